Context: an optimization exercise on an open-source flow, tuned for small area. The choices shown serve that exercise and are no tape-out recipe.
At most, simulation tests tie the RTL to the original design; equivalence was not proved.
The runs stand in the order in which they began. Some may have run side by side, so a run need not build on the results above it, and the first need not be the original design.
The series may have gaps, and a smaller design here may also do less where the tests do not look.
Function not checked in runs 11 and 13: the RTL went through the layout flow alone.
Power figures rest on the tool's default switching activity, not on a simulated workload.

$ cat flow/design.v
module RAM (
  input clka,
  input wea,
  input [5:0] addra,
  input [63:0] dina,
  output reg [63:0] douta
);
  reg [63:0] mem [0:63];
  always @(posedge clka) begin
    if (wea) begin
      mem[addra] <= dina;
      douta <= dina;
    end else begin
      douta <= mem[addra];
    end
  end
endmodule
module RAM_ctrl (
  input [99:0] game_table,  
  input clk,
  input rst_n,
  input change,
  input [3:0]addr_in,
  input en,
  output reg [7:0] data_out,
  output reg data_valid
);
  parameter IDLE  = 2'd0;
  parameter WRITE = 2'd1;
  parameter GETDATA = 2'd2;
  parameter TRANSDATA = 2'd3;
  reg [5:0] addr, addr_next;
  reg [5:0] counter_word, counter_word_next;
  wire [63:0] data_out_64;
  reg [63:0] data_in;
  reg [5:0] in_temp0, in_temp1, in_temp2, in_temp3,in_temp4,in_temp5,in_temp6,in_temp7,in_temp8,in_temp9;
  reg [3:0] cnt, cnt_next;   
  reg [511:0] mem, mem_next;
  reg [1:0] state, state_next;
  reg flag, flag_next;
  reg [7:0] data_out_next;
  reg data_valid_next;
  reg wen, wen_next;
  reg temp_change, temp_change_next;
	reg [9:0] data;
	always @*
	begin
		case(cnt)
			4'd0: data = game_table[9:0];
			4'd1: data = game_table[19:10];
			4'd2: data = game_table[29:20];
			4'd3: data = game_table[39:30];
			4'd4: data = game_table[49:40];
			4'd5: data = game_table[59:50];
			4'd6: data = game_table[69:60];
			4'd7: data = game_table[79:70];
			4'd8: data = game_table[89:80];
			4'd9: data = game_table[99:90];
			default: data = 10'd0;
		endcase
	end
  always @*
   begin
    if(data[9]==0)
        in_temp9 = 6'b0000_00;
    else 
        in_temp9 = 6'b1111_11;
    if(data[8]==0)
        in_temp8 = 6'b0000_00;
    else 
        in_temp8 = 6'b1111_11;
    if(data[7]==0)
        in_temp7 = 6'b0000_00;
    else 
        in_temp7 = 6'b1111_11;
    if(data[6]==0)
        in_temp6 = 6'b0000_00;
    else 
        in_temp6 = 6'b1111_11;
    if(data[5]==0)
        in_temp5 = 6'b0000_00;
    else 
        in_temp5 = 6'b1111_11;
    if(data[4]==0)
        in_temp4 = 6'b0000_00;
    else 
        in_temp4 = 6'b1111_11;
    if(data[3]==0)
        in_temp3 = 6'b0000_00;
    else 
        in_temp3 = 6'b1111_11;
    if(data[2]==0)
        in_temp2 = 6'b0000_00;
    else 
        in_temp2 = 6'b1111_11;
    if(data[1]==0)
        in_temp1 = 6'b0000_00;
    else 
        in_temp1 = 6'b1111_11;
    if(data[0]==0)
        in_temp0 = 6'b0000_00;
    else 
        in_temp0 = 6'b1111_11;
  end
  RAM R1(
    .clka(clk),
    .wea(wen),
    .addra(addr),
    .dina(data_in),
    .douta(data_out_64)
  );
  always @(posedge clk or negedge rst_n) begin
    if (!rst_n) begin
      addr <= 6'd0;
      cnt <= 2'd0;
      mem <= 512'd0;
      state <= IDLE;
      flag <= 1'b0;
      counter_word <= 6'd0;
      data_out <= 8'd0;
      data_valid <= 1'd0;
      wen <= 1'b1;
      temp_change <= 1'b0;
    end else begin
      addr <= addr_next;
      cnt <= cnt_next;
      mem <= mem_next;
      state <= state_next;
      flag <= flag_next;
      counter_word <= counter_word_next;
      data_out <= data_out_next;
      data_valid <= data_valid_next;
      wen <= wen_next;
      temp_change <= temp_change_next;
    end
  end
  always @(*) begin
    state_next = state;
    case(state)
      IDLE: begin
        if (wen) begin
          state_next = WRITE;
        end else begin
          state_next = GETDATA;
        end
      end
      WRITE: begin
        if (addr == 6'd63) begin
          state_next = GETDATA;
        end
      end
      GETDATA: begin
        if (flag == 1'b1) begin
          state_next = TRANSDATA;
        end
      end
      TRANSDATA: begin
        if (addr == 6'd0 && counter_word == 6'd63 && en) begin
          state_next = IDLE;
        end else if (counter_word == 6'd63 && en) begin
          state_next = GETDATA;
        end
      end
    endcase
  end
  always @(*) begin
    addr_next = addr;
    data_in = 64'd0;
    cnt_next = cnt;
    mem_next = mem;
    flag_next = 1'b0;
    counter_word_next = counter_word;
    data_valid_next = 1'd0;
    data_out_next = 8'd0;
    case(state)
      WRITE: begin
        addr_next = addr + 1'b1;
        if(addr == 6'd0 || addr == 6'd1 || addr == 6'd62 || addr == 6'd63)
          data_in = 64'b11111111_11111111_11111111_11111111_11111111_11111111_11111111_11111111;
        else
          data_in = {2'b11,in_temp0, in_temp1, in_temp2, in_temp3,in_temp4,in_temp5,in_temp6,in_temp7,in_temp8,in_temp9,2'b11};
        if (addr == 6'd7 || addr == 6'd13 || addr == 6'd19 || addr == 6'd25 || addr == 6'd31 || addr == 6'd37 || addr == 6'd43 || addr == 6'd49 || addr == 6'd55 || addr == 6'd61)
        begin
          if(cnt == 4'd9)
            cnt_next =4'd0;
          else
            cnt_next = cnt + 1'd1;
        end
      end
      GETDATA: begin
        if (!flag) begin
          addr_next = addr + 1'b1;
        end
        if ((addr%8) == 6'd7) begin
          flag_next = 1'b1;
        end
        if ((addr%8) >= 6'd1 || flag) begin
          mem_next[(((addr-1)%8)*64)+:64] = data_out_64;
        end
      end
      TRANSDATA: begin
        if (en) begin
          counter_word_next = counter_word + 1'b1;
          data_valid_next = 1'b1;
          data_out_next = {mem[511 - counter_word],
            mem[447 - counter_word],
            mem[383 - counter_word],
            mem[319 - counter_word],
            mem[255 - counter_word],
            mem[191 - counter_word],
            mem[127 - counter_word],
            mem[63 - counter_word]};
        end
      end
    endcase
  end
  always @(*) begin
    wen_next = wen;
    temp_change_next = temp_change;
    if (change) begin
      temp_change_next = 1'b1;
    end
    if (state == WRITE && addr == 6'd63) begin
      wen_next = 1'b0;
    end
    if (state == TRANSDATA && addr == 6'd0 && counter_word == 6'd63 && temp_change == 1'b1) begin
      temp_change_next = 1'b0;
      wen_next = 1'b1;
    end
  end
endmodule
module LCD_control (
  input wire clk,
  input wire rst_n,
  input wire [7:0] data,     
  input wire data_valid,     
  output reg LCD_di,
  output wire LCD_rw,
  output reg LCD_en,
  output wire LCD_rst,
  output wire [1:0] LCD_cs,
  output reg [7:0] LCD_data,
  output reg en_tran
);
  parameter SETDSL = 3'd0;
  parameter SetY = 3'd1;
  parameter SetX = 3'd2;
  parameter Display = 3'd3;
  parameter IDLE = 3'd4;
  parameter EARSE = 3'd5;
  assign LCD_rst = rst_n;
  assign LCD_cs = 2'b10;
  assign LCD_rw = 1'b0;
  reg LCD_di_next;
  reg [7:0] LCD_data_next;
  reg LCD_en_next;
  reg [2:0] state,state_next;
  reg en_tran_next;
  reg [5:0] y_cnt,y_cnt_next;
  reg [1:0] flag,flag_next;
  reg [2:0] x_cnt,x_cnt_next;
  always @(posedge clk or negedge rst_n) begin
    if (~rst_n) begin
      LCD_di <= 1'd0;
      LCD_data <= 8'b0000_0000;
      LCD_en <= 1'b1;
      state <= SETDSL;
      en_tran <= 1'b0;
      y_cnt <= 6'd0;
      x_cnt <= 3'd0;
      flag <= 2'd0;
    end else begin
      LCD_di <= LCD_di_next;
      LCD_data <= LCD_data_next;
      LCD_en <= LCD_en_next;
      state <= state_next;
      en_tran <= en_tran_next;
      y_cnt <= y_cnt_next;
      x_cnt <= x_cnt_next;
      flag <= flag_next;
    end
  end
  always @* begin
    state_next = state;
    if (LCD_en == 1'b0) begin
      case (state)
        SETDSL: begin
          state_next = EARSE;
        end
        EARSE: begin
          if ({x_cnt,y_cnt} == {3'd7,6'd63}) state_next = SetX;
        end
        SetX: begin
          state_next = SetY;
        end
        SetY: begin
          state_next = IDLE;
        end
        Display: begin
          if(flag == 1'b1 && x_cnt == 3'd0 && y_cnt == 6'd0) state_next = IDLE;
        end
        IDLE:begin
          state_next = Display;
        end
      endcase
    end
  end
  always @(*) begin
    LCD_en_next = ~LCD_en;
    LCD_data_next = LCD_data;
    LCD_di_next = LCD_di;
    en_tran_next = 1'd0;
    y_cnt_next = y_cnt;
    x_cnt_next = x_cnt;
    flag_next = flag;
    if (LCD_en ==1'd0) begin
      case (state)
        SETDSL: begin
          LCD_data_next = 8'b1100_0000;
          LCD_di_next   = 1'd0;
        end
        EARSE: begin
          if (flag == 2'b0) begin
            LCD_di_next   = 1'd0;
            LCD_data_next = {5'b10111,x_cnt};
            flag_next = flag + 1'b1;
          end else if (flag == 2'b1) begin
            LCD_di_next   = 1'd0;
            LCD_data_next = 8'b0100_0000;
            flag_next = flag + 1'b1;
          end else begin
            LCD_di_next   = 1'd1;
            LCD_data_next  = 8'b0000_0000;
            if (y_cnt == 6'd63) begin
              y_cnt_next = 6'd0;
              flag_next = 2'd0;
              x_cnt_next = x_cnt + 1'b1;
            end else begin
              y_cnt_next = y_cnt + 1'b1;
            end
          end
        end
        SetX: begin
          LCD_data_next = 8'b10111000;
          LCD_di_next   = 1'd0;
        end
        SetY: begin
          LCD_data_next = 8'b0100_0000;
          LCD_di_next   = 1'd0;
        end
        Display: begin
          if (flag == 2'b0) begin
            en_tran_next = 1'd1;
          end else if (flag == 2'd1) begin
            LCD_data_next = {5'b10111, x_cnt};
            LCD_di_next = 1'd0;
            flag_next = 2'd0;
          end
          if (data_valid) begin
            y_cnt_next = y_cnt + 1'b1;
            LCD_di_next = 1'd1;
            LCD_data_next = data;
            if (y_cnt == 6'd63) begin
              flag_next = flag + 1'b1;
              x_cnt_next = x_cnt + 1'b1;
            end
          end
        end
        IDLE: begin
          LCD_di_next = 1'd0;
          LCD_data_next = 8'b0011_1111;
        end
      endcase
    end
  end
endmodule
module lcd_renderer (
  input clk,
  input rst_n,
  input [99:0] game_table,
  output LCD_rst,
  output [1:0] LCD_cs,
  output LCD_rw,
  output LCD_di,
  output [7:0] LCD_data,
  output LCD_en
);
  wire en;
  wire [7:0] ram_data_out;
  wire out_valid;
  RAM_ctrl ram_c (
    .game_table(game_table),
    .clk(clk),
    .rst_n(rst_n),
    .change(1'b1),
    .addr_in(4'd0),
    .en(en),
    .data_out(ram_data_out),
    .data_valid(out_valid)
  );
  LCD_control LCD_ctrl (
    .clk(clk),
    .rst_n(rst_n),
    .data(ram_data_out),
    .data_valid(out_valid),
    .LCD_di(LCD_di),
    .LCD_rw(LCD_rw),
    .LCD_en(LCD_en),
    .LCD_rst(LCD_rst),
    .LCD_cs(LCD_cs),
    .LCD_data(LCD_data),
    .en_tran(en)
  );
endmodule
$ cat flow/run.sh
#!/bin/bash
# synth_recipe.tcl (not shown) runs the flow's synth.tcl, then flattens the netlist and writes it again
# the make line also repeats each setting of config.mk as NAME=value (left out here)
make -C /OpenROAD-flow-scripts/flow DESIGN_CONFIG=/design/flow/config.mk WORK_HOME=/design/flow/orfs CLKGATE_MAP_FILE= SYNTH_SCRIPT=/design/flow/synth_recipe.tcl finish
$ cat flow/config.mk
export PLATFORM = sky130hd
export DESIGN_NAME = lcd_renderer
export DESIGN_NICKNAME = lcd_renderer
export VERILOG_FILES = /design/flow/design.v
export SDC_FILE = /design/flow/constraint.sdc
export NUM_CORES = 4
export LEC_CHECK = 0
export CAP_MARGIN = 20
export CORE_MARGIN = 2
export CORE_UTILIZATION = 40
export SLEW_MARGIN = 20
$ cat flow/constraint.sdc
create_clock -name core_clock -period 10.0 [get_ports {clk}]
set_input_delay 2.0000 -clock core_clock [delete_from_list [all_inputs] [get_ports {clk}]]
set_output_delay 2.0000 -clock core_clock [all_outputs]
set_load 0.01 [all_outputs]
==> results.txt, run 1 <==
- Syn avg cell area: 14.48 um2
- Simple-gate share of the synthesized area: 8.583%
- TritonRoute pass-1 iters: 6
- Avg Vias per Cell: 5.756
- Filler cell count: 11,580
- Crit path time final: 5.135 ns
- Full die area: 136,500 um2
- Share of layout cells above drive strength 1: 15.68%
- Main combinational cell family by area after synthesis: multiplexers
- Reg2reg end: ram_c.mem[200]
- WL/cell: 24.35 um
- Setup_tns: 0 ns
- Hold wc startpoint: ram_c.mem[183]
- DRT met1 WL: 60.69 mm
- CTS Buffer Depth: 3
- Max_cap viols: 0
- Pre-CTS setup slack: 4.777 ns
- Most frequent cells in the layout: 704 x edfxtp_1, 560 x dfrtp_1, 437 x nand2_1, 364 x nand3_1, 250 x mux2i_1
- Delay-heaviest family, CP: buffers and inverters
- Slowest CP cell: clkdlybuf4s50_1
- DRT Wirelength: 139.0 mm
- Final worst slack: 4.865 ns
- H-tree Lvls: 4
- Post-route DRC: 0
- Routed Antenna Nets: 0
- Adder-cell share of the synthesized area: 0.4449%
- Yosys warnings: 3
- Number of cells produced by synthesis: 3,691
- Die width: 369.5 um
- Num rows: 134
- Post-Synth XOR/XNOR Area: 0.3278%
- Total setup buffers inserted after CTS: 0
- IO buf count: 112
- Final setup violation count: 0
- Max frequency: 0.1947 GHz
- Hold WC Path Type: flip-flop to flip-flop
- Worst hold path cell count: 1
- First-pass GRT wire length: 208.2 mm
- Clock transition at path regs: 0.06 ns
- CP Buf/Inv Count: 2
- Status: complete, no violations
- Top layer in use: met4
- CP cell instances: buf_8 > clkdlybuf4s50_1
- Worst-path fanout max: 90
- Routability cong.: 0.8191
- TritonCTS clock tree: done
- Reg-to-reg slack, setup: 5.40 ns
- Met3 WL: 8.979 mm
- Initial Util: 40.19%
- R2R depth: 9
- Crit end category: primary output
- Clk_skew: 0.02715 ns
- Vias: 32,870
- Unrepaired setup endpoints after global routing: false
- Commonest non-fill, non-tap cell in the layout: edfxtp_1
- Number of CTS-inserted buffers: 132
- Die Ht: 369.5 um
- Tcrit/Tclk final: 51.35%
- Seq/Total Area, Yosys: 66.34%
- Worst Max-Slew Pin Slew: 1.169 ns
- Core ar.: 133,000 um2
- Synth cell types: 66
- Number of synthesized flops with an enable pin: 704
- Yosys reg bits: 1,277
- Vias in the first global route: 32,260
- Area Overhead vs Synth: 14.71%
- Final net count: 3,959
- Dpl hpwl: 81.42 mm
- Worst path required time: 8.00 ns
- Cell area after synthesis: 53,440 um2
- Crit Path Category: primary input to primary output
- Post-cts resize count: 0
- Met2 routed WL: 65.63 mm
- Ys flop type: edfxtp_1
- Largest net degree at the start of global routing: 174
- Compound-gate portion of the synthesized area: 8.291%
- Mux cell area share after synthesis: 14.22%
- Slew Viols, Final: 0
- Hold buffers post-CTS: 0
- Initial drt markers: 3,612
- Total GRT Usage: 20.20%
- Synth async-reset ratio: 44.40%
- Initial antenna violation count: 0
- Clock latency (worst-skew pair): 0.76 ns
- Number of I/O pins: 116
- Crit-path max cell delay: 0.66 ns
- Final hold vios: 0
- Hold Crit Endpoint: ram_c.mem[183]
- Critical path arrival: 3.13 ns
- Worst setup SP type: primary input
- Total clock sinks: 1,277
- Root Driver: clkbuf_16
- Max transition margin: 20.54%
- Grt ovf: 0
-- final cells by class --
class	count	area [um2]	share of cell area, %
Sequential cell	1277	35470	57.87
Multi-Input combinational cell	2183	17370	28.34
Clock buffer	176	3661	5.973
Tap cell	1768	2212	3.609
Timing Repair Buffer	221	1973	3.219
Clock inverter	61	520.5	0.8491
Inverter	23	86.33	0.1408
Antenna cell	1	2.502	0.004082
-- cell usage after synthesis (all sizes together), types with 3 or more instances --
cell | count | area (um2)
o21ai | 133 | 665.6
nand3b | 3 | 22.52
a31oi | 11 | 68.82
o21bai | 8 | 60.06
dfxtp | 6 | 120.1
nand4 | 11 | 68.82
nor3 | 28 | 140.1
xnor2 | 15 | 131.4
nand4b | 3 | 26.28
clkbuf | 126 | 473.0
nand2b | 7 | 43.79
edfxtp | 704 | 21140
o211ai | 3 | 22.52
a21oi | 19 | 95.09
dfrtp | 565 | 14140
xor2 | 5 | 43.79
nor2 | 105 | 394.1
and3 | 13 | 81.33
nor2b | 17 | 106.4
mux2 | 6 | 67.56
a22oi | 144 | 1081
and4b | 3 | 30.03
mux2i | 258 | 2665
a22o | 21 | 183.9
o31a | 5 | 43.79
nand3 | 365 | 1827
buf | 83 | 392.9
or3 | 5 | 31.28
a2111oi | 4 | 35.03
o31ai | 8 | 60.06
a21o | 179 | 1344
and4 | 3 | 26.28
ha | 19 | 237.7
nand2 | 443 | 1663
inv | 23 | 86.33
a221oi | 8 | 70.07
and2 | 9 | 56.30
a221o | 6 | 60.06
a211oi | 8 | 60.06
o22ai | 69 | 481.7
mux4 | 216 | 4865
-- kinds of logic (layout without fill, tap and decap cells) --
kind of cell	after synthesis	after routing
flip-flops	1277	1277
AO/OA/AOI/OAI	637	637
XOR/XNOR	20	20
AND/OR/NAND/NOR	1024	1024
other	2	4
multiplexers	480	480
buffers and inverters	232	481
adder cells (fa/ha/maj)	19	19
-- through the flow --
stage	utilization, %	instance area [um2]	cells	hold WS [ns]
after floorplan	-	53440	3692	0.3590
after global placement	42.87	57000	5470	0.4534
after detailed placement	42.90	57040	5471	0.4598
after CTS	46.04	61220	5708	0.4727
after global routing	46.10	61300	5709	0.4824
final	46.10	61300	5710	0.4703
-- how the worst max path moves through the flow --
stage              startpoint             endpoint  slack (ns)  cells past startpoint
6_report                rst_n              LCD_rst        4.87                      2
5_1_grt                 rst_n              LCD_rst        4.70                      2
4_1_cts                 rst_n              LCD_rst        4.78                      2
3_5_place_dp            rst_n              LCD_rst        4.78                      2
3_3_place_gp            rst_n              LCD_rst        4.78                      2
2_1_floorplan  game_table[33]  ram_c.R1.mem[0][43]        5.20                      3
-- flip-flops by register name, indices dropped and copies added, names as in the netlist, 2 cells and up, named ones only --
register and cells:
LCD_ctrl.LCD_data 8, LCD_ctrl.flag 2, LCD_ctrl.state 3, LCD_ctrl.x_cnt 3, LCD_ctrl.y_cnt 6, ram_c.R1.mem 704
ram_c.addr 6, ram_c.cnt 4, ram_c.counter_word 6, ram_c.data_out 8, ram_c.mem 512, ram_c.state 2
-- metal layers --
| metal | vias to the layer above | GRT usage [%] |
|---|---|---|
| met3 | 236 | 3.343 |
| met1 | 17000 | 28.81 |
| met2 | 1188 | 31.60 |
| met4 | 0 | 6.531 |
| met5 | - | 0 |
| li1 | 14440 | - |
Power of run 1 is not shown: the default activity estimate is doubtful for this run.
==> run 2, diff against run 1 <==
==> flow/design.v (replaced) <==
module RAM (
  input clk,
  input we_s,           
  input we_f,           
  input [9:0] din,      
  input [2:0] sel,      
  output reg [7:0] dout
);
  reg [127:0] r0, r1, r2, r3, r4;
  wire [127:0] n0, n1, n2, n3, n4;
  function [127:0] step;
    input [127:0] r;
    input [6:0] es_a, es_b, ef_a, ef_b;
    input a, b, ws, wf;
    begin
      step = {r[126:0], r[127]};
      if (ws) begin step[es_a] = a; step[es_b] = b; end
      if (wf) begin step[ef_a] = a; step[ef_b] = b; end
    end
  endfunction
  assign n0 = step(r0, 7'd57, 7'd125, 7'd90, 7'd30, din[0], din[5], we_s, we_f);
  assign n1 = step(r1, 7'd45, 7'd113, 7'd78, 7'd18, din[1], din[6], we_s, we_f);
  assign n2 = step(r2, 7'd33, 7'd101, 7'd66, 7'd6,  din[2], din[7], we_s, we_f);
  assign n3 = step(r3, 7'd21, 7'd89,  7'd54, 7'd122, din[3], din[8], we_s, we_f);
  assign n4 = step(r4, 7'd9,  7'd77,  7'd42, 7'd110, din[4], din[9], we_s, we_f);
  always @(posedge clk) begin
    r0 <= n0; r1 <= n1; r2 <= n2; r3 <= n3; r4 <= n4;
  end
  integer i;
  always @* begin
    for (i = 0; i < 8; i = i + 1)
      case (sel)
        3'd0: dout[i] = r0[7-i];
        3'd1: dout[i] = r1[7-i];
        3'd2: dout[i] = r2[7-i];
        3'd3: dout[i] = r3[7-i];
        default: dout[i] = r4[7-i];
      endcase
  end
endmodule
module RAM_ctrl (
  input [99:0] game_table,
  input clk,
  input rst_n,
  input en,
  input y_last,           
  input x_last,           
  output reg data_valid,
  output we_s,
  output we_f,
  output reg [9:0] din
);
  localparam IDLE = 2'd0, WRITE = 2'd1, GETDATA = 2'd2, TRANSDATA = 2'd3;
  reg [1:0] state;
  reg [5:0] addr;
  reg [3:0] cnt;
  reg first;
  always @* begin
    case (cnt)
      4'd0: din = game_table[9:0];
      4'd1: din = game_table[19:10];
      4'd2: din = game_table[29:20];
      4'd3: din = game_table[39:30];
      4'd4: din = game_table[49:40];
      4'd5: din = game_table[59:50];
      4'd6: din = game_table[69:60];
      4'd7: din = game_table[79:70];
      4'd8: din = game_table[89:80];
      default: din = game_table[99:90];
    endcase
  end
  wire wr = (state == WRITE) && (addr[5:1] != 5'b11111);
  assign we_s = wr && !first;
  assign we_f = wr && first;
  always @(posedge clk or negedge rst_n) begin
    if (!rst_n) begin
      state <= IDLE;
      addr <= 6'd0;
      cnt <= 4'd0;
      first <= 1'b1;
      data_valid <= 1'b0;
    end else begin
      data_valid <= (state == TRANSDATA) && en;
      case (state)
        IDLE: state <= WRITE;
        WRITE: begin
          addr <= addr + 1'b1;
          if (addr == 6'd7 || addr == 6'd13 || addr == 6'd19 || addr == 6'd25 || addr == 6'd31 ||
              addr == 6'd37 || addr == 6'd43 || addr == 6'd49 || addr == 6'd55)
            cnt <= cnt + 1'b1;
          if (addr == 6'd61) cnt <= 4'd0;
          if (addr == 6'd63) begin
            state <= GETDATA;
            first <= 1'b0;
          end
        end
        GETDATA: begin
          addr <= addr + 1'b1;
          if (addr == 6'd8) begin
            state <= TRANSDATA;
            addr <= 6'd0;
          end
        end
        TRANSDATA: begin
          if (en && y_last) state <= x_last ? IDLE : GETDATA;
        end
      endcase
    end
  end
endmodule
module LCD_control (
  input wire clk,
  input wire rst_n,
  input wire [7:0] tap,      
  input wire data_valid,     
  output reg [2:0] sel,      
  output wire y_last,
  output wire x_last,
  output reg LCD_di,
  output wire LCD_rw,
  output reg LCD_en,
  output wire LCD_rst,
  output wire [1:0] LCD_cs,
  output reg [7:0] LCD_data,
  output reg en_tran
);
  parameter SETDSL = 3'd0;
  parameter SetY = 3'd1;
  parameter SetX = 3'd2;
  parameter Display = 3'd3;
  parameter IDLE = 3'd4;
  parameter EARSE = 3'd5;
  assign LCD_rst = rst_n;
  assign LCD_cs = 2'b10;
  assign LCD_rw = 1'b0;
  reg LCD_di_next;
  reg [7:0] LCD_data_next;
  reg LCD_en_next;
  reg [2:0] state,state_next;
  reg en_tran_next;
  reg [5:0] y_cnt,y_cnt_next;
  reg [1:0] flag,flag_next;
  reg [2:0] x_cnt,x_cnt_next;
  assign y_last = (y_cnt == 6'd63);
  assign x_last = (x_cnt == 3'd7);
  wire border_col = (y_cnt < 6'd2) || (y_cnt > 6'd61);
  reg first_byte;
  always @* begin
    first_byte = 1'b0;
    sel = 3'd0;
    case (y_cnt)
      6'd2:  begin first_byte = 1'b1; sel = 3'd0; end
      6'd8:  begin first_byte = 1'b1; sel = 3'd1; end
      6'd14: begin first_byte = 1'b1; sel = 3'd2; end
      6'd20: begin first_byte = 1'b1; sel = 3'd3; end
      6'd26: begin first_byte = 1'b1; sel = 3'd4; end
      6'd32: begin first_byte = 1'b1; sel = 3'd0; end
      6'd38: begin first_byte = 1'b1; sel = 3'd1; end
      6'd44: begin first_byte = 1'b1; sel = 3'd2; end
      6'd50: begin first_byte = 1'b1; sel = 3'd3; end
      6'd56: begin first_byte = 1'b1; sel = 3'd4; end
      default: ;
    endcase
  end
  wire [7:0] rowmask = (x_cnt == 3'd0) ? 8'b0000_0011 : (x_cnt == 3'd7) ? 8'b1100_0000 : 8'b0;
  always @(posedge clk or negedge rst_n) begin
    if (~rst_n) begin
      LCD_di <= 1'd0;
      LCD_data <= 8'b0000_0000;
      LCD_en <= 1'b1;
      state <= SETDSL;
      en_tran <= 1'b0;
      y_cnt <= 6'd0;
      x_cnt <= 3'd0;
      flag <= 2'd0;
    end else begin
      LCD_di <= LCD_di_next;
      LCD_data <= LCD_data_next;
      LCD_en <= LCD_en_next;
      state <= state_next;
      en_tran <= en_tran_next;
      y_cnt <= y_cnt_next;
      x_cnt <= x_cnt_next;
      flag <= flag_next;
    end
  end
  always @* begin
    state_next = state;
    if (LCD_en == 1'b0) begin
      case (state)
        SETDSL: begin
          state_next = EARSE;
        end
        EARSE: begin
          if ({x_cnt,y_cnt} == {3'd7,6'd63}) state_next = SetX;
        end
        SetX: begin
          state_next = SetY;
        end
        SetY: begin
          state_next = IDLE;
        end
        Display: begin
          if(flag == 1'b1 && x_cnt == 3'd0 && y_cnt == 6'd0) state_next = IDLE;
        end
        IDLE:begin
          state_next = Display;
        end
      endcase
    end
  end
  always @(*) begin
    LCD_en_next = ~LCD_en;
    LCD_data_next = LCD_data;
    LCD_di_next = LCD_di;
    en_tran_next = 1'd0;
    y_cnt_next = y_cnt;
    x_cnt_next = x_cnt;
    flag_next = flag;
    if (LCD_en ==1'd0) begin
      case (state)
        SETDSL: begin
          LCD_data_next = 8'b1100_0000;
          LCD_di_next   = 1'd0;
        end
        EARSE: begin
          if (flag == 2'b0) begin
            LCD_di_next   = 1'd0;
            LCD_data_next = {5'b10111,x_cnt};
            flag_next = flag + 1'b1;
          end else if (flag == 2'b1) begin
            LCD_di_next   = 1'd0;
            LCD_data_next = 8'b0100_0000;
            flag_next = flag + 1'b1;
          end else begin
            LCD_di_next   = 1'd1;
            LCD_data_next  = 8'b0000_0000;
            if (y_cnt == 6'd63) begin
              y_cnt_next = 6'd0;
              flag_next = 2'd0;
              x_cnt_next = x_cnt + 1'b1;
            end else begin
              y_cnt_next = y_cnt + 1'b1;
            end
          end
        end
        SetX: begin
          LCD_data_next = 8'b10111000;
          LCD_di_next   = 1'd0;
        end
        SetY: begin
          LCD_data_next = 8'b0100_0000;
          LCD_di_next   = 1'd0;
        end
        Display: begin
          if (flag == 2'b0) begin
            en_tran_next = 1'd1;
          end else if (flag == 2'd1) begin
            LCD_data_next = {5'b10111, x_cnt};
            LCD_di_next = 1'd0;
            flag_next = 2'd0;
          end
          if (data_valid) begin
            y_cnt_next = y_cnt + 1'b1;
            LCD_di_next = 1'd1;
            if (border_col) LCD_data_next = 8'hff;
            else if (first_byte) LCD_data_next = tap | rowmask;
            if (y_cnt == 6'd63) begin
              flag_next = flag + 1'b1;
              x_cnt_next = x_cnt + 1'b1;
            end
          end
        end
        IDLE: begin
          LCD_di_next = 1'd0;
          LCD_data_next = 8'b0011_1111;
        end
      endcase
    end
  end
endmodule
module lcd_renderer (
  input clk,
  input rst_n,
  input [99:0] game_table,
  output LCD_rst,
  output [1:0] LCD_cs,
  output LCD_rw,
  output LCD_di,
  output [7:0] LCD_data,
  output LCD_en
);
  wire en, out_valid, we_s, we_f, y_last, x_last;
  wire [9:0] din;
  wire [2:0] sel;
  wire [7:0] tap;
  RAM_ctrl ram_c (
    .game_table(game_table), .clk(clk), .rst_n(rst_n), .en(en),
    .y_last(y_last), .x_last(x_last), .data_valid(out_valid),
    .we_s(we_s), .we_f(we_f), .din(din)
  );
  RAM R1 (.clk(clk), .we_s(we_s), .we_f(we_f), .din(din), .sel(sel), .dout(tap));
  LCD_control LCD_ctrl (
    .clk(clk), .rst_n(rst_n), .tap(tap), .data_valid(out_valid),
    .sel(sel), .y_last(y_last), .x_last(x_last),
    .LCD_di(LCD_di), .LCD_rw(LCD_rw), .LCD_en(LCD_en), .LCD_rst(LCD_rst),
    .LCD_cs(LCD_cs), .LCD_data(LCD_data), .en_tran(en)
  );
endmodule
==> run 2 against run 1 <==
Against the previous run: still clean on timing, DRC and antenna; clock skew increased by 0.0076 ns; non-clock buffer count decreased by 103; cell area decreased by 66%; synthesized cell count decreased by 68%; final cell count decreased by 67%; utilization increased by 3.0 points; clock-buffer cell count decreased by 91; fmax decreased by 0.71%; register-to-register slack improved by 1.4 ns; via count decreased by 74%; global-route usage decreased by 6.2 points; critical path depth increased by 1; critical path type unchanged; highest routed layer unchanged.
==> results.txt, run 2 <==
- Fin cells: 1,895 (was 5,710)
- Dpl hpwl: 19.03 mm (was 81.42 mm)
- Crit Path Category: primary input to primary output (unchanged)
- Tcrit/Tclk final: 51.72% (was 51.35%)
- Worst Max-Slew Pin Slew: 1.125 ns (was 1.169 ns)
- Final hold vios: 0 (unchanged)
- Die Ht: 209.8 um (was 369.5 um)
- DRT Wirelength: 29.99 mm (was 139.0 mm)
- Placed Cells: 1,786 (was 5,471)
- Routability cong.: 0.8621 (was 0.8191)
- TritonCTS clock tree: done (unchanged)
- Number of synthesized flops with an enable pin: 0 (was 704)
- Crit end category: primary output (unchanged)
- H-tree Lvls: 2 (was 4)
- Seq/Total Area, Yosys: 81.37% (was 66.34%)
- Share of layout cells above drive strength 1: 10.32% (was 15.68%)
- Finished Core Util: 49.14% (was 46.10%)
- Syn avg cell area: 14.53 um2 (was 14.48 um2)
- Core ar.: 41,850 um2 (was 133,000 um2)
- Total clock sinks: 679 (was 1,277)
- Commonest non-fill, non-tap cell in the layout: dfxtp_1 (was edfxtp_1)
- Initial Util: 40.49% (was 40.19%)
- Final setup violation count: 0 (unchanged)
- Clock latency (worst-skew pair): 0.60 ns (was 0.76 ns)
- Initial antenna violation count: 0 (unchanged)
- Initial drt markers: 563 (was 3,612)
- Worst path required time: 8.00 ns (about the same)
- Synth cell types: 64 (was 66)
- Vias in the first global route: 8,741 (was 32,260)
- Avg Vias per Cell: 4.523 (was 5.756)
- Die width: 209.8 um (was 369.5 um)
- Ys flop type: dfxtp_1 (was edfxtp_1)
- Yosys reg bits: 679 (was 1,277)
- Hold WC Path Type: flip-flop to flip-flop (unchanged)
- Status: complete, no violations (unchanged)
- Post-route DRC: 0 (unchanged)
- Area Overhead vs Synth: 21.36% (was 14.71%)
- Total GRT Usage: 13.99% (was 20.20%)
- Vias: 8,572 (was 32,870)
- CTS Buffer Depth: 3 (unchanged)
- WL/cell: 15.82 um (was 24.35 um)
- Pwr Density: 249.4 nW/um2
- IO buf count: 112 (unchanged)
- Ant. Diodes: 0 (was 1)
- Number of I/O pins: 116 (unchanged)
- Cell area after synthesis: 16,950 um2 (was 53,440 um2)
- Most frequent cells in the layout: 640 x dfxtp_1, 111 x clkdlybuf4s50_1, 69 x nand2_1, 59 x clkbuf_16 (was 704 x edfxtp_1, 560 x dfrtp_1, 437 x nand2_1, 364 x nand3_1, 250 x mux2i_1)
- Crit path time final: 5.172 ns (was 5.135 ns)
- Max frequency: 0.1934 GHz (was 0.1947 GHz)
- Number of CTS-inserted buffers: 59 (was 132)
- Worst-path fanout max: 40 (was 90)
- P_leak: 8.389 nW
- Worst ir drop on vdd: 0.0001446 V
- Yosys top cell by area: dfxtp_1 (was edfxtp_1)
- Unrepaired setup endpoints after global routing: false (unchanged)
- Synth async-reset ratio: 5.744% (was 44.40%)
- Grt ovf: 0 (unchanged)
- Routed Antenna Nets: 0 (unchanged)
- Total setup buffers inserted after CTS: 0 (unchanged)
- Post-cts resize count: 0 (unchanged)
- Largest net degree at the start of global routing: 41 (was 174)
- Yosys warnings: 3 (unchanged)
- Final net count: 1,434 (was 3,959)
- Area contributors post-synth: dfxtp_1 76%, dfrtp_1 5.5%, ha_1 1.8% (was edfxtp_1 40%, dfrtp_1 26%, mux4_2 9.1%)
- Max_cap viols: 0 (unchanged)
- Number of cells produced by synthesis: 1,166 (was 3,691)
- Root Driver: clkbuf_16 (unchanged)
- Critical path arrival: 3.17 ns (was 3.13 ns)
- Most common cell in the netlist: dfxtp_1 (was edfxtp_1)
- Hold buffers post-CTS: 0 (unchanged)
- Max transition margin: 25.01% (was 20.54%)
- Clock transition at path regs: 0.06 ns (about the same)
- First-pass GRT wire length: 47.67 mm (was 208.2 mm)
- Slew Viols, Final: 0 (unchanged)
- Setup_tns: 0 ns (unchanged)
- Synth top area share: 75.60% (was 39.56%)
- Num rows: 75 (was 134)
- TritonRoute pass-1 iters: 5 (was 6)
- Clk_skew: 0.03475 ns (was 0.02715 ns)
- Worst setup SP type: primary input (unchanged)
- Full die area: 44,030 um2 (was 136,500 um2)
- Top post-synthesis cells by count: 640 x dfxtp_1, 69 x nand2_1, 42 x a21oi_1, 42 x o21ai_0, 37 x dfrtp_1 (was 704 x edfxtp_1, 565 x dfrtp_1, 443 x nand2_1)
## run 2: area by class of cell
| class | instances | area (um2) |
|---|---|---|
| Sequential cell | 679 | 13790 |
| Fill cell | 3585 | 21290 |
| Clock inverter | 24 | 259.0 |
| Timing Repair Buffer | 118 | 1161 |
| Clock buffer | 85 | 1704 |
| Tap cell | 539 | 674.4 |
| Multi-Input combinational cell | 425 | 2884 |
| Inverter | 25 | 93.84 |
## run 2: path summary, 6_finish.rpt
path | startpoint | endpoint | slack [ns] | cells after the start
setup / recovery | rst_n | LCD_rst | 4.83 | 3
hold / removal | R1.r3[127] | R1.r3[0] | 0.30 | 0
setup reg to reg | ram_c.cnt[0] | R1.r4[110] | 6.85 | 9
hold reg to reg | R1.r3[127] | R1.r3[0] | 0.30 | 0
max in group asynchronous | rst_n | ram_c.first | 8.14 | 2
min in group asynchronous | rst_n | LCD_ctrl.LCD_di | 1.49 | 2
## run 2: power breakdown
group,switching [mW],internal [mW],total (mW)
Sequential,0.0267,2.81,2.84
Clock,0.960,1.27,2.23
Combinational,0.0177,0.0428,0.0605
Total,1.00,4.12,5.13
## run 2: worst max-delay path, cell delays in order
cell	delay, ns
buf_2	0.07
buf_4	0.44
clkdlybuf4s50_1	0.64
## run 2: logic make-up (layout without fill, tap and decap cells)
kind of cell	count (synthesis)	after routing	synth area share, %
DFF	679	679	81.37
AOI/OAI and AO/OA	186	186	7.560
and+or+nand+nor	169	169	4.873
buffers and inverters	63	252	1.632
muxes	34	34	2.281
adders and majority gates	24	24	1.772
xor gates and xnor gates	9	9	0.4651
other	2	3	0.04431
## run 2: routing by layer
layer  track usage (%)  vias to the layer above  routed length [um]
met3             3.920                       62                1971
met2             20.66                      225               12450
met1             19.63                     4056               14730
met4             5.111                        0                 833
met5                 0                        -                   0
li1                  -                     4229                   -
## run 2: through the flow
| stage | setup WS, ns | hold slack, ns | instance area (um2) | power (mW) |
|---|---|---|---|---|
| floorplan | 5.881 | 0.3096 | 16950 | 2.897 |
| global placement | 4.808 | 0.3101 | 18600 | 2.956 |
| detailed placement | 4.779 | 0.3121 | 18600 | 2.957 |
| CTS | 4.783 | 0.2934 | 20570 | 5.190 |
| global route | 4.720 | 0.2978 | 20570 | 5.314 |
| finish | 4.828 | 0.2965 | 20570 | 5.129 |
==> run 3, diff against run 2 <==
==> flow/design.v (replaced) <==
module RAM (
  input clk,
  input we_s,           
  input we_f,           
  input [9:0] din,      
  input [3:0] col,      
  output reg [7:0] dout
);
  reg [127:0] r0, r1, r2, r3, r4;
  wire [127:0] n0, n1, n2, n3, n4;
  function [127:0] step;
    input [127:0] r;
    input [6:0] es_a, es_b, ef_a, ef_b;
    input a, b, ws, wf;
    begin
      step = {r[126:0], r[127]};
      if (ws) begin step[es_a] = a; step[es_b] = b; end
      if (wf) begin step[ef_a] = a; step[ef_b] = b; end
    end
  endfunction
  assign n0 = step(r0, 7'd57, 7'd125, 7'd90, 7'd30,  din[0], din[5], we_s, we_f);
  assign n1 = step(r1, 7'd45, 7'd113, 7'd78, 7'd18,  din[1], din[6], we_s, we_f);
  assign n2 = step(r2, 7'd33, 7'd101, 7'd66, 7'd6,   din[2], din[7], we_s, we_f);
  assign n3 = step(r3, 7'd21, 7'd89,  7'd54, 7'd122, din[3], din[8], we_s, we_f);
  assign n4 = step(r4, 7'd9,  7'd77,  7'd42, 7'd110, din[4], din[9], we_s, we_f);
  always @(posedge clk) begin
    r0 <= n0; r1 <= n1; r2 <= n2; r3 <= n3; r4 <= n4;
  end
  integer i;
  always @* begin
    for (i = 0; i < 8; i = i + 1)
      case (col)
        4'd1, 4'd6:  dout[i] = r0[7-i];
        4'd2, 4'd7:  dout[i] = r1[7-i];
        4'd3, 4'd8:  dout[i] = r2[7-i];
        4'd4, 4'd9:  dout[i] = r3[7-i];
        default:     dout[i] = r4[7-i];
      endcase
  end
endmodule
module RAM_ctrl (
  input [99:0] game_table,
  input clk,
  input rst_n,
  input en,
  input y_last,           
  input x_last,           
  input init,             
  output reg data_valid,
  output we_s,
  output we_f,
  output reg [9:0] din
);
  reg [3:0] b;
  reg [2:0] m;            
  localparam [2:0] M0 = 3'b000, M2 = 3'b011, M3 = 3'b111, M5 = 3'b100;
  always @* begin
    case (b)
      4'd1: din = game_table[9:0];
      4'd2: din = game_table[19:10];
      4'd3: din = game_table[29:20];
      4'd4: din = game_table[39:30];
      4'd5: din = game_table[49:40];
      4'd6: din = game_table[59:50];
      4'd7: din = game_table[69:60];
      4'd8: din = game_table[79:70];
      4'd9: din = game_table[89:80];
      default: din = game_table[99:90];
    endcase
  end
  wire wr = (b != 4'd0) && (b < 4'd11);
  assign we_s = wr && !init;
  assign we_f = wr && init;
  wire ready = (b == 4'd12) && m[2] && !m[1];    
  wire served = ready && en;
  always @(posedge clk or negedge rst_n) begin
    if (!rst_n) begin
      b <= 4'd0;
      m <= M3;
      data_valid <= 1'b0;
    end else begin
      data_valid <= served;
      if (served && y_last) begin
        if (x_last) begin b <= 4'd0; m <= M3; end
        else begin b <= 4'd11; m <= M2; end
      end else if (!ready) begin
        m <= {m[1:0], ~m[2]};
        if (m[2] && !m[1]) b <= b + 1'b1;
      end
    end
  end
endmodule
module LCD_control (
  input wire clk,
  input wire rst_n,
  input wire [7:0] tap,      
  input wire data_valid,     
  output wire [3:0] col,     
  output wire y_last,
  output wire x_last,
  output wire init,
  output reg LCD_di,
  output wire LCD_rw,
  output reg LCD_en,
  output wire LCD_rst,
  output wire [1:0] LCD_cs,
  output reg [7:0] LCD_data,
  output reg en_tran
);
  localparam [3:0] SETDSL = 4'd0, E_X = 4'd1, E_Y = 4'd2, E_D = 4'd3,
                   SETX = 4'd4, SETY = 4'd5, IDLE = 4'd6, D_D = 4'd7, D_X = 4'd8;
  assign LCD_rst = rst_n;
  assign LCD_cs = 2'b10;
  assign LCD_rw = 1'b0;
  reg [3:0] state;
  reg [2:0] x_cnt;
  reg [3:0] yb;
  reg [2:0] ym;
  assign y_last = (yb == 4'd11) && ym[0] && !ym[1];        
  assign x_last = (x_cnt == 3'd7);
  assign init = (state == SETDSL) || (state == E_X) || (state == E_Y) || (state == E_D);
  assign col = yb;
  wire border = (yb == 4'd0) || (yb == 4'd11);
  wire first_byte = !ym[2] && !ym[0];                       
  wire [7:0] rowmask = (x_cnt == 3'd0) ? 8'b0000_0011 : (x_cnt == 3'd7) ? 8'b1100_0000 : 8'b0;
  always @(posedge clk or negedge rst_n) begin
    if (!rst_n) begin
      LCD_di <= 1'b0;
      LCD_data <= 8'h00;
      LCD_en <= 1'b1;
      state <= SETDSL;
      en_tran <= 1'b0;
      x_cnt <= 3'd0;
      yb <= 4'd0;
      ym <= 3'b110;
    end else begin
      LCD_en <= ~LCD_en;
      en_tran <= 1'b0;
      if (!LCD_en) begin
        case (state)
          SETDSL: begin LCD_di <= 1'b0; LCD_data <= 8'hc0; state <= E_X; end
          E_X:    begin LCD_di <= 1'b0; LCD_data <= {5'b10111, x_cnt}; state <= E_Y; end
          E_Y:    begin LCD_di <= 1'b0; LCD_data <= 8'h40; state <= E_D; end
          E_D: begin
            LCD_di <= 1'b1; LCD_data <= 8'h00;
            if (y_last) begin
              x_cnt <= x_cnt + 1'b1;
              state <= x_last ? SETX : E_X;
            end
          end
          SETX:   begin LCD_di <= 1'b0; LCD_data <= 8'hb8; state <= SETY; end
          SETY:   begin LCD_di <= 1'b0; LCD_data <= 8'h40; state <= IDLE; end
          IDLE:   begin LCD_di <= 1'b0; LCD_data <= 8'h3f; state <= D_D; end
          D_D: begin
            en_tran <= 1'b1;
            if (data_valid) begin
              LCD_di <= 1'b1;
              if (border) LCD_data <= 8'hff;
              else if (first_byte) LCD_data <= tap | rowmask;
              if (y_last) begin
                x_cnt <= x_cnt + 1'b1;
                state <= D_X;
              end
            end
          end
          default: begin    
            LCD_di <= 1'b0; LCD_data <= {5'b10111, x_cnt};
            state <= (x_cnt == 3'd0) ? IDLE : D_D;
          end
        endcase
        if ((state == E_D) || (state == D_D && data_valid)) begin
          if (y_last) begin
            yb <= 4'd0; ym <= 3'b110;
          end else begin
            ym <= {ym[1:0], ~ym[2]};
            if (ym[2] && !ym[1]) yb <= yb + 1'b1;
          end
        end
      end
    end
  end
endmodule
module lcd_renderer (
  input clk,
  input rst_n,
  input [99:0] game_table,
  output LCD_rst,
  output [1:0] LCD_cs,
  output LCD_rw,
  output LCD_di,
  output [7:0] LCD_data,
  output LCD_en
);
  wire en, out_valid, we_s, we_f, y_last, x_last, init;
  wire [9:0] din;
  wire [3:0] col;
  wire [7:0] tap;
  RAM_ctrl ram_c (
    .game_table(game_table), .clk(clk), .rst_n(rst_n), .en(en),
    .y_last(y_last), .x_last(x_last), .init(init), .data_valid(out_valid),
    .we_s(we_s), .we_f(we_f), .din(din)
  );
  RAM R1 (.clk(clk), .we_s(we_s), .we_f(we_f), .din(din), .col(col), .dout(tap));
  LCD_control LCD_ctrl (
    .clk(clk), .rst_n(rst_n), .tap(tap), .data_valid(out_valid),
    .col(col), .y_last(y_last), .x_last(x_last), .init(init),
    .LCD_di(LCD_di), .LCD_rw(LCD_rw), .LCD_en(LCD_en), .LCD_rst(LCD_rst),
    .LCD_cs(LCD_cs), .LCD_data(LCD_data), .en_tran(en)
  );
endmodule
--- a/flow/config.mk
+++ b/flow/config.mk
@@ -6,6 +6,7 @@
 export NUM_CORES = 4
 export LEC_CHECK = 0
+export ABC_AREA = 1
 export CAP_MARGIN = 20
 export CORE_MARGIN = 2
-export CORE_UTILIZATION = 40
+export CORE_UTILIZATION = 70
 export SLEW_MARGIN = 20
==> run 3 against run 2 <==
Against the previous run: routed wire length is 18% higher; largest power group unchanged; clock power is 4% higher; critical path type unchanged; total power rose by 1.2%; die area fell by 45%; non-clock buffer count grew 1; flip-flop and latch count shrank 6; first-iteration DRC count rose by 34%; largest cell class unchanged; clock skew decreased by 0.025 ns; global-route usage is 16 points higher.
==> results.txt, run 3 <==
- Number of synthesized flops with an enable pin: 0 (unchanged)
- Slew Viols, Final: 0 (unchanged)
- Full die area: 24,260 um2 (was 44,030 um2)
- Initial Util: 71.21% (was 40.49%)
- Core ar.: 22,640 um2 (was 41,850 um2)
- Area Overhead vs Synth: 21.44% (was 21.36%)
- Initial drt markers: 752 (was 563)
- DRT Wirelength: 35.50 mm (was 29.99 mm)
- Top post-synthesis cells by count: 640 x dfxtp_1, 232 x nand2_1, 67 x nand3_1 (was 640 x dfxtp_1, 69 x nand2_1, 42 x a21oi_1, 42 x o21ai_0, 37 x dfrtp_1)
- CP Buf/Inv Count: 3 (unchanged)
- Total clock sinks: 673 (was 679)
- Final net count: 1,472 (was 1,434)
- Grt ovf: 0 (unchanged)
- Hold WC Path Type: flip-flop to flip-flop (unchanged)
- Crit path time final: 5.496 ns (was 5.172 ns)
- Slowest CP cell: clkdlybuf4s50_1 (unchanged)
- Area contributors post-synth: dfxtp_1 79%, nand2_1 5.4%, dfrtp_1 4.2% (was dfxtp_1 76%, dfrtp_1 5.5%, ha_1 1.8%)
- Critical path arrival: 3.50 ns (was 3.17 ns)
- Vias: 8,970 (was 8,572)
- TritonCTS clock tree: done (unchanged)
- Max frequency: 0.1820 GHz (was 0.1934 GHz)
- Filler cell count: 927 (was 3,585)
- Reg-to-reg slack, setup: 7.15 ns (was 6.85 ns)
- Yosys top cell by area: dfxtp_1 (unchanged)
- Post-cts resize count: 0 (unchanged)
- Clock transition at path regs: 0.07 ns (was 0.06 ns)
- Setup_tns: 0 ns (unchanged)
- Max transition margin: 42.34% (was 25.01%)
- Clock latency (worst-skew pair): 0.56 ns (was 0.60 ns)
- Final setup violation count: 0 (unchanged)
- Max_cap viols: 0 (unchanged)
- Number of CTS-inserted buffers: 57 (was 59)
- First-pass GRT wire length: 53.74 mm (was 47.67 mm)
- Commonest non-fill, non-tap cell in the layout: dfxtp_1 (unchanged)
- Post-route DRC: 0 (unchanged)
- Sequential cell area: 13,650 um2 (was 13,790 um2)
- Routed Antenna Nets: 0 (unchanged)
- Most frequent cells in the layout: 640 x dfxtp_1, 232 x nand2_1, 112 x clkdlybuf4s50_1, 67 x nand3_1, 58 x clkbuf_16 (was 640 x dfxtp_1, 111 x clkdlybuf4s50_1, 69 x nand2_1, 59 x clkbuf_16)
- Crit Path Category: primary input to primary output (unchanged)
- Most frequent CP cell: clkdlybuf4s50_1
- Die Ht: 155.8 um (was 209.8 um)
- Hold buffers post-CTS: 0 (unchanged)
- Largest net degree at the start of global routing: 35 (was 41)
- TritonRoute pass-1 iters: 5 (unchanged)
- Crit end category: primary output (unchanged)
- Root Driver: clkbuf_16 (unchanged)
- Vias in the first global route: 9,510 (was 8,741)
- Share of layout cells above drive strength 1: 10.81% (was 10.32%)
- Number of cells produced by synthesis: 1,196 (was 1,166)
- Status: complete, no violations (unchanged)
- H-tree Lvls: 2 (unchanged)
- CP cell instances: clkdlybuf4s50_1 > buf_4 > clkdlybuf4s50_1 (was buf_2 > buf_4 > clkdlybuf4s50_1)
- Unrepaired setup endpoints after global routing: false (unchanged)
- Total setup buffers inserted after CTS: 0 (unchanged)
- Number of I/O pins: 116 (unchanged)
- IO buf count: 112 (unchanged)
- Ant. Diodes: 0 (unchanged)
- Synth cell types: 37 (was 64)
- Total GRT Usage: 29.68% (was 13.99%)
- Delay-heaviest family, CP: buffers and inverters (unchanged)
- Worst path required time: 8.00 ns (about the same)
- Multi-input logic area: 2198 um2 (was 2884 um2)
- Clk_skew: 0.009534 ns (was 0.03475 ns)
- Syn avg cell area: 13.48 um2 (was 14.53 um2)
- Worst Max-Slew Pin Slew: 0.8640 ns (was 1.125 ns)
- Ys flop type: dfxtp_1 (unchanged)
- Die width: 155.8 um (was 209.8 um)
- Crit-path max cell delay: 0.64 ns (about the same)
- Yosys reg bits: 673 (was 679)
- Dpl hpwl: 18.12 mm (was 19.03 mm)
- Worst Hold Slack: 0.3209 ns (was 0.2965 ns)
- Worst-path fanout max: 34 (was 40)
- CTS Buffer Depth: 3 (unchanged)
- Yosys warnings: 3 (unchanged)
- WL/cell: 20.99 um (was 15.82 um)
- Num rows: 55 (was 75)
- Final hold vios: 0 (unchanged)
- P_leak: 8.513 nW (was 8.389 nW)
- Routability cong.: 0.8204 (was 0.8621)
- Cell area after synthesis: 16,120 um2 (was 16,950 um2)
- Worst ir drop on vdd: 0.0001961 V (was 0.0001446 V)
- Seq/Total Area, Yosys: 84.64% (was 81.37%)
- Pwr Density: 265.2 nW/um2 (was 249.4 nW/um2)
- Most common cell in the netlist: dfxtp_1 (unchanged)
- Initial antenna violation count: 0 (unchanged)
- Synth top area share: 79.47% (was 75.60%)
- Worst setup SP type: primary input (unchanged)
- Synth async-reset ratio: 4.903% (was 5.744%)
- Tcrit/Tclk final: 54.96% (was 51.72%)
- Avg Vias per Cell: 5.305 (was 4.523)
## run 3: kinds of logic after synthesis
| logic type | after synthesis | share of synthesized area [%] |
|---|---|---|
| compound gates | 41 | 1.529 |
| other cells | 2 | 0.04658 |
| fa+ha+maj | 11 | 0.8537 |
| buf+inv | 65 | 1.746 |
| simple gates | 400 | 10.97 |
| xor+xnor | 4 | 0.2173 |
| flops | 673 | 84.64 |
## run 3: cell type report
type                       count  area share, %
clock buffer                  82          8.743
clock inverter                24          1.547
inverter                      49         0.9650
multi-input combinational    459          11.23
sequential                   673          69.70
tap                          285          1.821
timing repair buffer         119          5.995
## run 3: final timing paths
path,start,endpoint,cells past startpoint
worst max-delay path,rst_n,LCD_rst,3
worst min-delay path,R1.r4[75],R1.r4[76],0
worst max register to register,ram_c.b[1],R1.r1[18],10
worst min register to register,R1.r4[75],R1.r4[76],0
max in group asynchronous,rst_n,LCD_ctrl.LCD_en,2
min in group asynchronous,rst_n,ram_c.b[1],2
## run 3: layer usage
layer / vias up / share of wire [%] / track usage (%)
li1: 4112 / - / -
met2: 433 / 50 / 51.03
met3: 129 / 6.7 / 5.917
met5: - / 0 / 0
met4: 0 / 4.1 / 11.88
met1: 4296 / 40 / 37.17
## run 3: report_power, final
part           leakage (nW)  switching [mW]  internal (mW)
sequential             5.75          0.0316           2.77
combinational          1.77          0.0205         0.0391
clock                 0.998           0.975           1.35
total                  8.51            1.03           4.16
## run 3: through the flow
stage	area [um2]	utilization [%]	std cells	total power, mW	setup slack, ns
2_1_floorplan	16130	-	1197	2.856	5.881
3_3_place_gp	17560	77.57	1585	2.911	4.506
3_5_place_dp	17560	77.57	1585	2.915	4.497
4_1_cts	19580	86.47	1691	5.211	4.471
5_1_grt	19580	86.47	1691	5.319	4.382
6_report	19580	86.47	1691	5.192	4.504
==> run 4, diff against run 3 <==
--- a/flow/config.mk
+++ b/flow/config.mk
@@ -10,3 +10,4 @@
 export CORE_MARGIN = 2
 export CORE_UTILIZATION = 70
+export CTS_BUF_LIST = sky130_fd_sc_hd__clkbuf_2 sky130_fd_sc_hd__clkbuf_4
 export SLEW_MARGIN = 20
==> run 4 against run 3 <==
Against the previous run: still clean; synthesized cell count stayed put; clock power decreased by 11%; global-route usage decreased by 2.5 points; final cell count increased by 8.9%; register-to-register slack improved by 0.16 ns; sequential share of layout area grew 0.46 points; die area unchanged; clock skew rose by 0.079 ns; fmax up 0.53%; non-clock buffer count did not move; largest cell class unchanged.
==> results.txt, run 4 <==
- Status: complete, no violations (unchanged)
- Post-cts resize count: 0 (unchanged)
- Avg Vias per Cell: 4.932 (was 5.305)
- Number of synthesized flops with an enable pin: 0 (unchanged)
- Full die area: 24,260 um2 (unchanged)
- Worst-path fanout max: 34 (unchanged)
- Sw Ratio: 21.48% (was 19.79%)
- Max frequency: 0.1829 GHz (was 0.1820 GHz)
- TritonCTS clock tree: done (unchanged)
- Critical path arrival: 3.47 ns (was 3.50 ns)
- Reg-to-reg startpoint: ram_c.b[1] (unchanged)
- Initial drt markers: 473 (was 752)
- Area Overhead vs Synth: 20.64% (was 21.44%)
- Met3 Use GR: 8.333% (was 5.917%)
- Clock latency (worst-skew pair): 0.82 ns (was 0.56 ns)
- Number of cells produced by synthesis: 1,196 (unchanged)
- Cell area after synthesis: 16,120 um2 (unchanged)
- Root Driver: clkbuf_4 (was clkbuf_16)
- Die width: 155.8 um (unchanged)
- Crit path launch: rst_n (unchanged)
- CTS Buffer Depth: 3 (unchanged)
- Initial antenna violation count: 1 (was 0)
- Final hold vios: 0 (unchanged)
- Tcrit/Tclk final: 54.66% (was 54.96%)
- Grt met1 use: 32.26% (was 37.17%)
- Total clock sinks: 673 (unchanged)
- Number of CTS-inserted buffers: 149 (was 57)
- Area contributors post-synth: dfxtp_1 79%, nand2_1 5.4%, dfrtp_1 4.2% (unchanged)
- First-pass GRT wire length: 49.64 mm (was 53.74 mm)
- Setup_tns: 0 ns (unchanged)
- Fin cells: 1,841 (was 1,691)
- R2R depth: 10 (unchanged)
- Dpl cell area: 17,560 um2 (unchanged)
- Post-Synth XOR/XNOR Area: 0.2173% (unchanged)
- Hold buffers post-CTS: 0 (unchanged)
- Mux cell area share after synthesis: 0% (unchanged)
- CP cell instances: clkdlybuf4s50_1 > buf_4 > clkdlybuf4s50_1 (unchanged)
- Yosys warnings: 3 (unchanged)
- Yosys reg bits: 673 (unchanged)
- Crit path time final: 5.466 ns (was 5.496 ns)
- Number of I/O pins: 116 (unchanged)
- Most frequent CP cell: clkdlybuf4s50_1 (unchanged)
- Vias: 9,079 (was 8,970)
- Most frequent cells in the layout: 640 x dfxtp_1, 232 x nand2_1, 218 x clkbuf_4, 112 x clkdlybuf4s50_1, 67 x nand3_1 (was 640 x dfxtp_1, 232 x nand2_1, 112 x clkdlybuf4s50_1, 67 x nand3_1, 58 x clkbuf_16)
- Hold wc startpoint: R1.r3[8] (was R1.r4[75])
- NetSw: 1.059 mW (was 1.027 mW)
- Max transition margin: 45.10% (was 42.34%)
- Dpl hpwl: 18.12 mm (unchanged)
- Clk_skew: 0.08864 ns (was 0.009534 ns)
- Hold Crit Endpoint: R1.r3[9] (was R1.r4[76])
- Reg-to-reg slack, setup: 7.31 ns (was 7.15 ns)
- DRT Wirelength: 31.61 mm (was 35.50 mm)
- Crit end category: primary output (unchanged)
- Adder-cell share of the synthesized area: 0.8537% (unchanged)
- Final instance area: 19,450 um2 (was 19,580 um2)
- Clk pwr share: 42.0% (was 44.8%)
- Hold WC Path Type: flip-flop to flip-flop (unchanged)
- Filler cell count: 1,082 (was 927)
- Worst Max-Slew Pin Slew: 0.8226 ns (was 0.8640 ns)
- WL/cell: 17.17 um (was 20.99 um)
- Top post-synthesis cells by count: 640 x dfxtp_1, 232 x nand2_1, 67 x nand3_1 (unchanged)
- Worst ir drop on vdd: 0.0002010 V (was 0.0001961 V)
- Pwr Density: 253.5 nW/um2 (was 265.2 nW/um2)
- Num rows: 55 (unchanged)
- Main combinational cell family by area after synthesis: simple AND/OR/NAND/NOR gates (unchanged)
- Vias in the first global route: 9,778 (was 9,510)
- Met2 Use GR: 45.51% (was 51.03%)
- Routability cong.: 0.8204 (unchanged)
- Routed Antenna Nets: 0 (unchanged)
- Slew Viols, Final: 0 (unchanged)
- Total setup buffers inserted after CTS: 0 (unchanged)
- Die Ht: 155.8 um (unchanged)
- Reg2reg end: R1.r2[101] (was R1.r1[18])
- Unrepaired setup endpoints after global routing: false (unchanged)
- Simple-gate share of the synthesized area: 10.97% (unchanged)
- Slowest CP cell: clkdlybuf4s50_1 (unchanged)
- Compound-gate portion of the synthesized area: 1.529% (unchanged)
- Largest net degree at the start of global routing: 35 (unchanged)
- Worst setup SP type: primary input (unchanged)
- Clock transition at path regs: 0.08 ns (was 0.07 ns)
- Crit-path max cell delay: 0.62 ns (was 0.64 ns)
- Share of layout cells above drive strength 1: 18.52% (was 10.81%)
- Most common cell in the netlist: dfxtp_1 (unchanged)
- Post-route DRC: 0 (unchanged)
- Synth cell types: 37 (unchanged)
- Worst hold path cell count: 0 (unchanged)
- Crit Path Category: primary input to primary output (unchanged)
- Synth async-reset ratio: 4.903% (unchanged)
- P_leak: 8.623 nW (was 8.513 nW)
- Seq/Total Area, Yosys: 84.64% (unchanged)
- Initial Util: 71.21% (unchanged)
- Sequential power share: 56.8% (was 54.0%)
- Final setup violation count: 0 (unchanged)
- Combinational share of power: 1.1% (about the same)
- Core ar.: 22,640 um2 (unchanged)
- Max_cap viols: 0 (unchanged)
- Worst path required time: 8.00 ns (about the same)
- Yosys top cell by area: dfxtp_1 (unchanged)
- Placed Cells: 1,585 (unchanged)
- Ys flop type: dfxtp_1 (unchanged)
- TritonRoute pass-1 iters: 5 (unchanged)
- Busiest grt layer: met2 (unchanged)
- Syn avg cell area: 13.48 um2 (unchanged)
- IO buf count: 112 (unchanged)
- H-tree Lvls: 4 (was 2)
- Grt ovf: 0 (unchanged)
- Total GRT Usage: 27.20% (was 29.68%)
- Synth top area share: 79.47% (unchanged)
- Final net count: 1,564 (was 1,472)
- Commonest non-fill, non-tap cell in the layout: dfxtp_1 (unchanged)
- Int Pwr: 3.871 mW (was 4.165 mW)
-- run 4: area by class of cell --
class,count,area (um2),share of cell area [%]
Clock buffer,218,1637,8.415
Timing Repair Buffer,119,1174,6.034
Tap cell,285,356.6,1.834
Sequential cell,673,13650,70.16
Antenna cell,1,2.502,0.01287
Clock inverter,37,246.5,1.267
Inverter,49,188.9,0.9714
Multi-Input combinational cell,459,2198,11.30
-- run 4: power by group through the flow --
stage	Sequential (mW)	Combinational [mW]	Clock [mW]
finish	2.80	0.0560	2.07
global route	2.81	0.0599	2.25
CTS	2.80	0.0562	2.12
detailed placement	2.86	0.0550	0
global placement	2.86	0.0539	0
floorplan	2.85	0.00947	0
-- run 4: layer usage --
layer | part of all wire, % | vias up
li1 | - | 4384
met1 | 41 | 4322
met2 | 49 | 295
met3 | 6.2 | 78
met4 | 3.1 | 0
met5 | 0 | -
-- run 4: stage by stage --
step	worst slack, ns	power, mW	hold slack [ns]	utilization [%]
after floorplan	5.881	2.856	0.3096	-
after global placement	4.506	2.911	0.3100	77.57
after detailed placement	4.497	2.915	0.3121	77.57
after CTS	4.499	4.978	0.2847	85.89
after global routing	4.402	5.120	0.2874	85.90
final	4.534	4.931	0.2882	85.90
-- run 4: worst max path at each step --
stage and endpoint:
5_1_grt LCD_rst, 6_report LCD_rst, 3_5_place_dp LCD_rst, 2_1_floorplan LCD_rst
4_1_cts LCD_rst, 3_3_place_gp LCD_rst
-- run 4: critical path: cells and delay by family --
family	cells	cell delay, ns
buffers and inverters	3	1.46
-- run 4: cells by family after synthesis --
group,Yosys count
buffers and inverters,65
XOR/XNOR,4
AND/OR/NAND/NOR,400
other,2
flip-flops,673
adder cells (fa/ha/maj),11
AO/OA/AOI/OAI,41
==> run 5, diff against run 4 <==
--- a/flow/config.mk
+++ b/flow/config.mk
@@ -10,4 +10,5 @@
 export CORE_MARGIN = 2
 export CORE_UTILIZATION = 70
-export CTS_BUF_LIST = sky130_fd_sc_hd__clkbuf_2 sky130_fd_sc_hd__clkbuf_4
+export CTS_BUF_LIST = sky130_fd_sc_hd__clkbuf_4
+export CTS_CLUSTER_SIZE = 30
 export SLEW_MARGIN = 20
==> run 5 against run 4 <==
Against the previous run: largest power group unchanged; still clean on timing, DRC and antenna; synthesized cell count did not move; clock-buffer cell count did not move; clock power about the same; first-iteration DRC count stayed put; die area did not move; area after synthesis unchanged; cell area unchanged.
==> results.txt, run 5 <==
- Status: complete, no violations (unchanged)
- Clock latency (worst-skew pair): 0.82 ns (about the same)
- Hold buffers post-CTS: 0 (unchanged)
- Syn avg cell area: 13.48 um2 (unchanged)
- Crit-path max cell delay: 0.62 ns (about the same)
- IO buf count: 112 (unchanged)
- Slew Viols, Final: 0 (unchanged)
- Cell area after synthesis: 16,120 um2 (unchanged)
- Most frequent CP cell: clkdlybuf4s50_1 (unchanged)
- Reg-to-reg startpoint: ram_c.b[1] (unchanged)
- Top post-synthesis cells by count: 640 x dfxtp_1, 232 x nand2_1, 67 x nand3_1 (unchanged)
- Worst hold path cell count: 0 (unchanged)
- Worst setup SP type: primary input (unchanged)
- Slowest CP cell: clkdlybuf4s50_1 (unchanged)
- TritonCTS clock tree: done (unchanged)
- Post-cts resize count: 0 (unchanged)
- Reg2reg end: R1.r2[101] (unchanged)
- Hold Crit Endpoint: R1.r3[9] (unchanged)
- Largest net degree at the start of global routing: 35 (unchanged)
- Reg-to-reg slack, setup: 7.31 ns (about the same)
- Yosys top cell by area: dfxtp_1 (unchanged)
- Seq/Total Area, Yosys: 84.64% (unchanged)
- Number of cells produced by synthesis: 1,196 (unchanged)
- Tcrit/Tclk final: 54.66% (unchanged)
- Yosys reg bits: 673 (unchanged)
- Share of layout cells above drive strength 1: 18.52% (unchanged)
- Number of CTS-inserted buffers: 149 (unchanged)
- Dpl hpwl: 18.12 mm (unchanged)
- Number of I/O pins: 116 (unchanged)
- Root Driver: clkbuf_4 (unchanged)
- Initial antenna violation count: 1 (unchanged)
- Most frequent cells in the layout: 640 x dfxtp_1, 232 x nand2_1, 218 x clkbuf_4, 112 x clkdlybuf4s50_1, 67 x nand3_1 (unchanged)
- Avg Vias per Cell: 4.932 (unchanged)
- Synth top area share: 79.47% (unchanged)
- Max transition margin: 45.10% (unchanged)
- Vias: 9,079 (unchanged)
- Worst ir drop on vdd: 0.0002010 V (unchanged)
- P_leak: 8.623 nW (unchanged)
- Most common cell in the netlist: dfxtp_1 (unchanged)
- Pre-CTS setup slack: 4.497 ns (unchanged)
- Grt ovf: 0 (unchanged)
- Total GRT Usage: 27.20% (unchanged)
- Crit Path Category: primary input to primary output (unchanged)
- Pwr Density: 253.5 nW/um2 (unchanged)
- Hold wc startpoint: R1.r3[8] (unchanged)
- CTS Buffer Depth: 3 (unchanged)
- Num rows: 55 (unchanged)
- Core ar.: 22,640 um2 (unchanged)
- Full die area: 24,260 um2 (unchanged)
- H-tree Lvls: 4 (unchanged)
- Setup_tns: 0 ns (unchanged)
- Final net count: 1,564 (unchanged)
- Final setup violation count: 0 (unchanged)
- Area Overhead vs Synth: 20.64% (unchanged)
- Commonest non-fill, non-tap cell in the layout: dfxtp_1 (unchanged)
- TritonRoute pass-1 iters: 5 (unchanged)
- Synth async-reset ratio: 4.903% (unchanged)
- Synth cell types: 37 (unchanged)
- Final hold vios: 0 (unchanged)
- Initial Util: 71.21% (unchanged)
- Die width: 155.8 um (unchanged)
- Crit end category: primary output (unchanged)
- CP cell instances: clkdlybuf4s50_1 > buf_4 > clkdlybuf4s50_1 (unchanged)
- Delay-heaviest family, CP: buffers and inverters (unchanged)
- Routability cong.: 0.8204 (unchanged)
- Final worst slack: 4.534 ns (unchanged)
- Worst-path fanout max: 34 (unchanged)
- Hold WC Path Type: flip-flop to flip-flop (unchanged)
- First-pass GRT wire length: 49.64 mm (unchanged)
- Total setup buffers inserted after CTS: 0 (unchanged)
- WL/cell: 17.17 um (unchanged)
- Total clock sinks: 673 (unchanged)
- Yosys warnings: 3 (unchanged)
- Die Ht: 155.8 um (unchanged)
- Number of synthesized flops with an enable pin: 0 (unchanged)
- Critical path arrival: 3.47 ns (about the same)
- Worst Max-Slew Pin Slew: 0.8226 ns (unchanged)
- Area contributors post-synth: dfxtp_1 79%, nand2_1 5.4%, dfrtp_1 4.2% (unchanged)
- Routed Antenna Nets: 0 (unchanged)
- R2R depth: 10 (unchanged)
- Clk_skew: 0.08864 ns (unchanged)
- Worst path required time: 8.00 ns (about the same)
- Ys flop type: dfxtp_1 (unchanged)
- Post-route DRC: 0 (unchanged)
- Max_cap viols: 0 (unchanged)
- Max frequency: 0.1829 GHz (unchanged)
- Unrepaired setup endpoints after global routing: false (unchanged)
- Clock transition at path regs: 0.08 ns (about the same)
- Vias in the first global route: 9,778 (unchanged)
- Crit path time final: 5.466 ns (unchanged)
- CP Buf/Inv Count: 3 (unchanged)
- Initial drt markers: 473 (unchanged)
- DRT Wirelength: 31.61 mm (unchanged)
run 5: kinds of logic after synthesis:
group	after synthesis	synth area share, %
flip-flops	673	84.64
AND/OR/NAND/NOR	400	10.97
buffers and inverters	65	1.746
AO/OA/AOI/OAI	41	1.529
adder cells (fa/ha/maj)	11	0.8537
XOR/XNOR	4	0.2173
other	2	0.04658
run 5: through the flow:
stage	hold WS (ns)	utilization, %	area [um2]	std cells	total power [mW]
final	0.2882	85.90	19450	1841	4.931
after global routing	0.2874	85.90	19450	1841	5.120
after CTS	0.2847	85.89	19450	1840	4.978
after detailed placement	0.3121	77.57	17560	1585	2.915
after global placement	0.3100	77.57	17560	1585	2.911
after floorplan	0.3096	-	16130	1197	2.856
run 5: how the worst max path moves through the flow:
stage               start  endpoint  slack, ns  cells after the start
finish              rst_n   LCD_rst       4.53                      3
CTS                 rst_n   LCD_rst       4.50                      3
global route        rst_n   LCD_rst       4.40                      3
floorplan           rst_n   LCD_rst       5.88                      1
global placement    rst_n   LCD_rst       4.51                      3
detailed placement  rst_n   LCD_rst       4.50                      3
run 5: routing by layer:
metal  up-vias  global-route usage (%)  wire [um]
met5         -                       0          0
met2       295                   45.51      15560
met1      4322                   32.26      13110
met4         0                   13.06        994
met3        78                   8.333       1945
li1       4384                       -          -
run 5: area by class of cell:
type                            count  area (um2)
Antenna cell                        1       2.502
Clock buffer                      218        1637
Clock inverter                     37       246.5
Fill cell                        1082        3192
Inverter                           49       188.9
Multi-Input combinational cell    459        2198
Sequential cell                   673       13650
Tap cell                          285       356.6
Timing Repair Buffer              119        1174
run 5: worst register-to-register path, stage by stage, from the launching register on:
cell and delay [ns]:
dfrtp_1 0.42, inv_1 0.12, ha_1 0.60, inv_1 0.12, nor2_2 0.67, nand2_1 0.13
nand4_1 0.23, nor2_1 0.07, nand3_1 0.11, nand2_1 0.07, nand2_1 0.07
run 5: report_power, final:
part           switching, mW  total, mW  internal, mW
sequential            0.0280       2.80          2.77
combinational         0.0172     0.0560        0.0388
clock                   1.01       2.07          1.06
==> run 6, diff against run 5 <==
--- a/flow/config.mk
+++ b/flow/config.mk
@@ -6,9 +6,9 @@
 export NUM_CORES = 4
 export LEC_CHECK = 0
-export ABC_AREA = 1
 export CAP_MARGIN = 20
 export CORE_MARGIN = 2
 export CORE_UTILIZATION = 70
-export CTS_BUF_LIST = sky130_fd_sc_hd__clkbuf_4
-export CTS_CLUSTER_SIZE = 30
+export CTS_BUF_LIST = sky130_fd_sc_hd__clkbuf_8
+export CTS_CLUSTER_DIAMETER = 60
+export CTS_CLUSTER_SIZE = 20
 export SLEW_MARGIN = 20
==> run 6 against run 5 <==
Against the previous run: via count down 17%; critical path type unchanged; clock skew down 0.068 ns; clock-buffer cell count is 176 lower; sequential power about the same.
==> results.txt, run 6 <==
- Top post-synthesis cells by count: 640 x dfxtp_1, 52 x nand2_1, 37 x o21ai_0 (was 640 x dfxtp_1, 232 x nand2_1, 67 x nand3_1)
- Dpl hpwl: 16.47 mm (was 18.12 mm)
- Max frequency: 0.1835 GHz (was 0.1829 GHz)
- Avg Vias per Cell: 5.199 (was 4.932)
- Num rows: 55 (unchanged)
- Yosys top cell by area: dfxtp_1 (unchanged)
- Mux cell area share after synthesis: 1.350% (was 0%)
- Worst Max-Slew Pin Slew: 1.073 ns (was 0.8226 ns)
- P_leak: 7.349 nW (was 8.623 nW)
- Clock transition at path regs: 0.12 ns (was 0.08 ns)
- Final setup violation count: 0 (unchanged)
- Hold wc startpoint: R1.r1[78] (was R1.r3[8])
- Slew Viols, Final: 0 (unchanged)
- Core ar.: 22,570 um2 (was 22,640 um2)
- Simple-gate share of the synthesized area: 3.746% (was 10.97%)
- Multi-input logic area: 2155 um2 (was 2198 um2)
- Commonest non-fill, non-tap cell in the layout: dfxtp_1 (unchanged)
- Reg2reg end: R1.r4[9] (was R1.r2[101])
- Largest net degree at the start of global routing: 35 (unchanged)
- Status: complete, no violations (unchanged)
- Crit-path max cell delay: 0.62 ns (about the same)
- TritonRoute pass-1 iters: 8 (was 5)
- Int Pwr: 3.205 mW (was 3.871 mW)
- Clk pwr share: 28.3% (was 42.0%)
- Most common cell in the netlist: dfxtp_1 (unchanged)
- Pwr Total: 3.985 mW (was 4.931 mW)
- Area contributors post-synth: dfxtp_1 80%, dfrtp_1 4.2%, nand2_1 1.2% (was dfxtp_1 79%, nand2_1 5.4%, dfrtp_1 4.2%)
- TritonCTS clock tree: done (unchanged)
- Number of synthesized flops with an enable pin: 0 (unchanged)
- Pwr Density: 221.5 nW/um2 (was 253.5 nW/um2)
- CP Buf/Inv Count: 3 (unchanged)
- Unrepaired setup endpoints after global routing: false (unchanged)
- Clock latency (worst-skew pair): 0.57 ns (was 0.82 ns)
- Cell area after synthesis: 16,030 um2 (was 16,120 um2)
- Crit end category: primary output (unchanged)
- CTS Buffer Depth: 3 (unchanged)
- Max transition margin: 28.44% (was 45.10%)
- Worst setup SP type: primary input (unchanged)
- Slowest CP cell: clkdlybuf4s50_1 (unchanged)
- CP cell instances: clkdlybuf4s50_1 > buf_4 > clkdlybuf4s50_1 (unchanged)
- Final net count: 1,280 (was 1,564)
- Die Ht: 155.3 um (was 155.8 um)
- Hold Crit Endpoint: R1.r1[79] (was R1.r3[9])
- DRT Wirelength: 26.23 mm (was 31.61 mm)
- Filler cell count: 1,280 (was 1,082)
- Number of I/O pins: 116 (unchanged)
- Yosys reg bits: 673 (unchanged)
- Fin cells: 1,457 (was 1,841)
- Hold WC Path Type: flip-flop to flip-flop (unchanged)
- Routed Antenna Nets: 0 (unchanged)
- Total clock sinks: 673 (unchanged)
- Crit Path Category: primary input to primary output (unchanged)
- Initial Util: 71.02% (was 71.21%)
- Clk_skew: 0.02078 ns (was 0.08864 ns)
- Vias: 7,575 (was 9,079)
- Initial antenna violation count: 1 (unchanged)
- Placed Cells: 1,410 (was 1,585)
- First-pass GRT wire length: 40.67 mm (was 49.64 mm)
- Combinational share of power: 1.4% (was 1.1%)
- Worst ir drop on vdd: 0.0001764 V (was 0.0002010 V)
- Final hold vios: 0 (unchanged)
- Worst hold path cell count: 0 (unchanged)
- Critical path arrival: 3.45 ns (was 3.47 ns)
- R2R depth: 6 (was 10)
- Grt ovf: 0 (unchanged)
- Post-route DRC: 0 (unchanged)
- Syn avg cell area: 15.41 um2 (was 13.48 um2)
- Pre-CTS setup slack: 4.525 ns (was 4.497 ns)
- Compound-gate portion of the synthesized area: 7.220% (was 1.529%)
- Vias in the first global route: 7,555 (was 9,778)
- Most frequent cells in the layout: 640 x dfxtp_1, 112 x clkdlybuf4s50_1, 52 x nand2_1, 42 x clkbuf_8, 37 x o21ai_0 (was 640 x dfxtp_1, 232 x nand2_1, 218 x clkbuf_4, 112 x clkdlybuf4s50_1, 67 x nand3_1)
- Area Overhead vs Synth: 12.24% (was 20.64%)
- Synth top area share: 79.93% (was 79.47%)
- Final worst slack: 4.550 ns (was 4.534 ns)
- Most frequent CP cell: clkdlybuf4s50_1 (unchanged)
- Number of CTS-inserted buffers: 40 (was 149)
- Crit path time final: 5.450 ns (was 5.466 ns)
- Total setup buffers inserted after CTS: 0 (unchanged)
- Seq/Total Area, Yosys: 85.12% (was 84.64%)
- Yosys warnings: 3 (unchanged)
- Delay-heaviest family, CP: buffers and inverters (unchanged)
- Hold buffers post-CTS: 0 (unchanged)
- Post-Synth XOR/XNOR Area: 0.1561% (was 0.2173%)
- Ys flop type: dfxtp_1 (unchanged)
- WL/cell: 18.00 um (was 17.17 um)
- Die width: 155.3 um (was 155.8 um)
- NetSw: 0.7801 mW (was 1.059 mW)
- Number of cells produced by synthesis: 1,040 (was 1,196)
- Ant. Diodes: 0 (was 1)
- Sequential power share: 70.3% (was 56.8%)
- IO buf count: 112 (unchanged)
- Sw Ratio: 19.58% (was 21.48%)
- H-tree Lvls: 2 (was 4)
- Reg-to-reg slack, setup: 7.08 ns (was 7.31 ns)
- Root Driver: clkbuf_8 (was clkbuf_4)
- Worst path required time: 8.00 ns (about the same)
- Max_cap viols: 0 (unchanged)
- Reg-to-reg startpoint: ram_c.b[0] (was ram_c.b[1])
- Synth async-reset ratio: 4.903% (unchanged)
- Synth cell types: 63 (was 37)
- Routability cong.: 0.8583 (was 0.8204)
- Sequential cell area: 13,650 um2 (unchanged)
- Adder-cell share of the synthesized area: 0.8586% (was 0.8537%)
- Full die area: 24,130 um2 (was 24,260 um2)
- Worst-path fanout max: 34 (unchanged)
- Post-cts resize count: 0 (unchanged)
- Setup_tns: 0 ns (unchanged)
- Tcrit/Tclk final: 54.50% (was 54.66%)
- Initial drt markers: 540 (was 473)
- Share of layout cells above drive strength 1: 7.082% (was 18.52%)
- Finished Core Util: 79.71% (was 85.90%)
- Main combinational cell family by area after synthesis: compound AO/OA/AOI/OAI gates (was simple AND/OR/NAND/NOR gates)
- Total GRT Usage: 21.99% (was 27.20%)
## run 6: cell count changes after synthesis, sizes merged, moves of 17 or more
cell    change
nand2     -189
nand3      -61
inv        -32
nand4      -29
nor2       -26
o21ai      +20
a22oi      +18
a221oi     +17
## run 6: worst max-delay path by stage
stage,slack (ns),startpoint,end,cells past startpoint
after CTS,4.52,rst_n,LCD_rst,3
after floorplan,5.88,rst_n,LCD_rst,1
final,4.55,rst_n,LCD_rst,3
after global routing,4.43,rst_n,LCD_rst,3
after detailed placement,4.52,rst_n,LCD_rst,3
after global placement,4.49,rst_n,LCD_rst,3
## run 6: routing by layer
metal | vias up | global-route usage, % | part of all wire, %
met5 | - | 0 | 0.046
met4 | 2 | 6.684 | 2.1
met3 | 48 | 4.680 | 5.4
met2 | 198 | 32.83 | 44
met1 | 3621 | 32.79 | 48
li1 | 3706 | - | -
## run 6: logic make-up (layout without fill, tap and decap cells)
family          after synthesis  after routing
flops                       673            673
compound gates              161            161
simple gates                125            125
buf+inv                      46            177
mux                          20             20
fa+ha+maj                    11             11
other cells                   2              3
xor+xnor                      2              2
## run 6: power by group through the flow
| stage | Clock, mW | Combinational [mW] | Sequential (mW) |
|---|---|---|---|
| after global routing | 1.25 | 0.0613 | 2.81 |
| after global placement | 0 | 0.0555 | 2.86 |
| final | 1.13 | 0.0568 | 2.80 |
| after detailed placement | 0 | 0.0566 | 2.86 |
| after floorplan | 0 | 0.0103 | 2.85 |
| after CTS | 1.15 | 0.0570 | 2.80 |
## run 6: area by class of cell
class	instances	share of cell area, %
flip-flops and latches	673	75.84
multi-input cells	322	11.97
repair buffers	118	6.481
clock buffers	42	3.213
well taps	285	1.982
clock inverters	5	0.2573
inverters	12	0.2503
## run 6: metrics by stage
stage	hold slack [ns]	instance area, um2
global route	0.3257	17990
global placement	0.3106	17370
CTS	0.3199	17990
finish	0.3187	17990
floorplan	0.3096	16030
detailed placement	0.3121	17370
==> run 7, diff against run 6 <==
--- a/flow/config.mk
+++ b/flow/config.mk
@@ -9,6 +9,6 @@
 export CORE_MARGIN = 2
 export CORE_UTILIZATION = 70
-export CTS_BUF_LIST = sky130_fd_sc_hd__clkbuf_8
+export CTS_BUF_LIST = sky130_fd_sc_hd__clkbuf_16
 export CTS_CLUSTER_DIAMETER = 60
-export CTS_CLUSTER_SIZE = 20
+export CTS_CLUSTER_SIZE = 30
 export SLEW_MARGIN = 20
==> run 7 against run 6 <==
Against the previous run: flip-flop and latch count is the same; still clean on timing, DRC and antenna; area after synthesis is the same; clock-buffer cell count shrank 14; register-to-register slack lost 0.10 ns; largest power group unchanged; final cell count shrank 0.62%; critical endpoint unchanged; clock power grew 17%; critical path depth is the same; critical path type unchanged; first-iteration DRC count grew 12%.
==> results.txt, run 7 <==
- Commonest non-fill, non-tap cell in the layout: dfxtp_1 (unchanged)
- Slew Viols, Final: 0 (unchanged)
- Clock latency (worst-skew pair): 0.58 ns (was 0.57 ns)
- H-tree Lvls: 1 (was 2)
- Most frequent cells in the layout: 640 x dfxtp_1, 112 x clkdlybuf4s50_1, 52 x nand2_1, 37 x o21ai_0, 28 x clkbuf_16 (was 640 x dfxtp_1, 112 x clkdlybuf4s50_1, 52 x nand2_1, 42 x clkbuf_8, 37 x o21ai_0)
- Share of layout cells above drive strength 1: 6.363% (was 7.082%)
- Grt ovf: 0 (unchanged)
- Clock transition at path regs: 0.11 ns (was 0.12 ns)
- Number of cells produced by synthesis: 1,040 (unchanged)
- TritonRoute pass-1 iters: 5 (was 8)
- Max_cap viols: 0 (unchanged)
- Final net count: 1,268 (was 1,280)
- Yosys top cell by area: dfxtp_1 (unchanged)
- Dpl hpwl: 16.47 mm (unchanged)
- CTS Buffer Depth: 3 (unchanged)
- Area contributors post-synth: dfxtp_1 80%, dfrtp_1 4.2%, nand2_1 1.2% (unchanged)
- Cell area after synthesis: 16,030 um2 (unchanged)
- Pwr Density: 229.9 nW/um2 (was 221.5 nW/um2)
- Number of I/O pins: 116 (unchanged)
- Initial drt markers: 603 (was 540)
- Worst ir drop on vdd: 0.0001764 V (about the same)
- First-pass GRT wire length: 43.19 mm (was 40.67 mm)
- P_leak: 7.419 nW (was 7.349 nW)
- Total GRT Usage: 23.56% (was 21.99%)
- Ys flop type: dfxtp_1 (unchanged)
- Worst-path fanout max: 34 (unchanged)
- Critical path arrival: 3.45 ns (about the same)
- Number of CTS-inserted buffers: 28 (was 40)
- Routability cong.: 0.8583 (unchanged)
- Hold buffers post-CTS: 0 (unchanged)
- Yosys warnings: 3 (unchanged)
- Initial Util: 71.02% (unchanged)
- Top post-synthesis cells by count: 640 x dfxtp_1, 52 x nand2_1, 37 x o21ai_0 (unchanged)
- Worst path required time: 8.00 ns (about the same)
- Crit path time final: 5.450 ns (about the same)
- Clk_skew: 0.02485 ns (was 0.02078 ns)
- Total setup buffers inserted after CTS: 0 (unchanged)
- Synth cell types: 63 (unchanged)
- Syn avg cell area: 15.41 um2 (unchanged)
- Most common cell in the netlist: dfxtp_1 (unchanged)
- Pre-CTS setup slack: 4.525 ns (unchanged)
- Fin cells: 1,448 (was 1,457)
- WL/cell: 19.42 um (was 18.00 um)
- Crit Path Category: primary input to primary output (unchanged)
- Seq/Total Area, Yosys: 85.12% (unchanged)
- Initial antenna violation count: 1 (unchanged)
- Full die area: 24,130 um2 (unchanged)
- Filler cell count: 1,214 (was 1,280)
- Yosys reg bits: 673 (unchanged)
- Number of synthesized flops with an enable pin: 0 (unchanged)
- Hold WC Path Type: flip-flop to flip-flop (unchanged)
- Reg-to-reg slack, setup: 6.98 ns (was 7.08 ns)
- Die width: 155.3 um (unchanged)
- Max transition margin: 28.43% (was 28.44%)
- Largest net degree at the start of global routing: 35 (unchanged)
- Avg Vias per Cell: 5.276 (was 5.199)
- Tcrit/Tclk final: 54.50% (about the same)
- Post-cts resize count: 0 (unchanged)
- Core ar.: 22,570 um2 (unchanged)
- Routed Antenna Nets: 0 (unchanged)
- Vias: 7,640 (was 7,575)
- Root Driver: clkbuf_16 (was clkbuf_8)
- Post-route DRC: 0 (unchanged)
- Final setup violation count: 0 (unchanged)
- Synth async-reset ratio: 4.903% (unchanged)
- Die Ht: 155.3 um (unchanged)
- Worst Max-Slew Pin Slew: 1.074 ns (was 1.073 ns)
- DRT Wirelength: 28.11 mm (was 26.23 mm)
- Final worst slack: 4.550 ns (about the same)
- Unrepaired setup endpoints after global routing: false (unchanged)
- Synth top area share: 79.93% (unchanged)
- Status: complete, no violations (unchanged)
- Num rows: 55 (unchanged)
- Vias in the first global route: 7,716 (was 7,555)
- Area Overhead vs Synth: 13.39% (was 12.24%)
- Final hold vios: 0 (unchanged)
- TritonCTS clock tree: done (unchanged)
- Crit end category: primary output (unchanged)
- Placed Cells: 1,410 (unchanged)
- Worst setup SP type: primary input (unchanged)
- Ant. Diodes: 0 (unchanged)
- Setup_tns: 0 ns (unchanged)
- Max frequency: 0.1835 GHz (about the same)
- Total clock sinks: 673 (unchanged)
- IO buf count: 112 (unchanged)
-- run 7: cell counts after synthesis --
No cell type changed its count.
-- run 7: final cells by class --
class,count,area [um2],share of cell area (%)
sequential,673,13650,75.07
clock buffer,28,700.7,3.855
tap,285,356.6,1.962
inverter,12,45.04,0.2478
timing repair buffer,118,1166,6.415
multi-input combinational,322,2155,11.85
clock inverter,10,108.9,0.5988
-- run 7: worst paths after layout --
kind / cells past startpoint / to / start
worst min register to register: 0 / R1.r2[126] / R1.r2[125]
worst min-delay path: 0 / R1.r2[126] / R1.r2[125]
worst max-delay path: 3 / LCD_rst / rst_n
max in group asynchronous: 2 / ram_c.m[1] / rst_n
worst max register to register: 6 / R1.r4[77] / ram_c.b[0]
min in group asynchronous: 2 / LCD_ctrl.state[2] / rst_n
-- run 7: through the flow --
step | hold slack [ns] | instance area (um2) | util (%) | total power, mW
2_1_floorplan | 0.3096 | 16030 | - | 2.857
3_3_place_gp | 0.3106 | 17370 | 76.93 | 2.912
3_5_place_dp | 0.3121 | 17370 | 76.93 | 2.917
4_1_cts | 0.3243 | 18170 | 80.52 | 4.201
5_1_grt | 0.3229 | 18180 | 80.53 | 4.305
6_report | 0.3208 | 18180 | 80.53 | 4.179
-- run 7: report_power, final --
| part | internal, mW | switching, mW | leakage, nW |
|---|---|---|---|
| clock | 0.529 | 0.790 | 0.398 |
| sequential | 2.77 | 0.0282 | 5.75 |
| combinational | 0.0404 | 0.0176 | 1.28 |
-- run 7: routing by layer --
layer	vias up	track usage, %	routed length [um]
li1	3696	-	-
met1	3696	33.56	12680
met2	198	37.82	13210
met3	48	4.290	1495
met4	2	6.378	715
met5	-	0	12
-- run 7: worst max-delay path, stage by stage --
cell             delay, ns
clkdlybuf4s50_1       0.45
buf_4                 0.37
clkdlybuf4s50_1       0.62
-- run 7: cell families (layout without fill, tap and decap cells) --
logic type	count (synthesis)	count (layout)	share of synthesized area (%)
xor+xnor	2	2	0.1561
simple gates	125	125	3.747
flops	673	673	85.12
other cells	2	3	0.04685
mux	20	20	1.350
compound gates	161	161	7.220
buf+inv	46	168	1.499
fa+ha+maj	11	11	0.8586
==> run 8, diff against run 7 <==
==> flow/flow/run.sh (new file) <==
#!/bin/bash
set -euo pipefail
cat >> config.mk <<'C'
export BUFFER_PORTS_ARGS = -buffer_cell sky130_fd_sc_hd__buf_1
export CTS_ARGS = -sink_clustering_enable -repair_clock_nets -dont_use_dummy_load -buf_list sky130_fd_sc_hd__clkbuf_8 -sink_clustering_size 16 -sink_clustering_max_diameter 40
C
bash standard.sh finish > make.log 2>&1
==> flow/standard.sh (new file) <==
#!/bin/bash
# synth_recipe.tcl (not shown) runs the flow's synth.tcl, then flattens the netlist and writes it again
# the make line also repeats each setting of config.mk as NAME=value (left out here)
make -C /OpenROAD-flow-scripts/flow DESIGN_CONFIG=/design/flow/config.mk WORK_HOME=/design/flow/orfs CLKGATE_MAP_FILE= SYNTH_SCRIPT=/design/flow/synth_recipe.tcl "${@:-finish}"
--- a/flow/config.mk
+++ b/flow/config.mk
@@ -9,6 +9,5 @@
 export CORE_MARGIN = 2
 export CORE_UTILIZATION = 70
-export CTS_BUF_LIST = sky130_fd_sc_hd__clkbuf_16
-export CTS_CLUSTER_DIAMETER = 60
-export CTS_CLUSTER_SIZE = 30
 export SLEW_MARGIN = 20
+export BUFFER_PORTS_ARGS = -buffer_cell sky130_fd_sc_hd__buf_1
+export CTS_ARGS = -sink_clustering_enable -repair_clock_nets -dont_use_dummy_load -buf_list sky130_fd_sc_hd__clkbuf_8 -sink_clustering_size 16 -sink_clustering_max_diameter 40
removed: flow/run.sh
==> run 8 against run 7 <==
Against the previous run: cell area fell by 4.4%; register-to-register slack improved by 0.26 ns; routed wire length shrank 11%; critical endpoint unchanged; area after synthesis stayed put; critical path type unchanged; global-route usage down 2.7 points; setup slack better by 0.57 ns; synthesized cell count stayed put; critical path depth down 1; total power fell by 3.8%.
==> results.txt, run 8 <==
- Ant. Diodes: 0 (unchanged)
- Clock transition at path regs: 0.08 ns (was 0.11 ns)
- Worst setup SP type: primary input (unchanged)
- H-tree Lvls: 2 (was 1)
- Crit Path Category: primary input to primary output (unchanged)
- Root Driver: clkbuf_8 (was clkbuf_16)
- Area Overhead vs Synth: 8.430% (was 13.39%)
- Delay-heaviest family, CP: buffers and inverters (unchanged)
- Largest net degree at the start of global routing: 35 (unchanged)
- Number of I/O pins: 116 (unchanged)
- Seq/Total Area, Yosys: 85.12% (unchanged)
- Number of CTS-inserted buffers: 52 (was 28)
- Clock latency (worst-skew pair): 0.59 ns (was 0.58 ns)
- Total clock sinks: 673 (unchanged)
- Tcrit/Tclk final: 48.80% (was 54.50%)
- Final net count: 1,292 (was 1,268)
- Final setup violation count: 0 (unchanged)
- Initial Util: 71.02% (unchanged)
- Crit path time final: 4.880 ns (was 5.450 ns)
- Worst path required time: 8.00 ns (about the same)
- Hold WC Path Type: flip-flop to flip-flop (unchanged)
- TritonCTS clock tree: done (unchanged)
- Synth async-reset ratio: 4.903% (unchanged)
- Most common cell in the netlist: dfxtp_1 (unchanged)
- Area contributors post-synth: dfxtp_1 80%, dfrtp_1 4.2%, nand2_1 1.2% (unchanged)
- Die width: 155.3 um (unchanged)
- Setup_tns: 0 ns (unchanged)
- Synth top area share: 79.93% (unchanged)
- WL/cell: 17.04 um (was 19.42 um)
- CP cell instances: clkbuf_2 > buf_1 (was clkdlybuf4s50_1 > buf_4 > clkdlybuf4s50_1)
- Unrepaired setup endpoints after global routing: false (unchanged)
- Commonest non-fill, non-tap cell in the layout: dfxtp_1 (unchanged)
- Sequential cell area: 13,650 um2 (unchanged)
- Initial antenna violation count: 0 (was 1)
- Num rows: 55 (unchanged)
- Yosys warnings: 3 (unchanged)
- P_leak: 7.099 nW (was 7.419 nW)
- Total setup buffers inserted after CTS: 0 (unchanged)
- Routed Antenna Nets: 0 (unchanged)
- Final hold vios: 0 (unchanged)
- Initial drt markers: 574 (was 603)
- Crit-path max cell delay: 0.66 ns (was 0.62 ns)
- CTS Buffer Depth: 3 (unchanged)
- Finished Core Util: 77.01% (was 80.53%)
- Status: complete, no violations (unchanged)
- Pwr Density: 231.3 nW/um2 (was 229.9 nW/um2)
- Syn avg cell area: 15.41 um2 (unchanged)
- Worst-path fanout max: 34 (unchanged)
- Slew Viols, Final: 0 (unchanged)
- Dpl cell area: 16,670 um2 (was 17,370 um2)
- Fin cells: 1,462 (was 1,448)
- Cell area after synthesis: 16,030 um2 (unchanged)
- Crit end category: primary output (unchanged)
- Worst ir drop on vdd: 0.0001629 V (was 0.0001764 V)
- Filler cell count: 1,351 (was 1,214)
- Max transition margin: 40.37% (was 28.43%)
- CP Buf/Inv Count: 2 (was 3)
- Grt ovf: 0 (unchanged)
- DRT Wirelength: 24.91 mm (was 28.11 mm)
- Most frequent cells in the layout: 640 x dfxtp_1, 111 x buf_1, 52 x nand2_1, 52 x clkbuf_8, 37 x o21ai_0 (was 640 x dfxtp_1, 112 x clkdlybuf4s50_1, 52 x nand2_1, 37 x o21ai_0, 28 x clkbuf_16)
- Critical path arrival: 2.88 ns (was 3.45 ns)
- Dpl hpwl: 15.67 mm (was 16.47 mm)
- Core ar.: 22,570 um2 (unchanged)
- Worst Max-Slew Pin Slew: 0.8943 ns (was 1.074 ns)
- Vias in the first global route: 7,351 (was 7,716)
- Synth cell types: 63 (unchanged)
- Yosys top cell by area: dfxtp_1 (unchanged)
- Max frequency: 0.2049 GHz (was 0.1835 GHz)
- Vias: 7,626 (was 7,640)
- First-pass GRT wire length: 38.58 mm (was 43.19 mm)
- Multi-input logic area: 2152 um2 (was 2155 um2)
- Yosys reg bits: 673 (unchanged)
- Number of synthesized flops with an enable pin: 0 (unchanged)
- Share of layout cells above drive strength 1: 7.562% (was 6.363%)
- Top post-synthesis cells by count: 640 x dfxtp_1, 52 x nand2_1, 37 x o21ai_0 (unchanged)
- Placed Cells: 1,410 (unchanged)
- Die Ht: 155.3 um (unchanged)
- Full die area: 24,130 um2 (unchanged)
- Final instance area: 17,380 um2 (was 18,180 um2)
- Hold buffers post-CTS: 0 (unchanged)
- Avg Vias per Cell: 5.216 (was 5.276)
- Number of cells produced by synthesis: 1,040 (unchanged)
- TritonRoute pass-1 iters: 8 (was 5)
- Ys flop type: dfxtp_1 (unchanged)
- Routability cong.: 0.8287 (was 0.8583)
- IO buf count: 112 (unchanged)
- Max_cap viols: 0 (unchanged)
- Post-cts resize count: 0 (unchanged)
- Total GRT Usage: 20.88% (was 23.56%)
- Post-route DRC: 0 (unchanged)
- Slowest CP cell: clkbuf_2 (was clkdlybuf4s50_1)
- Clk_skew: 0.04637 ns (was 0.02485 ns)
-- run 8: kinds of logic after synthesis --
| kind of cell | synth area share (%) |
|---|---|
| xor+xnor | 0.1561 |
| compound gates | 7.220 |
| simple gates | 3.747 |
| other cells | 0.04685 |
| mux | 1.350 |
| flops | 85.12 |
| buf+inv | 1.499 |
| fa+ha+maj | 0.8586 |
-- run 8: layout make-up --
cell class,instances,area share [%]
sequential,673,78.51
multi-input combinational,322,12.38
inverter,12,0.2591
tap,285,2.052
timing repair buffer,118,2.685
clock buffer,52,4.117
-- run 8: power breakdown --
group / internal, mW / total [mW] / switching, mW
registers: 2.77 / 2.80 / 0.0244
clock network: 0.465 / 1.19 / 0.727
logic: 0.0144 / 0.0312 / 0.0168
-- run 8: final timing paths --
| kind | slack [ns] | cells after the start | start | endpoint |
|---|---|---|---|---|
| min in group asynchronous | 1.52 | 1 | rst_n | ram_c.b[1] |
| worst max register to register | 7.24 | 7 | ram_c.b[0] | R1.r1[18] |
| max in group asynchronous | 7.88 | 1 | rst_n | LCD_ctrl.yb[3] |
| worst max-delay path | 5.12 | 2 | rst_n | LCD_rst |
| worst min register to register | 0.29 | 0 | R1.r3[9] | R1.r3[10] |
| worst min-delay path | 0.29 | 0 | R1.r3[9] | R1.r3[10] |
-- run 8: per-stage QoR --
step	setup WS (ns)	total power [mW]	hold slack (ns)
2_1_floorplan	5.881	2.857	0.3096
3_3_place_gp	5.085	2.887	0.3107
3_5_place_dp	5.069	2.890	0.3121
4_1_cts	5.067	4.060	0.2739
5_1_grt	4.971	4.168	0.2921
6_report	5.120	4.020	0.2922
-- run 8: layer usage --
metal / routed length [um] / global-route usage [%] / vias to the layer above
met4: 686 / 7.383 / 0
li1: - / - / 3719
met2: 10600 / 30.21 / 240
met5: 0 / 0 / -
met1: 11940 / 30.56 / 3608
met3: 1681 / 5.822 / 59
==> run 9, diff against run 8 <==
==> flow/flow/run.sh (replaced) <==
#!/bin/bash
set -euo pipefail
cat >> config.mk <<'C'
export BUFFER_PORTS_ARGS = -buffer_cell sky130_fd_sc_hd__buf_1
export CTS_ARGS = -sink_clustering_enable -repair_clock_nets -dont_use_dummy_load -buf_list sky130_fd_sc_hd__clkbuf_4 -sink_clustering_size 10 -sink_clustering_max_diameter 30
C
bash standard.sh finish > make.log 2>&1
--- a/flow/config.mk
+++ b/flow/config.mk
@@ -11,3 +11,3 @@
 export SLEW_MARGIN = 20
 export BUFFER_PORTS_ARGS = -buffer_cell sky130_fd_sc_hd__buf_1
-export CTS_ARGS = -sink_clustering_enable -repair_clock_nets -dont_use_dummy_load -buf_list sky130_fd_sc_hd__clkbuf_8 -sink_clustering_size 16 -sink_clustering_max_diameter 40
+export CTS_ARGS = -sink_clustering_enable -repair_clock_nets -dont_use_dummy_load -buf_list sky130_fd_sc_hd__clkbuf_4 -sink_clustering_size 10 -sink_clustering_max_diameter 30
==> run 9 against run 8 <==
Against the previous run: still clean; flip-flop and latch count unchanged; total power fell by 1.6%; synthesized cell count is the same; critical path depth did not move; global-route usage increased by 0.33 points; area after synthesis is the same; fmax about the same; register-to-register slack is essentially flat; sequential power about the same; sequential share of layout area is 0.31 points higher; critical endpoint unchanged.
==> results.txt, run 9 <==
- Status: complete, no violations (unchanged)
- Die Ht: 155.3 um (unchanged)
- R2R depth: 7 (unchanged)
- Number of I/O pins: 116 (unchanged)
- Reg-to-reg startpoint: ram_c.b[0] (unchanged)
- Post-cts resize count: 0 (unchanged)
- Initial drt markers: 635 (was 574)
- Most common cell in the netlist: dfxtp_1 (unchanged)
- Final net count: 1,326 (was 1,292)
- Reg-to-reg slack, setup: 7.23 ns (was 7.24 ns)
- Num rows: 55 (unchanged)
- Initial Util: 71.02% (unchanged)
- Root Driver: clkbuf_4 (was clkbuf_8)
- Core ar.: 22,570 um2 (unchanged)
- Clk_skew: 0.07181 ns (was 0.04637 ns)
- Syn avg cell area: 15.41 um2 (unchanged)
- Synth cell types: 63 (unchanged)
- Yosys reg bits: 673 (unchanged)
- Avg Vias per Cell: 5.242 (was 5.216)
- Crit-path max cell delay: 0.66 ns (about the same)
- Delay-heaviest family, CP: buffers and inverters (unchanged)
- Pre-CTS setup slack: 5.069 ns (unchanged)
- Crit path launch: rst_n (unchanged)
- Most frequent cells in the layout: 640 x dfxtp_1, 111 x buf_1, 86 x clkbuf_4, 52 x nand2_1, 37 x o21ai_0 (was 640 x dfxtp_1, 111 x buf_1, 52 x nand2_1, 52 x clkbuf_8, 37 x o21ai_0)
- Routability cong.: 0.8287 (unchanged)
- First-pass GRT wire length: 39.19 mm (was 38.58 mm)
- Share of layout cells above drive strength 1: 10.16% (was 7.562%)
- Yosys top cell by area: dfxtp_1 (unchanged)
- Hold wc startpoint: R1.r4[46] (was R1.r3[9])
- Total GRT Usage: 21.21% (was 20.88%)
- Total setup buffers inserted after CTS: 0 (unchanged)
- Vias in the first global route: 7,618 (was 7,351)
- Ys flop type: dfxtp_1 (unchanged)
- H-tree Lvls: 3 (was 2)
- Cell area after synthesis: 16,030 um2 (unchanged)
- Worst setup SP type: primary input (unchanged)
- P_leak: 7.121 nW (was 7.099 nW)
- Max transition margin: 38.14% (was 40.37%)
- Slowest CP cell: clkbuf_2 (unchanged)
- Unrepaired setup endpoints after global routing: false (unchanged)
- Pwr Density: 228.6 nW/um2 (was 231.3 nW/um2)
- Synth top area share: 79.93% (unchanged)
- Worst path required time: 8.00 ns (about the same)
- Slew Viols, Final: 0 (unchanged)
- CP cell instances: clkbuf_2 > buf_1 (unchanged)
- WP depth: 2 (unchanged)
- Initial antenna violation count: 1 (was 0)
- Final setup violation count: 0 (unchanged)
- Top post-synthesis cells by count: 640 x dfxtp_1, 52 x nand2_1, 37 x o21ai_0 (unchanged)
- Worst hold path cell count: 0 (unchanged)
- Max_cap viols: 0 (unchanged)
- WL/cell: 16.75 um (was 17.04 um)
- TritonRoute pass-1 iters: 6 (was 8)
- Clock transition at path regs: 0.09 ns (was 0.08 ns)
- Post-route DRC: 0 (unchanged)
- Crit path time final: 4.883 ns (was 4.880 ns)
- Vias: 7,848 (was 7,626)
- CP Buf/Inv Count: 2 (unchanged)
- Synth async-reset ratio: 4.903% (unchanged)
- Clock latency (worst-skew pair): 0.71 ns (was 0.59 ns)
- Area Overhead vs Synth: 8.008% (was 8.430%)
- Number of cells produced by synthesis: 1,040 (unchanged)
- Worst-path fanout max: 34 (unchanged)
- CTS Buffer Depth: 3 (unchanged)
- Crit Path Category: primary input to primary output (unchanged)
- Total clock sinks: 673 (unchanged)
- Hold buffers post-CTS: 0 (unchanged)
- Crit end category: primary output (unchanged)
- Tcrit/Tclk final: 48.83% (was 48.80%)
- Critical path arrival: 2.88 ns (about the same)
- Commonest non-fill, non-tap cell in the layout: dfxtp_1 (unchanged)
- Largest net degree at the start of global routing: 35 (unchanged)
- Worst ir drop on vdd: 0.0001541 V (was 0.0001629 V)
- Number of CTS-inserted buffers: 86 (was 52)
- Setup_tns: 0 ns (unchanged)
- Seq/Total Area, Yosys: 85.12% (unchanged)
- Dpl hpwl: 15.67 mm (unchanged)
- DRT Wirelength: 25.07 mm (was 24.91 mm)
- Hold WC Path Type: flip-flop to flip-flop (unchanged)
- TritonCTS clock tree: done (unchanged)
- Grt ovf: 0 (unchanged)
- IO buf count: 112 (unchanged)
- Routed Antenna Nets: 0 (unchanged)
- Full die area: 24,130 um2 (unchanged)
- Filler cell count: 1,398 (was 1,351)
- Area contributors post-synth: dfxtp_1 80%, dfrtp_1 4.2%, nand2_1 1.2% (unchanged)
- Die width: 155.3 um (unchanged)
- Yosys warnings: 3 (unchanged)
- Worst Max-Slew Pin Slew: 0.9279 ns (was 0.8943 ns)
- Final hold vios: 0 (unchanged)
- Number of synthesized flops with an enable pin: 0 (unchanged)
- Max frequency: 0.2048 GHz (was 0.2049 GHz)
- Final worst slack: 5.117 ns (was 5.120 ns)
==> run 9: cell counts after synthesis <==
No cell type changed its count.
==> run 9: cells by family after synthesis <==
logic type,synth area share [%]
other,0.04685
buffers and inverters,1.499
AND/OR/NAND/NOR,3.747
adder cells (fa/ha/maj),0.8586
AO/OA/AOI/OAI,7.220
multiplexers,1.350
flip-flops,85.12
XOR/XNOR,0.1561
==> run 9: layer usage <==
| layer | global-route usage [%] | vias up | part of all wire [%] |
|---|---|---|---|
| met1 | 30.44 | 3693 | 47 |
| met4 | 8.825 | 0 | 2.6 |
| met3 | 6.490 | 62 | 7.2 |
| li1 | - | 3822 | - |
| met2 | 30.28 | 271 | 43 |
| met5 | 0 | - | 0 |
==> run 9: layout make-up <==
type	count	area (um2)	share of cell area [%]
Sequential cell	673	13650	78.81
Multi-Input combinational cell	322	2152	12.43
Clock buffer	86	645.6	3.729
Timing Repair Buffer	118	466.7	2.695
Tap cell	285	356.6	2.060
Inverter	12	45.04	0.2602
Antenna cell	1	2.502	0.01445
==> run 9: worst register-to-register path: cells and delay by family, from the launching register on <==
family / cells / cell delay, ns
AO/OA/AOI/OAI: 1 / 0.12
adder cells (fa/ha/maj): 1 / 0.37
buffers and inverters: 2 / 0.50
flip-flops: 1 / 0.45
multiplexers: 1 / 0.42
AND/OR/NAND/NOR: 2 / 0.79
==> run 9: per-stage QoR <==
| step | std cells | instance area, um2 | utilization [%] | power [mW] | hold WS, ns |
|---|---|---|---|---|---|
| detailed placement | 1410 | 16670 | 73.84 | 2.890 | 0.3121 |
| floorplan | 1041 | 16030 | - | 2.857 | 0.3096 |
| global placement | 1410 | 16670 | 73.84 | 2.887 | 0.3107 |
| CTS | 1496 | 17310 | 76.70 | 4.009 | 0.2511 |
| finish | 1497 | 17310 | 76.71 | 3.957 | 0.2741 |
| global route | 1497 | 17310 | 76.71 | 4.127 | 0.2761 |
==> run 9: where the power goes <==
| group | leakage, nW | internal, mW | switching, mW | total [mW] |
|---|---|---|---|---|
| Sequential | 5.75 | 2.77 | 0.0243 | 2.80 |
| Combinational | 0.980 | 0.0144 | 0.0169 | 0.0313 |
| Clock | 0.396 | 0.397 | 0.732 | 1.13 |
| Total | 7.12 | 3.18 | 0.773 | 3.96 |
==> run 9: final timing paths <==
kind | to
setup / recovery | LCD_rst
hold / removal | R1.r4[47]
setup reg to reg | R1.r1[18]
hold reg to reg | R1.r4[47]
max in group asynchronous | LCD_ctrl.state[0]
min in group asynchronous | ram_c.b[1]
==> run 10, diff against run 9 <==
==> flow/flow/run.sh (replaced) <==
#!/bin/bash
set -euo pipefail
cat >> config.mk <<'C'
export BUFFER_PORTS_ARGS = -buffer_cell sky130_fd_sc_hd__buf_1
export CTS_ARGS = -sink_clustering_enable -repair_clock_nets -dont_use_dummy_load -buf_list sky130_fd_sc_hd__clkbuf_4 -sink_clustering_size 12 -sink_clustering_max_diameter 25
C
bash standard.sh finish > make.log 2>&1
--- a/flow/config.mk
+++ b/flow/config.mk
@@ -11,3 +11,3 @@
 export SLEW_MARGIN = 20
 export BUFFER_PORTS_ARGS = -buffer_cell sky130_fd_sc_hd__buf_1
-export CTS_ARGS = -sink_clustering_enable -repair_clock_nets -dont_use_dummy_load -buf_list sky130_fd_sc_hd__clkbuf_4 -sink_clustering_size 10 -sink_clustering_max_diameter 30
+export CTS_ARGS = -sink_clustering_enable -repair_clock_nets -dont_use_dummy_load -buf_list sky130_fd_sc_hd__clkbuf_4 -sink_clustering_size 12 -sink_clustering_max_diameter 25
==> run 10 against run 9 <==
Against the previous run: hold slack got worse by 0.014 ns; final cell count increased by 1.7%; utilization increased by 0.80 points; cell area increased by 1.0%; fmax about the same; register-to-register slack got worse by 0.04 ns; sequential power about the same; die area unchanged; first-iteration DRC count decreased by 15%; clock power increased by 12%.
==> results.txt, run 10 <==
- Status: complete, no violations (unchanged)
- NetSw: 0.8005 mW (was 0.7730 mW)
- TritonRoute pass-1 iters: 7 (was 6)
- Critical path arrival: 2.89 ns (was 2.88 ns)
- Combinational share of power: 0.8% (about the same)
- Crit-path max cell delay: 0.66 ns (about the same)
- Share of layout cells above drive strength 1: 11.83% (was 10.16%)
- Slowest CP cell: clkbuf_2 (unchanged)
- Clk_skew: 0.08096 ns (was 0.07181 ns)
- Yosys top cell by area: dfxtp_1 (unchanged)
- Number of I/O pins: 116 (unchanged)
- H-tree Lvls: 3 (unchanged)
- Clk pwr share: 30.8% (was 28.5%)
- Yosys warnings: 3 (unchanged)
- Crit Path Category: primary input to primary output (unchanged)
- Die Ht: 155.3 um (unchanged)
- Full die area: 24,130 um2 (unchanged)
- Tcrit/Tclk final: 48.86% (was 48.83%)
- P_leak: 7.227 nW (was 7.121 nW)
- Dpl cell area: 16,670 um2 (unchanged)
- CTS Buffer Depth: 3 (unchanged)
- Worst path required time: 8.00 ns (about the same)
- Routability cong.: 0.8287 (unchanged)
- Crit path time final: 4.886 ns (was 4.883 ns)
- Sequential power share: 68.5% (was 70.7%)
- Total clock sinks: 673 (unchanged)
- Final setup violation count: 0 (unchanged)
- Final hold vios: 0 (unchanged)
- Hold buffers post-CTS: 0 (unchanged)
- Pre-CTS setup slack: 5.069 ns (unchanged)
- Number of synthesized flops with an enable pin: 0 (unchanged)
- Pwr Density: 233.6 nW/um2 (was 228.6 nW/um2)
- Commonest non-fill, non-tap cell in the layout: dfxtp_1 (unchanged)
- Number of CTS-inserted buffers: 109 (was 86)
- Cell area after synthesis: 16,030 um2 (unchanged)
- Most frequent cells in the layout: 640 x dfxtp_1, 111 x buf_1, 109 x clkbuf_4, 52 x nand2_1, 37 x o21ai_0 (was 640 x dfxtp_1, 111 x buf_1, 86 x clkbuf_4, 52 x nand2_1, 37 x o21ai_0)
- Core ar.: 22,570 um2 (unchanged)
- Yosys reg bits: 673 (unchanged)
- CP Buf/Inv Count: 2 (unchanged)
- Avg Vias per Cell: 5.164 (was 5.242)
- Vias: 7,865 (was 7,848)
- Clock transition at path regs: 0.08 ns (was 0.09 ns)
- Final instance area: 17,490 um2 (was 17,310 um2)
- Grt ovf: 0 (unchanged)
- Delay-heaviest family, CP: buffers and inverters (unchanged)
- Worst Max-Slew Pin Slew: 0.8938 ns (was 0.9279 ns)
- Routed Antenna Nets: 0 (unchanged)
- Final worst slack: 5.114 ns (was 5.117 ns)
- Worst ir drop on vdd: 0.0001388 V (was 0.0001541 V)
- Hold WC Path Type: flip-flop to flip-flop (unchanged)
- Root Driver: clkbuf_4 (unchanged)
- Setup_tns: 0 ns (unchanged)
- Syn avg cell area: 15.41 um2 (unchanged)
- Unrepaired setup endpoints after global routing: false (unchanged)
- Final net count: 1,349 (was 1,326)
- Initial antenna violation count: 2 (was 1)
- Max_cap viols: 0 (unchanged)
- WP depth: 2 (unchanged)
- Dpl hpwl: 15.67 mm (unchanged)
- Max transition margin: 40.41% (was 38.14%)
- TritonCTS clock tree: done (unchanged)
- Die width: 155.3 um (unchanged)
- Largest net degree at the start of global routing: 35 (unchanged)
- Crit end category: primary output (unchanged)
- Total GRT Usage: 21.40% (was 21.21%)
- CP cell instances: clkbuf_2 > buf_1 (unchanged)
- Worst setup SP type: primary input (unchanged)
- Fin cells: 1,523 (was 1,497)
- Area contributors post-synth: dfxtp_1 80%, dfrtp_1 4.2%, nand2_1 1.2% (unchanged)
- Most common cell in the netlist: dfxtp_1 (unchanged)
- Clock latency (worst-skew pair): 0.72 ns (was 0.71 ns)
- IO buf count: 112 (unchanged)
- Slew Viols, Final: 0 (unchanged)
- Vias in the first global route: 7,876 (was 7,618)
- Initial drt markers: 538 (was 635)
- Number of cells produced by synthesis: 1,040 (unchanged)
- First-pass GRT wire length: 39.62 mm (was 39.19 mm)
- Total setup buffers inserted after CTS: 0 (unchanged)
- Top post-synthesis cells by count: 640 x dfxtp_1, 52 x nand2_1, 37 x o21ai_0 (unchanged)
- Sw Ratio: 19.59% (was 19.53%)
- Num rows: 55 (unchanged)
- Post-cts resize count: 0 (unchanged)
- Worst-path fanout max: 34 (unchanged)
- Area Overhead vs Synth: 9.132% (was 8.008%)
- Int Pwr: 3.286 mW (was 3.184 mW)
- Worst hold path cell count: 0 (unchanged)
- Synth async-reset ratio: 4.903% (unchanged)
- Synth top area share: 79.93% (unchanged)
- Placed Cells: 1,410 (unchanged)
- WL/cell: 16.57 um (was 16.75 um)
- Synth cell types: 63 (unchanged)
- R2R depth: 7 (unchanged)
- Initial Util: 71.02% (unchanged)
- Max frequency: 0.2047 GHz (was 0.2048 GHz)
- Seq/Total Area, Yosys: 85.12% (unchanged)
- DRT Wirelength: 25.24 mm (was 25.07 mm)
- Post-route DRC: 0 (unchanged)
- Ys flop type: dfxtp_1 (unchanged)
run 10: final cells by class:
class,count,area [um2]
timing repair buffer,118,466.7
multi-input combinational,322,2152
tap,285,356.6
inverter,12,45.04
sequential,673,13650
clock buffer,109,818.3
antenna,4,10.01
fill,1371,5077
run 10: logic make-up after synthesis:
family                   count (synthesis)  share of synthesized area, %
flip-flops                             673                         85.12
AO/OA/AOI/OAI                          161                         7.220
AND/OR/NAND/NOR                        125                         3.747
buffers and inverters                   46                         1.499
multiplexers                            20                         1.350
adder cells (fa/ha/maj)                 11                        0.8586
other                                    2                       0.04685
XOR/XNOR                                 2                        0.1561
run 10: stage by stage:
stage	hold slack, ns	power [mW]	util [%]
5_1_grt	0.2421	4.271	77.48
4_1_cts	0.2439	4.135	77.46
3_3_place_gp	0.3107	2.887	73.84
3_5_place_dp	0.3121	2.890	73.84
2_1_floorplan	0.3096	2.857	-
6_report	0.2605	4.087	77.51
run 10: power groups by stage:
stage / sequential [mW] / clock [mW] / combinational [mW]
finish: 2.80 / 1.26 / 0.0311
global route: 2.81 / 1.43 / 0.0347
CTS: 2.80 / 1.30 / 0.0309
detailed placement: 2.86 / 0 / 0.0308
global placement: 2.86 / 0 / 0.0299
floorplan: 2.85 / 0 / 0.0103
run 10: routing by layer:
metal  share of wire [%]  global-route usage [%]
met1                  47                   30.23
met2                  43                   30.43
met3                 7.2                   7.214
met4                 2.3                   9.262
met5                   0                       0
run 10: final timing paths:
| check | start | endpoint | slack, ns |
|---|---|---|---|
| setup / recovery | rst_n | LCD_rst | 5.11 |
| hold / removal | R1.r0[51] | R1.r0[52] | 0.26 |
| setup reg to reg | ram_c.b[0] | R1.r2[6] | 7.19 |
| max in group asynchronous | rst_n | LCD_ctrl.LCD_data[6] | 7.96 |
| hold reg to reg | R1.r0[51] | R1.r0[52] | 0.26 |
| min in group asynchronous | rst_n | ram_c.b[1] | 1.42 |
==> run 11, diff against run 10 <==
--- a/flow/design.v
+++ b/flow/design.v
@@ -43,9 +43,9 @@
   input clk,
   input rst_n,
-  input en,
+  input data_valid,       
   input y_last,           
   input x_last,           
   input init,             
-  output reg data_valid,
+  output ready,
   output we_s,
   output we_f,
@@ -54,5 +54,4 @@
   reg [3:0] b;
   reg [2:0] m;            
-  localparam [2:0] M0 = 3'b000, M2 = 3'b011, M3 = 3'b111, M5 = 3'b100;
   always @* begin
     case (b)
@@ -72,19 +71,16 @@
   assign we_s = wr && !init;
   assign we_f = wr && init;
-  wire ready = (b == 4'd12) && m[2] && !m[1];    
-  wire served = ready && en;
+  assign ready = (b == 4'd13) && m[2] && m[0];     
   always @(posedge clk or negedge rst_n) begin
     if (!rst_n) begin
       b <= 4'd0;
-      m <= M3;
-      data_valid <= 1'b0;
+      m <= 3'b000;                                    
     end else begin
-      data_valid <= served;
-      if (served && y_last) begin
-        if (x_last) begin b <= 4'd0; m <= M3; end
-        else begin b <= 4'd11; m <= M2; end
+      if (data_valid && y_last) begin
+        if (x_last) begin b <= 4'd0; m <= 3'b001; end    
+        else begin b <= 4'd11; m <= 3'b001; end           
       end else if (!ready) begin
         m <= {m[1:0], ~m[2]};
-        if (m[2] && !m[1]) b <= b + 1'b1;
+        if (m[1] && !m[2]) b <= b + 1'b1;              
       end
     end
@@ -95,5 +91,6 @@
   input wire rst_n,
   input wire [7:0] tap,      
-  input wire data_valid,     
+  input wire ready,          
+  output wire data_valid,    
   output wire [3:0] col,     
   output wire y_last,
@@ -105,9 +102,8 @@
   output wire LCD_rst,
   output wire [1:0] LCD_cs,
-  output reg [7:0] LCD_data,
-  output reg en_tran
+  output reg [7:0] LCD_data
 );
   localparam [3:0] SETDSL = 4'd0, E_X = 4'd1, E_Y = 4'd2, E_D = 4'd3,
-                   SETX = 4'd4, SETY = 4'd5, IDLE = 4'd6, D_D = 4'd7, D_X = 4'd8;
+                   SETX = 4'd4, SETY = 4'd5, IDLE = 4'd6, D_D = 4'd7, D_X = 4'd8, D_D0 = 4'd9;
   assign LCD_rst = rst_n;
   assign LCD_cs = 2'b10;
@@ -117,11 +113,26 @@
   reg [3:0] yb;
   reg [2:0] ym;
-  assign y_last = (yb == 4'd11) && ym[0] && !ym[1];        
+  assign data_valid = ready && (state == D_D) && !LCD_en;
+  assign y_last = (yb == 4'd11) && ym[2] && ym[0];         
   assign x_last = (x_cnt == 3'd7);
   assign init = (state == SETDSL) || (state == E_X) || (state == E_Y) || (state == E_D);
   assign col = yb;
   wire border = (yb == 4'd0) || (yb == 4'd11);
-  wire first_byte = !ym[2] && !ym[0];                       
+  wire first_byte = ym[1] && !ym[2];                        
   wire [7:0] rowmask = (x_cnt == 3'd0) ? 8'b0000_0011 : (x_cnt == 3'd7) ? 8'b1100_0000 : 8'b0;
+  reg [7:0] cmd;
+  always @* begin
+    case (state)
+      SETDSL:     cmd = 8'hc0;
+      E_X, D_X:   cmd = {5'b10111, x_cnt};
+      E_Y, SETY:  cmd = 8'h40;
+      SETX:       cmd = 8'hb8;
+      IDLE:       cmd = 8'h3f;
+      default:    cmd = 8'h00;    
+    endcase
+  end
+  wire data_st = (state == D_D) || (state == D_D0);
+  wire load = !LCD_en && (data_st ? (data_valid && (border || first_byte)) : 1'b1);
+  wire [7:0] data_next = data_st ? (tap | rowmask | {8{border}}) : cmd;
   always @(posedge clk or negedge rst_n) begin
     if (!rst_n) begin
@@ -130,18 +141,17 @@
       LCD_en <= 1'b1;
       state <= SETDSL;
-      en_tran <= 1'b0;
       x_cnt <= 3'd0;
       yb <= 4'd0;
-      ym <= 3'b110;
+      ym <= 3'b000;
     end else begin
       LCD_en <= ~LCD_en;
-      en_tran <= 1'b0;
+      if (load) LCD_data <= data_next;
       if (!LCD_en) begin
         case (state)
-          SETDSL: begin LCD_di <= 1'b0; LCD_data <= 8'hc0; state <= E_X; end
-          E_X:    begin LCD_di <= 1'b0; LCD_data <= {5'b10111, x_cnt}; state <= E_Y; end
-          E_Y:    begin LCD_di <= 1'b0; LCD_data <= 8'h40; state <= E_D; end
+          SETDSL: begin LCD_di <= 1'b0; state <= E_X; end
+          E_X:    begin LCD_di <= 1'b0; state <= E_Y; end
+          E_Y:    begin LCD_di <= 1'b0; state <= E_D; end
           E_D: begin
-            LCD_di <= 1'b1; LCD_data <= 8'h00;
+            LCD_di <= 1'b1;
             if (y_last) begin
               x_cnt <= x_cnt + 1'b1;
@@ -149,13 +159,11 @@
             end
           end
-          SETX:   begin LCD_di <= 1'b0; LCD_data <= 8'hb8; state <= SETY; end
-          SETY:   begin LCD_di <= 1'b0; LCD_data <= 8'h40; state <= IDLE; end
-          IDLE:   begin LCD_di <= 1'b0; LCD_data <= 8'h3f; state <= D_D; end
+          SETX:   begin LCD_di <= 1'b0; state <= SETY; end
+          SETY:   begin LCD_di <= 1'b0; state <= IDLE; end
+          IDLE:   begin LCD_di <= 1'b0; state <= D_D0; end
+          D_D0:   state <= D_D;    
           D_D: begin
-            en_tran <= 1'b1;
             if (data_valid) begin
               LCD_di <= 1'b1;
-              if (border) LCD_data <= 8'hff;
-              else if (first_byte) LCD_data <= tap | rowmask;
               if (y_last) begin
                 x_cnt <= x_cnt + 1'b1;
@@ -164,15 +172,16 @@
             end
           end
-          default: begin    
-            LCD_di <= 1'b0; LCD_data <= {5'b10111, x_cnt};
+          D_X: begin
+            LCD_di <= 1'b0;
             state <= (x_cnt == 3'd0) ? IDLE : D_D;
           end
+          default: ;
         endcase
         if ((state == E_D) || (state == D_D && data_valid)) begin
           if (y_last) begin
-            yb <= 4'd0; ym <= 3'b110;
+            yb <= 4'd0; ym <= 3'b000;
           end else begin
             ym <= {ym[1:0], ~ym[2]};
-            if (ym[2] && !ym[1]) yb <= yb + 1'b1;
+            if (ym[0] && !ym[1]) yb <= yb + 1'b1;    
           end
         end
@@ -192,19 +201,19 @@
   output LCD_en
 );
-  wire en, out_valid, we_s, we_f, y_last, x_last, init;
+  wire ready, out_valid, we_s, we_f, y_last, x_last, init;
   wire [9:0] din;
   wire [3:0] col;
   wire [7:0] tap;
   RAM_ctrl ram_c (
-    .game_table(game_table), .clk(clk), .rst_n(rst_n), .en(en),
-    .y_last(y_last), .x_last(x_last), .init(init), .data_valid(out_valid),
+    .game_table(game_table), .clk(clk), .rst_n(rst_n), .data_valid(out_valid),
+    .y_last(y_last), .x_last(x_last), .init(init), .ready(ready),
     .we_s(we_s), .we_f(we_f), .din(din)
   );
   RAM R1 (.clk(clk), .we_s(we_s), .we_f(we_f), .din(din), .col(col), .dout(tap));
   LCD_control LCD_ctrl (
-    .clk(clk), .rst_n(rst_n), .tap(tap), .data_valid(out_valid),
+    .clk(clk), .rst_n(rst_n), .tap(tap), .ready(ready), .data_valid(out_valid),
     .col(col), .y_last(y_last), .x_last(x_last), .init(init),
     .LCD_di(LCD_di), .LCD_rw(LCD_rw), .LCD_en(LCD_en), .LCD_rst(LCD_rst),
-    .LCD_cs(LCD_cs), .LCD_data(LCD_data), .en_tran(en)
+    .LCD_cs(LCD_cs), .LCD_data(LCD_data)
   );
 endmodule
==> flow/flow/run.sh (replaced) <==
#!/bin/bash
set -euo pipefail
cat >> config.mk <<'C'
export BUFFER_PORTS_ARGS = -buffer_cell sky130_fd_sc_hd__buf_1
export CTS_ARGS = -sink_clustering_enable -repair_clock_nets -dont_use_dummy_load -buf_list sky130_fd_sc_hd__clkbuf_4 -sink_clustering_size 10 -sink_clustering_max_diameter 30
C
bash standard.sh finish > make.log 2>&1
--- a/flow/config.mk
+++ b/flow/config.mk
@@ -11,3 +11,3 @@
 export SLEW_MARGIN = 20
 export BUFFER_PORTS_ARGS = -buffer_cell sky130_fd_sc_hd__buf_1
-export CTS_ARGS = -sink_clustering_enable -repair_clock_nets -dont_use_dummy_load -buf_list sky130_fd_sc_hd__clkbuf_4 -sink_clustering_size 12 -sink_clustering_max_diameter 25
+export CTS_ARGS = -sink_clustering_enable -repair_clock_nets -dont_use_dummy_load -buf_list sky130_fd_sc_hd__clkbuf_4 -sink_clustering_size 10 -sink_clustering_max_diameter 30
==> run 11 against run 10 <==
Against the previous run: synthesized cell count shrank 0.58%; sequential share of layout area up 0.57 points; hold slack improved by 0.022 ns; routed wire length is 2.2% higher; utilization fell by 0.65 points; global-route usage rose by 0.65 points; via count down 0.13%; cell area decreased by 1.1%; critical path depth is the same; non-clock buffer count did not move; critical endpoint unchanged.
==> results.txt, run 11 <==
- Hold wc startpoint: R1.r3[86] (was R1.r0[51])
- Max frequency: 0.2076 GHz (was 0.2047 GHz)
- Max_cap viols: 0 (unchanged)
- Hold buffers post-CTS: 0 (unchanged)
- Full die area: 24,050 um2 (was 24,130 um2)
- Commonest non-fill, non-tap cell in the layout: dfxtp_1 (unchanged)
- Initial drt markers: 491 (was 538)
- Area contributors post-synth: dfxtp_1 80%, dfrtp_1 4.7%, a22oi_1 1.1% (was dfxtp_1 80%, dfrtp_1 4.2%, nand2_1 1.2%)
- Worst path required time: 8.00 ns (about the same)
- Most frequent cells in the layout: 640 x dfxtp_1, 111 x buf_1, 86 x clkbuf_4, 40 x nand2_1, 30 x dfrtp_1 (was 640 x dfxtp_1, 111 x buf_1, 109 x clkbuf_4, 52 x nand2_1, 37 x o21ai_0)
- Cell area after synthesis: 15,980 um2 (was 16,030 um2)
- TritonCTS clock tree: done (unchanged)
- DRT met1 WL: 12.38 mm (was 11.92 mm)
- Met3 WL: 1.437 mm (was 1.823 mm)
- Dpl cell area: 16,650 um2 (was 16,670 um2)
- Clk_skew: 0.07078 ns (was 0.08096 ns)
- Unrepaired setup endpoints after global routing: false (unchanged)
- Crit-path max cell delay: 0.61 ns (was 0.66 ns)
- Initial antenna violation count: 1 (was 2)
- Worst-path fanout max: 32 (was 34)
- Crit path time final: 4.817 ns (was 4.886 ns)
- Adder-cell share of the synthesized area: 0.8614% (was 0.8586%)
- Final net count: 1,320 (was 1,349)
- Synth async-reset ratio: 4.620% (was 4.903%)
- Post-route DRC: 0 (unchanged)
- Worst setup SP type: primary input (unchanged)
- Clock transition at path regs: 0.09 ns (was 0.08 ns)
- Delay-heaviest family, CP: buffers and inverters (unchanged)
- CP Buf/Inv Count: 2 (unchanged)
- CP cell instances: clkbuf_2 > buf_1 (unchanged)
- Slowest CP cell: clkbuf_2 (unchanged)
- Yosys top cell by area: dfxtp_1 (unchanged)
- H-tree Lvls: 3 (unchanged)
- Number of CTS-inserted buffers: 86 (was 109)
- Area Overhead vs Synth: 8.246% (was 9.132%)
- Final hold vios: 0 (unchanged)
- Reg-to-reg startpoint: ram_c.b[0] (unchanged)
- Critical path arrival: 2.82 ns (was 2.89 ns)
- Routed Antenna Nets: 0 (unchanged)
- Simple-gate share of the synthesized area: 3.375% (was 3.746%)
- First-pass GRT wire length: 40.30 mm (was 39.62 mm)
- Final setup violation count: 0 (unchanged)
- TritonRoute pass-1 iters: 8 (was 7)
- Yosys reg bits: 671 (was 673)
- Total clock sinks: 671 (was 673)
- WL/cell: 17.30 um (was 16.57 um)
- Share of layout cells above drive strength 1: 8.880% (was 11.83%)
- Hold WC Path Type: flip-flop to flip-flop (unchanged)
- Worst Max-Slew Pin Slew: 1.184 ns (was 0.8938 ns)
- DRT Wirelength: 25.80 mm (was 25.24 mm)
- Met2 routed WL: 11.35 mm (was 10.92 mm)
- Seq/Total Area, Yosys: 85.05% (was 85.12%)
- Top post-synthesis cells by count: 640 x dfxtp_1, 40 x nand2_1, 30 x dfrtp_1 (was 640 x dfxtp_1, 52 x nand2_1, 37 x o21ai_0)
- Synth top area share: 80.19% (was 79.93%)
- Final instance area: 17,300 um2 (was 17,490 um2)
- IO buf count: 112 (unchanged)
- Status: complete, no violations (unchanged)
- Die Ht: 155.1 um (was 155.3 um)
- Grt ovf: 0 (unchanged)
- Setup_tns: 0 ns (unchanged)
- Tcrit/Tclk final: 48.17% (was 48.86%)
- Number of cells produced by synthesis: 1,034 (was 1,040)
- Die width: 155.1 um (was 155.3 um)
- Largest net degree at the start of global routing: 33 (was 35)
- Total GRT Usage: 22.05% (was 21.40%)
- Main combinational cell family by area after synthesis: compound AO/OA/AOI/OAI gates (unchanged)
- Crit end category: primary output (unchanged)
- Root Driver: clkbuf_4 (unchanged)
- Worst Hold Slack: 0.2824 ns (was 0.2605 ns)
- Total setup buffers inserted after CTS: 0 (unchanged)
- Post-cts resize count: 0 (unchanged)
- Number of I/O pins: 116 (unchanged)
- Clock latency (worst-skew pair): 0.68 ns (was 0.72 ns)
- Compound-gate portion of the synthesized area: 7.173% (was 7.220%)
- Vias in the first global route: 7,603 (was 7,876)
- Dpl hpwl: 16.05 mm (was 15.67 mm)
- Most common cell in the netlist: dfxtp_1 (unchanged)
- Mux cell area share after synthesis: 1.825% (was 1.350%)
- Ys flop type: dfxtp_1 (unchanged)
- Routability cong.: 0.8204 (was 0.8287)
- Max transition margin: 20.91% (was 40.41%)
- Crit Path Category: primary input to primary output (unchanged)
- Worst ir drop on vdd: 0.0001452 V (was 0.0001388 V)
- Synth cell types: 60 (was 63)
- Crit path launch: rst_n (unchanged)
- Core ar.: 22,500 um2 (was 22,570 um2)
- Initial Util: 71.00% (was 71.02%)
- Number of synthesized flops with an enable pin: 0 (unchanged)
- Syn avg cell area: 15.45 um2 (was 15.41 um2)
- Post-Synth XOR/XNOR Area: 0.3289% (was 0.1561%)
- Num rows: 55 (unchanged)
- Slew Viols, Final: 0 (unchanged)
- Vias: 7,855 (was 7,865)
- P_leak: 7.065 nW (was 7.227 nW)
- CTS Buffer Depth: 3 (unchanged)
- Pwr Density: 229.4 nW/um2 (was 233.6 nW/um2)
- Avg Vias per Cell: 5.268 (was 5.164)
- Top layer in use: met4 (unchanged)
- Yosys warnings: 3 (unchanged)
run 11: cell types whose count changed in the layout (fill, tap and decap cells not counted), moves of 8 or more:
cell / delta
clkbuf_4: -23
mux2_1: +9
nand2_1: -12
o21ai_0: -27
o21ai_1: +12
o22a_1: +8
run 11: stage by stage:
stage,worst slack [ns],util (%),cells,total power [mW]
detailed placement,5.115,73.98,1404,2.890
finish,5.183,76.86,1491,3.968
floorplan,5.881,-,1035,2.858
global placement,5.135,73.98,1404,2.887
global route,4.997,76.86,1491,4.130
CTS,5.115,76.85,1490,4.008
run 11: final cells by class:
| class | count | area (um2) |
|---|---|---|
| inverter | 14 | 52.55 |
| timing repair buffer | 118 | 466.7 |
| tap | 285 | 356.6 |
| clock buffer | 86 | 645.6 |
| multi-input combinational | 316 | 2182 |
| sequential | 671 | 13590 |
| fill | 1359 | 5207 |
| antenna | 1 | 2.502 |
run 11: worst paths after layout:
check | to | cells past startpoint | slack (ns)
min in group asynchronous | ram_c.b[1] | 1 | 1.41
worst max register to register | R1.r2[6] | 6 | 6.70
max in group asynchronous | LCD_ctrl.state[2] | 1 | 8.02
worst min-delay path | R1.r3[87] | 0 | 0.28
worst max-delay path | LCD_rst | 2 | 5.18
worst min register to register | R1.r3[87] | 0 | 0.28
run 11: where the power goes:
group | internal [mW] | total, mW | switching (mW)
logic | 0.0155 | 0.0310 | 0.0154
clock network | 0.397 | 1.14 | 0.742
registers | 2.77 | 2.80 | 0.0268
total | 3.18 | 3.97 | 0.784
run 11: layer usage:
layer / vias up / global-route usage, %
li1: 3812 / -
met1: 3697 / 32.07
met2: 276 / 33.27
met3: 70 / 4.708
met4: 0 / 7.848
met5: - / 0
run 11: cells by family after synthesis:
group / after synthesis
AO/OA/AOI/OAI: 158
XOR/XNOR: 6
flip-flops: 671
multiplexers: 27
adder cells (fa/ha/maj): 11
other: 2
AND/OR/NAND/NOR: 111
buffers and inverters: 48
==> run 12, diff against run 11 <==
==> flow/design.v: back to that of run 3 <==
==> flow/flow/run.sh (replaced) <==
#!/bin/bash
set -euo pipefail
cat >> config.mk <<'C'
export BUFFER_PORTS_ARGS = -buffer_cell sky130_fd_sc_hd__buf_1
export CTS_ARGS = -sink_clustering_enable -repair_clock_nets -dont_use_dummy_load -buf_list sky130_fd_sc_hd__clkbuf_4 -sink_clustering_size 11 -sink_clustering_max_diameter 30
C
bash standard.sh finish > make.log 2>&1
--- a/flow/config.mk
+++ b/flow/config.mk
@@ -11,3 +11,3 @@
 export SLEW_MARGIN = 20
 export BUFFER_PORTS_ARGS = -buffer_cell sky130_fd_sc_hd__buf_1
-export CTS_ARGS = -sink_clustering_enable -repair_clock_nets -dont_use_dummy_load -buf_list sky130_fd_sc_hd__clkbuf_4 -sink_clustering_size 10 -sink_clustering_max_diameter 30
+export CTS_ARGS = -sink_clustering_enable -repair_clock_nets -dont_use_dummy_load -buf_list sky130_fd_sc_hd__clkbuf_4 -sink_clustering_size 11 -sink_clustering_max_diameter 30
==> run 12 against run 11 <==
Against the previous run: clock-buffer cell count fell by 1; total power shrank 0.35%; critical path type unchanged; non-clock buffer count unchanged; still clean on timing, DRC and antenna; die area is 0.32% higher.
==> results.txt, run 12 <==
- Clk pwr share: 28.5% (was 28.7%)
- Number of synthesized flops with an enable pin: 0 (unchanged)
- Total GRT Usage: 21.15% (was 22.05%)
- H-tree Lvls: 3 (unchanged)
- Most common cell in the netlist: dfxtp_1 (unchanged)
- Core ar.: 22,570 um2 (was 22,500 um2)
- Critical path arrival: 2.88 ns (was 2.82 ns)
- Avg Vias per Cell: 5.231 (was 5.268)
- Crit Path Category: primary input to primary output (unchanged)
- Die Ht: 155.3 um (was 155.1 um)
- Int Pwr: 3.180 mW (was 3.184 mW)
- Fin cells: 1,496 (was 1,491)
- P_leak: 7.117 nW (was 7.065 nW)
- Full die area: 24,130 um2 (was 24,050 um2)
- Worst-path fanout max: 34 (was 32)
- Die width: 155.3 um (was 155.1 um)
- Status: complete, no violations (unchanged)
- Hold buffers post-CTS: 0 (unchanged)
- Worst Max-Slew Pin Slew: 0.8862 ns (was 1.184 ns)
- Sw Ratio: 19.58% (was 19.77%)
- Finished Core Util: 76.67% (was 76.86%)
- Yosys warnings: 3 (unchanged)
- Delay-heaviest family, CP: buffers and inverters (unchanged)
- Cell area after synthesis: 16,030 um2 (was 15,980 um2)
- DRT Wirelength: 25.09 mm (was 25.80 mm)
- Clock latency (worst-skew pair): 0.70 ns (was 0.68 ns)
- First-pass GRT wire length: 39.07 mm (was 40.30 mm)
- Final hold vios: 0 (unchanged)
- Synth cell types: 63 (was 60)
- Post-cts resize count: 0 (unchanged)
- Ys flop type: dfxtp_1 (unchanged)
- Root Driver: clkbuf_4 (unchanged)
- Slew Viols, Final: 0 (unchanged)
- Crit-path max cell delay: 0.66 ns (was 0.61 ns)
- TritonRoute pass-1 iters: 8 (unchanged)
- Area contributors post-synth: dfxtp_1 80%, dfrtp_1 4.2%, nand2_1 1.2% (was dfxtp_1 80%, dfrtp_1 4.7%, a22oi_1 1.1%)
- Max transition margin: 40.91% (was 20.91%)
- Combinational share of power: 0.8% (about the same)
- Final net count: 1,325 (was 1,320)
- Max frequency: 0.2050 GHz (was 0.2076 GHz)
- Number of CTS-inserted buffers: 85 (was 86)
- Largest net degree at the start of global routing: 35 (was 33)
- Clock transition at path regs: 0.10 ns (was 0.09 ns)
- NetSw: 0.7740 mW (was 0.7843 mW)
- WL/cell: 16.77 um (was 17.30 um)
- TritonCTS clock tree: done (unchanged)
- WP depth: 2 (unchanged)
- Synth top area share: 79.93% (was 80.19%)
- Crit end category: primary output (unchanged)
- Hold WC Path Type: flip-flop to flip-flop (unchanged)
- Sequential power share: 70.8% (was 70.5%)
- Share of layout cells above drive strength 1: 10.08% (was 8.880%)
- Routed Antenna Nets: 0 (unchanged)
- Number of I/O pins: 116 (unchanged)
- Post-route DRC: 0 (unchanged)
- Worst setup SP type: primary input (unchanged)
- CTS Buffer Depth: 3 (unchanged)
- IO buf count: 112 (unchanged)
- Total clock sinks: 673 (was 671)
- Pwr Density: 228.5 nW/um2 (was 229.4 nW/um2)
- Dpl hpwl: 15.67 mm (was 16.05 mm)
- Yosys reg bits: 673 (was 671)
- Routability cong.: 0.8287 (was 0.8204)
- R2R depth: 7 (was 6)
- Reg-to-reg slack, setup: 7.22 ns (was 6.70 ns)
- Final setup violation count: 0 (unchanged)
- Worst path required time: 8.00 ns (about the same)
- Crit path time final: 4.878 ns (was 4.817 ns)
- Synth async-reset ratio: 4.903% (was 4.620%)
- Most frequent cells in the layout: 640 x dfxtp_1, 111 x buf_1, 85 x clkbuf_4, 52 x nand2_1, 37 x o21ai_0 (was 640 x dfxtp_1, 111 x buf_1, 86 x clkbuf_4, 40 x nand2_1, 30 x dfrtp_1)
- Area Overhead vs Synth: 7.961% (was 8.246%)
- Initial Util: 71.02% (was 71.00%)
- Placed Cells: 1,410 (was 1,404)
- Yosys top cell by area: dfxtp_1 (unchanged)
- Vias in the first global route: 7,583 (was 7,603)
- Vias: 7,825 (was 7,855)
- Worst ir drop on vdd: 0.0001548 V (was 0.0001452 V)
- Max_cap viols: 0 (unchanged)
- Initial drt markers: 664 (was 491)
- Setup_tns: 0 ns (unchanged)
- Number of cells produced by synthesis: 1,040 (was 1,034)
- CP cell instances: clkbuf_2 > buf_1 (unchanged)
- Clk_skew: 0.06618 ns (was 0.07078 ns)
- Syn avg cell area: 15.41 um2 (was 15.45 um2)
- Seq/Total Area, Yosys: 85.12% (was 85.05%)
- Grt ovf: 0 (unchanged)
- Slowest CP cell: clkbuf_2 (unchanged)
- Initial antenna violation count: 1 (unchanged)
- Total setup buffers inserted after CTS: 0 (unchanged)
- Unrepaired setup endpoints after global routing: false (unchanged)
- Num rows: 55 (unchanged)
- CP Buf/Inv Count: 2 (unchanged)
- Top post-synthesis cells by count: 640 x dfxtp_1, 52 x nand2_1, 37 x o21ai_0 (was 640 x dfxtp_1, 40 x nand2_1, 30 x dfrtp_1)
- Tcrit/Tclk final: 48.78% (was 48.17%)
- Commonest non-fill, non-tap cell in the layout: dfxtp_1 (unchanged)
- Worst hold path cell count: 0 (unchanged)
-- run 12: cell count changes after synthesis, sizes merged, moves of 8 or more --
cell   delta
o22ai     +8
o22a      -8
o21ai    +16
nand2    +13
-- run 12: kinds of logic (layout without fill, tap and decap cells) --
logic type	count (synthesis)	count (layout)	share of synthesized area [%]
DFF	673	673	85.12
adders and majority gates	11	11	0.8586
muxes	20	20	1.350
other	2	4	0.04685
buffers and inverters	46	215	1.499
AOI/OAI and AO/OA	161	161	7.220
xor gates and xnor gates	2	2	0.1561
and+or+nand+nor	125	125	3.747
-- run 12: routing by layer --
layer / vias up / routed length, um / global-route usage (%)
met5: - / 0 / 0
li1: 3828 / - / -
met2: 266 / 10770 / 30.09
met4: 0 / 690 / 8.563
met1: 3670 / 11730 / 30.46
met3: 61 / 1902 / 6.630
-- run 12: power by group through the flow --
stage / combinational (mW) / clock, mW / sequential [mW]
after detailed placement: 0.0308 / 0 / 2.86
final: 0.0312 / 1.13 / 2.80
after CTS: 0.0310 / 1.17 / 2.80
after global routing: 0.0347 / 1.28 / 2.81
after global placement: 0.0299 / 0 / 2.86
after floorplan: 0.0103 / 0 / 2.85
-- run 12: area by class of cell --
type,count,area (um2)
inverter,12,45.04
antenna,1,2.502
tap,285,356.6
multi-input combinational,322,2152
timing repair buffer,118,466.7
sequential,673,13650
fill,1398,5265
clock buffer,85,638.1
-- run 12: path summary, 6_finish.rpt --
path	to	start
worst max-delay path	LCD_rst	rst_n
worst max register to register	R1.r1[18]	ram_c.b[0]
worst min register to register	R1.r1[88]	R1.r1[87]
min in group asynchronous	ram_c.b[1]	rst_n
worst min-delay path	R1.r1[88]	R1.r1[87]
max in group asynchronous	LCD_ctrl.yb[1]	rst_n
-- run 12: stage by stage --
stage	power (mW)	hold slack [ns]	setup WS, ns	cell area [um2]
6_report	3.954	0.2790	5.122	17310
5_1_grt	4.119	0.2741	4.971	17310
4_1_cts	4.000	0.2660	5.067	17300
3_5_place_dp	2.890	0.3121	5.069	16670
3_3_place_gp	2.887	0.3107	5.085	16670
2_1_floorplan	2.857	0.3096	5.881	16030
==> run 13, diff against run 12 <==
==> flow/design.v: back to that of run 11 <==
==> flow/flow/run.sh (replaced) <==
#!/bin/bash
set -euo pipefail
cat >> config.mk <<'C'
export BUFFER_PORTS_ARGS = -buffer_cell sky130_fd_sc_hd__buf_1
export CTS_ARGS = -sink_clustering_enable -repair_clock_nets -dont_use_dummy_load -buf_list sky130_fd_sc_hd__clkbuf_4 -sink_clustering_size 10 -sink_clustering_max_diameter 30
C
bash standard.sh finish > make.log 2>&1
==> flow/config.mk (replaced) <==
export PLATFORM = sky130hd
export DESIGN_NAME = lcd_renderer
export DESIGN_NICKNAME = lcd_renderer
export VERILOG_FILES = /design/flow/design.v
export SDC_FILE = /design/flow/constraint.sdc
export NUM_CORES = 4
export LEC_CHECK = 0
export CAP_MARGIN = 20
export CORE_MARGIN = 2
export CORE_UTILIZATION = 55
export SLEW_MARGIN = 20
export BUFFER_PORTS_ARGS = -buffer_cell sky130_fd_sc_hd__buf_1
export CTS_ARGS = -sink_clustering_enable -repair_clock_nets -dont_use_dummy_load -buf_list sky130_fd_sc_hd__clkbuf_4 -sink_clustering_size 10 -sink_clustering_max_diameter 30
==> run 13 against run 12 <==
Against the previous run: still clean; register-to-register slack got worse by 0.56 ns; area after synthesis is 0.33% lower; cell area is 0.89% higher; fmax is 0.27% higher; via count is 0.77% lower; critical endpoint unchanged; highest routed layer unchanged.
==> results.txt, run 13 <==
- Hold WC Path Type: flip-flop to flip-flop (unchanged)
- Yosys top cell by area: dfxtp_1 (unchanged)
- Worst path required time: 8.00 ns (about the same)
- Int Pwr: 3.210 mW (was 3.180 mW)
- Max_cap viols: 0 (unchanged)
- Slew Viols, Final: 0 (unchanged)
- Clock latency (worst-skew pair): 0.70 ns (about the same)
- Core ar.: 28,630 um2 (was 22,570 um2)
- Status: complete, no violations (unchanged)
- Slowest CP cell: clkbuf_2 (unchanged)
- CTS Buffer Depth: 3 (unchanged)
- Fin cells: 1,596 (was 1,496)
- Crit path time final: 4.865 ns (was 4.878 ns)
- Setup_tns: 0 ns (unchanged)
- Number of cells produced by synthesis: 1,034 (was 1,040)
- Routability cong.: 0.8106 (was 0.8287)
- Vias in the first global route: 7,607 (was 7,583)
- Clk pwr share: 29.2% (was 28.5%)
- Full die area: 30,430 um2 (was 24,130 um2)
- CP Buf/Inv Count: 2 (unchanged)
- Sw Ratio: 19.66% (was 19.58%)
- Worst setup SP type: primary input (unchanged)
- H-tree Lvls: 3 (unchanged)
- Clock transition at path regs: 0.07 ns (was 0.10 ns)
- Combinational share of power: 0.8% (about the same)
- Hold buffers post-CTS: 0 (unchanged)
- Area Overhead vs Synth: 9.280% (was 7.961%)
- Die width: 174.4 um (was 155.3 um)
- Total setup buffers inserted after CTS: 0 (unchanged)
- Synth async-reset ratio: 4.620% (was 4.903%)
- Top post-synthesis cells by count: 640 x dfxtp_1, 40 x nand2_1, 30 x dfrtp_1 (was 640 x dfxtp_1, 52 x nand2_1, 37 x o21ai_0)
- Yosys warnings: 3 (unchanged)
- CP cell instances: clkbuf_2 > buf_1 (unchanged)
- Final net count: 1,326 (was 1,325)
- Crit Path Category: primary input to primary output (unchanged)
- Seq/Total Area, Yosys: 85.05% (was 85.12%)
- Crit-path max cell delay: 0.64 ns (was 0.66 ns)
- Pwr Density: 228.8 nW/um2 (was 228.5 nW/um2)
- Initial drt markers: 435 (was 664)
- Root Driver: clkbuf_4 (unchanged)
- Largest net degree at the start of global routing: 35 (unchanged)
- Total GRT Usage: 17.01% (was 21.15%)
- Die Ht: 174.4 um (was 155.3 um)
- IO buf count: 112 (unchanged)
- Tcrit/Tclk final: 48.65% (was 48.78%)
- P_leak: 7.093 nW (was 7.117 nW)
- Syn avg cell area: 15.45 um2 (was 15.41 um2)
- Dpl hpwl: 15.73 mm (was 15.67 mm)
- Placed Cells: 1,503 (was 1,410)
- Vias: 7,765 (was 7,825)
- Sequential power share: 70.0% (was 70.8%)
- First-pass GRT wire length: 39.97 mm (was 39.07 mm)
- Grt ovf: 0 (unchanged)
- Dpl cell area: 16,770 um2 (was 16,670 um2)
- TritonRoute pass-1 iters: 5 (was 8)
- Final hold vios: 0 (unchanged)
- Total clock sinks: 671 (was 673)
- Worst-path fanout max: 32 (was 34)
- Delay-heaviest family, CP: buffers and inverters (unchanged)
- Commonest non-fill, non-tap cell in the layout: dfxtp_1 (unchanged)
- Post-cts resize count: 0 (unchanged)
- Area contributors post-synth: dfxtp_1 80%, dfrtp_1 4.7%, a22oi_1 1.1% (was dfxtp_1 80%, dfrtp_1 4.2%, nand2_1 1.2%)
- Share of layout cells above drive strength 1: 9.249% (was 10.08%)
- Final setup violation count: 0 (unchanged)
- Ys flop type: dfxtp_1 (unchanged)
- Max frequency: 0.2056 GHz (was 0.2050 GHz)
- Post-route DRC: 0 (unchanged)
- Crit end category: primary output (unchanged)
- Initial Util: 55.82% (was 71.02%)
- WL/cell: 15.87 um (was 16.77 um)
- Number of I/O pins: 116 (unchanged)
- Initial antenna violation count: 1 (unchanged)
- Final instance area: 17,460 um2 (was 17,310 um2)
- Avg Vias per Cell: 4.865 (was 5.231)
- Worst ir drop on vdd: 0.0001284 V (was 0.0001548 V)
- Synth cell types: 60 (was 63)
- Most common cell in the netlist: dfxtp_1 (unchanged)
- Critical path arrival: 2.86 ns (was 2.88 ns)
- Max transition margin: 32.53% (was 40.91%)
- Finished Core Util: 61.00% (was 76.67%)
- Number of synthesized flops with an enable pin: 0 (unchanged)
- Yosys reg bits: 671 (was 673)
- Num rows: 62 (was 55)
- Most frequent cells in the layout: 640 x dfxtp_1, 111 x buf_1, 92 x clkbuf_4, 40 x nand2_1, 30 x dfrtp_1 (was 640 x dfxtp_1, 111 x buf_1, 85 x clkbuf_4, 52 x nand2_1, 37 x o21ai_0)
- Routed Antenna Nets: 0 (unchanged)
- DRT Wirelength: 25.34 mm (was 25.09 mm)
- Cell area after synthesis: 15,980 um2 (was 16,030 um2)
- Number of CTS-inserted buffers: 92 (was 85)
- Clk_skew: 0.08515 ns (was 0.06618 ns)
- TritonCTS clock tree: done (unchanged)
- Synth top area share: 80.19% (was 79.93%)
- Unrepaired setup endpoints after global routing: false (unchanged)
- NetSw: 0.7853 mW (was 0.7740 mW)
- Worst Max-Slew Pin Slew: 1.010 ns (was 0.8862 ns)
## run 13: cell count changes in the layout (fill, tap and decap cells not counted), sizes merged, moves of 5 or more
cell | before | now
o21ai | 40 | 24
mux2 | 10 | 17
a22o | 4 | 11
o22a | 1 | 9
o22ai | 10 | 2
dfstp | 6 | 1
a31oi | 1 | 8
a211oi | 7 | 2
nor3 | 2 | 8
a222oi | 14 | 7
clkbuf | 86 | 93
nand2 | 53 | 40
## run 13: power by group through the flow
stage,Clock (mW),Sequential [mW],Combinational (mW)
2_1_floorplan,0,2.85,0.0113
3_3_place_gp,0,2.86,0.0303
3_5_place_dp,0,2.86,0.0308
4_1_cts,1.22,2.80,0.0310
5_1_grt,1.34,2.81,0.0343
6_report,1.17,2.80,0.0304
## run 13: kinds of logic (layout without fill, tap and decap cells)
| kind of cell | after synthesis | count (layout) | share of synthesized area [%] |
|---|---|---|---|
| AOI/OAI and AO/OA | 158 | 158 | 7.173 |
| DFF | 671 | 671 | 85.05 |
| xor gates and xnor gates | 6 | 6 | 0.3289 |
| adders and majority gates | 11 | 11 | 0.8614 |
| and+or+nand+nor | 111 | 111 | 3.375 |
| other | 2 | 4 | 0.04700 |
| buffers and inverters | 48 | 224 | 1.339 |
| muxes | 27 | 27 | 1.825 |
## run 13: path summary, 6_finish.rpt
| path | start | end | slack, ns | depth (start not counted) |
|---|---|---|---|---|
| worst min register to register | R1.r4[22] | R1.r4[23] | 0.25 | 0 |
| worst max register to register | ram_c.b[0] | R1.r2[6] | 6.66 | 6 |
| max in group asynchronous | rst_n | LCD_ctrl.LCD_data[1] | 7.97 | 1 |
| min in group asynchronous | rst_n | LCD_ctrl.LCD_data[7] | 1.44 | 1 |
| worst max-delay path | rst_n | LCD_rst | 5.14 | 2 |
| worst min-delay path | R1.r4[22] | R1.r4[23] | 0.25 | 0 |
## run 13: routing by layer
| metal | share of wire (%) | track usage, % | vias up | routed length (um) |
|---|---|---|---|---|
| li1 | - | - | 3839 | - |
| met1 | 50 | 24.86 | 3681 | 12680 |
| met2 | 42 | 24.11 | 187 | 10640 |
| met3 | 5.1 | 4.003 | 58 | 1301 |
| met4 | 2.8 | 7.703 | 0 | 715 |
| met5 | 0 | 0 | - | 0 |
## run 13: stage by stage
stage / power, mW / hold slack [ns] / setup slack (ns)
detailed placement: 2.889 / 0.3121 / 5.074
global route: 4.180 / 0.2432 / 5.009
finish: 3.996 / 0.2522 / 5.135
CTS: 4.054 / 0.2404 / 5.076
floorplan: 2.858 / 0.3096 / 5.881
global placement: 2.888 / 0.3101 / 5.081
## run 13: area by class of cell
cell class	instances	area, um2
multi-input combinational	316	2178
clock buffer	92	690.7
tap	384	480.5
inverter	14	52.55
timing repair buffer	118	466.7
antenna	1	2.502
fill	2239	11160
sequential	671	13590
==> run 14, diff against run 13 <==
--- a/flow/design.v
+++ b/flow/design.v
@@ -97,5 +97,5 @@
   output wire x_last,
   output wire init,
-  output reg LCD_di,
+  output wire LCD_di,
   output wire LCD_rw,
   output reg LCD_en,
@@ -104,17 +104,21 @@
   output reg [7:0] LCD_data
 );
-  localparam [3:0] SETDSL = 4'd0, E_X = 4'd1, E_Y = 4'd2, E_D = 4'd3,
-                   SETX = 4'd4, SETY = 4'd5, IDLE = 4'd6, D_D = 4'd7, D_X = 4'd8, D_D0 = 4'd9;
+  localparam [3:0] SETDSL = 4'b0000, E_X0 = 4'b0001, E_Y = 4'b0010, E_D0 = 4'b0011,
+                   SETY = 4'b0100, IDLE = 4'b0101, D_D0 = 4'b0110, D_D1 = 4'b0111,
+                   SETX = 4'b1000, E_X1 = 4'b1001, E_D = 4'b1011,
+                   D_X = 4'b1101, D_D = 4'b1111;
   assign LCD_rst = rst_n;
   assign LCD_cs = 2'b10;
   assign LCD_rw = 1'b0;
   reg [3:0] state;
+  assign LCD_di = state[3];
   reg [2:0] x_cnt;
   reg [3:0] yb;
   reg [2:0] ym;
-  assign data_valid = ready && (state == D_D) && !LCD_en;
+  wire data_st = (state[2:0] == 3'b111);         
+  assign data_valid = ready && data_st && !LCD_en;
   assign y_last = (yb == 4'd11) && ym[2] && ym[0];         
   assign x_last = (x_cnt == 3'd7);
-  assign init = (state == SETDSL) || (state == E_X) || (state == E_Y) || (state == E_D);
+  assign init = !state[2];
   assign col = yb;
   wire border = (yb == 4'd0) || (yb == 4'd11);
@@ -125,17 +129,14 @@
     case (state)
       SETDSL:     cmd = 8'hc0;
-      E_X, D_X:   cmd = {5'b10111, x_cnt};
+      E_X0, E_X1, D_X, SETX: cmd = {5'b10111, x_cnt};    
       E_Y, SETY:  cmd = 8'h40;
-      SETX:       cmd = 8'hb8;
       IDLE:       cmd = 8'h3f;
       default:    cmd = 8'h00;    
     endcase
   end
-  wire data_st = (state == D_D) || (state == D_D0);
-  wire load = !LCD_en && (data_st ? (data_valid && (border || first_byte)) : 1'b1);
+  wire load = !LCD_en && (state[2:1] == 2'b11 ? (data_valid && (border || first_byte)) : 1'b1);
   wire [7:0] data_next = data_st ? (tap | rowmask | {8{border}}) : cmd;
   always @(posedge clk or negedge rst_n) begin
     if (!rst_n) begin
-      LCD_di <= 1'b0;
       LCD_data <= 8'h00;
       LCD_en <= 1'b1;
@@ -149,21 +150,21 @@
       if (!LCD_en) begin
         case (state)
-          SETDSL: begin LCD_di <= 1'b0; state <= E_X; end
-          E_X:    begin LCD_di <= 1'b0; state <= E_Y; end
-          E_Y:    begin LCD_di <= 1'b0; state <= E_D; end
-          E_D: begin
-            LCD_di <= 1'b1;
+          SETDSL: state <= E_X0;
+          E_X0, E_X1: state <= E_Y;
+          E_Y:    state <= E_D0;
+          E_D0, E_D: begin
+            state <= E_D;
             if (y_last) begin
               x_cnt <= x_cnt + 1'b1;
-              state <= x_last ? SETX : E_X;
+              state <= x_last ? SETX : E_X1;
             end
           end
-          SETX:   begin LCD_di <= 1'b0; state <= SETY; end
-          SETY:   begin LCD_di <= 1'b0; state <= IDLE; end
-          IDLE:   begin LCD_di <= 1'b0; state <= D_D0; end
-          D_D0:   state <= D_D;    
-          D_D: begin
+          SETX:   state <= SETY;
+          SETY:   state <= IDLE;
+          IDLE:   state <= D_D0;
+          D_D0:   state <= D_D1;    
+          D_D1, D_D: begin
             if (data_valid) begin
-              LCD_di <= 1'b1;
+              state <= D_D;
               if (y_last) begin
                 x_cnt <= x_cnt + 1'b1;
@@ -172,11 +173,8 @@
             end
           end
-          D_X: begin
-            LCD_di <= 1'b0;
-            state <= (x_cnt == 3'd0) ? IDLE : D_D;
-          end
+          D_X:    state <= (x_cnt == 3'd0) ? IDLE : D_D1;
           default: ;
         endcase
-        if ((state == E_D) || (state == D_D && data_valid)) begin
+        if ((state[2:0] == 3'b011) || data_valid) begin    
           if (y_last) begin
             yb <= 4'd0; ym <= 3'b000;
--- a/flow/config.mk
+++ b/flow/config.mk
@@ -8,5 +8,5 @@
 export CAP_MARGIN = 20
 export CORE_MARGIN = 2
-export CORE_UTILIZATION = 55
+export CORE_UTILIZATION = 70
 export SLEW_MARGIN = 20
 export BUFFER_PORTS_ARGS = -buffer_cell sky130_fd_sc_hd__buf_1
==> run 14 against run 13 <==
Against the previous run: highest routed layer unchanged; synthesized cell count decreased by 1.9%; still clean on timing, DRC and antenna; first-iteration DRC count increased by 10%; largest cell class unchanged; cell area decreased by 1.4%; hold slack improved by 0.014 ns; critical path type unchanged; register-to-register slack improved by 0.34 ns; flip-flop and latch count decreased by 1; global-route usage increased by 3.2 points.
==> results.txt, run 14 <==
- Avg Vias per Cell: 5.143 (was 4.865)
- IO buf count: 112 (unchanged)
- Post-cts resize count: 0 (unchanged)
- Hold wc startpoint: R1.r3[93] (was R1.r4[22])
- Routability cong.: 0.8675 (was 0.8106)
- Syn avg cell area: 15.71 um2 (was 15.45 um2)
- Clock transition at path regs: 0.09 ns (was 0.07 ns)
- Die width: 154.9 um (was 174.4 um)
- CTS Buffer Depth: 3 (unchanged)
- Reg-to-reg startpoint: ram_c.b[1] (was ram_c.b[0])
- Sequential cell area: 13,560 um2 (was 13,590 um2)
- H-tree Lvls: 3 (unchanged)
- Seq/Total Area, Yosys: 85.15% (was 85.05%)
- Core ar.: 22,500 um2 (was 28,630 um2)
- Crit path time final: 4.795 ns (was 4.865 ns)
- Most common cell in the netlist: dfxtp_1 (unchanged)
- Number of I/O pins: 116 (unchanged)
- Worst setup SP type: primary input (unchanged)
- Int Pwr: 3.189 mW (was 3.210 mW)
- Synth cell types: 63 (was 60)
- Hold Crit Endpoint: R1.r3[94] (was R1.r4[23])
- CP cell instances: clkbuf_2 > buf_1 (unchanged)
- TritonCTS clock tree: done (unchanged)
- Sw Ratio: 19.40% (was 19.66%)
- Cell area after synthesis: 15,930 um2 (was 15,980 um2)
- Unrepaired setup endpoints after global routing: false (unchanged)
- Status: complete, no violations (unchanged)
- Commonest non-fill, non-tap cell in the layout: dfxtp_1 (unchanged)
- Final setup violation count: 0 (unchanged)
- Synth async-reset ratio: 4.478% (was 4.620%)
- Die Ht: 154.9 um (was 174.4 um)
- Ys flop type: dfxtp_1 (unchanged)
- Post-route DRC: 0 (unchanged)
- Slew Viols, Final: 0 (unchanged)
- Worst-path fanout max: 31 (was 32)
- Slowest CP cell: clkbuf_2 (unchanged)
- Crit end category: primary output (unchanged)
- Worst Max-Slew Pin Slew: 1.077 ns (was 1.010 ns)
- TritonRoute pass-1 iters: 7 (was 5)
- Routed Antenna Nets: 0 (unchanged)
- Vias: 7,576 (was 7,765)
- Hold WC Path Type: flip-flop to flip-flop (unchanged)
- Max transition margin: 28.19% (was 32.53%)
- Delay-heaviest family, CP: buffers and inverters (unchanged)
- Max_cap viols: 0 (unchanged)
- Crit Path Category: primary input to primary output (unchanged)
- NetSw: 0.7678 mW (was 0.7853 mW)
- Filler cell count: 1,358 (was 2,239)
- Multi-input logic area: 2126 um2 (was 2178 um2)
- Initial drt markers: 479 (was 435)
- Pwr Density: 229.9 nW/um2 (was 228.8 nW/um2)
- Final net count: 1,302 (was 1,326)
- Area contributors post-synth: dfxtp_1 80%, dfrtp_1 4.6%, mux2_2 1.2% (was dfxtp_1 80%, dfrtp_1 4.7%, a22oi_1 1.1%)
- WL/cell: 15.92 um (was 15.87 um)
- Final hold vios: 0 (unchanged)
- Pwr Total: 3.957 mW (was 3.996 mW)
- Max frequency: 0.2086 GHz (was 0.2056 GHz)
- Hold buffers post-CTS: 0 (unchanged)
- Largest net degree at the start of global routing: 32 (was 35)
- Worst ir drop on vdd: 0.0001388 V (was 0.0001284 V)
- Full die area: 23,980 um2 (was 30,430 um2)
- Number of CTS-inserted buffers: 88 (was 92)
- Clk_skew: 0.07091 ns (was 0.08515 ns)
- Tcrit/Tclk final: 47.95% (was 48.65%)
- Dpl hpwl: 14.38 mm (was 15.73 mm)
- Area Overhead vs Synth: 8.067% (was 9.280%)
- Yosys warnings: 3 (unchanged)
- Total GRT Usage: 20.21% (was 17.01%)
- Reg2reg end: R1.r4[9] (was R1.r2[6])
- Sequential power share: 70.6% (was 70.0%)
- Top post-synthesis cells by count: 640 x dfxtp_1, 35 x a21oi_1, 29 x dfrtp_1 (was 640 x dfxtp_1, 40 x nand2_1, 30 x dfrtp_1)
- Number of synthesized flops with an enable pin: 0 (unchanged)
- Yosys reg bits: 670 (was 671)
- Combinational share of power: 0.8% (about the same)
- Worst path required time: 8.00 ns (about the same)
- Finished Core Util: 76.50% (was 61.00%)
- First-pass GRT wire length: 37.34 mm (was 39.97 mm)
- DRT Wirelength: 23.46 mm (was 25.34 mm)
- R2R depth: 7 (was 6)
- Number of cells produced by synthesis: 1,014 (was 1,034)
- Total clock sinks: 670 (was 671)
- Total setup buffers inserted after CTS: 0 (unchanged)
- Reg-to-reg slack, setup: 7.00 ns (was 6.66 ns)
- Num rows: 55 (was 62)
- Initial antenna violation count: 1 (unchanged)
- Setup_tns: 0 ns (unchanged)
- Crit-path max cell delay: 0.58 ns (was 0.64 ns)
- Synth top area share: 80.43% (was 80.19%)
- CP Buf/Inv Count: 2 (unchanged)
- Most frequent cells in the layout: 640 x dfxtp_1, 111 x buf_1, 88 x clkbuf_4, 35 x a21oi_1, 29 x dfrtp_1 (was 640 x dfxtp_1, 111 x buf_1, 92 x clkbuf_4, 40 x nand2_1, 30 x dfrtp_1)
- Share of layout cells above drive strength 1: 10.36% (was 9.249%)
- Grt ovf: 0 (unchanged)
- Yosys top cell by area: dfxtp_1 (unchanged)
- Critical path arrival: 2.79 ns (was 2.86 ns)
- Clk pwr share: 28.6% (was 29.2%)
- Worst hold path cell count: 0 (unchanged)
- Clock latency (worst-skew pair): 0.71 ns (was 0.70 ns)
- P_leak: 7.075 nW (was 7.093 nW)
- Initial Util: 70.79% (was 55.82%)
- Root Driver: clkbuf_4 (unchanged)
- Vias in the first global route: 7,299 (was 7,607)
==> run 14: changes by cell type in the layout (fill, tap and decap cells not counted), moves of 5 or more <==
cell | previous run | this run
mux2_1 | 9 | 1
o22a_1 | 9 | 1
mux2_2 | 8 | 17
o21ai_1 | 13 | 8
a21oi_1 | 27 | 35
nand2_1 | 40 | 25
nor3_1 | 8 | 2
==> run 14: worst max path at each step <==
| stage | slack, ns | startpoint | endpoint | cells after the start |
|---|---|---|---|---|
| floorplan | 5.88 | rst_n | LCD_rst | 1 |
| global placement | 5.18 | rst_n | LCD_rst | 2 |
| detailed placement | 5.16 | rst_n | LCD_rst | 2 |
| CTS | 5.16 | rst_n | LCD_rst | 2 |
| global route | 5.06 | rst_n | LCD_rst | 2 |
| finish | 5.21 | rst_n | LCD_rst | 2 |
==> run 14: metal layers <==
layer  vias up  wire (um)  track usage [%]
met5         -          0                0
met4         0        384            7.363
met3        35       1239            4.847
met2       216      10170            28.87
met1      3557      11660            30.50
li1       3768          -                -
==> run 14: power groups by stage <==
stage	Combinational (mW)	Clock [mW]	Sequential, mW
2_1_floorplan	0.0130	0	2.84
3_3_place_gp	0.0318	0	2.85
3_5_place_dp	0.0324	0	2.85
4_1_cts	0.0328	1.19	2.80
5_1_grt	0.0361	1.29	2.80
6_report	0.0326	1.13	2.79
==> run 14: final cells by class <==
type,count,area share [%]
clock buffer,88,3.838
antenna,1,0.01454
sequential,670,78.80
multi-input combinational,300,12.35
inverter,12,0.2617
timing repair buffer,117,2.668
tap,285,2.072
==> run 14: kinds of logic after synthesis <==
kind of cell	count (synthesis)	share of synthesized area, %
other cells	2	0.04715
compound gates	158	7.266
xor+xnor	4	0.2200
fa+ha+maj	11	0.8640
buf+inv	45	1.524
simple gates	100	3.276
flops	670	85.15
mux	24	1.650
==> run 14: through the flow <==
stage          hold WS [ns]  cell area (um2)  setup slack, ns  instances
5_1_grt              0.2607            17210            5.064       1473
3_5_place_dp         0.3121            16550            5.162       1384
4_1_cts              0.2523            17210            5.161       1472
2_1_floorplan        0.3096            15930            5.881       1015
6_report             0.2663            17210            5.205       1473
3_3_place_gp         0.3097            16550            5.181       1384
==> run 15, diff against run 14 <==
--- a/flow/design.v
+++ b/flow/design.v
@@ -3,4 +3,5 @@
   input we_s,           
   input we_f,           
+  input first,          
   input [9:0] din,      
   input [3:0] col,      
@@ -12,16 +13,18 @@
     input [127:0] r;
     input [6:0] es_a, es_b, ef_a, ef_b;
-    input a, b, ws, wf;
+    input a, b, ws, wf, f;
     begin
       step = {r[126:0], r[127]};
-      if (ws) begin step[es_a] = a; step[es_b] = b; end
-      if (wf) begin step[ef_a] = a; step[ef_b] = b; end
+      step[es_a] = (a & !f) | (r[es_a - 1] & !ws);
+      step[es_b] = (b & !f) | (r[es_b - 1] & !ws);
+      step[ef_a] = (a & f) | (r[ef_a - 1] & !wf);
+      step[ef_b] = (b & f) | (r[ef_b - 1] & !wf);
     end
   endfunction
-  assign n0 = step(r0, 7'd57, 7'd125, 7'd90, 7'd30,  din[0], din[5], we_s, we_f);
-  assign n1 = step(r1, 7'd45, 7'd113, 7'd78, 7'd18,  din[1], din[6], we_s, we_f);
-  assign n2 = step(r2, 7'd33, 7'd101, 7'd66, 7'd6,   din[2], din[7], we_s, we_f);
-  assign n3 = step(r3, 7'd21, 7'd89,  7'd54, 7'd122, din[3], din[8], we_s, we_f);
-  assign n4 = step(r4, 7'd9,  7'd77,  7'd42, 7'd110, din[4], din[9], we_s, we_f);
+  assign n0 = step(r0, 7'd57, 7'd125, 7'd90, 7'd30,  din[0], din[5], we_s, we_f, first);
+  assign n1 = step(r1, 7'd45, 7'd113, 7'd78, 7'd18,  din[1], din[6], we_s, we_f, first);
+  assign n2 = step(r2, 7'd33, 7'd101, 7'd66, 7'd6,   din[2], din[7], we_s, we_f, first);
+  assign n3 = step(r3, 7'd21, 7'd89,  7'd54, 7'd122, din[3], din[8], we_s, we_f, first);
+  assign n4 = step(r4, 7'd9,  7'd77,  7'd42, 7'd110, din[4], din[9], we_s, we_f, first);
   always @(posedge clk) begin
     r0 <= n0; r1 <= n1; r2 <= n2; r3 <= n3; r4 <= n4;
@@ -54,17 +57,11 @@
   reg [3:0] b;
   reg [2:0] m;            
+  integer jj, kk;
   always @* begin
-    case (b)
-      4'd1: din = game_table[9:0];
-      4'd2: din = game_table[19:10];
-      4'd3: din = game_table[29:20];
-      4'd4: din = game_table[39:30];
-      4'd5: din = game_table[49:40];
-      4'd6: din = game_table[59:50];
-      4'd7: din = game_table[69:60];
-      4'd8: din = game_table[79:70];
-      4'd9: din = game_table[89:80];
-      default: din = game_table[99:90];
-    endcase
+    for (jj = 0; jj < 10; jj = jj + 1) begin
+      din[jj] = 1'b0;
+      for (kk = 0; kk < 10; kk = kk + 1)
+        din[jj] = din[jj] | ((b == kk + 1) & game_table[10*kk + jj]);
+    end
   end
   wire wr = (b != 4'd0) && (b < 4'd11);
@@ -208,5 +205,5 @@
     .we_s(we_s), .we_f(we_f), .din(din)
   );
-  RAM R1 (.clk(clk), .we_s(we_s), .we_f(we_f), .din(din), .col(col), .dout(tap));
+  RAM R1 (.clk(clk), .we_s(we_s), .we_f(we_f), .first(init), .din(din), .col(col), .dout(tap));
   LCD_control LCD_ctrl (
     .clk(clk), .rst_n(rst_n), .tap(tap), .ready(ready), .data_valid(out_valid),
==> flow/flow/run.sh (replaced) <==
#!/bin/bash
set -euo pipefail
cat >> config.mk <<'C'
export BUFFER_PORTS_ARGS = -buffer_cell sky130_fd_sc_hd__buf_1
export CTS_ARGS = -sink_clustering_enable -repair_clock_nets -dont_use_dummy_load -buf_list sky130_fd_sc_hd__clkbuf_4 -sink_clustering_size 10 -sink_clustering_max_diameter 30
export RECOVER_POWER = 100
C
bash standard.sh finish > make.log 2>&1
--- a/flow/config.mk
+++ b/flow/config.mk
@@ -12,2 +12,3 @@
 export BUFFER_PORTS_ARGS = -buffer_cell sky130_fd_sc_hd__buf_1
 export CTS_ARGS = -sink_clustering_enable -repair_clock_nets -dont_use_dummy_load -buf_list sky130_fd_sc_hd__clkbuf_4 -sink_clustering_size 10 -sink_clustering_max_diameter 30
+export RECOVER_POWER = 100
==> run 15 against run 14 <==
Against the previous run: sequential power barely moved; sequential share of layout area rose by 0.23 points; critical endpoint unchanged; total power rose by 0.52%; critical path depth did not move; now fails the layout checks on max-capacitance violations, max-slew violations; die area fell by 0.25%; synthesized cell count rose by 0.59%.
==> results.txt, run 15 <==
- Reg2reg end: LCD_ctrl.x_cnt[2] (was R1.r4[9])
- Reg-to-reg startpoint: ram_c.b[1] (unchanged)
- R2R depth: 6 (was 7)
- Routed Antenna Nets: 0 (unchanged)
- Critical path destination: LCD_rst (unchanged)
- Final net count: 1,309 (was 1,302)
- Root Driver: clkbuf_4 (unchanged)
- Hold buffers post-CTS: 0 (unchanged)
- Status: failed layout checks (was complete, no violations)
- Clk_skew: 0.06977 ns (was 0.07091 ns)
- Number of CTS-inserted buffers: 89 (was 88)
- Initial Util: 70.83% (was 70.79%)
- Worst-path fanout max: 31 (unchanged)
- Max_cap viols: 2 (was 0)
- Hold WC Path Type: flip-flop to flip-flop (unchanged)
- CTS Buffer Depth: 3 (unchanged)
- Post-route DRC: 0 (unchanged)
- Most common cell in the netlist: dfxtp_1 (unchanged)
- Routability cong.: 0.9003 (was 0.8675)
- Crit path launch: rst_n (unchanged)
- Slowest CP cell: clkbuf_1 (was clkbuf_2)
- Filler cell count: 1,398 (was 1,358)
- Crit-path max cell delay: 1.24 ns (was 0.58 ns)
- WL/cell: 17.38 um (was 15.92 um)
- Synth async-reset ratio: 4.478% (unchanged)
- Delay-heaviest family, CP: buffers and inverters (unchanged)
- Yosys top cell by area: dfxtp_1 (unchanged)
- Adder-cell share of the synthesized area: 0.8662% (was 0.8640%)
- CP Buf/Inv Count: 2 (unchanged)
- IO buf count: 112 (unchanged)
- Total clock sinks: 670 (unchanged)
- Crit Path Category: primary input to primary output (unchanged)
- Max transition margin: -17.38% (was 28.19%)
- Syn avg cell area: 15.58 um2 (was 15.71 um2)
- Largest net degree at the start of global routing: 32 (unchanged)
- Number of I/O pins: 116 (unchanged)
- Grt ovf: 0 (unchanged)
- Pwr Total: 3.978 mW (was 3.957 mW)
- Dpl cell area: 16,530 um2 (was 16,550 um2)
- Sequential cell area: 13,560 um2 (unchanged)
- Ys flop type: dfxtp_1 (unchanged)
- TritonCTS clock tree: done (unchanged)
- Num rows: 55 (unchanged)
- Critical path arrival: 3.47 ns (was 2.79 ns)
- Final setup violation count: 0 (unchanged)
- Die Ht: 154.7 um (was 154.9 um)
- Simple-gate share of the synthesized area: 3.244% (was 3.275%)
- Final hold vios: 0 (unchanged)
- Number of cells produced by synthesis: 1,020 (was 1,014)
- Cell area after synthesis: 15,890 um2 (was 15,930 um2)
- Post-Synth XOR/XNOR Area: 0.2205% (was 0.2199%)
- Finished Core Util: 76.51% (was 76.50%)
- CP cell instances: clkbuf_1 > buf_1 (was clkbuf_2 > buf_1)
- Final instance area: 17,160 um2 (was 17,210 um2)
- Share of layout cells above drive strength 1: 8.626% (was 10.36%)
- Top post-synthesis cells by count: 640 x dfxtp_1, 34 x nand2_1, 32 x a21oi_1 (was 640 x dfxtp_1, 35 x a21oi_1, 29 x dfrtp_1)
- Slew Viols, Final: 38 (was 0)
- Pwr Density: 231.8 nW/um2 (was 229.9 nW/um2)
- Max frequency: 0.1827 GHz (was 0.2086 GHz)
- Area contributors post-synth: dfxtp_1 81%, dfrtp_1 4.6%, a22o_1 1.3% (was dfxtp_1 80%, dfrtp_1 4.6%, mux2_2 1.2%)
- TritonRoute pass-1 iters: 7 (unchanged)
- First-pass GRT wire length: 39.41 mm (was 37.34 mm)
- Worst setup SP type: primary input (unchanged)
- Total GRT Usage: 21.89% (was 20.21%)
- Initial antenna violation count: 1 (unchanged)
- Avg Vias per Cell: 5.229 (was 5.143)
- Main combinational cell family by area after synthesis: compound AO/OA/AOI/OAI gates (unchanged)
- Yosys reg bits: 670 (unchanged)
- Compound-gate portion of the synthesized area: 8.142% (was 7.266%)
- Crit end category: primary output (unchanged)
- Post-cts resize count: 0 (unchanged)
- H-tree Lvls: 3 (unchanged)
- Vias in the first global route: 7,533 (was 7,299)
- Dpl hpwl: 16.26 mm (was 14.38 mm)
- Total setup buffers inserted after CTS: 0 (unchanged)
- Area Overhead vs Synth: 8.024% (was 8.067%)
- Setup_tns: 0 ns (unchanged)
- SO Faults: max-capacitance violations, max-slew violations
- Reg-to-reg slack, setup: 6.68 ns (was 7.00 ns)
- Seq/Total Area, Yosys: 85.37% (was 85.15%)
- Worst Max-Slew Pin Slew: 1.761 ns (was 1.077 ns)
- Tcrit/Tclk final: 54.74% (was 47.95%)
- Clock latency (worst-skew pair): 0.68 ns (was 0.71 ns)
- Core ar.: 22,430 um2 (was 22,500 um2)
- Synth top area share: 80.64% (was 80.43%)
- P_leak: 7.030 nW (was 7.075 nW)
- Full die area: 23,920 um2 (was 23,980 um2)
- Multi-input logic area: 2042 um2 (was 2126 um2)
- Worst ir drop on vdd: 0.0001346 V (was 0.0001388 V)
- Worst path required time: 8.00 ns (about the same)
- Yosys warnings: 3 (unchanged)
- Vias: 7,750 (was 7,576)
- Most frequent cells in the layout: 640 x dfxtp_1, 111 x buf_1, 89 x clkbuf_4, 35 x nand2_1, 32 x a21oi_1 (was 640 x dfxtp_1, 111 x buf_1, 88 x clkbuf_4, 35 x a21oi_1, 29 x dfrtp_1)
- Synth cell types: 65 (was 63)
- Number of synthesized flops with an enable pin: 0 (unchanged)
- DRT Wirelength: 25.75 mm (was 23.46 mm)
- Initial drt markers: 422 (was 479)
- WP depth: 2 (unchanged)
- Clock transition at path regs: 0.09 ns (about the same)
- Die width: 154.7 um (was 154.9 um)
- Crit path time final: 5.474 ns (was 4.795 ns)
- Unrepaired setup endpoints after global routing: false (unchanged)
- Mux cell area share after synthesis: 0.5827% (was 1.650%)
- Commonest non-fill, non-tap cell in the layout: dfxtp_1 (unchanged)
[run 15: changes by cell type after synthesis, sizes merged, moves of 7 or more]
| cell | before | now |
|---|---|---|
| mux2 | 18 | 2 |
| nor2 | 29 | 17 |
| a22o | 12 | 23 |
| nand2 | 26 | 36 |
| clkbuf | 6 | 15 |
| o21ai | 20 | 29 |
| o31ai | 8 | 0 |
| a22oi | 22 | 15 |
| buf | 27 | 20 |
| nand3 | 4 | 11 |
[run 15: metal layers]
layer | wire (um) | vias to the layer above | track usage, %
met2 | 10910 | 231 | 30.97
met3 | 1638 | 54 | 5.996
met5 | 0 | - | 0
li1 | - | 3796 | -
met4 | 756 | 0 | 9.788
met1 | 12450 | 3669 | 31.92
[run 15: logic make-up (layout without fill, tap and decap cells)]
kind of cell / Yosys count / in the layout
compound gates: 175 / 175
buf+inv: 49 / 222
simple gates: 100 / 100
flops: 670 / 670
other cells: 2 / 6
mux: 9 / 9
xor+xnor: 4 / 4
fa+ha+maj: 11 / 11
[run 15: worst min-delay path by stage]
stage               startpoint        end  cells past startpoint
floorplan           R1.r0[127]   R1.r0[0]                      0
global placement     R1.r1[22]  R1.r1[23]                      0
detailed placement   R1.r1[11]  R1.r1[12]                      0
CTS                  R1.r2[66]  R1.r2[67]                      0
global route          R1.r3[8]   R1.r3[9]                      0
finish                R1.r3[8]   R1.r3[9]                      0
[run 15: per-stage QoR]
step	hold WS, ns	setup WS (ns)	instances
after floorplan	0.3096	5.881	1021
after global placement	0.3103	5.126	1390
after detailed placement	0.3121	5.126	1390
final	0.2772	4.526	1482
after CTS	0.2746	5.122	1479
after global routing	0.2745	4.218	1481
[run 15: area by class of cell]
type | instances | area share [%]
Sequential cell | 670 | 79.03
Antenna cell | 3 | 0.04374
Tap cell | 285 | 2.078
Multi-Input combinational cell | 302 | 11.90
Clock buffer | 89 | 3.893
Inverter | 14 | 0.3062
Timing Repair Buffer | 119 | 2.755
[run 15: power breakdown]
group	total, mW	switching [mW]	internal, mW
sequential	2.79	0.0262	2.77
combinational	0.0343	0.0171	0.0171
clock	1.15	0.740	0.410
==> run 16, diff against run 15 <==
==> flow/flow/run.sh (replaced) <==
#!/bin/bash
set -euo pipefail
cat >> config.mk <<'C'
export BUFFER_PORTS_ARGS = -buffer_cell sky130_fd_sc_hd__buf_1
export CTS_ARGS = -sink_clustering_enable -repair_clock_nets -dont_use_dummy_load -buf_list sky130_fd_sc_hd__clkbuf_4 -sink_clustering_size 10 -sink_clustering_max_diameter 25
export RECOVER_POWER = 100
C
bash standard.sh finish > make.log 2>&1
==> flow/config.mk (replaced) <==
export PLATFORM = sky130hd
export DESIGN_NAME = lcd_renderer
export DESIGN_NICKNAME = lcd_renderer
export VERILOG_FILES = /design/flow/design.v
export SDC_FILE = /design/flow/constraint.sdc
export NUM_CORES = 4
export LEC_CHECK = 0
export CAP_MARGIN = 20
export CORE_MARGIN = 2
export CORE_UTILIZATION = 80
export SLEW_MARGIN = 20
export BUFFER_PORTS_ARGS = -buffer_cell sky130_fd_sc_hd__buf_1
export CTS_ARGS = -sink_clustering_enable -repair_clock_nets -dont_use_dummy_load -buf_list sky130_fd_sc_hd__clkbuf_4 -sink_clustering_size 10 -sink_clustering_max_diameter 25
export RECOVER_POWER = 100
==> run 16 against run 15 <==
Against the previous run: the layout still fails its checks (max-capacitance violations, max-slew violations); sequential share of layout area is 0.33 points lower; hold slack worse by 0.029 ns; global-route usage is 13 points higher; total power is 4.1% higher; clock power is 13% higher; sequential power hardly changed; via count is 12% higher; highest routed layer unchanged.
==> results.txt, run 16 <==
- Status: failed layout checks (unchanged)
- SO Faults: max-capacitance violations, max-slew violations (unchanged)
- Total setup buffers inserted after CTS: 0 (unchanged)
- Worst path required time: 8.00 ns (about the same)
- Post-cts resize count: 0 (unchanged)
- TritonRoute pass-1 iters: 8 (was 7)
- Synth cell types: 65 (unchanged)
- Pwr Density: 240.2 nW/um2 (was 231.8 nW/um2)
- Synth top area share: 80.64% (unchanged)
- H-tree Lvls: 3 (unchanged)
- Max transition margin: -20.62% (was -17.38%)
- Cell area after synthesis: 15,890 um2 (unchanged)
- Hold buffers post-CTS: 0 (unchanged)
- Num rows: 51 (was 55)
- Max_cap viols: 4 (was 2)
- Tcrit/Tclk final: 54.70% (was 54.74%)
- Routability cong.: 0.9173 (was 0.9003)
- Clk_skew: 0.08619 ns (was 0.06977 ns)
- Number of CTS-inserted buffers: 102 (was 89)
- Die Ht: 144.9 um (was 154.7 um)
- Die width: 144.9 um (was 154.7 um)
- Grt ovf: 0 (unchanged)
- WL/cell: 24.62 um (was 17.38 um)
- Met2 routed WL: 18.01 mm (was 10.91 mm)
- Clock latency (worst-skew pair): 0.74 ns (was 0.68 ns)
- Unrepaired setup endpoints after global routing: false (unchanged)
- Crit end category: primary output (unchanged)
- Number of cells produced by synthesis: 1,020 (unchanged)
- Vias in the first global route: 9,544 (was 7,533)
- Total GRT Usage: 34.86% (was 21.89%)
- Vias: 8,699 (was 7,750)
- Worst hold path cell count: 0 (unchanged)
- Worst-path fanout max: 31 (unchanged)
- Share of layout cells above drive strength 1: 9.512% (was 8.626%)
- Initial Util: 81.64% (was 70.83%)
- Full die area: 21,000 um2 (was 23,920 um2)
- WP depth: 2 (unchanged)
- Met3 WL: 2.513 mm (was 1.638 mm)
- Top post-synthesis cells by count: 640 x dfxtp_1, 34 x nand2_1, 32 x a21oi_1 (unchanged)
- Total clock sinks: 670 (unchanged)
- Worst setup SP type: primary input (unchanged)
- Most frequent cells in the layout: 640 x dfxtp_1, 111 x buf_1, 102 x clkbuf_4, 35 x nand2_1, 32 x a21oi_1 (was 640 x dfxtp_1, 111 x buf_1, 89 x clkbuf_4, 35 x nand2_1, 32 x a21oi_1)
- Syn avg cell area: 15.58 um2 (unchanged)
- Delay-heaviest family, CP: buffers and inverters (unchanged)
- Area Overhead vs Synth: 8.473% (was 8.024%)
- Commonest non-fill, non-tap cell in the layout: dfxtp_1 (unchanged)
- Slew Viols, Final: 63 (was 38)
- Root Driver: clkbuf_4 (unchanged)
- Sw Ratio: 21.42% (was 19.70%)
- CTS Buffer Depth: 3 (unchanged)
- Int Pwr: 3.253 mW (was 3.194 mW)
- Worst Hold Slack: 0.2485 ns (was 0.2772 ns)
- Largest net degree at the start of global routing: 32 (unchanged)
- Yosys reg bits: 670 (unchanged)
- Worst ir drop on vdd: 0.0001755 V (was 0.0001346 V)
- DRT Wirelength: 36.31 mm (was 25.75 mm)
- Initial drt markers: 813 (was 422)
- TritonCTS clock tree: done (unchanged)
- Final net count: 1,324 (was 1,309)
- Area contributors post-synth: dfxtp_1 81%, dfrtp_1 4.6%, a22o_1 1.3% (unchanged)
- Crit-path max cell delay: 1.23 ns (was 1.24 ns)
- Crit Path Category: primary input to primary output (unchanged)
- Seq/Total Area, Yosys: 85.37% (unchanged)
- Final hold vios: 0 (unchanged)
- First-pass GRT wire length: 54.41 mm (was 39.41 mm)
- Post-route DRC: 0 (unchanged)
- IO buf count: 112 (unchanged)
- Number of synthesized flops with an enable pin: 0 (unchanged)
- Top layer in use: met4 (unchanged)
- NetSw: 0.8868 mW (was 0.7836 mW)
- Worst Max-Slew Pin Slew: 1.809 ns (was 1.761 ns)
- Hold WC Path Type: flip-flop to flip-flop (unchanged)
- Avg Vias per Cell: 5.898 (was 5.229)
- Final setup violation count: 0 (unchanged)
- P_leak: 7.087 nW (was 7.030 nW)
- Initial antenna violation count: 1 (unchanged)
- Yosys top cell by area: dfxtp_1 (unchanged)
- Clk pwr share: 31.3% (was 28.9%)
- Crit path time final: 5.470 ns (was 5.474 ns)
- Routed Antenna Nets: 0 (unchanged)
- Clock transition at path regs: 0.10 ns (was 0.09 ns)
- R2R depth: 7 (was 6)
- Number of I/O pins: 116 (unchanged)
- Synth async-reset ratio: 4.478% (unchanged)
- DRT met1 WL: 13.72 mm (was 12.45 mm)
- Most common cell in the netlist: dfxtp_1 (unchanged)
- CP cell instances: clkbuf_1 > buf_1 (unchanged)
- CP Buf/Inv Count: 2 (unchanged)
- Final instance area: 17,240 um2 (was 17,160 um2)
- Critical path arrival: 3.47 ns (about the same)
- Yosys warnings: 3 (unchanged)
- Setup_tns: 0 ns (unchanged)
- Sequential power share: 67.8% (was 70.2%)
- Dpl hpwl: 21.36 mm (was 16.26 mm)
- Combinational share of power: 0.9% (about the same)
- Ys flop type: dfxtp_1 (unchanged)
- Max frequency: 0.1828 GHz (was 0.1827 GHz)
- Dpl cell area: 16,520 um2 (was 16,530 um2)
- Slowest CP cell: clkbuf_1 (unchanged)
- Core ar.: 19,460 um2 (was 22,430 um2)
[run 16: cell counts after synthesis]
Identical to the previous run, type by type.
[run 16: worst paths after layout]
path,from,end,slack (ns)
hold / removal,R1.r0[17],R1.r0[18],0.25
setup reg to reg,ram_c.b[1],LCD_ctrl.x_cnt[2],5.30
max in group asynchronous,rst_n,ram_c.b[2],7.20
min in group asynchronous,rst_n,ram_c.m[1],1.73
hold reg to reg,R1.r0[17],R1.r0[18],0.25
setup / recovery,rst_n,LCD_rst,4.53
[run 16: metrics by stage]
stage          setup slack [ns]  std cells  total power [mW]  utilization (%)
2_1_floorplan             5.881       1021             2.855                -
3_3_place_gp              5.167       1372             2.884            84.90
3_5_place_dp              5.147       1372             2.896            84.90
4_1_cts                   5.149       1474             4.144            88.83
5_1_grt                   4.313       1475             4.261            88.56
6_report                  4.530       1475             4.140            88.56
[run 16: cell families (layout without fill, tap and decap cells)]
group                    Yosys count  in the layout  synth area share (%)
flip-flops                       670            670                 85.37
AND/OR/NAND/NOR                  100            100                 3.244
XOR/XNOR                           4              4                0.2205
adder cells (fa/ha/maj)           11             11                0.8662
multiplexers                       9              9                0.5827
other                              2              4               0.04727
AO/OA/AOI/OAI                    175            175                 8.142
buffers and inverters             49            237                 1.528
[run 16: layout make-up]
class	count	area (um2)
Inverter	14	52.55
Antenna cell	1	2.502
Fill cell	743	2227
Clock buffer	102	765.7
Multi-Input combinational cell	302	2042
Tap cell	265	331.6
Timing Repair Buffer	121	476.7
Sequential cell	670	13560
[run 16: power groups by stage]
| stage | Combinational [mW] | Clock (mW) | Sequential [mW] |
|---|---|---|---|
| after global routing | 0.0411 | 1.41 | 2.81 |
| final | 0.0392 | 1.30 | 2.81 |
| after floorplan | 0.0134 | 0 | 2.84 |
| after CTS | 0.0383 | 1.30 | 2.81 |
| after detailed placement | 0.0360 | 0 | 2.86 |
| after global placement | 0.0315 | 0 | 2.85 |
[run 16: metal layers]
layer  global-route usage, %  up-vias
li1                        -     3808
met5                       0        -
met1                   41.29     4194
met3                   9.057      155
met4                   21.04        0
met2                   57.62      542
==> run 17, diff against run 16 <==
==> flow/flow/run.sh (replaced) <==
#!/bin/bash
set -euo pipefail
cat >> config.mk <<'C'
export BUFFER_PORTS_ARGS = -buffer_cell sky130_fd_sc_hd__buf_1
export CTS_ARGS = -sink_clustering_enable -repair_clock_nets -dont_use_dummy_load -buf_list sky130_fd_sc_hd__clkbuf_4 -sink_clustering_size 10 -sink_clustering_max_diameter 30
C
bash standard.sh finish > make.log 2>&1
==> flow/config.mk (replaced) <==
export PLATFORM = sky130hd
export DESIGN_NAME = lcd_renderer
export DESIGN_NICKNAME = lcd_renderer
export VERILOG_FILES = /design/flow/design.v
export SDC_FILE = /design/flow/constraint.sdc
export NUM_CORES = 4
export LEC_CHECK = 0
export CAP_MARGIN = 20
export CORE_MARGIN = 2
export CORE_UTILIZATION = 70
export SLEW_MARGIN = 20
export BUFFER_PORTS_ARGS = -buffer_cell sky130_fd_sc_hd__buf_1
export CTS_ARGS = -sink_clustering_enable -repair_clock_nets -dont_use_dummy_load -buf_list sky130_fd_sc_hd__clkbuf_4 -sink_clustering_size 10 -sink_clustering_max_diameter 30
==> run 17 against run 16 <==
Against the previous run: now clean on timing, DRC and antenna; cell area is 0.15% lower; sequential share of layout area is 0.12 points higher; area after synthesis stayed put; largest power group unchanged.
==> results.txt, run 17 <==
- Slowest CP cell: clkbuf_2 (was clkbuf_1)
- Sw Ratio: 19.67% (was 21.42%)
- Clock transition at path regs: 0.09 ns (was 0.10 ns)
- Final net count: 1,309 (was 1,324)
- Routed Antenna Nets: 0 (unchanged)
- IO buf count: 112 (unchanged)
- Number of cells produced by synthesis: 1,020 (unchanged)
- NetSw: 0.7821 mW (was 0.8868 mW)
- Syn avg cell area: 15.58 um2 (unchanged)
- P_leak: 7.054 nW (was 7.087 nW)
- Setup_tns: 0 ns (unchanged)
- Yosys warnings: 3 (unchanged)
- Area Overhead vs Synth: 8.308% (was 8.473%)
- CP cell instances: clkbuf_2 > buf_1 (was clkbuf_1 > buf_1)
- Number of synthesized flops with an enable pin: 0 (unchanged)
- Max_cap viols: 0 (was 4)
- Crit-path max cell delay: 0.62 ns (was 1.23 ns)
- Simple-gate share of the synthesized area: 3.244% (unchanged)
- Top post-synthesis cells by count: 640 x dfxtp_1, 34 x nand2_1, 32 x a21oi_1 (unchanged)
- Grt ovf: 0 (unchanged)
- Pwr Density: 231.1 nW/um2 (was 240.2 nW/um2)
- Die width: 154.7 um (was 144.9 um)
- Fin cells: 1,482 (was 1,475)
- Root Driver: clkbuf_4 (unchanged)
- Synth cell types: 65 (unchanged)
- CTS Buffer Depth: 3 (unchanged)
- Initial Util: 70.83% (was 81.64%)
- Max frequency: 0.2069 GHz (was 0.1828 GHz)
- Worst-path fanout max: 31 (unchanged)
- H-tree Lvls: 3 (unchanged)
- First-pass GRT wire length: 39.41 mm (was 54.41 mm)
- Compound-gate portion of the synthesized area: 8.142% (unchanged)
- Final hold vios: 0 (unchanged)
- Initial drt markers: 464 (was 813)
- DRT Wirelength: 25.65 mm (was 36.31 mm)
- Yosys reg bits: 670 (unchanged)
- Vias: 7,761 (was 8,699)
- Hold buffers post-CTS: 0 (unchanged)
- Share of layout cells above drive strength 1: 9.129% (was 9.512%)
- WL/cell: 17.31 um (was 24.62 um)
- Post-route DRC: 0 (unchanged)
- Worst setup SP type: primary input (unchanged)
- Adder-cell share of the synthesized area: 0.8662% (unchanged)
- Number of I/O pins: 116 (unchanged)
- Commonest non-fill, non-tap cell in the layout: dfxtp_1 (unchanged)
- Status: complete, no violations (was failed layout checks)
- Worst Max-Slew Pin Slew: 1.036 ns (was 1.809 ns)
- Slew Viols, Final: 0 (was 63)
- Clock latency (worst-skew pair): 0.68 ns (was 0.74 ns)
- Main combinational cell family by area after synthesis: compound AO/OA/AOI/OAI gates (unchanged)
- Largest net degree at the start of global routing: 32 (unchanged)
- Vias in the first global route: 7,533 (was 9,544)
- Total GRT Usage: 21.89% (was 34.86%)
- Total clock sinks: 670 (unchanged)
- Crit path time final: 4.834 ns (was 5.470 ns)
- Most common cell in the netlist: dfxtp_1 (unchanged)
- Finished Core Util: 76.71% (was 88.56%)
- Synth top area share: 80.64% (unchanged)
- Unrepaired setup endpoints after global routing: false (unchanged)
- Avg Vias per Cell: 5.237 (was 5.898)
- Post-cts resize count: 0 (unchanged)
- Yosys top cell by area: dfxtp_1 (unchanged)
- Number of CTS-inserted buffers: 89 (was 102)
- Int Pwr: 3.194 mW (was 3.253 mW)
- Placed Cells: 1,390 (was 1,372)
- Critical path arrival: 2.83 ns (was 3.47 ns)
- Worst ir drop on vdd: 0.0001346 V (was 0.0001755 V)
- Dpl hpwl: 16.26 mm (was 21.36 mm)
- Most frequent cells in the layout: 640 x dfxtp_1, 111 x buf_1, 89 x clkbuf_4, 34 x nand2_1, 32 x a21oi_1 (was 640 x dfxtp_1, 111 x buf_1, 102 x clkbuf_4, 35 x nand2_1, 32 x a21oi_1)
- Mux cell area share after synthesis: 0.5827% (unchanged)
- Ys flop type: dfxtp_1 (unchanged)
- Filler cell count: 1,388 (was 743)
- Post-Synth XOR/XNOR Area: 0.2205% (unchanged)
- Crit Path Category: primary input to primary output (unchanged)
- Synth async-reset ratio: 4.478% (unchanged)
- Total setup buffers inserted after CTS: 0 (unchanged)
- Hold WC Path Type: flip-flop to flip-flop (unchanged)
- TritonRoute pass-1 iters: 5 (was 8)
- Core ar.: 22,430 um2 (was 19,460 um2)
- Full die area: 23,920 um2 (was 21,000 um2)
- TritonCTS clock tree: done (unchanged)
- Combinational share of power: 0.9% (about the same)
- Area contributors post-synth: dfxtp_1 81%, dfrtp_1 4.6%, a22o_1 1.3% (unchanged)
- Die Ht: 154.7 um (was 144.9 um)
- Routability cong.: 0.9003 (was 0.9173)
- Sequential power share: 70.2% (was 67.8%)
- Max transition margin: 30.91% (was -20.62%)
- Seq/Total Area, Yosys: 85.37% (unchanged)
- Clk pwr share: 28.9% (was 31.3%)
- Final setup violation count: 0 (unchanged)
- Cell area after synthesis: 15,890 um2 (unchanged)
- Num rows: 55 (was 51)
- Clk_skew: 0.06885 ns (was 0.08619 ns)
- CP Buf/Inv Count: 2 (unchanged)
- Tcrit/Tclk final: 48.34% (was 54.70%)
- Delay-heaviest family, CP: buffers and inverters (unchanged)
- Initial antenna violation count: 1 (unchanged)
- Worst path required time: 8.00 ns (about the same)
- Crit end category: primary output (unchanged)
run 17: logic make-up (layout without fill, tap and decap cells):
family          Yosys count  in the layout
compound gates          175            175
xor+xnor                  4              4
fa+ha+maj                11             11
buf+inv                  49            222
flops                   670            670
mux                       9              9
other cells               2              6
simple gates            100            100
run 17: power groups by stage:
stage	Combinational (mW)	Sequential, mW	Clock [mW]
finish	0.0343	2.79	1.15
global route	0.0376	2.80	1.30
CTS	0.0343	2.80	1.19
detailed placement	0.0340	2.85	0
global placement	0.0334	2.85	0
floorplan	0.0134	2.84	0
run 17: per-layer routing:
| layer | up-vias | wire (um) | global-route usage (%) |
|---|---|---|---|
| li1 | 3797 | - | - |
| met1 | 3661 | 12370 | 31.92 |
| met2 | 241 | 10810 | 30.97 |
| met3 | 62 | 1656 | 5.996 |
| met4 | 0 | 816 | 9.788 |
| met5 | - | 0 | 0 |
run 17: final cells by class:
cell class | count | area (um2) | share of cell area [%]
inverters | 14 | 52.55 | 0.3054
diodes | 3 | 7.507 | 0.04362
multi-input cells | 302 | 2086 | 12.12
clock buffers | 89 | 668.1 | 3.883
well taps | 285 | 356.6 | 2.072
repair buffers | 119 | 474.2 | 2.756
flip-flops and latches | 670 | 13560 | 78.82
run 17: metrics by stage:
stage | hold slack, ns | setup slack [ns] | power (mW) | area, um2
final | 0.2766 | 5.166 | 3.976 | 17210
after floorplan | 0.3096 | 5.881 | 2.855 | 15890
after CTS | 0.2746 | 5.122 | 4.020 | 17200
after global routing | 0.2745 | 5.019 | 4.141 | 17210
after detailed placement | 0.3121 | 5.126 | 2.889 | 16530
after global placement | 0.3103 | 5.126 | 2.886 | 16530
run 17: path summary, 6_finish.rpt:
check                                 from                   end  slack, ns  depth (start not counted)
worst max register to register  ram_c.b[0]             R1.r2[66]       7.45                          6
worst min register to register    R1.r3[8]              R1.r3[9]       0.28                          0
worst min-delay path              R1.r3[8]              R1.r3[9]       0.28                          0
min in group asynchronous            rst_n            ram_c.b[0]       1.41                          1
worst max-delay path                 rst_n               LCD_rst       5.17                          2
max in group asynchronous            rst_n  LCD_ctrl.LCD_data[6]       8.00                          1
==> run 18, diff against run 17 <==
--- a/flow/design.v
+++ b/flow/design.v
@@ -5,40 +5,159 @@
   input first,          
   input [9:0] din,      
+  input [3:0] b,        
+  input [2:0] m,        
   input [3:0] col,      
-  output reg [7:0] dout
+  input [2:0] page,     
+  output [7:0] dout
 );
-  reg [127:0] r0, r1, r2, r3, r4;
-  wire [127:0] n0, n1, n2, n3, n4;
-  function [127:0] step;
-    input [127:0] r;
-    input [6:0] es_a, es_b, ef_a, ef_b;
-    input a, b, ws, wf, f;
-    begin
-      step = {r[126:0], r[127]};
-      step[es_a] = (a & !f) | (r[es_a - 1] & !ws);
-      step[es_b] = (b & !f) | (r[es_b - 1] & !ws);
-      step[ef_a] = (a & f) | (r[ef_a - 1] & !wf);
-      step[ef_b] = (b & f) | (r[ef_b - 1] & !wf);
-    end
-  endfunction
-  assign n0 = step(r0, 7'd57, 7'd125, 7'd90, 7'd30,  din[0], din[5], we_s, we_f, first);
-  assign n1 = step(r1, 7'd45, 7'd113, 7'd78, 7'd18,  din[1], din[6], we_s, we_f, first);
-  assign n2 = step(r2, 7'd33, 7'd101, 7'd66, 7'd6,   din[2], din[7], we_s, we_f, first);
-  assign n3 = step(r3, 7'd21, 7'd89,  7'd54, 7'd122, din[3], din[8], we_s, we_f, first);
-  assign n4 = step(r4, 7'd9,  7'd77,  7'd42, 7'd110, din[4], din[9], we_s, we_f, first);
+  wire n0 = !m[2] && !m[0];
+  wire n1 = m[0] && !m[1];
+  wire n2 = m[1] && !m[2];
+  wire n3 = m[2] && m[0];
+  wire n4 = m[1] && !m[0];
+  wire n5 = m[2] && !m[1];
+  wire w_r0 = (b == 4'd3) || ((b == 4'd4) && (n3 || n4));    
+  wire ws_r0 = we_s && w_r0;
+  wire wf_r0 = we_f && w_r0;
+  wire w_r1 = (b == 4'd5) || ((b == 4'd6) && (n3 || n4));    
+  wire ws_r1 = we_s && w_r1;
+  wire wf_r1 = we_f && w_r1;
+  wire w_r2 = (b == 4'd7) || ((b == 4'd8) && (n3 || n4));    
+  wire ws_r2 = we_s && w_r2;
+  wire wf_r2 = we_f && w_r2;
+  wire w_r3 = (b == 4'd9) || ((b == 4'd10) && (n3 || n4));    
+  wire ws_r3 = we_s && w_r3;
+  wire wf_r3 = we_f && w_r3;
+  wire w_ra = ((b == 4'd1) && (n0 || n3 || n4 || n5));    
+  wire ws_ra = we_s && w_ra;
+  wire wf_ra = we_f && w_ra;
+  wire w_rb = ((b == 4'd1) && (n1 || n2)) || (b == 4'd2) || ((b == 4'd6) && (n0 || n1 || n2 || n5)) || ((b == 4'd8) && (n0 || n1 || n2 || n5));    
+  wire ws_rb = we_s && w_rb;
+  wire wf_rb = we_f && w_rb;
+  wire w_rc = ((b == 4'd4) && (n0 || n1 || n2 || n5)) || ((b == 4'd10) && (n0 || n1 || n2 || n5));    
+  wire ws_rc = we_s && w_rc;
+  wire wf_rc = we_f && w_rc;
+  reg [127:0] r0;
+  reg [127:0] r1;
+  reg [127:0] r2;
+  reg [127:0] r3;
+  reg [63:0] ra;
+  reg [15:0] rb;
+  reg [7:0] rc;
   always @(posedge clk) begin
-    r0 <= n0; r1 <= n1; r2 <= n2; r3 <= n3; r4 <= n4;
-  end
-  integer i;
-  always @* begin
-    for (i = 0; i < 8; i = i + 1)
-      case (col)
-        4'd1, 4'd6:  dout[i] = r0[7-i];
-        4'd2, 4'd7:  dout[i] = r1[7-i];
-        4'd3, 4'd8:  dout[i] = r2[7-i];
-        4'd4, 4'd9:  dout[i] = r3[7-i];
-        default:     dout[i] = r4[7-i];
-      endcase
-  end
+    r0[30] <= (din[5] & first) | (r0[29] & !we_f);
+    r0[57] <= (din[0] & !first) | (r0[56] & !we_s);
+    r0[77] <= ws_r0 ? din[9] : r0[76];
+    r0[90] <= (din[0] & first) | (r0[89] & !we_f);
+    r0[110] <= wf_r0 ? din[9] : r0[109];
+    r0[125] <= (din[5] & !first) | (r0[124] & !we_s);
+    r0[0] <= r0[127];
+    r0[29:1] <= r0[28:0];
+    r0[56:31] <= r0[55:30];
+    r0[76:58] <= r0[75:57];
+    r0[89:78] <= r0[88:77];
+    r0[109:91] <= r0[108:90];
+    r0[124:111] <= r0[123:110];
+    r0[127:126] <= r0[126:125];
+    r1[18] <= (din[6] & first) | (r1[17] & !we_f);
+    r1[45] <= (din[1] & !first) | (r1[44] & !we_s);
+    r1[77] <= ws_r1 ? din[9] : r1[76];
+    r1[78] <= (din[1] & first) | (r1[77] & !we_f);
+    r1[110] <= wf_r1 ? din[9] : r1[109];
+    r1[113] <= (din[6] & !first) | (r1[112] & !we_s);
+    r1[0] <= r1[127];
+    r1[17:1] <= r1[16:0];
+    r1[44:19] <= r1[43:18];
+    r1[76:46] <= r1[75:45];
+    r1[109:79] <= r1[108:78];
+    r1[112:111] <= r1[111:110];
+    r1[127:114] <= r1[126:113];
+    r2[6] <= (din[7] & first) | (r2[5] & !we_f);
+    r2[33] <= (din[2] & !first) | (r2[32] & !we_s);
+    r2[66] <= (din[2] & first) | (r2[65] & !we_f);
+    r2[77] <= ws_r2 ? din[9] : r2[76];
+    r2[101] <= (din[7] & !first) | (r2[100] & !we_s);
+    r2[110] <= wf_r2 ? din[9] : r2[109];
+    r2[0] <= r2[127];
+    r2[5:1] <= r2[4:0];
+    r2[32:7] <= r2[31:6];
+    r2[65:34] <= r2[64:33];
+    r2[76:67] <= r2[75:66];
+    r2[100:78] <= r2[99:77];
+    r2[109:102] <= r2[108:101];
+    r2[127:111] <= r2[126:110];
+    r3[21] <= (din[3] & !first) | (r3[20] & !we_s);
+    r3[54] <= (din[3] & first) | (r3[53] & !we_f);
+    r3[77] <= ws_r3 ? din[9] : r3[76];
+    r3[89] <= (din[8] & !first) | (r3[88] & !we_s);
+    r3[110] <= wf_r3 ? din[9] : r3[109];
+    r3[122] <= (din[8] & first) | (r3[121] & !we_f);
+    r3[0] <= r3[127];
+    r3[20:1] <= r3[19:0];
+    r3[53:22] <= r3[52:21];
+    r3[76:55] <= r3[75:54];
+    r3[88:78] <= r3[87:77];
+    r3[109:90] <= r3[108:89];
+    r3[121:111] <= r3[120:110];
+    r3[127:123] <= r3[126:122];
+    ra[9] <= (din[4] & !first) | (ra[8] & !we_s);
+    ra[13] <= ws_ra ? din[9] : ra[12];
+    ra[42] <= (din[4] & first) | (ra[41] & !we_f);
+    ra[46] <= wf_ra ? din[9] : ra[45];
+    ra[0] <= ra[63];
+    ra[8:1] <= ra[7:0];
+    ra[12:10] <= ra[11:9];
+    ra[41:14] <= ra[40:13];
+    ra[45:43] <= ra[44:42];
+    ra[63:47] <= ra[62:46];
+    rb[13] <= ws_rb ? din[9] : rb[12];
+    rb[14] <= wf_rb ? din[9] : rb[13];
+    rb[0] <= rb[15];
+    rb[12:1] <= rb[11:0];
+    rb[15] <= rb[14];
+    rc[5] <= ws_rc ? din[9] : rc[4];
+    rc[6] <= wf_rc ? din[9] : rc[5];
+    rc[0] <= rc[7];
+    rc[4:1] <= rc[3:0];
+    rc[7] <= rc[6];
+  end
+  wire c9 = (col == 4'd10);
+  wire p0 = (page == 3'd0);
+  wire p1 = (page == 3'd1);
+  wire p2 = (page == 3'd2);
+  wire p3 = (page == 3'd3);
+  wire p4 = (page == 3'd4);
+  wire p5 = (page == 3'd5);
+  wire p6 = (page == 3'd6);
+  wire p7 = (page == 3'd7);
+  wire s0_r0 = (col == 4'd1) || (col == 4'd6) || (c9 && (p2));
+  wire s0_r1 = (col == 4'd2) || (col == 4'd7) || (c9 && (p4));
+  wire s0_r2 = (col == 4'd3) || (col == 4'd8) || (c9 && (p5));
+  wire s0_r3 = (col == 4'd4) || (col == 4'd9) || (c9 && (p7));
+  wire s0_ra = (col == 4'd5);
+  wire s0_rb = (c9 && (p1 || p6));
+  wire s0_rc = (c9 && (p3));
+  wire s1_r0 = (col == 4'd1) || (col == 4'd6) || (c9 && (p2));
+  wire s1_r1 = (col == 4'd2) || (col == 4'd7) || (c9 && (p3));
+  wire s1_r2 = (col == 4'd3) || (col == 4'd8) || (c9 && (p5));
+  wire s1_r3 = (col == 4'd4) || (col == 4'd9) || (c9 && (p6));
+  wire s1_ra = (col == 4'd5) || (c9 && (p0));
+  wire s1_rb = (c9 && (p1 || p4));
+  wire s1_rc = (c9 && (p7));
+  wire s2_r0 = (col == 4'd1) || (col == 4'd6) || (c9 && (p1));
+  wire s2_r1 = (col == 4'd2) || (col == 4'd7) || (c9 && (p3));
+  wire s2_r2 = (col == 4'd3) || (col == 4'd8) || (c9 && (p4));
+  wire s2_r3 = (col == 4'd4) || (col == 4'd9) || (c9 && (p6));
+  wire s2_ra = (col == 4'd5);
+  wire s2_rb = (c9 && (p0 || p5));
+  wire s2_rc = (c9 && (p2));
+  assign dout[0] = (s0_r0 & r0[7]) | (s0_r1 & r1[7]) | (s0_r2 & r2[7]) | (s0_r3 & r3[7]) | (s0_ra & ra[7]) | (s0_rb & rb[7]) | (s0_rc & rc[7]);
+  assign dout[1] = (s0_r0 & r0[6]) | (s0_r1 & r1[6]) | (s0_r2 & r2[6]) | (s0_r3 & r3[6]) | (s0_ra & ra[6]) | (s0_rb & rb[6]) | (s0_rc & rc[6]);
+  assign dout[2] = (s1_r0 & r0[5]) | (s1_r1 & r1[5]) | (s1_r2 & r2[5]) | (s1_r3 & r3[5]) | (s1_ra & ra[5]) | (s1_rb & rb[5]) | (s1_rc & rc[5]);
+  assign dout[3] = (s1_r0 & r0[4]) | (s1_r1 & r1[4]) | (s1_r2 & r2[4]) | (s1_r3 & r3[4]) | (s1_ra & ra[4]) | (s1_rb & rb[4]) | (s1_rc & rc[4]);
+  assign dout[4] = (s1_r0 & r0[3]) | (s1_r1 & r1[3]) | (s1_r2 & r2[3]) | (s1_r3 & r3[3]) | (s1_ra & ra[3]) | (s1_rb & rb[3]) | (s1_rc & rc[3]);
+  assign dout[5] = (s1_r0 & r0[2]) | (s1_r1 & r1[2]) | (s1_r2 & r2[2]) | (s1_r3 & r3[2]) | (s1_ra & ra[2]) | (s1_rb & rb[2]) | (s1_rc & rc[2]);
+  assign dout[6] = (s2_r0 & r0[1]) | (s2_r1 & r1[1]) | (s2_r2 & r2[1]) | (s2_r3 & r3[1]) | (s2_ra & ra[1]) | (s2_rb & rb[1]) | (s2_rc & rc[1]);
+  assign dout[7] = (s2_r0 & r0[0]) | (s2_r1 & r1[0]) | (s2_r2 & r2[0]) | (s2_r3 & r3[0]) | (s2_ra & ra[0]) | (s2_rb & rb[0]) | (s2_rc & rc[0]);
 endmodule
 module RAM_ctrl (
@@ -53,8 +172,8 @@
   output we_s,
   output we_f,
-  output reg [9:0] din
+  output reg [9:0] din,
+  output reg [3:0] b,
+  output reg [2:0] m      
 );
-  reg [3:0] b;
-  reg [2:0] m;            
   integer jj, kk;
   always @* begin
@@ -94,4 +213,5 @@
   output wire x_last,
   output wire init,
+  output wire [2:0] page,
   output wire LCD_di,
   output wire LCD_rw,
@@ -119,4 +239,5 @@
   assign init = !state[2];
   assign col = yb;
+  assign page = x_cnt;
   wire border = (yb == 4'd0) || (yb == 4'd11);
   wire first_byte = ym[1] && !ym[2];                        
@@ -200,13 +321,16 @@
   wire [3:0] col;
   wire [7:0] tap;
+  wire [3:0] wb;
+  wire [2:0] wm, page;
   RAM_ctrl ram_c (
     .game_table(game_table), .clk(clk), .rst_n(rst_n), .data_valid(out_valid),
     .y_last(y_last), .x_last(x_last), .init(init), .ready(ready),
-    .we_s(we_s), .we_f(we_f), .din(din)
+    .we_s(we_s), .we_f(we_f), .din(din), .b(wb), .m(wm)
   );
-  RAM R1 (.clk(clk), .we_s(we_s), .we_f(we_f), .first(init), .din(din), .col(col), .dout(tap));
+  RAM R1 (.clk(clk), .we_s(we_s), .we_f(we_f), .first(init), .din(din), .b(wb), .m(wm),
+          .col(col), .page(page), .dout(tap));
   LCD_control LCD_ctrl (
     .clk(clk), .rst_n(rst_n), .tap(tap), .ready(ready), .data_valid(out_valid),
-    .col(col), .y_last(y_last), .x_last(x_last), .init(init),
+    .col(col), .y_last(y_last), .x_last(x_last), .init(init), .page(page),
     .LCD_di(LCD_di), .LCD_rw(LCD_rw), .LCD_en(LCD_en), .LCD_rst(LCD_rst),
     .LCD_cs(LCD_cs), .LCD_data(LCD_data)
==> flow/flow/run.sh (replaced) <==
#!/bin/bash
# Layout flow: the standard ORFS flow (standard.sh) with these changes:
#  - synthesis: the standard synthesis, but yosys abc maps the logic with
#    the area-oriented script flow/abc_area.script (flow/synth_area.tcl);
#    the registers are the standard synthesis's;
#  - port buffers use the smallest buffer (buf_1) instead of ORFS's default
#    pick; every input and output port still gets its own buffer;
#  - clock tree synthesis builds leaf clusters of at most 10 sinks driven by
#    clkbuf_4 and inserts no dummy loads.
# Each tool's full output goes to a log file in this folder (make.log) and to
# ORFS's own per-step logs under orfs/logs/.
set -euo pipefail
export FLOW_SYNTH_TCL="$PWD/synth_recipe.tcl"
export FLOW_ABC_AREA_SCRIPT="$PWD/flow/abc_area.script"
cat >> config.mk <<'C'
export BUFFER_PORTS_ARGS = -buffer_cell sky130_fd_sc_hd__buf_1
export CTS_ARGS = -sink_clustering_enable -repair_clock_nets -dont_use_dummy_load -buf_list sky130_fd_sc_hd__clkbuf_4 -sink_clustering_size 10 -sink_clustering_max_diameter 30
C
bash standard.sh "SYNTH_SCRIPT=$PWD/flow/synth_area.tcl" finish > make.log 2>&1
==> flow/flow/abc_area.script (new file) <==
strash
&get -n
&fraig -x
&put
scorr
dc2
dretime
strash
&get -n
&dc2
&dch -f
&nf -R 1000
&put
==> flow/flow/synth_area.tcl (new file) <==
# The standard synthesis (synth_recipe.tcl, sourced unchanged: ORFS's
# synth.tcl with yosys synth -nofsm -noshare, then flatten and rename) with
# one change: the combinational mapping (yosys abc) runs the area-oriented
# script flow/abc_area.script instead of ORFS's delay-oriented one. Flip-flops
# are mapped before abc and abc does not touch them, so the registers (count,
# names, cell types) are those of the standard synthesis.
proc abc {args} {
  set i [lsearch -exact $args -script]
  if {$i >= 0} { lset args [expr {$i + 1}] $::env(FLOW_ABC_AREA_SCRIPT) }
  yosys abc {*}$args
}
source $::env(FLOW_SYNTH_TCL)
==> run 18 against run 17 <==
Against the previous run: register-to-register slack lost 0.79 ns; sequential power shrank 5%; global-route usage grew 0.56 points; die area shrank 5.3%; total power shrank 6.5%; via count shrank 1.1%; critical path depth is the same.
==> results.txt, run 18 <==
- Status: complete, no violations (unchanged)
- Synth async-reset ratio: 4.762% (was 4.478%)
- Hold buffers post-CTS: 0 (unchanged)
- Number of cells produced by synthesis: 978 (was 1,020)
- Worst Hold Slack: 0.2861 ns (was 0.2766 ns)
- CP cell instances: clkbuf_2 > buf_1 (unchanged)
- Reg2reg end: LCD_ctrl.LCD_data[3] (was R1.r2[66])
- Total clock sinks: 630 (was 670)
- Final net count: 1,292 (was 1,309)
- Filler cell count: 1,254 (was 1,388)
- Clk_skew: 0.05875 ns (was 0.06885 ns)
- Routed Antenna Nets: 0 (unchanged)
- WL/cell: 17.08 um (was 17.31 um)
- Pwr Density: 226.4 nW/um2 (was 231.1 nW/um2)
- Vias in the first global route: 7,390 (was 7,533)
- Die width: 150.5 um (was 154.7 um)
- Vias: 7,677 (was 7,761)
- Hold WC Path Type: flip-flop to flip-flop (unchanged)
- Yosys top cell by area: dfxtp_1 (unchanged)
- Unrepaired setup endpoints after global routing: false (unchanged)
- Most frequent cells in the layout: 600 x dfxtp_1, 111 x buf_1, 79 x clkbuf_4, 49 x nand2_1, 37 x nor2_1 (was 640 x dfxtp_1, 111 x buf_1, 89 x clkbuf_4, 34 x nand2_1, 32 x a21oi_1)
- Ys flop type: dfxtp_1 (unchanged)
- Crit path time final: 4.794 ns (was 4.834 ns)
- TritonCTS clock tree: done (unchanged)
- Final hold vios: 0 (unchanged)
- Pre-CTS setup slack: 5.137 ns (was 5.126 ns)
- Pwr Total: 3.718 mW (was 3.976 mW)
- Grt ovf: 0 (unchanged)
- Final instance area: 16,420 um2 (was 17,210 um2)
- Synth top area share: 79.95% (was 80.64%)
- Max transition margin: 40.47% (was 30.91%)
- Number of I/O pins: 116 (unchanged)
- Max_cap viols: 0 (unchanged)
- R2R depth: 7 (was 6)
- CTS Buffer Depth: 3 (unchanged)
- Delay-heaviest family, CP: buffers and inverters (unchanged)
- Hold wc startpoint: R1.r3[111] (was R1.r3[8])
- Reg-to-reg startpoint: LCD_ctrl.state[2] (was ram_c.b[0])
- Clock latency (worst-skew pair): 0.68 ns (about the same)
- Syn avg cell area: 15.36 um2 (was 15.58 um2)
- P_leak: 6.818 nW (was 7.054 nW)
- Post-cts resize count: 0 (unchanged)
- DRT Wirelength: 24.77 mm (was 25.65 mm)
- Initial antenna violation count: 1 (unchanged)
- Worst Max-Slew Pin Slew: 0.8930 ns (was 1.036 ns)
- Synth cell types: 41 (was 65)
- Tcrit/Tclk final: 47.94% (was 48.34%)
- First-pass GRT wire length: 38.07 mm (was 39.41 mm)
- Yosys warnings: 3 (unchanged)
- Cell area after synthesis: 15,020 um2 (was 15,890 um2)
- Worst hold path cell count: 0 (unchanged)
- Die Ht: 150.5 um (was 154.7 um)
- Yosys reg bits: 630 (was 670)
- Crit-path max cell delay: 0.57 ns (was 0.62 ns)
- Largest net degree at the start of global routing: 32 (unchanged)
- Post-route DRC: 0 (unchanged)
- Number of CTS-inserted buffers: 79 (was 89)
- Clock transition at path regs: 0.09 ns (about the same)
- Reg-to-reg slack, setup: 6.66 ns (was 7.45 ns)
- CP Buf/Inv Count: 2 (unchanged)
- H-tree Lvls: 3 (unchanged)
- Final worst slack: 5.206 ns (was 5.166 ns)
- Crit end category: primary output (unchanged)
- Avg Vias per Cell: 5.294 (was 5.237)
- Number of synthesized flops with an enable pin: 0 (unchanged)
- Worst-path fanout max: 31 (unchanged)
- Root Driver: clkbuf_4 (unchanged)
- Max frequency: 0.2086 GHz (was 0.2069 GHz)
- Critical path arrival: 2.79 ns (was 2.83 ns)
- Initial drt markers: 490 (was 464)
- Total setup buffers inserted after CTS: 0 (unchanged)
- Worst path required time: 8.00 ns (about the same)
- Slowest CP cell: clkbuf_2 (unchanged)
- Total GRT Usage: 22.45% (was 21.89%)
- Area Overhead vs Synth: 9.285% (was 8.308%)
- Most common cell in the netlist: dfxtp_1 (unchanged)
- Core ar.: 21,020 um2 (was 22,430 um2)
- Crit Path Category: primary input to primary output (unchanged)
- Worst ir drop on vdd: 0.0001538 V (was 0.0001346 V)
- Num rows: 53 (was 55)
- Slew Viols, Final: 0 (unchanged)
- Commonest non-fill, non-tap cell in the layout: dfxtp_1 (unchanged)
- Routability cong.: 0.8831 (was 0.9003)
- Initial Util: 71.47% (was 70.83%)
- Full die area: 22,650 um2 (was 23,920 um2)
- Worst setup SP type: primary input (unchanged)
- Area contributors post-synth: dfxtp_1 80%, dfrtp_1 4.8%, a222oi_1 1.9% (was dfxtp_1 81%, dfrtp_1 4.6%, a22o_1 1.3%)
- Dpl cell area: 15,820 um2 (was 16,530 um2)
- IO buf count: 112 (unchanged)
- Dpl hpwl: 15.98 mm (was 16.26 mm)
- TritonRoute pass-1 iters: 5 (unchanged)
- Seq/Total Area, Yosys: 84.95% (was 85.37%)
- Share of layout cells above drive strength 1: 7.581% (was 9.129%)
- Final setup violation count: 0 (unchanged)
- Setup_tns: 0 ns (unchanged)
- Top post-synthesis cells by count: 600 x dfxtp_1, 49 x nand2_1, 37 x nor2_1 (was 640 x dfxtp_1, 34 x nand2_1, 32 x a21oi_1)
- Hold Crit Endpoint: R1.r3[112] (was R1.r3[9])
## run 18: cell count changes in the layout (fill, tap and decap cells not counted), sizes merged, moves of 7 or more
cell | previous run | this run
nand3 | 11 | 18
clkbuf | 90 | 80
clkinv | 0 | 15
mux2 | 2 | 15
dfxtp | 640 | 600
a21boi | 0 | 9
a222oi | 13 | 28
and2 | 2 | 14
inv | 14 | 0
nand2 | 36 | 49
o22ai | 10 | 1
nor2 | 17 | 37
a21oi | 32 | 17
## run 18: worst max path at each step
stage	cells after the start	start	slack, ns	endpoint
2_1_floorplan	1	rst_n	5.88	LCD_rst
3_3_place_gp	2	rst_n	5.14	LCD_rst
3_5_place_dp	2	rst_n	5.14	LCD_rst
4_1_cts	2	rst_n	5.14	LCD_rst
5_1_grt	2	rst_n	5.04	LCD_rst
6_report	2	rst_n	5.21	LCD_rst
## run 18: where the power goes
group / switching, mW / internal (mW) / leakage (nW)
logic: 0.0162 / 0.0156 / 1.06
registers: 0.0284 / 2.61 / 5.39
clock network: 0.684 / 0.365 / 0.363
## run 18: metrics by stage
stage	cells	utilization, %
floorplan	979	-
global placement	1370	75.28
detailed placement	1370	75.28
CTS	1449	78.10
global route	1450	78.11
finish	1450	78.11
## run 18: area by class of cell
type / count / area, um2 / area share [%]
antenna: 1 / 2.502 / 0.01524
tap: 275 / 344.1 / 2.096
sequential: 630 / 12760 / 77.73
clock buffer: 79 / 593.1 / 3.612
multi-input combinational: 330 / 2178 / 13.27
inverter: 15 / 56.30 / 0.3429
timing repair buffer: 120 / 481.7 / 2.934
## run 18: kinds of logic (layout without fill, tap and decap cells)
family,Yosys count,in the layout,share of synthesized area [%]
flops,630,630,84.95
compound gates,147,147,7.354
simple gates,145,145,4.422
buf+inv,19,214,0.5746
mux,16,16,1.191
fa+ha+maj,14,14,1.166
xor+xnor,5,5,0.2915
other cells,2,4,0.04999
## run 18: per-layer routing
metal  track usage [%]  wire length (um)  part of all wire (%)
met5                 0                 0                     0
met4             7.877               545                   2.2
met3             5.818              1722                   7.0
met2             33.98             10860                    44
met1             31.83             11650                    47
==> run 19, diff against run 18 <==
==> flow/flow/abc_area.script (replaced) <==
strash
&get -n
&fraig -x
&put
dc2
strash
&get -n
&dc2
&dch -f
&nf -R 2000 -C 20
&put
==> run 19 against run 18 <==
Against the previous run: still clean on timing, DRC and antenna; fmax decreased by 0.18%; first-iteration DRC count increased by 7.3%; register-to-register slack improved by 0.16 ns; clock-buffer cell count rose by 1; hold slack got worse by 0.027 ns; critical path depth unchanged; clock power about the same; setup slack worse by 0.0086 ns; clock skew up 0.0060 ns; die area down 0.19%; critical endpoint unchanged; largest power group unchanged.
==> results.txt, run 19 <==
- Status: complete, no violations (unchanged)
- Final net count: 1,285 (was 1,292)
- Total clock sinks: 630 (unchanged)
- Setup_tns: 0 ns (unchanged)
- Final hold vios: 0 (unchanged)
- CP Buf/Inv Count: 2 (unchanged)
- NetSw: 0.7405 mW (was 0.7290 mW)
- Initial Util: 71.34% (was 71.47%)
- Avg Vias per Cell: 5.410 (was 5.294)
- Unrepaired setup endpoints after global routing: false (unchanged)
- Sequential power share: 70.6% (was 70.9%)
- Critical path arrival: 2.80 ns (was 2.79 ns)
- Worst Max-Slew Pin Slew: 1.005 ns (was 0.8930 ns)
- Slowest CP cell: clkbuf_2 (unchanged)
- Worst-path fanout max: 31 (unchanged)
- Crit-path max cell delay: 0.58 ns (was 0.57 ns)
- CP cell instances: clkbuf_2 > buf_1 (unchanged)
- Max transition margin: 32.96% (was 40.47%)
- Die Ht: 150.4 um (was 150.5 um)
- H-tree Lvls: 3 (unchanged)
- Crit path time final: 4.803 ns (was 4.794 ns)
- Root Driver: clkbuf_4 (unchanged)
- Fin cells: 1,443 (was 1,450)
- Tcrit/Tclk final: 48.03% (was 47.94%)
- Number of CTS-inserted buffers: 80 (was 79)
- Top post-synthesis cells by count: 600 x dfxtp_1, 61 x nand2_1, 34 x nor2_1 (was 600 x dfxtp_1, 49 x nand2_1, 37 x nor2_1)
- Pwr Density: 228.1 nW/um2 (was 226.4 nW/um2)
- Hold buffers post-CTS: 0 (unchanged)
- Most common cell in the netlist: dfxtp_1 (unchanged)
- Delay-heaviest family, CP: buffers and inverters (unchanged)
- Reg-to-reg slack, setup: 6.82 ns (was 6.66 ns)
- Clk pwr share: 28.5% (was 28.2%)
- Synth async-reset ratio: 4.762% (unchanged)
- Core ar.: 21,020 um2 (unchanged)
- Seq/Total Area, Yosys: 85.11% (was 84.95%)
- Number of synthesized flops with an enable pin: 0 (unchanged)
- Total GRT Usage: 23.78% (was 22.45%)
- Worst ir drop on vdd: 0.0001529 V (was 0.0001538 V)
- IO buf count: 112 (unchanged)
- Synth cell types: 44 (was 41)
- Worst Hold Slack: 0.2595 ns (was 0.2861 ns)
- Syn avg cell area: 15.40 um2 (was 15.36 um2)
- Placed Cells: 1,362 (was 1,370)
- Yosys reg bits: 630 (unchanged)
- Crit path launch: rst_n (unchanged)
- Clock transition at path regs: 0.09 ns (about the same)
- Area Overhead vs Synth: 9.153% (was 9.285%)
- DRT Wirelength: 25.88 mm (was 24.77 mm)
- Number of I/O pins: 116 (unchanged)
- Initial antenna violation count: 1 (unchanged)
- Hold WC Path Type: flip-flop to flip-flop (unchanged)
- Crit Path Category: primary input to primary output (unchanged)
- CTS Buffer Depth: 3 (unchanged)
- Routability cong.: 0.8828 (was 0.8831)
- Routed Antenna Nets: 0 (unchanged)
- Final setup violation count: 0 (unchanged)
- TritonRoute pass-1 iters: 6 (was 5)
- R2R depth: 6 (was 7)
- Grt ovf: 0 (unchanged)
- Critical path destination: LCD_rst (unchanged)
- Max_cap viols: 0 (unchanged)
- Clk_skew: 0.06477 ns (was 0.05875 ns)
- Finished Core Util: 77.86% (was 78.11%)
- Commonest non-fill, non-tap cell in the layout: dfxtp_1 (unchanged)
- Grt met1 use: 31.46% (was 31.83%)
- Synth top area share: 80.10% (was 79.95%)
- Sw Ratio: 19.84% (was 19.61%)
- Clock latency (worst-skew pair): 0.70 ns (was 0.68 ns)
- Cell area after synthesis: 15,000 um2 (was 15,020 um2)
- Largest net degree at the start of global routing: 32 (unchanged)
- WP depth: 2 (unchanged)
- Initial drt markers: 526 (was 490)
- Most frequent cells in the layout: 600 x dfxtp_1, 111 x buf_1, 80 x clkbuf_4, 61 x nand2_1, 34 x nor2_1 (was 600 x dfxtp_1, 111 x buf_1, 79 x clkbuf_4, 49 x nand2_1, 37 x nor2_1)
- TritonCTS clock tree: done (unchanged)
- Slew Viols, Final: 0 (unchanged)
- Yosys warnings: 3 (unchanged)
- Max frequency: 0.2082 GHz (was 0.2086 GHz)
- Reg2reg end: R1.r0[110] (was LCD_ctrl.LCD_data[3])
- Ys flop type: dfxtp_1 (unchanged)
- P_leak: 6.781 nW (was 6.818 nW)
- Crit end category: primary output (unchanged)
- Area contributors post-synth: dfxtp_1 80%, dfrtp_1 4.8%, a222oi_1 2.0% (was dfxtp_1 80%, dfrtp_1 4.8%, a222oi_1 1.9%)
- Int Pwr: 2.993 mW (was 2.989 mW)
- Met3 Use GR: 6.879% (was 5.818%)
- WL/cell: 17.93 um (was 17.08 um)
- Share of layout cells above drive strength 1: 7.369% (was 7.581%)
- Busiest grt layer: met2 (unchanged)
- Full die area: 22,610 um2 (was 22,650 um2)
- Post-route DRC: 0 (unchanged)
- Die width: 150.4 um (was 150.5 um)
- Number of cells produced by synthesis: 974 (was 978)
- Yosys top cell by area: dfxtp_1 (unchanged)
- Post-cts resize count: 0 (unchanged)
- Vias: 7,806 (was 7,677)
- Vias in the first global route: 7,677 (was 7,390)
- Total setup buffers inserted after CTS: 0 (unchanged)
- Reg-to-reg startpoint: ram_c.b[0] (was LCD_ctrl.state[2])
- First-pass GRT wire length: 39.85 mm (was 38.07 mm)
- Worst path required time: 8.00 ns (about the same)
- Met2 Use GR: 36.57% (was 33.98%)
- Combinational share of power: 0.9% (about the same)
- Num rows: 53 (unchanged)
- Dpl hpwl: 16.83 mm (was 15.98 mm)
- Worst setup SP type: primary input (unchanged)
==> run 19: cell count changes after synthesis, sizes merged, moves of 3 or more <==
cell,previous run,this run
a21boi,9,0
nor2,37,34
and3,5,2
and4,0,3
nand4,6,10
a22o,17,13
nand2,49,61
nand3,18,7
a22oi,19,16
==> run 19: layout make-up <==
cell class / count / area (um2)
Multi-Input combinational cell: 327 / 2153
Clock buffer: 80 / 600.6
Sequential cell: 630 / 12760
Fill cell: 1265 / 4653
Antenna cell: 1 / 2.502
Timing Repair Buffer: 116 / 451.7
Inverter: 14 / 52.55
Tap cell: 275 / 344.1
==> run 19: worst min-delay path by stage <==
stage	end	depth (start not counted)	from	slack [ns]
3_3_place_gp	R1.r3[78]	0	R1.r3[77]	0.31
4_1_cts	R1.r3[90]	0	R1.r3[89]	0.27
3_5_place_dp	R1.r1[49]	0	R1.r1[48]	0.31
5_1_grt	R1.r3[65]	0	R1.r3[64]	0.28
6_report	R1.r3[90]	0	R1.r3[89]	0.26
2_1_floorplan	R1.r0[0]	0	R1.r0[127]	0.31
==> run 19: per-stage QoR <==
step / area [um2] / total power, mW / worst slack, ns
after floorplan: 15000 / 2.690 / 5.881
after global placement: 15770 / 2.722 / 5.157
after detailed placement: 15770 / 2.726 / 5.147
after CTS: 16370 / 3.769 / 5.152
after global routing: 16370 / 3.883 / 5.077
final: 16370 / 3.733 / 5.197
==> run 19: cell families (layout without fill, tap and decap cells) <==
logic type,count (synthesis),after routing,synth area share [%]
other cells,2,4,0.05008
compound gates,140,140,7.051
mux,16,16,1.193
buf+inv,18,210,0.5507
flops,630,630,85.11
simple gates,149,149,4.581
fa+ha+maj,14,14,1.168
xor+xnor,5,5,0.2921
==> run 19: power groups by stage <==
stage | Clock, mW | Combinational [mW] | Sequential [mW]
4_1_cts | 1.10 | 0.0318 | 2.64
3_5_place_dp | 0 | 0.0315 | 2.69
6_report | 1.06 | 0.0323 | 2.64
5_1_grt | 1.20 | 0.0356 | 2.65
3_3_place_gp | 0 | 0.0308 | 2.69
2_1_floorplan | 0 | 0.0102 | 2.68
==> run 19: per-layer routing <==
metal / vias to the layer above / share of wire [%]
li1: 3713 / -
met1: 3705 / 45
met2: 307 / 44
met3: 81 / 8.3
met4: 0 / 3.3
met5: - / 0
==> run 20, diff against run 19 <==
--- a/flow/flow/run.sh
+++ b/flow/flow/run.sh
@@ -2,6 +2,7 @@
 # Layout flow: the standard ORFS flow (standard.sh) with these changes:
 #  - synthesis: the standard synthesis, but yosys abc maps the logic with
-#    the area-oriented script flow/abc_area.script (flow/synth_area.tcl);
-#    the registers are the standard synthesis's;
+#    the area-oriented script flow/abc_area.script and no adder cells are
+#    extracted (flow/synth_area.tcl); the registers are the standard
+#    synthesis's;
 #  - port buffers use the smallest buffer (buf_1) instead of ORFS's default
 #    pick; every input and output port still gets its own buffer;
==> flow/flow/synth_area.tcl (replaced) <==
# The standard synthesis (synth_recipe.tcl, sourced unchanged: ORFS's
# synth.tcl with yosys synth -nofsm -noshare, then flatten and rename) with
# two changes to the combinational logic only:
#  - yosys abc maps the logic with the area-oriented script
#    flow/abc_area.script instead of ORFS's delay-oriented one;
#  - half and full adders are not extracted into adder cells (extract_fa is
#    skipped), so abc maps the counters' increments with the rest.
# Flip-flops are mapped before abc and abc does not touch them, so the
# registers (count, names, cell types) are those of the standard synthesis.
proc abc {args} {
  set i [lsearch -exact $args -script]
  if {$i >= 0} { lset args [expr {$i + 1}] $::env(FLOW_ABC_AREA_SCRIPT) }
  yosys abc {*}$args
}
proc extract_fa {args} {}
source $::env(FLOW_SYNTH_TCL)
==> run 20 against run 19 <==
Against the previous run: flip-flop and latch count unchanged; sequential share of layout area increased by 0.42 points; highest routed layer unchanged; non-clock buffer count increased by 7; clock skew increased by 0.0028 ns; largest power group unchanged; hold slack improved by 0.0059 ns; register-to-register slack improved by 0.04 ns; global-route usage about the same.
==> results.txt, run 20 <==
- Final setup violation count: 0 (unchanged)
- Crit end category: primary output (unchanged)
- Number of I/O pins: 116 (unchanged)
- Routed Antenna Nets: 0 (unchanged)
- Total setup buffers inserted after CTS: 0 (unchanged)
- Slowest CP cell: clkbuf_2 (unchanged)
- Number of CTS-inserted buffers: 77 (was 80)
- Initial drt markers: 598 (was 526)
- TritonCTS clock tree: done (unchanged)
- Sequential power share: 71.1% (was 70.6%)
- Seq/Total Area, Yosys: 85.95% (was 85.11%)
- Largest net degree at the start of global routing: 32 (unchanged)
- WL/cell: 17.89 um (was 17.93 um)
- Finished Core Util: 77.94% (was 77.86%)
- CP cell instances: clkbuf_2 > buf_1 (unchanged)
- Final hold vios: 0 (unchanged)
- Dpl hpwl: 17.00 mm (was 16.83 mm)
- Hold WC Path Type: flip-flop to flip-flop (unchanged)
- Syn avg cell area: 15.40 um2 (about the same)
- Cell area after synthesis: 14,850 um2 (was 15,000 um2)
- Sw Ratio: 19.65% (was 19.84%)
- P_leak: 6.691 nW (was 6.781 nW)
- Post-cts resize count: 0 (unchanged)
- Worst setup SP type: primary input (unchanged)
- Post-route DRC: 0 (unchanged)
- Reg-to-reg slack, setup: 6.86 ns (was 6.82 ns)
- Synth async-reset ratio: 4.762% (unchanged)
- Avg Vias per Cell: 5.320 (was 5.410)
- Synth top area share: 80.89% (was 80.10%)
- Max_cap viols: 0 (unchanged)
- Commonest non-fill, non-tap cell in the layout: dfxtp_1 (unchanged)
- Delay-heaviest family, CP: buffers and inverters (unchanged)
- Crit-path max cell delay: 0.57 ns (was 0.58 ns)
- Total GRT Usage: 23.80% (was 23.78%)
- Yosys reg bits: 630 (unchanged)
- Yosys top cell by area: dfxtp_1 (unchanged)
- Setup_tns: 0 ns (unchanged)
- Yosys warnings: 3 (unchanged)
- Clk pwr share: 28.0% (was 28.5%)
- DRT Wirelength: 25.71 mm (was 25.88 mm)
- CP Buf/Inv Count: 2 (unchanged)
- Status: complete, no violations (unchanged)
- Pwr Density: 227.8 nW/um2 (was 228.1 nW/um2)
- Area contributors post-synth: dfxtp_1 81%, dfrtp_1 4.9%, a222oi_1 2.2% (was dfxtp_1 80%, dfrtp_1 4.8%, a222oi_1 2.0%)
- Worst-path fanout max: 31 (unchanged)
- Tcrit/Tclk final: 47.84% (was 48.03%)
- Routability cong.: 0.8735 (was 0.8828)
- Most frequent cells in the layout: 600 x dfxtp_1, 111 x buf_1, 77 x clkbuf_4, 57 x nand2_1, 48 x nor2_1 (was 600 x dfxtp_1, 111 x buf_1, 80 x clkbuf_4, 61 x nand2_1, 34 x nor2_1)
- Top post-synthesis cells by count: 600 x dfxtp_1, 57 x nand2_1, 48 x nor2_1 (was 600 x dfxtp_1, 61 x nand2_1, 34 x nor2_1)
- IO buf count: 112 (unchanged)
- TritonRoute pass-1 iters: 8 (was 6)
- Number of cells produced by synthesis: 964 (was 974)
- Total clock sinks: 630 (unchanged)
- Unrepaired setup endpoints after global routing: false (unchanged)
- Share of layout cells above drive strength 1: 8.183% (was 7.369%)
- Die width: 149.6 um (was 150.4 um)
- Vias: 7,645 (was 7,806)
- Clk_skew: 0.06756 ns (was 0.06477 ns)
- Combinational share of power: 0.8% (was 0.9%)
- Most common cell in the netlist: dfxtp_1 (unchanged)
- Int Pwr: 2.980 mW (was 2.993 mW)
- Max transition margin: 35.25% (was 32.96%)
- Num rows: 53 (unchanged)
- Worst Max-Slew Pin Slew: 0.9630 ns (was 1.005 ns)
- Worst path required time: 8.00 ns (about the same)
- Die Ht: 149.6 um (was 150.4 um)
- Final net count: 1,265 (was 1,285)
- Clock transition at path regs: 0.10 ns (was 0.09 ns)
- Synth cell types: 42 (was 44)
- Core ar.: 20,890 um2 (was 21,020 um2)
- Initial Util: 71.09% (was 71.34%)
- Root Driver: clkbuf_4 (unchanged)
- Worst ir drop on vdd: 0.0001632 V (was 0.0001529 V)
- First-pass GRT wire length: 39.76 mm (was 39.85 mm)
- Clock latency (worst-skew pair): 0.69 ns (was 0.70 ns)
- H-tree Lvls: 3 (unchanged)
- NetSw: 0.7285 mW (was 0.7405 mW)
- Full die area: 22,390 um2 (was 22,610 um2)
- Area Overhead vs Synth: 9.639% (was 9.153%)
- Crit path time final: 4.784 ns (was 4.803 ns)
- Ys flop type: dfxtp_1 (unchanged)
- Initial antenna violation count: 1 (unchanged)
- Number of synthesized flops with an enable pin: 0 (unchanged)
- Crit Path Category: primary input to primary output (unchanged)
- Max frequency: 0.2090 GHz (was 0.2082 GHz)
- Critical path arrival: 2.78 ns (was 2.80 ns)
- Worst Hold Slack: 0.2654 ns (was 0.2595 ns)
- CTS Buffer Depth: 3 (unchanged)
- Vias in the first global route: 7,620 (was 7,677)
- Grt ovf: 0 (unchanged)
- Hold buffers post-CTS: 0 (unchanged)
- Slew Viols, Final: 0 (unchanged)
## run 20: final timing paths
| check | from | endpoint | cells past startpoint |
|---|---|---|---|
| min in group asynchronous | rst_n | LCD_ctrl.state[3] | 1 |
| worst min register to register | R1.rb[11] | R1.rb[12] | 0 |
| worst max register to register | ram_c.b[1] | LCD_ctrl.yb[3] | 7 |
| max in group asynchronous | rst_n | ram_c.m[1] | 1 |
| worst min-delay path | R1.rb[11] | R1.rb[12] | 0 |
| worst max-delay path | rst_n | LCD_rst | 2 |
## run 20: cell families after synthesis
family	count (synthesis)	share of synthesized area, %
compound gates	133	6.918
xor+xnor	4	0.2360
buf+inv	10	0.3539
flops	630	85.95
mux	15	1.137
other cells	2	0.05057
simple gates	170	5.351
## run 20: routing by layer
metal,vias to the layer above,share of wire [%],GRT usage (%),routed length (um)
met5,-,0,0,0
met4,0,2.6,8.667,665
met3,62,5.9,5.396,1511
met2,265,47,37.55,12210
met1,3624,44,32.77,11320
li1,3694,-,-,-
## run 20: worst register-to-register path: cells and delay by family, from the launching register on
family | cells | cell delay [ns]
AO/OA/AOI/OAI | 4 | 1.47
AND/OR/NAND/NOR | 3 | 1.11
flip-flops | 1 | 0.49
## run 20: power groups by stage
stage / registers (mW) / clock network, mW / logic [mW]
finish: 2.64 / 1.04 / 0.0313
global route: 2.65 / 1.18 / 0.0342
CTS: 2.64 / 1.07 / 0.0311
detailed placement: 2.70 / 0 / 0.0308
global placement: 2.69 / 0 / 0.0296
floorplan: 2.68 / 0 / 0.0104
## run 20: through the flow
| step | power, mW | cell area (um2) | setup slack [ns] | std cells |
|---|---|---|---|---|
| after floorplan | 2.690 | 14850 | 5.881 | 965 |
| after global placement | 2.721 | 15690 | 5.185 | 1358 |
| after detailed placement | 2.727 | 15690 | 5.159 | 1358 |
| after CTS | 3.745 | 16270 | 5.155 | 1435 |
| after global routing | 3.866 | 16280 | 5.089 | 1437 |
| final | 3.708 | 16280 | 5.216 | 1437 |
## run 20: cell type report
type	instances	area (um2)
Sequential cell	630	12760
Fill cell	1275	4608
Multi-Input combinational cell	325	2062
Clock buffer	77	578.1
Timing Repair Buffer	123	508.0
Tap cell	275	344.1
Inverter	6	22.52
Antenna cell	1	2.502
==> run 21, diff against run 20 <==
--- a/flow/design.v
+++ b/flow/design.v
@@ -17,23 +17,23 @@
   wire n4 = m[1] && !m[0];
   wire n5 = m[2] && !m[1];
-  wire w_r0 = (b == 4'd3) || ((b == 4'd4) && (n3 || n4));    
+  wire w_r0 = (b == 4'b0111) || ((b == 4'b1110) && (n3 || n4));    
   wire ws_r0 = we_s && w_r0;
   wire wf_r0 = we_f && w_r0;
-  wire w_r1 = (b == 4'd5) || ((b == 4'd6) && (n3 || n4));    
+  wire w_r1 = (b == 4'b1101) || ((b == 4'b1011) && (n3 || n4));    
   wire ws_r1 = we_s && w_r1;
   wire wf_r1 = we_f && w_r1;
-  wire w_r2 = (b == 4'd7) || ((b == 4'd8) && (n3 || n4));    
+  wire w_r2 = (b == 4'b0110) || ((b == 4'b1100) && (n3 || n4));    
   wire ws_r2 = we_s && w_r2;
   wire wf_r2 = we_f && w_r2;
-  wire w_r3 = (b == 4'd9) || ((b == 4'd10) && (n3 || n4));    
+  wire w_r3 = (b == 4'b1001) || ((b == 4'b0010) && (n3 || n4));    
   wire ws_r3 = we_s && w_r3;
   wire wf_r3 = we_f && w_r3;
-  wire w_ra = ((b == 4'd1) && (n0 || n3 || n4 || n5));    
+  wire w_ra = ((b == 4'b0001) && (n0 || n3 || n4 || n5));    
   wire ws_ra = we_s && w_ra;
   wire wf_ra = we_f && w_ra;
-  wire w_rb = ((b == 4'd1) && (n1 || n2)) || (b == 4'd2) || ((b == 4'd6) && (n0 || n1 || n2 || n5)) || ((b == 4'd8) && (n0 || n1 || n2 || n5));    
+  wire w_rb = ((b == 4'b0001) && (n1 || n2)) || (b == 4'b0011) || ((b == 4'b1011) && (n0 || n1 || n2 || n5)) || ((b == 4'b1100) && (n0 || n1 || n2 || n5));    
   wire ws_rb = we_s && w_rb;
   wire wf_rb = we_f && w_rb;
-  wire w_rc = ((b == 4'd4) && (n0 || n1 || n2 || n5)) || ((b == 4'd10) && (n0 || n1 || n2 || n5));    
+  wire w_rc = ((b == 4'b1110) && (n0 || n1 || n2 || n5)) || ((b == 4'b0010) && (n0 || n1 || n2 || n5));    
   wire ws_rc = we_s && w_rc;
   wire wf_rc = we_f && w_rc;
@@ -122,5 +122,5 @@
     rc[7] <= rc[6];
   end
-  wire c9 = (col == 4'd10);
+  wire c9 = (col == 4'b0010);
   wire p0 = (page == 3'd0);
   wire p1 = (page == 3'd1);
@@ -131,23 +131,23 @@
   wire p6 = (page == 3'd6);
   wire p7 = (page == 3'd7);
-  wire s0_r0 = (col == 4'd1) || (col == 4'd6) || (c9 && (p2));
-  wire s0_r1 = (col == 4'd2) || (col == 4'd7) || (c9 && (p4));
-  wire s0_r2 = (col == 4'd3) || (col == 4'd8) || (c9 && (p5));
-  wire s0_r3 = (col == 4'd4) || (col == 4'd9) || (c9 && (p7));
-  wire s0_ra = (col == 4'd5);
+  wire s0_r0 = (col == 4'b0001) || (col == 4'b1011) || (c9 && (p2));
+  wire s0_r1 = (col == 4'b0011) || (col == 4'b0110) || (c9 && (p4));
+  wire s0_r2 = (col == 4'b0111) || (col == 4'b1100) || (c9 && (p5));
+  wire s0_r3 = (col == 4'b1110) || (col == 4'b1001) || (c9 && (p7));
+  wire s0_ra = (col == 4'b1101);
   wire s0_rb = (c9 && (p1 || p6));
   wire s0_rc = (c9 && (p3));
-  wire s1_r0 = (col == 4'd1) || (col == 4'd6) || (c9 && (p2));
-  wire s1_r1 = (col == 4'd2) || (col == 4'd7) || (c9 && (p3));
-  wire s1_r2 = (col == 4'd3) || (col == 4'd8) || (c9 && (p5));
-  wire s1_r3 = (col == 4'd4) || (col == 4'd9) || (c9 && (p6));
-  wire s1_ra = (col == 4'd5) || (c9 && (p0));
+  wire s1_r0 = (col == 4'b0001) || (col == 4'b1011) || (c9 && (p2));
+  wire s1_r1 = (col == 4'b0011) || (col == 4'b0110) || (c9 && (p3));
+  wire s1_r2 = (col == 4'b0111) || (col == 4'b1100) || (c9 && (p5));
+  wire s1_r3 = (col == 4'b1110) || (col == 4'b1001) || (c9 && (p6));
+  wire s1_ra = (col == 4'b1101) || (c9 && (p0));
   wire s1_rb = (c9 && (p1 || p4));
   wire s1_rc = (c9 && (p7));
-  wire s2_r0 = (col == 4'd1) || (col == 4'd6) || (c9 && (p1));
-  wire s2_r1 = (col == 4'd2) || (col == 4'd7) || (c9 && (p3));
-  wire s2_r2 = (col == 4'd3) || (col == 4'd8) || (c9 && (p4));
-  wire s2_r3 = (col == 4'd4) || (col == 4'd9) || (c9 && (p6));
-  wire s2_ra = (col == 4'd5);
+  wire s2_r0 = (col == 4'b0001) || (col == 4'b1011) || (c9 && (p1));
+  wire s2_r1 = (col == 4'b0011) || (col == 4'b0110) || (c9 && (p3));
+  wire s2_r2 = (col == 4'b0111) || (col == 4'b1100) || (c9 && (p4));
+  wire s2_r3 = (col == 4'b1110) || (col == 4'b1001) || (c9 && (p6));
+  wire s2_ra = (col == 4'b1101);
   wire s2_rb = (c9 && (p0 || p5));
   wire s2_rc = (c9 && (p2));
@@ -176,4 +176,10 @@
   output reg [2:0] m      
 );
+  localparam [4*15-1:0] BS = {4'b1000, 4'b0100, 4'b1010, 4'b0101, 4'b0010, 4'b1001, 4'b1100, 4'b0110, 4'b1011, 4'b1101, 4'b1110, 4'b0111, 4'b0011, 4'b0001, 4'b0000};
+  wire [3:0] B [0:14];
+  genvar g;
+  generate for (g = 0; g < 15; g = g + 1) begin : g_b
+    assign B[g] = BS[4*g +: 4];
+  end endgenerate
   integer jj, kk;
   always @* begin
@@ -181,22 +187,22 @@
       din[jj] = 1'b0;
       for (kk = 0; kk < 10; kk = kk + 1)
-        din[jj] = din[jj] | ((b == kk + 1) & game_table[10*kk + jj]);
+        din[jj] = din[jj] | ((b == B[kk + 1]) & game_table[10*kk + jj]);
     end
   end
-  wire wr = (b != 4'd0) && (b < 4'd11);
+  wire wr = (b != B[0]) && (b != B[11]) && (b != B[12]) && (b != B[13]);
   assign we_s = wr && !init;
   assign we_f = wr && init;
-  assign ready = (b == 4'd13) && m[2] && m[0];     
+  assign ready = (b == B[13]) && m[2] && m[0];     
   always @(posedge clk or negedge rst_n) begin
     if (!rst_n) begin
-      b <= 4'd0;
+      b <= 4'b0000;
       m <= 3'b000;                                    
     end else begin
       if (data_valid && y_last) begin
-        if (x_last) begin b <= 4'd0; m <= 3'b001; end    
-        else begin b <= 4'd11; m <= 3'b001; end           
+        if (x_last) begin b <= B[0]; m <= 3'b001; end    
+        else begin b <= B[11]; m <= 3'b001; end           
       end else if (!ready) begin
         m <= {m[1:0], ~m[2]};
-        if (m[1] && !m[2]) b <= b + 1'b1;              
+        if (m[1] && !m[2]) b <= {b[2:0], ~(b[3] ^ b[2])};    
       end
     end
@@ -233,12 +239,15 @@
   reg [3:0] yb;
   reg [2:0] ym;
+  localparam [3:0] Y0 = 4'b0000, Y1 = 4'b0001, Y2 = 4'b0011, Y3 = 4'b0111, Y4 = 4'b1110,
+                   Y5 = 4'b1101, Y6 = 4'b1011, Y7 = 4'b0110, Y8 = 4'b1100, Y9 = 4'b1001,
+                   Y10 = 4'b0010, Y11 = 4'b0101;
   wire data_st = (state[2:0] == 3'b111);         
   assign data_valid = ready && data_st && !LCD_en;
-  assign y_last = (yb == 4'd11) && ym[2] && ym[0];         
+  assign y_last = (yb == Y11) && ym[2] && ym[0];           
   assign x_last = (x_cnt == 3'd7);
   assign init = !state[2];
   assign col = yb;
   assign page = x_cnt;
-  wire border = (yb == 4'd0) || (yb == 4'd11);
+  wire border = (yb == Y0) || (yb == Y11);
   wire first_byte = ym[1] && !ym[2];                        
   wire [7:0] rowmask = (x_cnt == 3'd0) ? 8'b0000_0011 : (x_cnt == 3'd7) ? 8'b1100_0000 : 8'b0;
@@ -261,5 +270,5 @@
       state <= SETDSL;
       x_cnt <= 3'd0;
-      yb <= 4'd0;
+      yb <= Y0;
       ym <= 3'b000;
     end else begin
@@ -296,8 +305,8 @@
         if ((state[2:0] == 3'b011) || data_valid) begin    
           if (y_last) begin
-            yb <= 4'd0; ym <= 3'b000;
+            yb <= Y0; ym <= 3'b000;
           end else begin
             ym <= {ym[1:0], ~ym[2]};
-            if (ym[0] && !ym[1]) yb <= yb + 1'b1;    
+            if (ym[0] && !ym[1]) yb <= {yb[2:0], ~(yb[3] ^ yb[2])};    
           end
         end
==> run 21 against run 20 <==
Against the previous run: critical path type unchanged; clock-buffer cell count unchanged; clock skew down 0.0026 ns; non-clock buffer count down 5; flip-flop and latch count unchanged; critical endpoint unchanged; register-to-register slack better by 0.10 ns; still clean on timing, DRC and antenna; synthesized cell count unchanged; die area down 0.27%; via count up 0.44%; total power about the same; final cell count down 0.28%.
==> results.txt, run 21 <==
- Status: complete, no violations (unchanged)
- Number of cells produced by synthesis: 964 (unchanged)
- Vias in the first global route: 7,554 (was 7,620)
- Critical path arrival: 2.79 ns (was 2.78 ns)
- Final hold vios: 0 (unchanged)
- Number of synthesized flops with an enable pin: 0 (unchanged)
- Crit path time final: 4.785 ns (was 4.784 ns)
- Crit-path max cell delay: 0.57 ns (about the same)
- Final net count: 1,260 (was 1,265)
- Area contributors post-synth: dfxtp_1 81%, dfrtp_1 4.9%, a222oi_1 2.2% (unchanged)
- Delay-heaviest family, CP: buffers and inverters (unchanged)
- Die width: 149.4 um (was 149.6 um)
- Ys flop type: dfxtp_1 (unchanged)
- Seq/Total Area, Yosys: 86.19% (was 85.95%)
- TritonRoute pass-1 iters: 9 (was 8)
- Worst path required time: 8.00 ns (about the same)
- Worst ir drop on vdd: 0.0001792 V (was 0.0001632 V)
- Hold WC Path Type: flip-flop to flip-flop (unchanged)
- Total setup buffers inserted after CTS: 0 (unchanged)
- Crit end category: primary output (unchanged)
- Clock latency (worst-skew pair): 0.67 ns (was 0.69 ns)
- Commonest non-fill, non-tap cell in the layout: dfxtp_1 (unchanged)
- Avg Vias per Cell: 5.359 (was 5.320)
- Syn avg cell area: 15.36 um2 (was 15.40 um2)
- Vias: 7,679 (was 7,645)
- Num rows: 53 (unchanged)
- Pwr Density: 229.2 nW/um2 (was 227.8 nW/um2)
- Yosys warnings: 3 (unchanged)
- Top post-synthesis cells by count: 600 x dfxtp_1, 62 x nand2_1, 55 x nor2_1 (was 600 x dfxtp_1, 57 x nand2_1, 48 x nor2_1)
- Max frequency: 0.2090 GHz (about the same)
- Clk_skew: 0.06493 ns (was 0.06756 ns)
- Dpl hpwl: 16.51 mm (was 17.00 mm)
- H-tree Lvls: 3 (unchanged)
- CP cell instances: clkbuf_2 > buf_1 (unchanged)
- Crit Path Category: primary input to primary output (unchanged)
- Filler cell count: 1,240 (was 1,275)
- Worst Hold Slack: 0.2857 ns (was 0.2654 ns)
- CTS Buffer Depth: 3 (unchanged)
- Synth cell types: 40 (was 42)
- Yosys reg bits: 630 (unchanged)
- Worst hold path cell count: 0 (unchanged)
- Clock transition at path regs: 0.10 ns (about the same)
- TritonCTS clock tree: done (unchanged)
- Initial Util: 70.89% (was 71.09%)
- Largest net degree at the start of global routing: 32 (unchanged)
- R2R depth: 8 (was 7)
- Core ar.: 20,890 um2 (unchanged)
- Routed Antenna Nets: 0 (unchanged)
- Full die area: 22,330 um2 (was 22,390 um2)
- Pre-CTS setup slack: 5.168 ns (was 5.159 ns)
- Slew Viols, Final: 0 (unchanged)
- Setup_tns: 0 ns (unchanged)
- Hold buffers post-CTS: 0 (unchanged)
- DRT Wirelength: 25.13 mm (was 25.71 mm)
- Cell area after synthesis: 14,810 um2 (was 14,850 um2)
- Initial antenna violation count: 2 (was 1)
- Number of I/O pins: 116 (unchanged)
- Max_cap viols: 0 (unchanged)
- P_leak: 6.615 nW (was 6.691 nW)
- Post-cts resize count: 0 (unchanged)
- First-pass GRT wire length: 38.61 mm (was 39.76 mm)
- WP depth: 2 (unchanged)
- Die Ht: 149.4 um (was 149.6 um)
- WL/cell: 17.53 um (was 17.89 um)
- Reg-to-reg slack, setup: 6.96 ns (was 6.86 ns)
- Total clock sinks: 630 (unchanged)
- Slowest CP cell: clkbuf_2 (unchanged)
- CP Buf/Inv Count: 2 (unchanged)
- Most common cell in the netlist: dfxtp_1 (unchanged)
- IO buf count: 112 (unchanged)
- Max transition margin: 21.12% (was 35.25%)
- Final setup violation count: 0 (unchanged)
- Yosys top cell by area: dfxtp_1 (unchanged)
- Post-route DRC: 0 (unchanged)
- Area Overhead vs Synth: 9.337% (was 9.639%)
- Unrepaired setup endpoints after global routing: false (unchanged)
- Synth async-reset ratio: 4.762% (unchanged)
- Worst setup SP type: primary input (unchanged)
- Worst-path fanout max: 31 (unchanged)
- Share of layout cells above drive strength 1: 7.612% (was 8.183%)
- Root Driver: clkbuf_4 (unchanged)
- Total GRT Usage: 23.04% (was 23.80%)
- Tcrit/Tclk final: 47.85% (was 47.84%)
- Initial drt markers: 705 (was 598)
- Worst Max-Slew Pin Slew: 1.177 ns (was 0.9630 ns)
- Final worst slack: 5.215 ns (was 5.216 ns)
- Number of CTS-inserted buffers: 77 (unchanged)
- Grt ovf: 0 (unchanged)
- Routability cong.: 0.8965 (was 0.8735)
- Most frequent cells in the layout: 600 x dfxtp_1, 111 x buf_1, 77 x clkbuf_4, 62 x nand2_1, 55 x nor2_1 (was 600 x dfxtp_1, 111 x buf_1, 77 x clkbuf_4, 57 x nand2_1, 48 x nor2_1)
- Synth top area share: 81.12% (was 80.89%)
==> run 21: cell types whose count changed after synthesis, moves of 3 or more <==
| cell | before | now |
|---|---|---|
| nor2b_1 | 12 | 2 |
| a221oi_1 | 7 | 11 |
| nand3_1 | 4 | 7 |
| mux2_1 | 15 | 18 |
| o21ai_0 | 17 | 23 |
| nor2_1 | 48 | 55 |
| nand2_1 | 57 | 62 |
| and3_1 | 6 | 1 |
| and2_0 | 3 | 0 |
==> run 21: metal layers <==
layer / up-vias / GRT usage, % / part of all wire [%]
met5: - / 0 / 0
met4: 0 / 9.952 / 2.5
met3: 50 / 5.335 / 7.5
met2: 313 / 34.20 / 45
met1: 3635 / 32.93 / 45
li1: 3681 / - / -
==> run 21: final timing paths <==
kind | from | endpoint
setup / recovery | rst_n | LCD_rst
hold / removal | R1.r2[75] | R1.r2[76]
setup reg to reg | ram_c.b[2] | LCD_ctrl.LCD_data[0]
hold reg to reg | R1.r2[75] | R1.r2[76]
max in group asynchronous | rst_n | LCD_ctrl.yb[0]
min in group asynchronous | rst_n | LCD_ctrl.LCD_data[7]
==> run 21: cells by family (layout without fill, tap and decap cells) <==
| logic type | count (synthesis) | in the layout | share of synthesized area, % |
|---|---|---|---|
| xor gates and xnor gates | 2 | 2 | 0.1183 |
| AOI/OAI and AO/OA | 128 | 128 | 6.591 |
| other | 2 | 5 | 0.05072 |
| DFF | 630 | 630 | 86.19 |
| and+or+nand+nor | 172 | 172 | 5.230 |
| buffers and inverters | 11 | 202 | 0.3803 |
| muxes | 19 | 19 | 1.436 |
==> run 21: where the power goes <==
group / internal (mW) / switching [mW]
combinational: 0.0150 / 0.0162
clock: 0.357 / 0.685
sequential: 2.61 / 0.0294
==> run 21: area by class of cell <==
class                   count  area, um2  area share [%]
well taps                 275      344.1           2.125
flip-flops and latches    630      12760           78.83
repair buffers            118      466.7           2.883
inverters                   7      26.28          0.1623
diodes                      2      5.005         0.03091
clock buffers              77      578.1           3.570
multi-input cells         324       2007           12.40
==> run 21: worst register-to-register path, stage by stage (launching register included) <==
cell and delay, ns:
dfrtp_1 0.51, nand2_1 0.20, or3_1 0.49, nor3_1 0.37
a21oi_1 0.11, nor2_1 0.53, o31ai_1 0.30, a221oi_1 0.33
nor2_1 0.09
==> run 21: per-stage QoR <==
step / cells / power [mW] / util (%) / cell area [um2]
floorplan: 965 / 2.690 / - / 14810
global placement: 1354 / 2.722 / 74.72 / 15610
detailed placement: 1354 / 2.726 / 74.72 / 15610
CTS: 1431 / 3.749 / 77.48 / 16190
global route: 1433 / 3.865 / 77.51 / 16190
finish: 1433 / 3.710 / 77.51 / 16190
==> run 22, diff against run 21 <==
--- a/flow/flow/run.sh
+++ b/flow/flow/run.sh
@@ -16,5 +16,5 @@
 cat >> config.mk <<'C'
 export BUFFER_PORTS_ARGS = -buffer_cell sky130_fd_sc_hd__buf_1
-export CTS_ARGS = -sink_clustering_enable -repair_clock_nets -dont_use_dummy_load -buf_list sky130_fd_sc_hd__clkbuf_4 -sink_clustering_size 10 -sink_clustering_max_diameter 30
+export CTS_ARGS = -sink_clustering_enable -repair_clock_nets -dont_use_dummy_load -buf_list sky130_fd_sc_hd__clkbuf_4 -sink_clustering_size 10 -sink_clustering_max_diameter 25
 C
 bash standard.sh "SYNTH_SCRIPT=$PWD/flow/synth_area.tcl" finish > make.log 2>&1
==> flow/config.mk (replaced) <==
export PLATFORM = sky130hd
export DESIGN_NAME = lcd_renderer
export DESIGN_NICKNAME = lcd_renderer
export VERILOG_FILES = /design/flow/design.v
export SDC_FILE = /design/flow/constraint.sdc
export NUM_CORES = 4
export LEC_CHECK = 0
export CAP_MARGIN = 20
export CORE_MARGIN = 2
export CORE_UTILIZATION = 78
export SLEW_MARGIN = 20
export BUFFER_PORTS_ARGS = -buffer_cell sky130_fd_sc_hd__buf_1
export CTS_ARGS = -sink_clustering_enable -repair_clock_nets -dont_use_dummy_load -buf_list sky130_fd_sc_hd__clkbuf_4 -sink_clustering_size 10 -sink_clustering_max_diameter 25
==> run 22 against run 21 <==
Against the previous run: area after synthesis unchanged; critical path type unchanged; still clean; cell area grew 0.46%; clock power up 13%; non-clock buffer count increased by 4; clock-buffer cell count rose by 14; via count is 8.3% higher; final cell count fell by 1.7%; utilization increased by 9.7 points; largest power group unchanged; clock skew increased by 0.0079 ns; flip-flop and latch count is the same; setup slack got worse by 0.015 ns.
==> results.txt, run 22 <==
- Max transition margin: 21.45% (was 21.12%)
- Worst ir drop on vdd: 0.0001706 V (was 0.0001792 V)
- Hold WC Path Type: flip-flop to flip-flop (unchanged)
- Pwr Density: 236.6 nW/um2 (was 229.2 nW/um2)
- Yosys warnings: 3 (unchanged)
- Slew Viols, Final: 0 (unchanged)
- Area Overhead vs Synth: 9.835% (was 9.337%)
- Ys flop type: dfxtp_1 (unchanged)
- Area contributors post-synth: dfxtp_1 81%, dfrtp_1 4.9%, a222oi_1 2.2% (unchanged)
- Share of layout cells above drive strength 1: 8.944% (was 7.612%)
- Max_cap viols: 0 (unchanged)
- Die width: 141.8 um (was 149.4 um)
- Max frequency: 0.2083 GHz (was 0.2090 GHz)
- Dpl hpwl: 19.31 mm (was 16.51 mm)
- Syn avg cell area: 15.36 um2 (unchanged)
- Initial Util: 79.43% (was 70.89%)
- Critical path arrival: 2.80 ns (was 2.79 ns)
- Sequential power share: 68.7% (was 71.1%)
- WP depth: 2 (unchanged)
- Status: complete, no violations (unchanged)
- Most frequent cells in the layout: 600 x dfxtp_1, 111 x buf_1, 91 x clkbuf_4, 62 x nand2_1, 54 x nor2_1 (was 600 x dfxtp_1, 111 x buf_1, 77 x clkbuf_4, 62 x nand2_1, 55 x nor2_1)
- Worst hold path cell count: 0 (unchanged)
- Num rows: 50 (was 53)
- Worst path required time: 8.00 ns (about the same)
- Post-route DRC: 0 (unchanged)
- Routability cong.: 0.9211 (was 0.8965)
- Vias in the first global route: 8,717 (was 7,554)
- Sw Ratio: 20.93% (was 19.69%)
- WL/cell: 23.10 um (was 17.53 um)
- TritonRoute pass-1 iters: 6 (was 9)
- Yosys top cell by area: dfxtp_1 (unchanged)
- Crit path time final: 4.800 ns (was 4.785 ns)
- Synth async-reset ratio: 4.762% (unchanged)
- Slowest CP cell: clkbuf_2 (unchanged)
- Full die area: 20,100 um2 (was 22,330 um2)
- Pre-CTS setup slack: 5.156 ns (was 5.168 ns)
- P_leak: 6.698 nW (was 6.615 nW)
- Grt ovf: 0 (unchanged)
- Number of CTS-inserted buffers: 91 (was 77)
- Worst-path fanout max: 31 (unchanged)
- CP cell instances: clkbuf_2 > buf_1 (unchanged)
- Core ar.: 18,640 um2 (was 20,890 um2)
- Tcrit/Tclk final: 48.00% (was 47.85%)
- Total GRT Usage: 33.20% (was 23.04%)
- CP Buf/Inv Count: 2 (unchanged)
- Top post-synthesis cells by count: 600 x dfxtp_1, 62 x nand2_1, 55 x nor2_1 (unchanged)
- Hold buffers post-CTS: 0 (unchanged)
- Final net count: 1,278 (was 1,260)
- Number of I/O pins: 116 (unchanged)
- Yosys reg bits: 630 (unchanged)
- Crit Path Category: primary input to primary output (unchanged)
- Crit-path max cell delay: 0.57 ns (about the same)
- Combinational share of power: 0.9% (was 0.8%)
- Final worst slack: 5.200 ns (was 5.215 ns)
- Final hold vios: 0 (unchanged)
- Largest net degree at the start of global routing: 32 (unchanged)
- Most common cell in the netlist: dfxtp_1 (unchanged)
- Final instance area: 16,260 um2 (was 16,190 um2)
- R2R depth: 9 (was 8)
- Delay-heaviest family, CP: buffers and inverters (unchanged)
- Clk_skew: 0.07287 ns (was 0.06493 ns)
- Unrepaired setup endpoints after global routing: false (unchanged)
- Synth top area share: 81.12% (unchanged)
- Number of synthesized flops with an enable pin: 0 (unchanged)
- Cell area after synthesis: 14,810 um2 (unchanged)
- Final setup violation count: 0 (unchanged)
- Worst setup SP type: primary input (unchanged)
- NetSw: 0.8057 mW (was 0.7307 mW)
- Post-cts resize count: 0 (unchanged)
- Setup_tns: 0 ns (unchanged)
- Crit end category: primary output (unchanged)
- Clock latency (worst-skew pair): 0.77 ns (was 0.67 ns)
- Routed Antenna Nets: 0 (unchanged)
- First-pass GRT wire length: 49.03 mm (was 38.61 mm)
- Number of cells produced by synthesis: 964 (unchanged)
- Avg Vias per Cell: 5.903 (was 5.359)
- Total clock sinks: 630 (unchanged)
- TritonCTS clock tree: done (unchanged)
- Vias: 8,317 (was 7,679)
- Initial drt markers: 745 (was 705)
- Clk pwr share: 30.4% (was 28.1%)
- Dpl cell area: 15,580 um2 (was 15,610 um2)
- Worst Max-Slew Pin Slew: 1.169 ns (was 1.177 ns)
- Seq/Total Area, Yosys: 86.19% (unchanged)
- IO buf count: 112 (unchanged)
- Total setup buffers inserted after CTS: 0 (unchanged)
- Clock transition at path regs: 0.10 ns (about the same)
- Synth cell types: 40 (unchanged)
- Initial antenna violation count: 2 (unchanged)
- Commonest non-fill, non-tap cell in the layout: dfxtp_1 (unchanged)
- DRT Wirelength: 32.55 mm (was 25.13 mm)
- H-tree Lvls: 3 (unchanged)
- Root Driver: clkbuf_4 (unchanged)
- Int Pwr: 3.043 mW (was 2.980 mW)
- Finished Core Util: 87.24% (was 77.51%)
- Die Ht: 141.8 um (was 149.4 um)
- CTS Buffer Depth: 3 (unchanged)
## run 22: layout make-up
class | count | area (um2)
sequential | 630 | 12760
fill | 734 | 2379
clock buffer | 91 | 683.2
timing repair buffer | 122 | 496.7
antenna | 1 | 2.502
tap | 234 | 292.8
multi-input combinational | 324 | 1999
inverter | 7 | 26.28
## run 22: path summary, 6_finish.rpt
| path | start | endpoint | slack [ns] |
|---|---|---|---|
| min reg2reg | R1.rb[9] | R1.rb[10] | 0.27 |
| min | R1.rb[9] | R1.rb[10] | 0.27 |
| max in group asynchronous | rst_n | ram_c.m[0] | 8.14 |
| max reg2reg | ram_c.b[3] | LCD_ctrl.LCD_data[2] | 6.66 |
| min in group asynchronous | rst_n | LCD_ctrl.state[3] | 1.31 |
| max | rst_n | LCD_rst | 5.20 |
## run 22: cell families after synthesis
family | after synthesis | synth area share, %
AND/OR/NAND/NOR | 172 | 5.230
flip-flops | 630 | 86.19
buffers and inverters | 11 | 0.3803
multiplexers | 19 | 1.436
other | 2 | 0.05072
XOR/XNOR | 2 | 0.1183
AO/OA/AOI/OAI | 128 | 6.591
## run 22: metrics by stage
stage,hold WS [ns],std cells,power (mW)
global route,0.2469,1409,3.972
finish,0.2742,1409,3.849
detailed placement,0.3121,1317,2.729
CTS,0.2747,1408,3.862
global placement,0.3104,1317,2.722
floorplan,0.3096,965,2.690
## run 22: power groups by stage
| stage | clock (mW) | sequential, mW | combinational [mW] |
|---|---|---|---|
| after CTS | 1.18 | 2.65 | 0.0339 |
| after global routing | 1.28 | 2.65 | 0.0370 |
| after global placement | 0 | 2.69 | 0.0295 |
| after floorplan | 0 | 2.68 | 0.0106 |
| final | 1.17 | 2.64 | 0.0346 |
| after detailed placement | 0 | 2.70 | 0.0319 |
## run 22: metal layers
layer | vias up | global-route usage [%] | share of wire (%)
li1 | 3704 | - | -
met1 | 3962 | 39.96 | 38
met4 | 0 | 16.84 | 4.6
met5 | - | 0 | 0
met2 | 516 | 55.42 | 49
met3 | 135 | 9.112 | 8.5
==> run 23, diff against run 22 <==
--- a/flow/flow/run.sh
+++ b/flow/flow/run.sh
@@ -16,5 +16,5 @@
 cat >> config.mk <<'C'
 export BUFFER_PORTS_ARGS = -buffer_cell sky130_fd_sc_hd__buf_1
-export CTS_ARGS = -sink_clustering_enable -repair_clock_nets -dont_use_dummy_load -buf_list sky130_fd_sc_hd__clkbuf_4 -sink_clustering_size 10 -sink_clustering_max_diameter 25
+export CTS_ARGS = -sink_clustering_enable -repair_clock_nets -dont_use_dummy_load -buf_list sky130_fd_sc_hd__clkbuf_4 -sink_clustering_size 10 -sink_clustering_max_diameter 40
 C
 bash standard.sh "SYNTH_SCRIPT=$PWD/flow/synth_area.tcl" finish > make.log 2>&1
==> flow/config.mk (replaced) <==
export PLATFORM = sky130hd
export DESIGN_NAME = lcd_renderer
export DESIGN_NICKNAME = lcd_renderer
export VERILOG_FILES = /design/flow/design.v
export SDC_FILE = /design/flow/constraint.sdc
export NUM_CORES = 4
export LEC_CHECK = 0
export CAP_MARGIN = 20
export CORE_MARGIN = 2
export CORE_UTILIZATION = 70
export SLEW_MARGIN = 20
export BUFFER_PORTS_ARGS = -buffer_cell sky130_fd_sc_hd__buf_1
export CTS_ARGS = -sink_clustering_enable -repair_clock_nets -dont_use_dummy_load -buf_list sky130_fd_sc_hd__clkbuf_4 -sink_clustering_size 10 -sink_clustering_max_diameter 40
==> run 23 against run 22 <==
Against the previous run: still clean; global-route usage is 9.9 points lower; cell area is 0.64% lower; synthesized cell count stayed put; area after synthesis stayed put; flip-flop and latch count stayed put; total power is 4.0% lower; clock power is 12% lower; clock-buffer cell count is 18 lower; die area is 11% higher; setup slack better by 0.017 ns; largest cell class unchanged.
==> results.txt, run 23 <==
- Die width: 149.4 um (was 141.8 um)
- Placed Cells: 1,354 (was 1,317)
- Max frequency: 0.2091 GHz (was 0.2083 GHz)
- Dpl hpwl: 16.51 mm (was 19.31 mm)
- Clock latency (worst-skew pair): 0.67 ns (was 0.77 ns)
- Fin cells: 1,429 (was 1,409)
- Most common cell in the netlist: dfxtp_1 (unchanged)
- Final hold vios: 0 (unchanged)
- Vias in the first global route: 7,607 (was 8,717)
- Synth top area share: 81.12% (unchanged)
- Reg2reg end: LCD_ctrl.LCD_data[0] (was LCD_ctrl.LCD_data[2])
- Synth async-reset ratio: 4.762% (unchanged)
- Initial Util: 70.89% (was 79.43%)
- Most frequent cells in the layout: 600 x dfxtp_1, 111 x buf_1, 73 x clkbuf_4, 62 x nand2_1, 55 x nor2_1 (was 600 x dfxtp_1, 111 x buf_1, 91 x clkbuf_4, 62 x nand2_1, 54 x nor2_1)
- Total setup buffers inserted after CTS: 0 (unchanged)
- Hold WC Path Type: flip-flop to flip-flop (unchanged)
- Routed Antenna Nets: 0 (unchanged)
- Max transition margin: 19.17% (was 21.45%)
- DRT Wirelength: 25.31 mm (was 32.55 mm)
- Clk_skew: 0.05790 ns (was 0.07287 ns)
- Yosys reg bits: 630 (unchanged)
- Crit-path max cell delay: 0.56 ns (was 0.57 ns)
- Crit end category: primary output (unchanged)
- Slew Viols, Final: 0 (unchanged)
- R2R depth: 8 (was 9)
- Unrepaired setup endpoints after global routing: false (unchanged)
- Number of synthesized flops with an enable pin: 0 (unchanged)
- Number of CTS-inserted buffers: 73 (was 91)
- CP cell instances: clkbuf_2 > buf_1 (unchanged)
- Yosys top cell by area: dfxtp_1 (unchanged)
- Largest net degree at the start of global routing: 32 (unchanged)
- Ys flop type: dfxtp_1 (unchanged)
- Crit Path Category: primary input to primary output (unchanged)
- Post-cts resize count: 0 (unchanged)
- WL/cell: 17.71 um (was 23.10 um)
- Vias: 7,616 (was 8,317)
- Number of I/O pins: 116 (unchanged)
- Clock transition at path regs: 0.09 ns (was 0.10 ns)
- Grt ovf: 0 (unchanged)
- TritonCTS clock tree: done (unchanged)
- Delay-heaviest family, CP: buffers and inverters (unchanged)
- Worst Max-Slew Pin Slew: 1.206 ns (was 1.169 ns)
- Commonest non-fill, non-tap cell in the layout: dfxtp_1 (unchanged)
- Total clock sinks: 630 (unchanged)
- Critical path arrival: 2.78 ns (was 2.80 ns)
- Avg Vias per Cell: 5.330 (was 5.903)
- Area contributors post-synth: dfxtp_1 81%, dfrtp_1 4.9%, a222oi_1 2.2% (unchanged)
- Reg-to-reg slack, setup: 6.97 ns (was 6.66 ns)
- H-tree Lvls: 3 (unchanged)
- Reg-to-reg startpoint: ram_c.b[2] (was ram_c.b[3])
- TritonRoute pass-1 iters: 10 (was 6)
- Pwr Density: 228.7 nW/um2 (was 236.6 nW/um2)
- Worst hold path cell count: 0 (unchanged)
- Routability cong.: 0.8965 (was 0.9211)
- Top post-synthesis cells by count: 600 x dfxtp_1, 62 x nand2_1, 55 x nor2_1 (unchanged)
- Hold buffers post-CTS: 0 (unchanged)
- Worst Hold Slack: 0.3052 ns (was 0.2742 ns)
- Initial antenna violation count: 2 (unchanged)
- Yosys warnings: 3 (unchanged)
- Seq/Total Area, Yosys: 86.19% (unchanged)
- Syn avg cell area: 15.36 um2 (unchanged)
- Post-route DRC: 0 (unchanged)
- Full die area: 22,330 um2 (was 20,100 um2)
- Total GRT Usage: 23.26% (was 33.20%)
- Final net count: 1,256 (was 1,278)
- Initial drt markers: 743 (was 745)
- Core ar.: 20,890 um2 (was 18,640 um2)
- Pwr Total: 3.695 mW (was 3.849 mW)
- Num rows: 53 (was 50)
- Final worst slack: 5.217 ns (was 5.200 ns)
- IO buf count: 112 (unchanged)
- Die Ht: 149.4 um (was 141.8 um)
- Pre-CTS setup slack: 5.168 ns (was 5.156 ns)
- First-pass GRT wire length: 39.01 mm (was 49.03 mm)
- CP Buf/Inv Count: 2 (unchanged)
- P_leak: 6.596 nW (was 6.698 nW)
- Crit path time final: 4.783 ns (was 4.800 ns)
- Cell area after synthesis: 14,810 um2 (unchanged)
- Setup_tns: 0 ns (unchanged)
- Root Driver: clkbuf_4 (unchanged)
- Final setup violation count: 0 (unchanged)
- Worst-path fanout max: 31 (unchanged)
- Status: complete, no violations (unchanged)
- Max_cap viols: 0 (unchanged)
- Worst path required time: 8.00 ns (about the same)
- Hold wc startpoint: R1.ra[25] (was R1.rb[9])
- Tcrit/Tclk final: 47.83% (was 48.00%)
- Synth cell types: 40 (unchanged)
- Number of cells produced by synthesis: 964 (unchanged)
- Share of layout cells above drive strength 1: 7.292% (was 8.944%)
- Area Overhead vs Synth: 9.134% (was 9.835%)
- Worst setup SP type: primary input (unchanged)
- Worst ir drop on vdd: 0.0001442 V (was 0.0001706 V)
- Hold Crit Endpoint: R1.ra[26] (was R1.rb[10])
- Slowest CP cell: clkbuf_2 (unchanged)
- CTS Buffer Depth: 3 (unchanged)
-- run 23: cell count changes in the layout (fill, tap and decap cells not counted) --
cell | before | now
clkbuf_4 | 91 | 73
buf_4 | 10 | 6
nor3_1 | 9 | 7
nor3_2 | 1 | 3
diode_2 | 1 | 2
nor2_1 | 54 | 55
nor2_2 | 1 | 0
-- run 23: area by class of cell --
class,count,area (um2)
sequential,630,12760
fill,1254,4728
multi-input combinational,324,2007
clock buffer,73,548.0
timing repair buffer,118,466.7
tap,275,344.1
inverter,7,26.28
antenna,2,5.005
-- run 23: cells by family (layout without fill, tap and decap cells) --
logic type,after synthesis,in the layout,share of synthesized area [%]
AO/OA/AOI/OAI,128,128,6.591
XOR/XNOR,2,2,0.1183
buffers and inverters,11,198,0.3803
flip-flops,630,630,86.19
multiplexers,19,19,1.436
other,2,5,0.05072
AND/OR/NAND/NOR,172,172,5.230
-- run 23: metrics by stage --
step / utilization [%] / cell area, um2
6_report: 77.36 / 16160
3_3_place_gp: 74.72 / 15610
4_1_cts: 77.34 / 16160
3_5_place_dp: 74.72 / 15610
5_1_grt: 77.36 / 16160
2_1_floorplan: - / 14810
-- run 23: metal layers --
layer / vias up / part of all wire [%] / global-route usage, %
met5: - / 0 / 0
met4: 0 / 3.0 / 10.00
met3: 63 / 7.5 / 5.701
met2: 291 / 45 / 34.59
met1: 3587 / 45 / 33.00
li1: 3675 / - / -
-- run 23: how the worst max path moves through the flow --
stage	from	end	slack (ns)	cells past startpoint
after floorplan	rst_n	LCD_rst	5.88	1
after global placement	rst_n	LCD_rst	5.18	2
after detailed placement	rst_n	LCD_rst	5.17	2
after CTS	rst_n	LCD_rst	5.16	2
after global routing	rst_n	LCD_rst	5.07	2
final	rst_n	LCD_rst	5.22	2
-- run 23: power breakdown --
part           leakage, nW  switching, mW  total (mW)  internal, mW
Clock                0.336          0.688        1.03         0.339
Sequential            5.38         0.0295        2.64          2.61
Combinational        0.883         0.0163      0.0314        0.0150
Total                 6.60          0.733        3.70          2.96
==> run 24, diff against run 23 <==
--- a/flow/flow/run.sh
+++ b/flow/flow/run.sh
@@ -7,5 +7,5 @@
 #  - port buffers use the smallest buffer (buf_1) instead of ORFS's default
 #    pick; every input and output port still gets its own buffer;
-#  - clock tree synthesis builds leaf clusters of at most 10 sinks driven by
+#  - clock tree synthesis builds leaf clusters of at most 11 sinks driven by
 #    clkbuf_4 and inserts no dummy loads.
 # Each tool's full output goes to a log file in this folder (make.log) and to
@@ -16,5 +16,5 @@
 cat >> config.mk <<'C'
 export BUFFER_PORTS_ARGS = -buffer_cell sky130_fd_sc_hd__buf_1
-export CTS_ARGS = -sink_clustering_enable -repair_clock_nets -dont_use_dummy_load -buf_list sky130_fd_sc_hd__clkbuf_4 -sink_clustering_size 10 -sink_clustering_max_diameter 40
+export CTS_ARGS = -sink_clustering_enable -repair_clock_nets -dont_use_dummy_load -buf_list sky130_fd_sc_hd__clkbuf_4 -sink_clustering_size 11 -sink_clustering_max_diameter 30
 C
 bash standard.sh "SYNTH_SCRIPT=$PWD/flow/synth_area.tcl" finish > make.log 2>&1
--- a/flow/config.mk
+++ b/flow/config.mk
@@ -11,3 +11,3 @@
 export SLEW_MARGIN = 20
 export BUFFER_PORTS_ARGS = -buffer_cell sky130_fd_sc_hd__buf_1
-export CTS_ARGS = -sink_clustering_enable -repair_clock_nets -dont_use_dummy_load -buf_list sky130_fd_sc_hd__clkbuf_4 -sink_clustering_size 10 -sink_clustering_max_diameter 40
+export CTS_ARGS = -sink_clustering_enable -repair_clock_nets -dont_use_dummy_load -buf_list sky130_fd_sc_hd__clkbuf_4 -sink_clustering_size 11 -sink_clustering_max_diameter 30
==> run 24 against run 23 <==
Against the previous run: synthesized cell count did not move; sequential power barely moved; routed wire length fell by 0.56%; first-iteration DRC count fell by 6.9%; critical path depth did not move; largest power group unchanged; global-route usage fell by 0.10 points; cell area barely moved; hold slack got worse by 0.026 ns; fmax barely moved; die area did not move; flip-flop and latch count did not move.
==> results.txt, run 24 <==
- Synth cell types: 40 (unchanged)
- Syn avg cell area: 15.36 um2 (unchanged)
- Die Ht: 149.4 um (unchanged)
- Max frequency: 0.2093 GHz (was 0.2091 GHz)
- Clk_skew: 0.06054 ns (was 0.05790 ns)
- Num rows: 53 (unchanged)
- Total clock sinks: 630 (unchanged)
- Die width: 149.4 um (unchanged)
- Routed Antenna Nets: 0 (unchanged)
- Pwr Total: 3.705 mW (was 3.695 mW)
- Delay-heaviest family, CP: buffers and inverters (unchanged)
- Setup_tns: 0 ns (unchanged)
- Filler cell count: 1,235 (was 1,254)
- Mux cell area share after synthesis: 1.436% (unchanged)
- Synth top area share: 81.12% (unchanged)
- Slowest CP cell: clkbuf_2 (unchanged)
- Vias in the first global route: 7,566 (was 7,607)
- Worst setup SP type: primary input (unchanged)
- Critical path arrival: 2.78 ns (about the same)
- Grt ovf: 0 (unchanged)
- Avg Vias per Cell: 5.327 (was 5.330)
- H-tree Lvls: 3 (unchanged)
- Worst Max-Slew Pin Slew: 1.246 ns (was 1.206 ns)
- Area contributors post-synth: dfxtp_1 81%, dfrtp_1 4.9%, a222oi_1 2.2% (unchanged)
- Yosys reg bits: 630 (unchanged)
- Final hold vios: 0 (unchanged)
- Main combinational cell family by area after synthesis: compound AO/OA/AOI/OAI gates (unchanged)
- Max transition margin: 16.48% (was 19.17%)
- Number of cells produced by synthesis: 964 (unchanged)
- Yosys top cell by area: dfxtp_1 (unchanged)
- Vias: 7,618 (was 7,616)
- Post-cts resize count: 0 (unchanged)
- Most common cell in the netlist: dfxtp_1 (unchanged)
- DRT Wirelength: 25.16 mm (was 25.31 mm)
- Post-Synth XOR/XNOR Area: 0.1183% (unchanged)
- Number of synthesized flops with an enable pin: 0 (unchanged)
- Adder-cell share of the synthesized area: 0% (unchanged)
- Finished Core Util: 77.42% (was 77.36%)
- Full die area: 22,330 um2 (unchanged)
- Total GRT Usage: 23.16% (was 23.26%)
- WL/cell: 17.60 um (was 17.71 um)
- Final setup violation count: 0 (unchanged)
- Initial drt markers: 692 (was 743)
- Synth async-reset ratio: 4.762% (unchanged)
- Hold buffers post-CTS: 0 (unchanged)
- Crit path time final: 4.779 ns (was 4.783 ns)
- Max_cap viols: 0 (unchanged)
- Crit Path Category: primary input to primary output (unchanged)
- First-pass GRT wire length: 38.85 mm (was 39.01 mm)
- Initial antenna violation count: 1 (was 2)
- Core ar.: 20,890 um2 (unchanged)
- Dpl hpwl: 16.51 mm (unchanged)
- Area Overhead vs Synth: 9.218% (was 9.134%)
- Simple-gate share of the synthesized area: 5.230% (unchanged)
- TritonRoute pass-1 iters: 5 (was 10)
- Commonest non-fill, non-tap cell in the layout: dfxtp_1 (unchanged)
- Number of I/O pins: 116 (unchanged)
- Slew Viols, Final: 0 (unchanged)
- Fin cells: 1,430 (was 1,429)
- Compound-gate portion of the synthesized area: 6.591% (unchanged)
- Placed Cells: 1,354 (unchanged)
- Total setup buffers inserted after CTS: 0 (unchanged)
- CTS Buffer Depth: 3 (unchanged)
- Final net count: 1,258 (was 1,256)
- Hold WC Path Type: flip-flop to flip-flop (unchanged)
- Initial Util: 70.89% (unchanged)
- Share of layout cells above drive strength 1: 7.452% (was 7.292%)
- Clock latency (worst-skew pair): 0.69 ns (was 0.67 ns)
- Worst-path fanout max: 31 (unchanged)
- Routability cong.: 0.8965 (unchanged)
- Cell area after synthesis: 14,810 um2 (unchanged)
- Status: complete, no violations (unchanged)
- Pwr Density: 229.1 nW/um2 (was 228.7 nW/um2)
- Post-route DRC: 0 (unchanged)
- Clock transition at path regs: 0.10 ns (was 0.09 ns)
- TritonCTS clock tree: done (unchanged)
- Reg-to-reg slack, setup: 7.00 ns (was 6.97 ns)
- Seq/Total Area, Yosys: 86.19% (unchanged)
- CP cell instances: clkbuf_2 > buf_1 (unchanged)
- Tcrit/Tclk final: 47.79% (was 47.83%)
- Largest net degree at the start of global routing: 32 (unchanged)
- Root Driver: clkbuf_4 (unchanged)
- Worst ir drop on vdd: 0.0001718 V (was 0.0001442 V)
- Yosys warnings: 3 (unchanged)
- CP Buf/Inv Count: 2 (unchanged)
- P_leak: 6.605 nW (was 6.596 nW)
- Unrepaired setup endpoints after global routing: false (unchanged)
- Top post-synthesis cells by count: 600 x dfxtp_1, 62 x nand2_1, 55 x nor2_1 (unchanged)
- Most frequent cells in the layout: 600 x dfxtp_1, 111 x buf_1, 75 x clkbuf_4, 62 x nand2_1, 55 x nor2_1 (was 600 x dfxtp_1, 111 x buf_1, 73 x clkbuf_4, 62 x nand2_1, 55 x nor2_1)
- Crit-path max cell delay: 0.56 ns (about the same)
- Worst path required time: 8.00 ns (about the same)
- Number of CTS-inserted buffers: 75 (was 73)
- Crit end category: primary output (unchanged)
- Ys flop type: dfxtp_1 (unchanged)
- IO buf count: 112 (unchanged)
-- run 24: cell counts after synthesis --
No cell type changed its count.
-- run 24: power breakdown --
group	total, mW	switching (mW)	internal (mW)	leakage [nW]
clock network	1.04	0.688	0.347	0.345
registers	2.64	0.0294	2.61	5.38
logic	0.0312	0.0162	0.0150	0.883
-- run 24: kinds of logic (layout without fill, tap and decap cells) --
logic type | count (synthesis) | after routing
other cells | 2 | 4
mux | 19 | 19
flops | 630 | 630
buf+inv | 11 | 200
simple gates | 172 | 172
xor+xnor | 2 | 2
compound gates | 128 | 128
-- run 24: final cells by class --
class,count,area [um2],area share [%]
antenna,1,2.502,0.01547
clock buffer,75,563.0,3.481
inverter,7,26.28,0.1625
multi-input combinational,324,2007,12.41
sequential,630,12760,78.92
tap,275,344.1,2.127
timing repair buffer,118,466.7,2.886
-- run 24: final timing paths --
check,startpoint,depth (start not counted),to
worst min-delay path,R1.r0[41],0,R1.r0[42]
worst min register to register,R1.r0[41],0,R1.r0[42]
worst max register to register,ram_c.b[2],8,LCD_ctrl.LCD_data[1]
worst max-delay path,rst_n,2,LCD_rst
max in group asynchronous,rst_n,1,LCD_ctrl.yb[0]
min in group asynchronous,rst_n,1,LCD_ctrl.LCD_data[0]
-- run 24: per-stage QoR --
step	setup slack [ns]	instance area, um2	hold WS, ns
2_1_floorplan	5.881	14810	0.3096
3_3_place_gp	5.180	15610	0.3097
3_5_place_dp	5.168	15610	0.3121
4_1_cts	5.165	16170	0.2798
5_1_grt	5.066	16170	0.2781
6_report	5.221	16170	0.2792
-- run 24: routing by layer --
metal | vias to the layer above | wire length, um | track usage (%)
li1 | 3669 | - | -
met1 | 3601 | 11490 | 32.76
met2 | 286 | 11300 | 35.09
met3 | 62 | 1613 | 4.939
met4 | 0 | 758 | 9.952
met5 | - | 0 | 0
==> run 25, diff against run 24 <==
--- a/flow/flow/run.sh
+++ b/flow/flow/run.sh
@@ -7,5 +7,5 @@
 #  - port buffers use the smallest buffer (buf_1) instead of ORFS's default
 #    pick; every input and output port still gets its own buffer;
-#  - clock tree synthesis builds leaf clusters of at most 11 sinks driven by
+#  - clock tree synthesis builds leaf clusters of at most 10 sinks driven by
 #    clkbuf_4 and inserts no dummy loads.
 # Each tool's full output goes to a log file in this folder (make.log) and to
@@ -16,5 +16,5 @@
 cat >> config.mk <<'C'
 export BUFFER_PORTS_ARGS = -buffer_cell sky130_fd_sc_hd__buf_1
-export CTS_ARGS = -sink_clustering_enable -repair_clock_nets -dont_use_dummy_load -buf_list sky130_fd_sc_hd__clkbuf_4 -sink_clustering_size 11 -sink_clustering_max_diameter 30
+export CTS_ARGS = -sink_clustering_enable -repair_clock_nets -dont_use_dummy_load -buf_list sky130_fd_sc_hd__clkbuf_4 -sink_clustering_size 10 -sink_clustering_max_diameter 40
 C
 bash standard.sh "SYNTH_SCRIPT=$PWD/flow/synth_area.tcl" finish > make.log 2>&1
--- a/flow/config.mk
+++ b/flow/config.mk
@@ -9,5 +9,6 @@
 export CORE_MARGIN = 2
 export CORE_UTILIZATION = 70
+export GPL_TIMING_DRIVEN = 0
 export SLEW_MARGIN = 20
 export BUFFER_PORTS_ARGS = -buffer_cell sky130_fd_sc_hd__buf_1
-export CTS_ARGS = -sink_clustering_enable -repair_clock_nets -dont_use_dummy_load -buf_list sky130_fd_sc_hd__clkbuf_4 -sink_clustering_size 11 -sink_clustering_max_diameter 30
+export CTS_ARGS = -sink_clustering_enable -repair_clock_nets -dont_use_dummy_load -buf_list sky130_fd_sc_hd__clkbuf_4 -sink_clustering_size 10 -sink_clustering_max_diameter 40
==> run 25 against run 24 <==
Against the previous run: area after synthesis unchanged; largest cell class unchanged; die area unchanged; largest power group unchanged; flip-flop and latch count unchanged; via count fell by 0.88%; hold slack gained 0.013 ns; register-to-register slack worse by 0.14 ns; still clean on timing, DRC and antenna; first-iteration DRC count fell by 16%.
==> results.txt, run 25 <==
- Avg Vias per Cell: 5.280 (was 5.327)
- Area Overhead vs Synth: 9.353% (was 9.218%)
- Full die area: 22,330 um2 (unchanged)
- Max transition margin: 20.37% (was 16.48%)
- Number of CTS-inserted buffers: 73 (was 75)
- Synth async-reset ratio: 4.762% (unchanged)
- TritonRoute pass-1 iters: 7 (was 5)
- Final instance area: 16,190 um2 (was 16,170 um2)
- WL/cell: 17.31 um (was 17.60 um)
- Worst ir drop on vdd: 0.0001396 V (was 0.0001718 V)
- Yosys top cell by area: dfxtp_1 (unchanged)
- Yosys reg bits: 630 (unchanged)
- P_leak: 6.604 nW (was 6.605 nW)
- Initial antenna violation count: 1 (unchanged)
- Tcrit/Tclk final: 48.93% (was 47.79%)
- Final setup violation count: 0 (unchanged)
- First-pass GRT wire length: 38.37 mm (was 38.85 mm)
- Crit-path max cell delay: 0.53 ns (was 0.56 ns)
- Dpl cell area: 15,640 um2 (was 15,610 um2)
- Pwr Total: 3.688 mW (was 3.705 mW)
- Core ar.: 20,890 um2 (unchanged)
- Crit end category: primary output (unchanged)
- CP cell instances: buf_2 > buf_4 > buf_1 (was clkbuf_2 > buf_1)
- Ys flop type: dfxtp_1 (unchanged)
- Number of synthesized flops with an enable pin: 0 (unchanged)
- Routed Antenna Nets: 0 (unchanged)
- Worst Hold Slack: 0.2925 ns (was 0.2792 ns)
- Number of I/O pins: 116 (unchanged)
- Die Ht: 149.4 um (unchanged)
- Area contributors post-synth: dfxtp_1 81%, dfrtp_1 4.9%, a222oi_1 2.2% (unchanged)
- Total clock sinks: 630 (unchanged)
- Synth top area share: 81.12% (unchanged)
- Hold buffers post-CTS: 0 (unchanged)
- Initial drt markers: 583 (was 692)
- Number of cells produced by synthesis: 964 (unchanged)
- Worst-path fanout max: 31 (unchanged)
- Dpl hpwl: 16.09 mm (was 16.51 mm)
- Routability cong.: 0.8644 (was 0.8965)
- Slew Viols, Final: 0 (unchanged)
- Hold WC Path Type: flip-flop to flip-flop (unchanged)
- Cell area after synthesis: 14,810 um2 (unchanged)
- Fin cells: 1,430 (unchanged)
- Slowest CP cell: buf_2 (was clkbuf_2)
- Commonest non-fill, non-tap cell in the layout: dfxtp_1 (unchanged)
- Num rows: 53 (unchanged)
- Status: complete, no violations (unchanged)
- Syn avg cell area: 15.36 um2 (unchanged)
- Worst setup SP type: primary input (unchanged)
- Most frequent cells in the layout: 600 x dfxtp_1, 111 x buf_1, 73 x clkbuf_4, 62 x nand2_1, 52 x nor2_1 (was 600 x dfxtp_1, 111 x buf_1, 75 x clkbuf_4, 62 x nand2_1, 55 x nor2_1)
- Clock latency (worst-skew pair): 0.68 ns (was 0.69 ns)
- Vias in the first global route: 7,491 (was 7,566)
- Unrepaired setup endpoints after global routing: false (unchanged)
- Worst Max-Slew Pin Slew: 1.190 ns (was 1.246 ns)
- Initial Util: 70.89% (unchanged)
- Grt ovf: 0 (unchanged)
- Critical path arrival: 2.89 ns (was 2.78 ns)
- Crit Path Category: primary input to primary output (unchanged)
- Seq/Total Area, Yosys: 86.19% (unchanged)
- Share of layout cells above drive strength 1: 7.799% (was 7.452%)
- Top post-synthesis cells by count: 600 x dfxtp_1, 62 x nand2_1, 55 x nor2_1 (unchanged)
- Yosys warnings: 3 (unchanged)
- Worst path required time: 8.00 ns (about the same)
- Post-cts resize count: 0 (unchanged)
- Final net count: 1,258 (unchanged)
- Max_cap viols: 0 (unchanged)
- Most common cell in the netlist: dfxtp_1 (unchanged)
- CTS Buffer Depth: 3 (unchanged)
- Final hold vios: 0 (unchanged)
- DRT Wirelength: 24.75 mm (was 25.16 mm)
- Setup_tns: 0 ns (unchanged)
- Largest net degree at the start of global routing: 32 (unchanged)
- Total GRT Usage: 22.82% (was 23.16%)
- Clk_skew: 0.04255 ns (was 0.06054 ns)
- Placed Cells: 1,356 (was 1,354)
- TritonCTS clock tree: done (unchanged)
- Die width: 149.4 um (unchanged)
- Crit path time final: 4.893 ns (was 4.779 ns)
- Total setup buffers inserted after CTS: 0 (unchanged)
- Clock transition at path regs: 0.09 ns (was 0.10 ns)
- Pwr Density: 227.8 nW/um2 (was 229.1 nW/um2)
- Root Driver: clkbuf_4 (unchanged)
- IO buf count: 112 (unchanged)
- H-tree Lvls: 3 (unchanged)
- Synth cell types: 40 (unchanged)
- Reg-to-reg slack, setup: 6.86 ns (was 7.00 ns)
- Vias: 7,551 (was 7,618)
- Max frequency: 0.2044 GHz (was 0.2093 GHz)
- Post-route DRC: 0 (unchanged)
## run 25: path summary, 6_finish.rpt
check                                  start              endpoint  depth (start not counted)
min in group asynchronous              rst_n     LCD_ctrl.state[3]                          1
min reg2reg                        R1.r2[88]             R1.r2[89]                          0
max                                    rst_n               LCD_rst                          3
max reg2reg                LCD_ctrl.state[2]  LCD_ctrl.LCD_data[4]                          6
min                                R1.r2[88]             R1.r2[89]                          0
max in group asynchronous              rst_n        LCD_ctrl.yb[3]                          1
## run 25: routing by layer
layer  part of all wire [%]  up-vias  wire (um)  track usage [%]
met5                      0        -          0                0
met4                    2.6        0        635            9.048
met3                    6.3       58       1552            4.970
met2                     45      264      11160            35.14
met1                     46     3553      11400            32.02
li1                       -     3676          -                -
## run 25: kinds of logic after synthesis
kind of cell	share of synthesized area (%)
AO/OA/AOI/OAI	6.591
AND/OR/NAND/NOR	5.230
XOR/XNOR	0.1183
other	0.05072
flip-flops	86.19
multiplexers	1.436
buffers and inverters	0.3803
## run 25: metrics by stage
step	setup slack [ns]	util [%]
3_3_place_gp	4.359	74.57
2_1_floorplan	5.881	-
6_report	5.107	77.52
4_1_cts	5.057	77.48
3_5_place_dp	5.069	74.86
5_1_grt	4.964	77.52
## run 25: area by class of cell
type / instances / area (um2)
flip-flops and latches: 630 / 12760
diodes: 1 / 2.502
repair buffers: 116 / 459.2
multi-input cells: 324 / 2019
inverters: 7 / 26.28
well taps: 275 / 344.1
plain buffers: 4 / 30.03
fillers: 1270 / 4696
clock buffers: 73 / 548.0
## run 25: worst max-delay path, delay by kind of cell
| family | cells | cell delay, ns |
|---|---|---|
| buffers and inverters | 3 | 0.89 |
## run 25: power breakdown
part | leakage (nW) | total [mW] | internal, mW | switching [mW]
clock network | 0.336 | 1.02 | 0.339 | 0.681
registers | 5.38 | 2.64 | 2.61 | 0.0282
logic | 0.891 | 0.0325 | 0.0161 | 0.0165
==> run 26, diff against run 25 <==
--- a/flow/flow/run.sh
+++ b/flow/flow/run.sh
@@ -7,5 +7,5 @@
 #  - port buffers use the smallest buffer (buf_1) instead of ORFS's default
 #    pick; every input and output port still gets its own buffer;
-#  - clock tree synthesis builds leaf clusters of at most 10 sinks driven by
+#  - clock tree synthesis builds leaf clusters of at most 11 sinks driven by
 #    clkbuf_4 and inserts no dummy loads.
 # Each tool's full output goes to a log file in this folder (make.log) and to
@@ -16,5 +16,5 @@
 cat >> config.mk <<'C'
 export BUFFER_PORTS_ARGS = -buffer_cell sky130_fd_sc_hd__buf_1
-export CTS_ARGS = -sink_clustering_enable -repair_clock_nets -dont_use_dummy_load -buf_list sky130_fd_sc_hd__clkbuf_4 -sink_clustering_size 10 -sink_clustering_max_diameter 40
+export CTS_ARGS = -sink_clustering_enable -repair_clock_nets -dont_use_dummy_load -buf_list sky130_fd_sc_hd__clkbuf_4 -sink_clustering_size 11 -sink_clustering_max_diameter 40
 C
 bash standard.sh "SYNTH_SCRIPT=$PWD/flow/synth_area.tcl" finish > make.log 2>&1
==> flow/config.mk (replaced) <==
export PLATFORM = sky130hd
export DESIGN_NAME = lcd_renderer
export DESIGN_NICKNAME = lcd_renderer
export VERILOG_FILES = /design/flow/design.v
export SDC_FILE = /design/flow/constraint.sdc
export NUM_CORES = 4
export LEC_CHECK = 0
export CAP_MARGIN = 20
export CORE_MARGIN = 2
export CORE_UTILIZATION = 70
export SLEW_MARGIN = 20
export BUFFER_PORTS_ARGS = -buffer_cell sky130_fd_sc_hd__buf_1
export CTS_ARGS = -sink_clustering_enable -repair_clock_nets -dont_use_dummy_load -buf_list sky130_fd_sc_hd__clkbuf_4 -sink_clustering_size 11 -sink_clustering_max_diameter 40
==> run 26 against run 25 <==
Against the previous run: register-to-register slack gained 0.04 ns; flip-flop and latch count is the same; via count up 0.64%; critical path depth fell by 1; non-clock buffer count shrank 2; highest routed layer unchanged.
==> results.txt, run 26 <==
- Ys flop type: dfxtp_1 (unchanged)
- Reg-to-reg startpoint: ram_c.b[2] (was LCD_ctrl.state[2])
- Worst setup SP type: primary input (unchanged)
- Critical path arrival: 2.79 ns (was 2.89 ns)
- Initial drt markers: 699 (was 583)
- Clock transition at path regs: 0.11 ns (was 0.09 ns)
- Unrepaired setup endpoints after global routing: false (unchanged)
- TritonCTS clock tree: done (unchanged)
- Die width: 149.4 um (unchanged)
- Full die area: 22,330 um2 (unchanged)
- Top post-synthesis cells by count: 600 x dfxtp_1, 62 x nand2_1, 55 x nor2_1 (unchanged)
- CTS Buffer Depth: 3 (unchanged)
- Worst ir drop on vdd: 0.0001789 V (was 0.0001396 V)
- Max transition margin: 19.50% (was 20.37%)
- Seq/Total Area, Yosys: 86.19% (unchanged)
- Final hold vios: 0 (unchanged)
- Delay-heaviest family, CP: buffers and inverters (unchanged)
- Status: complete, no violations (unchanged)
- Max_cap viols: 0 (unchanged)
- Crit end category: primary output (unchanged)
- CP Buf/Inv Count: 2 (was 3)
- Total clock sinks: 630 (unchanged)
- Syn avg cell area: 15.36 um2 (unchanged)
- Share of layout cells above drive strength 1: 6.806% (was 7.799%)
- Yosys warnings: 3 (unchanged)
- Initial Util: 70.89% (unchanged)
- Routability cong.: 0.8965 (was 0.8644)
- Total setup buffers inserted after CTS: 0 (unchanged)
- Core ar.: 20,890 um2 (unchanged)
- Hold wc startpoint: R1.r2[105] (was R1.r2[88])
- Pwr Density: 227.3 nW/um2 (was 227.8 nW/um2)
- Slew Viols, Final: 0 (unchanged)
- Crit Path Category: primary input to primary output (unchanged)
- Most common cell in the netlist: dfxtp_1 (unchanged)
- DRT Wirelength: 25.20 mm (was 24.75 mm)
- Yosys reg bits: 630 (unchanged)
- Slowest CP cell: clkbuf_2 (was buf_2)
- Grt ovf: 0 (unchanged)
- Finished Core Util: 77.15% (was 77.52%)
- Post-cts resize count: 0 (unchanged)
- Vias: 7,599 (was 7,551)
- Final setup violation count: 0 (unchanged)
- Post-route DRC: 0 (unchanged)
- Fin cells: 1,423 (was 1,430)
- Synth cell types: 40 (unchanged)
- H-tree Lvls: 3 (unchanged)
- Number of I/O pins: 116 (unchanged)
- CP cell instances: clkbuf_2 > buf_1 (was buf_2 > buf_4 > buf_1)
- Cell area after synthesis: 14,810 um2 (unchanged)
- Largest net degree at the start of global routing: 32 (unchanged)
- Worst Max-Slew Pin Slew: 1.201 ns (was 1.190 ns)
- Synth async-reset ratio: 4.762% (unchanged)
- Number of CTS-inserted buffers: 67 (was 73)
- Crit-path max cell delay: 0.57 ns (was 0.53 ns)
- R2R depth: 8 (was 6)
- Synth top area share: 81.12% (unchanged)
- Clk_skew: 0.05852 ns (was 0.04255 ns)
- WL/cell: 17.71 um (was 17.31 um)
- Area contributors post-synth: dfxtp_1 81%, dfrtp_1 4.9%, a222oi_1 2.2% (unchanged)
- Crit path time final: 4.790 ns (was 4.893 ns)
- Hold buffers post-CTS: 0 (unchanged)
- Hold WC Path Type: flip-flop to flip-flop (unchanged)
- Avg Vias per Cell: 5.340 (was 5.280)
- Clock latency (worst-skew pair): 0.67 ns (was 0.68 ns)
- Area Overhead vs Synth: 8.830% (was 9.353%)
- Number of cells produced by synthesis: 964 (unchanged)
- Die Ht: 149.4 um (unchanged)
- Dpl hpwl: 16.51 mm (was 16.09 mm)
- First-pass GRT wire length: 38.71 mm (was 38.37 mm)
- Final net count: 1,250 (was 1,258)
- Num rows: 53 (unchanged)
- Root Driver: clkbuf_4 (unchanged)
- Critical path destination: LCD_rst (unchanged)
- TritonRoute pass-1 iters: 6 (was 7)
- Max frequency: 0.2088 GHz (was 0.2044 GHz)
- Reg-to-reg slack, setup: 6.90 ns (was 6.86 ns)
- Yosys top cell by area: dfxtp_1 (unchanged)
- Placed Cells: 1,354 (was 1,356)
- Commonest non-fill, non-tap cell in the layout: dfxtp_1 (unchanged)
- Crit path launch: rst_n (unchanged)
- Most frequent cells in the layout: 600 x dfxtp_1, 111 x buf_1, 67 x clkbuf_4, 62 x nand2_1, 55 x nor2_1 (was 600 x dfxtp_1, 111 x buf_1, 73 x clkbuf_4, 62 x nand2_1, 52 x nor2_1)
- Reg2reg end: LCD_ctrl.LCD_data[0] (was LCD_ctrl.LCD_data[4])
- Worst path required time: 8.00 ns (about the same)
- Vias in the first global route: 7,469 (was 7,491)
- WP depth: 2 (was 3)
- Total GRT Usage: 23.07% (was 22.82%)
- Routed Antenna Nets: 0 (unchanged)
- Setup_tns: 0 ns (unchanged)
- IO buf count: 112 (unchanged)
- Tcrit/Tclk final: 47.90% (was 48.93%)
- Worst-path fanout max: 31 (unchanged)
- P_leak: 6.569 nW (was 6.604 nW)
- Initial antenna violation count: 2 (was 1)
- Number of synthesized flops with an enable pin: 0 (unchanged)
-- run 26: worst min path at each step --
stage / endpoint / cells past startpoint
6_report: R1.r2[106] / 0
5_1_grt: R1.r2[106] / 0
4_1_cts: R1.r2[106] / 0
3_5_place_dp: R1.r1[69] / 0
3_3_place_gp: R1.r3[112] / 0
2_1_floorplan: R1.r0[0] / 0
-- run 26: metal layers --
layer | routed length (um) | part of all wire, % | vias to the layer above | global-route usage [%]
met3 | 1802 | 7.2 | 47 | 5.671
li1 | - | - | 3671 | -
met4 | 615 | 2.4 | 0 | 9.476
met5 | 0 | 0 | - | 0
met2 | 11210 | 44 | 286 | 33.92
met1 | 11570 | 46 | 3595 | 33.27
-- run 26: per-stage QoR --
step	hold slack [ns]	setup slack [ns]	power, mW	cell area [um2]
floorplan	0.3096	5.881	2.690	14810
global placement	0.3097	5.180	2.722	15610
detailed placement	0.3121	5.168	2.726	15610
CTS	0.2828	5.165	3.696	16110
global route	0.2939	5.070	3.814	16120
finish	0.2878	5.210	3.664	16120
-- run 26: area by class of cell --
class | instances | area (um2)
Sequential cell | 630 | 12760
Inverter | 7 | 26.28
Fill cell | 1245 | 4773
Timing Repair Buffer | 118 | 466.7
Clock buffer | 67 | 503.0
Multi-Input combinational cell | 324 | 2007
Tap cell | 275 | 344.1
Antenna cell | 2 | 5.005
-- run 26: power breakdown --
group / leakage (nW) / internal, mW / switching, mW
clock network: 0.308 / 0.312 / 0.682
registers: 5.38 / 2.61 / 0.0296
logic: 0.883 / 0.0150 / 0.0162
-- run 26: kinds of logic after synthesis --
kind of cell	synth area share, %
muxes	1.436
and+or+nand+nor	5.230
buffers and inverters	0.3803
AOI/OAI and AO/OA	6.591
xor gates and xnor gates	0.1183
other	0.05072
DFF	86.19
==> run 27, diff against run 26 <==
--- a/flow/design.v
+++ b/flow/design.v
@@ -17,23 +17,23 @@
   wire n4 = m[1] && !m[0];
   wire n5 = m[2] && !m[1];
-  wire w_r0 = (b == 4'b0111) || ((b == 4'b1110) && (n3 || n4));    
+  wire w_r0 = ((b == 4'b0001) && (n1 || n2)) || (b == 4'b0011);    
   wire ws_r0 = we_s && w_r0;
   wire wf_r0 = we_f && w_r0;
-  wire w_r1 = (b == 4'b1101) || ((b == 4'b1011) && (n3 || n4));    
+  wire w_r1 = ((b == 4'b0111) && (n1 || n2)) || (b == 4'b1110);    
   wire ws_r1 = we_s && w_r1;
   wire wf_r1 = we_f && w_r1;
-  wire w_r2 = (b == 4'b0110) || ((b == 4'b1100) && (n3 || n4));    
+  wire w_r2 = ((b == 4'b1101) && (n1 || n2)) || (b == 4'b1011);    
   wire ws_r2 = we_s && w_r2;
   wire wf_r2 = we_f && w_r2;
-  wire w_r3 = (b == 4'b1001) || ((b == 4'b0010) && (n3 || n4));    
+  wire w_r3 = ((b == 4'b0110) && (n1 || n2)) || (b == 4'b1100);    
   wire ws_r3 = we_s && w_r3;
   wire wf_r3 = we_f && w_r3;
-  wire w_ra = ((b == 4'b0001) && (n0 || n3 || n4 || n5));    
+  wire w_ra = ((b == 4'b0010) && (n0 || n1 || n2 || n5));    
   wire ws_ra = we_s && w_ra;
   wire wf_ra = we_f && w_ra;
-  wire w_rb = ((b == 4'b0001) && (n1 || n2)) || (b == 4'b0011) || ((b == 4'b1011) && (n0 || n1 || n2 || n5)) || ((b == 4'b1100) && (n0 || n1 || n2 || n5));    
+  wire w_rb = ((b == 4'b0001) && (n0 || n3 || n4 || n5)) || ((b == 4'b0111) && (n0 || n3 || n4 || n5)) || ((b == 4'b1101) && (n0 || n3 || n4 || n5)) || ((b == 4'b0110) && (n0 || n3 || n4 || n5));    
   wire ws_rb = we_s && w_rb;
   wire wf_rb = we_f && w_rb;
-  wire w_rc = ((b == 4'b1110) && (n0 || n1 || n2 || n5)) || ((b == 4'b0010) && (n0 || n1 || n2 || n5));    
+  wire w_rc = (b == 4'b1001) || ((b == 4'b0010) && (n3 || n4));    
   wire ws_rc = we_s && w_rc;
   wire wf_rc = we_f && w_rc;
@@ -46,81 +46,80 @@
   reg [7:0] rc;
   always @(posedge clk) begin
-    r0[30] <= (din[5] & first) | (r0[29] & !we_f);
-    r0[57] <= (din[0] & !first) | (r0[56] & !we_s);
-    r0[77] <= ws_r0 ? din[9] : r0[76];
-    r0[90] <= (din[0] & first) | (r0[89] & !we_f);
-    r0[110] <= wf_r0 ? din[9] : r0[109];
-    r0[125] <= (din[5] & !first) | (r0[124] & !we_s);
+    r0[18] <= (din[6] & first) | (r0[17] & !we_f);
+    r0[45] <= (din[1] & !first) | (r0[44] & !we_s);
+    r0[57] <= ws_r0 ? din[0] : r0[56];
+    r0[78] <= (din[1] & first) | (r0[77] & !we_f);
+    r0[90] <= wf_r0 ? din[0] : r0[89];
+    r0[113] <= (din[6] & !first) | (r0[112] & !we_s);
     r0[0] <= r0[127];
-    r0[29:1] <= r0[28:0];
-    r0[56:31] <= r0[55:30];
-    r0[76:58] <= r0[75:57];
-    r0[89:78] <= r0[88:77];
-    r0[109:91] <= r0[108:90];
-    r0[124:111] <= r0[123:110];
-    r0[127:126] <= r0[126:125];
-    r1[18] <= (din[6] & first) | (r1[17] & !we_f);
-    r1[45] <= (din[1] & !first) | (r1[44] & !we_s);
-    r1[77] <= ws_r1 ? din[9] : r1[76];
-    r1[78] <= (din[1] & first) | (r1[77] & !we_f);
-    r1[110] <= wf_r1 ? din[9] : r1[109];
-    r1[113] <= (din[6] & !first) | (r1[112] & !we_s);
+    r0[17:1] <= r0[16:0];
+    r0[44:19] <= r0[43:18];
+    r0[56:46] <= r0[55:45];
+    r0[77:58] <= r0[76:57];
+    r0[89:79] <= r0[88:78];
+    r0[112:91] <= r0[111:90];
+    r0[127:114] <= r0[126:113];
+    r1[6] <= (din[7] & first) | (r1[5] & !we_f);
+    r1[33] <= (din[2] & !first) | (r1[32] & !we_s);
+    r1[57] <= ws_r1 ? din[0] : r1[56];
+    r1[66] <= (din[2] & first) | (r1[65] & !we_f);
+    r1[90] <= wf_r1 ? din[0] : r1[89];
+    r1[101] <= (din[7] & !first) | (r1[100] & !we_s);
     r1[0] <= r1[127];
-    r1[17:1] <= r1[16:0];
-    r1[44:19] <= r1[43:18];
-    r1[76:46] <= r1[75:45];
-    r1[109:79] <= r1[108:78];
-    r1[112:111] <= r1[111:110];
-    r1[127:114] <= r1[126:113];
-    r2[6] <= (din[7] & first) | (r2[5] & !we_f);
-    r2[33] <= (din[2] & !first) | (r2[32] & !we_s);
-    r2[66] <= (din[2] & first) | (r2[65] & !we_f);
-    r2[77] <= ws_r2 ? din[9] : r2[76];
-    r2[101] <= (din[7] & !first) | (r2[100] & !we_s);
-    r2[110] <= wf_r2 ? din[9] : r2[109];
+    r1[5:1] <= r1[4:0];
+    r1[32:7] <= r1[31:6];
+    r1[56:34] <= r1[55:33];
+    r1[65:58] <= r1[64:57];
+    r1[89:67] <= r1[88:66];
+    r1[100:91] <= r1[99:90];
+    r1[127:102] <= r1[126:101];
+    r2[21] <= (din[3] & !first) | (r2[20] & !we_s);
+    r2[54] <= (din[3] & first) | (r2[53] & !we_f);
+    r2[57] <= ws_r2 ? din[0] : r2[56];
+    r2[89] <= (din[8] & !first) | (r2[88] & !we_s);
+    r2[90] <= wf_r2 ? din[0] : r2[89];
+    r2[122] <= (din[8] & first) | (r2[121] & !we_f);
     r2[0] <= r2[127];
-    r2[5:1] <= r2[4:0];
-    r2[32:7] <= r2[31:6];
-    r2[65:34] <= r2[64:33];
-    r2[76:67] <= r2[75:66];
-    r2[100:78] <= r2[99:77];
-    r2[109:102] <= r2[108:101];
-    r2[127:111] <= r2[126:110];
-    r3[21] <= (din[3] & !first) | (r3[20] & !we_s);
-    r3[54] <= (din[3] & first) | (r3[53] & !we_f);
-    r3[77] <= ws_r3 ? din[9] : r3[76];
-    r3[89] <= (din[8] & !first) | (r3[88] & !we_s);
-    r3[110] <= wf_r3 ? din[9] : r3[109];
-    r3[122] <= (din[8] & first) | (r3[121] & !we_f);
+    r2[20:1] <= r2[19:0];
+    r2[53:22] <= r2[52:21];
+    r2[56:55] <= r2[55:54];
+    r2[88:58] <= r2[87:57];
+    r2[121:91] <= r2[120:90];
+    r2[127:123] <= r2[126:122];
+    r3[9] <= (din[4] & !first) | (r3[8] & !we_s);
+    r3[42] <= (din[4] & first) | (r3[41] & !we_f);
+    r3[57] <= ws_r3 ? din[0] : r3[56];
+    r3[77] <= (din[9] & !first) | (r3[76] & !we_s);
+    r3[90] <= wf_r3 ? din[0] : r3[89];
+    r3[110] <= (din[9] & first) | (r3[109] & !we_f);
     r3[0] <= r3[127];
-    r3[20:1] <= r3[19:0];
-    r3[53:22] <= r3[52:21];
-    r3[76:55] <= r3[75:54];
-    r3[88:78] <= r3[87:77];
-    r3[109:90] <= r3[108:89];
-    r3[121:111] <= r3[120:110];
-    r3[127:123] <= r3[126:122];
-    ra[9] <= (din[4] & !first) | (ra[8] & !we_s);
-    ra[13] <= ws_ra ? din[9] : ra[12];
-    ra[42] <= (din[4] & first) | (ra[41] & !we_f);
-    ra[46] <= wf_ra ? din[9] : ra[45];
+    r3[8:1] <= r3[7:0];
+    r3[41:10] <= r3[40:9];
+    r3[56:43] <= r3[55:42];
+    r3[76:58] <= r3[75:57];
+    r3[89:78] <= r3[88:77];
+    r3[109:91] <= r3[108:90];
+    r3[127:111] <= r3[126:110];
+    ra[26] <= wf_ra ? din[0] : ra[25];
+    ra[30] <= (din[5] & first) | (ra[29] & !we_f);
+    ra[57] <= ws_ra ? din[0] : ra[56];
+    ra[61] <= (din[5] & !first) | (ra[60] & !we_s);
     ra[0] <= ra[63];
-    ra[8:1] <= ra[7:0];
-    ra[12:10] <= ra[11:9];
-    ra[41:14] <= ra[40:13];
-    ra[45:43] <= ra[44:42];
-    ra[63:47] <= ra[62:46];
-    rb[13] <= ws_rb ? din[9] : rb[12];
-    rb[14] <= wf_rb ? din[9] : rb[13];
+    ra[25:1] <= ra[24:0];
+    ra[29:27] <= ra[28:26];
+    ra[56:31] <= ra[55:30];
+    ra[60:58] <= ra[59:57];
+    ra[63:62] <= ra[62:61];
+    rb[9] <= ws_rb ? din[0] : rb[8];
+    rb[10] <= wf_rb ? din[0] : rb[9];
     rb[0] <= rb[15];
-    rb[12:1] <= rb[11:0];
-    rb[15] <= rb[14];
-    rc[5] <= ws_rc ? din[9] : rc[4];
-    rc[6] <= wf_rc ? din[9] : rc[5];
+    rb[8:1] <= rb[7:0];
+    rb[15:11] <= rb[14:10];
+    rc[1] <= ws_rc ? din[0] : rc[0];
+    rc[2] <= wf_rc ? din[0] : rc[1];
     rc[0] <= rc[7];
-    rc[4:1] <= rc[3:0];
-    rc[7] <= rc[6];
+    rc[7:3] <= rc[6:2];
   end
-  wire c9 = (col == 4'b0010);
+  wire cf = (col == 4'b0001);
   wire p0 = (page == 3'd0);
   wire p1 = (page == 3'd1);
@@ -131,25 +130,25 @@
   wire p6 = (page == 3'd6);
   wire p7 = (page == 3'd7);
-  wire s0_r0 = (col == 4'b0001) || (col == 4'b1011) || (c9 && (p2));
-  wire s0_r1 = (col == 4'b0011) || (col == 4'b0110) || (c9 && (p4));
-  wire s0_r2 = (col == 4'b0111) || (col == 4'b1100) || (c9 && (p5));
-  wire s0_r3 = (col == 4'b1110) || (col == 4'b1001) || (c9 && (p7));
-  wire s0_ra = (col == 4'b1101);
-  wire s0_rb = (c9 && (p1 || p6));
-  wire s0_rc = (c9 && (p3));
-  wire s1_r0 = (col == 4'b0001) || (col == 4'b1011) || (c9 && (p2));
-  wire s1_r1 = (col == 4'b0011) || (col == 4'b0110) || (c9 && (p3));
-  wire s1_r2 = (col == 4'b0111) || (col == 4'b1100) || (c9 && (p5));
-  wire s1_r3 = (col == 4'b1110) || (col == 4'b1001) || (c9 && (p6));
-  wire s1_ra = (col == 4'b1101) || (c9 && (p0));
-  wire s1_rb = (c9 && (p1 || p4));
-  wire s1_rc = (c9 && (p7));
-  wire s2_r0 = (col == 4'b0001) || (col == 4'b1011) || (c9 && (p1));
-  wire s2_r1 = (col == 4'b0011) || (col == 4'b0110) || (c9 && (p3));
-  wire s2_r2 = (col == 4'b0111) || (col == 4'b1100) || (c9 && (p4));
-  wire s2_r3 = (col == 4'b1110) || (col == 4'b1001) || (c9 && (p6));
-  wire s2_ra = (col == 4'b1101);
-  wire s2_rb = (c9 && (p0 || p5));
-  wire s2_rc = (c9 && (p2));
+  wire s0_r0 = (col == 4'b0011) || (col == 4'b0110) || (cf && (p1));
+  wire s0_r1 = (col == 4'b0111) || (col == 4'b1100) || (cf && (p3));
+  wire s0_r2 = (col == 4'b1110) || (col == 4'b1001) || (cf && (p4));
+  wire s0_r3 = (col == 4'b1101) || (col == 4'b0010) || (cf && (p6));
+  wire s0_ra = (col == 4'b1011);
+  wire s0_rb = (cf && (p2 || p5));
+  wire s0_rc = (cf && (p7));
+  wire s1_r0 = (col == 4'b0011) || (col == 4'b0110) || (cf && (p1));
+  wire s1_r1 = (col == 4'b0111) || (col == 4'b1100) || (cf && (p2));
+  wire s1_r2 = (col == 4'b1110) || (col == 4'b1001) || (cf && (p4));
+  wire s1_r3 = (col == 4'b1101) || (col == 4'b0010) || (cf && (p5));
+  wire s1_ra = (col == 4'b1011) || (cf && (p7));
+  wire s1_rb = (cf && (p0 || p3));
+  wire s1_rc = (cf && (p6));
+  wire s2_r0 = (col == 4'b0011) || (col == 4'b0110) || (cf && (p0));
+  wire s2_r1 = (col == 4'b0111) || (col == 4'b1100) || (cf && (p2));
+  wire s2_r2 = (col == 4'b1110) || (col == 4'b1001) || (cf && (p3));
+  wire s2_r3 = (col == 4'b1101) || (col == 4'b0010) || (cf && (p5));
+  wire s2_ra = (col == 4'b1011);
+  wire s2_rb = (cf && (p1 || p4));
+  wire s2_rc = (cf && (p6));
   assign dout[0] = (s0_r0 & r0[7]) | (s0_r1 & r1[7]) | (s0_r2 & r2[7]) | (s0_r3 & r3[7]) | (s0_ra & ra[7]) | (s0_rb & rb[7]) | (s0_rc & rc[7]);
   assign dout[1] = (s0_r0 & r0[6]) | (s0_r1 & r1[6]) | (s0_r2 & r2[6]) | (s0_r3 & r3[6]) | (s0_ra & ra[6]) | (s0_rb & rb[6]) | (s0_rc & rc[6]);
==> run 27 against run 26 <==
Against the previous run: largest power group unchanged; final cell count fell by 0.28%; clock skew rose by 0.013 ns; hold slack got worse by 0.010 ns; first-iteration DRC count fell by 13%; largest cell class unchanged; critical path type unchanged; sequential share of layout area barely moved; critical path depth did not move; sequential power barely moved; flip-flop and latch count did not move.
==> results.txt, run 27 <==
- TritonRoute pass-1 iters: 8 (was 6)
- Setup_tns: 0 ns (unchanged)
- Total clock sinks: 630 (unchanged)
- Pwr Density: 226.7 nW/um2 (was 227.3 nW/um2)
- Worst path required time: 8.00 ns (about the same)
- P_leak: 6.555 nW (was 6.569 nW)
- Delay-heaviest family, CP: buffers and inverters (unchanged)
- Hold buffers post-CTS: 0 (unchanged)
- Synth cell types: 36 (was 40)
- Filler cell count: 1,231 (was 1,245)
- CP Buf/Inv Count: 2 (unchanged)
- Number of I/O pins: 116 (unchanged)
- TritonCTS clock tree: done (unchanged)
- Slew Viols, Final: 0 (unchanged)
- Die width: 149.3 um (was 149.4 um)
- Post-cts resize count: 0 (unchanged)
- Root Driver: clkbuf_4 (unchanged)
- CTS Buffer Depth: 3 (unchanged)
- Avg Vias per Cell: 5.306 (was 5.340)
- Slowest CP cell: clkbuf_2 (unchanged)
- Max_cap viols: 0 (unchanged)
- Tcrit/Tclk final: 48.17% (was 47.90%)
- Crit end category: primary output (unchanged)
- Crit-path max cell delay: 0.59 ns (was 0.57 ns)
- Area contributors post-synth: dfxtp_1 81%, dfrtp_1 4.9%, a222oi_1 2.3% (was dfxtp_1 81%, dfrtp_1 4.9%, a222oi_1 2.2%)
- Seq/Total Area, Yosys: 86.31% (was 86.19%)
- Synth async-reset ratio: 4.762% (unchanged)
- Total setup buffers inserted after CTS: 0 (unchanged)
- Final net count: 1,246 (was 1,250)
- Dpl cell area: 15,610 um2 (unchanged)
- Status: complete, no violations (unchanged)
- Crit Path Category: primary input to primary output (unchanged)
- IO buf count: 112 (unchanged)
- Initial drt markers: 607 (was 699)
- DRT Wirelength: 24.78 mm (was 25.20 mm)
- Unrepaired setup endpoints after global routing: false (unchanged)
- Total GRT Usage: 22.99% (was 23.07%)
- Max frequency: 0.2076 GHz (was 0.2088 GHz)
- Crit path launch: rst_n (unchanged)
- Grt ovf: 0 (unchanged)
- Number of cells produced by synthesis: 955 (was 964)
- CP cell instances: clkbuf_2 > buf_1 (unchanged)
- Post-route DRC: 0 (unchanged)
- Most common cell in the netlist: dfxtp_1 (unchanged)
- Final instance area: 16,120 um2 (about the same)
- Yosys top cell by area: dfxtp_1 (unchanged)
- Dpl hpwl: 16.31 mm (was 16.51 mm)
- Yosys warnings: 3 (unchanged)
- Syn avg cell area: 15.48 um2 (was 15.36 um2)
- Most frequent cells in the layout: 600 x dfxtp_1, 111 x buf_1, 68 x clkbuf_4, 53 x nand2_1, 44 x nor2_1 (was 600 x dfxtp_1, 111 x buf_1, 67 x clkbuf_4, 62 x nand2_1, 55 x nor2_1)
- Clock transition at path regs: 0.10 ns (was 0.11 ns)
- Worst Max-Slew Pin Slew: 1.181 ns (was 1.201 ns)
- H-tree Lvls: 3 (unchanged)
- Cell area after synthesis: 14,790 um2 (was 14,810 um2)
- Largest net degree at the start of global routing: 32 (unchanged)
- Reg-to-reg startpoint: ram_c.b[3] (was ram_c.b[2])
- Top post-synthesis cells by count: 600 x dfxtp_1, 53 x nand2_1, 44 x nor2_1 (was 600 x dfxtp_1, 62 x nand2_1, 55 x nor2_1)
- Yosys reg bits: 630 (unchanged)
- First-pass GRT wire length: 38.74 mm (was 38.71 mm)
- Vias: 7,529 (was 7,599)
- Clk_skew: 0.07128 ns (was 0.05852 ns)
- Synth top area share: 81.23% (was 81.12%)
- Number of CTS-inserted buffers: 68 (was 67)
- Routability cong.: 0.9109 (was 0.8965)
- Initial Util: 70.79% (was 70.89%)
- Routed Antenna Nets: 0 (unchanged)
- Worst-path fanout max: 31 (unchanged)
- Full die area: 22,300 um2 (was 22,330 um2)
- Core ar.: 20,890 um2 (unchanged)
- Area Overhead vs Synth: 9.028% (was 8.830%)
- WL/cell: 17.46 um (was 17.71 um)
- Vias in the first global route: 7,445 (was 7,469)
- Share of layout cells above drive strength 1: 7.093% (was 6.806%)
- Critical path arrival: 2.82 ns (was 2.79 ns)
- Worst setup SP type: primary input (unchanged)
- Worst ir drop on vdd: 0.0001647 V (was 0.0001789 V)
- Max transition margin: 20.96% (was 19.50%)
- Num rows: 53 (unchanged)
- Final hold vios: 0 (unchanged)
- Hold WC Path Type: flip-flop to flip-flop (unchanged)
- Final setup violation count: 0 (unchanged)
- Ys flop type: dfxtp_1 (unchanged)
- Crit path time final: 4.817 ns (was 4.790 ns)
- Initial antenna violation count: 1 (was 2)
- Clock latency (worst-skew pair): 0.70 ns (was 0.67 ns)
- Commonest non-fill, non-tap cell in the layout: dfxtp_1 (unchanged)
- Die Ht: 149.3 um (was 149.4 um)
- Hold wc startpoint: R1.r1[115] (was R1.r2[105])
- Number of synthesized flops with an enable pin: 0 (unchanged)
==> run 27: cell types whose count changed in the layout (fill, tap and decap cells not counted), sizes merged, moves of 4 or more <==
cell | before | now
nor2 | 55 | 44
buf | 117 | 121
nor2b | 2 | 6
o21ai | 23 | 30
nand2 | 62 | 53
and2 | 0 | 4
==> run 27: per-layer routing <==
metal / up-vias / GRT usage [%] / part of all wire (%)
met3: 51 / 4.679 / 6.8
met5: - / 0 / 0
met4: 0 / 8.524 / 2.4
met1: 3542 / 32.74 / 46
li1: 3646 / - / -
met2: 290 / 35.39 / 45
==> run 27: cells by family after synthesis <==
group / share of synthesized area, %
DFF: 86.31
and+or+nand+nor: 4.857
AOI/OAI and AO/OA: 6.870
muxes: 1.371
buffers and inverters: 0.3554
other: 0.05078
xor gates and xnor gates: 0.1185
adders and majority gates: 0.06769
==> run 27: where the power goes <==
group / internal, mW / total (mW) / leakage (nW) / switching [mW]
logic: 0.0153 / 0.0313 / 0.865 / 0.0160
clock network: 0.316 / 0.987 / 0.313 / 0.671
registers: 2.61 / 2.64 / 5.38 / 0.0291
==> run 27: final cells by class <==
type,count,area (um2),share of cell area [%]
Sequential cell,630,12760,79.16
Tap cell,275,344.1,2.134
Timing Repair Buffer,122,496.7,3.081
Clock buffer,68,510.5,3.166
Inverter,6,22.52,0.1397
Multi-Input combinational cell,316,1981,12.28
Antenna cell,2,5.005,0.03104
==> run 27: worst paths after layout <==
path / to / slack [ns] / depth (start not counted)
setup / recovery: LCD_rst / 5.18 / 2
hold / removal: R1.r1[116] / 0.28 / 0
setup reg to reg: LCD_ctrl.LCD_data[2] / 6.62 / 10
hold reg to reg: R1.r1[116] / 0.28 / 0
max in group asynchronous: LCD_ctrl.yb[0] / 8.02 / 1
min in group asynchronous: LCD_ctrl.ym[2] / 1.41 / 1
==> run 27: per-stage QoR <==
step / hold WS (ns) / total power [mW] / std cells / setup slack (ns) / util, %
detailed placement: 0.3121 / 2.726 / 1349 / 5.138 / 74.72
global route: 0.2735 / 3.802 / 1419 / 5.052 / 77.18
finish: 0.2774 / 3.655 / 1419 / 5.183 / 77.18
global placement: 0.3095 / 2.721 / 1349 / 5.166 / 74.72
floorplan: 0.3096 / 2.690 / 956 / 5.881 / -
CTS: 0.2753 / 3.694 / 1417 / 5.142 / 77.16
==> run 28, diff against run 27 <==
--- a/flow/flow/run.sh
+++ b/flow/flow/run.sh
@@ -7,5 +7,5 @@
 #  - port buffers use the smallest buffer (buf_1) instead of ORFS's default
 #    pick; every input and output port still gets its own buffer;
-#  - clock tree synthesis builds leaf clusters of at most 11 sinks driven by
+#  - clock tree synthesis builds leaf clusters of at most 10 sinks driven by
 #    clkbuf_4 and inserts no dummy loads.
 # Each tool's full output goes to a log file in this folder (make.log) and to
@@ -16,5 +16,5 @@
 cat >> config.mk <<'C'
 export BUFFER_PORTS_ARGS = -buffer_cell sky130_fd_sc_hd__buf_1
-export CTS_ARGS = -sink_clustering_enable -repair_clock_nets -dont_use_dummy_load -buf_list sky130_fd_sc_hd__clkbuf_4 -sink_clustering_size 11 -sink_clustering_max_diameter 40
+export CTS_ARGS = -sink_clustering_enable -repair_clock_nets -dont_use_dummy_load -buf_list sky130_fd_sc_hd__clkbuf_4 -sink_clustering_size 10 -sink_clustering_max_diameter 40
 C
 bash standard.sh "SYNTH_SCRIPT=$PWD/flow/synth_area.tcl" finish > make.log 2>&1
--- a/flow/config.mk
+++ b/flow/config.mk
@@ -11,3 +11,3 @@
 export SLEW_MARGIN = 20
 export BUFFER_PORTS_ARGS = -buffer_cell sky130_fd_sc_hd__buf_1
-export CTS_ARGS = -sink_clustering_enable -repair_clock_nets -dont_use_dummy_load -buf_list sky130_fd_sc_hd__clkbuf_4 -sink_clustering_size 11 -sink_clustering_max_diameter 40
+export CTS_ARGS = -sink_clustering_enable -repair_clock_nets -dont_use_dummy_load -buf_list sky130_fd_sc_hd__clkbuf_4 -sink_clustering_size 10 -sink_clustering_max_diameter 40
==> run 28 against run 27 <==
Against the previous run: still clean on timing, DRC and antenna; setup slack worse by 0.021 ns; clock-buffer cell count up 5; total power increased by 0.96%; synthesized cell count stayed put; hold slack better by 0.0019 ns.
==> results.txt, run 28 <==
- Number of I/O pins: 116 (unchanged)
- TritonRoute pass-1 iters: 7 (was 8)
- Initial Util: 70.79% (unchanged)
- Post-route DRC: 0 (unchanged)
- Yosys reg bits: 630 (unchanged)
- Reg-to-reg slack, setup: 6.70 ns (was 6.62 ns)
- Yosys top cell by area: dfxtp_1 (unchanged)
- Setup_tns: 0 ns (unchanged)
- Slew Viols, Final: 0 (unchanged)
- Worst Max-Slew Pin Slew: 1.242 ns (was 1.181 ns)
- Number of cells produced by synthesis: 955 (unchanged)
- Root Driver: clkbuf_4 (unchanged)
- R2R depth: 10 (unchanged)
- Unrepaired setup endpoints after global routing: false (unchanged)
- Grt ovf: 0 (unchanged)
- Crit-path max cell delay: 0.61 ns (was 0.59 ns)
- Synth cell types: 36 (unchanged)
- Dpl hpwl: 16.31 mm (unchanged)
- Final net count: 1,251 (was 1,246)
- NetSw: 0.7286 mW (was 0.7158 mW)
- IO buf count: 112 (unchanged)
- Syn avg cell area: 15.48 um2 (unchanged)
- Reg2reg end: LCD_ctrl.LCD_data[2] (unchanged)
- DRT Wirelength: 24.91 mm (was 24.78 mm)
- Crit end category: primary output (unchanged)
- Pwr Density: 228.4 nW/um2 (was 226.7 nW/um2)
- First-pass GRT wire length: 39.25 mm (was 38.74 mm)
- Number of synthesized flops with an enable pin: 0 (unchanged)
- Area contributors post-synth: dfxtp_1 81%, dfrtp_1 4.9%, a222oi_1 2.3% (unchanged)
- Max transition margin: 16.89% (was 20.96%)
- Max frequency: 0.2067 GHz (was 0.2076 GHz)
- Worst hold path cell count: 0 (unchanged)
- Worst setup SP type: primary input (unchanged)
- Finished Core Util: 77.35% (was 77.18%)
- Initial antenna violation count: 1 (unchanged)
- Seq/Total Area, Yosys: 86.31% (unchanged)
- Most frequent cells in the layout: 600 x dfxtp_1, 111 x buf_1, 73 x clkbuf_4, 53 x nand2_1, 44 x nor2_1 (was 600 x dfxtp_1, 111 x buf_1, 68 x clkbuf_4, 53 x nand2_1, 44 x nor2_1)
- Final hold vios: 0 (unchanged)
- Avg Vias per Cell: 5.301 (was 5.306)
- Sequential power share: 71.5% (was 72.2%)
- CP Buf/Inv Count: 2 (unchanged)
- Most common cell in the netlist: dfxtp_1 (unchanged)
- Worst Hold Slack: 0.2793 ns (was 0.2774 ns)
- H-tree Lvls: 3 (unchanged)
- Synth top area share: 81.23% (unchanged)
- Hold Crit Endpoint: R1.r3[64] (was R1.r1[116])
- Num rows: 53 (unchanged)
- Clk_skew: 0.05394 ns (was 0.07128 ns)
- Slowest CP cell: clkbuf_2 (unchanged)
- Total clock sinks: 630 (unchanged)
- Crit Path Category: primary input to primary output (unchanged)
- Ys flop type: dfxtp_1 (unchanged)
- CTS Buffer Depth: 3 (unchanged)
- Max_cap viols: 0 (unchanged)
- Routed Antenna Nets: 0 (unchanged)
- Routability cong.: 0.9109 (unchanged)
- Full die area: 22,300 um2 (unchanged)
- Top layer in use: met4 (unchanged)
- WL/cell: 17.50 um (was 17.46 um)
- Synth async-reset ratio: 4.762% (unchanged)
- Sw Ratio: 19.74% (was 19.58%)
- Post-cts resize count: 0 (unchanged)
- Hold wc startpoint: R1.r3[63] (was R1.r1[115])
- Yosys warnings: 3 (unchanged)
- Clk pwr share: 27.7% (was 27.0%)
- Filler cell count: 1,238 (was 1,231)
- Vias: 7,543 (was 7,529)
- Met2 routed WL: 11.40 mm (was 11.20 mm)
- Clock latency (worst-skew pair): 0.68 ns (was 0.70 ns)
- P_leak: 6.578 nW (was 6.555 nW)
- Worst-path fanout max: 31 (unchanged)
- Share of layout cells above drive strength 1: 7.498% (was 7.093%)
- Total setup buffers inserted after CTS: 0 (unchanged)
- Die width: 149.3 um (unchanged)
- Top post-synthesis cells by count: 600 x dfxtp_1, 53 x nand2_1, 44 x nor2_1 (unchanged)
- Final setup violation count: 0 (unchanged)
- Die Ht: 149.3 um (unchanged)
- Commonest non-fill, non-tap cell in the layout: dfxtp_1 (unchanged)
- Delay-heaviest family, CP: buffers and inverters (unchanged)
- Total GRT Usage: 23.26% (was 22.99%)
- Reg-to-reg startpoint: ram_c.b[3] (unchanged)
- Vias in the first global route: 7,519 (was 7,445)
- Crit path time final: 4.838 ns (was 4.817 ns)
- Tcrit/Tclk final: 48.38% (was 48.17%)
- TritonCTS clock tree: done (unchanged)
- Largest net degree at the start of global routing: 32 (unchanged)
- Met3 WL: 1.712 mm (was 1.696 mm)
- Area Overhead vs Synth: 9.265% (was 9.028%)
- Critical path arrival: 2.84 ns (was 2.82 ns)
- Combinational share of power: 0.8% (was 0.9%)
- Status: complete, no violations (unchanged)
- Worst path required time: 8.00 ns (about the same)
- Number of CTS-inserted buffers: 73 (was 68)
- Initial drt markers: 621 (was 607)
- Hold WC Path Type: flip-flop to flip-flop (unchanged)
- Hold buffers post-CTS: 0 (unchanged)
- DRT met1 WL: 11.48 mm (was 11.29 mm)
- CP cell instances: clkbuf_2 > buf_1 (unchanged)
- Core ar.: 20,890 um2 (unchanged)
- Int Pwr: 2.962 mW (was 2.940 mW)
- Worst ir drop on vdd: 0.0001363 V (was 0.0001647 V)
- Cell area after synthesis: 14,790 um2 (unchanged)
- Clock transition at path regs: 0.10 ns (about the same)
## run 28: metal layers
layer | up-vias | GRT usage [%]
met5 | - | 0
met4 | 0 | 7.619
met3 | 24 | 5.657
met2 | 271 | 35.37
met1 | 3596 | 33.35
li1 | 3652 | -
## run 28: worst max path at each step
stage,startpoint,to,slack (ns),cells after the start
2_1_floorplan,rst_n,LCD_rst,5.88,1
5_1_grt,rst_n,LCD_rst,5.05,2
3_3_place_gp,rst_n,LCD_rst,5.17,2
3_5_place_dp,rst_n,LCD_rst,5.14,2
4_1_cts,rst_n,LCD_rst,5.14,2
6_report,rst_n,LCD_rst,5.16,2
## run 28: through the flow
stage / worst slack [ns] / power, mW / instances / area (um2)
finish: 5.162 / 3.691 / 1423 / 16160
global route: 5.049 / 3.848 / 1423 / 16160
CTS: 5.142 / 3.732 / 1422 / 16160
detailed placement: 5.138 / 2.726 / 1349 / 15610
global placement: 5.166 / 2.721 / 1349 / 15610
floorplan: 5.881 / 2.690 / 956 / 14790
## run 28: final cells by class
cell class	count	area (um2)	area share, %
timing repair buffer	122	496.7	3.074
inverter	6	22.52	0.1394
multi-input combinational	316	1981	12.26
sequential	630	12760	78.99
antenna	1	2.502	0.01549
tap	275	344.1	2.129
clock buffer	73	548.0	3.392
## run 28: kinds of logic (layout without fill, tap and decap cells)
kind of cell               count (synthesis)  count (layout)  share of synthesized area [%]
xor gates and xnor gates                   2               2                         0.1185
other                                      2               4                        0.05078
adders and majority gates                  1               1                        0.06769
buffers and inverters                     10             201                         0.3554
AOI/OAI and AO/OA                        137             137                          6.870
DFF                                      630             630                          86.31
muxes                                     18              18                          1.371
and+or+nand+nor                          155             155                          4.857
## run 28: power by group through the flow
stage	combinational [mW]	clock [mW]	sequential (mW)
after floorplan	0.0108	0	2.68
final	0.0313	1.02	2.64
after CTS	0.0310	1.06	2.64
after global placement	0.0296	0	2.69
after detailed placement	0.0308	0	2.69
after global routing	0.0342	1.17	2.65

what the ideal ports hide:
Ports are ideal in the flow. The routed layouts listed here were re-timed in OpenROAD. Step 1: set_driving_cell puts a clkbuf_16 on clk and a buf_2 on each other input, an assumption about the parent block. Step 2 times the ports against the registers' clock, not the clock port: input delays grow and output delays shrink by t, the midpoint of the rising clock arrivals with the driver on. Slacks: ideal ports / drivers / drivers and shift; pairs: ideal ports / drivers.
run	t (ns)	setup WS [ns]	worst setup path at the end	clock arrival spread, ns	worst data-port slew with drivers (ns)
run 1	0.812	4.865 / 4.810 / 4.810	input to output	0.027 / 0.027	0.08
run 2	0.635	4.828 / 4.802 / 4.802	input to output	0.036 / 0.036	0.05
run 3	0.607	4.504 / 4.473 / 4.473	input to output	0.012 / 0.013	0.07
run 4	0.814	4.534 / 4.503 / 4.503	input to output	0.093 / 0.094	0.05
run 5	0.814	4.534 / 4.503 / 4.503	input to output	0.093 / 0.094	0.05
run 6	0.611	4.550 / 4.527 / 4.527	input to output	0.024 / 0.024	0.07
run 7	0.620	4.550 / 4.527 / 4.527	input to output	0.026 / 0.026	0.08
run 8	0.613	5.120 / 5.098 / 5.098	input to output	0.049 / 0.049	0.06
run 9	0.712	5.117 / 5.096 / 5.096	input to output	0.086 / 0.086	0.06
run 10	0.736	5.114 / 5.093 / 5.093	input to output	0.120 / 0.120	0.06
run 11	0.694	5.183 / 5.161 / 5.161	input to output	0.084 / 0.084	0.07
run 12	0.710	5.122 / 5.101 / 5.101	input to output	0.076 / 0.076	0.06
run 13	0.710	5.135 / 5.115 / 5.115	input to output	0.109 / 0.109	0.04
run 14	0.699	5.205 / 5.184 / 5.184	input to output	0.107 / 0.107	0.04
run 15	0.698	4.526 / 4.490 / 4.490	input to output	0.081 / 0.081	0.05
run 16	0.740	4.530 / 4.488 / 4.488	input to output	0.094 / 0.095	0.07
run 17	0.695	5.166 / 5.144 / 5.144	input to output	0.084 / 0.083	0.05
run 18	0.691	5.206 / 5.183 / 5.183	input to output	0.064 / 0.064	0.04
run 19	0.710	5.197 / 5.177 / 5.177	input to output	0.065 / 0.066	0.05
run 20	0.691	5.216 / 5.192 / 5.192	input to output	0.077 / 0.077	0.05
run 21	0.694	5.215 / 5.192 / 5.192	input to output	0.079 / 0.079	0.07
run 22	0.763	5.200 / 5.177 / 5.177	input to output	0.120 / 0.119	0.07
run 23	0.688	5.217 / 5.194 / 5.194	input to output	0.058 / 0.059	0.07
run 24	0.706	5.221 / 5.199 / 5.199	input to output	0.079 / 0.080	0.07
run 25	0.696	5.107 / 5.083 / 5.083	input to output	0.051 / 0.051	0.06
run 26	0.678	5.210 / 5.187 / 5.187	input to output	0.059 / 0.060	0.07
run 27	0.688	5.183 / 5.157 / 5.157	input to output	0.111 / 0.111	0.04
run 28	0.686	5.162 / 5.137 / 5.137	input to output	0.079 / 0.079	0.04
For run 1, which loses most, drivers alone change the setup slack by -0.055 ns; drivers and shift together by -0.055 ns.
